From an optimization exercise on the open Yosys and OpenROAD flow, aimed at small area, a short achievable clock period and few clock cycles per item; shortcuts taken in it are not production practice. At most, simulation tests tie the RTL to the original design; equivalence was not proved. The runs stand in the order in which they began. Some may have run side by side, so a run need not build on the results above it, and the first need not be the original design. Some runs may be left out. An edit can pass the tests and still lose a function that they never use. Function not checked in runs 2 to 10, 12 to 14, 17, 20, 22, 26, 38 and 39: the RTL went through the layout flow alone.

[flow/config.mk]
export PLATFORM = sky130hd
export DESIGN_NAME = cordic
export DESIGN_NICKNAME = cordic
export VERILOG_FILES = /design/flow/design.v
export SDC_FILE = /design/flow/constraint.sdc
export NUM_CORES = 4
export LEC_CHECK = 0
export CAP_MARGIN = 20
export CORE_MARGIN = 2
export CORE_UTILIZATION = 40
export SLEW_MARGIN = 20
[flow/constraint.sdc]
create_clock -name core_clock -period 7.0 [get_ports {clk}]
set_input_delay 1.4000 -clock core_clock [delete_from_list [all_inputs] [get_ports {clk}]]
set_output_delay 1.4000 -clock core_clock [all_outputs]
set_load 0.01 [all_outputs]
[flow/design.v]
module cordic #(parameter WIDTH = 32, ITER = 16)(
    input clk,
    input rst,
    input start,
    input mode,  
    input signed [WIDTH-1:0] x_in,
    input signed [WIDTH-1:0] y_in,
    input signed [WIDTH-1:0] z_in,
    output signed [WIDTH-1:0] x_out,
    output signed [WIDTH-1:0] y_out,
    output signed [WIDTH-1:0] z_out,
    output reg done
);
    localparam signed [WIDTH-1:0] K = 32'sd19898;   
    reg signed [WIDTH-1:0] x, y, z;
    reg [3:0] i;       
    reg busy;
    reg mode_r;        
    function signed [WIDTH-1:0] atan_table;
        input [3:0] idx;
        case (idx)
            4'd0:  atan_table = 32'sd25736;
            4'd1:  atan_table = 32'sd15192;
            4'd2:  atan_table = 32'sd8027;
            4'd3:  atan_table = 32'sd4074;
            4'd4:  atan_table = 32'sd2045;
            4'd5:  atan_table = 32'sd1023;
            4'd6:  atan_table = 32'sd511;
            4'd7:  atan_table = 32'sd256;
            4'd8:  atan_table = 32'sd128;
            4'd9:  atan_table = 32'sd64;
            4'd10: atan_table = 32'sd32;
            4'd11: atan_table = 32'sd16;
            4'd12: atan_table = 32'sd8;
            4'd13: atan_table = 32'sd4;
            4'd14: atan_table = 32'sd2;
            default: atan_table = 32'sd1;
        endcase
    endfunction
    wire m = busy ? mode_r : mode;
    wire signed [WIDTH-1:0] xa = busy ? x : (mode ? x_in : K);
    wire signed [WIDTH-1:0] ya = busy ? y : (mode ? y_in : {WIDTH{1'b0}});
    wire signed [WIDTH-1:0] za = busy ? z : (mode ? {WIDTH{1'b0}} : z_in);
    wire signed [WIDTH-1:0] xs = busy ? (x >>> i) : xa;
    wire signed [WIDTH-1:0] ys = busy ? (y >>> i) : ya;
    wire d = m ? ya[WIDTH-1] : ~za[WIDTH-1];
    wire signed [WIDTH-1:0] xn = d ? xa - ys : xa + ys;
    wire signed [WIDTH-1:0] yn = d ? ya + xs : ya - xs;
    wire signed [WIDTH-1:0] zn = d ? za - atan_table(i) : za + atan_table(i);
    wire step = busy | start;
    always @(posedge clk) begin
        if (step) begin
            x <= xn;
            y <= yn;
            z <= zn;
        end
    end
    always @(posedge clk or posedge rst) begin
        if (rst) begin
            busy <= 1'b0;
            done <= 1'b0;
            i <= 4'd0;
            mode_r <= 1'b0;
        end else begin
            done <= busy & (i == ITER - 1);
            if (step)
                i <= i + 4'd1;
            if (!busy && start) begin
                busy <= 1'b1;
                mode_r <= mode;
            end else if (i == ITER - 1) begin
                busy <= 1'b0;
            end
        end
    end
    assign x_out = x;
    assign y_out = y;
    assign z_out = z;
endmodule
[flow/run.sh]
#!/bin/bash
# synth_recipe.tcl (not shown) runs the flow's synth.tcl, then flattens the netlist and writes it again
# the make line also repeats each setting of config.mk as NAME=value (left out here)
make -C /OpenROAD-flow-scripts/flow DESIGN_CONFIG=/design/flow/config.mk WORK_HOME=/design/flow/orfs CLKGATE_MAP_FILE= SYNTH_SCRIPT=/design/flow/synth_recipe.tcl finish
==> flow_summary.json, run 1 <==
{
  "status": "finished clean",
  "final_cell_mix": "clkdlybuf4s50_1, nand2_1, a21oi_1",
  "clockBufferDepth": 2,
  "path_max_fanout": 40,
  "cp_slowest_cell": "clkdlybuf4s50_1",
  "n_antenna_cell": 0,
  "grt_overflow": 0,
  "layout.nets": 2031,
  "yosysSeqAreaShare_pct": 20.7,
  "crit_buf_inv": 2,
  "setup_violations": 0,
  "fmax_mhz": 157,
  "gp_congestion": 0.990,
  "grt_pass1_vias": 13900,
  "async_reset_ff_share_pct": 6.80,
  "synth_ff_type": "edfxtp_1",
  "drive_above_1_share_pct": 10.0,
  "setup_slack_ns": 0.619,
  "first_pass_iters": 6,
  "cts_resized": 0,
  "die_x_um": 196,
  "cp_top_family": "simple AND/OR/NAND/NOR gates",
  "routed_wl_um": 54800,
  "syn_to_final_growth_pct": 19.2,
  "cts_setup_buffers": 0,
  "multi_input_area_mm2": 0.0111,
  "drv_slew": 0,
  "relSlewSlack_pct": 49.2,
  "path_clk_slew_ns": 0.09,
  "cts_tree": "built",
  "synth_edf_count": 96,
  "end_kind": "register",
  "start_util_pct": 40.5,
  "register_area_mm2": 0.00307,
  "setup-tns-final_ns": 0,
  "coreArea_mm2": 0.0364,
  "track_usage_pct": 28.2,
  "hold_path_class": "register to register",
  "cts-htree-levels": 3,
  "antenna_found_initial": 0,
  "io-pin-count": 197,
  "rrSetupSlack_ns": 0.62,
  "ctsHoldBuffers": 0,
  "synthTopCellsByArea": "edfxtp_1, mux4_2, ha_1, xnor2_1, nand2_1",
  "synth_top_area_share_pct": 19.5,
  "ys_ff_latch": 103,
  "place_hpwl_um": 42200,
  "grt_setup_unrepaired": "no",
  "crit_chain": "clkdlybuf4s50_1, nor2b_4, buf_12, a22oi_1, o211ai_1, nor4_1, and3_1, nand2_1, or3_1, o31ai_1, xor2_1, ha_1, a21o_1, o21bai_1, nand2_1, o31ai_1, a31oi_1, a21oi_1, mux2i_1, or4_1",
  "post-place-ws_ns": 0.221,
  "vias_per_cell": 6.36,
  "synthCells": 1664,
  "portBuffers": 196,
  "fin_crit_sh_pct": 91.2,
  "final.fill_count": 3540,
  "grt_pass1_wl_um": 83300,
  "die_h_um": 196,
  "vias": 14600,
  "final_hold_viol_count": 0,
  "max-cap-violations": 0,
  "stdcell_area_mm2": 0.0176,
  "netlist_area_mm2": 0.0148,
  "syn_nets": 1879,
  "fin_util_pct": 48.3,
  "worstMarginPinSlew_ns": 0.743,
  "layout_commonest_cell": "clkdlybuf4s50_1",
  "postPlaceCellArea_mm2": 0.0173,
  "startpoint_type": "input pin",
  "period_minus_slack_ns": 6.38,
  "routedWlPerCell_um": 23.9,
  "cp.required_ns": 7.14,
  "drt_iter0_drc": 1600,
  "clock_latency_ns": 0.39,
  "slowest_delay_ns": 0.58,
  "synth_top_area_cell": "edfxtp_1",
  "clock_sinks": 103,
  "rows": 70,
  "root_buffer": "clkbuf_16",
  "skew_ns": 0.0147,
  "drc": 0,
  "grt_max_degree": 59,
  "syn_avg_cell_area_um2": 8.87,
  "synth_cell_types": 80,
  "path_class": "input pin to register",
  "antenna_left": 0,
  "crit_arrival_ns": 6.53,
  "dieArea_mm2": 0.0384,
  "numCtsBuffers": 9,
  "yosys_warnings": 1
}
[cell type report]
type | instances | area share [%]
clock buffer | 10 | 1.36
sequential | 103 | 17.5
clock inverter | 6 | 0.434
inverter | 49 | 1.06
multi-input combinational | 1415 | 63.1
timing repair buffer | 238 | 13.2
tap | 468 | 3.33
[registers in the layout (all words and copies together), names as in the netlist]
name and count:
x 32, y 32, z 32, i 4, busy 1, done 1, mode_r 1
[synth_stat cells, types with 15 or more instances]
master / instances
and3_1: 18
nor2_1: 105
o21a_1: 19
clkbuf_1: 58
a21o_1: 43
edfxtp_1: 96
mux2i_1: 40
nor3_1: 24
inv_1: 46
nand2b_1: 29
xnor2_1: 99
a21oi_1: 132
ha_1: 112
buf_1: 15
a22o_1: 61
o21ai_0: 98
a31oi_1: 28
o211ai_1: 21
nand3_1: 25
mux4_2: 77
nand2_1: 186
xor2_1: 55
a22oi_1: 25
nor2b_1: 16
[worst register-to-register path, delay by kind of cell, from the launching register on]
| family | cells | cell delay (ns) |
|---|---|---|
| flops | 1 | 0.81 |
| mux | 3 | 1.08 |
| compound gates | 7 | 1.38 |
| simple gates | 6 | 1.96 |
| buf+inv | 1 | 0.36 |
| fa+ha+maj | 1 | 0.35 |
| xor+xnor | 1 | 0.19 |
[metrics by stage]
stage,hold WS (ns),cells
final,0.684,2289
after global routing,0.768,2289
after CTS,0.686,2289
after detailed placement,0.667,2273
after global placement,0.656,2273
after floorplan,0.638,1664
[kinds of logic after synthesis]
kind of cell             count (synthesis)  synth area share (%)
AO/OA/AOI/OAI                          547                  25.0
AND/OR/NAND/NOR                        467                  14.8
XOR/XNOR                               155                  9.29
buffers and inverters                  146                  4.19
multiplexers                           131                  16.0
adder cells (fa/ha/maj)                115                  9.90
flip-flops                             103                  20.7
[per-layer routing]
| layer | track usage [%] | share of wire (%) | up-vias |
|---|---|---|---|
| met1 | 37.8 | 43 | 7004 |
| met4 | 10.7 | 3.4 | 0 |
| met3 | 3.87 | 7.2 | 122 |
| met2 | 46.3 | 46 | 738 |
| li1 | - | - | 6691 |
| met5 | 0.639 | 0 | - |
[path summary, 6_finish.rpt]
kind	start	end	cells after the start
worst max register to register	i[1]	x[29]	19
min in group asynchronous	rst	mode_r	2
worst max-delay path	mode	x[29]	20
worst min-delay path	mode_r	mode_r	2
worst min register to register	mode_r	mode_r	2
max in group asynchronous	rst	i[1]	2
Testbench counts, summed over its fixed seeds: cycles 54,392, ops 3,200.
Power of run 1 is left out: the tool's default activity adds up to more than one toggle a clock period on the data nets, which glitch-free logic cannot reach.
==> run 2, diff against run 1 <==
--- a/flow/design.v
+++ b/flow/design.v
@@ -50,9 +50,7 @@
     wire step = busy | start;
     always @(posedge clk) begin
-        if (step) begin
-            x <= xn;
-            y <= yn;
-            z <= zn;
-        end
+        x <= xn;
+        y <= yn;
+        z <= zn;
     end
     always @(posedge clk or posedge rst) begin
--- a/flow/config.mk
+++ b/flow/config.mk
@@ -9,3 +9,4 @@
 export CORE_MARGIN = 2
 export CORE_UTILIZATION = 40
+export SETUP_SLACK_MARGIN = 3
 export SLEW_MARGIN = 20
==> run 2 against run 1 <==
Effect of this change:
- wire length rose by 11%
- largest cell class unchanged
- die area fell by 6.7%
- via count increased by 7.9%
- sequential cell count unchanged
- hold slack lost 0.046 ns
- setup slack improved by 1.0 ns
- first-iteration DRC count grew 24%
- global-route usage is 3.5 points higher
- fmax grew 19%
- core utilization grew 14 points
==> flow_summary.json, run 2 <==
{
  "status": "finished clean",
  "yosys_warnings": 1,
  "register_area_mm2": 0.00212,
  "place_hpwl_um": 40900,
  "synth-adder-area-share_pct": 10.6,
  "rr_startpoint": "i[1]",
  "clockBufferDepth": 2,
  "synth_edf_count": 0,
  "rows": 67,
  "fin_crit_sh_pct": 76.7,
  "max-cap-violations": 0,
  "top_layer_used": "met4",
  "worstMarginPinSlew_ns": 0.892,
  "yosysSeqAreaShare_pct": 15.3,
  "setup_violations": 0,
  "antenna_found_initial": 0,
  "synthTopCellsByArea": "dfxtp_1, mux4_2, ha_1, xnor2_1, a21oi_1",
  "vias": 15700,
  "start_util_pct": 40.8,
  "top_regs": "x (32), y (32), z (32)",
  "die_h_um": 189,
  "ctsHoldBuffers": 0,
  "hold_start": "y[0]",
  "path_class": "register to register",
  "dieArea_mm2": 0.0359,
  "grt_setup_unrepaired": "yes",
  "synthCells": 1649,
  "track_usage_pct": 31.7,
  "gp_congestion": 0.961,
  "synth_compound_area_share_pct": 26.5,
  "skew_ns": 0.0112,
  "n_antenna_cell": 0,
  "layout.nets": 2234,
  "cts_tree": "built",
  "synth_most_common_cell": "nand2_1",
  "drive_above_1_share_pct": 35.4,
  "synth_common_cells": "nand2_1, a21oi_1, nor2_1",
  "final_cell_mix": "clkdlybuf4s50_1, buf_4, nand2_1",
  "first_pass_iters": 6,
  "syn_avg_cell_area_um2": 8.34,
  "path_clk_slew_ns": 0.08,
  "multi_input_area_mm2": 0.0132,
  "synth_top_area_cell": "dfxtp_1",
  "drv_slew": 0,
  "route.met2.wl_um": 27800,
  "end_kind": "register",
  "layout_commonest_cell": "clkdlybuf4s50_1",
  "routed_wl_um": 61000,
  "die_x_um": 189,
  "fin_util_pct": 61.9,
  "ys_ff_latch": 103,
  "relSlewSlack_pct": 39.9,
  "grt_overflow": 0,
  "synthSimpleGateAreaFrac_pct": 15.2,
  "drt_iter0_drc": 1982,
  "root_buffer": "clkbuf_16",
  "routedWlPerCell_um": 24.7,
  "clock_latency_ns": 0.40,
  "grt_max_degree": 42,
  "portBuffers": 196,
  "hold_ws_ns": 0.639,
  "synth_top_family_by_area": "compound AO/OA/AOI/OAI gates",
  "netlist_area_mm2": 0.0137,
  "cts-htree-levels": 3,
  "async_reset_ff_share_pct": 6.80,
  "path_max_fanout": 5,
  "synth_top_area_share_pct": 14.0,
  "hold_path_class": "register to register",
  "wirelength_met1_um": 24500,
  "coreArea_mm2": 0.0337,
  "synth_xor_area_share_pct": 10.1,
  "cp.required_ns": 7.33,
  "period_minus_slack_ns": 5.37,
  "drc": 0,
  "grt_pass1_vias": 15100,
  "grt_pass1_wl_um": 87700,
  "syn_nets": 1864,
  "crit_arrival_ns": 5.70,
  "place_inst": 2236,
  "setup-tns-final_ns": 0,
  "io-pin-count": 197,
  "clock_sinks": 103,
  "final.fill_count": 2775,
  "final_hold_viol_count": 0,
  "synth_cell_types": 85,
  "numCtsBuffers": 9,
  "stdcell_count": 2472,
  "met3_length_um": 6090,
  "startpoint_type": "register",
  "antenna_left": 0,
  "cp-startpoint": "i[1]",
  "vias_per_cell": 6.35,
  "synthMuxAreaShare_pct": 17.2,
  "synth_ff_type": "dfxtp_1",
  "syn_to_final_growth_pct": 51.6,
  "fmax_mhz": 186
}
[run 2: cell count changes after synthesis, moves of 10 or more]
| cell | previous run | this run |
|---|---|---|
| edfxtp_1 | 96 | 0 |
| dfxtp_1 | 0 | 96 |
| mux4_2 | 77 | 63 |
| and3_1 | 18 | 7 |
| and2_1 | 9 | 19 |
| nor2_1 | 105 | 121 |
| a31oi_1 | 28 | 18 |
| mux2_2 | 9 | 19 |
| nand2_1 | 186 | 166 |
| buf_2 | 14 | 25 |
| o21ai_0 | 98 | 83 |
| clkbuf_1 | 58 | 45 |
| inv_1 | 46 | 64 |
[run 2: logic make-up (layout without fill, tap and decap cells)]
kind of cell	after synthesis	count (layout)
buffers and inverters	157	532
and+or+nand+nor	446	446
muxes	137	137
DFF	103	103
AOI/OAI and AO/OA	532	532
adders and majority gates	115	115
xor gates and xnor gates	159	159
[run 2: cell type report]
| type | instances | area share, % |
|---|---|---|
| Tap cell | 448 | 2.69 |
| Inverter | 66 | 1.33 |
| Sequential cell | 103 | 10.1 |
| Clock inverter | 4 | 0.156 |
| Multi-Input combinational cell | 1389 | 63.4 |
| Timing Repair Buffer | 450 | 21.1 |
| Clock buffer | 12 | 1.18 |
[run 2: what timing repair did]
action                     CTS  global route
buffers inserted           158            56
cloned                       6             0
pin swaps                  120           149
setup endpoints to repair   84            74
resized for setup          276           197
[run 2: path summary, 6_finish.rpt]
kind | endpoint | slack (ns) | depth (start not counted)
max | x[29] | 1.63 | 23
min | y[0] | 0.64 | 3
max reg2reg | x[29] | 1.63 | 23
min reg2reg | y[0] | 0.64 | 3
max in group asynchronous | i[1] | 5.43 | 2
min in group asynchronous | i[2] | 1.27 | 2
[run 2: metrics by stage]
| step | worst slack (ns) | cell area [µm²] |
|---|---|---|
| global route | 1.49 | 20800 |
| finish | 1.63 | 20800 |
| CTS | 1.74 | 19400 |
| detailed placement | 0.517 | 16500 |
| global placement | 0.588 | 16500 |
| floorplan | 1.90 | 14200 |
[run 2: worst max-delay path, cell delays in order, from the launching register on]
cell	delay, ns
dfrtp_4	0.53
buf_12	0.15
buf_12	0.15
buf_16	0.14
mux4_2	0.57
mux2i_4	0.23
o221a_2	0.26
nand2_1	0.15
nor2_4	0.18
nand4_1	0.12
buf_6	0.16
o31ai_4	0.20
xor2_2	0.28
ha_4	0.28
nand4_1	0.16
o21bai_1	0.11
o221ai_2	0.27
o2111ai_4	0.19
a31oi_4	0.31
o21ai_4	0.10
o41ai_4	0.34
o21bai_1	0.14
a21oi_2	0.15
xnor2_1	0.12
[run 2: per-layer routing]
| layer | track usage, % | vias to the layer above |
|---|---|---|
| met5 | 0 | - |
| met4 | 12.2 | 0 |
| met3 | 7.60 | 196 |
| met2 | 50.5 | 965 |
| met1 | 41.6 | 7627 |
| li1 | - | 6913 |
Power of run 2 is left out for the same reason.
==> run 3, diff against run 2 <==
--- a/flow/config.mk
+++ b/flow/config.mk
@@ -9,4 +9,4 @@
 export CORE_MARGIN = 2
 export CORE_UTILIZATION = 40
-export SETUP_SLACK_MARGIN = 3
+export SETUP_SLACK_MARGIN = 4
 export SLEW_MARGIN = 20
==> run 3 against run 2 <==
Effect of this change:
- still clean
- cell count decreased by 0.61%
- hold slack worse by 0.014 ns
- final area decreased by 1.1%
- critical endpoint is now y[30]
- largest cell class unchanged
==> flow_summary.json, run 3 <==
{
  "coreArea_mm2": 0.0337,
  "path_max_fanout": 5,
  "async_reset_ff_share_pct": 6.80,
  "stdcell_area_mm2": 0.0206,
  "period_minus_slack_ns": 5.35,
  "status": "finished clean",
  "layout_commonest_cell": "clkdlybuf4s50_1",
  "setup_violations": 0,
  "rows": 67,
  "first_pass_iters": 5,
  "clock_latency_ns": 0.40,
  "final_cell_mix": "clkdlybuf4s50_1, buf_4, nand2_1",
  "synth_cell_types": 85,
  "track_usage_pct": 31.3,
  "ys_ff_latch": 103,
  "cts-htree-levels": 3,
  "max-cap-violations": 0,
  "vias_per_cell": 6.27,
  "drv_slew": 0,
  "dieArea_mm2": 0.0359,
  "n_antenna_cell": 0,
  "top_regs": "x (32), y (32), z (32)",
  "synth_ff_type": "dfxtp_1",
  "stdcell_count": 2457,
  "antenna_left": 0,
  "yosys_warnings": 1,
  "routed_wl_um": 59600,
  "worstMarginPinSlew_ns": 0.756,
  "rr_startpoint": "i[1]",
  "io-pin-count": 197,
  "grt_max_degree": 41,
  "start_util_pct": 40.8,
  "drive_above_1_share_pct": 35.5,
  "hold_start": "y[0]",
  "netlist_area_mm2": 0.0137,
  "skew_ns": 0.0143,
  "die_x_um": 189,
  "hold_path_class": "register to register",
  "drt_iter0_drc": 1528,
  "postPlaceCellArea_mm2": 0.0165,
  "relSlewSlack_pct": 49.0,
  "gp_congestion": 0.950,
  "grt_pass1_vias": 14900,
  "portBuffers": 196,
  "fin_crit_sh_pct": 76.4,
  "synthTopCellsByArea": "dfxtp_1, mux4_2, ha_1, xnor2_1, a21oi_1",
  "syn_avg_cell_area_um2": 8.34,
  "fmax_mhz": 187,
  "syn_nets": 1864,
  "place_hpwl_um": 39800,
  "syn_to_final_growth_pct": 50.0,
  "root_buffer": "clkbuf_16",
  "final_hold_viol_count": 0,
  "layout.nets": 2219,
  "die_h_um": 189,
  "fin_util_pct": 61.2,
  "path_class": "register to register",
  "numCtsBuffers": 9,
  "place_inst": 2235,
  "clockBufferDepth": 2,
  "startpoint_type": "register",
  "grt_pass1_wl_um": 86700,
  "clock_sinks": 103,
  "cp-startpoint": "i[1]",
  "ctsHoldBuffers": 0,
  "grt_overflow": 0,
  "synth_top_area_cell": "dfxtp_1",
  "cts_tree": "built",
  "end_kind": "register",
  "setup-tns-final_ns": 0,
  "yosysSeqAreaShare_pct": 15.3,
  "synth_edf_count": 0,
  "synthCells": 1649,
  "drc": 0,
  "vias": 15400,
  "crit_arrival_ns": 5.68,
  "routedWlPerCell_um": 24.3,
  "synth_top_area_share_pct": 14.0,
  "path_clk_slew_ns": 0.09,
  "synth_common_cells": "nand2_1, a21oi_1, nor2_1",
  "synth_most_common_cell": "nand2_1",
  "antenna_found_initial": 0,
  "grt_setup_unrepaired": "yes",
  "cp.required_ns": 7.33
}
==> run 3: changes by cell type in the layout (fill, tap and decap cells not counted), sizes merged <==
cell	change
bufinv	+1
buf	-20
clkinv	-1
clkbuf	+3
clkinvlp	-1
bufbuf	+1
clkdlybuf4s50	-1
dlymetal6s2s	+1
inv	+2
==> run 3: layout make-up <==
| class | count | area, µm² |
|---|---|---|
| Inverter | 66 | 280 |
| Multi-Input combinational cell | 1389 | 13000 |
| Clock buffer | 11 | 254 |
| Fill cell | 2851 | 13100 |
| Clock inverter | 5 | 70.1 |
| Tap cell | 448 | 561 |
| Timing Repair Buffer | 435 | 4320 |
| Sequential cell | 103 | 2140 |
==> run 3: final timing paths <==
check | cells after the start | to | slack, ns
worst max-delay path | 21 | y[30] | 1.65
worst min-delay path | 3 | y[0] | 0.63
worst max register to register | 21 | y[30] | 1.65
worst min register to register | 3 | y[0] | 0.63
max in group asynchronous | 2 | i[2] | 5.48
min in group asynchronous | 2 | i[1] | 1.24
==> run 3: cell families (layout without fill, tap and decap cells) <==
group           count (synthesis)  in the layout  synth area share (%)
fa+ha+maj                     115            115                  10.6
xor+xnor                      159            159                  10.1
flops                         103            103                  15.3
simple gates                  446            446                  15.2
compound gates                532            532                  26.5
mux                           137            137                  17.2
buf+inv                       157            517                  5.08
==> run 3: metrics by stage <==
stage	setup WS [ns]	hold slack, ns
floorplan	1.90	0.619
global placement	0.497	0.587
detailed placement	0.549	0.589
CTS	1.73	0.616
global route	1.56	0.659
finish	1.65	0.625
==> run 3: timing repair <==
action	CTS	global route
gates resized for setup	236	213
endpoints found under the hold margin	0	0
pin swaps	114	126
cloned	3	5
setup buffers	128	70
endpoints found under the setup margin	106	100
==> run 3: critical path: stages, from the launching register on <==
cell       delay [ns]
dfrtp_4          0.51
buf_12           0.16
mux4_2           0.51
mux4_2           0.53
a21oi_4          0.24
buf_6            0.14
and4_4           0.22
and3_4           0.25
nand2_2          0.09
o21ai_2          0.18
xnor2_2          0.13
ha_2             0.30
a21oi_2          0.16
o21bai_1         0.11
a21o_1           0.22
a221oi_4         0.33
o31ai_2          0.11
a21oi_2          0.18
a2111oi_2        0.09
or3_1            0.35
o31ai_2          0.30
xnor2_1          0.14
==> run 3: layer usage <==
layer | share of wire [%] | up-vias | global-route usage [%]
met5 | 0 | - | 0
met4 | 3.9 | 0 | 12.0
met3 | 9.2 | 163 | 5.41
met2 | 46 | 897 | 51.4
met1 | 40 | 7460 | 41.2
li1 | - | 6895 | -
Power of run 3 is left out for the same reason.
==> run 4, diff against run 3 <==
--- a/flow/design.v
+++ b/flow/design.v
@@ -38,19 +38,47 @@
         endcase
     endfunction
-    wire m = busy ? mode_r : mode;
-    wire signed [WIDTH-1:0] xa = busy ? x : (mode ? x_in : K);
-    wire signed [WIDTH-1:0] ya = busy ? y : (mode ? y_in : {WIDTH{1'b0}});
-    wire signed [WIDTH-1:0] za = busy ? z : (mode ? {WIDTH{1'b0}} : z_in);
-    wire signed [WIDTH-1:0] xs = busy ? (x >>> i) : xa;
-    wire signed [WIDTH-1:0] ys = busy ? (y >>> i) : ya;
-    wire d = m ? ya[WIDTH-1] : ~za[WIDTH-1];
-    wire signed [WIDTH-1:0] xn = d ? xa - ys : xa + ys;
-    wire signed [WIDTH-1:0] yn = d ? ya + xs : ya - xs;
-    wire signed [WIDTH-1:0] zn = d ? za - atan_table(i) : za + atan_table(i);
-    wire step = busy | start;
+    function [WIDTH-1:0] addsub;
+        input [WIDTH-1:0] a;
+        input [WIDTH-1:0] b;
+        input sub;
+        reg [WIDTH-1:0] bb, p, g, pp, gg, pn, gn;
+        integer l, k;
+        begin
+            bb = b ^ {WIDTH{sub}};
+            p = a ^ bb;
+            g = a & bb;
+            g[0] = g[0] | (p[0] & sub);
+            gg = g;
+            pp = p;
+            for (l = 1; l < WIDTH; l = l * 2) begin
+                gn = gg;
+                pn = pp;
+                for (k = l; k < WIDTH; k = k + 1) begin
+                    gn[k] = gg[k] | (pp[k] & gg[k-l]);
+                    pn[k] = pp[k] & pp[k-l];
+                end
+                gg = gn;
+                pp = pn;
+            end
+            addsub = p ^ {gg[WIDTH-2:0], sub};
+        end
+    endfunction
+    wire signed [WIDTH-1:0] xs = x >>> i;
+    wire signed [WIDTH-1:0] ys = y >>> i;
+    wire d = mode_r ? y[WIDTH-1] : ~z[WIDTH-1];
+    wire signed [WIDTH-1:0] xn = addsub(x, ys, d);
+    wire signed [WIDTH-1:0] yn = addsub(y, xs, ~d);
+    wire signed [WIDTH-1:0] zn = addsub(z, atan_table(i), d);
+    wire load = start & ~busy;
     always @(posedge clk) begin
-        x <= xn;
-        y <= yn;
-        z <= zn;
+        if (load) begin
+            x <= mode ? x_in : K;
+            y <= mode ? y_in : {WIDTH{1'b0}};
+            z <= mode ? {WIDTH{1'b0}} : z_in;
+        end else begin
+            x <= xn;
+            y <= yn;
+            z <= zn;
+        end
     end
     always @(posedge clk or posedge rst) begin
@@ -62,7 +90,7 @@
         end else begin
             done <= busy & (i == ITER - 1);
-            if (step)
+            if (busy)
                 i <= i + 4'd1;
-            if (!busy && start) begin
+            if (load) begin
                 busy <= 1'b1;
                 mode_r <= mode;
==> flow/flow/run.sh (new file) <==
#!/bin/bash
# The standard layout, with plain buf_1 cells as the port buffers instead of
# the delay buffers buffer_ports picks by default. The make output goes to
# make.log in the work folder; each ORFS step keeps its own log under orfs/logs.
set -euo pipefail
export BUFFER_PORTS_ARGS="-buffer_cell sky130_fd_sc_hd__buf_1"
bash standard.sh finish > make.log 2>&1
==> flow/standard.sh (new file) <==
#!/bin/bash
# synth_recipe.tcl (not shown) runs the flow's synth.tcl, then flattens the netlist and writes it again
# the make line also repeats each setting of config.mk as NAME=value (left out here)
make -C /OpenROAD-flow-scripts/flow DESIGN_CONFIG=/design/flow/config.mk WORK_HOME=/design/flow/orfs CLKGATE_MAP_FILE= SYNTH_SCRIPT=/design/flow/synth_recipe.tcl "${@:-finish}"
--- a/flow/config.mk
+++ b/flow/config.mk
@@ -6,7 +6,7 @@
 export NUM_CORES = 4
 export LEC_CHECK = 0
+export ABC_AREA = 1
 export CAP_MARGIN = 20
 export CORE_MARGIN = 2
 export CORE_UTILIZATION = 40
-export SETUP_SLACK_MARGIN = 4
 export SLEW_MARGIN = 20
removed: flow/run.sh
==> run 4 against run 3 <==
Effect of this change:
- critical path depth down 6
- hold slack worse by 0.068 ns
- first-iteration DRC count down 43%
- sequential share of layout area up 5.3 points
- global-route usage down 3.8 points
- sequential cell count unchanged
- clock skew down 0.0029 ns
- die area down 12%
- synthesized cell count up 21%
- count of clock-buffer cells in the layout down 1
- critical endpoint is now x[24]
==> flow_summary.json, run 4 <==
{
  "skew_ns": 0.0114,
  "syn_avg_cell_area_um2": 6.07,
  "first_pass_iters": 7,
  "worstMarginPinSlew_ns": 1.08,
  "path_clk_slew_ns": 0.08,
  "drt_iter0_drc": 878,
  "coreArea_mm2": 0.0297,
  "synth_ff_type": "dfxtp_1",
  "vias": 13700,
  "cts-htree-levels": 3,
  "synthCells": 1996,
  "synth_top_area_share_pct": 18.7,
  "grt_pass1_vias": 12700,
  "drive_above_1_share_pct": 3.27,
  "cts_tree": "built",
  "io-pin-count": 197,
  "final_cell_mix": "nand2_1, o21ai_0, buf_1",
  "crit_arrival_ns": 5.20,
  "cp_top_family": "simple AND/OR/NAND/NOR gates",
  "setup_violations": 0,
  "syn_nets": 2201,
  "max-cap-violations": 0,
  "root_buffer": "clkbuf_16",
  "clock_sinks": 103,
  "hold_path_class": "register to register",
  "path_class": "register to register",
  "routedWlPerCell_um": 17.6,
  "clock_latency_ns": 0.39,
  "fin_util_pct": 45.1,
  "rrSetupSlack_ns": 2.08,
  "vias_per_cell": 5.40,
  "synth_edf_count": 0,
  "netlist_area_mm2": 0.0121,
  "synth_top_area_cell": "nand2_1",
  "fin_crit_sh_pct": 70.2,
  "portBuffers": 196,
  "gp_congestion": 0.903,
  "antenna_left": 0,
  "relSlewSlack_pct": 28.0,
  "yosysSeqAreaShare_pct": 17.3,
  "clockBufferDepth": 2,
  "ctsHoldBuffers": 0,
  "cp.required_ns": 7.28,
  "synth_cell_types": 50,
  "layout.nets": 2339,
  "synthTopCellsByArea": "nand2_1, dfxtp_1, ha_1, o21ai_0, a21oi_1",
  "n_antenna_cell": 0,
  "synth_most_common_cell": "nand2_1",
  "period_minus_slack_ns": 4.92,
  "async_reset_ff_share_pct": 6.80,
  "antenna_found_initial": 0,
  "die_h_um": 178,
  "cts_resized": 0,
  "drc": 0,
  "fmax_mhz": 203,
  "met3_length_um": 2230,
  "drv_slew": 0,
  "ys_ff_latch": 103,
  "cp_slowest_cell": "dfrtp_2",
  "crit_buf_inv": 1,
  "crit_chain": "inv_2, nand3_1, o21ai_0, o21ai_0, mux2i_1, xor2_1, ha_1, nand2_1, nor4_1, nand3_1, nand3_1, nand2_1, nand2_1, nand2_1, a32o_1",
  "final_hold_viol_count": 0,
  "syn_to_final_growth_pct": 10.8,
  "grt_max_degree": 70,
  "dieArea_mm2": 0.0317,
  "postPlaceCellArea_mm2": 0.0131,
  "start_util_pct": 40.8,
  "route.met2.wl_um": 21400,
  "numCtsBuffers": 9,
  "yosys_warnings": 1,
  "setup-tns-final_ns": 0,
  "status": "finished clean",
  "layout_commonest_cell": "nand2_1",
  "stdcell_area_mm2": 0.0134,
  "cts_setup_buffers": 0,
  "path_max_fanout": 66,
  "synth_common_cells": "nand2_1, o21ai_0, a21oi_1",
  "wirelength_met1_um": 19800,
  "routed_wl_um": 44400,
  "grt_pass1_wl_um": 67700,
  "track_usage_pct": 27.5,
  "place_hpwl_um": 35300,
  "die_x_um": 178,
  "startpoint_type": "register",
  "rows": 63,
  "top_regs": "x (32), y (32), z (32)",
  "hold_ws_ns": 0.557,
  "top_layer_used": "met4",
  "slowest_delay_ns": 1.05,
  "grt_setup_unrepaired": "no",
  "grt_overflow": 0,
  "cp_common_cell": "nand2_1",
  "end_kind": "register"
}
==> run 4: cell count changes in the layout (fill, tap and decap cells not counted), moves of 81 or more <==
cell and delta:
clkdlybuf4s50_1 -192, inv_1 +81, buf_4 -159, o21ai_0 +168, nand2_1 +461, buf_1 +196
nand3_1 +130, a21oi_1 +86
==> run 4: path summary, 6_finish.rpt <==
path / start / end / cells after the start
max: i[1] / x[24] / 15
min: busy / i[0] / 1
max reg2reg: i[1] / x[24] / 15
min reg2reg: busy / i[0] / 1
max in group asynchronous: rst / i[1] / 2
min in group asynchronous: rst / mode_r / 2
==> run 4: layout make-up <==
type                            count  area [µm²]
Fill cell                        3363       16300
Multi-Input combinational cell   1666        9130
Sequential cell                   103        2100
Timing Repair Buffer              205         803
Inverter                          149         561
Tap cell                          390         488
Clock buffer                       10         229
Clock inverter                      6         109
==> run 4: metrics by stage <==
step                      std cells  setup WS (ns)
after floorplan                1996           3.55
after CTS                      2529           2.19
final                          2529           2.08
after global placement         2513           2.25
after global routing           2529           1.54
after detailed placement       2513           2.19
==> run 4: kinds of logic (layout without fill, tap and decap cells) <==
kind of cell | count (synthesis) | count (layout) | synth area share (%)
AND/OR/NAND/NOR | 940 | 940 | 31.8
AO/OA/AOI/OAI | 491 | 491 | 22.6
buffers and inverters | 227 | 370 | 7.54
adder cells (fa/ha/maj) | 105 | 105 | 11.0
flip-flops | 103 | 103 | 17.3
XOR/XNOR | 101 | 101 | 7.30
multiplexers | 29 | 29 | 2.41
==> run 4: layer usage <==
layer | up-vias | GRT usage [%]
met2 | 389 | 48.1
li1 | 7007 | -
met4 | 0 | 8.03
met1 | 6212 | 35.2
met3 | 50 | 3.73
met5 | - | 0
Power of run 4 is left out for the same reason.
==> run 5, diff against run 4 <==
--- a/flow/config.mk
+++ b/flow/config.mk
@@ -10,3 +10,4 @@
 export CORE_MARGIN = 2
 export CORE_UTILIZATION = 40
+export SETUP_SLACK_MARGIN = 3.5
 export SLEW_MARGIN = 20
==> run 5 against run 4 <==
Effect of this change:
- still clean on timing, DRC and antenna
- die area stayed put
- hold slack improved by 0.0060 ns
- critical path depth increased by 5
- sequential cell count did not move
- fmax grew 37%
- via count is 5.6% higher
- synthesized area did not move
- critical endpoint is now y[30]
- highest routed layer unchanged
==> flow_summary.json, run 5 <==
{
  "status": "finished clean",
  "first_pass_iters": 5,
  "portBuffers": 196,
  "max-cap-violations": 0,
  "top_regs": "x (32), y (32), z (32)",
  "fmax_mhz": 280,
  "syn_nets": 2201,
  "fin_crit_sh_pct": 51.1,
  "synth_top_area_cell": "nand2_1",
  "setup_violations": 0,
  "async_reset_ff_share_pct": 6.80,
  "synthTopCellsByArea": "nand2_1, dfxtp_1, ha_1, o21ai_0, a21oi_1",
  "startpoint_type": "register",
  "synth_edf_count": 0,
  "ys_ff_latch": 103,
  "hold_path_class": "register to register",
  "clock_sinks": 103,
  "rows": 63,
  "multi_input_area_mm2": 0.0101,
  "clockBufferDepth": 2,
  "root_buffer": "clkbuf_16",
  "cts_tree": "built",
  "final_hold_viol_count": 0,
  "place_inst": 2513,
  "clock_latency_ns": 0.39,
  "stdcell_count": 2619,
  "synthCells": 1996,
  "track_usage_pct": 28.3,
  "syn_to_final_growth_pct": 27.0,
  "drv_slew": 0,
  "path_max_fanout": 18,
  "gp_congestion": 0.903,
  "grt_pass1_vias": 13100,
  "netlist_area_mm2": 0.0121,
  "antenna_found_initial": 0,
  "end_kind": "register",
  "cp.required_ns": 7.28,
  "drc": 0,
  "drive_above_1_share_pct": 16.0,
  "dieArea_mm2": 0.0317,
  "vias": 14400,
  "die_x_um": 178,
  "path_class": "register to register",
  "synth_top_area_share_pct": 18.7,
  "synth_most_common_cell": "nand2_1",
  "layout.nets": 2429,
  "worstMarginPinSlew_ns": 0.705,
  "register_area_mm2": 0.00210,
  "die_h_um": 178,
  "synth_common_cells": "nand2_1, o21ai_0, a21oi_1",
  "coreArea_mm2": 0.0297,
  "relSlewSlack_pct": 52.9,
  "fin_util_pct": 51.8,
  "io-pin-count": 197,
  "period_minus_slack_ns": 3.58,
  "routed_wl_um": 47900,
  "start_util_pct": 40.8,
  "grt_max_degree": 68,
  "vias_per_cell": 5.51,
  "cts-htree-levels": 3,
  "yosysSeqAreaShare_pct": 17.3,
  "synth_cell_types": 50,
  "grt_setup_unrepaired": "yes",
  "layout_commonest_cell": "nand2_1",
  "grt_overflow": 0,
  "setup-tns-final_ns": 0,
  "drt_iter0_drc": 990,
  "yosys_warnings": 1,
  "place_hpwl_um": 35300,
  "routedWlPerCell_um": 18.3,
  "antenna_left": 0,
  "final_cell_mix": "nand2_1, buf_1, nand3_1",
  "postPlaceCellArea_mm2": 0.0131,
  "grt_pass1_wl_um": 69600,
  "synth_ff_type": "dfxtp_1",
  "skew_ns": 0.0120,
  "path_clk_slew_ns": 0.08,
  "final.fill_count": 3159,
  "n_antenna_cell": 0,
  "syn_avg_cell_area_um2": 6.07,
  "crit_arrival_ns": 3.85,
  "stdcell_area_mm2": 0.0154,
  "numCtsBuffers": 9
}
-- run 5: cell count changes in the layout (fill, tap and decap cells not counted), sizes merged --
cell,previous run,this run
buf,205,288
clkbuf,10,14
clkinv,5,7
bufbuf,0,1
-- run 5: layout make-up --
type                            instances  area share (%)
Inverter                              149            4.04
Timing Repair Buffer                  293            11.0
Clock inverter                          6           0.707
Timing Repair inverter                  2           0.236
Sequential cell                       103            13.7
Tap cell                              390            3.17
Multi-Input combinational cell       1666            65.6
Clock buffer                           10            1.49
-- run 5: metal layers --
metal | vias up | part of all wire (%) | global-route usage (%)
met2 | 528 | 47 | 49.0
li1 | 7222 | - | -
met1 | 6581 | 43 | 36.2
met4 | 0 | 3.3 | 9.73
met5 | - | 0 | 0
met3 | 89 | 6.0 | 3.69
-- run 5: cell families (layout without fill, tap and decap cells) --
family                   count (synthesis)  after routing  synth area share (%)
AND/OR/NAND/NOR                        940            940                  31.8
adder cells (fa/ha/maj)                105            105                  11.0
buffers and inverters                  227            460                  7.54
AO/OA/AOI/OAI                          491            491                  22.6
XOR/XNOR                               101            101                  7.30
multiplexers                            29             29                  2.41
flip-flops                             103            103                  17.3
-- run 5: timing repair --
item	in CTS	in global routing
endpoints found under the setup margin	92	60
pin swaps	16	91
setup buffers	16	64
cloned	5	5
hold buffers	0	0
resized for setup	92	286
-- run 5: path summary, 6_finish.rpt --
check                           from  slack (ns)  cells after the start     end
worst min register to register  busy        0.56                      1    i[0]
max in group asynchronous        rst        5.81                      2    i[1]
min in group asynchronous        rst        0.94                      2  mode_r
worst max register to register  i[0]        3.42                     20   y[30]
worst max-delay path            i[0]        3.42                     20   y[30]
worst min-delay path            busy        0.56                      1    i[0]
-- run 5: worst max-delay path, cell delays in order, from the launching register on --
cell	delay, ns
dfrtp_2	0.48
buf_4	0.17
buf_16	0.15
nand2_1	0.07
o21ai_1	0.08
o21ai_1	0.21
a21boi_0	0.15
nand2_1	0.10
o21ai_0	0.10
xor2_1	0.17
ha_1	0.37
nand2_2	0.10
nor2_2	0.15
nand2_1	0.13
nor4_2	0.16
nand2_1	0.11
o211ai_1	0.26
nand2_1	0.15
nand2_1	0.09
nand2_1	0.05
a32o_1	0.21
-- run 5: metrics by stage --
step	hold slack, ns	setup WS, ns
global route	0.601	3.28
CTS	0.564	3.43
floorplan	0.474	3.55
finish	0.563	3.42
detailed placement	0.555	2.19
global placement	0.553	2.25
Power of run 5 is left out for the same reason.
==> run 6, diff against run 5 <==
--- a/flow/design.v
+++ b/flow/design.v
@@ -43,5 +43,4 @@
         input sub;
         reg [WIDTH-1:0] bb, p, g, pp, gg, pn, gn;
-        integer l, k;
         begin
             bb = b ^ {WIDTH{sub}};
@@ -49,16 +48,71 @@
             g = a & bb;
             g[0] = g[0] | (p[0] & sub);
-            gg = g;
-            pp = p;
-            for (l = 1; l < WIDTH; l = l * 2) begin
-                gn = gg;
-                pn = pp;
-                for (k = l; k < WIDTH; k = k + 1) begin
-                    gn[k] = gg[k] | (pp[k] & gg[k-l]);
-                    pn[k] = pp[k] & pp[k-l];
-                end
-                gg = gn;
-                pp = pn;
-            end
+            gg = g; pp = p; gn = g; pn = p;
+                gn[1] = gg[1] | (pp[1] & gg[0]); pn[1] = pp[1] & pp[0];
+                gn[3] = gg[3] | (pp[3] & gg[2]); pn[3] = pp[3] & pp[2];
+                gn[5] = gg[5] | (pp[5] & gg[4]); pn[5] = pp[5] & pp[4];
+                gn[7] = gg[7] | (pp[7] & gg[6]); pn[7] = pp[7] & pp[6];
+                gn[9] = gg[9] | (pp[9] & gg[8]); pn[9] = pp[9] & pp[8];
+                gn[11] = gg[11] | (pp[11] & gg[10]); pn[11] = pp[11] & pp[10];
+                gn[13] = gg[13] | (pp[13] & gg[12]); pn[13] = pp[13] & pp[12];
+                gn[15] = gg[15] | (pp[15] & gg[14]); pn[15] = pp[15] & pp[14];
+                gn[17] = gg[17] | (pp[17] & gg[16]); pn[17] = pp[17] & pp[16];
+                gn[19] = gg[19] | (pp[19] & gg[18]); pn[19] = pp[19] & pp[18];
+                gn[21] = gg[21] | (pp[21] & gg[20]); pn[21] = pp[21] & pp[20];
+                gn[23] = gg[23] | (pp[23] & gg[22]); pn[23] = pp[23] & pp[22];
+                gn[25] = gg[25] | (pp[25] & gg[24]); pn[25] = pp[25] & pp[24];
+                gn[27] = gg[27] | (pp[27] & gg[26]); pn[27] = pp[27] & pp[26];
+                gn[29] = gg[29] | (pp[29] & gg[28]); pn[29] = pp[29] & pp[28];
+                gn[31] = gg[31] | (pp[31] & gg[30]); pn[31] = pp[31] & pp[30];
+                gg = gn; pp = pn;
+                gn[3] = gg[3] | (pp[3] & gg[1]); pn[3] = pp[3] & pp[1];
+                gn[7] = gg[7] | (pp[7] & gg[5]); pn[7] = pp[7] & pp[5];
+                gn[11] = gg[11] | (pp[11] & gg[9]); pn[11] = pp[11] & pp[9];
+                gn[15] = gg[15] | (pp[15] & gg[13]); pn[15] = pp[15] & pp[13];
+                gn[19] = gg[19] | (pp[19] & gg[17]); pn[19] = pp[19] & pp[17];
+                gn[23] = gg[23] | (pp[23] & gg[21]); pn[23] = pp[23] & pp[21];
+                gn[27] = gg[27] | (pp[27] & gg[25]); pn[27] = pp[27] & pp[25];
+                gn[31] = gg[31] | (pp[31] & gg[29]); pn[31] = pp[31] & pp[29];
+                gg = gn; pp = pn;
+                gn[7] = gg[7] | (pp[7] & gg[3]); pn[7] = pp[7] & pp[3];
+                gn[15] = gg[15] | (pp[15] & gg[11]); pn[15] = pp[15] & pp[11];
+                gn[23] = gg[23] | (pp[23] & gg[19]); pn[23] = pp[23] & pp[19];
+                gn[31] = gg[31] | (pp[31] & gg[27]); pn[31] = pp[31] & pp[27];
+                gg = gn; pp = pn;
+                gn[15] = gg[15] | (pp[15] & gg[7]); pn[15] = pp[15] & pp[7];
+                gn[31] = gg[31] | (pp[31] & gg[23]); pn[31] = pp[31] & pp[23];
+                gg = gn; pp = pn;
+                gn[31] = gg[31] | (pp[31] & gg[15]); pn[31] = pp[31] & pp[15];
+                gg = gn; pp = pn;
+                gn[23] = gg[23] | (pp[23] & gg[15]); pn[23] = pp[23] & pp[15];
+                gg = gn; pp = pn;
+                gn[11] = gg[11] | (pp[11] & gg[7]); pn[11] = pp[11] & pp[7];
+                gn[19] = gg[19] | (pp[19] & gg[15]); pn[19] = pp[19] & pp[15];
+                gn[27] = gg[27] | (pp[27] & gg[23]); pn[27] = pp[27] & pp[23];
+                gg = gn; pp = pn;
+                gn[5] = gg[5] | (pp[5] & gg[3]); pn[5] = pp[5] & pp[3];
+                gn[9] = gg[9] | (pp[9] & gg[7]); pn[9] = pp[9] & pp[7];
+                gn[13] = gg[13] | (pp[13] & gg[11]); pn[13] = pp[13] & pp[11];
+                gn[17] = gg[17] | (pp[17] & gg[15]); pn[17] = pp[17] & pp[15];
+                gn[21] = gg[21] | (pp[21] & gg[19]); pn[21] = pp[21] & pp[19];
+                gn[25] = gg[25] | (pp[25] & gg[23]); pn[25] = pp[25] & pp[23];
+                gn[29] = gg[29] | (pp[29] & gg[27]); pn[29] = pp[29] & pp[27];
+                gg = gn; pp = pn;
+                gn[2] = gg[2] | (pp[2] & gg[1]); pn[2] = pp[2] & pp[1];
+                gn[4] = gg[4] | (pp[4] & gg[3]); pn[4] = pp[4] & pp[3];
+                gn[6] = gg[6] | (pp[6] & gg[5]); pn[6] = pp[6] & pp[5];
+                gn[8] = gg[8] | (pp[8] & gg[7]); pn[8] = pp[8] & pp[7];
+                gn[10] = gg[10] | (pp[10] & gg[9]); pn[10] = pp[10] & pp[9];
+                gn[12] = gg[12] | (pp[12] & gg[11]); pn[12] = pp[12] & pp[11];
+                gn[14] = gg[14] | (pp[14] & gg[13]); pn[14] = pp[14] & pp[13];
+                gn[16] = gg[16] | (pp[16] & gg[15]); pn[16] = pp[16] & pp[15];
+                gn[18] = gg[18] | (pp[18] & gg[17]); pn[18] = pp[18] & pp[17];
+                gn[20] = gg[20] | (pp[20] & gg[19]); pn[20] = pp[20] & pp[19];
+                gn[22] = gg[22] | (pp[22] & gg[21]); pn[22] = pp[22] & pp[21];
+                gn[24] = gg[24] | (pp[24] & gg[23]); pn[24] = pp[24] & pp[23];
+                gn[26] = gg[26] | (pp[26] & gg[25]); pn[26] = pp[26] & pp[25];
+                gn[28] = gg[28] | (pp[28] & gg[27]); pn[28] = pp[28] & pp[27];
+                gn[30] = gg[30] | (pp[30] & gg[29]); pn[30] = pp[30] & pp[29];
+                gg = gn; pp = pn;
             addsub = p ^ {gg[WIDTH-2:0], sub};
         end
==> flow/flow/run.sh (replaced) <==
#!/bin/bash
# The standard layout with two changes: plain buf_1 cells as the port buffers
# (buffer_ports otherwise picks delay buffers), and no adder-cell mapping in
# synthesis (ADDER_MAP_FILE empty), so abc maps the adders' prefix logic from
# gates instead of ha/fa cells. Registers and their names are unchanged.
# make's output goes to make.log here; each ORFS step keeps its own log under orfs/logs.
set -euo pipefail
export BUFFER_PORTS_ARGS="-buffer_cell sky130_fd_sc_hd__buf_1"
bash standard.sh ADDER_MAP_FILE= finish > make.log 2>&1
--- a/flow/config.mk
+++ b/flow/config.mk
@@ -10,4 +10,4 @@
 export CORE_MARGIN = 2
 export CORE_UTILIZATION = 40
-export SETUP_SLACK_MARGIN = 3.5
+export SETUP_SLACK_MARGIN = 4
 export SLEW_MARGIN = 20
==> run 6 against run 5 <==
Effect of this change:
- core utilization increased by 4.8 points
- clock skew increased by 0.0034 ns
- global-route usage decreased by 1.0 points
- first-iteration DRC count increased by 22%
- critical path depth increased by 4
- sequential share of layout area decreased by 0.30 points
- setup slack improved by 0.36 ns
- critical path type unchanged
- hold slack improved by 0.059 ns
- count of clock-buffer cells in the layout decreased by 1
==> flow_summary.json, run 6 <==
{
  "status": "finished clean",
  "setup_violations": 0,
  "root_buffer": "clkbuf_16",
  "skew_ns": 0.0154,
  "async_reset_ff_share_pct": 6.80,
  "place_hpwl_um": 28400,
  "hold_start": "busy",
  "rr_startpoint": "i[0]",
  "antenna_left": 0,
  "worstHoldEndpoint": "i[0]",
  "cp_common_cell": "nand2_2",
  "clock_latency_ns": 0.38,
  "drive_above_1_share_pct": 26.9,
  "hold_path_depth": 1,
  "cp_top_family": "simple AND/OR/NAND/NOR gates",
  "setup-tns-final_ns": 0,
  "drc": 0,
  "drv_slew": 0,
  "portBuffers": 196,
  "layout_commonest_cell": "nand2_1",
  "vias_per_cell": 5.51,
  "crit_buf_inv": 6,
  "yosysSeqAreaShare_pct": 18.5,
  "layout.nets": 2398,
  "path_clk_slew_ns": 0.09,
  "hold_ws_ns": 0.622,
  "rr_endpoint": "x[24]",
  "rows": 61,
  "antenna_found_initial": 2,
  "setup_slack_ns": 3.79,
  "synth_ff_type": "dfxtp_1",
  "synthTopCellsByArea": "nand2_1, nand3_1, dfxtp_1, inv_1, nor2_1",
  "top_regs": "x (32), y (32), z (32)",
  "routed_wl_um": 45300,
  "die_x_um": 172,
  "cp.required_ns": 7.26,
  "synth_common_cells": "nand2_1, nand3_1, inv_1",
  "post-place-ws_ns": 2.45,
  "end_kind": "register",
  "grt_setup_unrepaired": "yes",
  "track_usage_pct": 27.3,
  "yosys_warnings": 1,
  "cts-htree-levels": 3,
  "drt_iter0_drc": 1209,
  "numCtsBuffers": 9,
  "syn_avg_cell_area_um2": 5.46,
  "relSlewSlack_pct": 52.3,
  "worst-path-stages": 24,
  "vias": 14800,
  "cts_tree": "built",
  "worstMarginPinSlew_ns": 0.713,
  "rrSetupSlack_ns": 3.79,
  "slowest_delay_ns": 0.52,
  "ys_ff_latch": 103,
  "synth_cell_types": 54,
  "first_pass_iters": 6,
  "startpoint_type": "register",
  "grt_pass1_vias": 12800,
  "die_h_um": 172,
  "fin_crit_sh_pct": 45.9,
  "synth_edf_count": 0,
  "grt_max_degree": 61,
  "crit_chain": "buf_12, buf_16, buf_4, nand2_2, nand3_2, nand3_2, nand3_1, nand2_2, nand2_2, nand2_2, nor2_1, inv_2, nand2_2, nor2_4, nand2_1, nor2_2, nand2_4, nand2_4, nand2_4, nand2_4, buf_4, inv_2, or2_0, a32o_1",
  "hold_path_class": "register to register",
  "synth_top_area_cell": "nand2_1",
  "dieArea_mm2": 0.0297,
  "path_class": "register to register",
  "cp-startpoint": "i[0]",
  "netlist_area_mm2": 0.0114,
  "path_max_fanout": 5,
  "routedWlPerCell_um": 16.9,
  "syn_to_final_growth_pct": 38.7,
  "cp_slowest_cell": "dfrtp_2",
  "start_util_pct": 40.8,
  "max-cap-violations": 0,
  "grt_overflow": 0,
  "period_minus_slack_ns": 3.21,
  "synthCells": 2081,
  "clock_sinks": 103,
  "io-pin-count": 197,
  "fmax_mhz": 311,
  "coreArea_mm2": 0.0279,
  "final_cell_mix": "nand2_1, nand3_1, buf_1",
  "gp_congestion": 0.874,
  "rr_worst_depth": 24,
  "crit_arrival_ns": 3.48,
  "final_hold_viol_count": 0,
  "synth_top_area_share_pct": 27.5,
  "synth_most_common_cell": "nand2_1",
  "syn_nets": 2181,
  "clockBufferDepth": 2,
  "grt_pass1_wl_um": 64000
}
## run 6: routing by layer
metal / GRT usage (%) / part of all wire (%) / vias to the layer above
met5: 0 / 0 / -
met4: 9.32 / 4.1 / 0
met3: 5.77 / 9.2 / 142
met2: 43.4 / 44 / 692
met1: 36.7 / 42 / 6701
li1: - / - / 7235
## run 6: area by class of cell
type	instances	area, µm²
diodes	1	2.50
multi-input cells	1708	10100
inverters	182	783
fillers	2801	12100
flip-flops and latches	103	2110
well taps	378	473
repair inverters	7	97.6
clock inverters	7	81.3
repair buffers	287	1890
clock buffers	9	225
## run 6: cells by family (layout without fill, tap and decap cells)
| group | after synthesis | count (layout) | synth area share, % |
|---|---|---|---|
| other | 0 | 1 | 0 |
| adders and majority gates | 1 | 1 | 0.0882 |
| DFF | 103 | 103 | 18.5 |
| and+or+nand+nor | 1408 | 1408 | 52.9 |
| buffers and inverters | 271 | 492 | 11.0 |
| AOI/OAI and AO/OA | 242 | 243 | 13.1 |
| xor gates and xnor gates | 56 | 56 | 4.51 |
## run 6: how the worst max path moves through the flow
stage,to
after floorplan,x[31]
after global placement,y[31]
after detailed placement,y[31]
after CTS,y[31]
after global routing,x[25]
final,x[24]
## run 6: what timing repair did
action	4_1_cts	5_1_grt
hold buffers	0	0
buffers inserted	32	35
cloned	12	12
endpoints found under the setup margin	94	72
pin swaps	9	119
resized for setup	161	451
## run 6: metrics by stage
stage	utilization (%)	area (µm²)	cells
after floorplan	-	11400	2081
after global placement	43.4	12100	2574
after detailed placement	43.4	12100	2574
after CTS	48.7	13600	2634
after global routing	56.5	15700	2681
final	56.5	15800	2682
Power of run 6 is left out for the same reason.
==> run 7, diff against run 6 <==
--- a/flow/config.mk
+++ b/flow/config.mk
@@ -10,4 +10,4 @@
 export CORE_MARGIN = 2
 export CORE_UTILIZATION = 40
-export SETUP_SLACK_MARGIN = 4
+export SETUP_SLACK_MARGIN = 4.5
 export SLEW_MARGIN = 20
==> run 7 against run 6 <==
Effect of this change:
- critical path depth increased by 5
- core utilization increased by 5.6 points
- non-clock buffer count increased by 115
- sequential cell count unchanged
- hold slack improved by 0.0097 ns
- global-route usage increased by 3.6 points
- count of clock-buffer cells in the layout unchanged
- die area unchanged
- synthesized cell count unchanged
- wire length increased by 9.6%
- largest cell class unchanged
==> flow_summary.json, run 7 <==
{
  "root_buffer": "clkbuf_16",
  "path_class": "register to register",
  "numCtsBuffers": 9,
  "setup-tns-final_ns": 0,
  "async_reset_ff_share_pct": 6.80,
  "path_max_fanout": 6,
  "synthTopCellsByArea": "nand2_1, nand3_1, dfxtp_1, inv_1, nor2_1",
  "synth_cell_types": 54,
  "setup_violations": 0,
  "top_regs": "x (32), y (32), z (32)",
  "rr_endpoint": "y[31]",
  "drive_above_1_share_pct": 35.4,
  "rr_startpoint": "i[0]",
  "yosysSeqAreaShare_pct": 18.5,
  "die_x_um": 172,
  "routedWlPerCell_um": 17.8,
  "routed_wl_um": 49700,
  "clockBufferDepth": 2,
  "rows": 61,
  "synth_most_common_cell": "nand2_1",
  "final_hold_viol_count": 0,
  "ys_ff_latch": 103,
  "relSlewSlack_pct": 58.4,
  "synthCells": 2081,
  "synth_ff_type": "dfxtp_1",
  "worstMarginPinSlew_ns": 0.624,
  "drc": 0,
  "fin_crit_sh_pct": 48.1,
  "first_pass_iters": 8,
  "period_minus_slack_ns": 3.37,
  "cts-htree-levels": 3,
  "grt_setup_unrepaired": "yes",
  "io-pin-count": 197,
  "netlist_area_mm2": 0.0114,
  "hold_start": "busy",
  "track_usage_pct": 30.9,
  "grt_pass1_wl_um": 73000,
  "antenna_left": 0,
  "syn_to_final_growth_pct": 52.6,
  "cts_tree": "built",
  "max-cap-violations": 0,
  "layout.nets": 2513,
  "place_hpwl_um": 29100,
  "stdcell_count": 2796,
  "hold_ws_ns": 0.632,
  "portBuffers": 196,
  "yosys_warnings": 1,
  "end_kind": "register",
  "startpoint_type": "register",
  "fmax_mhz": 297,
  "drv_slew": 0,
  "slowest_delay_ns": 0.53,
  "synth_common_cells": "nand2_1, nand3_1, inv_1",
  "start_util_pct": 40.8,
  "drt_iter0_drc": 1234,
  "place_inst": 2575,
  "rrSetupSlack_ns": 3.63,
  "layout_commonest_cell": "nand2_1",
  "status": "finished clean",
  "synth_top_area_share_pct": 27.5,
  "hold_path_depth": 1,
  "vias": 15500,
  "clock_sinks": 103,
  "coreArea_mm2": 0.0279,
  "clock_latency_ns": 0.38,
  "path_clk_slew_ns": 0.10,
  "dieArea_mm2": 0.0297,
  "die_h_um": 172,
  "rr_worst_depth": 29,
  "syn_avg_cell_area_um2": 5.46,
  "worstHoldEndpoint": "i[2]",
  "cp.required_ns": 7.27,
  "grt_max_degree": 64,
  "vias_per_cell": 5.56,
  "hold_path_class": "register to register",
  "final.fill_count": 2539,
  "syn_nets": 2181,
  "grt_overflow": 0,
  "antenna_found_initial": 2,
  "synth_top_area_cell": "nand2_1",
  "gp_congestion": 0.929,
  "grt_pass1_vias": 14400,
  "crit_arrival_ns": 3.64,
  "cp_slowest_cell": "dfrtp_4",
  "final_cell_mix": "nand2_1, nand3_1, buf_1",
  "skew_ns": 0.0166,
  "n_antenna_cell": 0,
  "synth_edf_count": 0
}
run 7: cell counts after synthesis:
Identical to the previous run, type by type.
run 7: layer usage:
layer / track usage (%) / vias to the layer above / part of all wire [%]
li1: - / 7471 / -
met1: 39.6 / 7178 / 40
met2: 50.8 / 722 / 46
met3: 6.36 / 160 / 9.3
met4: 11.9 / 2 / 4.0
met5: 0 / - / 0.026
run 7: final cells by class:
cell class | instances | area (µm²) | area share [%]
Clock buffer | 9 | 225 | 1.30
Clock inverter | 7 | 87.6 | 0.506
Inverter | 182 | 769 | 4.44
Multi-Input combinational cell | 1707 | 10600 | 61.3
Sequential cell | 103 | 2140 | 12.4
Tap cell | 378 | 473 | 2.73
Timing Repair Buffer | 402 | 2890 | 16.7
Timing Repair inverter | 8 | 104 | 0.600
run 7: cell families after synthesis:
family          share of synthesized area [%]
xor+xnor                                 4.51
simple gates                             52.9
compound gates                           13.1
flops                                    18.5
fa+ha+maj                              0.0882
buf+inv                                  11.0
run 7: worst max-delay path by stage:
stage,startpoint,slack (ns),end,cells past startpoint
after global routing,i[0],3.43,y[31],29
after floorplan,i[0],4.39,x[31],25
after detailed placement,i[2],2.56,y[23],25
after CTS,i[0],3.84,x[31],25
final,i[0],3.63,y[31],29
after global placement,i[2],2.66,y[31],27
run 7: critical path, delay by kind of cell, from the launching register on:
kind,cells,cell delay (ns)
and+or+nand+nor,25,2.17
DFF,1,0.53
buffers and inverters,4,0.53
run 7: per-stage QoR:
| step | area, µm² | utilization (%) | setup slack [ns] |
|---|---|---|---|
| 6_report | 17300 | 62.2 | 3.63 |
| 5_1_grt | 17300 | 62.2 | 3.43 |
| 2_1_floorplan | 11400 | - | 4.39 |
| 3_5_place_dp | 12100 | 43.5 | 2.56 |
| 3_3_place_gp | 12100 | 43.5 | 2.66 |
| 4_1_cts | 16100 | 57.8 | 3.84 |
run 7: timing repair:
action	in CTS	in global routing
gates resized for setup	601	219
setup buffers	133	51
hold buffers	0	0
pin swaps	122	91
setup endpoints to repair	105	117
gates cloned	18	3
endpoints found under the hold margin	0	0
Power of run 7 is left out for the same reason.
==> run 8, diff against run 7 <==
--- a/flow/config.mk
+++ b/flow/config.mk
@@ -10,4 +10,4 @@
 export CORE_MARGIN = 2
 export CORE_UTILIZATION = 40
-export SETUP_SLACK_MARGIN = 4.5
+export SETUP_SLACK_MARGIN = 3.5
 export SLEW_MARGIN = 20
==> run 8 against run 7 <==
Effect of this change:
- still clean on timing, DRC and antenna
- register-to-register slack gained 0.06 ns
- via count shrank 10%
- synthesized area is the same
- hold slack lost 0.029 ns
- synthesized cell count is the same
- non-clock buffer count shrank 170
- count of clock-buffer cells in the layout is the same
- highest routed layer is now met4
==> flow_summary.json, run 8 <==
{
  "status": "finished clean",
  "register_area_mm2": 0.00211,
  "path_class": "register to register",
  "synthCells": 2081,
  "cp_common_cell": "nand2_1",
  "routed_wl_um": 40600,
  "layout.nets": 2338,
  "final_cell_mix": "nand2_1, nand3_1, buf_1",
  "rr_endpoint": "y[31]",
  "synth_common_cells": "nand2_1, nand3_1, inv_1",
  "multi_input_area_mm2": 0.00818,
  "synth_edf_count": 0,
  "synthTopCellsByArea": "nand2_1, nand3_1, dfxtp_1, inv_1, nor2_1",
  "yosysSeqAreaShare_pct": 18.5,
  "portBuffers": 196,
  "yosys_warnings": 1,
  "max-cap-violations": 0,
  "clock_latency_ns": 0.38,
  "setup_violations": 0,
  "ys_ff_latch": 103,
  "synth_most_common_cell": "nand2_1",
  "hold_path_class": "register to register",
  "top_regs": "x (32), y (32), z (32)",
  "met2_usage_pct": 40.0,
  "root_buffer": "clkbuf_16",
  "period_minus_slack_ns": 3.31,
  "ctsHoldBuffers": 0,
  "syn_avg_cell_area_um2": 5.46,
  "worstHoldEndpoint": "i[0]",
  "syn_to_final_growth_pct": 15.2,
  "gp_congestion": 0.874,
  "startpoint_type": "register",
  "async_reset_ff_share_pct": 6.80,
  "synth_top_area_cell": "nand2_1",
  "routedWlPerCell_um": 15.5,
  "hold_start": "busy",
  "crit_arrival_ns": 3.58,
  "die_h_um": 172,
  "grt.busiest_layer": "met2",
  "setup-tns-final_ns": 0,
  "layout_commonest_cell": "nand2_1",
  "use_met3_pct": 5.20,
  "synth_ff_type": "dfxtp_1",
  "grt_pass1_wl_um": 60200,
  "rr_worst_depth": 30,
  "drv_slew": 0,
  "antenna_found_initial": 2,
  "cts-htree-levels": 3,
  "first_pass_iters": 7,
  "syn_nets": 2181,
  "end_kind": "register",
  "fmax_mhz": 302,
  "grt_overflow": 0,
  "grt_setup_unrepaired": "yes",
  "path_max_fanout": 20,
  "track_usage_pct": 25.5,
  "vias_per_cell": 5.31,
  "worstMarginPinSlew_ns": 0.926,
  "slowest_delay_ns": 0.47,
  "cp_slowest_cell": "dfrtp_2",
  "coreArea_mm2": 0.0279,
  "hold_path_depth": 1,
  "grt_pass1_vias": 12200,
  "synth_cell_types": 54,
  "use_met1_pct": 35.1,
  "path_clk_slew_ns": 0.09,
  "rr_startpoint": "i[0]",
  "relSlewSlack_pct": 37.9,
  "drc": 0,
  "netlist_area_mm2": 0.0114,
  "antenna_left": 0,
  "grt_max_degree": 81,
  "final_hold_viol_count": 0,
  "fin_util_pct": 47.0,
  "start_util_pct": 40.8,
  "skew_ns": 0.0171,
  "place_hpwl_um": 28400,
  "numCtsBuffers": 9,
  "final.fill_count": 3110,
  "clockBufferDepth": 2,
  "vias": 13900,
  "die_x_um": 172,
  "rows": 61,
  "rrSetupSlack_ns": 3.69,
  "clock_sinks": 103,
  "io-pin-count": 197,
  "fin_crit_sh_pct": 47.3,
  "synth_top_area_share_pct": 27.5,
  "drt_iter0_drc": 1225,
  "dieArea_mm2": 0.0297,
  "drive_above_1_share_pct": 6.73,
  "cp.required_ns": 7.27,
  "cts_tree": "built"
}
==> run 8: cell counts after synthesis <==
No cell type changed its count.
==> run 8: timing repair <==
action                                  CTS  global route
gates cloned                              1             8
pin swaps                                 1             8
setup buffers                             4            18
endpoints found under the setup margin   83            62
resized for setup                        23            57
==> run 8: worst max-delay path by stage <==
stage | startpoint | slack [ns] | cells past startpoint | to
finish | i[0] | 3.69 | 30 | y[31]
global route | i[0] | 3.43 | 30 | x[31]
CTS | i[2] | 3.47 | 27 | y[31]
detailed placement | i[2] | 2.45 | 27 | y[31]
global placement | i[2] | 2.48 | 27 | y[31]
floorplan | i[0] | 4.37 | 27 | x[31]
==> run 8: kinds of logic after synthesis <==
logic type,count (synthesis),share of synthesized area [%]
and+or+nand+nor,1408,52.9
xor gates and xnor gates,56,4.51
adders and majority gates,1,0.0882
AOI/OAI and AO/OA,242,13.1
DFF,103,18.5
buffers and inverters,271,11.0
==> run 8: per-layer routing <==
metal | routed length, µm | vias to the layer above
li1 | - | 7119
met1 | 18700 | 6238
met2 | 17500 | 520
met3 | 3530 | 55
met4 | 862 | 0
met5 | 0 | -
==> run 8: cell type report <==
class | instances | share of cell area, %
multi-input combinational | 1708 | 62.5
sequential | 103 | 16.1
timing repair buffer | 232 | 9.25
inverter | 182 | 6.03
tap | 378 | 3.62
clock buffer | 9 | 1.72
clock inverter | 7 | 0.622
timing repair inverter | 2 | 0.153
antenna | 1 | 0.0191
==> run 8: per-stage QoR <==
stage,hold WS (ns),area [µm²],setup WS [ns],instances
global placement,0.588,12100,2.48,2574
CTS,0.616,12500,3.47,2595
floorplan,0.560,11400,4.37,2081
finish,0.603,13100,3.69,2622
detailed placement,0.602,12100,2.45,2574
global route,0.651,13100,3.43,2621
==> run 8: worst max-delay path: cells and delay by family, from the launching register on <==
kind / cells / cell delay, ns
flops: 1 / 0.47
simple gates: 28 / 2.31
buf+inv: 2 / 0.39
Power of run 8 is left out for the same reason.
==> run 9, diff against run 8 <==
--- a/flow/config.mk
+++ b/flow/config.mk
@@ -9,5 +9,5 @@
 export CAP_MARGIN = 20
 export CORE_MARGIN = 2
-export CORE_UTILIZATION = 40
-export SETUP_SLACK_MARGIN = 3.5
+export CORE_UTILIZATION = 65
+export SETUP_SLACK_MARGIN = 4
 export SLEW_MARGIN = 20
==> run 9 against run 8 <==
Effect of this change:
- the run now fails in 5_1_grt
- synthesized area is the same
- synthesized cell count stayed put
==> flow_summary.json, run 9 <==
{
  "synth_cell_types": 54,
  "status": "stopped before the end",
  "synth_top_area_share_pct": 27.5,
  "ctsHoldBuffers": 0,
  "gp_congestion": 0.933,
  "netlist_area_mm2": 0.0114,
  "grt_worst_setup_endpoint": "y[8]$_DFF_P_/D",
  "numCtsBuffers": 9,
  "synth_ff_type": "dfxtp_1",
  "ys_ff_latch": 103,
  "grt_overflow": 20,
  "cts-htree-levels": 3,
  "synth_top_area_cell": "nand2_1",
  "start_util_pct": 66.1,
  "yosysSeqAreaShare_pct": 18.5,
  "clockBufferDepth": 2,
  "synth_edf_count": 0,
  "die_h_um": 136,
  "io-pin-count": 197,
  "async_reset_ff_share_pct": 6.80,
  "synth_most_common_cell": "nand2_1",
  "failed_stage": "5_1_grt",
  "timing.worst_endpoint.kind": "register input",
  "die_x_um": 136,
  "synthCells": 2081,
  "track_usage_pct": 76.3,
  "syn_avg_cell_area_um2": 5.46,
  "tool.error": "[ERROR GRT-0232] Routing congestion too high. Check the congestion heatmap in the GUI.",
  "yosys_warnings": 1,
  "portBuffers": 196,
  "syn_nets": 2181,
  "synthTopCellsByArea": "nand2_1, nand3_1, dfxtp_1, inv_1, nor2_1",
  "place_hpwl_um": 26300,
  "synth_common_cells": "nand2_1, nand3_1, inv_1",
  "root_buffer": "clkbuf_16",
  "grt_max_degree": 84,
  "clock_sinks": 103,
  "rows": 48
}
-- run 9: cell counts after synthesis --
Identical to the previous run, type by type.
-- run 9: how the worst min path moves through the flow --
stage                     startpoint      to  slack (ns)  depth (start not counted)
after floorplan               mode_r  mode_r        0.56                          2
after global placement          busy    i[0]        0.61                          1
after detailed placement        busy    i[0]        0.60                          1
after CTS                      z[22]   z[23]        0.65                          3
-- run 9: stage by stage --
| stage | hold slack, ns | instance area [µm²] | instances | setup WS (ns) | util [%] |
|---|---|---|---|---|---|
| 2_1_floorplan | 0.560 | 11400 | 2081 | 4.37 | - |
| 3_3_place_gp | 0.613 | 11900 | 2421 | 2.81 | 69.3 |
| 3_5_place_dp | 0.602 | 11900 | 2421 | 2.70 | 69.3 |
| 4_1_cts | 0.646 | 14100 | 2533 | 3.96 | 82.4 |
-- run 9: repair_timing --
item	in CTS
setup buffers	82
endpoints found under the setup margin	95
cloned	14
pin swaps	87
resized for setup	247
-- run 9: logic make-up after synthesis --
logic type	synth area share [%]
simple gates	52.9
buf+inv	11.0
compound gates	13.1
flops	18.5
xor+xnor	4.51
fa+ha+maj	0.0882
-- run 9: layer usage --
metal	GRT overflow	global-route usage [%]
met1	0	76.5
met2	10	92.8
met3	0	60.4
met4	10	74.8
met5	0	35.0
==> run 10, diff against run 9 <==
--- a/flow/config.mk
+++ b/flow/config.mk
@@ -9,5 +9,5 @@
 export CAP_MARGIN = 20
 export CORE_MARGIN = 2
-export CORE_UTILIZATION = 65
-export SETUP_SLACK_MARGIN = 4
+export CORE_UTILIZATION = 40
+export SETUP_SLACK_MARGIN = 3
 export SLEW_MARGIN = 20
==> run 10 against run 9 <==
Effect of this change:
- the run now finishes clean
- synthesized cell count is the same
- synthesized area is the same
==> flow_summary.json, run 10 <==
{
  "dieArea_mm2": 0.0297,
  "syn_nets": 2181,
  "setup_slack_ns": 3.40,
  "cts_tree": "built",
  "fin_util_pct": 45.1,
  "rows": 61,
  "status": "finished clean",
  "routedWlPerCell_um": 14.9,
  "synthTopCellsByArea": "nand2_1, nand3_1, dfxtp_1, inv_1, nor2_1",
  "path_clk_slew_ns": 0.09,
  "end_kind": "register",
  "yosys_warnings": 1,
  "grt_pass1_wl_um": 59900,
  "synthCells": 2081,
  "ys_ff_latch": 103,
  "synth_edf_count": 0,
  "yosysSeqAreaShare_pct": 18.5,
  "root_buffer": "clkbuf_16",
  "slowest_delay_ns": 0.47,
  "grt_max_degree": 81,
  "cp_slowest_cell": "dfrtp_2",
  "start_util_pct": 40.8,
  "hold_path_class": "register to register",
  "path_class": "register to register",
  "grt_setup_unrepaired": "no",
  "period_minus_slack_ns": 3.60,
  "relSlewSlack_pct": 36.1,
  "final_hold_viol_count": 0,
  "cp_common_cell": "nand2_1",
  "rr_endpoint": "y[31]",
  "max-cap-violations": 0,
  "clock_latency_ns": 0.38,
  "rr_worst_depth": 30,
  "grt_pass1_vias": 12200,
  "cp.required_ns": 7.27,
  "startpoint_type": "register",
  "place_hpwl_um": 28400,
  "synth_top_area_cell": "nand2_1",
  "synth_most_common_cell": "nand2_1",
  "clock_sinks": 103,
  "synth_cell_types": 54,
  "path_max_fanout": 51,
  "io-pin-count": 197,
  "skew_ns": 0.0157,
  "setup_violations": 0,
  "die_h_um": 172,
  "synth_common_cells": "nand2_1, nand3_1, inv_1",
  "vias_per_cell": 5.24,
  "worstMarginPinSlew_ns": 0.959,
  "layout_commonest_cell": "nand2_1",
  "cp-startpoint": "i[0]",
  "top_regs": "x (32), y (32), z (32)",
  "grt_overflow": 0,
  "async_reset_ff_share_pct": 6.80,
  "first_pass_iters": 7,
  "gp_congestion": 0.874,
  "setup-tns-final_ns": 0,
  "rrSetupSlack_ns": 3.40,
  "clockBufferDepth": 2,
  "numCtsBuffers": 9,
  "synth_top_area_share_pct": 27.5,
  "portBuffers": 196,
  "cts-htree-levels": 3,
  "vias": 13600,
  "routed_wl_um": 38800,
  "antenna_found_initial": 2,
  "syn_avg_cell_area_um2": 5.46,
  "drive_above_1_share_pct": 4.33,
  "fmax_mhz": 278,
  "synth_ff_type": "dfxtp_1",
  "worst-path-stages": 30,
  "post-place-ws_ns": 2.45,
  "drt_iter0_drc": 1068,
  "track_usage_pct": 25.4,
  "endpoint": "y[31]",
  "netlist_area_mm2": 0.0114,
  "die_x_um": 172,
  "drv_slew": 0,
  "cp_top_family": "simple AND/OR/NAND/NOR gates",
  "drc": 0,
  "final.fill_count": 3178,
  "rr_startpoint": "i[0]",
  "final_cell_mix": "nand2_1, nand3_1, buf_1",
  "crit_buf_inv": 2,
  "layout.nets": 2314,
  "ctsHoldBuffers": 0,
  "syn_to_final_growth_pct": 10.6,
  "coreArea_mm2": 0.0279,
  "antenna_left": 0,
  "fin_crit_sh_pct": 51.4,
  "crit_arrival_ns": 3.87
}
## run 10: cells by family after synthesis
logic type,count (synthesis),synth area share [%]
xor gates and xnor gates,56,4.51
buffers and inverters,271,11.0
DFF,103,18.5
adders and majority gates,1,0.0882
and+or+nand+nor,1408,52.9
AOI/OAI and AO/OA,242,13.1
## run 10: worst min-delay path by stage
stage / start / end / depth (start not counted)
CTS: busy / i[0] / 1
finish: busy / i[0] / 1
floorplan: mode_r / mode_r / 2
global route: busy / i[0] / 1
detailed placement: busy / i[0] / 1
global placement: busy / i[0] / 1
## run 10: cell type report
type | count | area [µm²] | area share, %
Antenna cell | 1 | 2.50 | 0.0199
Timing Repair Buffer | 210 | 910 | 7.24
Sequential cell | 103 | 2100 | 16.8
Clock inverter | 7 | 81.3 | 0.648
Tap cell | 378 | 473 | 3.77
Clock buffer | 9 | 225 | 1.79
Multi-Input combinational cell | 1708 | 8040 | 64.1
Inverter | 182 | 718 | 5.72
## run 10: routing by layer
metal	track usage [%]	up-vias	share of wire [%]
met4	7.23	0	1.9
li1	-	7059	-
met2	39.9	412	43
met1	35.1	6105	48
met5	0	-	0
met3	5.04	45	7.5
## run 10: repair_timing
action / 4_1_cts / 5_1_grt
hold endpoints to repair: 0 / 0
setup buffers: 0 / 5
setup endpoints to repair: 62 / 45
gates cloned: 1 / 1
gates resized for setup: 5 / 20
pin swaps: 1 / 0
## run 10: through the flow
step | instances | hold slack, ns | instance area (µm²)
after floorplan | 2081 | 0.560 | 11400
after global placement | 2574 | 0.588 | 12100
after detailed placement | 2574 | 0.602 | 12100
after CTS | 2591 | 0.616 | 12400
after global routing | 2597 | 0.645 | 12600
final | 2598 | 0.608 | 12600
Power of run 10 is left out for the same reason.
==> run 11, diff against run 10 <==
--- a/flow/design.v
+++ b/flow/design.v
@@ -15,4 +15,5 @@
     reg signed [WIDTH-1:0] x, y, z;
     reg [3:0] i;       
+    reg [3:0] ix, iy;  
     reg busy;
     reg mode_r;        
@@ -118,6 +119,6 @@
         end
     endfunction
-    wire signed [WIDTH-1:0] xs = x >>> i;
-    wire signed [WIDTH-1:0] ys = y >>> i;
+    wire signed [WIDTH-1:0] xs = x >>> ix;
+    wire signed [WIDTH-1:0] ys = y >>> iy;
     wire d = mode_r ? y[WIDTH-1] : ~z[WIDTH-1];
     wire signed [WIDTH-1:0] xn = addsub(x, ys, d);
@@ -141,9 +142,14 @@
             done <= 1'b0;
             i <= 4'd0;
+            ix <= 4'd0;
+            iy <= 4'd0;
             mode_r <= 1'b0;
         end else begin
             done <= busy & (i == ITER - 1);
-            if (busy)
+            if (busy) begin
                 i <= i + 4'd1;
+                ix <= ix + 4'd1;
+                iy <= iy + 4'd1;
+            end
             if (load) begin
                 busy <= 1'b1;
--- a/flow/config.mk
+++ b/flow/config.mk
@@ -10,4 +10,4 @@
 export CORE_MARGIN = 2
 export CORE_UTILIZATION = 40
-export SETUP_SLACK_MARGIN = 3
+export SETUP_SLACK_MARGIN = 3.5
 export SLEW_MARGIN = 20
==> run 11 against run 10 <==
Effect of this change:
- setup slack gained 0.37 ns
- critical path depth shrank 6
- die area grew 5.0%
- hold slack lost 0.023 ns
- register-to-register slack gained 0.37 ns
- sequential share of layout area grew 0.43 points
- via count grew 1.9%
- final area grew 6.7%
- first-iteration DRC count shrank 3.6%
- still clean
==> flow_summary.json, run 11 <==
{
  "final_hold_viol_count": 0,
  "numCtsBuffers": 9,
  "die_x_um": 177,
  "grt_pass1_vias": 12500,
  "synthTopCellsByArea": "nand2_1, nand3_1, dfxtp_1, inv_1, xor2_1",
  "layout.nets": 2346,
  "synth_cell_types": 57,
  "drv_slew": 0,
  "grt_max_degree": 80,
  "setup-tns-final_ns": 0,
  "synth_edf_count": 0,
  "antenna_left": 0,
  "start_util_pct": 40.5,
  "vias": 13900,
  "grt_setup_unrepaired": "yes",
  "yosys_warnings": 1,
  "syn_avg_cell_area_um2": 5.70,
  "clock_sinks": 111,
  "clock_latency_ns": 0.38,
  "fin_crit_sh_pct": 46.1,
  "place_hpwl_um": 29800,
  "path_class": "register to register",
  "fmax_mhz": 310,
  "antenna_found_initial": 1,
  "hold_start": "i[0]",
  "cts_tree": "built",
  "track_usage_pct": 24.7,
  "period_minus_slack_ns": 3.23,
  "rr_startpoint": "mode_r",
  "ys_ff_latch": 111,
  "coreArea_mm2": 0.0295,
  "hold_path_class": "register to register",
  "grt_pass1_wl_um": 62200,
  "startpoint_type": "register",
  "max-cap-violations": 0,
  "clockBufferDepth": 2,
  "rows": 63,
  "drc": 0,
  "final_cell_mix": "nand2_1, nand3_1, buf_1",
  "routedWlPerCell_um": 15.1,
  "drive_above_1_share_pct": 10.4,
  "layout_commonest_cell": "nand2_1",
  "syn_to_final_growth_pct": 12.2,
  "path_max_fanout": 36,
  "async_reset_ff_share_pct": 13.5,
  "syn_nets": 2193,
  "gp_congestion": 0.895,
  "netlist_area_mm2": 0.0119,
  "synth_top_area_share_pct": 23.9,
  "root_buffer": "clkbuf_16",
  "cts-htree-levels": 3,
  "worstHoldEndpoint": "i[0]",
  "dieArea_mm2": 0.0312,
  "rrSetupSlack_ns": 3.77,
  "portBuffers": 196,
  "rr_worst_depth": 24,
  "status": "finished clean",
  "synth_common_cells": "nand2_1, nand3_1, inv_1",
  "worstMarginPinSlew_ns": 0.939,
  "path_clk_slew_ns": 0.09,
  "first_pass_iters": 10,
  "synth_most_common_cell": "nand2_1",
  "hold_path_depth": 1,
  "cp.required_ns": 7.26,
  "synthCells": 2093,
  "setup_violations": 0,
  "synth_top_area_cell": "nand2_1",
  "routed_wl_um": 39800,
  "end_kind": "register",
  "ctsHoldBuffers": 0,
  "die_h_um": 177,
  "n_antenna_cell": 0,
  "crit_arrival_ns": 3.49,
  "drt_iter0_drc": 1030,
  "relSlewSlack_pct": 37.4,
  "top_regs": "x (32), y (32), z (32)",
  "yosysSeqAreaShare_pct": 19.2,
  "skew_ns": 0.0161,
  "synth_ff_type": "dfxtp_1",
  "vias_per_cell": 5.25,
  "grt_overflow": 0,
  "io-pin-count": 197,
  "rr_endpoint": "z[31]"
}
==> run 11: cell count changes after synthesis, sizes merged, moves of 3 or more <==
cell | before | now
nand3 | 393 | 444
a21oi | 59 | 56
a21boi | 5 | 8
nand3b | 12 | 15
dfrtp | 7 | 15
xnor2 | 12 | 6
inv | 178 | 190
nand2 | 845 | 813
o21bai | 6 | 3
nor2 | 126 | 115
xor2 | 43 | 46
o21ai | 113 | 107
and2 | 4 | 1
a31oi | 5 | 2
==> run 11: worst max-delay path by stage <==
stage	from	to	slack, ns	cells past startpoint
after floorplan	y[31]	x[31]	4.47	21
after global placement	y[31]	z[31]	2.94	24
after detailed placement	y[31]	z[31]	2.86	24
after CTS	z[31]	z[31]	3.49	25
after global routing	iy[0]	x[31]	3.50	28
final	mode_r	z[31]	3.77	24
==> run 11: final cells by class <==
cell class	instances	area (µm²)
Clock inverter	6	75.1
Timing Repair inverter	4	30.0
Timing Repair Buffer	226	1110
Inverter	192	776
Tap cell	390	488
Clock buffer	10	229
Fill cell	3321	16100
Multi-Input combinational cell	1702	8380
Sequential cell	111	2300
==> run 11: per-stage QoR <==
stage	worst slack, ns	area, µm²	hold slack (ns)	instances	util, %
global route	3.50	13400	0.619	2641	45.4
detailed placement	2.86	12700	0.460	2603	43.0
global placement	2.94	12700	0.457	2603	43.0
CTS	3.49	13100	0.474	2622	44.3
floorplan	4.47	11900	0.495	2093	-
finish	3.77	13400	0.585	2641	45.4
==> run 11: logic make-up (layout without fill, tap and decap cells) <==
| kind of cell | after synthesis | in the layout | synth area share (%) |
|---|---|---|---|
| buffers and inverters | 281 | 438 | 11.0 |
| XOR/XNOR | 53 | 53 | 4.13 |
| AO/OA/AOI/OAI | 233 | 234 | 12.8 |
| flip-flops | 111 | 111 | 19.2 |
| AND/OR/NAND/NOR | 1415 | 1415 | 52.8 |
==> run 11: per-layer routing <==
layer  global-route usage (%)  part of all wire [%]
met1                     32.8                    46
met2                     41.2                    45
met3                     4.79                   7.2
met4                     5.92                   1.9
met5                        0                 0.033
==> run 11: critical path, stage by stage (launching register included) <==
cell	delay (ns)
dfrtp_1	0.37
inv_1	0.21
nand2_2	0.16
o21ai_4	0.16
inv_8	0.17
buf_16	0.21
xor2_2	0.25
xor2_1	0.24
a21oi_1	0.09
nand2_1	0.13
nand3_2	0.09
nand2_2	0.10
nand2_1	0.08
nand2_2	0.11
nand2_2	0.07
nand2_2	0.08
nand2_2	0.06
nand2_2	0.07
nand2_1	0.06
nand2_2	0.07
nand2_2	0.06
nand2_1	0.06
nand2_1	0.04
nand3_1	0.06
nand2_1	0.06
==> run 11: timing repair <==
action / CTS / global route
resized for setup: 12 / 40
cloned: 2 / 7
endpoints found under the setup margin: 58 / 50
setup buffers: 1 / 12
pin swaps: 1 / 0
Testbench counts for the RTL of run 11, summed over its fixed seeds: cycles 57,592, ops 3,200.
Power of run 11 is left out for the same reason.
==> run 12, diff against run 11 <==
--- a/flow/design.v
+++ b/flow/design.v
@@ -68,35 +68,55 @@
                 gg = gn; pp = pn;
                 gn[3] = gg[3] | (pp[3] & gg[1]); pn[3] = pp[3] & pp[1];
+                gn[5] = gg[5] | (pp[5] & gg[3]); pn[5] = pp[5] & pp[3];
                 gn[7] = gg[7] | (pp[7] & gg[5]); pn[7] = pp[7] & pp[5];
+                gn[9] = gg[9] | (pp[9] & gg[7]); pn[9] = pp[9] & pp[7];
                 gn[11] = gg[11] | (pp[11] & gg[9]); pn[11] = pp[11] & pp[9];
+                gn[13] = gg[13] | (pp[13] & gg[11]); pn[13] = pp[13] & pp[11];
                 gn[15] = gg[15] | (pp[15] & gg[13]); pn[15] = pp[15] & pp[13];
+                gn[17] = gg[17] | (pp[17] & gg[15]); pn[17] = pp[17] & pp[15];
                 gn[19] = gg[19] | (pp[19] & gg[17]); pn[19] = pp[19] & pp[17];
+                gn[21] = gg[21] | (pp[21] & gg[19]); pn[21] = pp[21] & pp[19];
                 gn[23] = gg[23] | (pp[23] & gg[21]); pn[23] = pp[23] & pp[21];
+                gn[25] = gg[25] | (pp[25] & gg[23]); pn[25] = pp[25] & pp[23];
                 gn[27] = gg[27] | (pp[27] & gg[25]); pn[27] = pp[27] & pp[25];
+                gn[29] = gg[29] | (pp[29] & gg[27]); pn[29] = pp[29] & pp[27];
                 gn[31] = gg[31] | (pp[31] & gg[29]); pn[31] = pp[31] & pp[29];
                 gg = gn; pp = pn;
+                gn[5] = gg[5] | (pp[5] & gg[1]); pn[5] = pp[5] & pp[1];
                 gn[7] = gg[7] | (pp[7] & gg[3]); pn[7] = pp[7] & pp[3];
+                gn[9] = gg[9] | (pp[9] & gg[5]); pn[9] = pp[9] & pp[5];
+                gn[11] = gg[11] | (pp[11] & gg[7]); pn[11] = pp[11] & pp[7];
+                gn[13] = gg[13] | (pp[13] & gg[9]); pn[13] = pp[13] & pp[9];
                 gn[15] = gg[15] | (pp[15] & gg[11]); pn[15] = pp[15] & pp[11];
+                gn[17] = gg[17] | (pp[17] & gg[13]); pn[17] = pp[17] & pp[13];
+                gn[19] = gg[19] | (pp[19] & gg[15]); pn[19] = pp[19] & pp[15];
+                gn[21] = gg[21] | (pp[21] & gg[17]); pn[21] = pp[21] & pp[17];
                 gn[23] = gg[23] | (pp[23] & gg[19]); pn[23] = pp[23] & pp[19];
+                gn[25] = gg[25] | (pp[25] & gg[21]); pn[25] = pp[25] & pp[21];
+                gn[27] = gg[27] | (pp[27] & gg[23]); pn[27] = pp[27] & pp[23];
+                gn[29] = gg[29] | (pp[29] & gg[25]); pn[29] = pp[29] & pp[25];
                 gn[31] = gg[31] | (pp[31] & gg[27]); pn[31] = pp[31] & pp[27];
                 gg = gn; pp = pn;
+                gn[9] = gg[9] | (pp[9] & gg[1]); pn[9] = pp[9] & pp[1];
+                gn[11] = gg[11] | (pp[11] & gg[3]); pn[11] = pp[11] & pp[3];
+                gn[13] = gg[13] | (pp[13] & gg[5]); pn[13] = pp[13] & pp[5];
                 gn[15] = gg[15] | (pp[15] & gg[7]); pn[15] = pp[15] & pp[7];
+                gn[17] = gg[17] | (pp[17] & gg[9]); pn[17] = pp[17] & pp[9];
+                gn[19] = gg[19] | (pp[19] & gg[11]); pn[19] = pp[19] & pp[11];
+                gn[21] = gg[21] | (pp[21] & gg[13]); pn[21] = pp[21] & pp[13];
+                gn[23] = gg[23] | (pp[23] & gg[15]); pn[23] = pp[23] & pp[15];
+                gn[25] = gg[25] | (pp[25] & gg[17]); pn[25] = pp[25] & pp[17];
+                gn[27] = gg[27] | (pp[27] & gg[19]); pn[27] = pp[27] & pp[19];
+                gn[29] = gg[29] | (pp[29] & gg[21]); pn[29] = pp[29] & pp[21];
                 gn[31] = gg[31] | (pp[31] & gg[23]); pn[31] = pp[31] & pp[23];
                 gg = gn; pp = pn;
+                gn[17] = gg[17] | (pp[17] & gg[1]); pn[17] = pp[17] & pp[1];
+                gn[19] = gg[19] | (pp[19] & gg[3]); pn[19] = pp[19] & pp[3];
+                gn[21] = gg[21] | (pp[21] & gg[5]); pn[21] = pp[21] & pp[5];
+                gn[23] = gg[23] | (pp[23] & gg[7]); pn[23] = pp[23] & pp[7];
+                gn[25] = gg[25] | (pp[25] & gg[9]); pn[25] = pp[25] & pp[9];
+                gn[27] = gg[27] | (pp[27] & gg[11]); pn[27] = pp[27] & pp[11];
+                gn[29] = gg[29] | (pp[29] & gg[13]); pn[29] = pp[29] & pp[13];
                 gn[31] = gg[31] | (pp[31] & gg[15]); pn[31] = pp[31] & pp[15];
-                gg = gn; pp = pn;
-                gn[23] = gg[23] | (pp[23] & gg[15]); pn[23] = pp[23] & pp[15];
-                gg = gn; pp = pn;
-                gn[11] = gg[11] | (pp[11] & gg[7]); pn[11] = pp[11] & pp[7];
-                gn[19] = gg[19] | (pp[19] & gg[15]); pn[19] = pp[19] & pp[15];
-                gn[27] = gg[27] | (pp[27] & gg[23]); pn[27] = pp[27] & pp[23];
-                gg = gn; pp = pn;
-                gn[5] = gg[5] | (pp[5] & gg[3]); pn[5] = pp[5] & pp[3];
-                gn[9] = gg[9] | (pp[9] & gg[7]); pn[9] = pp[9] & pp[7];
-                gn[13] = gg[13] | (pp[13] & gg[11]); pn[13] = pp[13] & pp[11];
-                gn[17] = gg[17] | (pp[17] & gg[15]); pn[17] = pp[17] & pp[15];
-                gn[21] = gg[21] | (pp[21] & gg[19]); pn[21] = pp[21] & pp[19];
-                gn[25] = gg[25] | (pp[25] & gg[23]); pn[25] = pp[25] & pp[23];
-                gn[29] = gg[29] | (pp[29] & gg[27]); pn[29] = pp[29] & pp[27];
                 gg = gn; pp = pn;
                 gn[2] = gg[2] | (pp[2] & gg[1]); pn[2] = pp[2] & pp[1];
==> run 12 against run 11 <==
Effect of this change:
- non-clock buffer count shrank 17
- hold slack gained 0.024 ns
- still clean
- global-route usage grew 1.3 points
- fmax grew 0.75%
- largest cell class unchanged
- clock skew grew 0.0079 ns
- critical path type unchanged
==> flow_summary.json, run 12 <==
{
  "cp.required_ns": 7.29,
  "first_pass_iters": 6,
  "synth_edf_count": 0,
  "syn_to_final_growth_pct": 9.07,
  "postPlaceCellArea_mm2": 0.0141,
  "grt_max_degree": 94,
  "crit_buf_inv": 3,
  "antenna_found_initial": 0,
  "clock_latency_ns": 0.40,
  "rows": 67,
  "cp_slowest_cell": "clkinvlp_4",
  "relSlewSlack_pct": 27.2,
  "vias_per_cell": 5.27,
  "hold_path_class": "register to register",
  "grt_overflow": 0,
  "routedWlPerCell_um": 15.7,
  "syn_avg_cell_area_um2": 5.48,
  "fin_util_pct": 43.9,
  "fin_crit_sh_pct": 45.8,
  "crit_chain": "buf_4, clkinvlp_4, nand3_1, nand3_1, nand2_1, nand2_1, nand3_1, nand2_1, inv_2, nand2_1, nor2_1, nand2_1, nor3_2, nand2_1, nand2_1, nand2_1, nand2_1, nand2_1, nand3_1, nand2_1",
  "io-pin-count": 197,
  "synth_common_cells": "nand2_1, nand3_1, inv_1",
  "skew_ns": 0.0240,
  "max-cap-violations": 0,
  "drv_slew": 0,
  "path_clk_slew_ns": 0.10,
  "end_kind": "register",
  "final_cell_mix": "nand2_1, nand3_1, inv_1",
  "rr_startpoint": "ix[2]",
  "yosys_warnings": 1,
  "hold_start": "i[0]",
  "path_class": "register to register",
  "synth_ff_type": "dfxtp_1",
  "dieArea_mm2": 0.0350,
  "drt_iter0_drc": 1460,
  "setup-tns-final_ns": 0,
  "cts-htree-levels": 3,
  "root_buffer": "clkbuf_16",
  "register_area_mm2": 0.00230,
  "async_reset_ff_share_pct": 13.5,
  "grt_pass1_wl_um": 73700,
  "clock_sinks": 111,
  "startpoint_type": "register",
  "cp_top_family": "simple AND/OR/NAND/NOR gates",
  "setup_violations": 0,
  "track_usage_pct": 26.0,
  "coreArea_mm2": 0.0333,
  "synthCells": 2444,
  "ys_ff_latch": 111,
  "path_max_fanout": 31,
  "synth_top_area_cell": "nand2_1",
  "synth_top_area_share_pct": 27.0,
  "final.fill_count": 3777,
  "clockBufferDepth": 2,
  "drive_above_1_share_pct": 8.87,
  "synth_cell_types": 56,
  "place_hpwl_um": 36500,
  "synth_most_common_cell": "nand2_1",
  "worstMarginPinSlew_ns": 1.09,
  "die_h_um": 187,
  "cts_tree": "built",
  "routed_wl_um": 47500,
  "slowest_delay_ns": 0.40,
  "numCtsBuffers": 9,
  "gp_congestion": 0.991,
  "vias": 16000,
  "period_minus_slack_ns": 3.20,
  "crit_arrival_ns": 3.49,
  "yosysSeqAreaShare_pct": 17.1,
  "n_antenna_cell": 0,
  "grt_setup_unrepaired": "no",
  "netlist_area_mm2": 0.0134,
  "grt_pass1_vias": 14600,
  "syn_nets": 2544,
  "cp-startpoint": "ix[2]",
  "hold_ws_ns": 0.609,
  "fmax_mhz": 312,
  "layout_commonest_cell": "nand2_1",
  "start_util_pct": 40.3,
  "antenna_left": 0,
  "final_hold_viol_count": 0,
  "cp_common_cell": "nand2_1",
  "multi_input_area_mm2": 0.00959,
  "stdcell_area_mm2": 0.0146,
  "layout.nets": 2676,
  "synthTopCellsByArea": "nand2_1, nand3_1, dfxtp_1, inv_1, nor2_1",
  "die_x_um": 187,
  "drc": 0,
  "status": "finished clean",
  "top_regs": "x (32), y (32), z (32)",
  "portBuffers": 196
}
==> run 12: final timing paths <==
check / depth (start not counted) / endpoint / slack, ns
setup / recovery: 20 / y[29] / 3.80
hold / removal: 1 / i[0] / 0.61
setup reg to reg: 20 / y[29] / 3.80
hold reg to reg: 1 / i[0] / 0.61
max in group asynchronous: 2 / iy[0] / 5.40
min in group asynchronous: 2 / ix[1] / 1.08
==> run 12: metrics by stage <==
step	instances	setup WS, ns
after CTS	3019	3.54
after global placement	3002	2.92
after floorplan	2444	4.66
final	3029	3.80
after detailed placement	3002	2.89
after global routing	3029	3.51
==> run 12: final cells by class <==
type	instances	share of cell area, %
clock buffer	9	1.54
clock inverter	7	0.779
inverter	241	6.48
multi-input combinational	2000	65.6
sequential	111	15.8
tap	448	3.84
timing repair buffer	209	5.79
timing repair inverter	4	0.206
==> run 12: cell families (layout without fill, tap and decap cells) <==
group	after synthesis	after routing	synth area share, %
AO/OA/AOI/OAI	183	183	8.16
XOR/XNOR	43	43	3.40
buffers and inverters	337	470	11.8
flip-flops	111	111	17.1
AND/OR/NAND/NOR	1770	1774	59.5
==> run 12: what timing repair did <==
item	in CTS	in global routing
setup endpoints to repair	80	57
hold buffers	0	0
cloned	1	7
pin swaps	1	2
gates resized for setup	6	19
buffers inserted	0	3
==> run 12: worst reg2reg max path, delay by kind of cell, from the launching register on <==
family	cells	cell delay, ns
buffers and inverters	3	0.83
DFF	1	0.35
and+or+nand+nor	17	1.91
==> run 12: per-layer routing <==
layer  track usage (%)  routed length [µm]  vias to the layer above  part of all wire [%]
li1                  -                   -                     8148                     -
met1              32.6               20600                     7138                    43
met2              43.7               21200                      589                    45
met3              5.20                3780                       96                   8.0
met4              10.7                1930                        0                   4.1
met5                 0                   0                        -                     0
Power of run 12 is left out for the same reason.
==> run 13, diff against run 12 <==
--- a/flow/design.v
+++ b/flow/design.v
@@ -68,55 +68,35 @@
                 gg = gn; pp = pn;
                 gn[3] = gg[3] | (pp[3] & gg[1]); pn[3] = pp[3] & pp[1];
-                gn[5] = gg[5] | (pp[5] & gg[3]); pn[5] = pp[5] & pp[3];
                 gn[7] = gg[7] | (pp[7] & gg[5]); pn[7] = pp[7] & pp[5];
-                gn[9] = gg[9] | (pp[9] & gg[7]); pn[9] = pp[9] & pp[7];
                 gn[11] = gg[11] | (pp[11] & gg[9]); pn[11] = pp[11] & pp[9];
-                gn[13] = gg[13] | (pp[13] & gg[11]); pn[13] = pp[13] & pp[11];
                 gn[15] = gg[15] | (pp[15] & gg[13]); pn[15] = pp[15] & pp[13];
-                gn[17] = gg[17] | (pp[17] & gg[15]); pn[17] = pp[17] & pp[15];
                 gn[19] = gg[19] | (pp[19] & gg[17]); pn[19] = pp[19] & pp[17];
-                gn[21] = gg[21] | (pp[21] & gg[19]); pn[21] = pp[21] & pp[19];
                 gn[23] = gg[23] | (pp[23] & gg[21]); pn[23] = pp[23] & pp[21];
-                gn[25] = gg[25] | (pp[25] & gg[23]); pn[25] = pp[25] & pp[23];
                 gn[27] = gg[27] | (pp[27] & gg[25]); pn[27] = pp[27] & pp[25];
-                gn[29] = gg[29] | (pp[29] & gg[27]); pn[29] = pp[29] & pp[27];
                 gn[31] = gg[31] | (pp[31] & gg[29]); pn[31] = pp[31] & pp[29];
                 gg = gn; pp = pn;
-                gn[5] = gg[5] | (pp[5] & gg[1]); pn[5] = pp[5] & pp[1];
                 gn[7] = gg[7] | (pp[7] & gg[3]); pn[7] = pp[7] & pp[3];
-                gn[9] = gg[9] | (pp[9] & gg[5]); pn[9] = pp[9] & pp[5];
-                gn[11] = gg[11] | (pp[11] & gg[7]); pn[11] = pp[11] & pp[7];
-                gn[13] = gg[13] | (pp[13] & gg[9]); pn[13] = pp[13] & pp[9];
                 gn[15] = gg[15] | (pp[15] & gg[11]); pn[15] = pp[15] & pp[11];
-                gn[17] = gg[17] | (pp[17] & gg[13]); pn[17] = pp[17] & pp[13];
-                gn[19] = gg[19] | (pp[19] & gg[15]); pn[19] = pp[19] & pp[15];
-                gn[21] = gg[21] | (pp[21] & gg[17]); pn[21] = pp[21] & pp[17];
                 gn[23] = gg[23] | (pp[23] & gg[19]); pn[23] = pp[23] & pp[19];
-                gn[25] = gg[25] | (pp[25] & gg[21]); pn[25] = pp[25] & pp[21];
-                gn[27] = gg[27] | (pp[27] & gg[23]); pn[27] = pp[27] & pp[23];
-                gn[29] = gg[29] | (pp[29] & gg[25]); pn[29] = pp[29] & pp[25];
                 gn[31] = gg[31] | (pp[31] & gg[27]); pn[31] = pp[31] & pp[27];
                 gg = gn; pp = pn;
-                gn[9] = gg[9] | (pp[9] & gg[1]); pn[9] = pp[9] & pp[1];
-                gn[11] = gg[11] | (pp[11] & gg[3]); pn[11] = pp[11] & pp[3];
-                gn[13] = gg[13] | (pp[13] & gg[5]); pn[13] = pp[13] & pp[5];
                 gn[15] = gg[15] | (pp[15] & gg[7]); pn[15] = pp[15] & pp[7];
-                gn[17] = gg[17] | (pp[17] & gg[9]); pn[17] = pp[17] & pp[9];
-                gn[19] = gg[19] | (pp[19] & gg[11]); pn[19] = pp[19] & pp[11];
-                gn[21] = gg[21] | (pp[21] & gg[13]); pn[21] = pp[21] & pp[13];
-                gn[23] = gg[23] | (pp[23] & gg[15]); pn[23] = pp[23] & pp[15];
-                gn[25] = gg[25] | (pp[25] & gg[17]); pn[25] = pp[25] & pp[17];
-                gn[27] = gg[27] | (pp[27] & gg[19]); pn[27] = pp[27] & pp[19];
-                gn[29] = gg[29] | (pp[29] & gg[21]); pn[29] = pp[29] & pp[21];
                 gn[31] = gg[31] | (pp[31] & gg[23]); pn[31] = pp[31] & pp[23];
                 gg = gn; pp = pn;
-                gn[17] = gg[17] | (pp[17] & gg[1]); pn[17] = pp[17] & pp[1];
-                gn[19] = gg[19] | (pp[19] & gg[3]); pn[19] = pp[19] & pp[3];
-                gn[21] = gg[21] | (pp[21] & gg[5]); pn[21] = pp[21] & pp[5];
-                gn[23] = gg[23] | (pp[23] & gg[7]); pn[23] = pp[23] & pp[7];
-                gn[25] = gg[25] | (pp[25] & gg[9]); pn[25] = pp[25] & pp[9];
-                gn[27] = gg[27] | (pp[27] & gg[11]); pn[27] = pp[27] & pp[11];
-                gn[29] = gg[29] | (pp[29] & gg[13]); pn[29] = pp[29] & pp[13];
                 gn[31] = gg[31] | (pp[31] & gg[15]); pn[31] = pp[31] & pp[15];
+                gg = gn; pp = pn;
+                gn[23] = gg[23] | (pp[23] & gg[15]); pn[23] = pp[23] & pp[15];
+                gg = gn; pp = pn;
+                gn[11] = gg[11] | (pp[11] & gg[7]); pn[11] = pp[11] & pp[7];
+                gn[19] = gg[19] | (pp[19] & gg[15]); pn[19] = pp[19] & pp[15];
+                gn[27] = gg[27] | (pp[27] & gg[23]); pn[27] = pp[27] & pp[23];
+                gg = gn; pp = pn;
+                gn[5] = gg[5] | (pp[5] & gg[3]); pn[5] = pp[5] & pp[3];
+                gn[9] = gg[9] | (pp[9] & gg[7]); pn[9] = pp[9] & pp[7];
+                gn[13] = gg[13] | (pp[13] & gg[11]); pn[13] = pp[13] & pp[11];
+                gn[17] = gg[17] | (pp[17] & gg[15]); pn[17] = pp[17] & pp[15];
+                gn[21] = gg[21] | (pp[21] & gg[19]); pn[21] = pp[21] & pp[19];
+                gn[25] = gg[25] | (pp[25] & gg[23]); pn[25] = pp[25] & pp[23];
+                gn[29] = gg[29] | (pp[29] & gg[27]); pn[29] = pp[29] & pp[27];
                 gg = gn; pp = pn;
                 gn[2] = gg[2] | (pp[2] & gg[1]); pn[2] = pp[2] & pp[1];
@@ -141,10 +121,15 @@
     wire signed [WIDTH-1:0] xs = x >>> ix;
     wire signed [WIDTH-1:0] ys = y >>> iy;
-    wire d = mode_r ? y[WIDTH-1] : ~z[WIDTH-1];
+    reg d_r, dn_r;
+    wire d = d_r;
     wire signed [WIDTH-1:0] xn = addsub(x, ys, d);
-    wire signed [WIDTH-1:0] yn = addsub(y, xs, ~d);
+    wire signed [WIDTH-1:0] yn = addsub(y, xs, dn_r);
     wire signed [WIDTH-1:0] zn = addsub(z, atan_table(i), d);
     wire load = start & ~busy;
+    wire d_next = load ? (mode ? y_in[WIDTH-1] : ~z_in[WIDTH-1])
+                       : (mode_r ? yn[WIDTH-1] : ~zn[WIDTH-1]);
     always @(posedge clk) begin
+        d_r <= d_next;
+        dn_r <= ~d_next;
         if (load) begin
             x <= mode ? x_in : K;
==> run 13 against run 12 <==
Effect of this change:
- core utilization rose by 4.4 points
- non-clock buffer count rose by 32
- fmax fell by 3.7%
- sequential cell count rose by 2
- cell count fell by 13%
- via count fell by 12%
- die area fell by 10%
- synthesized cell count fell by 15%
- hold slack got worse by 0.054 ns
- critical path depth fell by 13
- sequential share of layout area rose by 0.76 points
- first-iteration DRC count fell by 35%
- highest routed layer unchanged
==> flow_summary.json, run 13 <==
{
  "cts_tree": "built",
  "routed_wl_um": 41200,
  "synth_common_cells": "nand2_1, nand3_1, inv_1",
  "clock_sinks": 113,
  "portBuffers": 196,
  "relSlewSlack_pct": 42.6,
  "worstHoldEndpoint": "i[0]",
  "layout_commonest_cell": "nand2_1",
  "die_x_um": 177,
  "path_max_fanout": 36,
  "final_cell_mix": "nand2_1, nand3_1, buf_1",
  "grt_overflow": 0,
  "track_usage_pct": 24.8,
  "path_clk_slew_ns": 0.06,
  "synth_cell_types": 57,
  "hold_path_class": "register to register",
  "antenna_found_initial": 0,
  "period_minus_slack_ns": 3.33,
  "end_kind": "register",
  "skew_ns": 0.00922,
  "dieArea_mm2": 0.0313,
  "setup_violations": 0,
  "start_util_pct": 40.5,
  "netlist_area_mm2": 0.0120,
  "die_h_um": 177,
  "place_hpwl_um": 30300,
  "rr_endpoint": "d_r",
  "root_buffer": "clkbuf_16",
  "multi_input_area_mm2": 0.00876,
  "ys_ff_latch": 113,
  "worstMarginPinSlew_ns": 0.856,
  "synth_most_common_cell": "nand2_1",
  "synthTopCellsByArea": "nand2_1, dfxtp_1, nand3_1, inv_1, nor2_1",
  "rrSetupSlack_ns": 3.79,
  "fin_util_pct": 48.3,
  "final.fill_count": 3201,
  "gp_congestion": 0.899,
  "ctsHoldBuffers": 0,
  "async_reset_ff_share_pct": 13.3,
  "fin_crit_sh_pct": 47.5,
  "yosysSeqAreaShare_pct": 19.5,
  "grt_pass1_vias": 12800,
  "vias_per_cell": 5.30,
  "startpoint_type": "input pin",
  "synth_ff_type": "dfxtp_1",
  "grt_pass1_wl_um": 62500,
  "syn_to_final_growth_pct": 19.3,
  "synth_top_area_cell": "nand2_1",
  "synthCells": 2071,
  "cts-htree-levels": 4,
  "setup-tns-final_ns": 0,
  "register_area_mm2": 0.00236,
  "io-pin-count": 197,
  "top_regs": "x (32), y (32), z (32)",
  "layout.nets": 2345,
  "path_class": "input pin to register",
  "syn_avg_cell_area_um2": 5.78,
  "crit_arrival_ns": 3.65,
  "rr_worst_depth": 27,
  "syn_nets": 2171,
  "status": "finished clean",
  "cp_slowest_cell": "clkinv_1",
  "clock_latency_ns": 0.43,
  "crit_buf_inv": 2,
  "numCtsBuffers": 17,
  "synth_edf_count": 0,
  "antenna_left": 0,
  "cp.required_ns": 7.32,
  "fmax_mhz": 301,
  "slowest_delay_ns": 0.82,
  "rr_startpoint": "ix[0]",
  "max-cap-violations": 0,
  "drive_above_1_share_pct": 14.1,
  "cp_top_family": "simple AND/OR/NAND/NOR gates",
  "vias": 14000,
  "drt_iter0_drc": 943,
  "final_hold_viol_count": 0,
  "crit_chain": "buf_1, nand2_4, clkinv_1, nor2_1, nand3_2, nand2_1, nor2_2",
  "coreArea_mm2": 0.0296,
  "first_pass_iters": 5,
  "routedWlPerCell_um": 15.6,
  "drv_slew": 0,
  "hold_start": "i[0]",
  "grt_max_degree": 65,
  "synth_top_area_share_pct": 22.7,
  "drc": 0,
  "rows": 63,
  "n_antenna_cell": 0,
  "grt_setup_unrepaired": "yes",
  "yosys_warnings": 1,
  "hold_path_depth": 1,
  "clockBufferDepth": 2
}
[run 13: changes by cell type after synthesis, moves of 19 or more]
| cell | before | now |
|---|---|---|
| o21ai_0 | 39 | 87 |
| nand3_1 | 503 | 336 |
| xor2_1 | 30 | 49 |
| nand2_1 | 964 | 723 |
| inv_1 | 221 | 189 |
| nand2_2 | 65 | 46 |
[run 13: final cells by class]
type / count / area share, %
clock inverters: 13 / 0.964
well taps: 390 / 3.42
repair buffers: 241 / 8.76
multi-input cells: 1663 / 61.4
clock buffers: 19 / 3.03
repair inverters: 5 / 0.289
inverters: 204 / 5.66
flip-flops and latches: 113 / 16.5
[run 13: worst max-delay path by stage]
stage	startpoint	to	slack [ns]	cells past startpoint
5_1_grt	iy[0]	x[31]	3.43	27
4_1_cts	ix[0]	d_r	3.51	28
3_3_place_gp	ix[0]	d_r	2.91	27
2_1_floorplan	ix[0]	d_r	4.33	29
3_5_place_dp	ix[0]	d_r	2.82	27
6_report	start	d_r	3.67	7
[run 13: logic make-up (layout without fill, tap and decap cells)]
kind of cell           after synthesis  after routing  synth area share (%)
AND/OR/NAND/NOR                   1335           1335                  50.7
XOR/XNOR                            61             61                  4.53
buffers and inverters              295            482                  11.0
flip-flops                         113            113                  19.5
AO/OA/AOI/OAI                      267            267                  14.2
[run 13: metrics by stage]
stage | hold WS [ns] | instances | area (µm²) | worst slack (ns)
2_1_floorplan | 0.514 | 2071 | 12000 | 4.33
3_3_place_gp | 0.542 | 2576 | 12700 | 2.91
3_5_place_dp | 0.542 | 2576 | 12700 | 2.82
4_1_cts | 0.555 | 2612 | 13400 | 3.51
5_1_grt | 0.582 | 2648 | 14300 | 3.43
6_report | 0.555 | 2648 | 14300 | 3.67
[run 13: metal layers]
metal  GRT usage (%)  vias up  wire length, µm
met5               0        -                0
met4            10.6        0             1650
met3            5.39      103             2720
met2            44.2      430            19900
met1            28.5     6376            16900
li1                -     7117                -
[run 13: worst reg2reg max path, delay by kind of cell (launching register included)]
family                 cells  cell delay (ns)
AND/OR/NAND/NOR           26             2.35
buffers and inverters      1             0.18
flip-flops                 1             0.57
[run 13: repair_timing]
item	4_1_cts	5_1_grt
gates cloned	3	8
endpoints found under the setup margin	54	32
resized for setup	30	125
buffers inserted	1	28
pin swaps	0	24
Power of run 13 is left out for the same reason.
==> run 14, diff against run 13 <==
--- a/flow/design.v
+++ b/flow/design.v
@@ -127,17 +127,19 @@
     wire signed [WIDTH-1:0] zn = addsub(z, atan_table(i), d);
     wire load = start & ~busy;
-    wire d_next = load ? (mode ? y_in[WIDTH-1] : ~z_in[WIDTH-1])
-                       : (mode_r ? yn[WIDTH-1] : ~zn[WIDTH-1]);
+    wire d_next = busy ? (mode_r ? yn[WIDTH-1] : ~zn[WIDTH-1])
+                       : (mode ? y_in[WIDTH-1] : ~z_in[WIDTH-1]);
     always @(posedge clk) begin
         d_r <= d_next;
         dn_r <= ~d_next;
-        if (load) begin
+        ix <= busy ? ix + 4'd1 : 4'd0;
+        iy <= busy ? iy + 4'd1 : 4'd0;
+        if (busy) begin
+            x <= xn;
+            y <= yn;
+            z <= zn;
+        end else begin
             x <= mode ? x_in : K;
             y <= mode ? y_in : {WIDTH{1'b0}};
             z <= mode ? {WIDTH{1'b0}} : z_in;
-        end else begin
-            x <= xn;
-            y <= yn;
-            z <= zn;
         end
     end
@@ -147,6 +149,4 @@
             done <= 1'b0;
             i <= 4'd0;
-            ix <= 4'd0;
-            iy <= 4'd0;
             mode_r <= 1'b0;
         end else begin
@@ -154,6 +154,4 @@
             if (busy) begin
                 i <= i + 4'd1;
-                ix <= ix + 4'd1;
-                iy <= iy + 4'd1;
             end
             if (load) begin
==> run 14 against run 13 <==
Effect of this change:
- synthesized area decreased by 4.1%
- fmax is 3.3% higher
- cell count fell by 1.8%
- first-iteration DRC count increased by 1.6%
- global-route usage rose by 0.092 points
- clock skew is 0.011 ns higher
- setup slack gained 0.11 ns
- core utilization shrank 2.2 points
- via count down 2.8%
- final area decreased by 8.2%
- largest cell class unchanged
- highest routed layer unchanged
==> flow_summary.json, run 14 <==
{
  "layout.nets": 2301,
  "path_max_fanout": 33,
  "path_clk_slew_ns": 0.06,
  "crit_arrival_ns": 3.54,
  "setup-tns-final_ns": 0,
  "drive_above_1_share_pct": 7.41,
  "synth_most_common_cell": "nand2_1",
  "cp.required_ns": 7.32,
  "synthCells": 2056,
  "register_area_mm2": 0.00231,
  "place_hpwl_um": 29000,
  "grt_max_degree": 69,
  "drt_iter0_drc": 958,
  "relSlewSlack_pct": 24.3,
  "ctsHoldBuffers": 0,
  "antenna_found_initial": 4,
  "routedWlPerCell_um": 14.7,
  "final.fill_count": 3175,
  "rrSetupSlack_ns": 3.78,
  "grt_pass1_vias": 12500,
  "async_reset_ff_share_pct": 6.19,
  "stdcell_count": 2600,
  "yosysSeqAreaShare_pct": 20.0,
  "max-cap-violations": 0,
  "clockBufferDepth": 2,
  "drv_slew": 0,
  "skew_ns": 0.0202,
  "grt_setup_unrepaired": "no",
  "startpoint_type": "register",
  "cts-htree-levels": 4,
  "die_x_um": 173,
  "synth_top_area_cell": "nand2_1",
  "vias_per_cell": 5.24,
  "ys_ff_latch": 113,
  "synth_edf_count": 0,
  "root_buffer": "clkbuf_16",
  "grt.busiest_layer": "met2",
  "routed_wl_um": 38300,
  "clock_sinks": 113,
  "portBuffers": 196,
  "gp_congestion": 0.892,
  "fmax_mhz": 310,
  "fin_crit_sh_pct": 46.0,
  "clock_latency_ns": 0.45,
  "synthTopCellsByArea": "nand2_1, dfxtp_1, nand3_1, inv_1, o21ai_0",
  "multi_input_area_mm2": 0.00810,
  "setup_violations": 0,
  "synth_common_cells": "nand2_1, nand3_1, inv_1",
  "synth_top_area_share_pct": 24.3,
  "drc": 0,
  "layout_commonest_cell": "nand2_1",
  "track_usage_pct": 24.9,
  "syn_avg_cell_area_um2": 5.58,
  "cts_tree": "built",
  "start_util_pct": 40.3,
  "worstMarginPinSlew_ns": 1.13,
  "yosys_warnings": 1,
  "grt_pass1_wl_um": 61200,
  "syn_nets": 2156,
  "end_kind": "register",
  "period_minus_slack_ns": 3.22,
  "vias": 13600,
  "path_class": "register to register",
  "hold_path_class": "register to register",
  "final_hold_viol_count": 0,
  "use_met3_pct": 5.42,
  "netlist_area_mm2": 0.0115,
  "numCtsBuffers": 17,
  "die_h_um": 173,
  "use_met1_pct": 32.5,
  "dieArea_mm2": 0.0301,
  "grt_overflow": 0,
  "first_pass_iters": 5,
  "status": "finished clean",
  "rows": 62,
  "io-pin-count": 197,
  "place_inst": 2561,
  "coreArea_mm2": 0.0285,
  "top_regs": "x (32), y (32), z (32)",
  "synth_ff_type": "dfxtp_1",
  "syn_to_final_growth_pct": 14.2,
  "final_cell_mix": "nand2_1, nand3_1, buf_1",
  "antenna_left": 0,
  "met2_usage_pct": 40.3,
  "synth_cell_types": 50
}
run 14: cell count changes after synthesis, sizes merged, moves of 8 or more:
cell | previous run | this run
inv | 202 | 163
o21ai | 125 | 150
xor2 | 50 | 39
nand3 | 380 | 390
a21o | 4 | 12
a21oi | 65 | 73
a22o | 2 | 10
a32o | 27 | 19
dfrtp | 15 | 7
dfxtp | 98 | 106
o211ai | 16 | 8
run 14: worst paths after layout:
kind / depth (start not counted) / to / from
worst max register to register: 24 / x[31] / iy[2]
worst min-delay path: 1 / i[0] / i[0]
worst max-delay path: 24 / x[31] / iy[2]
worst min register to register: 1 / i[0] / i[0]
min in group asynchronous: 2 / done / rst
max in group asynchronous: 2 / busy / rst
run 14: logic make-up after synthesis:
kind of cell | count (synthesis) | share of synthesized area (%)
simple gates | 1340 | 50.8
xor+xnor | 50 | 4.05
flops | 113 | 20.0
buf+inv | 257 | 9.67
compound gates | 296 | 15.4
run 14: timing repair:
action / CTS / global route
resized for setup: 5 / 30
cloned: 0 / 2
endpoints found under the setup margin: 29 / 33
endpoints found under the hold margin: 0 / 0
setup buffers: 0 / 3
run 14: metrics by stage:
step / utilization (%) / hold WS (ns) / instance area (µm²) / setup WS [ns]
5_1_grt: 46.0 / 0.587 / 13100 / 3.50
6_report: 46.1 / 0.561 / 13100 / 3.78
4_1_cts: 45.5 / 0.589 / 13000 / 3.53
2_1_floorplan: - / 0.492 / 11500 / 4.42
3_5_place_dp: 43.4 / 0.594 / 12300 / 3.15
3_3_place_gp: 43.4 / 0.585 / 12300 / 3.22
run 14: routing by layer:
layer	wire (µm)	share of wire [%]	vias up
met5	0	0	-
met3	2750	7.2	66
met2	16700	44	420
met1	17600	46	6069
li1	-	-	7077
met4	1190	3.1	0
run 14: final cells by class:
| type | instances | share of cell area [%] |
|---|---|---|
| sequential | 113 | 17.6 |
| clock buffer | 20 | 3.33 |
| antenna | 2 | 0.0382 |
| timing repair buffer | 215 | 7.37 |
| timing repair inverter | 1 | 0.0573 |
| multi-input combinational | 1686 | 61.7 |
| inverter | 167 | 4.96 |
| tap | 384 | 3.66 |
| clock inverter | 12 | 1.23 |
run 14: worst max-delay path, cell delays in order, from the launching register on:
cell,delay [ns]
dfxtp_1,0.38
clkinvlp_4,0.48
nand3_1,0.28
nand3_1,0.16
nand3b_1,0.15
nand2_1,0.08
nand3b_1,0.18
nand2_1,0.11
nand2_1,0.06
nand2_1,0.10
nand2_1,0.09
nand2_2,0.10
nand2_1,0.09
nand2_2,0.11
nand2_2,0.08
nand2_2,0.09
nand2_1,0.06
nand2_1,0.07
nand2_1,0.05
nand2_1,0.08
nand2_2,0.07
nand2_1,0.06
nand2_1,0.04
nand3_1,0.06
nand2_1,0.05
Power of run 14 is left out for the same reason.
==> run 15, diff against run 14 <==
--- a/flow/design.v
+++ b/flow/design.v
@@ -121,17 +121,10 @@
     wire signed [WIDTH-1:0] xs = x >>> ix;
     wire signed [WIDTH-1:0] ys = y >>> iy;
-    reg d_r, dn_r;
-    wire d = d_r;
+    wire d = mode_r ? y[WIDTH-1] : ~z[WIDTH-1];
     wire signed [WIDTH-1:0] xn = addsub(x, ys, d);
-    wire signed [WIDTH-1:0] yn = addsub(y, xs, dn_r);
+    wire signed [WIDTH-1:0] yn = addsub(y, xs, ~d);
     wire signed [WIDTH-1:0] zn = addsub(z, atan_table(i), d);
     wire load = start & ~busy;
-    wire d_next = busy ? (mode_r ? yn[WIDTH-1] : ~zn[WIDTH-1])
-                       : (mode ? y_in[WIDTH-1] : ~z_in[WIDTH-1]);
     always @(posedge clk) begin
-        d_r <= d_next;
-        dn_r <= ~d_next;
-        ix <= busy ? ix + 4'd1 : 4'd0;
-        iy <= busy ? iy + 4'd1 : 4'd0;
         if (busy) begin
             x <= xn;
@@ -149,4 +142,6 @@
             done <= 1'b0;
             i <= 4'd0;
+            ix <= 4'd0;
+            iy <= 4'd0;
             mode_r <= 1'b0;
         end else begin
@@ -154,4 +149,6 @@
             if (busy) begin
                 i <= i + 4'd1;
+                ix <= ix + 4'd1;
+                iy <= iy + 4'd1;
             end
             if (load) begin
==> run 15 against run 14 <==
Effect of this change:
- still clean on timing, DRC and antenna
- sequential cell count is 2 lower
- global-route usage is 0.67 points lower
- fmax is 1.0% higher
- wire length is 2.2% higher
- cell count is 0.77% higher
- critical path depth is 3 higher
- sequential share of layout area is 0.051 points higher
- critical endpoint is now y[31]
==> flow_summary.json, run 15 <==
{
  "top_regs": "x (32), y (32), z (32)",
  "syn_nets": 2174,
  "place_inst": 2571,
  "ctsHoldBuffers": 0,
  "numCtsBuffers": 9,
  "drive_above_1_share_pct": 6.51,
  "wirelength_met1_um": 17100,
  "synth_cell_types": 53,
  "max-cap-violations": 0,
  "fin_crit_sh_pct": 45.6,
  "path_max_fanout": 11,
  "path_class": "register to register",
  "cp.required_ns": 7.27,
  "layout.nets": 2337,
  "synth_top_area_cell": "nand2_1",
  "period_minus_slack_ns": 3.19,
  "fmax_mhz": 314,
  "portBuffers": 196,
  "die_h_um": 173,
  "root_buffer": "clkbuf_16",
  "track_usage_pct": 24.3,
  "setup-tns-final_ns": 0,
  "drc": 0,
  "crit_arrival_ns": 3.46,
  "synthTopCellsByArea": "nand2_1, nand3_1, dfxtp_1, inv_1, xor2_1",
  "synthCells": 2074,
  "status": "finished clean",
  "ys_ff_latch": 111,
  "cts-htree-levels": 3,
  "synth_common_cells": "nand2_1, nand3_1, inv_1",
  "drv_slew": 0,
  "final_cell_mix": "nand2_1, nand3_1, buf_1",
  "synth_ff_type": "dfxtp_1",
  "antenna_left": 0,
  "grt_setup_unrepaired": "yes",
  "synth_top_area_share_pct": 25.5,
  "layout_commonest_cell": "nand2_1",
  "drt_iter0_drc": 1181,
  "cp_slowest_cell": "dfrtp_4",
  "setup_violations": 0,
  "startpoint_type": "register",
  "gp_congestion": 0.888,
  "yosys_warnings": 1,
  "antenna_found_initial": 0,
  "die_x_um": 173,
  "skew_ns": 0.0135,
  "routedWlPerCell_um": 14.9,
  "vias_per_cell": 5.25,
  "vias": 13700,
  "syn_avg_cell_area_um2": 5.53,
  "async_reset_ff_share_pct": 13.5,
  "first_pass_iters": 5,
  "io-pin-count": 197,
  "grt_pass1_vias": 12400,
  "syn_to_final_growth_pct": 14.4,
  "coreArea_mm2": 0.0280,
  "relSlewSlack_pct": 43.2,
  "synth_most_common_cell": "nand2_1",
  "routed_wl_um": 39100,
  "met3_length_um": 3020,
  "clock_latency_ns": 0.38,
  "clockBufferDepth": 2,
  "worstMarginPinSlew_ns": 0.851,
  "top_layer_used": "met4",
  "cp_common_cell": "nand2_1",
  "grt_overflow": 0,
  "place_hpwl_um": 28800,
  "cts_tree": "built",
  "rows": 61,
  "dieArea_mm2": 0.0300,
  "final.fill_count": 3120,
  "grt_max_degree": 66,
  "start_util_pct": 40.9,
  "route.met2.wl_um": 17800,
  "hold_ws_ns": 0.541,
  "path_clk_slew_ns": 0.09,
  "netlist_area_mm2": 0.0115,
  "final_hold_viol_count": 0,
  "slowest_delay_ns": 0.58,
  "end_kind": "register",
  "stdcell_count": 2620,
  "clock_sinks": 111,
  "grt_pass1_wl_um": 60500,
  "synth_edf_count": 0,
  "n_antenna_cell": 0,
  "hold_path_class": "register to register",
  "yosysSeqAreaShare_pct": 20.0
}
## run 15: stage by stage
stage	cell area [µm²]	worst slack [ns]	util [%]
2_1_floorplan	11500	4.42	-
4_1_cts	12700	3.50	45.2
3_3_place_gp	12300	2.82	43.8
5_1_grt	13100	3.49	46.8
3_5_place_dp	12300	2.78	43.8
6_report	13100	3.81	46.8
## run 15: repair_timing
| action | 4_1_cts | 5_1_grt |
|---|---|---|
| setup endpoints to repair | 51 | 38 |
| resized for setup | 20 | 44 |
| cloned | 2 | 7 |
| setup buffers | 1 | 23 |
## run 15: final timing paths
check / start / slack (ns) / cells past startpoint / to
hold reg to reg: i[0] / 0.54 / 1 / i[0]
max in group asynchronous: rst / 5.20 / 2 / iy[2]
setup reg to reg: ix[0] / 3.81 / 27 / y[31]
setup / recovery: ix[0] / 3.81 / 27 / y[31]
hold / removal: i[0] / 0.54 / 1 / i[0]
min in group asynchronous: rst / 1.16 / 2 / i[2]
## run 15: cell families (layout without fill, tap and decap cells)
group	after synthesis	after routing	share of synthesized area, %
and+or+nand+nor	1398	1398	52.4
buffers and inverters	268	436	10.3
AOI/OAI and AO/OA	237	237	12.5
DFF	111	111	20.0
xor gates and xnor gates	59	59	4.69
adders and majority gates	1	1	0.0873
## run 15: layer usage
layer | GRT usage (%) | vias to the layer above
met5 | 0 | -
met4 | 7.24 | 0
met3 | 4.87 | 77
met2 | 41.0 | 466
met1 | 31.2 | 6092
li1 | - | 7111
## run 15: final cells by class
cell class	count	area [µm²]	share of cell area [%]
repair inverters	4	30.0	0.229
flip-flops and latches	111	2320	17.7
repair buffers	236	1230	9.40
inverters	180	721	5.49
multi-input cells	1695	8030	61.2
well taps	378	473	3.61
clock inverters	6	72.6	0.553
clock buffers	10	239	1.82
## run 15: worst max-delay path: cells and delay by family (launching register included)
kind / cells / cell delay (ns)
flip-flops: 1 / 0.58
AND/OR/NAND/NOR: 25 / 2.23
buffers and inverters: 2 / 0.27
Testbench counts for the RTL of run 15, summed over its fixed seeds: cycles 57,592, ops 3,200.
Power of run 15 is left out for the same reason.
==> run 16, diff against run 15 <==
--- a/flow/config.mk
+++ b/flow/config.mk
@@ -10,4 +10,4 @@
 export CORE_MARGIN = 2
 export CORE_UTILIZATION = 40
-export SETUP_SLACK_MARGIN = 3.5
+export SETUP_SLACK_MARGIN = 4
 export SLEW_MARGIN = 20
==> run 16 against run 15 <==
Effect of this change:
- still clean on timing, DRC and antenna
- via count up 12%
- count of clock-buffer cells in the layout unchanged
- global-route usage increased by 2.5 points
- first-iteration DRC count is 21% higher
- synthesized cell count did not move
- critical endpoint is now x[31]
==> flow_summary.json, run 16 <==
{
  "grt_overflow": 0,
  "postPlaceCellArea_mm2": 0.0123,
  "grt_max_degree": 57,
  "die_x_um": 173,
  "final_cell_mix": "nand2_1, nand3_2, nand3_1",
  "antenna_left": 0,
  "synth_xor_area_share_pct": 4.69,
  "grt_pass1_vias": 13300,
  "clockBufferDepth": 2,
  "cts-htree-levels": 3,
  "synthSimpleGateAreaFrac_pct": 52.4,
  "drive_above_1_share_pct": 31.6,
  "io-pin-count": 197,
  "end_kind": "register",
  "syn_to_final_growth_pct": 45.7,
  "synth_edf_count": 0,
  "synthTopCellsByArea": "nand2_1, nand3_1, dfxtp_1, inv_1, xor2_1",
  "setup-tns-final_ns": 0,
  "gp_congestion": 0.888,
  "yosysSeqAreaShare_pct": 20.0,
  "crit_arrival_ns": 3.44,
  "vias": 15300,
  "async_reset_ff_share_pct": 13.5,
  "layout_commonest_cell": "nand2_1",
  "netlist_area_mm2": 0.0115,
  "cp_slowest_cell": "dfrtp_2",
  "track_usage_pct": 26.7,
  "drv_slew": 0,
  "synth_top_area_share_pct": 25.5,
  "slowest_delay_ns": 0.55,
  "portBuffers": 196,
  "layout.nets": 2436,
  "hold_path_class": "register to register",
  "cts_tree": "built",
  "period_minus_slack_ns": 3.16,
  "drc": 0,
  "relSlewSlack_pct": 41.1,
  "root_buffer": "clkbuf_16",
  "clock_sinks": 111,
  "ys_ff_latch": 111,
  "coreArea_mm2": 0.0280,
  "synth_most_common_cell": "nand2_1",
  "fmax_mhz": 316,
  "path_class": "register to register",
  "antenna_found_initial": 0,
  "numCtsBuffers": 9,
  "fin_crit_sh_pct": 45.2,
  "die_h_um": 173,
  "crit_buf_inv": 2,
  "setup_violations": 0,
  "cp_common_cell": "nand2_1",
  "synthCells": 2074,
  "synth_ff_type": "dfxtp_1",
  "drt_iter0_drc": 1433,
  "synth_common_cells": "nand2_1, nand3_1, inv_1",
  "n_antenna_cell": 0,
  "rows": 61,
  "max-cap-violations": 0,
  "syn_avg_cell_area_um2": 5.53,
  "top_regs": "x (32), y (32), z (32)",
  "path_clk_slew_ns": 0.09,
  "synth_cell_types": 53,
  "path_max_fanout": 7,
  "skew_ns": 0.0138,
  "final_hold_viol_count": 0,
  "status": "finished clean",
  "synth_top_family_by_area": "simple AND/OR/NAND/NOR gates",
  "synthMuxAreaShare_pct": 0,
  "synth_top_area_cell": "nand2_1",
  "grt_setup_unrepaired": "yes",
  "syn_nets": 2174,
  "ctsHoldBuffers": 0,
  "routedWlPerCell_um": 17.9,
  "routed_wl_um": 48500,
  "cp_top_family": "simple AND/OR/NAND/NOR gates",
  "worstMarginPinSlew_ns": 0.883,
  "startpoint_type": "register",
  "synth_compound_area_share_pct": 12.5,
  "yosys_warnings": 1,
  "grt_pass1_wl_um": 66000,
  "dieArea_mm2": 0.0300,
  "first_pass_iters": 7,
  "place_hpwl_um": 28800,
  "cp.required_ns": 7.28,
  "stdcell_area_mm2": 0.0167,
  "clock_latency_ns": 0.39,
  "start_util_pct": 40.9,
  "synth-adder-area-share_pct": 0.0873,
  "vias_per_cell": 5.64
}
==> run 16: cell counts after synthesis <==
No cell type changed its count.
==> run 16: final cells by class <==
type / instances / area, µm²
clock inverters: 6 / 72.6
repair inverters: 8 / 80.1
multi-input cells: 1695 / 10500
fillers: 2617 / 11300
flip-flops and latches: 111 / 2320
well taps: 378 / 473
repair buffers: 331 / 2270
inverters: 180 / 773
clock buffers: 10 / 239
==> run 16: worst min-delay path, delay by kind of cell (launching register included) <==
kind / cells / cell delay, ns
AND/OR/NAND/NOR: 1 / 0.07
flip-flops: 1 / 0.42
AO/OA/AOI/OAI: 1 / 0.06
==> run 16: metal layers <==
layer | up-vias | GRT usage, % | wire length, µm
met4 | 0 | 11.5 | 3330
met5 | - | 0 | 0
li1 | 7320 | - | -
met3 | 261 | 5.94 | 4700
met1 | 6944 | 32.6 | 18500
met2 | 811 | 45.3 | 22000
==> run 16: worst paths after layout <==
path | endpoint | depth (start not counted) | slack [ns] | start
max | x[31] | 27 | 3.84 | iy[0]
min | mode_r | 2 | 0.58 | mode_r
max reg2reg | x[31] | 27 | 3.84 | iy[0]
min reg2reg | mode_r | 2 | 0.58 | mode_r
max in group asynchronous | iy[2] | 2 | 5.18 | rst
min in group asynchronous | i[2] | 2 | 1.17 | rst
==> run 16: logic make-up (layout without fill, tap and decap cells) <==
| kind of cell | after synthesis | count (layout) |
|---|---|---|
| AND/OR/NAND/NOR | 1398 | 1398 |
| buffers and inverters | 268 | 535 |
| AO/OA/AOI/OAI | 237 | 237 |
| flip-flops | 111 | 111 |
| XOR/XNOR | 59 | 59 |
| adder cells (fa/ha/maj) | 1 | 1 |
==> run 16: repair_timing <==
item | 4_1_cts | 5_1_grt
pin swaps | 41 | 131
cloned | 14 | 8
resized for setup | 194 | 514
setup buffers | 52 | 58
setup endpoints to repair | 78 | 58
==> run 16: stage by stage <==
stage	util [%]	hold slack, ns	instances	worst slack (ns)
6_report	59.7	0.584	2719	3.84
5_1_grt	59.7	0.626	2719	3.56
4_1_cts	50.1	0.543	2653	3.99
3_5_place_dp	43.8	0.529	2571	2.78
3_3_place_gp	43.8	0.533	2571	2.82
2_1_floorplan	-	0.453	2074	4.42
Power of run 16 is left out for the same reason.
==> run 17, diff against run 16 <==
--- a/flow/design.v
+++ b/flow/design.v
@@ -39,11 +39,10 @@
         endcase
     endfunction
-    function [WIDTH-1:0] addsub;
+    function [WIDTH-1:0] addc;
         input [WIDTH-1:0] a;
-        input [WIDTH-1:0] b;
+        input [WIDTH-1:0] bb;
         input sub;
-        reg [WIDTH-1:0] bb, p, g, pp, gg, pn, gn;
+        reg [WIDTH-1:0] p, g, pp, gg, pn, gn;
         begin
-            bb = b ^ {WIDTH{sub}};
             p = a ^ bb;
             g = a & bb;
@@ -116,15 +115,20 @@
                 gn[30] = gg[30] | (pp[30] & gg[29]); pn[30] = pp[30] & pp[29];
                 gg = gn; pp = pn;
-            addsub = p ^ {gg[WIDTH-2:0], sub};
+            addc = p ^ {gg[WIDTH-2:0], sub};
         end
     endfunction
-    wire signed [WIDTH-1:0] xs = x >>> ix;
-    wire signed [WIDTH-1:0] ys = y >>> iy;
-    wire d = mode_r ? y[WIDTH-1] : ~z[WIDTH-1];
-    wire signed [WIDTH-1:0] xn = addsub(x, ys, d);
-    wire signed [WIDTH-1:0] yn = addsub(y, xs, ~d);
-    wire signed [WIDTH-1:0] zn = addsub(z, atan_table(i), d);
+    reg d_r, dn_r;
+    wire d = d_r;
+    wire signed [WIDTH-1:0] xs = $signed(x ^ {WIDTH{dn_r}}) >>> ix;
+    wire signed [WIDTH-1:0] ys = $signed(y ^ {WIDTH{d_r}}) >>> iy;
+    wire signed [WIDTH-1:0] xn = addc(x, ys, d_r);
+    wire signed [WIDTH-1:0] yn = addc(y, xs, dn_r);
+    wire signed [WIDTH-1:0] zn = addc(z, atan_table(i) ^ {WIDTH{d_r}}, d_r);
     wire load = start & ~busy;
+    wire d_next = busy ? (mode_r ? yn[WIDTH-1] : ~zn[WIDTH-1])
+                       : (mode ? y_in[WIDTH-1] : ~z_in[WIDTH-1]);
     always @(posedge clk) begin
+        d_r <= d_next;
+        dn_r <= ~d_next;
         if (busy) begin
             x <= xn;
--- a/flow/config.mk
+++ b/flow/config.mk
@@ -9,5 +9,5 @@
 export CAP_MARGIN = 20
 export CORE_MARGIN = 2
-export CORE_UTILIZATION = 40
-export SETUP_SLACK_MARGIN = 4
+export CORE_UTILIZATION = 50
+export SETUP_SLACK_MARGIN = 3.5
 export SLEW_MARGIN = 20
==> run 17 against run 16 <==
Effect of this change:
- die area down 18%
- critical path depth is the same
- final area down 15%
- global-route usage grew 3.6 points
- count of clock-buffer cells in the layout increased by 13
- sequential share of layout area grew 2.8 points
- setup slack got worse by 0.13 ns
- first-iteration DRC count decreased by 42%
- clock skew about the same
- fmax down 4.0%
- wire length is 19% lower
- hold slack worse by 0.055 ns
- highest routed layer unchanged
==> flow_summary.json, run 17 <==
{
  "cp.required_ns": 7.32,
  "ys_ff_latch": 113,
  "setup_violations": 0,
  "top_layer_used": "met4",
  "setup-tns-final_ns": 0,
  "vias_per_cell": 5.32,
  "grt_max_degree": 57,
  "grt_pass1_wl_um": 59300,
  "startpoint_type": "register",
  "syn_nets": 2170,
  "drt_iter0_drc": 837,
  "layout_commonest_cell": "nand2_1",
  "place_hpwl_um": 28100,
  "cts-htree-levels": 4,
  "final_cell_mix": "nand2_1, buf_1, inv_1",
  "drv_slew": 0,
  "hold_ws_ns": 0.529,
  "rows": 55,
  "postPlaceCellArea_mm2": 0.0124,
  "hold_path_class": "register to register",
  "route.met2.wl_um": 19000,
  "path_clk_slew_ns": 0.06,
  "synth_ff_type": "dfxtp_1",
  "max-cap-violations": 0,
  "period_minus_slack_ns": 3.29,
  "fin_crit_sh_pct": 47.0,
  "antenna_left": 0,
  "clock_sinks": 113,
  "post-place-ws_ns": 2.51,
  "crit_arrival_ns": 3.61,
  "worstMarginPinSlew_ns": 0.843,
  "clockBufferDepth": 2,
  "coreArea_mm2": 0.0228,
  "synth_cell_types": 54,
  "synth_top_area_cell": "nand2_1",
  "start_util_pct": 51.1,
  "antenna_found_initial": 0,
  "ctsHoldBuffers": 0,
  "yosysSeqAreaShare_pct": 20.1,
  "met3_length_um": 2240,
  "top_regs": "x (32), y (32), z (32)",
  "clock_latency_ns": 0.44,
  "drive_above_1_share_pct": 12.8,
  "fmax_mhz": 304,
  "synthTopCellsByArea": "nand2_1, dfxtp_1, nand3_1, inv_1, o21ai_0",
  "yosys_warnings": 1,
  "stdcell_area_mm2": 0.0141,
  "io-pin-count": 197,
  "vias": 13700,
  "n_antenna_cell": 0,
  "syn_avg_cell_area_um2": 5.63,
  "path_max_fanout": 9,
  "synth_common_cells": "nand2_1, inv_1, nand3_1",
  "synthCells": 2070,
  "portBuffers": 196,
  "synth_most_common_cell": "nand2_1",
  "skew_ns": 0.0141,
  "path_class": "register to register",
  "root_buffer": "clkbuf_16",
  "die_h_um": 157,
  "routedWlPerCell_um": 15.2,
  "netlist_area_mm2": 0.0116,
  "status": "finished clean",
  "final_hold_viol_count": 0,
  "cts_tree": "built",
  "layout.nets": 2355,
  "gp_congestion": 1.02,
  "numCtsBuffers": 17,
  "end_kind": "register",
  "routed_wl_um": 39300,
  "first_pass_iters": 6,
  "setup_slack_ns": 3.71,
  "grt_setup_unrepaired": "yes",
  "wirelength_met1_um": 16700,
  "die_x_um": 157,
  "synth_top_area_share_pct": 25.2,
  "dieArea_mm2": 0.0245,
  "track_usage_pct": 30.3,
  "grt_pass1_vias": 12200,
  "async_reset_ff_share_pct": 13.3,
  "syn_to_final_growth_pct": 21.2,
  "synth_edf_count": 0,
  "drc": 0,
  "relSlewSlack_pct": 43.7,
  "grt_overflow": 0
}
==> run 17: changes by cell type after synthesis, moves of 7 or more <==
| cell | change |
|---|---|
| inv_1 | +28 |
| nor2_1 | +32 |
| a21oi_1 | +10 |
| xnor2_1 | +29 |
| xor2_1 | +10 |
| o21ai_1 | +63 |
| o211ai_1 | +20 |
| nand3_1 | -261 |
| o21ai_0 | +36 |
| clkbuf_1 | +15 |
| buf_4 | -10 |
| nand3b_1 | -7 |
==> run 17: path summary, 6_finish.rpt <==
| kind | depth (start not counted) | slack (ns) | from | end |
|---|---|---|---|---|
| worst max register to register | 27 | 3.71 | d_r | x[31] |
| worst min register to register | 1 | 0.53 | i[0] | i[0] |
| max in group asynchronous | 2 | 5.49 | rst | iy[0] |
| worst min-delay path | 1 | 0.53 | i[0] | i[0] |
| min in group asynchronous | 2 | 1.03 | rst | ix[1] |
| worst max-delay path | 27 | 3.71 | d_r | x[31] |
==> run 17: cell families (layout without fill, tap and decap cells) <==
family                    count (synthesis)  after routing  synth area share, %
AOI/OAI and AO/OA                       382            382                 19.6
DFF                                     113            113                 20.1
and+or+nand+nor                        1169           1169                 41.3
buffers and inverters                   303            501                 11.0
muxes                                     2              2                0.172
xor gates and xnor gates                101            101                 7.92
==> run 17: critical path: stages (launching register included) <==
cell       delay [ns]
dfxtp_4          0.38
buf_6            0.15
clkbuf_16        0.17
xor2_1           0.17
o21ai_2          0.22
inv_1            0.08
o21ai_2          0.20
inv_1            0.07
o21ai_2          0.13
nand2_1          0.10
o211ai_1         0.20
nand2_1          0.14
inv_2            0.08
nand3_1          0.10
nor2_1           0.14
nand2_2          0.09
nand2_4          0.08
nand2_2          0.06
nand2_2          0.08
nand2_2          0.06
nand2_2          0.07
nand2_1          0.06
nand2_2          0.07
nand2_2          0.06
nand2_1          0.05
nand2_1          0.04
nand3_1          0.06
nand2_1          0.05
==> run 17: per-layer routing <==
metal | track usage (%) | vias to the layer above
li1 | - | 7032
met1 | 36.6 | 6214
met2 | 53.0 | 409
met3 | 5.10 | 69
met4 | 13.2 | 0
met5 | 0 | -
==> run 17: timing repair <==
item / CTS / global route
gates cloned: 3 / 7
pin swaps: 0 / 24
resized for setup: 22 / 157
hold endpoints to repair: 0 / 0
setup endpoints to repair: 55 / 41
buffers inserted: 10 / 33
==> run 17: stage by stage <==
| stage | utilization, % | cells |
|---|---|---|
| global placement | 54.3 | 2496 |
| CTS | 57.6 | 2541 |
| floorplan | - | 2070 |
| detailed placement | 54.3 | 2496 |
| finish | 62.0 | 2581 |
| global route | 62.0 | 2581 |
==> run 17: final cells by class <==
class                      instances  area (µm²)
sequential                       113        2360
multi-input combinational       1654        8570
timing repair buffer             255        1360
fill                            2332        8660
tap                              313         392
clock buffer                      23         478
clock inverter                     9        83.8
inverter                         211         845
timing repair inverter             3        22.5
Power of run 17 is left out for the same reason.
==> run 18, diff against run 17 <==
--- a/flow/design.v
+++ b/flow/design.v
@@ -39,10 +39,11 @@
         endcase
     endfunction
-    function [WIDTH-1:0] addc;
+    function [WIDTH-1:0] addsub;
         input [WIDTH-1:0] a;
-        input [WIDTH-1:0] bb;
+        input [WIDTH-1:0] b;
         input sub;
-        reg [WIDTH-1:0] p, g, pp, gg, pn, gn;
+        reg [WIDTH-1:0] bb, p, g, pp, gg, pn, gn;
         begin
+            bb = b ^ {WIDTH{sub}};
             p = a ^ bb;
             g = a & bb;
@@ -115,20 +116,15 @@
                 gn[30] = gg[30] | (pp[30] & gg[29]); pn[30] = pp[30] & pp[29];
                 gg = gn; pp = pn;
-            addc = p ^ {gg[WIDTH-2:0], sub};
+            addsub = p ^ {gg[WIDTH-2:0], sub};
         end
     endfunction
-    reg d_r, dn_r;
-    wire d = d_r;
-    wire signed [WIDTH-1:0] xs = $signed(x ^ {WIDTH{dn_r}}) >>> ix;
-    wire signed [WIDTH-1:0] ys = $signed(y ^ {WIDTH{d_r}}) >>> iy;
-    wire signed [WIDTH-1:0] xn = addc(x, ys, d_r);
-    wire signed [WIDTH-1:0] yn = addc(y, xs, dn_r);
-    wire signed [WIDTH-1:0] zn = addc(z, atan_table(i) ^ {WIDTH{d_r}}, d_r);
+    wire signed [WIDTH-1:0] xs = x >>> ix;
+    wire signed [WIDTH-1:0] ys = y >>> iy;
+    wire d = mode_r ? y[WIDTH-1] : ~z[WIDTH-1];
+    wire signed [WIDTH-1:0] xn = addsub(x, ys, d);
+    wire signed [WIDTH-1:0] yn = addsub(y, xs, ~d);
+    wire signed [WIDTH-1:0] zn = addsub(z, atan_table(i), d);
     wire load = start & ~busy;
-    wire d_next = busy ? (mode_r ? yn[WIDTH-1] : ~zn[WIDTH-1])
-                       : (mode ? y_in[WIDTH-1] : ~z_in[WIDTH-1]);
     always @(posedge clk) begin
-        d_r <= d_next;
-        dn_r <= ~d_next;
         if (busy) begin
             x <= xn;
--- a/flow/config.mk
+++ b/flow/config.mk
@@ -9,5 +9,5 @@
 export CAP_MARGIN = 20
 export CORE_MARGIN = 2
-export CORE_UTILIZATION = 50
+export CORE_UTILIZATION = 58
 export SETUP_SLACK_MARGIN = 3.5
 export SLEW_MARGIN = 20
==> run 18 against run 17 <==
Effect of this change:
- still clean
- global-route usage increased by 2.0 points
- die area decreased by 15%
- wire length decreased by 8.8%
- final area decreased by 9.5%
- count of clock-buffer cells in the layout decreased by 13
- non-clock buffer count decreased by 31
- fmax increased by 1.2%
==> flow_summary.json, run 18 <==
{
  "numCtsBuffers": 9,
  "synth_cell_types": 53,
  "n_antenna_cell": 0,
  "final_hold_viol_count": 0,
  "cts-htree-levels": 3,
  "grt_overflow": 0,
  "coreArea_mm2": 0.0195,
  "grt_max_degree": 70,
  "clockBufferDepth": 2,
  "die_x_um": 145,
  "end_kind": "register",
  "grt_setup_unrepaired": "no",
  "place_hpwl_um": 26100,
  "period_minus_slack_ns": 3.25,
  "async_reset_ff_share_pct": 13.5,
  "drive_above_1_share_pct": 5.70,
  "rr_worst_depth": 24,
  "register_area_mm2": 0.00232,
  "final.fill_count": 1950,
  "worstHoldEndpoint": "i[0]",
  "hold_path_depth": 1,
  "path_max_fanout": 34,
  "track_usage_pct": 32.3,
  "drv_slew": 0,
  "top_regs": "x (32), y (32), z (32)",
  "setup_violations": 0,
  "syn_avg_cell_area_um2": 5.53,
  "synthTopCellsByArea": "nand2_1, nand3_1, dfxtp_1, inv_1, xor2_1",
  "yosysSeqAreaShare_pct": 20.0,
  "gp_congestion": 0.925,
  "rr_startpoint": "iy[1]",
  "synth_top_area_cell": "nand2_1",
  "startpoint_type": "register",
  "synth_ff_type": "dfxtp_1",
  "rr_endpoint": "x[27]",
  "rows": 51,
  "root_buffer": "clkbuf_16",
  "netlist_area_mm2": 0.0115,
  "first_pass_iters": 8,
  "worstMarginPinSlew_ns": 0.975,
  "setup-tns-final_ns": 0,
  "io-pin-count": 197,
  "synth_top_area_share_pct": 25.5,
  "grt_pass1_vias": 11700,
  "clock_latency_ns": 0.38,
  "hold_path_class": "register to register",
  "drc": 0,
  "antenna_found_initial": 0,
  "cts_tree": "built",
  "status": "finished clean",
  "yosys_warnings": 1,
  "portBuffers": 196,
  "layout_commonest_cell": "nand2_1",
  "routedWlPerCell_um": 14.4,
  "antenna_left": 0,
  "path_class": "register to register",
  "relSlewSlack_pct": 35.0,
  "crit_arrival_ns": 3.52,
  "syn_to_final_growth_pct": 11.5,
  "cp.required_ns": 7.26,
  "ys_ff_latch": 111,
  "final_cell_mix": "nand2_1, nand3_1, buf_1",
  "synth_edf_count": 0,
  "start_util_pct": 58.9,
  "dieArea_mm2": 0.0209,
  "synth_most_common_cell": "nand2_1",
  "clock_sinks": 111,
  "vias": 13800,
  "path_clk_slew_ns": 0.08,
  "fmax_mhz": 307,
  "synth_common_cells": "nand2_1, nand3_1, inv_1",
  "routed_wl_um": 35800,
  "grt_pass1_wl_um": 54700,
  "fin_crit_sh_pct": 46.5,
  "multi_input_area_mm2": 0.00802,
  "hold_start": "i[0]",
  "syn_nets": 2174,
  "synthCells": 2074,
  "vias_per_cell": 5.55,
  "max-cap-violations": 0,
  "drt_iter0_drc": 1171,
  "die_h_um": 145,
  "layout.nets": 2324,
  "rrSetupSlack_ns": 3.75,
  "skew_ns": 0.0176
}
==> run 18: cell types whose count changed in the layout (fill, tap and decap cells not counted), moves of 21 or more <==
| cell | previous run | this run |
|---|---|---|
| nor2_1 | 129 | 108 |
| o21ai_1 | 77 | 27 |
| nand2_1 | 750 | 778 |
| o21ai_0 | 107 | 83 |
| o21ai_2 | 32 | 4 |
| nand2_2 | 50 | 21 |
| inv_1 | 190 | 164 |
| buf_4 | 43 | 18 |
| nand3_1 | 163 | 436 |
==> run 18: worst max-delay path by stage <==
| stage | start | end | slack, ns | depth (start not counted) |
|---|---|---|---|---|
| floorplan | ix[0] | y[31] | 4.42 | 25 |
| global placement | iy[0] | x[31] | 2.93 | 27 |
| detailed placement | iy[0] | x[31] | 2.88 | 27 |
| CTS | iy[0] | x[31] | 3.50 | 28 |
| global route | ix[2] | y[31] | 3.48 | 26 |
| finish | iy[1] | x[27] | 3.75 | 24 |
==> run 18: cell type report <==
class                   count  share of cell area [%]
multi-input cells        1695                    62.7
well taps                 265                    2.59
clock buffers              10                    1.96
repair inverters            3                   0.176
inverters                 180                    5.57
clock inverters             6                   0.460
flip-flops and latches    111                    18.2
repair buffers            224                    8.36
==> run 18: layer usage <==
metal	vias up	track usage, %	part of all wire (%)
met4	0	12.2	3.4
li1	7091	-	-
met3	104	7.48	9.0
met2	627	52.6	44
met1	6026	41.7	43
met5	-	0	0
==> run 18: critical path, stage by stage (launching register included) <==
cell,delay [ns]
dfrtp_1,0.40
buf_12,0.18
clkinvlp_4,0.07
buf_4,0.21
nand3_1,0.15
nand3_1,0.13
nand3_1,0.15
nand2_1,0.11
nand2_1,0.06
nand2_1,0.06
nand2_1,0.06
nand2_1,0.12
o21ai_0,0.13
a21oi_1,0.21
nand2_2,0.11
nand2_1,0.12
nand2_2,0.09
nand2_1,0.10
nand2_1,0.08
nand2_1,0.14
nor2_2,0.06
o21bai_2,0.15
nand3_1,0.09
nand3_1,0.09
nand2_1,0.06
==> run 18: through the flow <==
stage | hold WS [ns] | setup WS [ns] | util [%] | instances | cell area (µm²)
after floorplan | 0.453 | 4.42 | - | 2074 | 11500
after global placement | 0.531 | 2.93 | 62.2 | 2456 | 12100
after detailed placement | 0.531 | 2.88 | 62.2 | 2456 | 12100
after CTS | 0.548 | 3.50 | 64.2 | 2475 | 12500
after global routing | 0.584 | 3.48 | 65.7 | 2494 | 12800
final | 0.554 | 3.75 | 65.7 | 2494 | 12800
==> run 18: repair_timing <==
item	4_1_cts	5_1_grt
gates resized for setup	20	31
gates cloned	3	2
setup buffers	0	17
hold buffers	0	0
endpoints found under the setup margin	62	53
==> run 18: kinds of logic after synthesis <==
| group | count (synthesis) | synth area share [%] |
|---|---|---|
| AND/OR/NAND/NOR | 1398 | 52.4 |
| buffers and inverters | 268 | 10.3 |
| AO/OA/AOI/OAI | 237 | 12.5 |
| flip-flops | 111 | 20.0 |
| XOR/XNOR | 59 | 4.69 |
| adder cells (fa/ha/maj) | 1 | 0.0873 |
Testbench counts for the RTL of run 18, summed over its fixed seeds: cycles 57,592, ops 3,200.
Power of run 18 is left out for the same reason.
==> run 19, diff against run 18 <==
--- a/flow/config.mk
+++ b/flow/config.mk
@@ -9,5 +9,6 @@
 export CAP_MARGIN = 20
 export CORE_MARGIN = 2
-export CORE_UTILIZATION = 58
+export CORE_UTILIZATION = 50
 export SETUP_SLACK_MARGIN = 3.5
 export SLEW_MARGIN = 20
+export TNS_END_PERCENT = 10
==> run 19 against run 18 <==
Effect of this change:
- still clean
- register-to-register slack improved by 0.08 ns
- setup slack better by 0.079 ns
- global-route usage shrank 3.2 points
- synthesized area is the same
- via count is 2.9% lower
- first-iteration DRC count decreased by 17%
- core utilization fell by 9.0 points
- hold slack got worse by 0.0054 ns
- sequential share of layout area about the same
- synthesized cell count unchanged
- die area grew 16%
- largest cell class unchanged
- highest routed layer unchanged
==> flow_summary.json, run 19 <==
{
  "status": "finished clean",
  "die_h_um": 155,
  "layout_commonest_cell": "nand2_1",
  "n_antenna_cell": 0,
  "rr_startpoint": "ix[2]",
  "rrSetupSlack_ns": 3.82,
  "worstMarginPinSlew_ns": 1.02,
  "antenna_left": 0,
  "cp.required_ns": 7.28,
  "period_minus_slack_ns": 3.18,
  "gp_congestion": 0.894,
  "hold_path_depth": 1,
  "cp_top_family": "simple AND/OR/NAND/NOR gates",
  "grt_overflow": 0,
  "end_kind": "register",
  "setup_violations": 0,
  "clock_latency_ns": 0.37,
  "cp_common_cell": "nand2_1",
  "routed_wl_um": 36600,
  "max-cap-violations": 0,
  "die_x_um": 155,
  "ctsHoldBuffers": 0,
  "netlist_area_mm2": 0.0115,
  "yosysSeqAreaShare_pct": 20.0,
  "grt_pass1_vias": 11900,
  "first_pass_iters": 6,
  "stdcell_area_mm2": 0.0128,
  "drc": 0,
  "yosys_warnings": 1,
  "synth_top_area_cell": "nand2_1",
  "clockBufferDepth": 2,
  "stdcell_count": 2514,
  "setup-tns-final_ns": 0,
  "skew_ns": 0.0144,
  "top_regs": "x (32), y (32), z (32)",
  "syn_to_final_growth_pct": 11.6,
  "hold_start": "i[0]",
  "start_util_pct": 50.8,
  "relSlewSlack_pct": 31.6,
  "place_hpwl_um": 27300,
  "synth_top_area_share_pct": 25.5,
  "fin_crit_sh_pct": 45.4,
  "cts-htree-levels": 3,
  "drive_above_1_share_pct": 5.61,
  "cp_slowest_cell": "dfrtp_4",
  "clock_sinks": 111,
  "numCtsBuffers": 9,
  "grt_max_degree": 70,
  "rows": 55,
  "postPlaceCellArea_mm2": 0.0121,
  "path_max_fanout": 30,
  "place_inst": 2477,
  "synth_common_cells": "nand2_1, nand3_1, inv_1",
  "worstHoldEndpoint": "i[0]",
  "crit_buf_inv": 2,
  "rr_worst_depth": 26,
  "synth_most_common_cell": "nand2_1",
  "routedWlPerCell_um": 14.6,
  "startpoint_type": "register",
  "track_usage_pct": 29.1,
  "synth_ff_type": "dfxtp_1",
  "crit_arrival_ns": 3.45,
  "dieArea_mm2": 0.0242,
  "async_reset_ff_share_pct": 13.5,
  "ys_ff_latch": 111,
  "hold_ws_ns": 0.549,
  "slowest_delay_ns": 0.65,
  "vias": 13500,
  "root_buffer": "clkbuf_16",
  "syn_avg_cell_area_um2": 5.53,
  "synth_cell_types": 53,
  "antenna_found_initial": 0,
  "path_class": "register to register",
  "syn_nets": 2174,
  "io-pin-count": 197,
  "rr_endpoint": "y[31]",
  "drv_slew": 0,
  "portBuffers": 196,
  "vias_per_cell": 5.35,
  "synth_edf_count": 0,
  "synthCells": 2074,
  "path_clk_slew_ns": 0.09,
  "drt_iter0_drc": 970,
  "cts_tree": "built",
  "final.fill_count": 2432,
  "grt_pass1_wl_um": 57600,
  "hold_path_class": "register to register",
  "fmax_mhz": 315,
  "final_cell_mix": "nand2_1, nand3_1, buf_1",
  "coreArea_mm2": 0.0226,
  "synthTopCellsByArea": "nand2_1, nand3_1, dfxtp_1, inv_1, xor2_1",
  "grt_setup_unrepaired": "yes",
  "layout.nets": 2324,
  "final_hold_viol_count": 0
}
[run 19: cell counts after synthesis]
No cell type changed its count.
[run 19: area by class of cell]
type,count,area [µm²],share of cell area [%]
clock inverter,6,61.3,0.479
multi-input combinational,1695,8020,62.7
timing repair inverter,3,22.5,0.176
sequential,111,2320,18.1
clock buffer,10,229,1.79
timing repair buffer,224,1080,8.42
inverter,180,712,5.56
tap,285,357,2.79
[run 19: kinds of logic (layout without fill, tap and decap cells)]
logic type	count (synthesis)	in the layout	synth area share [%]
XOR/XNOR	59	59	4.69
buffers and inverters	268	423	10.3
adder cells (fa/ha/maj)	1	1	0.0873
AO/OA/AOI/OAI	237	237	12.5
flip-flops	111	111	20.0
AND/OR/NAND/NOR	1398	1398	52.4
[run 19: through the flow]
step,util (%),worst slack (ns)
floorplan,-,4.42
global placement,53.8,2.89
detailed placement,53.8,2.83
CTS,55.4,3.48
global route,56.7,3.43
finish,56.7,3.82
[run 19: metal layers]
metal | vias up | wire length, µm | global-route usage (%)
li1 | 7089 | - | -
met1 | 5876 | 16900 | 38.3
met2 | 427 | 16200 | 48.5
met3 | 61 | 2540 | 5.13
met4 | 0 | 894 | 9.09
met5 | - | 0 | 0
[run 19: worst max-delay path by stage]
stage,from,endpoint,depth (start not counted)
finish,ix[2],y[31],26
global route,iy[1],x[31],28
CTS,mode_r,x[31],26
detailed placement,iy[0],x[31],27
global placement,iy[0],x[31],27
floorplan,ix[0],y[31],25
[run 19: what timing repair did]
item | in CTS | in global routing
setup buffers | 1 | 15
resized for setup | 18 | 34
cloned | 3 | 2
setup endpoints to repair | 68 | 51
Power of run 19 is left out for the same reason.
==> run 20, diff against run 19 <==
--- a/flow/design.v
+++ b/flow/design.v
@@ -15,5 +15,4 @@
     reg signed [WIDTH-1:0] x, y, z;
     reg [3:0] i;       
-    reg [3:0] ix, iy;  
     reg busy;
     reg mode_r;        
@@ -119,6 +118,6 @@
         end
     endfunction
-    wire signed [WIDTH-1:0] xs = x >>> ix;
-    wire signed [WIDTH-1:0] ys = y >>> iy;
+    wire signed [WIDTH-1:0] xs = x >>> i;
+    wire signed [WIDTH-1:0] ys = y >>> i;
     wire d = mode_r ? y[WIDTH-1] : ~z[WIDTH-1];
     wire signed [WIDTH-1:0] xn = addsub(x, ys, d);
@@ -142,14 +141,9 @@
             done <= 1'b0;
             i <= 4'd0;
-            ix <= 4'd0;
-            iy <= 4'd0;
             mode_r <= 1'b0;
         end else begin
             done <= busy & (i == ITER - 1);
-            if (busy) begin
+            if (busy)
                 i <= i + 4'd1;
-                ix <= ix + 4'd1;
-                iy <= iy + 4'd1;
-            end
             if (load) begin
                 busy <= 1'b1;
--- a/flow/config.mk
+++ b/flow/config.mk
@@ -12,3 +12,2 @@
 export SETUP_SLACK_MARGIN = 3.5
 export SLEW_MARGIN = 20
-export TNS_END_PERCENT = 10
==> run 20 against run 19 <==
Effect of this change:
- still clean on timing, DRC and antenna
- global-route usage is 2.5 points higher
- hold slack worse by 0.0075 ns
- register-to-register slack worse by 0.12 ns
- highest routed layer unchanged
==> flow_summary.json, run 20 <==
{
  "path_class": "register to register",
  "grt_max_degree": 64,
  "root_buffer": "clkbuf_16",
  "post-place-ws_ns": 2.95,
  "synth_top_family_by_area": "simple AND/OR/NAND/NOR gates",
  "top_regs": "x (32), y (32), z (32)",
  "yosysSeqAreaShare_pct": 18.0,
  "grt_overflow": 0,
  "netlist_area_mm2": 0.0116,
  "track_usage_pct": 31.6,
  "worstMarginPinSlew_ns": 0.948,
  "rr_endpoint": "y[31]",
  "synth_xor_area_share_pct": 3.95,
  "register_area_mm2": 0.00211,
  "skew_ns": 0.0133,
  "gp_congestion": 0.906,
  "rows": 55,
  "end_kind": "register",
  "async_reset_ff_share_pct": 6.80,
  "period_minus_slack_ns": 3.29,
  "clockBufferDepth": 2,
  "synthCells": 2071,
  "synth_top_area_share_pct": 24.5,
  "fmax_mhz": 304,
  "coreArea_mm2": 0.0227,
  "relSlewSlack_pct": 36.8,
  "numCtsBuffers": 9,
  "die_h_um": 157,
  "grt_pass1_vias": 12300,
  "drt_iter0_drc": 1329,
  "syn_avg_cell_area_um2": 5.62,
  "crit_arrival_ns": 3.56,
  "cts_tree": "built",
  "ctsHoldBuffers": 0,
  "hold_start": "mode_r",
  "synth-adder-area-share_pct": 0.0968,
  "routedWlPerCell_um": 16.2,
  "synthMuxAreaShare_pct": 0,
  "synth_cell_types": 54,
  "synth_most_common_cell": "nand2_1",
  "synthTopCellsByArea": "nand2_1, nand3_1, dfxtp_1, inv_1, nor2_1",
  "synth_common_cells": "nand2_1, nand3_1, inv_1",
  "first_pass_iters": 6,
  "synthSimpleGateAreaFrac_pct": 52.8,
  "layout.nets": 2320,
  "place_hpwl_um": 29200,
  "die_x_um": 157,
  "startpoint_type": "register",
  "antenna_left": 0,
  "hold_path_class": "register to register",
  "synth_top_area_cell": "nand2_1",
  "grt_pass1_wl_um": 61800,
  "antenna_found_initial": 0,
  "status": "finished clean",
  "worstHoldEndpoint": "mode_r",
  "grt_setup_unrepaired": "yes",
  "final_hold_viol_count": 0,
  "final_cell_mix": "nand2_1, nand3_1, buf_1",
  "fin_crit_sh_pct": 47.1,
  "vias_per_cell": 5.56,
  "cp.required_ns": 7.26,
  "setup_violations": 0,
  "vias": 14000,
  "rrSetupSlack_ns": 3.71,
  "stdcell_count": 2511,
  "clock_sinks": 103,
  "layout_commonest_cell": "nand2_1",
  "max-cap-violations": 0,
  "path_clk_slew_ns": 0.09,
  "cts-htree-levels": 3,
  "hold_path_depth": 2,
  "syn_nets": 2171,
  "drc": 0,
  "path_max_fanout": 14,
  "dieArea_mm2": 0.0245,
  "yosys_warnings": 1,
  "setup_slack_ns": 3.71,
  "portBuffers": 196,
  "setup-tns-final_ns": 0,
  "rr_worst_depth": 28,
  "start_util_pct": 51.2,
  "ys_ff_latch": 103,
  "syn_to_final_growth_pct": 13.5,
  "io-pin-count": 197,
  "slowest_delay_ns": 0.54,
  "final.fill_count": 2363,
  "synth_edf_count": 0,
  "multi_input_area_mm2": 0.00842,
  "routed_wl_um": 40700,
  "clock_latency_ns": 0.38,
  "synth_ff_type": "dfxtp_1",
  "synth_compound_area_share_pct": 13.8,
  "rr_startpoint": "i[0]",
  "cp_slowest_cell": "dfrtp_4",
  "drive_above_1_share_pct": 10.8,
  "drv_slew": 0,
  "place_inst": 2472,
  "cp-startpoint": "i[0]"
}
run 20: cell count changes in the layout (fill, tap and decap cells not counted), moves of 8 or more:
cell / before / now
nand2_2: 21 / 40
nor2_1: 108 / 95
nand2_1: 778 / 757
o21ai_1: 27 / 37
nor2_2: 2 / 15
inv_2: 7 / 19
nand3_2: 6 / 57
nand3_1: 436 / 364
o21ai_0: 83 / 70
xor2_1: 49 / 41
run 20: through the flow:
step                hold slack [ns]  instance area, µm²  util, %
floorplan                     0.453               11600        -
CTS                           0.517               12600     55.6
detailed placement            0.483               12200     53.9
global route                  0.576               13200     58.1
global placement              0.480               12200     53.9
finish                        0.541               13200     58.1
run 20: worst max path at each step:
stage                  to  slack [ns]
floorplan           y[31]        4.38
global placement    x[31]        3.01
detailed placement  x[31]        2.95
CTS                 x[29]        3.53
global route        y[31]        3.45
finish              y[31]        3.71
run 20: cell type report:
class                      count  area share, %
tap                          285           2.70
clock buffer                  10           1.81
inverter                     190           5.90
antenna                        1         0.0190
sequential                   103           16.0
clock inverter                 6          0.474
timing repair inverter         3          0.256
multi-input combinational   1687           63.7
timing repair buffer         226           9.12
run 20: cell families after synthesis:
family,after synthesis
AO/OA/AOI/OAI,257
XOR/XNOR,50
adder cells (fa/ha/maj),1
buffers and inverters,281
flip-flops,103
AND/OR/NAND/NOR,1379
run 20: layer usage:
layer,global-route usage (%),vias up,wire length (µm)
li1,-,7088,-
met1,42.6,6242,18100
met2,52.4,541,18600
met3,3.90,79,2940
met4,10.1,0,1090
met5,0,-,0
run 20: what timing repair did:
item                                    in CTS  in global routing
endpoints found under the setup margin      66                 43
setup buffers                                2                 12
pin swaps                                    0                 10
resized for setup                           20                 71
cloned                                       0                  8
run 20: critical path, delay by kind of cell (launching register included):
family | cells | cell delay, ns
flip-flops | 1 | 0.54
AND/OR/NAND/NOR | 26 | 2.32
buffers and inverters | 2 | 0.33
Power of run 20 is left out for the same reason.
==> run 21, diff against run 20 <==
--- a/flow/design.v
+++ b/flow/design.v
@@ -15,4 +15,5 @@
     reg signed [WIDTH-1:0] x, y, z;
     reg [3:0] i;       
+    reg [3:0] ix, iy;  
     reg busy;
     reg mode_r;        
@@ -118,6 +119,6 @@
         end
     endfunction
-    wire signed [WIDTH-1:0] xs = x >>> i;
-    wire signed [WIDTH-1:0] ys = y >>> i;
+    wire signed [WIDTH-1:0] xs = x >>> ix;
+    wire signed [WIDTH-1:0] ys = y >>> iy;
     wire d = mode_r ? y[WIDTH-1] : ~z[WIDTH-1];
     wire signed [WIDTH-1:0] xn = addsub(x, ys, d);
@@ -141,9 +142,14 @@
             done <= 1'b0;
             i <= 4'd0;
+            ix <= 4'd0;
+            iy <= 4'd0;
             mode_r <= 1'b0;
         end else begin
             done <= busy & (i == ITER - 1);
-            if (busy)
+            if (busy) begin
                 i <= i + 4'd1;
+                ix <= ix + 4'd1;
+                iy <= iy + 4'd1;
+            end
             if (load) begin
                 busy <= 1'b1;
--- a/flow/config.mk
+++ b/flow/config.mk
@@ -7,7 +7,7 @@
 export LEC_CHECK = 0
 export ABC_AREA = 1
-export CAP_MARGIN = 20
+export CAP_MARGIN = 10
 export CORE_MARGIN = 2
 export CORE_UTILIZATION = 50
 export SETUP_SLACK_MARGIN = 3.5
-export SLEW_MARGIN = 20
+export SLEW_MARGIN = 10
==> run 21 against run 20 <==
Effect of this change:
- core utilization fell by 1.4 points
- cell count rose by 0.16%
- sequential cell count rose by 8
- hold slack improved by 0.0067 ns
- non-clock buffer count is 1 lower
==> flow_summary.json, run 21 <==
{
  "cp_top_family": "simple AND/OR/NAND/NOR gates",
  "drt_iter0_drc": 980,
  "final_hold_viol_count": 0,
  "antenna_found_initial": 0,
  "antenna_left": 0,
  "synth_edf_count": 0,
  "rows": 55,
  "path_clk_slew_ns": 0.09,
  "synth_most_common_cell": "nand2_1",
  "die_x_um": 155,
  "drc": 0,
  "routed_wl_um": 36700,
  "relSlewSlack_pct": 31.5,
  "synth_top_area_share_pct": 25.5,
  "slowest_delay_ns": 0.56,
  "synth_cell_types": 53,
  "end_kind": "register",
  "ys_ff_latch": 111,
  "cts_tree": "built",
  "dieArea_mm2": 0.0242,
  "routedWlPerCell_um": 14.6,
  "startpoint_type": "register",
  "first_pass_iters": 6,
  "vias": 13400,
  "worstMarginPinSlew_ns": 1.03,
  "setup_violations": 0,
  "portBuffers": 196,
  "rr_endpoint": "x[31]",
  "synthTopCellsByArea": "nand2_1, nand3_1, dfxtp_1, inv_1, xor2_1",
  "skew_ns": 0.0145,
  "hold_ws_ns": 0.548,
  "place_hpwl_um": 27300,
  "synth_common_cells": "nand2_1, nand3_1, inv_1",
  "grt_overflow": 0,
  "final_cell_mix": "nand2_1, nand3_1, buf_1",
  "drv_slew": 0,
  "die_h_um": 155,
  "syn_nets": 2174,
  "worstHoldEndpoint": "i[0]",
  "hold_start": "i[0]",
  "crit_buf_inv": 2,
  "cts-htree-levels": 3,
  "cp_slowest_cell": "dfrtp_4",
  "grt_max_degree": 70,
  "crit_arrival_ns": 3.46,
  "synthCells": 2074,
  "async_reset_ff_share_pct": 13.5,
  "vias_per_cell": 5.35,
  "track_usage_pct": 29.1,
  "yosys_warnings": 1,
  "path_max_fanout": 10,
  "start_util_pct": 50.8,
  "cp_common_cell": "nand2_1",
  "status": "finished clean",
  "clock_latency_ns": 0.37,
  "rr_worst_depth": 27,
  "layout.nets": 2325,
  "setup-tns-final_ns": 0,
  "grt_pass1_vias": 11900,
  "rrSetupSlack_ns": 3.82,
  "coreArea_mm2": 0.0226,
  "rr_startpoint": "iy[0]",
  "netlist_area_mm2": 0.0115,
  "worst-path-stages": 27,
  "io-pin-count": 197,
  "synth_top_area_cell": "nand2_1",
  "fin_crit_sh_pct": 45.5,
  "yosysSeqAreaShare_pct": 20.0,
  "top_regs": "x (32), y (32), z (32)",
  "max-cap-violations": 0,
  "layout_commonest_cell": "nand2_1",
  "period_minus_slack_ns": 3.18,
  "synth_ff_type": "dfxtp_1",
  "syn_avg_cell_area_um2": 5.53,
  "grt_pass1_wl_um": 57500,
  "hold_path_class": "register to register",
  "root_buffer": "clkbuf_16",
  "numCtsBuffers": 9,
  "path_class": "register to register",
  "drive_above_1_share_pct": 5.70,
  "n_antenna_cell": 0,
  "syn_to_final_growth_pct": 11.7,
  "fmax_mhz": 314,
  "gp_congestion": 0.894,
  "cp.required_ns": 7.27,
  "clock_sinks": 111,
  "hold_path_depth": 1,
  "clockBufferDepth": 2,
  "grt_setup_unrepaired": "yes"
}
## run 21: cell count changes in the layout (fill, tap and decap cells not counted), moves of 13 or more
| cell | previous run | this run |
|---|---|---|
| nand2_1 | 757 | 778 |
| nand2_2 | 40 | 21 |
| nand3_1 | 364 | 436 |
| nand3_2 | 57 | 6 |
| nor2_1 | 95 | 108 |
| o21ai_0 | 70 | 83 |
| nor2_2 | 15 | 2 |
## run 21: repair_timing
item,CTS,global route
resized for setup,20,33
hold buffers,0,0
setup endpoints to repair,68,49
setup buffers,1,16
pin swaps,0,0
cloned,3,2
## run 21: per-stage QoR
| stage | worst slack (ns) | instances | utilization, % | area [µm²] |
|---|---|---|---|---|
| final | 3.82 | 2515 | 56.7 | 12800 |
| after global routing | 3.43 | 2515 | 56.7 | 12800 |
| after CTS | 3.49 | 2497 | 55.4 | 12500 |
| after detailed placement | 2.83 | 2477 | 53.8 | 12100 |
| after global placement | 2.89 | 2477 | 53.8 | 12100 |
| after floorplan | 4.42 | 2074 | - | 11500 |
## run 21: kinds of logic (layout without fill, tap and decap cells)
| group | after synthesis | after routing | synth area share [%] |
|---|---|---|---|
| and+or+nand+nor | 1398 | 1398 | 52.4 |
| buffers and inverters | 268 | 424 | 10.3 |
| AOI/OAI and AO/OA | 237 | 237 | 12.5 |
| DFF | 111 | 111 | 20.0 |
| xor gates and xnor gates | 59 | 59 | 4.69 |
| adders and majority gates | 1 | 1 | 0.0873 |
## run 21: worst max path at each step
stage	startpoint	to	slack, ns
after floorplan	ix[0]	y[31]	4.42
after global placement	iy[0]	x[31]	2.89
after detailed placement	iy[0]	x[31]	2.83
after CTS	iy[0]	x[31]	3.49
after global routing	iy[1]	x[31]	3.43
final	iy[0]	x[31]	3.82
## run 21: area by class of cell
class	count	area, µm²
Clock buffer	10	229
Clock inverter	6	61.3
Tap cell	285	357
Timing Repair Buffer	225	1080
Inverter	180	712
Fill cell	2429	9770
Multi-Input combinational cell	1695	8020
Sequential cell	111	2320
Timing Repair inverter	3	22.5
## run 21: metal layers
layer	track usage, %	routed length (µm)	up-vias
li1	-	-	7090
met1	38.5	17100	5879
met2	48.7	16300	415
met3	4.87	2390	63
met4	8.78	964	0
met5	0	0	-
Testbench counts for the RTL of run 21, summed over its fixed seeds: cycles 57,592, ops 3,200.
Power of run 21 is left out for the same reason.
==> run 22, diff against run 21 <==
--- a/flow/design.v
+++ b/flow/design.v
@@ -67,52 +67,71 @@
                 gn[31] = gg[31] | (pp[31] & gg[30]); pn[31] = pp[31] & pp[30];
                 gg = gn; pp = pn;
+                gn[2] = gg[2] | (pp[2] & gg[1]); pn[2] = pp[2] & pp[1];
                 gn[3] = gg[3] | (pp[3] & gg[1]); pn[3] = pp[3] & pp[1];
+                gn[6] = gg[6] | (pp[6] & gg[5]); pn[6] = pp[6] & pp[5];
                 gn[7] = gg[7] | (pp[7] & gg[5]); pn[7] = pp[7] & pp[5];
+                gn[10] = gg[10] | (pp[10] & gg[9]); pn[10] = pp[10] & pp[9];
                 gn[11] = gg[11] | (pp[11] & gg[9]); pn[11] = pp[11] & pp[9];
+                gn[14] = gg[14] | (pp[14] & gg[13]); pn[14] = pp[14] & pp[13];
                 gn[15] = gg[15] | (pp[15] & gg[13]); pn[15] = pp[15] & pp[13];
+                gn[18] = gg[18] | (pp[18] & gg[17]); pn[18] = pp[18] & pp[17];
                 gn[19] = gg[19] | (pp[19] & gg[17]); pn[19] = pp[19] & pp[17];
+                gn[22] = gg[22] | (pp[22] & gg[21]); pn[22] = pp[22] & pp[21];
                 gn[23] = gg[23] | (pp[23] & gg[21]); pn[23] = pp[23] & pp[21];
+                gn[26] = gg[26] | (pp[26] & gg[25]); pn[26] = pp[26] & pp[25];
                 gn[27] = gg[27] | (pp[27] & gg[25]); pn[27] = pp[27] & pp[25];
+                gn[30] = gg[30] | (pp[30] & gg[29]); pn[30] = pp[30] & pp[29];
                 gn[31] = gg[31] | (pp[31] & gg[29]); pn[31] = pp[31] & pp[29];
                 gg = gn; pp = pn;
+                gn[4] = gg[4] | (pp[4] & gg[3]); pn[4] = pp[4] & pp[3];
+                gn[5] = gg[5] | (pp[5] & gg[3]); pn[5] = pp[5] & pp[3];
+                gn[6] = gg[6] | (pp[6] & gg[3]); pn[6] = pp[6] & pp[3];
                 gn[7] = gg[7] | (pp[7] & gg[3]); pn[7] = pp[7] & pp[3];
+                gn[12] = gg[12] | (pp[12] & gg[11]); pn[12] = pp[12] & pp[11];
+                gn[13] = gg[13] | (pp[13] & gg[11]); pn[13] = pp[13] & pp[11];
+                gn[14] = gg[14] | (pp[14] & gg[11]); pn[14] = pp[14] & pp[11];
                 gn[15] = gg[15] | (pp[15] & gg[11]); pn[15] = pp[15] & pp[11];
+                gn[20] = gg[20] | (pp[20] & gg[19]); pn[20] = pp[20] & pp[19];
+                gn[21] = gg[21] | (pp[21] & gg[19]); pn[21] = pp[21] & pp[19];
+                gn[22] = gg[22] | (pp[22] & gg[19]); pn[22] = pp[22] & pp[19];
                 gn[23] = gg[23] | (pp[23] & gg[19]); pn[23] = pp[23] & pp[19];
+                gn[28] = gg[28] | (pp[28] & gg[27]); pn[28] = pp[28] & pp[27];
+                gn[29] = gg[29] | (pp[29] & gg[27]); pn[29] = pp[29] & pp[27];
+                gn[30] = gg[30] | (pp[30] & gg[27]); pn[30] = pp[30] & pp[27];
                 gn[31] = gg[31] | (pp[31] & gg[27]); pn[31] = pp[31] & pp[27];
                 gg = gn; pp = pn;
+                gn[8] = gg[8] | (pp[8] & gg[7]); pn[8] = pp[8] & pp[7];
+                gn[9] = gg[9] | (pp[9] & gg[7]); pn[9] = pp[9] & pp[7];
+                gn[10] = gg[10] | (pp[10] & gg[7]); pn[10] = pp[10] & pp[7];
+                gn[11] = gg[11] | (pp[11] & gg[7]); pn[11] = pp[11] & pp[7];
+                gn[12] = gg[12] | (pp[12] & gg[7]); pn[12] = pp[12] & pp[7];
+                gn[13] = gg[13] | (pp[13] & gg[7]); pn[13] = pp[13] & pp[7];
+                gn[14] = gg[14] | (pp[14] & gg[7]); pn[14] = pp[14] & pp[7];
                 gn[15] = gg[15] | (pp[15] & gg[7]); pn[15] = pp[15] & pp[7];
+                gn[24] = gg[24] | (pp[24] & gg[23]); pn[24] = pp[24] & pp[23];
+                gn[25] = gg[25] | (pp[25] & gg[23]); pn[25] = pp[25] & pp[23];
+                gn[26] = gg[26] | (pp[26] & gg[23]); pn[26] = pp[26] & pp[23];
+                gn[27] = gg[27] | (pp[27] & gg[23]); pn[27] = pp[27] & pp[23];
+                gn[28] = gg[28] | (pp[28] & gg[23]); pn[28] = pp[28] & pp[23];
+                gn[29] = gg[29] | (pp[29] & gg[23]); pn[29] = pp[29] & pp[23];
+                gn[30] = gg[30] | (pp[30] & gg[23]); pn[30] = pp[30] & pp[23];
                 gn[31] = gg[31] | (pp[31] & gg[23]); pn[31] = pp[31] & pp[23];
                 gg = gn; pp = pn;
+                gn[16] = gg[16] | (pp[16] & gg[15]); pn[16] = pp[16] & pp[15];
+                gn[17] = gg[17] | (pp[17] & gg[15]); pn[17] = pp[17] & pp[15];
+                gn[18] = gg[18] | (pp[18] & gg[15]); pn[18] = pp[18] & pp[15];
+                gn[19] = gg[19] | (pp[19] & gg[15]); pn[19] = pp[19] & pp[15];
+                gn[20] = gg[20] | (pp[20] & gg[15]); pn[20] = pp[20] & pp[15];
+                gn[21] = gg[21] | (pp[21] & gg[15]); pn[21] = pp[21] & pp[15];
+                gn[22] = gg[22] | (pp[22] & gg[15]); pn[22] = pp[22] & pp[15];
+                gn[23] = gg[23] | (pp[23] & gg[15]); pn[23] = pp[23] & pp[15];
+                gn[24] = gg[24] | (pp[24] & gg[15]); pn[24] = pp[24] & pp[15];
+                gn[25] = gg[25] | (pp[25] & gg[15]); pn[25] = pp[25] & pp[15];
+                gn[26] = gg[26] | (pp[26] & gg[15]); pn[26] = pp[26] & pp[15];
+                gn[27] = gg[27] | (pp[27] & gg[15]); pn[27] = pp[27] & pp[15];
+                gn[28] = gg[28] | (pp[28] & gg[15]); pn[28] = pp[28] & pp[15];
+                gn[29] = gg[29] | (pp[29] & gg[15]); pn[29] = pp[29] & pp[15];
+                gn[30] = gg[30] | (pp[30] & gg[15]); pn[30] = pp[30] & pp[15];
                 gn[31] = gg[31] | (pp[31] & gg[15]); pn[31] = pp[31] & pp[15];
-                gg = gn; pp = pn;
-                gn[23] = gg[23] | (pp[23] & gg[15]); pn[23] = pp[23] & pp[15];
-                gg = gn; pp = pn;
-                gn[11] = gg[11] | (pp[11] & gg[7]); pn[11] = pp[11] & pp[7];
-                gn[19] = gg[19] | (pp[19] & gg[15]); pn[19] = pp[19] & pp[15];
-                gn[27] = gg[27] | (pp[27] & gg[23]); pn[27] = pp[27] & pp[23];
-                gg = gn; pp = pn;
-                gn[5] = gg[5] | (pp[5] & gg[3]); pn[5] = pp[5] & pp[3];
-                gn[9] = gg[9] | (pp[9] & gg[7]); pn[9] = pp[9] & pp[7];
-                gn[13] = gg[13] | (pp[13] & gg[11]); pn[13] = pp[13] & pp[11];
-                gn[17] = gg[17] | (pp[17] & gg[15]); pn[17] = pp[17] & pp[15];
-                gn[21] = gg[21] | (pp[21] & gg[19]); pn[21] = pp[21] & pp[19];
-                gn[25] = gg[25] | (pp[25] & gg[23]); pn[25] = pp[25] & pp[23];
-                gn[29] = gg[29] | (pp[29] & gg[27]); pn[29] = pp[29] & pp[27];
-                gg = gn; pp = pn;
-                gn[2] = gg[2] | (pp[2] & gg[1]); pn[2] = pp[2] & pp[1];
-                gn[4] = gg[4] | (pp[4] & gg[3]); pn[4] = pp[4] & pp[3];
-                gn[6] = gg[6] | (pp[6] & gg[5]); pn[6] = pp[6] & pp[5];
-                gn[8] = gg[8] | (pp[8] & gg[7]); pn[8] = pp[8] & pp[7];
-                gn[10] = gg[10] | (pp[10] & gg[9]); pn[10] = pp[10] & pp[9];
-                gn[12] = gg[12] | (pp[12] & gg[11]); pn[12] = pp[12] & pp[11];
-                gn[14] = gg[14] | (pp[14] & gg[13]); pn[14] = pp[14] & pp[13];
-                gn[16] = gg[16] | (pp[16] & gg[15]); pn[16] = pp[16] & pp[15];
-                gn[18] = gg[18] | (pp[18] & gg[17]); pn[18] = pp[18] & pp[17];
-                gn[20] = gg[20] | (pp[20] & gg[19]); pn[20] = pp[20] & pp[19];
-                gn[22] = gg[22] | (pp[22] & gg[21]); pn[22] = pp[22] & pp[21];
-                gn[24] = gg[24] | (pp[24] & gg[23]); pn[24] = pp[24] & pp[23];
-                gn[26] = gg[26] | (pp[26] & gg[25]); pn[26] = pp[26] & pp[25];
-                gn[28] = gg[28] | (pp[28] & gg[27]); pn[28] = pp[28] & pp[27];
-                gn[30] = gg[30] | (pp[30] & gg[29]); pn[30] = pp[30] & pp[29];
                 gg = gn; pp = pn;
             addsub = p ^ {gg[WIDTH-2:0], sub};
--- a/flow/config.mk
+++ b/flow/config.mk
@@ -7,7 +7,7 @@
 export LEC_CHECK = 0
 export ABC_AREA = 1
-export CAP_MARGIN = 10
+export CAP_MARGIN = 20
 export CORE_MARGIN = 2
 export CORE_UTILIZATION = 50
 export SETUP_SLACK_MARGIN = 3.5
-export SLEW_MARGIN = 10
+export SLEW_MARGIN = 20
==> run 22 against run 21 <==
Effect of this change:
- still clean on timing, DRC and antenna
- fmax decreased by 1.0%
- clock skew about the same
- first-iteration DRC count increased by 32%
- final area is 7.7% higher
- wire length up 12%
- critical path type unchanged
==> flow_summary.json, run 22 <==
{
  "path_max_fanout": 26,
  "crit_arrival_ns": 3.48,
  "antenna_left": 0,
  "synth_compound_area_share_pct": 7.39,
  "final_hold_viol_count": 0,
  "ys_ff_latch": 111,
  "portBuffers": 196,
  "vias": 15200,
  "end_kind": "register",
  "clockBufferDepth": 2,
  "vias_per_cell": 5.35,
  "slowest_delay_ns": 0.64,
  "drt_iter0_drc": 1295,
  "drc": 0,
  "yosys_warnings": 1,
  "clock_sinks": 111,
  "start_util_pct": 50.9,
  "die_h_um": 164,
  "antenna_found_initial": 0,
  "synthSimpleGateAreaFrac_pct": 60.0,
  "layout_commonest_cell": "nand2_1",
  "synth_common_cells": "nand2_1, nand3_1, inv_1",
  "cp_slowest_cell": "clkinvlp_2",
  "synth-adder-area-share_pct": 0,
  "synth_top_area_cell": "nand2_1",
  "max-cap-violations": 0,
  "synth_edf_count": 0,
  "netlist_area_mm2": 0.0128,
  "crit_buf_inv": 2,
  "syn_to_final_growth_pct": 7.92,
  "cts_tree": "built",
  "cp.required_ns": 7.27,
  "coreArea_mm2": 0.0251,
  "first_pass_iters": 6,
  "gp_congestion": 0.923,
  "relSlewSlack_pct": 47.2,
  "rows": 58,
  "hold_path_class": "register to register",
  "dieArea_mm2": 0.0269,
  "synth_most_common_cell": "nand2_1",
  "numCtsBuffers": 9,
  "drive_above_1_share_pct": 5.45,
  "io-pin-count": 197,
  "setup-tns-final_ns": 0,
  "drv_slew": 0,
  "syn_nets": 2489,
  "grt_pass1_vias": 13400,
  "synthCells": 2389,
  "skew_ns": 0.0148,
  "startpoint_type": "register",
  "grt_max_degree": 74,
  "crit_chain": "buf_4, clkinvlp_2, nand3_1, nand2_1, xnor3_1, nor2_1, nand2_1, nand2_1, a21oi_1, nand2_4, nand2_1, nand3_1, nand3_1, nand2_1",
  "synth_top_area_share_pct": 29.1,
  "fin_crit_sh_pct": 45.9,
  "synth_ff_type": "dfxtp_1",
  "routedWlPerCell_um": 14.5,
  "fmax_mhz": 311,
  "setup_violations": 0,
  "final_cell_mix": "nand2_1, nand3_1, buf_1",
  "place_hpwl_um": 31500,
  "status": "finished clean",
  "synthTopCellsByArea": "nand2_1, nand3_1, dfxtp_1, inv_1, nor2_1",
  "synth_xor_area_share_pct": 3.21,
  "top_regs": "x (32), y (32), z (32)",
  "worstMarginPinSlew_ns": 0.792,
  "grt_pass1_wl_um": 66100,
  "cp_top_family": "simple AND/OR/NAND/NOR gates",
  "grt_overflow": 0,
  "yosysSeqAreaShare_pct": 18.0,
  "synth_cell_types": 51,
  "clock_latency_ns": 0.38,
  "cp_common_cell": "nand2_1",
  "routed_wl_um": 41300,
  "ctsHoldBuffers": 0,
  "path_clk_slew_ns": 0.09,
  "cts-htree-levels": 3,
  "period_minus_slack_ns": 3.21,
  "n_antenna_cell": 0,
  "die_x_um": 164,
  "synth_top_family_by_area": "simple AND/OR/NAND/NOR gates",
  "root_buffer": "clkbuf_16",
  "synthMuxAreaShare_pct": 0,
  "path_class": "register to register",
  "track_usage_pct": 30.3,
  "async_reset_ff_share_pct": 13.5,
  "grt_setup_unrepaired": "yes",
  "layout.nets": 2611,
  "syn_avg_cell_area_um2": 5.35
}
-- run 22: cell types whose count changed after synthesis, moves of 7 or more --
cell / previous run / this run
a32o_1: 17 / 8
buf_6: 10 / 19
inv_1: 167 / 197
inv_2: 11 / 24
nand2_1: 779 / 992
nand2_2: 20 / 27
nand2_4: 0 / 9
nand3_1: 437 / 538
nand3b_1: 9 / 25
nor2_2: 1 / 8
nor3_1: 4 / 12
o21ai_0: 84 / 45
o21ai_1: 26 / 7
xor2_1: 50 / 32
-- run 22: cell type report --
class	count	area (µm²)
repair buffers	206	856
well taps	330	413
flip-flops and latches	111	2310
repair inverters	2	12.5
clock inverters	7	72.6
clock buffers	9	225
inverters	224	873
multi-input cells	1957	9030
fillers	2788	11300
-- run 22: worst reg2reg max path: cells and delay by family, from the launching register on --
| kind | cells | cell delay, ns |
|---|---|---|
| compound gates | 1 | 0.21 |
| flops | 1 | 0.34 |
| xor+xnor | 1 | 0.35 |
| buf+inv | 2 | 0.96 |
| simple gates | 10 | 1.27 |
-- run 22: timing repair --
item                                    in CTS  in global routing
cloned                                       1                  2
buffers inserted                             0                  0
endpoints found under the setup margin      48                 52
pin swaps                                    0                  0
gates resized for setup                      8                 19
-- run 22: per-stage QoR --
step	instances	hold WS [ns]	util (%)	cell area, µm²	setup WS [ns]
3_5_place_dp	2827	0.591	53.3	13400	3.27
5_1_grt	2846	0.618	54.9	13800	3.50
6_report	2846	0.610	54.9	13800	3.79
2_1_floorplan	2389	0.494	-	12800	4.65
3_3_place_gp	2827	0.599	53.3	13400	3.28
4_1_cts	2844	0.610	54.6	13700	3.56
-- run 22: kinds of logic after synthesis --
group                  count (synthesis)
XOR/XNOR                              39
AND/OR/NAND/NOR                     1759
buffers and inverters                321
AO/OA/AOI/OAI                        159
flip-flops                           111
-- run 22: final timing paths --
kind                            slack (ns)      to  cells past startpoint  start
worst min register to register        0.61    i[0]                      1   i[0]
worst min-delay path                  0.61    i[0]                      1   i[0]
worst max-delay path                  3.79   y[31]                     14  ix[3]
max in group asynchronous             5.25   ix[0]                      2    rst
min in group asynchronous             1.16  mode_r                      2    rst
worst max register to register        3.79   y[31]                     14  ix[3]
-- run 22: routing by layer --
metal	GRT usage (%)	share of wire [%]
met5	0	0
met4	8.93	2.1
met3	4.14	6.7
met2	47.5	43
met1	43.2	48
Power of run 22 is left out for the same reason.
==> run 23, diff against run 22 <==
==> flow/design.v: back to that of run 15 <==
--- a/flow/config.mk
+++ b/flow/config.mk
@@ -10,4 +10,4 @@
 export CORE_MARGIN = 2
 export CORE_UTILIZATION = 50
-export SETUP_SLACK_MARGIN = 3.5
+export SETUP_SLACK_MARGIN = 3.25
 export SLEW_MARGIN = 20
==> run 23 against run 22 <==
Effect of this change:
- critical path type unchanged
- first-iteration DRC count shrank 27%
- fmax down 4.1%
- register-to-register slack got worse by 0.14 ns
- critical endpoint is now x[31]
- synthesized cell count shrank 13%
==> flow_summary.json, run 23 <==
{
  "status": "finished clean",
  "grt_overflow": 0,
  "rr_startpoint": "iy[1]",
  "grt_setup_unrepaired": "yes",
  "antenna_left": 0,
  "netlist_area_mm2": 0.0115,
  "drive_above_1_share_pct": 5.00,
  "synth_top_area_share_pct": 25.5,
  "synth_top_area_cell": "nand2_1",
  "synthCells": 2074,
  "dieArea_mm2": 0.0242,
  "io-pin-count": 197,
  "syn_avg_cell_area_um2": 5.53,
  "yosys_warnings": 1,
  "rr_worst_depth": 29,
  "ys_ff_latch": 111,
  "slowest_delay_ns": 0.34,
  "coreArea_mm2": 0.0226,
  "n_antenna_cell": 0,
  "setup-tns-final_ns": 0,
  "vias": 13400,
  "final_hold_viol_count": 0,
  "first_pass_iters": 5,
  "synth_edf_count": 0,
  "vias_per_cell": 5.34,
  "numCtsBuffers": 9,
  "drt_iter0_drc": 939,
  "synthSimpleGateAreaFrac_pct": 52.4,
  "gp_congestion": 0.894,
  "hold_start": "i[0]",
  "hold_path_class": "register to register",
  "synth-adder-area-share_pct": 0.0873,
  "yosysSeqAreaShare_pct": 20.0,
  "antenna_found_initial": 0,
  "cp-startpoint": "iy[1]",
  "synth_ff_type": "dfxtp_1",
  "rr_endpoint": "x[31]",
  "root_buffer": "clkbuf_16",
  "rows": 55,
  "layout.nets": 2313,
  "drc": 0,
  "end_kind": "register",
  "cp.required_ns": 7.27,
  "synth_cell_types": 53,
  "start_util_pct": 50.8,
  "cp_common_cell": "nand2_1",
  "clock_latency_ns": 0.38,
  "ctsHoldBuffers": 0,
  "die_x_um": 155,
  "clock_sinks": 111,
  "routedWlPerCell_um": 14.4,
  "async_reset_ff_share_pct": 13.5,
  "synth_xor_area_share_pct": 4.69,
  "syn_to_final_growth_pct": 9.97,
  "period_minus_slack_ns": 3.35,
  "routed_wl_um": 35900,
  "synth_most_common_cell": "nand2_1",
  "setup_violations": 0,
  "synth_common_cells": "nand2_1, nand3_1, inv_1",
  "grt_pass1_wl_um": 57500,
  "rrSetupSlack_ns": 3.65,
  "endpoint": "x[31]",
  "top_regs": "x (32), y (32), z (32)",
  "synth_compound_area_share_pct": 12.5,
  "layout_commonest_cell": "nand2_1",
  "path_class": "register to register",
  "synth_top_family_by_area": "simple AND/OR/NAND/NOR gates",
  "path_clk_slew_ns": 0.08,
  "final_cell_mix": "nand2_1, nand3_1, buf_1",
  "clockBufferDepth": 2,
  "fin_crit_sh_pct": 47.9,
  "track_usage_pct": 29.0,
  "fmax_mhz": 298,
  "crit_arrival_ns": 3.63,
  "startpoint_type": "register",
  "place_hpwl_um": 27300,
  "die_h_um": 155,
  "grt_pass1_vias": 11900,
  "relSlewSlack_pct": 30.6,
  "cts-htree-levels": 3,
  "portBuffers": 196,
  "synthTopCellsByArea": "nand2_1, nand3_1, dfxtp_1, inv_1, xor2_1",
  "grt_max_degree": 70,
  "max-cap-violations": 0,
  "path_max_fanout": 34,
  "synthMuxAreaShare_pct": 0,
  "cts_tree": "built",
  "syn_nets": 2174,
  "worstMarginPinSlew_ns": 1.04,
  "skew_ns": 0.0130,
  "drv_slew": 0,
  "cp_slowest_cell": "buf_4"
}
-- run 23: kinds of logic after synthesis --
group | Yosys count
buffers and inverters | 268
and+or+nand+nor | 1398
AOI/OAI and AO/OA | 237
DFF | 111
adders and majority gates | 1
xor gates and xnor gates | 59
-- run 23: worst max-delay path: cells and delay by family (launching register included) --
family / cells / cell delay (ns)
simple gates: 25 / 2.18
buf+inv: 4 / 0.74
flops: 1 / 0.33
-- run 23: worst min path at each step --
| stage | to | cells after the start |
|---|---|---|
| after floorplan | mode_r | 2 |
| after global placement | i[0] | 1 |
| after detailed placement | i[0] | 1 |
| after CTS | i[0] | 1 |
| after global routing | mode_r | 2 |
| final | i[0] | 1 |
-- run 23: per-stage QoR --
stage	setup WS (ns)	hold WS (ns)	utilization (%)	cell area (µm²)	cells
after floorplan	4.42	0.453	-	11500	2074
after global placement	2.89	0.536	53.8	12100	2477
after detailed placement	2.83	0.535	53.8	12100	2477
after CTS	3.28	0.549	55.3	12500	2495
after global routing	3.22	0.592	55.9	12600	2503
final	3.65	0.549	55.9	12600	2503
-- run 23: what timing repair did --
item                       4_1_cts  5_1_grt
pin swaps                        0        0
resized for setup               12       20
gates cloned                     2        2
buffers inserted                 0        6
setup endpoints to repair       36       45
-- run 23: layout make-up --
type	instances	area, µm²
sequential	111	2320
clock inverter	6	61.3
clock buffer	10	229
inverter	180	696
timing repair inverter	3	22.5
fill	2446	9960
multi-input combinational	1695	8000
timing repair buffer	213	925
tap	285	357
-- run 23: per-layer routing --
metal / GRT usage (%) / part of all wire [%] / routed length (µm)
met4: 9.22 / 2.8 / 1020
met3: 5.15 / 6.4 / 2310
met1: 38.4 / 47 / 16800
met2: 48.2 / 44 / 15800
met5: 0 / 0 / 0
Testbench counts for the RTL of run 23, summed over its fixed seeds: cycles 57,592, ops 3,200.
Power of run 23 is left out for the same reason.
==> run 24, diff against run 23 <==
--- a/flow/config.mk
+++ b/flow/config.mk
@@ -10,4 +10,4 @@
 export CORE_MARGIN = 2
 export CORE_UTILIZATION = 50
-export SETUP_SLACK_MARGIN = 3.25
+export SETUP_SLACK_MARGIN = 3.5
 export SLEW_MARGIN = 20
==> run 24 against run 23 <==
Effect of this change:
- still clean
- fmax increased by 5.4%
- cell count rose by 0.48%
- core utilization grew 0.86 points
- global-route usage increased by 0.074 points
- critical path type unchanged
- critical endpoint unchanged
- highest routed layer unchanged
==> flow_summary.json, run 24 <==
{
  "slowest_delay_ns": 0.56,
  "synthTopCellsByArea": "nand2_1, nand3_1, dfxtp_1, inv_1, xor2_1",
  "end_kind": "register",
  "root_buffer": "clkbuf_16",
  "grt_overflow": 0,
  "hold_path_class": "register to register",
  "grt_pass1_wl_um": 57500,
  "drt_iter0_drc": 980,
  "relSlewSlack_pct": 31.5,
  "vias_per_cell": 5.35,
  "startpoint_type": "register",
  "rr_startpoint": "iy[0]",
  "final_cell_mix": "nand2_1, nand3_1, buf_1",
  "path_class": "register to register",
  "max-cap-violations": 0,
  "cp_common_cell": "nand2_1",
  "grt_max_degree": 70,
  "antenna_found_initial": 0,
  "stdcell_area_mm2": 0.0128,
  "place_hpwl_um": 27300,
  "status": "finished clean",
  "setup_violations": 0,
  "async_reset_ff_share_pct": 13.5,
  "synth_edf_count": 0,
  "routed_wl_um": 36700,
  "worstMarginPinSlew_ns": 1.03,
  "synth_top_area_share_pct": 25.5,
  "routedWlPerCell_um": 14.6,
  "rows": 55,
  "portBuffers": 196,
  "numCtsBuffers": 9,
  "yosysSeqAreaShare_pct": 20.0,
  "n_antenna_cell": 0,
  "cp.required_ns": 7.27,
  "yosys_warnings": 1,
  "die_h_um": 155,
  "postPlaceCellArea_mm2": 0.0121,
  "final_hold_viol_count": 0,
  "clock_sinks": 111,
  "track_usage_pct": 29.1,
  "period_minus_slack_ns": 3.18,
  "grt_setup_unrepaired": "yes",
  "cp-startpoint": "iy[0]",
  "synth_cell_types": 53,
  "gp_congestion": 0.894,
  "io-pin-count": 197,
  "layout.nets": 2325,
  "first_pass_iters": 6,
  "dieArea_mm2": 0.0242,
  "syn_avg_cell_area_um2": 5.53,
  "crit_arrival_ns": 3.46,
  "syn_nets": 2174,
  "coreArea_mm2": 0.0226,
  "clock_latency_ns": 0.37,
  "cp_slowest_cell": "dfrtp_4",
  "layout_commonest_cell": "nand2_1",
  "drive_above_1_share_pct": 5.70,
  "vias": 13400,
  "hold_start": "i[0]",
  "path_clk_slew_ns": 0.09,
  "netlist_area_mm2": 0.0115,
  "die_x_um": 155,
  "setup_slack_ns": 3.82,
  "synth_ff_type": "dfxtp_1",
  "synth_most_common_cell": "nand2_1",
  "clockBufferDepth": 2,
  "drc": 0,
  "cts-htree-levels": 3,
  "synth_top_area_cell": "nand2_1",
  "ctsHoldBuffers": 0,
  "grt_pass1_vias": 11900,
  "ys_ff_latch": 111,
  "path_max_fanout": 10,
  "drv_slew": 0,
  "synthCells": 2074,
  "top_regs": "x (32), y (32), z (32)",
  "fmax_mhz": 314,
  "syn_to_final_growth_pct": 11.7,
  "synth_common_cells": "nand2_1, nand3_1, inv_1",
  "skew_ns": 0.0145,
  "setup-tns-final_ns": 0,
  "antenna_left": 0,
  "fin_crit_sh_pct": 45.5,
  "start_util_pct": 50.8,
  "post-place-ws_ns": 2.83,
  "cts_tree": "built"
}
-- run 24: repair_timing --
item / 4_1_cts / 5_1_grt
cloned: 3 / 2
setup buffers: 1 / 16
setup endpoints to repair: 68 / 49
resized for setup: 20 / 33
-- run 24: cell families (layout without fill, tap and decap cells) --
family | Yosys count | count (layout) | share of synthesized area [%]
and+or+nand+nor | 1398 | 1398 | 52.4
buffers and inverters | 268 | 424 | 10.3
AOI/OAI and AO/OA | 237 | 237 | 12.5
DFF | 111 | 111 | 20.0
xor gates and xnor gates | 59 | 59 | 4.69
adders and majority gates | 1 | 1 | 0.0873
-- run 24: critical path, delay by kind of cell (launching register included) --
family	cells	cell delay, ns
AND/OR/NAND/NOR	25	2.25
buffers and inverters	2	0.27
flip-flops	1	0.56
-- run 24: worst paths after layout --
check,to,depth (start not counted),slack [ns]
setup / recovery,x[31],27,3.82
hold / removal,i[0],1,0.55
setup reg to reg,x[31],27,3.82
hold reg to reg,i[0],1,0.55
max in group asynchronous,iy[2],2,5.28
min in group asynchronous,i[2],2,1.13
-- run 24: cell type report --
| class | count | area (µm²) |
|---|---|---|
| clock buffer | 10 | 229 |
| clock inverter | 6 | 61.3 |
| fill | 2429 | 9770 |
| inverter | 180 | 712 |
| multi-input combinational | 1695 | 8020 |
| sequential | 111 | 2320 |
| tap | 285 | 357 |
| timing repair buffer | 225 | 1080 |
| timing repair inverter | 3 | 22.5 |
-- run 24: per-stage QoR --
| stage | util (%) | hold WS [ns] | cells |
|---|---|---|---|
| detailed placement | 53.8 | 0.535 | 2477 |
| finish | 56.7 | 0.548 | 2515 |
| global placement | 53.8 | 0.536 | 2477 |
| global route | 56.7 | 0.592 | 2515 |
| CTS | 55.4 | 0.549 | 2497 |
| floorplan | - | 0.453 | 2074 |
-- run 24: layer usage --
layer | up-vias | routed length, µm | global-route usage [%]
met4 | 0 | 964 | 8.78
met5 | - | 0 | 0
met3 | 63 | 2390 | 4.87
li1 | 7090 | - | -
met1 | 5879 | 17100 | 38.5
met2 | 415 | 16300 | 48.7
Power of run 24 is left out for the same reason.
==> run 25, diff against run 24 <==
--- a/flow/config.mk
+++ b/flow/config.mk
@@ -10,4 +10,4 @@
 export CORE_MARGIN = 2
 export CORE_UTILIZATION = 50
-export SETUP_SLACK_MARGIN = 3.5
+export SETUP_SLACK_MARGIN = 3.75
 export SLEW_MARGIN = 20
==> run 25 against run 24 <==
Effect of this change:
- global-route usage grew 0.39 points
- fmax grew 1.5%
- first-iteration DRC count grew 3.7%
- register-to-register slack gained 0.05 ns
- sequential cell count is the same
- cell count grew 1.3%
- clock skew is essentially flat
==> flow_summary.json, run 25 <==
{
  "drive_above_1_share_pct": 11.8,
  "synth_cell_types": 53,
  "grt_pass1_vias": 12000,
  "layout.nets": 2358,
  "start_util_pct": 50.8,
  "final_hold_viol_count": 0,
  "setup_violations": 0,
  "top_regs": "x (32), y (32), z (32)",
  "gp_congestion": 0.894,
  "cp_slowest_cell": "dfrtp_4",
  "slowest_delay_ns": 0.49,
  "numCtsBuffers": 9,
  "die_x_um": 155,
  "layout_commonest_cell": "nand2_1",
  "cp-startpoint": "iy[0]",
  "fmax_mhz": 319,
  "endpoint": "x[31]",
  "crit_arrival_ns": 3.42,
  "grt_setup_unrepaired": "yes",
  "path_clk_slew_ns": 0.09,
  "hold_path_class": "register to register",
  "path_class": "register to register",
  "yosys_warnings": 1,
  "ctsHoldBuffers": 0,
  "grt_overflow": 0,
  "cp_common_cell": "nand2_1",
  "syn_nets": 2174,
  "rrSetupSlack_ns": 3.87,
  "syn_to_final_growth_pct": 19.4,
  "antenna_found_initial": 0,
  "routedWlPerCell_um": 15.3,
  "max-cap-violations": 0,
  "cp.required_ns": 7.28,
  "worstMarginPinSlew_ns": 1.07,
  "synthTopCellsByArea": "nand2_1, nand3_1, dfxtp_1, inv_1, xor2_1",
  "cts-htree-levels": 3,
  "ys_ff_latch": 111,
  "period_minus_slack_ns": 3.13,
  "cts_tree": "built",
  "setup-tns-final_ns": 0,
  "drt_iter0_drc": 1016,
  "clock_latency_ns": 0.38,
  "drv_slew": 0,
  "synth_top_area_cell": "nand2_1",
  "status": "finished clean",
  "synth_common_cells": "nand2_1, nand3_1, inv_1",
  "io-pin-count": 197,
  "drc": 0,
  "async_reset_ff_share_pct": 13.5,
  "portBuffers": 196,
  "final.fill_count": 2343,
  "grt_pass1_wl_um": 58300,
  "die_h_um": 155,
  "relSlewSlack_pct": 28.5,
  "skew_ns": 0.0142,
  "synth_most_common_cell": "nand2_1",
  "rows": 55,
  "coreArea_mm2": 0.0226,
  "synth_ff_type": "dfxtp_1",
  "end_kind": "register",
  "rr_endpoint": "x[31]",
  "rr_startpoint": "iy[0]",
  "yosysSeqAreaShare_pct": 20.0,
  "netlist_area_mm2": 0.0115,
  "antenna_left": 0,
  "place_hpwl_um": 27300,
  "path_max_fanout": 5,
  "vias_per_cell": 5.45,
  "final_cell_mix": "nand2_1, nand3_1, buf_1",
  "synth_top_area_share_pct": 25.5,
  "routed_wl_um": 39000,
  "fin_crit_sh_pct": 44.8,
  "track_usage_pct": 29.5,
  "startpoint_type": "register",
  "n_antenna_cell": 0,
  "dieArea_mm2": 0.0242,
  "rr_worst_depth": 27,
  "syn_avg_cell_area_um2": 5.53,
  "first_pass_iters": 7,
  "grt_max_degree": 63,
  "clock_sinks": 111,
  "vias": 13900,
  "root_buffer": "clkbuf_16",
  "synthCells": 2074,
  "synth_edf_count": 0,
  "clockBufferDepth": 2
}
[run 25: worst min-delay path by stage]
stage	startpoint	to	slack (ns)	depth (start not counted)
after floorplan	mode_r	mode_r	0.45	2
after global placement	i[0]	i[0]	0.54	1
after detailed placement	i[0]	i[0]	0.53	1
after CTS	i[0]	i[0]	0.55	1
after global routing	i[0]	i[0]	0.56	1
final	i[0]	i[0]	0.51	1
[run 25: worst max-delay path, delay by kind of cell (launching register included)]
family                 cells  cell delay (ns)
and+or+nand+nor           23             2.01
DFF                        1             0.49
buffers and inverters      3             0.39
AOI/OAI and AO/OA          1             0.14
[run 25: cells by family (layout without fill, tap and decap cells)]
kind of cell             count (synthesis)  after routing  share of synthesized area [%]
XOR/XNOR                                59             59                           4.69
AND/OR/NAND/NOR                       1398           1398                           52.4
flip-flops                             111            111                           20.0
buffers and inverters                  268            457                           10.3
AO/OA/AOI/OAI                          237            237                           12.5
adder cells (fa/ha/maj)                  1              1                         0.0873
[run 25: final cells by class]
type / instances / area, µm² / area share, %
Clock buffer: 10 / 229 / 1.67
Clock inverter: 6 / 61.3 / 0.448
Inverter: 180 / 727 / 5.31
Multi-Input combinational cell: 1695 / 8480 / 62.0
Sequential cell: 111 / 2320 / 17.0
Tap cell: 285 / 357 / 2.60
Timing Repair Buffer: 256 / 1470 / 10.8
Timing Repair inverter: 5 / 36.3 / 0.265
[run 25: per-stage QoR]
stage / util, % / hold slack, ns / instance area [µm²] / worst slack [ns] / instances
2_1_floorplan: - / 0.453 / 11500 / 4.42 / 2074
3_3_place_gp: 53.8 / 0.536 / 12100 / 2.89 / 2477
3_5_place_dp: 53.8 / 0.535 / 12100 / 2.83 / 2477
4_1_cts: 56.0 / 0.549 / 12600 / 3.72 / 2503
5_1_grt: 60.7 / 0.557 / 13700 / 3.57 / 2548
6_report: 60.7 / 0.513 / 13700 / 3.87 / 2548
[run 25: metal layers]
metal  vias up  GRT usage [%]  share of wire (%)
met4         0           9.00                3.5
met1      6097           38.8                 45
met2       508           49.6                 45
met3       108           4.82                7.1
li1       7163              -                  -
met5         -              0                  0
[run 25: repair_timing]
action / in CTS / in global routing
hold endpoints to repair: 0 / 0
setup endpoints to repair: 78 / 55
gates resized for setup: 31 / 147
setup buffers: 6 / 36
pin swaps: 0 / 17
cloned: 4 / 9
Power of run 25 is left out for the same reason.
==> run 26, diff against run 25 <==
--- a/flow/design.v
+++ b/flow/design.v
@@ -14,6 +14,5 @@
     localparam signed [WIDTH-1:0] K = 32'sd19898;   
     reg signed [WIDTH-1:0] x, y, z;
-    reg [3:0] i;       
-    reg [3:0] ix, iy;  
+    reg [3:0] ix, iy;
     reg busy;
     reg mode_r;        
@@ -124,5 +123,5 @@
     wire signed [WIDTH-1:0] xn = addsub(x, ys, d);
     wire signed [WIDTH-1:0] yn = addsub(y, xs, ~d);
-    wire signed [WIDTH-1:0] zn = addsub(z, atan_table(i), d);
+    wire signed [WIDTH-1:0] zn = addsub(z, atan_table(iy), d);
     wire load = start & ~busy;
     always @(posedge clk) begin
@@ -141,12 +140,10 @@
             busy <= 1'b0;
             done <= 1'b0;
-            i <= 4'd0;
             ix <= 4'd0;
             iy <= 4'd0;
             mode_r <= 1'b0;
         end else begin
-            done <= busy & (i == ITER - 1);
+            done <= busy & (ix == ITER - 1);
             if (busy) begin
-                i <= i + 4'd1;
                 ix <= ix + 4'd1;
                 iy <= iy + 4'd1;
@@ -155,5 +152,5 @@
                 busy <= 1'b1;
                 mode_r <= mode;
-            end else if (i == ITER - 1) begin
+            end else if (ix == ITER - 1) begin
                 busy <= 1'b0;
             end
--- a/flow/config.mk
+++ b/flow/config.mk
@@ -10,4 +10,4 @@
 export CORE_MARGIN = 2
 export CORE_UTILIZATION = 50
-export SETUP_SLACK_MARGIN = 3.75
+export SETUP_SLACK_MARGIN = 3.5
 export SLEW_MARGIN = 20
==> run 26 against run 25 <==
Effect of this change:
- still clean on timing, DRC and antenna
- first-iteration DRC count grew 45%
- count of clock-buffer cells in the layout shrank 1
- final area shrank 4.2%
- cell count shrank 0.51%
- core utilization shrank 2.9 points
- clock skew grew 0.0018 ns
- sequential cell count shrank 4
- wire length grew 3.9%
- setup slack lost 0.11 ns
- die area grew 1.3%
- largest cell class unchanged
==> flow_summary.json, run 26 <==
{
  "vias_per_cell": 5.58,
  "synth_top_area_share_pct": 25.1,
  "synth_cell_types": 55,
  "async_reset_ff_share_pct": 10.3,
  "final_cell_mix": "nand2_1, nand3_1, buf_1",
  "synthTopCellsByArea": "nand2_1, nand3_1, dfxtp_1, inv_1, xor2_1",
  "ys_ff_latch": 107,
  "cp.required_ns": 7.27,
  "hold_path_class": "register to register",
  "drc": 0,
  "stdcell_area_mm2": 0.0131,
  "postPlaceCellArea_mm2": 0.0123,
  "synthCells": 2088,
  "status": "finished clean",
  "stdcell_count": 2535,
  "die_h_um": 156,
  "syn_avg_cell_area_um2": 5.56,
  "synth_ff_type": "dfxtp_1",
  "root_buffer": "clkbuf_16",
  "drt_iter0_drc": 1472,
  "antenna_left": 0,
  "layout_commonest_cell": "nand2_1",
  "cts-htree-levels": 3,
  "drv_slew": 0,
  "skew_ns": 0.0159,
  "setup_violations": 0,
  "gp_congestion": 0.995,
  "grt_setup_unrepaired": "yes",
  "rr_startpoint": "iy[0]",
  "grt_pass1_wl_um": 61200,
  "synth_common_cells": "nand2_1, nand3_1, inv_1",
  "fmax_mhz": 308,
  "io-pin-count": 197,
  "fin_util_pct": 57.7,
  "top_regs": "x (32), y (32), z (32)",
  "path_class": "register to register",
  "path_clk_slew_ns": 0.09,
  "rrSetupSlack_ns": 3.75,
  "first_pass_iters": 6,
  "numCtsBuffers": 9,
  "vias": 14100,
  "syn_to_final_growth_pct": 12.9,
  "layout.nets": 2345,
  "antenna_found_initial": 0,
  "final.fill_count": 2464,
  "startpoint_type": "register",
  "place_inst": 2489,
  "rows": 55,
  "drive_above_1_share_pct": 7.96,
  "routed_wl_um": 40500,
  "grt_overflow": 0,
  "start_util_pct": 51.2,
  "synth_most_common_cell": "nand2_1",
  "n_antenna_cell": 0,
  "routedWlPerCell_um": 16.0,
  "cp-startpoint": "iy[0]",
  "cts_tree": "built",
  "multi_input_area_mm2": 0.00815,
  "clockBufferDepth": 2,
  "setup-tns-final_ns": 0,
  "netlist_area_mm2": 0.0116,
  "grt_max_degree": 68,
  "die_x_um": 156,
  "clock_latency_ns": 0.38,
  "clock_sinks": 107,
  "ctsHoldBuffers": 0,
  "synth_edf_count": 0,
  "end_kind": "register",
  "coreArea_mm2": 0.0227,
  "period_minus_slack_ns": 3.25,
  "place_hpwl_um": 29600,
  "grt_pass1_vias": 12200,
  "yosysSeqAreaShare_pct": 18.9,
  "track_usage_pct": 31.1,
  "final_hold_viol_count": 0,
  "fin_crit_sh_pct": 46.4,
  "path_max_fanout": 19,
  "hold_start": "mode_r",
  "worstMarginPinSlew_ns": 0.865,
  "portBuffers": 196,
  "syn_nets": 2188,
  "register_area_mm2": 0.00222,
  "crit_arrival_ns": 3.52,
  "synth_top_area_cell": "nand2_1",
  "dieArea_mm2": 0.0245,
  "yosys_warnings": 1,
  "relSlewSlack_pct": 42.3,
  "max-cap-violations": 0
}
[run 26: cell types whose count changed after synthesis, moves of 4 or more]
cell     delta
nand3_2     +7
a32o_1      +6
o21ai_1     +4
inv_1       +7
inv_2      +12
a21oi_1     -4
nor2_1      -4
nand3_1     -8
nand2_2    +10
a31oi_1     +4
dfrtp_1     -4
o21ai_0     -8
o31ai_1     -4
[run 26: through the flow]
| stage | hold WS (ns) | setup WS, ns |
|---|---|---|
| 2_1_floorplan | 0.453 | 4.36 |
| 3_3_place_gp | 0.482 | 2.79 |
| 3_5_place_dp | 0.490 | 2.76 |
| 4_1_cts | 0.520 | 3.46 |
| 5_1_grt | 0.567 | 3.49 |
| 6_report | 0.511 | 3.75 |
[run 26: final timing paths]
kind                       endpoint  cells after the start
max                           x[31]                     24
min in group asynchronous     iy[0]                      2
max in group asynchronous      busy                      2
min                          mode_r                      2
max reg2reg                   x[31]                     24
min reg2reg                  mode_r                      2
[run 26: metal layers]
layer  share of wire, %  vias up  GRT usage (%)  routed length [µm]
met1                 45     6341           42.8               18100
met5                  0        -              0                   0
met3                7.9       89           2.77                3200
li1                   -     7146              -                   -
met2                 45      568           52.1               18100
met4                2.7        0           8.43                1090
[run 26: cell families after synthesis]
kind of cell	share of synthesized area, %
buf+inv	11.2
xor+xnor	5.01
compound gates	12.3
flops	18.9
simple gates	52.6
[run 26: cell type report]
cell class,instances,share of cell area [%]
Multi-Input combinational cell,1692,62.2
Timing Repair Buffer,235,9.61
Tap cell,285,2.72
Clock buffer,9,1.72
Sequential cell,107,16.9
Timing Repair inverter,2,0.115
Inverter,198,6.18
Clock inverter,7,0.573
[run 26: what timing repair did]
action | CTS | global route
pin swaps | 0 | 1
gates cloned | 1 | 7
buffers inserted | 0 | 22
gates resized for setup | 19 | 50
setup endpoints to repair | 69 | 59
[run 26: critical path: stages, from the launching register on]
cell       delay, ns
dfrtp_2         0.46
buf_4           0.16
clkbuf_16       0.19
nand2_1         0.10
nand3_1         0.11
nand3_1         0.15
nand3_1         0.14
nand2_1         0.18
xnor3_1         0.26
nor2_1          0.17
nand3_1         0.11
nor2_1          0.11
nand2_1         0.10
nand2_2         0.11
nand2_1         0.12
nand2_2         0.11
nand2_2         0.06
nand2_1         0.08
nand2_1         0.06
nand2_1         0.09
nand2_2         0.07
nand2_1         0.05
nand2_1         0.04
nand3_1         0.06
nand2_1         0.06
Power of run 26 is left out for the same reason.
==> run 27, diff against run 26 <==
--- a/flow/design.v
+++ b/flow/design.v
@@ -14,5 +14,6 @@
     localparam signed [WIDTH-1:0] K = 32'sd19898;   
     reg signed [WIDTH-1:0] x, y, z;
-    reg [3:0] ix, iy;
+    reg [3:0] i;       
+    reg [3:0] ix, iy;  
     reg busy;
     reg mode_r;        
@@ -123,5 +124,5 @@
     wire signed [WIDTH-1:0] xn = addsub(x, ys, d);
     wire signed [WIDTH-1:0] yn = addsub(y, xs, ~d);
-    wire signed [WIDTH-1:0] zn = addsub(z, atan_table(iy), d);
+    wire signed [WIDTH-1:0] zn = addsub(z, atan_table(i), d);
     wire load = start & ~busy;
     always @(posedge clk) begin
@@ -140,10 +141,12 @@
             busy <= 1'b0;
             done <= 1'b0;
+            i <= 4'd0;
             ix <= 4'd0;
             iy <= 4'd0;
             mode_r <= 1'b0;
         end else begin
-            done <= busy & (ix == ITER - 1);
+            done <= busy & (i == ITER - 1);
             if (busy) begin
+                i <= i + 4'd1;
                 ix <= ix + 4'd1;
                 iy <= iy + 4'd1;
@@ -152,5 +155,5 @@
                 busy <= 1'b1;
                 mode_r <= mode;
-            end else if (ix == ITER - 1) begin
+            end else if (i == ITER - 1) begin
                 busy <= 1'b0;
             end
--- a/flow/config.mk
+++ b/flow/config.mk
@@ -10,4 +10,5 @@
 export CORE_MARGIN = 2
 export CORE_UTILIZATION = 50
+export PLACE_DENSITY = 0.75
 export SETUP_SLACK_MARGIN = 3.5
 export SLEW_MARGIN = 20
==> run 27 against run 26 <==
Effect of this change:
- global-route usage decreased by 1.9 points
- die area decreased by 1.3%
- non-clock buffer count decreased by 7
- final area decreased by 1.8%
- sequential share of layout area increased by 1.1 points
- sequential cell count increased by 4
- fmax increased by 1.7%
- clock skew decreased by 0.0034 ns
- still clean on timing, DRC and antenna
- core utilization decreased by 0.69 points
- setup slack improved by 0.054 ns
- via count decreased by 1.1%
- hold slack improved by 0.041 ns
==> flow_summary.json, run 27 <==
{
  "startpoint_type": "register",
  "crit_arrival_ns": 3.46,
  "yosys_warnings": 1,
  "gp_congestion": 0.938,
  "end_kind": "register",
  "die_h_um": 155,
  "final_cell_mix": "nand2_1, nand3_1, buf_1",
  "cts-htree-levels": 3,
  "track_usage_pct": 29.2,
  "dieArea_mm2": 0.0242,
  "synth_edf_count": 0,
  "grt_setup_unrepaired": "no",
  "hold_start": "i[0]",
  "rows": 55,
  "synth_top_area_cell": "nand2_1",
  "synth_compound_area_share_pct": 12.5,
  "clock_sinks": 111,
  "fin_crit_sh_pct": 45.6,
  "cp-startpoint": "iy[2]",
  "synth_xor_area_share_pct": 4.69,
  "synth_top_area_share_pct": 25.5,
  "place_hpwl_um": 27200,
  "synth-adder-area-share_pct": 0.0873,
  "die_x_um": 155,
  "fmax_mhz": 313,
  "coreArea_mm2": 0.0226,
  "final_hold_viol_count": 0,
  "synth_top_family_by_area": "simple AND/OR/NAND/NOR gates",
  "synthMuxAreaShare_pct": 0,
  "relSlewSlack_pct": 31.0,
  "rr_startpoint": "iy[2]",
  "vias": 14000,
  "synthTopCellsByArea": "nand2_1, nand3_1, dfxtp_1, inv_1, xor2_1",
  "top_regs": "x (32), y (32), z (32)",
  "netlist_area_mm2": 0.0115,
  "root_buffer": "clkbuf_16",
  "grt_overflow": 0,
  "syn_avg_cell_area_um2": 5.53,
  "drt_iter0_drc": 1146,
  "synth_cell_types": 53,
  "setup_violations": 0,
  "syn_nets": 2174,
  "grt_pass1_vias": 12200,
  "cts_tree": "built",
  "setup-tns-final_ns": 0,
  "status": "finished clean",
  "ys_ff_latch": 111,
  "routedWlPerCell_um": 14.7,
  "synthCells": 2074,
  "clock_latency_ns": 0.37,
  "async_reset_ff_share_pct": 13.5,
  "drive_above_1_share_pct": 5.82,
  "drv_slew": 0,
  "path_max_fanout": 17,
  "synth_ff_type": "dfxtp_1",
  "synthSimpleGateAreaFrac_pct": 52.4,
  "yosysSeqAreaShare_pct": 20.0,
  "cp.required_ns": 7.27,
  "synth_common_cells": "nand2_1, nand3_1, inv_1",
  "drc": 0,
  "layout.nets": 2329,
  "numCtsBuffers": 9,
  "path_class": "register to register",
  "routed_wl_um": 37000,
  "hold_path_class": "register to register",
  "layout_commonest_cell": "nand2_1",
  "syn_to_final_growth_pct": 12.3,
  "max-cap-violations": 0,
  "final.fill_count": 2291,
  "start_util_pct": 50.8,
  "synth_most_common_cell": "nand2_1",
  "vias_per_cell": 5.55,
  "clockBufferDepth": 2,
  "first_pass_iters": 9,
  "n_antenna_cell": 0,
  "grt_pass1_wl_um": 58100,
  "portBuffers": 196,
  "grt_max_degree": 73,
  "path_clk_slew_ns": 0.08,
  "antenna_left": 0,
  "worstMarginPinSlew_ns": 1.03,
  "io-pin-count": 197,
  "skew_ns": 0.0125,
  "period_minus_slack_ns": 3.19,
  "antenna_found_initial": 0
}
run 27: stage by stage:
stage | utilization (%) | setup slack, ns | instances | hold slack [ns] | instance area [µm²]
6_report | 57.0 | 3.81 | 2519 | 0.552 | 12900
5_1_grt | 57.0 | 3.50 | 2519 | 0.570 | 12900
2_1_floorplan | - | 4.42 | 2074 | 0.453 | 11500
4_1_cts | 55.4 | 3.50 | 2495 | 0.546 | 12500
3_5_place_dp | 53.7 | 2.83 | 2475 | 0.536 | 12100
3_3_place_gp | 53.7 | 2.88 | 2475 | 0.532 | 12100
run 27: per-layer routing:
| layer | wire length, µm | track usage [%] | vias up |
|---|---|---|---|
| met3 | 3360 | 5.52 | 79 |
| met1 | 15400 | 37.7 | 6217 |
| li1 | - | - | 7121 |
| met2 | 17400 | 50.2 | 576 |
| met4 | 785 | 7.30 | 0 |
| met5 | 0 | 0 | - |
run 27: worst paths after layout:
check	endpoint	slack, ns	depth (start not counted)
min in group asynchronous	done	1.09	2
max reg2reg	x[29]	3.81	25
min	i[0]	0.55	1
max	x[29]	3.81	25
min reg2reg	i[0]	0.55	1
max in group asynchronous	iy[3]	5.37	2
run 27: cell type report:
class | count | area [µm²] | share of cell area (%)
multi-input combinational | 1695 | 8000 | 62.2
timing repair buffer | 228 | 1150 | 8.97
clock inverter | 6 | 60.1 | 0.466
tap | 285 | 357 | 2.77
inverter | 180 | 721 | 5.60
clock buffer | 10 | 229 | 1.78
sequential | 111 | 2320 | 18.0
timing repair inverter | 4 | 30.0 | 0.233
run 27: kinds of logic after synthesis:
family                     after synthesis
AOI/OAI and AO/OA                      237
adders and majority gates                1
and+or+nand+nor                       1398
buffers and inverters                  268
xor gates and xnor gates                59
DFF                                    111
run 27: worst max-delay path, stage by stage (launching register included):
cell        delay, ns
dfrtp_4          0.58
clkinvlp_4       0.12
buf_4            0.20
buf_4            0.15
nand3_1          0.09
nand3_1          0.14
nand2_1          0.10
nand2_1          0.06
nand3b_1         0.12
nand2_1          0.09
nor2_1           0.09
nand2_1          0.05
nand2_1          0.10
nand2_1          0.07
nand2_2          0.10
nand2_1          0.10
nand2_2          0.10
nand2_1          0.09
nand2_1          0.09
nand2_1          0.08
nand2_1          0.09
nand2_1          0.08
nand2_1          0.10
a21oi_1          0.08
o21ai_1          0.13
nand2_1          0.05
run 27: timing repair:
item,CTS,global route
pin swaps,0,0
gates cloned,4,4
buffers inserted,0,20
setup endpoints to repair,50,43
gates resized for setup,23,33
hold buffers,0,0
Testbench counts for the RTL of run 27, summed over its fixed seeds: cycles 57,592, ops 3,200.
Power of run 27 is left out for the same reason.
==> run 28, diff against run 27 <==
--- a/flow/config.mk
+++ b/flow/config.mk
@@ -9,6 +9,5 @@
 export CAP_MARGIN = 20
 export CORE_MARGIN = 2
-export CORE_UTILIZATION = 50
-export PLACE_DENSITY = 0.75
+export CORE_UTILIZATION = 45
 export SETUP_SLACK_MARGIN = 3.5
 export SLEW_MARGIN = 20
==> run 28 against run 27 <==
Effect of this change:
- still clean on timing, DRC and antenna
- wire length increased by 0.23%
- core utilization decreased by 5.8 points
- cell count increased by 1.6%
- hold slack got worse by 0.0055 ns
- critical path depth unchanged
- fmax increased by 1.3%
- sequential cell count unchanged
- clock skew about the same
- sequential share of layout area about the same
- setup slack improved by 0.040 ns
- highest routed layer unchanged
==> flow_summary.json, run 28 <==
{
  "fmax_mhz": 317,
  "fin_crit_sh_pct": 45.0,
  "numCtsBuffers": 9,
  "n_antenna_cell": 0,
  "path_max_fanout": 13,
  "cp.required_ns": 7.26,
  "synth_edf_count": 0,
  "multi_input_area_mm2": 0.00800,
  "place_hpwl_um": 28200,
  "use_met3_pct": 4.72,
  "routedWlPerCell_um": 14.5,
  "synth_ff_type": "dfxtp_1",
  "yosysSeqAreaShare_pct": 20.0,
  "worstMarginPinSlew_ns": 1.04,
  "met2_usage_pct": 44.9,
  "drive_above_1_share_pct": 5.47,
  "portBuffers": 196,
  "hold_path_class": "register to register",
  "clockBufferDepth": 2,
  "grt.busiest_layer": "met2",
  "crit_arrival_ns": 3.41,
  "first_pass_iters": 6,
  "cts_tree": "built",
  "synth_common_cells": "nand2_1, nand3_1, inv_1",
  "rows": 58,
  "dieArea_mm2": 0.0268,
  "use_met1_pct": 35.2,
  "synth_most_common_cell": "nand2_1",
  "final_cell_mix": "nand2_1, nand3_1, buf_1",
  "antenna_left": 0,
  "ctsHoldBuffers": 0,
  "routed_wl_um": 37000,
  "end_kind": "register",
  "layout.nets": 2324,
  "root_buffer": "clkbuf_16",
  "die_h_um": 164,
  "path_class": "register to register",
  "grt_setup_unrepaired": "no",
  "die_x_um": 164,
  "max-cap-violations": 0,
  "register_area_mm2": 0.00231,
  "top_regs": "x (32), y (32), z (32)",
  "synthTopCellsByArea": "nand2_1, nand3_1, dfxtp_1, inv_1, xor2_1",
  "antenna_found_initial": 0,
  "track_usage_pct": 26.7,
  "syn_nets": 2174,
  "async_reset_ff_share_pct": 13.5,
  "syn_to_final_growth_pct": 12.1,
  "grt_pass1_vias": 12200,
  "synth_cell_types": 53,
  "drv_slew": 0,
  "netlist_area_mm2": 0.0115,
  "skew_ns": 0.0120,
  "ys_ff_latch": 111,
  "period_minus_slack_ns": 3.15,
  "setup_violations": 0,
  "setup-tns-final_ns": 0,
  "grt_pass1_wl_um": 58400,
  "final.fill_count": 2802,
  "yosys_warnings": 1,
  "clock_sinks": 111,
  "status": "finished clean",
  "gp_congestion": 0.909,
  "final_hold_viol_count": 0,
  "grt_overflow": 0,
  "drt_iter0_drc": 731,
  "syn_avg_cell_area_um2": 5.53,
  "coreArea_mm2": 0.0251,
  "clock_latency_ns": 0.37,
  "relSlewSlack_pct": 30.3,
  "vias": 13500,
  "synth_top_area_cell": "nand2_1",
  "io-pin-count": 197,
  "synthCells": 2074,
  "vias_per_cell": 5.28,
  "path_clk_slew_ns": 0.08,
  "start_util_pct": 45.7,
  "layout_commonest_cell": "nand2_1",
  "drc": 0,
  "synth_top_area_share_pct": 25.5,
  "cts-htree-levels": 3,
  "grt_max_degree": 73,
  "startpoint_type": "register"
}
run 28: path summary, 6_finish.rpt:
kind | startpoint | depth (start not counted) | to | slack, ns
min | i[0] | 1 | i[0] | 0.55
max | iy[1] | 25 | x[27] | 3.85
max reg2reg | iy[1] | 25 | x[27] | 3.85
min reg2reg | i[0] | 1 | i[0] | 0.55
min in group asynchronous | rst | 2 | done | 1.11
max in group asynchronous | rst | 2 | iy[1] | 5.36
run 28: per-stage QoR:
| stage | setup slack, ns | cells | utilization (%) | hold WS [ns] | cell area, µm² |
|---|---|---|---|---|---|
| 2_1_floorplan | 4.42 | 2074 | - | 0.453 | 11500 |
| 3_3_place_gp | 2.86 | 2523 | 48.6 | 0.533 | 12200 |
| 3_5_place_dp | 2.79 | 2523 | 48.6 | 0.534 | 12200 |
| 4_1_cts | 3.51 | 2541 | 50.1 | 0.549 | 12600 |
| 5_1_grt | 3.48 | 2559 | 51.2 | 0.567 | 12900 |
| 6_report | 3.85 | 2559 | 51.2 | 0.546 | 12900 |
run 28: kinds of logic (layout without fill, tap and decap cells):
family	count (synthesis)	after routing	share of synthesized area, %
buffers and inverters	268	423	10.3
AO/OA/AOI/OAI	237	237	12.5
XOR/XNOR	59	59	4.69
AND/OR/NAND/NOR	1398	1398	52.4
adder cells (fa/ha/maj)	1	1	0.0873
flip-flops	111	111	20.0
run 28: layer usage:
layer  routed length (µm)  part of all wire [%]  up-vias
met5                    0                     0        -
li1                     -                     -     7080
met4                  795                   2.1        0
met2                16900                    46      369
met1                17100                    46     5994
met3                 2240                   6.1       56
run 28: layout make-up:
class / instances / area share [%]
repair buffers: 224 / 8.42
clock buffers: 11 / 1.98
inverters: 180 / 5.50
multi-input cells: 1695 / 62.2
well taps: 330 / 3.21
repair inverters: 3 / 0.175
clock inverters: 5 / 0.487
flip-flops and latches: 111 / 18.0
run 28: worst max-delay path: stages (launching register included):
cell	delay [ns]
dfrtp_4	0.52
buf_12	0.15
clkinvlp_4	0.05
buf_4	0.19
nand3_1	0.12
nand3_1	0.12
nand3_1	0.14
nand2_1	0.12
inv_1	0.04
nand2_1	0.07
a21o_1	0.15
nand2_1	0.09
nor2_1	0.14
nand2_1	0.09
nor2_1	0.10
nand2_1	0.10
nand2_2	0.10
nand2_1	0.09
nand2_1	0.10
nand2_1	0.12
nor2_2	0.15
o21bai_2	0.09
nand2_1	0.07
nand2_1	0.04
nand3_1	0.06
nand2_1	0.05
run 28: repair_timing:
| item | 4_1_cts | 5_1_grt |
|---|---|---|
| setup buffers | 0 | 15 |
| resized for setup | 14 | 31 |
| pin swaps | 0 | 0 |
| gates cloned | 2 | 3 |
| endpoints found under the setup margin | 50 | 35 |
Power of run 28 is left out for the same reason.
==> run 29, diff against run 28 <==
--- a/flow/config.mk
+++ b/flow/config.mk
@@ -10,4 +10,4 @@
 export CORE_MARGIN = 2
 export CORE_UTILIZATION = 45
-export SETUP_SLACK_MARGIN = 3.5
+export SETUP_SLACK_MARGIN = 3.6
 export SLEW_MARGIN = 20
==> run 29 against run 28 <==
Effect of this change:
- still clean on timing, DRC and antenna
- via count grew 0.67%
- final area grew 1.6%
- non-clock buffer count grew 4
- critical path depth grew 1
- highest routed layer unchanged
==> flow_summary.json, run 29 <==
{
  "final.fill_count": 2767,
  "worstMarginPinSlew_ns": 1.05,
  "cp.required_ns": 7.26,
  "vias_per_cell": 5.30,
  "grt_pass1_wl_um": 58400,
  "n_antenna_cell": 0,
  "skew_ns": 0.0131,
  "synth_common_cells": "nand2_1, nand3_1, inv_1",
  "yosys_warnings": 1,
  "async_reset_ff_share_pct": 13.5,
  "root_buffer": "clkbuf_16",
  "ys_ff_latch": 111,
  "cts-htree-levels": 3,
  "track_usage_pct": 26.7,
  "crit_arrival_ns": 3.37,
  "grt_overflow": 0,
  "io-pin-count": 197,
  "first_pass_iters": 5,
  "setup_violations": 0,
  "path_clk_slew_ns": 0.09,
  "path_max_fanout": 13,
  "rows": 58,
  "synth_ff_type": "dfxtp_1",
  "relSlewSlack_pct": 29.9,
  "clockBufferDepth": 2,
  "routed_wl_um": 37500,
  "layout_commonest_cell": "nand2_1",
  "hold_start": "i[0]",
  "top_regs": "x (32), y (32), z (32)",
  "status": "finished clean",
  "grt_max_degree": 73,
  "start_util_pct": 45.7,
  "rr_startpoint": "iy[1]",
  "cp_common_cell": "nand2_1",
  "syn_to_final_growth_pct": 13.9,
  "netlist_area_mm2": 0.0115,
  "routedWlPerCell_um": 14.6,
  "antenna_left": 0,
  "numCtsBuffers": 9,
  "max-cap-violations": 0,
  "die_h_um": 164,
  "end_kind": "register",
  "synth_top_area_cell": "nand2_1",
  "clock_latency_ns": 0.37,
  "syn_nets": 2174,
  "vias": 13600,
  "die_x_um": 164,
  "syn_avg_cell_area_um2": 5.53,
  "synthCells": 2074,
  "setup-tns-final_ns": 0,
  "dieArea_mm2": 0.0268,
  "coreArea_mm2": 0.0251,
  "synth_most_common_cell": "nand2_1",
  "drv_slew": 0,
  "path_class": "register to register",
  "final_hold_viol_count": 0,
  "rrSetupSlack_ns": 3.89,
  "clock_sinks": 111,
  "slowest_delay_ns": 0.52,
  "final_cell_mix": "nand2_1, nand3_1, buf_1",
  "yosysSeqAreaShare_pct": 20.0,
  "period_minus_slack_ns": 3.11,
  "layout.nets": 2328,
  "cp_slowest_cell": "dfrtp_4",
  "startpoint_type": "register",
  "grt_pass1_vias": 12200,
  "drive_above_1_share_pct": 6.45,
  "drt_iter0_drc": 850,
  "portBuffers": 196,
  "gp_congestion": 0.909,
  "synth_edf_count": 0,
  "register_area_mm2": 0.00232,
  "drc": 0,
  "cp-startpoint": "iy[1]",
  "synth_cell_types": 53,
  "fmax_mhz": 322,
  "synthTopCellsByArea": "nand2_1, nand3_1, dfxtp_1, inv_1, xor2_1",
  "hold_path_class": "register to register",
  "place_hpwl_um": 28200,
  "antenna_found_initial": 0,
  "multi_input_area_mm2": 0.00807,
  "grt_setup_unrepaired": "yes",
  "cts_tree": "built",
  "fin_crit_sh_pct": 44.4,
  "synth_top_area_share_pct": 25.5
}
[run 29: kinds of logic after synthesis]
kind of cell             share of synthesized area [%]
AO/OA/AOI/OAI                                     12.5
XOR/XNOR                                          4.69
adder cells (fa/ha/maj)                         0.0873
buffers and inverters                             10.3
flip-flops                                        20.0
AND/OR/NAND/NOR                                   52.4
[run 29: through the flow]
stage / cells / hold slack, ns / area [µm²] / worst slack, ns / utilization (%)
floorplan: 2074 / 0.453 / 11500 / 4.42 / -
global placement: 2523 / 0.533 / 12200 / 2.86 / 48.6
detailed placement: 2523 / 0.534 / 12200 / 2.79 / 48.6
CTS: 2542 / 0.549 / 12600 / 3.61 / 50.2
global route: 2563 / 0.567 / 13100 / 3.58 / 52.0
finish: 2563 / 0.546 / 13100 / 3.89 / 52.0
[run 29: per-layer routing]
metal	part of all wire [%]	up-vias	wire length [µm]	track usage [%]
met5	0	-	0	0
met4	2.1	0	797	7.26
met3	6.6	56	2490	4.72
met2	46	393	17300	44.8
met1	45	6061	17000	35.2
li1	-	7080	-	-
[run 29: area by class of cell]
type / instances / share of cell area (%)
clock buffer: 11 / 1.94
inverter: 180 / 5.51
sequential: 111 / 17.8
multi-input combinational: 1695 / 61.8
clock inverter: 5 / 0.479
tap: 330 / 3.16
timing repair buffer: 228 / 9.23
timing repair inverter: 3 / 0.172
[run 29: critical path: cells and delay by family, from the launching register on]
kind | cells | cell delay, ns
flip-flops | 1 | 0.52
AO/OA/AOI/OAI | 1 | 0.09
buffers and inverters | 3 | 0.36
AND/OR/NAND/NOR | 22 | 2.03
[run 29: repair_timing]
action / CTS / global route
cloned: 2 / 6
setup buffers: 1 / 15
hold buffers: 0 / 0
endpoints found under the setup margin: 52 / 40
gates resized for setup: 20 / 52
pin swaps: 0 / 1
[run 29: path summary, 6_finish.rpt]
| check | cells past startpoint | to |
|---|---|---|
| hold reg to reg | 1 | i[0] |
| setup / recovery | 26 | x[27] |
| min in group asynchronous | 2 | done |
| setup reg to reg | 26 | x[27] |
| hold / removal | 1 | i[0] |
| max in group asynchronous | 2 | iy[1] |
Power of run 29 is left out for the same reason.
==> run 30, diff against run 29 <==
--- a/flow/config.mk
+++ b/flow/config.mk
@@ -9,5 +9,5 @@
 export CAP_MARGIN = 20
 export CORE_MARGIN = 2
-export CORE_UTILIZATION = 45
-export SETUP_SLACK_MARGIN = 3.6
+export CORE_UTILIZATION = 47
+export SETUP_SLACK_MARGIN = 3.5
 export SLEW_MARGIN = 20
==> run 30 against run 29 <==
Effect of this change:
- final area shrank 1.7%
- global-route usage grew 0.63 points
- via count shrank 0.86%
- critical path type unchanged
- largest cell class unchanged
==> flow_summary.json, run 30 <==
{
  "grt_pass1_vias": 12200,
  "max-cap-violations": 0,
  "layout.nets": 2326,
  "drt_iter0_drc": 846,
  "grt.busiest_layer": "met2",
  "numCtsBuffers": 9,
  "drive_above_1_share_pct": 5.69,
  "startpoint_type": "register",
  "routedWlPerCell_um": 14.2,
  "syn_to_final_growth_pct": 12.0,
  "synth_most_common_cell": "nand2_1",
  "antenna_found_initial": 0,
  "grt_max_degree": 63,
  "drv_slew": 0,
  "end_kind": "register",
  "synth_cell_types": 53,
  "grt_setup_unrepaired": "yes",
  "routed_wl_um": 36300,
  "synth_xor_area_share_pct": 4.69,
  "die_x_um": 160,
  "clockBufferDepth": 2,
  "yosysSeqAreaShare_pct": 20.0,
  "relSlewSlack_pct": 27.2,
  "layout_commonest_cell": "nand2_1",
  "vias_per_cell": 5.27,
  "synthTopCellsByArea": "nand2_1, nand3_1, dfxtp_1, inv_1, xor2_1",
  "skew_ns": 0.0116,
  "synth-adder-area-share_pct": 0.0873,
  "syn_nets": 2174,
  "antenna_left": 0,
  "status": "finished clean",
  "drc": 0,
  "portBuffers": 196,
  "vias": 13500,
  "dieArea_mm2": 0.0257,
  "async_reset_ff_share_pct": 13.5,
  "start_util_pct": 47.6,
  "clock_sinks": 111,
  "synth_ff_type": "dfxtp_1",
  "gp_congestion": 0.919,
  "coreArea_mm2": 0.0241,
  "first_pass_iters": 7,
  "use_met1_pct": 36.0,
  "fin_crit_sh_pct": 45.4,
  "grt_overflow": 0,
  "final_hold_viol_count": 0,
  "path_max_fanout": 32,
  "synthMuxAreaShare_pct": 0,
  "n_antenna_cell": 0,
  "hold_ws_ns": 0.551,
  "yosys_warnings": 1,
  "io-pin-count": 197,
  "setup-tns-final_ns": 0,
  "setup_violations": 0,
  "met2_usage_pct": 45.4,
  "ys_ff_latch": 111,
  "synthSimpleGateAreaFrac_pct": 52.4,
  "final_cell_mix": "nand2_1, nand3_1, buf_1",
  "cts-htree-levels": 3,
  "period_minus_slack_ns": 3.18,
  "root_buffer": "clkbuf_16",
  "syn_avg_cell_area_um2": 5.53,
  "cts_tree": "built",
  "top_regs": "x (32), y (32), z (32)",
  "crit_arrival_ns": 3.44,
  "clock_latency_ns": 0.37,
  "path_class": "register to register",
  "track_usage_pct": 27.4,
  "synth_top_family_by_area": "simple AND/OR/NAND/NOR gates",
  "place_hpwl_um": 27500,
  "rows": 57,
  "synth_compound_area_share_pct": 12.5,
  "cp.required_ns": 7.27,
  "path_clk_slew_ns": 0.09,
  "hold_path_class": "register to register",
  "fmax_mhz": 315,
  "synth_edf_count": 0,
  "grt_pass1_wl_um": 58100,
  "synth_top_area_cell": "nand2_1",
  "synth_top_area_share_pct": 25.5,
  "synthCells": 2074,
  "ctsHoldBuffers": 0,
  "die_h_um": 160,
  "use_met3_pct": 4.60,
  "netlist_area_mm2": 0.0115,
  "worstMarginPinSlew_ns": 1.09,
  "synth_common_cells": "nand2_1, nand3_1, inv_1"
}
==> run 30: routing by layer <==
metal / share of wire (%) / up-vias
li1: - / 7103
met1: 47 / 5905
met2: 44 / 404
met3: 6.2 / 61
met4: 2.9 / 0
met5: 0 / -
==> run 30: cell families after synthesis <==
kind of cell	count (synthesis)
fa+ha+maj	1
flops	111
xor+xnor	59
buf+inv	268
simple gates	1398
compound gates	237
==> run 30: worst paths after layout <==
path | depth (start not counted) | slack (ns) | endpoint | startpoint
min in group asynchronous | 2 | 1.12 | i[2] | rst
max reg2reg | 24 | 3.82 | x[31] | y[31]
min reg2reg | 1 | 0.55 | i[0] | i[0]
max | 24 | 3.82 | x[31] | y[31]
max in group asynchronous | 2 | 5.33 | iy[0] | rst
min | 1 | 0.55 | i[0] | i[0]
==> run 30: critical path: stages, from the launching register on <==
cell and delay [ns]:
dfxtp_1 0.58, o21ai_4 0.13, inv_4 0.20, buf_4 0.40
nand2_1 0.13, nand3b_1 0.10, nand2_1 0.09, nor2_1 0.14
inv_1 0.06, nor2_1 0.08, nand2_1 0.08, nand2_2 0.09
nand2_1 0.09, nand2_2 0.10, nand2_1 0.09, nand2_1 0.09
nand2_1 0.08, nand2_1 0.09, nand2_1 0.05, nand2_1 0.08
nand2_2 0.07, nand2_1 0.06, nand2_1 0.05, nand3_1 0.06
nand2_1 0.06
==> run 30: what timing repair did <==
item / CTS / global route
gates cloned: 3 / 2
endpoints found under the setup margin: 47 / 58
gates resized for setup: 16 / 36
buffers inserted: 0 / 17
==> run 30: cell type report <==
cell class              instances  area [µm²]
fillers                      2649       11300
multi-input cells            1695        8020
flip-flops and latches        111        2320
repair buffers                226        1080
inverters                     180         714
well taps                     324         405
clock buffers                  10         229
clock inverters                 6        53.8
repair inverters                3        22.5
==> run 30: metrics by stage <==
step | instances | setup slack (ns) | area, µm² | util [%]
CTS | 2536 | 3.50 | 12500 | 52.0
finish | 2555 | 3.82 | 12800 | 53.3
global placement | 2517 | 2.94 | 12200 | 50.6
detailed placement | 2517 | 2.86 | 12200 | 50.6
global route | 2555 | 3.46 | 12800 | 53.3
floorplan | 2074 | 4.42 | 11500 | -
Power of run 30 is left out for the same reason.
==> run 31, diff against run 30 <==
--- a/flow/design.v
+++ b/flow/design.v
@@ -127,4 +127,8 @@
     wire load = start & ~busy;
     always @(posedge clk) begin
+        ix <= busy ? ix + 4'd1 : 4'd0;
+        iy <= busy ? iy + 4'd1 : 4'd0;
+        if (!busy)
+            mode_r <= mode;
         if (busy) begin
             x <= xn;
@@ -142,18 +146,12 @@
             done <= 1'b0;
             i <= 4'd0;
-            ix <= 4'd0;
-            iy <= 4'd0;
-            mode_r <= 1'b0;
         end else begin
             done <= busy & (i == ITER - 1);
             if (busy) begin
                 i <= i + 4'd1;
-                ix <= ix + 4'd1;
-                iy <= iy + 4'd1;
             end
-            if (load) begin
+            if (load)
                 busy <= 1'b1;
-                mode_r <= mode;
-            end else if (i == ITER - 1) begin
+            else if (i == ITER - 1) begin
                 busy <= 1'b0;
             end
--- a/flow/config.mk
+++ b/flow/config.mk
@@ -9,5 +9,5 @@
 export CAP_MARGIN = 20
 export CORE_MARGIN = 2
-export CORE_UTILIZATION = 47
+export CORE_UTILIZATION = 45
 export SETUP_SLACK_MARGIN = 3.5
 export SLEW_MARGIN = 20
==> run 31 against run 30 <==
Effect of this change:
- register-to-register slack better by 0.02 ns
- clock skew is 0.0082 ns higher
- die area is 4.8% higher
- sequential share of layout area is 0.40 points lower
- synthesized area is 0.50% higher
- first-iteration DRC count is 16% higher
- synthesized cell count is 0.29% higher
- critical path type unchanged
- highest routed layer unchanged
==> flow_summary.json, run 31 <==
{
  "coreArea_mm2": 0.0252,
  "hold_ws_ns": 0.620,
  "first_pass_iters": 5,
  "synth_cell_types": 51,
  "ctsHoldBuffers": 0,
  "skew_ns": 0.0198,
  "drv_slew": 0,
  "drc": 0,
  "synth-adder-area-share_pct": 0,
  "synth_compound_area_share_pct": 13.1,
  "setup-tns-final_ns": 0,
  "root_buffer": "clkbuf_16",
  "synth_common_cells": "nand2_1, nand3_1, inv_1",
  "grt_setup_unrepaired": "yes",
  "dieArea_mm2": 0.0269,
  "die_x_um": 164,
  "layout_commonest_cell": "nand2_1",
  "relSlewSlack_pct": 42.0,
  "status": "finished clean",
  "vias_per_cell": 5.25,
  "path_clk_slew_ns": 0.09,
  "cp.required_ns": 7.28,
  "synth_xor_area_share_pct": 3.38,
  "multi_input_area_mm2": 0.00811,
  "final.fill_count": 2784,
  "routed_wl_um": 36800,
  "track_usage_pct": 27.0,
  "synthMuxAreaShare_pct": 0,
  "netlist_area_mm2": 0.0115,
  "setup_violations": 0,
  "drive_above_1_share_pct": 6.50,
  "n_antenna_cell": 0,
  "crit_buf_inv": 2,
  "fmax_mhz": 317,
  "fin_crit_sh_pct": 45.1,
  "io-pin-count": 197,
  "synth_top_area_share_pct": 25.2,
  "synthSimpleGateAreaFrac_pct": 53.6,
  "syn_nets": 2180,
  "die_h_um": 164,
  "fin_util_pct": 51.3,
  "synth_top_area_cell": "nand2_1",
  "synthCells": 2080,
  "final_cell_mix": "nand2_1, nand3_1, buf_1",
  "yosys_warnings": 1,
  "startpoint_type": "register",
  "grt_max_degree": 76,
  "gp_congestion": 0.883,
  "clock_latency_ns": 0.38,
  "numCtsBuffers": 9,
  "period_minus_slack_ns": 3.16,
  "cp_top_family": "simple AND/OR/NAND/NOR gates",
  "cp_slowest_cell": "o21ai_0",
  "synth_ff_type": "dfxtp_1",
  "start_util_pct": 45.8,
  "cts_tree": "built",
  "layout.nets": 2326,
  "place_hpwl_um": 27700,
  "top_regs": "x (32), y (32), z (32)",
  "worstMarginPinSlew_ns": 0.864,
  "slowest_delay_ns": 0.40,
  "drt_iter0_drc": 981,
  "grt_pass1_wl_um": 59000,
  "clockBufferDepth": 2,
  "end_kind": "register",
  "grt_pass1_vias": 12300,
  "synth_top_family_by_area": "simple AND/OR/NAND/NOR gates",
  "synth_edf_count": 1,
  "routedWlPerCell_um": 14.4,
  "syn_to_final_growth_pct": 12.0,
  "cts-htree-levels": 3,
  "final_hold_viol_count": 0,
  "ys_ff_latch": 111,
  "path_class": "register to register",
  "clock_sinks": 111,
  "yosysSeqAreaShare_pct": 19.6,
  "path_max_fanout": 19,
  "crit_arrival_ns": 3.44,
  "synth_most_common_cell": "nand2_1",
  "vias": 13400,
  "max-cap-violations": 0,
  "antenna_found_initial": 0,
  "register_area_mm2": 0.00228,
  "synthTopCellsByArea": "nand2_1, nand3_1, dfxtp_1, inv_1, o21ai_0",
  "syn_avg_cell_area_um2": 5.54,
  "cp_common_cell": "nand2_1",
  "async_reset_ff_share_pct": 5.41,
  "rows": 58,
  "grt_overflow": 0,
  "hold_path_class": "register to register",
  "portBuffers": 196,
  "antenna_left": 0
}
==> run 31: cell count changes after synthesis, sizes merged, moves of 8 or more <==
cell,before,now
nand3,442,461
a32o,17,25
dfrtp,15,6
xor2,50,35
dfxtp,96,104
clkbuf,19,27
==> run 31: logic make-up (layout without fill, tap and decap cells) <==
group	Yosys count	after routing
AO/OA/AOI/OAI	245	245
XOR/XNOR	42	42
AND/OR/NAND/NOR	1413	1413
flip-flops	111	111
buffers and inverters	269	420
==> run 31: final cells by class <==
cell class | count | area share (%)
Clock buffer | 10 | 1.77
Clock inverter | 6 | 0.426
Inverter | 176 | 5.47
Multi-Input combinational cell | 1700 | 62.8
Sequential cell | 111 | 17.6
Tap cell | 330 | 3.20
Timing Repair Buffer | 224 | 8.46
Timing Repair inverter | 4 | 0.233
==> run 31: final timing paths <==
check                      start     to  slack (ns)  cells after the start
max reg2reg                iy[0]  x[31]        3.84                     25
max                        iy[0]  x[31]        3.84                     25
max in group asynchronous    rst   busy        5.91                      2
min reg2reg                 i[0]   i[0]        0.62                      1
min                         i[0]   i[0]        0.62                      1
min in group asynchronous    rst   busy        0.89                      2
==> run 31: stage by stage <==
step                cell area, µm²  cells  worst slack [ns]
finish                       12900   2561              3.84
global route                 12900   2561              3.48
CTS                          12600   2544              3.52
detailed placement           12200   2524              2.78
global placement             12200   2524              2.87
floorplan                    11500   2080              4.29
==> run 31: worst register-to-register path: cells and delay by family (launching register included) <==
kind | cells | cell delay (ns)
AOI/OAI and AO/OA | 1 | 0.40
and+or+nand+nor | 22 | 2.04
DFF | 1 | 0.38
buffers and inverters | 2 | 0.25
==> run 31: repair_timing <==
action	CTS	global route
gates cloned	4	4
setup buffers	0	13
endpoints found under the setup margin	76	48
gates resized for setup	14	31
==> run 31: per-layer routing <==
layer / GRT usage (%) / up-vias / part of all wire, %
li1: - / 7129 / -
met1: 35.7 / 5875 / 46
met2: 44.3 / 378 / 44
met3: 4.52 / 67 / 6.4
met4: 9.57 / 0 / 3.1
met5: 0 / - / 0
Testbench counts for the RTL of run 31, summed over its fixed seeds: cycles 57,592, ops 3,200.
Power of run 31 is left out for the same reason.
==> run 32, diff against run 31 <==
--- a/flow/config.mk
+++ b/flow/config.mk
@@ -9,5 +9,5 @@
 export CAP_MARGIN = 20
 export CORE_MARGIN = 2
-export CORE_UTILIZATION = 45
+export CORE_UTILIZATION = 50
 export SETUP_SLACK_MARGIN = 3.5
 export SLEW_MARGIN = 20
==> run 32 against run 31 <==
Effect of this change:
- die area shrank 9.8%
- synthesized area is the same
- critical endpoint unchanged
- final area is essentially flat
- fmax shrank 0.98%
- count of clock-buffer cells in the layout grew 1
- hold slack lost 0.00053 ns
- still clean on timing, DRC and antenna
- critical path depth is the same
- clock skew shrank 0.011 ns
- non-clock buffer count is the same
==> flow_summary.json, run 32 <==
{
  "cp_slowest_cell": "edfxtp_1",
  "synthTopCellsByArea": "nand2_1, nand3_1, dfxtp_1, inv_1, o21ai_0",
  "track_usage_pct": 29.8,
  "clock_latency_ns": 0.37,
  "ctsHoldBuffers": 0,
  "syn_nets": 2180,
  "synthCells": 2080,
  "grt_pass1_vias": 12400,
  "n_antenna_cell": 0,
  "setup-tns-final_ns": 0,
  "grt_max_degree": 80,
  "grt_overflow": 0,
  "gp_congestion": 0.902,
  "synth_most_common_cell": "nand2_1",
  "drv_slew": 0,
  "root_buffer": "clkbuf_16",
  "place_hpwl_um": 28300,
  "status": "finished clean",
  "yosysSeqAreaShare_pct": 19.6,
  "cp-startpoint": "mode_r",
  "startpoint_type": "register",
  "synth_edf_count": 1,
  "cts_tree": "built",
  "start_util_pct": 50.9,
  "grt_pass1_wl_um": 59400,
  "drc": 0,
  "die_x_um": 156,
  "final_hold_viol_count": 0,
  "cts-htree-levels": 3,
  "vias": 13700,
  "routedWlPerCell_um": 14.8,
  "dieArea_mm2": 0.0243,
  "max-cap-violations": 0,
  "fin_crit_sh_pct": 45.5,
  "rr_worst_depth": 25,
  "antenna_found_initial": 0,
  "syn_to_final_growth_pct": 12.0,
  "period_minus_slack_ns": 3.19,
  "path_max_fanout": 34,
  "routed_wl_um": 37300,
  "rr_endpoint": "x[31]",
  "fin_util_pct": 57.0,
  "top_regs": "x (32), y (32), z (32)",
  "wirelength_met1_um": 16800,
  "end_kind": "register",
  "synth_top_area_cell": "nand2_1",
  "syn_avg_cell_area_um2": 5.54,
  "clockBufferDepth": 2,
  "grt_setup_unrepaired": "yes",
  "rrSetupSlack_ns": 3.81,
  "vias_per_cell": 5.44,
  "async_reset_ff_share_pct": 5.41,
  "cp_common_cell": "nand2_1",
  "final.fill_count": 2456,
  "hold_ws_ns": 0.619,
  "first_pass_iters": 6,
  "ys_ff_latch": 111,
  "synth_ff_type": "dfxtp_1",
  "rows": 55,
  "top_layer_used": "met4",
  "hold_path_class": "register to register",
  "io-pin-count": 197,
  "yosys_warnings": 1,
  "layout_commonest_cell": "nand2_1",
  "crit_arrival_ns": 3.46,
  "antenna_left": 0,
  "crit_buf_inv": 2,
  "worst-path-stages": 25,
  "route.met2.wl_um": 17100,
  "endpoint": "x[31]",
  "path_clk_slew_ns": 0.09,
  "synth_common_cells": "nand2_1, nand3_1, inv_1",
  "drive_above_1_share_pct": 6.68,
  "path_class": "register to register",
  "coreArea_mm2": 0.0226,
  "skew_ns": 0.00926,
  "layout.nets": 2327,
  "numCtsBuffers": 9,
  "slowest_delay_ns": 0.39,
  "final_cell_mix": "nand2_1, nand3_1, buf_1",
  "relSlewSlack_pct": 39.9,
  "cp.required_ns": 7.27,
  "setup_violations": 0,
  "drt_iter0_drc": 858,
  "worstMarginPinSlew_ns": 0.901,
  "synth_top_area_share_pct": 25.2,
  "rr_startpoint": "mode_r",
  "die_h_um": 156,
  "synth_cell_types": 51,
  "met3_length_um": 2620,
  "netlist_area_mm2": 0.0115,
  "cp_top_family": "simple AND/OR/NAND/NOR gates",
  "portBuffers": 196,
  "clock_sinks": 111,
  "fmax_mhz": 314
}
[run 32: worst register-to-register path, delay by kind of cell, from the launching register on]
family	cells	cell delay (ns)
compound gates	1	0.15
buf+inv	2	0.39
flops	1	0.39
simple gates	22	2.16
[run 32: worst min-delay path by stage]
stage / from / endpoint / depth (start not counted)
after floorplan: i[0] / i[0] / 2
after global placement: y[0] / y[0] / 3
after detailed placement: i[0] / i[0] / 1
after CTS: i[0] / i[0] / 1
after global routing: i[0] / i[0] / 1
final: i[0] / i[0] / 1
[run 32: repair_timing]
action / 4_1_cts / 5_1_grt
endpoints found under the hold margin: 0 / 0
endpoints found under the setup margin: 54 / 53
pin swaps: 0 / 1
gates resized for setup: 10 / 47
setup buffers: 0 / 14
cloned: 2 / 6
[run 32: layer usage]
metal,GRT usage (%),up-vias
met5,0,-
met4,8.34,0
met3,5.92,65
met2,50.2,426
met1,38.9,6075
li1,-,7138
[run 32: cells by family (layout without fill, tap and decap cells)]
kind of cell | after synthesis | after routing | synth area share (%)
AND/OR/NAND/NOR | 1413 | 1413 | 53.6
AO/OA/AOI/OAI | 245 | 245 | 13.1
flip-flops | 111 | 111 | 19.6
XOR/XNOR | 42 | 42 | 3.38
buffers and inverters | 269 | 421 | 10.3
[run 32: through the flow]
step | cell area, µm² | setup slack (ns) | instances
final | 12900 | 3.81 | 2517
after global routing | 12900 | 3.48 | 2517
after CTS | 12600 | 3.45 | 2497
after detailed placement | 12200 | 2.89 | 2479
after global placement | 12200 | 2.88 | 2479
after floorplan | 11500 | 4.29 | 2080
[run 32: cell type report]
class                      instances  area [µm²]  share of cell area (%)
timing repair inverter             5        38.8                   0.301
clock buffer                      11         264                    2.05
inverter                         176         706                    5.47
timing repair buffer             224        1090                    8.43
multi-input combinational       1700        8110                    62.9
sequential                       111        2280                    17.7
clock inverter                     5        58.8                   0.456
tap                              285         357                    2.76
Power of run 32 is left out for the same reason.
==> run 33, diff against run 32 <==
--- a/flow/config.mk
+++ b/flow/config.mk
@@ -9,5 +9,5 @@
 export CAP_MARGIN = 20
 export CORE_MARGIN = 2
-export CORE_UTILIZATION = 50
-export SETUP_SLACK_MARGIN = 3.5
+export CORE_UTILIZATION = 45
+export SETUP_SLACK_MARGIN = 3.75
 export SLEW_MARGIN = 20
==> run 33 against run 32 <==
Effect of this change:
- cell count increased by 2.9%
- critical path depth decreased by 20
- still clean
- sequential cell count unchanged
- via count increased by 0.28%
- register-to-register slack improved by 0.12 ns
- largest cell class unchanged
==> flow_summary.json, run 33 <==
{
  "path_max_fanout": 53,
  "layout_commonest_cell": "nand2_1",
  "syn_nets": 2180,
  "cts-htree-levels": 3,
  "routedWlPerCell_um": 14.9,
  "final_cell_mix": "nand2_1, nand3_1, buf_1",
  "fmax_mhz": 326,
  "synth_top_area_cell": "nand2_1",
  "root_buffer": "clkbuf_16",
  "portBuffers": 196,
  "max-cap-violations": 0,
  "top_regs": "x (32), y (32), z (32)",
  "synth_cell_types": 51,
  "synthTopCellsByArea": "nand2_1, nand3_1, dfxtp_1, inv_1, o21ai_0",
  "register_area_mm2": 0.00229,
  "first_pass_iters": 5,
  "antenna_left": 0,
  "place_hpwl_um": 27700,
  "layout.nets": 2355,
  "numCtsBuffers": 9,
  "cp.required_ns": 7.31,
  "synth_edf_count": 1,
  "relSlewSlack_pct": 41.5,
  "gp_congestion": 0.883,
  "synth_common_cells": "nand2_1, nand3_1, inv_1",
  "path_clk_slew_ns": 0.09,
  "grt_max_degree": 76,
  "stdcell_count": 2590,
  "n_antenna_cell": 0,
  "grt_pass1_wl_um": 59800,
  "skew_ns": 0.0203,
  "netlist_area_mm2": 0.0115,
  "clock_latency_ns": 0.38,
  "ctsHoldBuffers": 0,
  "routed_wl_um": 38700,
  "startpoint_type": "register",
  "hold_path_class": "register to register",
  "drt_iter0_drc": 905,
  "rows": 58,
  "dieArea_mm2": 0.0269,
  "drv_slew": 0,
  "synthCells": 2080,
  "final_hold_viol_count": 0,
  "async_reset_ff_share_pct": 5.41,
  "yosysSeqAreaShare_pct": 19.6,
  "end_kind": "register",
  "cts_tree": "built",
  "io-pin-count": 197,
  "yosys_warnings": 1,
  "period_minus_slack_ns": 3.06,
  "worstMarginPinSlew_ns": 0.872,
  "track_usage_pct": 27.4,
  "grt_setup_unrepaired": "yes",
  "die_h_um": 164,
  "multi_input_area_mm2": 0.00848,
  "synth_top_area_share_pct": 25.2,
  "place_inst": 2524,
  "syn_to_final_growth_pct": 18.8,
  "rrSetupSlack_ns": 3.94,
  "drc": 0,
  "coreArea_mm2": 0.0252,
  "grt_overflow": 0,
  "synth_ff_type": "dfxtp_1",
  "vias_per_cell": 5.31,
  "clockBufferDepth": 2,
  "antenna_found_initial": 0,
  "synth_most_common_cell": "nand2_1",
  "grt_pass1_vias": 12300,
  "final.fill_count": 2704,
  "start_util_pct": 45.8,
  "path_class": "register to register",
  "clock_sinks": 111,
  "drive_above_1_share_pct": 11.2,
  "vias": 13700,
  "die_x_um": 164,
  "setup_violations": 0,
  "status": "finished clean",
  "setup-tns-final_ns": 0,
  "ys_ff_latch": 111,
  "syn_avg_cell_area_um2": 5.54,
  "fin_crit_sh_pct": 43.8,
  "crit_arrival_ns": 3.38
}
run 33: worst max-delay path: stages (launching register included):
cell and delay [ns]:
dfrtp_4 0.86, buf_4 0.59, clkinv_1 0.86, o21ai_0 0.46, o21ai_0 0.13, inv_1 0.07
run 33: final timing paths:
kind,to,cells past startpoint,startpoint
max,i[2],5,busy
min,y[0],3,y[0]
max reg2reg,i[2],5,busy
min reg2reg,y[0],3,y[0]
max in group asynchronous,busy,2,rst
min in group asynchronous,busy,2,rst
run 33: cell type report:
cell class,instances,share of cell area (%)
clock buffer,10,1.67
clock inverter,6,0.402
inverter,176,5.37
multi-input combinational,1700,61.9
sequential,111,16.7
tap,330,3.02
timing repair buffer,250,10.4
timing repair inverter,7,0.439
run 33: metrics by stage:
step           worst slack (ns)  util [%]  instance area [µm²]  hold slack [ns]
6_report                   3.94      54.4                13700            0.637
3_5_place_dp               2.78      48.6                12200            0.606
2_1_floorplan              4.29         -                11500            0.564
3_3_place_gp               2.87      48.6                12200            0.591
5_1_grt                    3.72      54.4                13700            0.685
4_1_cts                    3.76      50.7                12800            0.621
run 33: cell families (layout without fill, tap and decap cells):
kind of cell,Yosys count,count (layout),share of synthesized area [%]
xor+xnor,42,42,3.38
simple gates,1413,1413,53.6
flops,111,111,19.6
compound gates,245,245,13.1
buf+inv,269,449,10.3
run 33: timing repair:
item / CTS / global route
endpoints found under the setup margin: 84 / 48
gates cloned: 6 / 9
endpoints found under the hold margin: 0 / 0
pin swaps: 0 / 11
buffers inserted: 8 / 27
resized for setup: 26 / 138
run 33: metal layers:
| metal | up-vias | track usage [%] | wire length (µm) |
|---|---|---|---|
| li1 | 7176 | - | - |
| met3 | 81 | 4.37 | 2490 |
| met5 | - | 0 | 0 |
| met1 | 6046 | 36.2 | 17400 |
| met4 | 0 | 9.13 | 1330 |
| met2 | 439 | 45.5 | 17500 |
Power of run 33 is left out for the same reason.
==> run 34, diff against run 33 <==
--- a/flow/config.mk
+++ b/flow/config.mk
@@ -10,4 +10,5 @@
 export CORE_MARGIN = 2
 export CORE_UTILIZATION = 45
-export SETUP_SLACK_MARGIN = 3.75
+export GPL_ROUTABILITY_DRIVEN = 0
+export SETUP_SLACK_MARGIN = 3.6
 export SLEW_MARGIN = 20
==> run 34 against run 33 <==
Effect of this change:
- sequential share of layout area is 0.84 points higher
- die area did not move
- core utilization down 2.5 points
- critical path depth increased by 18
- via count hardly changed
- count of clock-buffer cells in the layout unchanged
- register-to-register slack lost 0.06 ns
- first-iteration DRC count rose by 7.3%
- hold slack worse by 0.013 ns
- synthesized cell count stayed put
- critical endpoint is now x[31]
- largest cell class unchanged
==> flow_summary.json, run 34 <==
{
  "rr_startpoint": "mode_r",
  "start_util_pct": 45.8,
  "crit_chain": "or2_2, o21ai_4, clkbuf_16, buf_12, nand3_1, nand3_2, nand2_1, nor2_1, nand2_1, nor3_1, nand2_1, nand2_2, nand2_2, nand2_2, nand2_1, nand2_1, nand2_1, nand2_1, nand2_1, nand2_1, nand2_1, nand3_1, nand2_1",
  "ys_ff_latch": 111,
  "synth_top_area_share_pct": 25.2,
  "async_reset_ff_share_pct": 5.41,
  "path_max_fanout": 29,
  "synth_common_cells": "nand2_1, nand3_1, inv_1",
  "dieArea_mm2": 0.0269,
  "syn_avg_cell_area_um2": 5.54,
  "routedWlPerCell_um": 14.4,
  "cp_slowest_cell": "edfxtp_1",
  "yosys_warnings": 1,
  "drc": 0,
  "layout.nets": 2335,
  "synthCells": 2080,
  "clock_latency_ns": 0.38,
  "stdcell_count": 2570,
  "skew_ns": 0.0191,
  "worstHoldEndpoint": "i[0]",
  "crit_arrival_ns": 3.39,
  "hold_path_depth": 1,
  "n_antenna_cell": 0,
  "grt_pass1_wl_um": 56600,
  "antenna_found_initial": 0,
  "grt_overflow": 0,
  "rr_worst_depth": 23,
  "synthTopCellsByArea": "nand2_1, nand3_1, dfxtp_1, inv_1, o21ai_0",
  "routed_wl_um": 37100,
  "cts-htree-levels": 3,
  "max-cap-violations": 0,
  "final_hold_viol_count": 0,
  "setup_slack_ns": 3.88,
  "top_regs": "x (32), y (32), z (32)",
  "final_cell_mix": "nand2_1, nand3_1, buf_1",
  "portBuffers": 196,
  "die_h_um": 164,
  "die_x_um": 164,
  "slowest_delay_ns": 0.40,
  "postPlaceCellArea_mm2": 0.0122,
  "clock_sinks": 111,
  "numCtsBuffers": 9,
  "vias": 13700,
  "grt_max_degree": 76,
  "period_minus_slack_ns": 3.12,
  "place_inst": 2521,
  "hold_path_class": "register to register",
  "final.fill_count": 2731,
  "stdcell_area_mm2": 0.0130,
  "synth_most_common_cell": "nand2_1",
  "status": "finished clean",
  "drv_slew": 0,
  "setup-tns-final_ns": 0,
  "rows": 58,
  "layout_commonest_cell": "nand2_1",
  "vias_per_cell": 5.34,
  "rr_endpoint": "x[31]",
  "first_pass_iters": 6,
  "synth_cell_types": 51,
  "cp_top_family": "simple AND/OR/NAND/NOR gates",
  "io-pin-count": 197,
  "cts_tree": "built",
  "synth_top_area_cell": "nand2_1",
  "startpoint_type": "register",
  "drive_above_1_share_pct": 7.28,
  "end_kind": "register",
  "syn_to_final_growth_pct": 13.2,
  "fin_crit_sh_pct": 44.6,
  "grt_pass1_vias": 11800,
  "path_clk_slew_ns": 0.09,
  "track_usage_pct": 25.8,
  "root_buffer": "clkbuf_16",
  "grt_setup_unrepaired": "yes",
  "hold_start": "i[0]",
  "worstMarginPinSlew_ns": 0.874,
  "cp_common_cell": "nand2_1",
  "cp-startpoint": "mode_r",
  "setup_violations": 0,
  "relSlewSlack_pct": 41.3,
  "synth_edf_count": 1,
  "syn_nets": 2180,
  "drt_iter0_drc": 971,
  "coreArea_mm2": 0.0252,
  "antenna_left": 0,
  "cp.required_ns": 7.27,
  "crit_buf_inv": 2,
  "place_hpwl_um": 27600,
  "post-place-ws_ns": 2.75,
  "clockBufferDepth": 2,
  "fmax_mhz": 320,
  "rrSetupSlack_ns": 3.88,
  "path_class": "register to register",
  "yosysSeqAreaShare_pct": 19.6,
  "synth_ff_type": "dfxtp_1",
  "netlist_area_mm2": 0.0115,
  "worst-path-stages": 23
}
## run 34: changes by cell type in the layout (fill, tap and decap cells not counted), sizes merged, moves of 2 or more
cell	delta
clkinv	+3
buf	-15
clkbuf	-3
clkinvlp	-2
inv	-2
bufbuf	-2
## run 34: logic make-up (layout without fill, tap and decap cells)
kind of cell | Yosys count | after routing | share of synthesized area, %
DFF | 111 | 111 | 19.6
xor gates and xnor gates | 42 | 42 | 3.38
AOI/OAI and AO/OA | 245 | 245 | 13.1
and+or+nand+nor | 1413 | 1413 | 53.6
buffers and inverters | 269 | 429 | 10.3
## run 34: timing repair
item                                    in CTS  in global routing
gates cloned                                 3                  8
hold endpoints to repair                     0                  0
endpoints found under the setup margin      68                 46
setup buffers                                1                 21
gates resized for setup                     23                 40
hold buffers                                 0                  0
pin swaps                                    0                  2
## run 34: worst max path at each step
stage / end / slack [ns]
after floorplan: z[31] / 4.29
after global placement: x[31] / 2.84
after detailed placement: x[31] / 2.75
after CTS: x[31] / 3.61
after global routing: y[31] / 3.58
final: x[31] / 3.88
## run 34: layer usage
metal	routed length [µm]	GRT usage (%)	part of all wire, %	vias to the layer above
li1	-	-	-	7169
met1	16600	34.2	45	6052
met2	16800	42.7	45	439
met3	2540	4.12	6.9	75
met4	1110	8.69	3.0	0
met5	0	0	0	-
## run 34: through the flow
| step | hold WS (ns) | utilization (%) |
|---|---|---|
| after global placement | 0.608 | 48.5 |
| after floorplan | 0.564 | - |
| final | 0.624 | 51.8 |
| after detailed placement | 0.611 | 48.5 |
| after CTS | 0.622 | 50.1 |
| after global routing | 0.657 | 51.8 |
## run 34: worst register-to-register path, stage by stage (launching register included)
cell and delay (ns):
edfxtp_1 0.40, or2_2 0.35, o21ai_4 0.11, clkbuf_16 0.25, buf_12 0.21, nand3_1 0.15, nand3_2 0.13, nand2_1 0.09
nor2_1 0.14, nand2_1 0.09, nor3_1 0.13, nand2_1 0.12, nand2_2 0.11, nand2_2 0.07, nand2_2 0.08, nand2_1 0.08
nand2_1 0.08, nand2_1 0.05, nand2_1 0.07, nand2_1 0.08, nand2_1 0.07, nand2_1 0.04, nand3_1 0.06, nand2_1 0.05
## run 34: final cells by class
class | count | area (µm²) | area share, %
clock buffer | 10 | 229 | 1.76
clock inverter | 6 | 78.8 | 0.604
inverter | 176 | 716 | 5.49
multi-input combinational | 1700 | 8140 | 62.4
sequential | 111 | 2290 | 17.6
tap | 330 | 413 | 3.17
timing repair buffer | 230 | 1130 | 8.65
timing repair inverter | 7 | 52.6 | 0.403
Power of run 34 is left out for the same reason.
==> run 35, diff against run 34 <==
--- a/flow/config.mk
+++ b/flow/config.mk
@@ -9,6 +9,5 @@
 export CAP_MARGIN = 20
 export CORE_MARGIN = 2
-export CORE_UTILIZATION = 45
-export GPL_ROUTABILITY_DRIVEN = 0
+export CORE_UTILIZATION = 42
 export SETUP_SLACK_MARGIN = 3.6
 export SLEW_MARGIN = 20
==> run 35 against run 34 <==
Effect of this change:
- synthesized cell count unchanged
- fmax up 0.86%
- first-iteration DRC count down 5.8%
- die area up 7.0%
- register-to-register slack better by 0.03 ns
- highest routed layer unchanged
- sequential share of layout area down 0.19 points
- synthesized area unchanged
==> flow_summary.json, run 35 <==
{
  "setup-tns-final_ns": 0,
  "hold_start": "y[0]",
  "first_pass_iters": 6,
  "root_buffer": "clkbuf_16",
  "place_hpwl_um": 28800,
  "hold_ws_ns": 0.628,
  "portBuffers": 196,
  "routed_wl_um": 38400,
  "crit_arrival_ns": 3.37,
  "synth_common_cells": "nand2_1, nand3_1, inv_1",
  "rr_endpoint": "z[31]",
  "synth_most_common_cell": "nand2_1",
  "max-cap-violations": 0,
  "fin_crit_sh_pct": 44.2,
  "clockBufferDepth": 2,
  "n_antenna_cell": 0,
  "register_area_mm2": 0.00228,
  "rr_worst_depth": 24,
  "routedWlPerCell_um": 14.9,
  "drive_above_1_share_pct": 7.72,
  "netlist_area_mm2": 0.0115,
  "synth_edf_count": 1,
  "ys_ff_latch": 111,
  "die_x_um": 170,
  "io-pin-count": 197,
  "grt_overflow": 0,
  "clock_latency_ns": 0.38,
  "rrSetupSlack_ns": 3.91,
  "cp_common_cell": "nand2_1",
  "die_h_um": 170,
  "relSlewSlack_pct": 40.1,
  "dieArea_mm2": 0.0288,
  "period_minus_slack_ns": 3.09,
  "track_usage_pct": 25.4,
  "synth_top_area_share_pct": 25.2,
  "synthTopCellsByArea": "nand2_1, nand3_1, dfxtp_1, inv_1, o21ai_0",
  "post-place-ws_ns": 2.74,
  "worstMarginPinSlew_ns": 0.893,
  "rr_startpoint": "mode_r",
  "synth_ff_type": "dfxtp_1",
  "crit_chain": "or2_4, o21ai_4, clkbuf_16, buf_4, xor2_1, or2_2, nand3b_1, nand2_1, nand2_1, nand2_1, nand2_1, nand2_1, nand2_2, nand2_2, nand2_1, nand2_2, nand2_2, nand2_2, nand2_1, nand2_2, nand2_2, nand3b_1, nand3_1, nand2_1",
  "cts-htree-levels": 3,
  "numCtsBuffers": 9,
  "path_class": "register to register",
  "cp_top_family": "simple AND/OR/NAND/NOR gates",
  "final_cell_mix": "nand2_1, nand3_1, buf_1",
  "grt_setup_unrepaired": "yes",
  "fmax_mhz": 323,
  "vias": 13700,
  "setup_slack_ns": 3.91,
  "end_kind": "register",
  "slowest_delay_ns": 0.40,
  "layout.nets": 2335,
  "startpoint_type": "register",
  "coreArea_mm2": 0.0270,
  "async_reset_ff_share_pct": 5.41,
  "cp_slowest_cell": "edfxtp_1",
  "hold_path_depth": 3,
  "yosys_warnings": 1,
  "syn_to_final_growth_pct": 14.0,
  "crit_buf_inv": 2,
  "synth_cell_types": 51,
  "top_regs": "x (32), y (32), z (32)",
  "final.fill_count": 2932,
  "status": "finished clean",
  "grt_max_degree": 71,
  "yosysSeqAreaShare_pct": 19.6,
  "antenna_left": 0,
  "grt_pass1_vias": 12200,
  "cp.required_ns": 7.28,
  "cts_tree": "built",
  "rows": 60,
  "skew_ns": 0.0157,
  "synth_top_area_cell": "nand2_1",
  "syn_avg_cell_area_um2": 5.54,
  "path_clk_slew_ns": 0.09,
  "final_hold_viol_count": 0,
  "setup_violations": 0,
  "syn_nets": 2180,
  "antenna_found_initial": 0,
  "start_util_pct": 42.8,
  "layout_commonest_cell": "nand2_1",
  "gp_congestion": 0.910,
  "synthCells": 2080,
  "drc": 0,
  "hold_path_class": "register to register",
  "vias_per_cell": 5.31,
  "ctsHoldBuffers": 0,
  "drt_iter0_drc": 915,
  "path_max_fanout": 5,
  "drv_slew": 0,
  "clock_sinks": 111,
  "grt_pass1_wl_um": 59900,
  "worstHoldEndpoint": "y[0]",
  "multi_input_area_mm2": 0.00818
}
## run 35: cell counts after synthesis
Identical to the previous run, type by type.
## run 35: logic make-up (layout without fill, tap and decap cells)
family | after synthesis | in the layout | synth area share, %
AND/OR/NAND/NOR | 1413 | 1413 | 53.6
AO/OA/AOI/OAI | 245 | 245 | 13.1
flip-flops | 111 | 111 | 19.6
buffers and inverters | 269 | 429 | 10.3
XOR/XNOR | 42 | 42 | 3.38
## run 35: per-layer routing
layer,vias up,global-route usage (%),wire length [µm]
met2,384,42.3,17500
met1,6099,33.9,17700
met3,61,4.13,2260
met5,-,0,0
met4,0,6.91,890
li1,7162,-,-
## run 35: worst min-delay path: stages, from the launching register on
cell and delay [ns]:
dfxtp_1 0.38, nand2_1 0.07, nand2_1 0.05, a22o_1 0.10
## run 35: final cells by class
| cell class | count | share of cell area, % |
|---|---|---|
| sequential | 111 | 17.4 |
| inverter | 176 | 5.40 |
| multi-input combinational | 1700 | 62.2 |
| clock buffer | 10 | 1.82 |
| timing repair inverter | 4 | 0.209 |
| tap | 341 | 3.25 |
| timing repair buffer | 233 | 9.23 |
| clock inverter | 6 | 0.495 |
## run 35: what timing repair did
| action | 4_1_cts | 5_1_grt |
|---|---|---|
| cloned | 2 | 8 |
| buffers inserted | 3 | 16 |
| resized for setup | 17 | 60 |
| pin swaps | 0 | 1 |
| endpoints found under the hold margin | 0 | 0 |
| setup endpoints to repair | 68 | 54 |
## run 35: metrics by stage
step / cells / utilization (%) / area [µm²]
after floorplan: 2080 / - / 11500
after global placement: 2536 / 45.5 / 12300
after detailed placement: 2536 / 45.5 / 12300
after CTS: 2557 / 46.9 / 12700
after global routing: 2581 / 48.8 / 13100
final: 2581 / 48.8 / 13100
## run 35: how the worst max path moves through the flow
stage | startpoint | cells after the start | endpoint | slack [ns]
floorplan | y[31] | 26 | z[31] | 4.29
global placement | ix[0] | 27 | y[31] | 2.82
detailed placement | ix[0] | 27 | y[31] | 2.74
CTS | ix[0] | 27 | y[31] | 3.56
global route | ix[3] | 22 | y[31] | 3.59
finish | mode_r | 24 | z[31] | 3.91
Power of run 35 is left out for the same reason.
==> run 36, diff against run 35 <==
--- a/flow/config.mk
+++ b/flow/config.mk
@@ -9,5 +9,5 @@
 export CAP_MARGIN = 20
 export CORE_MARGIN = 2
-export CORE_UTILIZATION = 42
+export CORE_UTILIZATION = 45
 export SETUP_SLACK_MARGIN = 3.6
 export SLEW_MARGIN = 20
==> run 36 against run 35 <==
Effect of this change:
- critical path depth did not move
- first-iteration DRC count grew 10%
- register-to-register slack worse by 0.02 ns
- clock skew up 0.0022 ns
- core utilization up 3.0 points
- non-clock buffer count shrank 5
- critical path type unchanged
==> flow_summary.json, run 36 <==
{
  "grt_pass1_vias": 12300,
  "place_hpwl_um": 27700,
  "top_regs": "x (32), y (32), z (32)",
  "ctsHoldBuffers": 0,
  "synth_cell_types": 51,
  "synth_most_common_cell": "nand2_1",
  "yosys_warnings": 1,
  "yosysSeqAreaShare_pct": 19.6,
  "skew_ns": 0.0179,
  "dieArea_mm2": 0.0269,
  "setup-tns-final_ns": 0,
  "end_kind": "register",
  "drc": 0,
  "routed_wl_um": 37000,
  "crit_arrival_ns": 3.39,
  "io-pin-count": 197,
  "synth_top_area_cell": "nand2_1",
  "drv_slew": 0,
  "setup_violations": 0,
  "startpoint_type": "register",
  "worstMarginPinSlew_ns": 0.875,
  "synth_top_area_share_pct": 25.2,
  "numCtsBuffers": 9,
  "clock_sinks": 111,
  "start_util_pct": 45.8,
  "path_class": "register to register",
  "routedWlPerCell_um": 14.4,
  "grt_pass1_wl_um": 59300,
  "n_antenna_cell": 0,
  "vias": 13500,
  "ys_ff_latch": 111,
  "grt_overflow": 0,
  "syn_to_final_growth_pct": 13.1,
  "hold_path_class": "register to register",
  "drive_above_1_share_pct": 7.11,
  "rows": 58,
  "grt_max_degree": 76,
  "syn_nets": 2180,
  "cts-htree-levels": 3,
  "fmax_mhz": 321,
  "root_buffer": "clkbuf_16",
  "fin_crit_sh_pct": 44.5,
  "final_cell_mix": "nand2_1, nand3_1, buf_1",
  "portBuffers": 196,
  "max-cap-violations": 0,
  "vias_per_cell": 5.27,
  "clock_latency_ns": 0.38,
  "first_pass_iters": 5,
  "synthTopCellsByArea": "nand2_1, nand3_1, dfxtp_1, inv_1, o21ai_0",
  "relSlewSlack_pct": 41.3,
  "clockBufferDepth": 2,
  "cts_tree": "built",
  "path_max_fanout": 15,
  "synth_common_cells": "nand2_1, nand3_1, inv_1",
  "antenna_left": 0,
  "synth_edf_count": 1,
  "cp.required_ns": 7.27,
  "status": "finished clean",
  "track_usage_pct": 27.1,
  "path_clk_slew_ns": 0.09,
  "netlist_area_mm2": 0.0115,
  "period_minus_slack_ns": 3.12,
  "die_x_um": 164,
  "layout_commonest_cell": "nand2_1",
  "die_h_um": 164,
  "final.fill_count": 2761,
  "gp_congestion": 0.883,
  "coreArea_mm2": 0.0252,
  "fin_util_pct": 51.7,
  "async_reset_ff_share_pct": 5.41,
  "final_hold_viol_count": 0,
  "antenna_found_initial": 0,
  "grt_setup_unrepaired": "yes",
  "synth_ff_type": "dfxtp_1",
  "syn_avg_cell_area_um2": 5.54,
  "drt_iter0_drc": 1010,
  "synthCells": 2080,
  "layout.nets": 2330
}
[run 36: cell count changes in the layout (fill, tap and decap cells not counted), moves of 2 or more]
cell	change
dfxtp_1	+2
clkinvlp_4	+4
buf_16	-2
nand2_2	-2
buf_4	-3
nand2_1	+2
inv_6	-4
buf_12	+3
buf_6	-2
[run 36: worst max-delay path, stage by stage (launching register included)]
cell      delay, ns
edfxtp_1       0.40
or2_2          0.35
o21ai_4        0.09
buf_12         0.17
buf_12         0.16
xor2_1         0.10
or2_2          0.32
nand3b_1       0.14
nand2_1        0.09
nand2_1        0.06
nand2_1        0.06
nand2_1        0.08
nand2_1        0.10
nand2_2        0.11
nand2_2        0.07
nand2_1        0.09
nand2_2        0.07
nand2_2        0.08
nand2_2        0.05
nand2_1        0.09
nand2_2        0.06
nand2_2        0.07
nand3b_1       0.08
nand3_1        0.08
nand2_1        0.05
[run 36: cell type report]
class	instances	area [µm²]	area share, %
Clock buffer	10	229	1.76
Clock inverter	6	55.1	0.423
Inverter	176	713	5.47
Multi-Input combinational cell	1700	8140	62.5
Sequential cell	111	2280	17.5
Tap cell	330	413	3.17
Timing Repair Buffer	228	1170	8.95
Timing Repair inverter	4	30.0	0.230
[run 36: cells by family after synthesis]
family | count (synthesis) | share of synthesized area [%]
compound gates | 245 | 13.1
xor+xnor | 42 | 3.38
buf+inv | 269 | 10.3
flops | 111 | 19.6
simple gates | 1413 | 53.6
[run 36: metal layers]
layer	up-vias	wire [µm]	GRT usage [%]
li1	7141	-	-
met1	5891	16900	35.9
met2	406	16500	44.8
met3	72	2470	4.47
met4	0	1150	9.25
met5	-	0	0
[run 36: path summary, 6_finish.rpt]
path	from	end	slack, ns	depth (start not counted)
min reg2reg	i[0]	i[0]	0.62	1
min in group asynchronous	rst	busy	0.89	2
max reg2reg	mode_r	z[31]	3.88	24
min	i[0]	i[0]	0.62	1
max in group asynchronous	rst	busy	5.91	2
max	mode_r	z[31]	3.88	24
[run 36: stage by stage]
stage | instance area, µm² | setup slack, ns | hold slack, ns | std cells
6_report | 13000 | 3.88 | 0.624 | 2565
5_1_grt | 13000 | 3.56 | 0.651 | 2565
4_1_cts | 12700 | 3.62 | 0.621 | 2548
3_5_place_dp | 12200 | 2.78 | 0.606 | 2524
3_3_place_gp | 12200 | 2.87 | 0.591 | 2524
2_1_floorplan | 11500 | 4.29 | 0.564 | 2080
[run 36: repair_timing]
item,in CTS,in global routing
gates cloned,4,5
buffers inserted,4,12
resized for setup,19,44
endpoints found under the setup margin,81,49
pin swaps,0,1
Power of run 36 is left out for the same reason.
==> run 37, diff against run 36 <==
--- a/flow/config.mk
+++ b/flow/config.mk
@@ -10,4 +10,6 @@
 export CORE_MARGIN = 2
 export CORE_UTILIZATION = 45
+export CTS_CLUSTER_DIAMETER = 100
+export CTS_CLUSTER_SIZE = 30
 export SETUP_SLACK_MARGIN = 3.6
 export SLEW_MARGIN = 20
==> run 37 against run 36 <==
Effect of this change:
- count of clock-buffer cells in the layout stayed put
- cell count did not move
- fmax is the same
- register-to-register slack about the same
- hold slack unchanged
- final area unchanged
- die area is the same
- clock skew unchanged
- highest routed layer unchanged
==> flow_summary.json, run 37 <==
{
  "crit_arrival_ns": 3.39,
  "syn_to_final_growth_pct": 13.1,
  "syn_nets": 2180,
  "max-cap-violations": 0,
  "cts_tree": "built",
  "cp_slowest_cell": "edfxtp_1",
  "synth_common_cells": "nand2_1, nand3_1, inv_1",
  "syn_avg_cell_area_um2": 5.54,
  "first_pass_iters": 5,
  "relSlewSlack_pct": 41.3,
  "async_reset_ff_share_pct": 5.41,
  "io-pin-count": 197,
  "place_hpwl_um": 27700,
  "synthMuxAreaShare_pct": 0,
  "hold_ws_ns": 0.624,
  "synth_top_area_cell": "nand2_1",
  "fin_crit_sh_pct": 44.5,
  "path_max_fanout": 15,
  "skew_ns": 0.0179,
  "cp_top_family": "simple AND/OR/NAND/NOR gates",
  "start_util_pct": 45.8,
  "cp.required_ns": 7.27,
  "vias": 13500,
  "vias_per_cell": 5.27,
  "root_buffer": "clkbuf_16",
  "cts-htree-levels": 3,
  "grt_pass1_vias": 12300,
  "clock_sinks": 111,
  "final_cell_mix": "nand2_1, nand3_1, buf_1",
  "routedWlPerCell_um": 14.4,
  "synthSimpleGateAreaFrac_pct": 53.6,
  "yosysSeqAreaShare_pct": 19.6,
  "synth_top_area_share_pct": 25.2,
  "synthCells": 2080,
  "synthTopCellsByArea": "nand2_1, nand3_1, dfxtp_1, inv_1, o21ai_0",
  "synth_top_family_by_area": "simple AND/OR/NAND/NOR gates",
  "grt_pass1_wl_um": 59300,
  "n_antenna_cell": 0,
  "startpoint_type": "register",
  "synth_ff_type": "dfxtp_1",
  "slowest_delay_ns": 0.40,
  "setup-tns-final_ns": 0,
  "period_minus_slack_ns": 3.12,
  "portBuffers": 196,
  "die_h_um": 164,
  "synth_most_common_cell": "nand2_1",
  "coreArea_mm2": 0.0252,
  "dieArea_mm2": 0.0269,
  "drv_slew": 0,
  "final_hold_viol_count": 0,
  "grt_max_degree": 76,
  "gp_congestion": 0.883,
  "yosys_warnings": 1,
  "drive_above_1_share_pct": 7.11,
  "crit_buf_inv": 2,
  "layout.nets": 2330,
  "clock_latency_ns": 0.38,
  "ctsHoldBuffers": 0,
  "synth_xor_area_share_pct": 3.38,
  "routed_wl_um": 37000,
  "path_clk_slew_ns": 0.09,
  "synth_compound_area_share_pct": 13.1,
  "track_usage_pct": 27.1,
  "rrSetupSlack_ns": 3.88,
  "numCtsBuffers": 9,
  "grt_overflow": 0,
  "setup_violations": 0,
  "antenna_left": 0,
  "worstMarginPinSlew_ns": 0.875,
  "top_regs": "x (32), y (32), z (32)",
  "path_class": "register to register",
  "cp_common_cell": "nand2_1",
  "drt_iter0_drc": 1010,
  "layout_commonest_cell": "nand2_1",
  "drc": 0,
  "clockBufferDepth": 2,
  "fmax_mhz": 321,
  "netlist_area_mm2": 0.0115,
  "ys_ff_latch": 111,
  "die_x_um": 164,
  "hold_path_class": "register to register",
  "status": "finished clean",
  "antenna_found_initial": 0,
  "synth_edf_count": 1,
  "rows": 58,
  "synth-adder-area-share_pct": 0,
  "synth_cell_types": 51,
  "crit_chain": "or2_2, o21ai_4, buf_12, buf_12, xor2_1, or2_2, nand3b_1, nand2_1, nand2_1, nand2_1, nand2_1, nand2_1, nand2_2, nand2_2, nand2_1, nand2_2, nand2_2, nand2_2, nand2_1, nand2_2, nand2_2, nand3b_1, nand3_1, nand2_1",
  "end_kind": "register",
  "grt_setup_unrepaired": "yes"
}
[run 37: cell counts in the layout (fill, tap and decap cells not counted)]
Identical to the previous run, type by type.
[run 37: final timing paths]
kind,depth (start not counted),to,start
max,24,z[31],mode_r
min,1,i[0],i[0]
max reg2reg,24,z[31],mode_r
min reg2reg,1,i[0],i[0]
max in group asynchronous,2,busy,rst
min in group asynchronous,2,busy,rst
[run 37: cell families (layout without fill, tap and decap cells)]
group	Yosys count	count (layout)
and+or+nand+nor	1413	1413
buffers and inverters	269	424
AOI/OAI and AO/OA	245	245
DFF	111	111
xor gates and xnor gates	42	42
[run 37: area by class of cell]
class                      instances  area, µm²
clock inverter                     6       55.1
sequential                       111       2280
fill                            2761      12200
clock buffer                      10        229
multi-input combinational       1700       8140
tap                              330        413
inverter                         176        713
timing repair inverter             4       30.0
timing repair buffer             228       1170
[run 37: metal layers]
metal | vias to the layer above | track usage [%] | part of all wire, %
met2 | 406 | 44.8 | 45
met1 | 5891 | 35.9 | 46
met5 | - | 0 | 0
met4 | 0 | 9.25 | 3.1
met3 | 72 | 4.47 | 6.7
li1 | 7141 | - | -
[run 37: metrics by stage]
stage                     setup slack [ns]  util (%)  cell area [µm²]  std cells
after CTS                             3.62      50.3            12700       2548
after global placement                2.87      48.6            12200       2524
after global routing                  3.56      51.7            13000       2565
after floorplan                       4.29         -            11500       2080
after detailed placement              2.78      48.6            12200       2524
final                                 3.88      51.7            13000       2565
[run 37: timing repair]
item	in CTS	in global routing
resized for setup	19	44
setup endpoints to repair	81	49
setup buffers	4	12
gates cloned	4	5
pin swaps	0	1
Power of run 37 is left out for the same reason.
==> run 38, diff against run 37 <==
--- a/flow/design.v
+++ b/flow/design.v
@@ -14,6 +14,5 @@
     localparam signed [WIDTH-1:0] K = 32'sd19898;   
     reg signed [WIDTH-1:0] x, y, z;
-    reg [3:0] i;       
-    reg [3:0] ix, iy;  
+    reg [3:0] ix, iy;
     reg busy;
     reg mode_r;        
@@ -124,5 +123,5 @@
     wire signed [WIDTH-1:0] xn = addsub(x, ys, d);
     wire signed [WIDTH-1:0] yn = addsub(y, xs, ~d);
-    wire signed [WIDTH-1:0] zn = addsub(z, atan_table(i), d);
+    wire signed [WIDTH-1:0] zn = addsub(z, atan_table(iy), d);
     wire load = start & ~busy;
     always @(posedge clk) begin
@@ -145,13 +144,9 @@
             busy <= 1'b0;
             done <= 1'b0;
-            i <= 4'd0;
         end else begin
-            done <= busy & (i == ITER - 1);
-            if (busy) begin
-                i <= i + 4'd1;
-            end
+            done <= busy & (ix == ITER - 1);
             if (load)
                 busy <= 1'b1;
-            else if (i == ITER - 1) begin
+            else if (ix == ITER - 1) begin
                 busy <= 1'b0;
             end
--- a/flow/config.mk
+++ b/flow/config.mk
@@ -10,6 +10,4 @@
 export CORE_MARGIN = 2
 export CORE_UTILIZATION = 45
-export CTS_CLUSTER_DIAMETER = 100
-export CTS_CLUSTER_SIZE = 30
 export SETUP_SLACK_MARGIN = 3.6
 export SLEW_MARGIN = 20
==> run 38 against run 37 <==
Effect of this change:
- synthesized cell count up 0.91%
- final area is 4.5% higher
- wire length is 7.7% higher
- core utilization grew 0.93 points
- first-iteration DRC count up 32%
- register-to-register slack lost 0.02 ns
- via count is 4.6% higher
- cell count rose by 1.9%
- setup slack worse by 0.025 ns
- fmax shrank 0.79%
- critical endpoint is now x[29]
==> flow_summary.json, run 38 <==
{
  "status": "finished clean",
  "syn_nets": 2199,
  "final_cell_mix": "nand2_1, nand3_1, buf_1",
  "synth_cell_types": 55,
  "cp.required_ns": 7.33,
  "grt_pass1_wl_um": 62200,
  "path_class": "register to register",
  "top_regs": "x (32), y (32), z (32)",
  "hold_path_class": "register to register",
  "synth_edf_count": 1,
  "first_pass_iters": 6,
  "synth_xor_area_share_pct": 3.46,
  "syn_to_final_growth_pct": 15.8,
  "vias_per_cell": 5.40,
  "antenna_left": 0,
  "synth_most_common_cell": "nand2_1",
  "coreArea_mm2": 0.0258,
  "synth_ff_type": "dfxtp_1",
  "syn_avg_cell_area_um2": 5.60,
  "gp_congestion": 0.947,
  "synth_common_cells": "nand2_1, nand3_1, inv_1",
  "synthSimpleGateAreaFrac_pct": 51.5,
  "drv_slew": 0,
  "clockBufferDepth": 2,
  "yosys_warnings": 1,
  "crit_arrival_ns": 3.47,
  "grt_overflow": 0,
  "synthTopCellsByArea": "nand2_1, dfxtp_1, nand3_1, inv_1, nor2_1",
  "antenna_found_initial": 0,
  "drc": 0,
  "ys_ff_latch": 122,
  "netlist_area_mm2": 0.0118,
  "path_clk_slew_ns": 0.07,
  "worstMarginPinSlew_ns": 0.799,
  "cts-htree-levels": 4,
  "startpoint_type": "register",
  "relSlewSlack_pct": 46.6,
  "routed_wl_um": 39900,
  "fmax_mhz": 318,
  "layout_commonest_cell": "nand2_1",
  "track_usage_pct": 27.4,
  "place_hpwl_um": 28600,
  "root_buffer": "clkbuf_16",
  "final.fill_count": 2759,
  "rows": 59,
  "grt_max_degree": 47,
  "path_max_fanout": 19,
  "yosysSeqAreaShare_pct": 20.9,
  "clock_sinks": 122,
  "synth-adder-area-share_pct": 0,
  "portBuffers": 196,
  "routedWlPerCell_um": 15.2,
  "synthMuxAreaShare_pct": 0,
  "async_reset_ff_share_pct": 1.64,
  "synthCells": 2099,
  "synth_top_area_share_pct": 23.8,
  "numCtsBuffers": 17,
  "drive_above_1_share_pct": 8.29,
  "synth_top_family_by_area": "simple AND/OR/NAND/NOR gates",
  "cts_tree": "built",
  "die_x_um": 166,
  "vias": 14100,
  "max-cap-violations": 0,
  "skew_ns": 0.0147,
  "clock_latency_ns": 0.44,
  "setup-tns-final_ns": 0,
  "end_kind": "register",
  "dieArea_mm2": 0.0274,
  "final_hold_viol_count": 0,
  "fin_util_pct": 52.7,
  "period_minus_slack_ns": 3.14,
  "synth_top_area_cell": "nand2_1",
  "layout.nets": 2367,
  "synth_compound_area_share_pct": 12.9,
  "io-pin-count": 197,
  "n_antenna_cell": 0,
  "grt_pass1_vias": 12200,
  "start_util_pct": 45.5,
  "grt_setup_unrepaired": "yes",
  "die_h_um": 166,
  "fin_crit_sh_pct": 44.9,
  "setup_violations": 0,
  "drt_iter0_drc": 1336
}
[run 38: changes by cell type after synthesis, moves of 6 or more]
cell / previous run / this run
inv_1: 162 / 180
nand3_1: 442 / 434
nor2_1: 105 / 117
nand3_2: 19 / 7
buf_6: 9 / 15
nand2_2: 20 / 37
a21oi_1: 57 / 63
nand2_1: 775 / 745
xor2_1: 34 / 41
or2_2: 18 / 11
dfxtp_1: 104 / 119
inv_2: 11 / 17
clkbuf_1: 26 / 19
[run 38: per-layer routing]
layer  vias up  global-route usage, %  share of wire [%]
met2       517                   45.1                 45
li1       7237                      -                  -
met3        53                   4.59                6.8
met4         0                   7.71                1.8
met1      6321                   37.1                 46
met5         -                      0                  0
[run 38: stage by stage]
stage | setup slack [ns] | cell area, µm² | hold slack (ns) | cells
after floorplan | 4.48 | 11800 | 0.528 | 2099
after global placement | 3.12 | 12500 | 0.401 | 2552
after detailed placement | 3.01 | 12500 | 0.408 | 2552
after CTS | 3.61 | 13200 | 0.440 | 2591
after global routing | 3.58 | 13600 | 0.504 | 2615
final | 3.86 | 13600 | 0.481 | 2615
[run 38: timing repair]
| action | CTS | global route |
|---|---|---|
| gates resized for setup | 17 | 47 |
| gates cloned | 5 | 6 |
| endpoints found under the setup margin | 59 | 50 |
| buffers inserted | 2 | 18 |
| hold buffers | 0 | 0 |
| pin swaps | 2 | 6 |
[run 38: cell type report]
class                   count  area [µm²]  share of cell area [%]
clock buffers              17         425                    3.13
clock inverters            15         148                    1.08
inverters                 198         779                    5.73
multi-input cells        1692        8150                    59.9
flip-flops and latches    122        2480                    18.2
well taps                 335         419                    3.08
repair buffers            234        1200                    8.80
repair inverters            2        15.0                   0.110
[run 38: path summary, 6_finish.rpt]
path / startpoint / to / slack [ns] / depth (start not counted)
min in group asynchronous: rst / busy / 0.78 / 2
max in group asynchronous: rst / busy / 6.08 / 2
max: iy[0] / x[29] / 3.86 / 26
min: ix[0] / ix[0] / 0.48 / 1
max reg2reg: iy[0] / x[29] / 3.86 / 26
min reg2reg: ix[0] / ix[0] / 0.48 / 1
[run 38: kinds of logic after synthesis]
logic type / count (synthesis)
simple gates: 1392
buf+inv: 289
compound gates: 252
flops: 122
xor+xnor: 44
[run 38: worst max-delay path, stage by stage (launching register included)]
cell and delay (ns):
dfxtp_4 0.37, buf_12 0.13, clkbuf_16 0.17, o21ai_1 0.21, nand2_1 0.10, nand3_1 0.11
nand3_1 0.13, nand2_1 0.09, nand2_1 0.05, nand2_1 0.11, nor2_1 0.08, inv_2 0.08
nand2_1 0.06, nor2_1 0.21, nand2_1 0.09, nor2_1 0.12, nand2_2 0.09, nand2_2 0.10
nand2_2 0.08, nand2_2 0.09, nand2_1 0.07, nand2_1 0.08, nand2_1 0.08, nand2_1 0.08
a21oi_1 0.06, o21ai_1 0.14, nand2_1 0.06
Power of run 38 is left out for the same reason.
==> run 39, diff against run 38 <==
--- a/flow/config.mk
+++ b/flow/config.mk
@@ -10,4 +10,4 @@
 export CORE_MARGIN = 2
 export CORE_UTILIZATION = 45
-export SETUP_SLACK_MARGIN = 3.6
+export SETUP_SLACK_MARGIN = 3.5
 export SLEW_MARGIN = 20
==> run 39 against run 38 <==
Effect of this change:
- largest cell class unchanged
- non-clock buffer count shrank 14
- first-iteration DRC count shrank 10%
- synthesized cell count unchanged
- wire length down 1.0%
- clock skew grew 0.0033 ns
- setup slack worse by 0.062 ns
- critical endpoint unchanged
==> flow_summary.json, run 39 <==
{
  "status": "finished clean",
  "yosysSeqAreaShare_pct": 20.9,
  "grt_overflow": 0,
  "clockBufferDepth": 2,
  "synthCells": 2099,
  "synth_edf_count": 1,
  "worstMarginPinSlew_ns": 0.805,
  "synth_ff_type": "dfxtp_1",
  "syn_to_final_growth_pct": 13.7,
  "grt_max_degree": 56,
  "rows": 59,
  "antenna_left": 0,
  "yosys_warnings": 1,
  "io-pin-count": 197,
  "portBuffers": 196,
  "async_reset_ff_share_pct": 1.64,
  "die_x_um": 166,
  "hold_path_class": "register to register",
  "final_cell_mix": "nand2_1, nand3_1, buf_1",
  "cts_tree": "built",
  "setup_violations": 0,
  "syn_avg_cell_area_um2": 5.60,
  "layout_commonest_cell": "nand2_1",
  "die_h_um": 166,
  "ctsHoldBuffers": 0,
  "synth_cell_types": 55,
  "max-cap-violations": 0,
  "layout.nets": 2353,
  "netlist_area_mm2": 0.0118,
  "first_pass_iters": 8,
  "n_antenna_cell": 0,
  "setup-tns-final_ns": 0,
  "drc": 0,
  "startpoint_type": "register",
  "synthTopCellsByArea": "nand2_1, dfxtp_1, nand3_1, inv_1, nor2_1",
  "ys_ff_latch": 122,
  "drv_slew": 0,
  "skew_ns": 0.0180,
  "grt_pass1_vias": 12200,
  "track_usage_pct": 26.8,
  "path_max_fanout": 34,
  "vias": 14000,
  "end_kind": "register",
  "postPlaceCellArea_mm2": 0.0125,
  "routedWlPerCell_um": 15.2,
  "cp.required_ns": 7.33,
  "start_util_pct": 45.5,
  "routed_wl_um": 39500,
  "drt_iter0_drc": 1197,
  "drive_above_1_share_pct": 7.33,
  "antenna_found_initial": 0,
  "relSlewSlack_pct": 46.2,
  "path_class": "register to register",
  "coreArea_mm2": 0.0258,
  "synth_top_area_cell": "nand2_1",
  "dieArea_mm2": 0.0274,
  "grt_pass1_wl_um": 60900,
  "fmax_mhz": 312,
  "synth_top_area_share_pct": 23.8,
  "numCtsBuffers": 17,
  "grt_setup_unrepaired": "yes",
  "syn_nets": 2199,
  "path_clk_slew_ns": 0.07,
  "cts-htree-levels": 4,
  "fin_crit_sh_pct": 45.8,
  "stdcell_area_mm2": 0.0134,
  "gp_congestion": 0.947,
  "hold_ws_ns": 0.480,
  "clock_latency_ns": 0.44,
  "clock_sinks": 122,
  "vias_per_cell": 5.40,
  "crit_arrival_ns": 3.53,
  "place_hpwl_um": 28600,
  "root_buffer": "clkbuf_16",
  "final_hold_viol_count": 0,
  "synth_most_common_cell": "nand2_1",
  "synth_common_cells": "nand2_1, nand3_1, inv_1",
  "period_minus_slack_ns": 3.20,
  "top_regs": "x (32), y (32), z (32)"
}
[run 39: cell counts after synthesis]
No cell type changed its count.
[run 39: area by class of cell]
type,instances,area (µm²)
timing repair inverter,2,15.0
fill,2783,12500
sequential,122,2480
tap,335,419
clock inverter,15,148
clock buffer,17,425
timing repair buffer,220,1000
inverter,198,767
multi-input combinational,1692,8110
[run 39: worst max-delay path, stage by stage, from the launching register on]
cell and delay, ns:
dfxtp_1 0.48, buf_4 0.40, nand3_1 0.19, nand3_1 0.19, nand3_1 0.12, nand3_1 0.15
nand2_1 0.10, nor2_1 0.11, nand2_1 0.05, nand2_1 0.11, nand2_1 0.11, nand2_2 0.11
nand2_1 0.10, nand2_2 0.11, nand2_2 0.08, nand2_2 0.09, nand2_1 0.07, nand2_1 0.08
nand2_1 0.07, nand2_1 0.08, a21oi_1 0.06, o21ai_1 0.14, nand2_1 0.06
[run 39: final timing paths]
kind                       start    end  slack, ns  cells past startpoint
min in group asynchronous    rst   busy       0.78                      2
hold / removal             ix[0]  ix[0]       0.48                      1
max in group asynchronous    rst   busy       6.08                      2
setup reg to reg           iy[2]  x[29]       3.80                     22
setup / recovery           iy[2]  x[29]       3.80                     22
hold reg to reg            ix[0]  ix[0]       0.48                      1
[run 39: per-layer routing]
metal | wire length (µm) | track usage (%) | vias up
li1 | - | - | 7199
met1 | 18100 | 36.4 | 6294
met5 | 0 | 0 | -
met4 | 830 | 7.79 | 0
met3 | 2820 | 4.42 | 55
met2 | 17700 | 43.9 | 500
[run 39: logic make-up after synthesis]
kind of cell    share of synthesized area, %
buf+inv                                 11.2
compound gates                          12.9
xor+xnor                                3.46
simple gates                            51.5
flops                                   20.9
[run 39: repair_timing]
action	4_1_cts	5_1_grt
endpoints found under the setup margin	48	52
buffers inserted	0	9
resized for setup	8	37
pin swaps	1	2
gates cloned	2	6
[run 39: stage by stage]
stage	std cells	utilization, %	worst slack (ns)
global placement	2552	48.2	3.12
detailed placement	2552	48.2	3.01
global route	2601	51.7	3.48
CTS	2586	50.6	3.50
floorplan	2099	-	4.48
finish	2601	51.7	3.80
Power of run 39 is left out for the same reason.
==> run 40, diff against run 39 <==
--- a/flow/design.v
+++ b/flow/design.v
@@ -14,5 +14,6 @@
     localparam signed [WIDTH-1:0] K = 32'sd19898;   
     reg signed [WIDTH-1:0] x, y, z;
-    reg [3:0] ix, iy;
+    reg [3:0] i;       
+    reg [3:0] ix, iy;  
     reg busy;
     reg mode_r;        
@@ -123,5 +124,5 @@
     wire signed [WIDTH-1:0] xn = addsub(x, ys, d);
     wire signed [WIDTH-1:0] yn = addsub(y, xs, ~d);
-    wire signed [WIDTH-1:0] zn = addsub(z, atan_table(iy), d);
+    wire signed [WIDTH-1:0] zn = addsub(z, atan_table(i), d);
     wire load = start & ~busy;
     always @(posedge clk) begin
@@ -144,9 +145,13 @@
             busy <= 1'b0;
             done <= 1'b0;
+            i <= 4'd0;
         end else begin
-            done <= busy & (ix == ITER - 1);
+            done <= busy & (i == ITER - 1);
+            if (busy) begin
+                i <= i + 4'd1;
+            end
             if (load)
                 busy <= 1'b1;
-            else if (ix == ITER - 1) begin
+            else if (i == ITER - 1) begin
                 busy <= 1'b0;
             end
--- a/flow/config.mk
+++ b/flow/config.mk
@@ -10,4 +10,5 @@
 export CORE_MARGIN = 2
 export CORE_UTILIZATION = 45
-export SETUP_SLACK_MARGIN = 3.5
+export PLACE_DENSITY = 0.7
+export SETUP_SLACK_MARGIN = 3.6
 export SLEW_MARGIN = 20
==> run 40 against run 39 <==
Effect of this change:
- sequential share of layout area is 1.1 points lower
- critical path depth is 3 higher
- core utilization is 0.075 points higher
==> flow_summary.json, run 40 <==
{
  "n_antenna_cell": 0,
  "yosysSeqAreaShare_pct": 19.6,
  "top_regs": "x (32), y (32), z (32)",
  "rows": 58,
  "syn_to_final_growth_pct": 13.2,
  "synth_ff_type": "dfxtp_1",
  "io-pin-count": 197,
  "path_class": "register to register",
  "place_hpwl_um": 28000,
  "synth_top_area_share_pct": 25.2,
  "grt_overflow": 0,
  "async_reset_ff_share_pct": 5.41,
  "fmax_mhz": 321,
  "hold_ws_ns": 0.613,
  "rr_endpoint": "y[31]",
  "startpoint_type": "register",
  "syn_avg_cell_area_um2": 5.54,
  "hold_path_class": "register to register",
  "hold_path_depth": 1,
  "synthCells": 2080,
  "crit_arrival_ns": 3.38,
  "setup_violations": 0,
  "synth_edf_count": 1,
  "clock_sinks": 111,
  "cp_slowest_cell": "dfxtp_1",
  "path_clk_slew_ns": 0.09,
  "drc": 0,
  "layout.nets": 2337,
  "synth_cell_types": 51,
  "rrSetupSlack_ns": 3.89,
  "synth_top_area_cell": "nand2_1",
  "worstHoldEndpoint": "i[0]",
  "fin_util_pct": 51.8,
  "slowest_delay_ns": 0.36,
  "vias": 14000,
  "syn_nets": 2180,
  "relSlewSlack_pct": 44.5,
  "ctsHoldBuffers": 0,
  "skew_ns": 0.0122,
  "drt_iter0_drc": 1082,
  "ys_ff_latch": 111,
  "period_minus_slack_ns": 3.11,
  "coreArea_mm2": 0.0252,
  "cts-htree-levels": 3,
  "netlist_area_mm2": 0.0115,
  "max-cap-violations": 0,
  "synth_most_common_cell": "nand2_1",
  "clockBufferDepth": 2,
  "worstMarginPinSlew_ns": 0.827,
  "layout_commonest_cell": "nand2_1",
  "status": "finished clean",
  "drv_slew": 0,
  "rr_startpoint": "ix[2]",
  "synth_common_cells": "nand2_1, nand3_1, inv_1",
  "grt_pass1_vias": 12200,
  "die_x_um": 164,
  "gp_congestion": 0.971,
  "die_h_um": 164,
  "end_kind": "register",
  "fin_crit_sh_pct": 44.5,
  "root_buffer": "clkbuf_16",
  "setup-tns-final_ns": 0,
  "dieArea_mm2": 0.0269,
  "yosys_warnings": 1,
  "numCtsBuffers": 9,
  "final_cell_mix": "nand2_1, nand3_1, buf_1",
  "synthTopCellsByArea": "nand2_1, nand3_1, dfxtp_1, inv_1, o21ai_0",
  "grt_setup_unrepaired": "yes",
  "track_usage_pct": 26.7,
  "final_hold_viol_count": 0,
  "path_max_fanout": 33,
  "antenna_left": 0,
  "antenna_found_initial": 0,
  "cts_tree": "built",
  "grt_pass1_wl_um": 58800,
  "routedWlPerCell_um": 14.7,
  "clock_latency_ns": 0.38,
  "rr_worst_depth": 25,
  "start_util_pct": 45.8,
  "portBuffers": 196,
  "hold_start": "i[0]",
  "first_pass_iters": 6,
  "final.fill_count": 2677,
  "cp.required_ns": 7.27,
  "routed_wl_um": 37700,
  "vias_per_cell": 5.46,
  "cp_common_cell": "nand2_1",
  "drive_above_1_share_pct": 7.09,
  "grt_max_degree": 65
}
-- run 40: timing repair --
action,4_1_cts,5_1_grt
endpoints found under the setup margin,41,49
resized for setup,13,44
gates cloned,2,6
setup buffers,3,20
-- run 40: cell type report --
type / count / area, µm² / share of cell area (%)
clock inverter: 6 / 58.8 / 0.451
inverter: 176 / 701 / 5.37
timing repair buffer: 236 / 1230 / 9.45
sequential: 111 / 2280 / 17.5
timing repair inverter: 3 / 22.5 / 0.173
tap: 330 / 413 / 3.16
clock buffer: 10 / 229 / 1.75
multi-input combinational: 1700 / 8110 / 62.2
-- run 40: kinds of logic (layout without fill, tap and decap cells) --
group | count (synthesis) | after routing | share of synthesized area (%)
XOR/XNOR | 42 | 42 | 3.38
buffers and inverters | 269 | 431 | 10.3
AO/OA/AOI/OAI | 245 | 245 | 13.1
AND/OR/NAND/NOR | 1413 | 1413 | 53.6
flip-flops | 111 | 111 | 19.6
-- run 40: through the flow --
| stage | area [µm²] | instances | worst slack, ns |
|---|---|---|---|
| 3_5_place_dp | 12300 | 2525 | 2.86 |
| 5_1_grt | 13000 | 2572 | 3.55 |
| 6_report | 13000 | 2572 | 3.89 |
| 4_1_cts | 12600 | 2546 | 3.59 |
| 3_3_place_gp | 12300 | 2525 | 2.90 |
| 2_1_floorplan | 11500 | 2080 | 4.29 |
-- run 40: layer usage --
| metal | vias up | share of wire (%) | global-route usage, % |
|---|---|---|---|
| met4 | 0 | 2.3 | 7.06 |
| li1 | 7158 | - | - |
| met1 | 6284 | 44 | 34.8 |
| met5 | - | 0 | 0 |
| met2 | 527 | 46 | 45.1 |
| met3 | 79 | 8.4 | 5.20 |
-- run 40: how the worst max path moves through the flow --
stage          slack [ns]    from     to  cells past startpoint
3_5_place_dp         2.86   iy[2]  x[31]                     25
6_report             3.89   ix[2]  y[31]                     25
3_3_place_gp         2.90   iy[0]  x[31]                     27
5_1_grt              3.55   ix[3]  y[31]                     27
2_1_floorplan        4.29   y[31]  z[31]                     26
4_1_cts              3.59  mode_r  z[31]                     23
-- run 40: worst max-delay path, delay by kind of cell, from the launching register on --
| family | cells | cell delay [ns] |
|---|---|---|
| and+or+nand+nor | 22 | 1.93 |
| buffers and inverters | 3 | 0.68 |
| DFF | 1 | 0.36 |
Testbench counts for the RTL of run 40, summed over its fixed seeds: cycles 57,592, ops 3,200.
Power of run 40 is left out for the same reason.
==> run 41, diff against run 40 <==
--- a/flow/config.mk
+++ b/flow/config.mk
@@ -9,6 +9,5 @@
 export CAP_MARGIN = 20
 export CORE_MARGIN = 2
-export CORE_UTILIZATION = 45
-export PLACE_DENSITY = 0.7
+export CORE_UTILIZATION = 50
 export SETUP_SLACK_MARGIN = 3.6
 export SLEW_MARGIN = 20
==> run 41 against run 40 <==
Effect of this change:
- hold slack better by 0.017 ns
- sequential cell count stayed put
- fmax is 0.65% higher
- first-iteration DRC count is 14% lower
- critical path depth stayed put
- synthesized cell count stayed put
- final area is 1.5% higher
- critical path type unchanged
- highest routed layer unchanged
==> flow_summary.json, run 41 <==
{
  "clock_sinks": 111,
  "coreArea_mm2": 0.0226,
  "final_cell_mix": "nand2_1, nand3_1, buf_1",
  "stdcell_count": 2533,
  "synth_top_family_by_area": "simple AND/OR/NAND/NOR gates",
  "cts-htree-levels": 3,
  "vias": 13900,
  "grt_setup_unrepaired": "yes",
  "place_inst": 2479,
  "routed_wl_um": 38300,
  "io-pin-count": 197,
  "synth_common_cells": "nand2_1, nand3_1, inv_1",
  "hold_path_class": "register to register",
  "antenna_left": 0,
  "hold_path_depth": 3,
  "synth_edf_count": 1,
  "dieArea_mm2": 0.0243,
  "ctsHoldBuffers": 0,
  "drive_above_1_share_pct": 8.05,
  "n_antenna_cell": 0,
  "synth_ff_type": "dfxtp_1",
  "yosys_warnings": 1,
  "synth_top_area_cell": "nand2_1",
  "async_reset_ff_share_pct": 5.41,
  "grt_pass1_wl_um": 59400,
  "hold_start": "y[0]",
  "routedWlPerCell_um": 15.1,
  "worstMarginPinSlew_ns": 0.897,
  "fin_crit_sh_pct": 44.2,
  "grt_pass1_vias": 12400,
  "cts_tree": "built",
  "synthSimpleGateAreaFrac_pct": 53.6,
  "rr_worst_depth": 25,
  "start_util_pct": 50.9,
  "layout_commonest_cell": "nand2_1",
  "syn_nets": 2180,
  "synth_top_area_share_pct": 25.2,
  "status": "finished clean",
  "synth_cell_types": 51,
  "skew_ns": 0.00968,
  "path_max_fanout": 17,
  "gp_congestion": 0.902,
  "end_kind": "register",
  "rr_endpoint": "x[31]",
  "setup-tns-final_ns": 0,
  "synthCells": 2080,
  "synthTopCellsByArea": "nand2_1, nand3_1, dfxtp_1, inv_1, o21ai_0",
  "synth_xor_area_share_pct": 3.38,
  "place_hpwl_um": 28300,
  "ys_ff_latch": 111,
  "layout.nets": 2343,
  "setup_violations": 0,
  "die_h_um": 156,
  "rows": 55,
  "drt_iter0_drc": 932,
  "numCtsBuffers": 9,
  "startpoint_type": "register",
  "relSlewSlack_pct": 40.2,
  "grt_overflow": 0,
  "clockBufferDepth": 2,
  "path_clk_slew_ns": 0.09,
  "synth_most_common_cell": "nand2_1",
  "vias_per_cell": 5.49,
  "die_x_um": 156,
  "track_usage_pct": 29.8,
  "crit_arrival_ns": 3.37,
  "synthMuxAreaShare_pct": 0,
  "root_buffer": "clkbuf_16",
  "first_pass_iters": 6,
  "worstHoldEndpoint": "y[0]",
  "fmax_mhz": 323,
  "portBuffers": 196,
  "top_regs": "x (32), y (32), z (32)",
  "clock_latency_ns": 0.37,
  "rr_startpoint": "mode_r",
  "drv_slew": 0,
  "yosysSeqAreaShare_pct": 19.6,
  "synth-adder-area-share_pct": 0,
  "grt_max_degree": 80,
  "final_hold_viol_count": 0,
  "antenna_found_initial": 0,
  "syn_to_final_growth_pct": 15.0,
  "rrSetupSlack_ns": 3.91,
  "cp.required_ns": 7.27,
  "path_class": "register to register",
  "synth_compound_area_share_pct": 13.1,
  "max-cap-violations": 0,
  "syn_avg_cell_area_um2": 5.54,
  "netlist_area_mm2": 0.0115,
  "drc": 0,
  "period_minus_slack_ns": 3.09
}
-- run 41: cell counts after synthesis --
No cell type changed its count.
-- run 41: repair_timing --
action,in CTS,in global routing
gates resized for setup,14,70
setup buffers,0,25
cloned,2,11
pin swaps,0,3
endpoints found under the setup margin,60,56
-- run 41: cell type report --
cell class	count	area (µm²)
fill	2432	9390
sequential	111	2290
timing repair inverter	5	38.8
clock inverter	5	58.8
timing repair buffer	240	1330
tap	285	357
multi-input combinational	1700	8200
clock buffer	11	264
inverter	176	713
-- run 41: how the worst max path moves through the flow --
| stage | end | from |
|---|---|---|
| finish | x[31] | mode_r |
| global route | y[31] | ix[0] |
| CTS | x[31] | y[31] |
| detailed placement | x[31] | iy[2] |
| global placement | x[31] | iy[2] |
| floorplan | z[31] | y[31] |
-- run 41: cell families (layout without fill, tap and decap cells) --
| logic type | Yosys count | in the layout |
|---|---|---|
| AO/OA/AOI/OAI | 245 | 245 |
| XOR/XNOR | 42 | 42 |
| buffers and inverters | 269 | 437 |
| flip-flops | 111 | 111 |
| AND/OR/NAND/NOR | 1413 | 1413 |
-- run 41: through the flow --
step / hold WS (ns) / utilization (%) / cell area [µm²] / worst slack [ns]
global placement: 0.598 / 53.8 / 12200 / 2.88
CTS: 0.616 / 55.5 / 12600 / 3.53
detailed placement: 0.600 / 53.8 / 12200 / 2.89
global route: 0.660 / 58.5 / 13200 / 3.59
floorplan: 0.564 / - / 11500 / 4.29
finish: 0.630 / 58.5 / 13200 / 3.91
-- run 41: critical path: stages (launching register included) --
cell and delay (ns):
edfxtp_1 0.40, or2_4 0.27, o21ai_4 0.11, buf_12 0.16, clkinv_8 0.06, buf_4 0.21
nand2_1 0.10, nand3_1 0.13, nand3_2 0.11, nand2_1 0.07, nand2_1 0.09, nand2_1 0.07
nand2_1 0.07, nand2_1 0.11, nand2_1 0.14, nand2_2 0.10, nand2_2 0.09, nand2_2 0.06
nand2_1 0.09, nand2_1 0.07, nand2_1 0.06, nand2_1 0.06, nand2_1 0.10, nand3_1 0.08
nand3_1 0.10, nand2_1 0.06
-- run 41: routing by layer --
| metal | GRT usage, % | share of wire [%] | vias to the layer above |
|---|---|---|---|
| met5 | 0 | 0 | - |
| met4 | 8.34 | 2.7 | 0 |
| met3 | 5.92 | 7.3 | 82 |
| met2 | 50.2 | 45 | 483 |
| met1 | 38.9 | 45 | 6166 |
| li1 | - | - | 7166 |
Power of run 41 is left out for the same reason.

separate check: timing with driven ports:
The flow's constraints put no driver on any port. The routed layouts listed below were extracted and timed again, unchanged, in two steps. Step 1 assumes that a clkbuf_16 drives the clock port and a buf_2 every other input. Step 2 moves the port delays by t, midway between the first and last clock arrival at a register: inputs arrive t later, outputs are due t later. That takes back most of the time a late clock gives input paths. a / b / c = ideal / step 1 / step 2; a / b = the first two.
run | t, ns | setup WS [ns] | worst hold slack (ns) | worst setup path at the end | clock arrival spread, ns
run 1 | 0.441 | 0.619 / 0.624 / 0.204 | 0.684 / 0.684 / 0.684 | input to register | 0.015 / 0.014
run 2 | 0.444 | 1.631 / 1.631 / 1.263 | 0.639 / 0.639 / 0.639 | input to register | 0.012 / 0.012
run 3 | 0.451 | 1.651 / 1.651 / 1.268 | 0.625 / 0.625 / 0.625 | input to register | 0.015 / 0.014
run 4 | 0.437 | 2.084 / 2.084 / 2.084 | 0.557 / 0.557 / 0.557 | register to register | 0.012 / 0.012
run 5 | 0.436 | 3.424 / 3.424 / 3.424 | 0.563 / 0.563 / 0.563 | register to register | 0.014 / 0.013
run 6 | 0.426 | 3.786 / 3.786 / 3.786 | 0.622 / 0.622 / 0.622 | register to register | 0.015 / 0.016
run 7 | 0.427 | 3.632 / 3.632 / 3.632 | 0.632 / 0.632 / 0.632 | register to register | 0.017 / 0.017
run 8 | 0.424 | 3.692 / 3.692 / 3.379 | 0.603 / 0.603 / 0.603 | input to register | 0.017 / 0.017
run 10 | 0.423 | 3.399 / 3.399 / 3.233 | 0.608 / 0.608 / 0.608 | input to register | 0.015 / 0.016
run 11 | 0.423 | 3.773 / 3.773 / 3.552 | 0.585 / 0.585 / 0.585 | input to register | 0.016 / 0.017
run 12 | 0.443 | 3.797 / 3.797 / 3.547 | 0.609 / 0.609 / 0.609 | input to register | 0.024 / 0.024
run 13 | 0.474 | 3.673 / 3.702 / 3.228 | 0.555 / 0.555 / 0.555 | input to register | 0.009 / 0.009
run 14 | 0.486 | 3.778 / 3.778 / 3.778 | 0.561 / 0.561 / 0.561 | register to register | 0.020 / 0.020
run 15 | 0.419 | 3.811 / 3.811 / 3.811 | 0.541 / 0.541 / 0.541 | register to register | 0.015 / 0.015
run 16 | 0.429 | 3.838 / 3.838 / 3.838 | 0.584 / 0.584 / 0.584 | register to register | 0.015 / 0.015
run 17 | 0.477 | 3.707 / 3.707 / 3.607 | 0.529 / 0.529 / 0.529 | input to register | 0.014 / 0.015
run 18 | 0.420 | 3.746 / 3.746 / 3.746 | 0.554 / 0.554 / 0.554 | register to register | 0.018 / 0.018
run 19 | 0.417 | 3.825 / 3.825 / 3.825 | 0.549 / 0.549 / 0.549 | register to register | 0.017 / 0.017
run 20 | 0.419 | 3.706 / 3.706 / 3.706 | 0.541 / 0.541 / 0.541 | register to register | 0.014 / 0.013
run 21 | 0.417 | 3.818 / 3.818 / 3.818 | 0.548 / 0.548 / 0.548 | register to register | 0.016 / 0.017
run 22 | 0.421 | 3.785 / 3.785 / 3.785 | 0.610 / 0.610 / 0.610 | register to register | 0.019 / 0.019
run 23 | 0.421 | 3.646 / 3.646 / 3.646 | 0.549 / 0.549 / 0.549 | register to register | 0.014 / 0.014
run 24 | 0.417 | 3.818 / 3.818 / 3.818 | 0.548 / 0.548 / 0.548 | register to register | 0.016 / 0.017
run 25 | 0.423 | 3.865 / 3.865 / 3.865 | 0.513 / 0.513 / 0.513 | register to register | 0.016 / 0.016
run 26 | 0.422 | 3.752 / 3.752 / 3.635 | 0.511 / 0.511 / 0.511 | input to register | 0.017 / 0.017
run 27 | 0.417 | 3.806 / 3.806 / 3.716 | 0.552 / 0.552 / 0.552 | input to register | 0.016 / 0.016
run 28 | 0.409 | 3.847 / 3.847 / 3.847 | 0.546 / 0.546 / 0.546 | register to register | 0.015 / 0.015
run 29 | 0.411 | 3.890 / 3.890 / 3.890 | 0.546 / 0.546 / 0.546 | register to register | 0.015 / 0.015
run 30 | 0.414 | 3.821 / 3.821 / 3.588 | 0.551 / 0.551 / 0.551 | input to register | 0.012 / 0.012
run 31 | 0.417 | 3.843 / 3.843 / 3.739 | 0.620 / 0.620 / 0.620 | input to register | 0.020 / 0.019
run 32 | 0.420 | 3.812 / 3.812 / 3.712 | 0.619 / 0.619 / 0.619 | input to register | 0.011 / 0.011
run 33 | 0.421 | 3.936 / 3.936 / 3.693 | 0.637 / 0.637 / 0.637 | input to register | 0.020 / 0.020
run 34 | 0.418 | 3.878 / 3.878 / 3.535 | 0.624 / 0.624 / 0.624 | input to register | 0.020 / 0.019
run 35 | 0.420 | 3.905 / 3.905 / 3.817 | 0.628 / 0.628 / 0.628 | input to register | 0.016 / 0.016
run 36 | 0.417 | 3.884 / 3.884 / 3.755 | 0.624 / 0.624 / 0.624 | input to register | 0.018 / 0.017
run 37 | 0.417 | 3.884 / 3.884 / 3.755 | 0.624 / 0.624 / 0.624 | input to register | 0.018 / 0.017
run 38 | 0.485 | 3.859 / 3.859 / 3.698 | 0.481 / 0.481 / 0.481 | input to register | 0.015 / 0.015
run 39 | 0.484 | 3.796 / 3.796 / 3.692 | 0.480 / 0.480 / 0.480 | input to register | 0.018 / 0.018
run 40 | 0.420 | 3.887 / 3.887 / 3.530 | 0.613 / 0.613 / 0.613 | input to register | 0.013 / 0.012
run 41 | 0.419 | 3.907 / 3.907 / 3.736 | 0.630 / 0.630 / 0.630 | input to register | 0.012 / 0.012
After both steps every run listed still meets setup and hold. The setup slack of run 13, which loses most, moves by +0.029 ns with the drivers and by -0.445 ns with both steps.
